From an optimization exercise on the open Yosys and OpenROAD flow, aimed at small area; shortcuts taken in it are not production practice. RTL that was checked went through simulation tests only; none was proved equivalent to the original. Order is by start time. A run may have started before the one above it ended, and the first run may already hold edits. The series may have gaps, and a smaller design here may also do less where the tests do not look. Only the layout flow was run in runs 4, 26, 29 and 33 to 36; the RTL was not checked for function there. In runs 18 to 37 the design's own scripts or RTL, not TritonCTS, make the clock network. The clock input has no modelled driver; a real chip could not lean on it and would need a root buffer or a full tree.

==> flow/design.v <==
module fir_filter(clk,reset,data_in,data_out);
input clk,reset;
input signed [15:0] data_in;  
output reg signed [15:0] data_out;  
parameter signed [15:0] b0=16'b1100101110011001;
parameter signed [15:0] b1=16'b1110101010001110;
parameter signed [15:0] b2=16'b0011001111011011;
parameter signed [15:0] b3=16'b0110100000001000;
parameter signed [15:0] b4=16'b0110100000001000;
parameter signed [15:0] b5=16'b0011001111011011;
parameter signed [15:0] b6=16'b1110101010001110;
parameter signed [15:0] b7=16'b1101110110111011;
wire signed [39:0]y;  
reg signed [15:0]x[0:7]; 
always @(posedge clk or posedge reset)
	if(reset)
		begin
		x[0] <=0;
		x[1] <=0;
		x[2] <=0;
		x[3] <=0;
		x[4] <=0;
		x[5] <=0;
		x[6] <=0;
		x[7] <=0;
		data_out<=0;
		end
	else
		begin
		x[0] <= data_in;
		x[1] <= x[0];
		x[2] <= x[1];
		x[3] <= x[2];
		x[4] <= x[3];
		x[5] <= x[4];
		x[6] <= x[5];
		x[7] <= x[6];
		data_out <= y[30:15];
		end
assign y=x[0] * b0 + x[1] * b1 + x[2] * b2 + x[3] * b3 + x[4] * b4 + x[5] * b5 + x[6] * b6 + x[7] * b7;
endmodule 
==> flow/run.sh <==
#!/bin/bash
# synth_recipe.tcl (not shown) runs the flow's synth.tcl, then flattens the netlist and writes it again
# the make line also repeats each setting of config.mk as NAME=value (left out here)
make -C /OpenROAD-flow-scripts/flow DESIGN_CONFIG=/design/flow/config.mk WORK_HOME=/design/flow/orfs CLKGATE_MAP_FILE= SYNTH_SCRIPT=/design/flow/synth_recipe.tcl finish
==> flow/config.mk <==
export PLATFORM = sky130hd
export DESIGN_NAME = fir_filter
export DESIGN_NICKNAME = fir_filter
export VERILOG_FILES = /design/flow/design.v
export SDC_FILE = /design/flow/constraint.sdc
export NUM_CORES = 4
export LEC_CHECK = 0
export CAP_MARGIN = 20
export CORE_MARGIN = 2
export CORE_UTILIZATION = 40
export SLEW_MARGIN = 20
==> flow/constraint.sdc <==
create_clock -name core_clock -period 13.0 [get_ports {clk}]
set_input_delay 2.6000 -clock core_clock [delete_from_list [all_inputs] [get_ports {clk}]]
set_output_delay 2.6000 -clock core_clock [all_outputs]
set_load 0.01 [all_outputs]
==> run_results.csv, run 1 <==
group,metric,value,unit
synth,async_reset_ff_share,100,%
setup_path,rrSetupSlack,0.66,ns
global_routing,grt_usage,21.4,%
sta,rsz0062_at_grt,"no",
setup_path,critical-path-slowest-cell,"fa_1",
drt,vias_per_cell,4.65,
layout,drive_above_1_share,1.59,%
place,hpwl,97600,um
clock_network,cts_tree,"yes",
layout,mostFrequentLayoutCell,"inv_1",
clock_network,clock-sinks,144,
die,ios,34,
synth,synth_edf_count,0,
flow_run,maxCapViolCount,0,
setup_path,slowest_delay,0.59,ns
die,core,0.103,mm^2
die,die_y,326,um
place,place_congestion,0.956,
setup_path,startpoint_type,"flip-flop",
clock_network,ctsHtreeMaxLevel,4,
global_routing,grt_pass1_vias,27200,
drt,vias,25200,
layout,seq_area,0.00360,mm^2
sta,finalHoldViolCount,0,
synth,synthMuxAreaShare,0.290,%
sta,slew_headroom,37.2,%
global_routing,antenna_found_initial,2,
setup_path,crit_arrival,12.74,ns
die,initial_core_util,40.2,%
setup_path,critPathBufInv,4,
sta,finalCriticalPeriod,12.34,ns
synth,synth_top_family_by_area,"adder cells",
setup_path,crit_required,13.41,ns
synth,netlist-cell-type-count,58,
drt,wl,107000,um
synth,ys.flop_type,"dfrtp_1",
synth,syn-cell-area,0.0414,mm^2
setup_path,crit_family,"adder cells",
setup_path,cpMostUsedCell,"fa_1",
clock_network,cts-buffers-inserted,17,
sta,setup_tns,0,ns
sta,fin_crit_sh,94.9,%
synth,yosysSeqAreaShare,8.69,%
synth,syn_area_per_cell,10.5,um^2
clock_network,clockBufferDepth,2,
layout,multi_input_area,0.0323,mm^2
place,placedInstanceArea,0.0436,mm^2
layout,syn_to_final_growth,6.71,%
synth,yosys.area_share.simple,2.47,%
setup_path,crit_type,"flip-flop to flip-flop",
layout,stdcell_area,0.0442,mm^2
drt,dr.pass1.iters,5,
hold_path,hold_path.class,"flip-flop to flip-flop",
drt,wl_per_cell,19.8,um
layout,num-fill-cells,9994,
synth,synth_adder_area_share,68.1,%
synth,synth-seq-cells,144,
sta,drv_slew,0,
global_routing,gr-total-overflow,0,
die,die_area,0.106,mm^2
drt,drtIter0Drc,1238,
synth,syn_inst,3950,
setup_path,crit_path_end_kind,"flip-flop",
sta,setup_viol,0,
outcome,status,"no timing/DRC/antenna violations",
global_routing,grt_first_pass_wirelength,166000,um
synth,ys_warn_count,2,
drt,drc_errors,0,
die,num_rows,118,
drt,final_antenna_net_count,0,
setup_path,crit_fanout,7,
clock_network,cts_root_buffer,"clkbuf_16",
clock_network,clk_pin_slew,0.09,ns
synth,synth-xor-area-share,3.76,%
sta,fmax,0.0811,GHz
layout,nets,5746,
clock_network,postCtsHoldBufs,0,
place,port_buffers,33,
synth,synth_compound_area_share,3.39,%
clock_network,worst_skew_pair.late_latency,0.53,ns
sta,worstMarginPinSlew,0.918,ns
sta,fin_skew,0.0206,ns
die,die_w,326,um
global_routing,grt_max_degree,52,
layout,final_cell_mix,"1468 x inv_1, 899 x fa_1, 816 x ha_1, 143 x dfrtp_1, 127 x xnor2_1",
## sequential cells by signal, summed over array words and instances (netlist names)
register,cells
x,128
data_out,16
## cell type report
cell class,count,area share [%]
Antenna cell,2,0.0113
Clock buffer,17,0.962
Clock inverter,15,0.385
Inverter,1469,12.5
Multi-Input combinational cell,2332,73.1
Sequential cell,144,8.15
Tap cell,1380,3.90
Timing Repair Buffer,49,1.02
## synthesized netlist by cell type, drive strengths merged, types with 8 or more instances
| cell | n | area, um^2 |
|---|---|---|
| nor2b | 18 | 113 |
| xnor2 | 128 | 1130 |
| dfrtp | 144 | 3600 |
| nor2 | 63 | 236 |
| ha | 816 | 10200 |
| or2 | 9 | 56.3 |
| a21boi | 8 | 60.1 |
| a211oi | 10 | 75.1 |
| mux2i | 12 | 120 |
| a21oi | 67 | 335 |
| o21ai | 50 | 250 |
| nand3 | 14 | 70.1 |
| inv | 1469 | 5510 |
| xor2 | 44 | 385 |
| nand2b | 13 | 81.3 |
| nor3 | 20 | 100 |
| nand2 | 47 | 176 |
| fa | 899 | 18000 |
| a21o | 23 | 173 |
## metrics by stage
stage,worst slack [ns],std cells,hold WS [ns],util (%)
final,0.662,5408,0.380,42.9
after global routing,0.0459,5406,0.388,42.9
after CTS,0.453,5406,0.383,42.8
after detailed placement,0.518,5374,0.365,42.3
after global placement,0.637,5374,0.367,42.3
after floorplan,1.21,3950,0.403,-
## final timing paths
path / from / to / cells after the start
setup / recovery: x[1][4] / data_out[15] / 40
hold / removal: x[6][15] / x[7][15] / 0
setup reg to reg: x[1][4] / data_out[15] / 40
hold reg to reg: x[6][15] / x[7][15] / 0
max in group asynchronous: reset / data_out[7] / 3
min in group asynchronous: reset / x[0][3] / 2
## cell families (layout without fill, tap and decap cells)
kind of cell	Yosys count	count (layout)
compound gates	219	219
other cells	0	2
simple gates	212	212
buf+inv	1474	1550
mux	12	12
flops	144	144
fa+ha+maj	1715	1715
xor+xnor	174	174
## per-layer routing
metal | vias up | track usage [%] | wire length [um]
met2 | 505 | 35.2 | 51500
li1 | 11700 | - | -
met3 | 111 | 4.46 | 6120
met1 | 12800 | 28.3 | 45900
met5 | - | 0 | 13
met4 | 2 | 6.63 | 3710
## timing repair
action | CTS | global route
setup buffers | 0 | 0
endpoints found under the setup margin | 0 | 1
gates resized for setup | 0 | 3
Power of run 1 is not shown: default switching activity piles up to over one toggle a cycle in this logic, so the estimate is an artifact.
==> run 2, diff against run 1 <==
==> flow/design.v (replaced) <==
module fir_filter(clk,reset,data_in,data_out);
input clk,reset;
input signed [15:0] data_in;  
output reg signed [15:0] data_out;  
reg [15:0] x0, x1, x2, x3, x4, x5, x6, x7;
wire [15:0] y;
always @(posedge clk or posedge reset)
  if (reset) begin
    x0 <= 0; x1 <= 0; x2 <= 0; x3 <= 0;
    x4 <= 0; x5 <= 0; x6 <= 0; x7 <= 0;
    data_out <= 0;
  end else begin
    x0 <= data_in; x1 <= x0; x2 <= x1; x3 <= x2;
    x4 <= x3; x5 <= x4; x6 <= x5; x7 <= x6;
    data_out <= y;
  end
  wire n1 = x1[0] ^ x6[0];
  wire n2 = x1[0] & x6[0];
  wire n3, n4;
  fir_fa u_n3 (.a(x1[1]), .b(x6[1]), .c(n2), .s(n3), .co(n4));
  wire n5, n6;
  fir_fa u_n5 (.a(x1[2]), .b(x6[2]), .c(n4), .s(n5), .co(n6));
  wire n7, n8;
  fir_fa u_n7 (.a(x1[3]), .b(x6[3]), .c(n6), .s(n7), .co(n8));
  wire n9, n10;
  fir_fa u_n9 (.a(x1[4]), .b(x6[4]), .c(n8), .s(n9), .co(n10));
  wire n11, n12;
  fir_fa u_n11 (.a(x1[5]), .b(x6[5]), .c(n10), .s(n11), .co(n12));
  wire n13, n14;
  fir_fa u_n13 (.a(x1[6]), .b(x6[6]), .c(n12), .s(n13), .co(n14));
  wire n15, n16;
  fir_fa u_n15 (.a(x1[7]), .b(x6[7]), .c(n14), .s(n15), .co(n16));
  wire n17, n18;
  fir_fa u_n17 (.a(x1[8]), .b(x6[8]), .c(n16), .s(n17), .co(n18));
  wire n19, n20;
  fir_fa u_n19 (.a(x1[9]), .b(x6[9]), .c(n18), .s(n19), .co(n20));
  wire n21, n22;
  fir_fa u_n21 (.a(x1[10]), .b(x6[10]), .c(n20), .s(n21), .co(n22));
  wire n23, n24;
  fir_fa u_n23 (.a(x1[11]), .b(x6[11]), .c(n22), .s(n23), .co(n24));
  wire n25, n26;
  fir_fa u_n25 (.a(x1[12]), .b(x6[12]), .c(n24), .s(n25), .co(n26));
  wire n27, n28;
  fir_fa u_n27 (.a(x1[13]), .b(x6[13]), .c(n26), .s(n27), .co(n28));
  wire n29, n30;
  fir_fa u_n29 (.a(x1[14]), .b(x6[14]), .c(n28), .s(n29), .co(n30));
  wire n31, n32;
  fir_fa u_n31 (.a(x1[15]), .b(x6[15]), .c(~n30), .s(n31), .co(n32));
  wire n33 = x2[0] ^ x5[0];
  wire n34 = x2[0] & x5[0];
  wire n35, n36;
  fir_fa u_n35 (.a(x2[1]), .b(x5[1]), .c(n34), .s(n35), .co(n36));
  wire n37, n38;
  fir_fa u_n37 (.a(x2[2]), .b(x5[2]), .c(n36), .s(n37), .co(n38));
  wire n39, n40;
  fir_fa u_n39 (.a(x2[3]), .b(x5[3]), .c(n38), .s(n39), .co(n40));
  wire n41, n42;
  fir_fa u_n41 (.a(x2[4]), .b(x5[4]), .c(n40), .s(n41), .co(n42));
  wire n43, n44;
  fir_fa u_n43 (.a(x2[5]), .b(x5[5]), .c(n42), .s(n43), .co(n44));
  wire n45, n46;
  fir_fa u_n45 (.a(x2[6]), .b(x5[6]), .c(n44), .s(n45), .co(n46));
  wire n47, n48;
  fir_fa u_n47 (.a(x2[7]), .b(x5[7]), .c(n46), .s(n47), .co(n48));
  wire n49, n50;
  fir_fa u_n49 (.a(x2[8]), .b(x5[8]), .c(n48), .s(n49), .co(n50));
  wire n51, n52;
  fir_fa u_n51 (.a(x2[9]), .b(x5[9]), .c(n50), .s(n51), .co(n52));
  wire n53, n54;
  fir_fa u_n53 (.a(x2[10]), .b(x5[10]), .c(n52), .s(n53), .co(n54));
  wire n55, n56;
  fir_fa u_n55 (.a(x2[11]), .b(x5[11]), .c(n54), .s(n55), .co(n56));
  wire n57, n58;
  fir_fa u_n57 (.a(x2[12]), .b(x5[12]), .c(n56), .s(n57), .co(n58));
  wire n59, n60;
  fir_fa u_n59 (.a(x2[13]), .b(x5[13]), .c(n58), .s(n59), .co(n60));
  wire n61, n62;
  fir_fa u_n61 (.a(x2[14]), .b(x5[14]), .c(n60), .s(n61), .co(n62));
  wire n63, n64;
  fir_fa u_n63 (.a(x2[15]), .b(x5[15]), .c(~n62), .s(n63), .co(n64));
  wire n65 = x3[0] ^ x4[0];
  wire n66 = x3[0] & x4[0];
  wire n67, n68;
  fir_fa u_n67 (.a(x3[1]), .b(x4[1]), .c(n66), .s(n67), .co(n68));
  wire n69, n70;
  fir_fa u_n69 (.a(x3[2]), .b(x4[2]), .c(n68), .s(n69), .co(n70));
  wire n71, n72;
  fir_fa u_n71 (.a(x3[3]), .b(x4[3]), .c(n70), .s(n71), .co(n72));
  wire n73, n74;
  fir_fa u_n73 (.a(x3[4]), .b(x4[4]), .c(n72), .s(n73), .co(n74));
  wire n75, n76;
  fir_fa u_n75 (.a(x3[5]), .b(x4[5]), .c(n74), .s(n75), .co(n76));
  wire n77, n78;
  fir_fa u_n77 (.a(x3[6]), .b(x4[6]), .c(n76), .s(n77), .co(n78));
  wire n79, n80;
  fir_fa u_n79 (.a(x3[7]), .b(x4[7]), .c(n78), .s(n79), .co(n80));
  wire n81, n82;
  fir_fa u_n81 (.a(x3[8]), .b(x4[8]), .c(n80), .s(n81), .co(n82));
  wire n83, n84;
  fir_fa u_n83 (.a(x3[9]), .b(x4[9]), .c(n82), .s(n83), .co(n84));
  wire n85, n86;
  fir_fa u_n85 (.a(x3[10]), .b(x4[10]), .c(n84), .s(n85), .co(n86));
  wire n87, n88;
  fir_fa u_n87 (.a(x3[11]), .b(x4[11]), .c(n86), .s(n87), .co(n88));
  wire n89, n90;
  fir_fa u_n89 (.a(x3[12]), .b(x4[12]), .c(n88), .s(n89), .co(n90));
  wire n91, n92;
  fir_fa u_n91 (.a(x3[13]), .b(x4[13]), .c(n90), .s(n91), .co(n92));
  wire n93, n94;
  fir_fa u_n93 (.a(x3[14]), .b(x4[14]), .c(n92), .s(n93), .co(n94));
  wire n95, n96;
  fir_fa u_n95 (.a(x3[15]), .b(x4[15]), .c(~n94), .s(n95), .co(n96));
  wire n97 = (~x0[0] & x7[0]) | (~x0[0] & n33) | (x7[0] & n33);
  wire n98, n99;
  fir_fa u_n98 (.a(x7[1]), .b(n1), .c(n35), .s(n98), .co(n99));
  wire n100 = (~x0[1] & n97) | (~x0[1] & n98) | (n97 & n98);
  wire n101, n102;
  fir_fa u_n101 (.a(1'b0), .b(x7[2]), .c(x7[0]), .s(n101), .co(n102));
  wire n103, n104;
  fir_fa u_n103 (.a(n33), .b(n101), .c(n3), .s(n103), .co(n104));
  wire n105, n106;
  fir_fa u_n105 (.a(n37), .b(n99), .c(n103), .s(n105), .co(n106));
  wire n107 = (~x0[2] & n100) | (~x0[2] & n105) | (n100 & n105);
  wire n108, n109;
  fir_fa u_n108 (.a(x0[0]), .b(x7[3]), .c(x7[1]), .s(n108), .co(n109));
  wire n110, n111;
  fir_fa u_n110 (.a(n102), .b(n108), .c(n35), .s(n110), .co(n111));
  wire n112, n113;
  fir_fa u_n112 (.a(n5), .b(n104), .c(n110), .s(n112), .co(n113));
  wire n114, n115;
  fir_fa u_n114 (.a(n39), .b(n106), .c(n112), .s(n114), .co(n115));
  wire n116, n117;
  fir_fa u_n116 (.a(x0[3]), .b(n65), .c(~n107), .s(n116), .co(n117));
  wire n118 = ~n114 & n116;
  wire n119, n120;
  fir_fa u_n119 (.a(1'b0), .b(x0[1]), .c(x7[4]), .s(n119), .co(n120));
  wire n121, n122;
  fir_fa u_n121 (.a(x7[2]), .b(n109), .c(n119), .s(n121), .co(n122));
  wire n123, n124;
  fir_fa u_n123 (.a(x0[4]), .b(n1), .c(n67), .s(n123), .co(n124));
  wire n125, n126;
  fir_fa u_n125 (.a(n121), .b(n37), .c(n111), .s(n125), .co(n126));
  wire n127, n128;
  fir_fa u_n127 (.a(n7), .b(n125), .c(n113), .s(n127), .co(n128));
  wire n129, n130;
  fir_fa u_n129 (.a(n41), .b(n115), .c(n127), .s(n129), .co(n130));
  wire n131, n132;
  fir_fa u_n131 (.a(n123), .b(n117), .c(n118), .s(n131), .co(n132));
  wire n133 = ~n129 & n131;
  wire n134, n135;
  fir_fa u_n134 (.a(1'b1), .b(x0[5]), .c(x0[0]), .s(n134), .co(n135));
  wire n136, n137;
  fir_fa u_n136 (.a(x0[2]), .b(x7[5]), .c(x7[3]), .s(n136), .co(n137));
  wire n138, n139;
  fir_fa u_n138 (.a(n33), .b(n120), .c(n136), .s(n138), .co(n139));
  wire n140, n141;
  fir_fa u_n140 (.a(n134), .b(n3), .c(n69), .s(n140), .co(n141));
  wire n142, n143;
  fir_fa u_n142 (.a(n122), .b(n138), .c(n126), .s(n142), .co(n143));
  wire n144, n145;
  fir_fa u_n144 (.a(n39), .b(n9), .c(n128), .s(n144), .co(n145));
  wire n146, n147;
  fir_fa u_n146 (.a(n142), .b(n43), .c(n130), .s(n146), .co(n147));
  wire n148, n149;
  fir_fa u_n148 (.a(n124), .b(n140), .c(~n144), .s(n148), .co(n149));
  wire n150, n151;
  fir_fa u_n150 (.a(n148), .b(n132), .c(n133), .s(n150), .co(n151));
  wire n152 = ~n146 & n150;
  wire n153, n154;
  fir_fa u_n153 (.a(1'b1), .b(x0[6]), .c(x0[1]), .s(n153), .co(n154));
  wire n155, n156;
  fir_fa u_n155 (.a(x0[3]), .b(x7[6]), .c(x7[4]), .s(n155), .co(n156));
  wire n157, n158;
  fir_fa u_n157 (.a(x7[0]), .b(n137), .c(n155), .s(n157), .co(n158));
  wire n159, n160;
  fir_fa u_n159 (.a(n35), .b(n139), .c(n157), .s(n159), .co(n160));
  wire n161, n162;
  fir_fa u_n161 (.a(n135), .b(n153), .c(n5), .s(n161), .co(n162));
  wire n163, n164;
  fir_fa u_n163 (.a(n141), .b(n71), .c(n161), .s(n163), .co(n164));
  wire n165, n166;
  fir_fa u_n165 (.a(n159), .b(n143), .c(n41), .s(n165), .co(n166));
  wire n167, n168;
  fir_fa u_n167 (.a(n11), .b(n145), .c(n165), .s(n167), .co(n168));
  wire n169, n170;
  fir_fa u_n169 (.a(n45), .b(n147), .c(n167), .s(n169), .co(n170));
  wire n171, n172;
  fir_fa u_n171 (.a(n163), .b(n149), .c(n151), .s(n171), .co(n172));
  wire n173 = (~n169 & n152) | (~n169 & n171) | (n152 & n171);
  wire n174, n175;
  fir_fa u_n174 (.a(1'b1), .b(x0[7]), .c(x0[2]), .s(n174), .co(n175));
  wire n176, n177;
  fir_fa u_n176 (.a(x0[4]), .b(x0[0]), .c(x7[7]), .s(n176), .co(n177));
  wire n178, n179;
  fir_fa u_n178 (.a(x7[5]), .b(x7[1]), .c(n156), .s(n178), .co(n179));
  wire n180, n181;
  fir_fa u_n180 (.a(n1), .b(n154), .c(n174), .s(n180), .co(n181));
  wire n182, n183;
  fir_fa u_n182 (.a(n176), .b(n158), .c(n178), .s(n182), .co(n183));
  wire n184, n185;
  fir_fa u_n184 (.a(n37), .b(n160), .c(n182), .s(n184), .co(n185));
  wire n186, n187;
  fir_fa u_n186 (.a(n180), .b(n162), .c(n7), .s(n186), .co(n187));
  wire n188, n189;
  fir_fa u_n188 (.a(n73), .b(n164), .c(n186), .s(n188), .co(n189));
  wire n190, n191;
  fir_fa u_n190 (.a(n184), .b(n43), .c(n166), .s(n190), .co(n191));
  wire n192, n193;
  fir_fa u_n192 (.a(n13), .b(n168), .c(n190), .s(n192), .co(n193));
  wire n194, n195;
  fir_fa u_n194 (.a(n47), .b(n170), .c(n192), .s(n194), .co(n195));
  wire n196, n197;
  fir_fa u_n196 (.a(n188), .b(n172), .c(n173), .s(n196), .co(n197));
  wire n198 = ~n194 & n196;
  wire n199, n200;
  fir_fa u_n199 (.a(x0[5]), .b(x0[1]), .c(x7[8]), .s(n199), .co(n200));
  wire n201, n202;
  fir_fa u_n201 (.a(x0[8]), .b(x0[3]), .c(n175), .s(n201), .co(n202));
  wire n203, n204;
  fir_fa u_n203 (.a(x7[6]), .b(x7[2]), .c(n177), .s(n203), .co(n204));
  wire n205, n206;
  fir_fa u_n205 (.a(n199), .b(n179), .c(n203), .s(n205), .co(n206));
  wire n207, n208;
  fir_fa u_n207 (.a(n3), .b(n181), .c(n201), .s(n207), .co(n208));
  wire n209, n210;
  fir_fa u_n209 (.a(n183), .b(n205), .c(n39), .s(n209), .co(n210));
  wire n211, n212;
  fir_fa u_n211 (.a(n207), .b(n9), .c(n187), .s(n211), .co(n212));
  wire n213, n214;
  fir_fa u_n213 (.a(n75), .b(n189), .c(n211), .s(n213), .co(n214));
  wire n215, n216;
  fir_fa u_n215 (.a(n185), .b(n209), .c(n45), .s(n215), .co(n216));
  wire n217, n218;
  fir_fa u_n217 (.a(n191), .b(n15), .c(n193), .s(n217), .co(n218));
  wire n219, n220;
  fir_fa u_n219 (.a(n215), .b(n49), .c(n217), .s(n219), .co(n220));
  wire n221, n222;
  fir_fa u_n221 (.a(~n213), .b(n195), .c(n219), .s(n221), .co(n222));
  wire n223 = (~n221 & n197) | (~n221 & n198) | (n197 & n198);
  wire n224, n225;
  fir_fa u_n224 (.a(1'b1), .b(x0[9]), .c(x0[4]), .s(n224), .co(n225));
  wire n226, n227;
  fir_fa u_n226 (.a(x0[6]), .b(x0[2]), .c(x7[9]), .s(n226), .co(n227));
  wire n228, n229;
  fir_fa u_n228 (.a(x7[7]), .b(x7[3]), .c(x7[0]), .s(n228), .co(n229));
  wire n230, n231;
  fir_fa u_n230 (.a(n200), .b(n226), .c(n228), .s(n230), .co(n231));
  wire n232, n233;
  fir_fa u_n232 (.a(n1), .b(n224), .c(n202), .s(n232), .co(n233));
  wire n234, n235;
  fir_fa u_n234 (.a(n204), .b(n230), .c(n206), .s(n234), .co(n235));
  wire n236, n237;
  fir_fa u_n236 (.a(n5), .b(n232), .c(n208), .s(n236), .co(n237));
  wire n238, n239;
  fir_fa u_n238 (.a(n234), .b(n41), .c(n210), .s(n238), .co(n239));
  wire n240, n241;
  fir_fa u_n240 (.a(n236), .b(n11), .c(n212), .s(n240), .co(n241));
  wire n242, n243;
  fir_fa u_n242 (.a(n77), .b(n214), .c(n240), .s(n242), .co(n243));
  wire n244, n245;
  fir_fa u_n244 (.a(n238), .b(n47), .c(n216), .s(n244), .co(n245));
  wire n246, n247;
  fir_fa u_n246 (.a(n17), .b(n218), .c(n244), .s(n246), .co(n247));
  wire n248, n249;
  fir_fa u_n248 (.a(n51), .b(n220), .c(n246), .s(n248), .co(n249));
  wire n250, n251;
  fir_fa u_n250 (.a(~n242), .b(n222), .c(n248), .s(n250), .co(n251));
  wire n252 = ~n250 & n223;
  wire n253, n254;
  fir_fa u_n253 (.a(1'b1), .b(x0[10]), .c(x0[5]), .s(n253), .co(n254));
  wire n255, n256;
  fir_fa u_n255 (.a(x0[7]), .b(x0[3]), .c(x0[0]), .s(n255), .co(n256));
  wire n257, n258;
  fir_fa u_n257 (.a(x7[10]), .b(x7[8]), .c(x7[4]), .s(n257), .co(n258));
  wire n259, n260;
  fir_fa u_n259 (.a(x7[1]), .b(n227), .c(n229), .s(n259), .co(n260));
  wire n261, n262;
  fir_fa u_n261 (.a(n33), .b(n225), .c(n253), .s(n261), .co(n262));
  wire n263, n264;
  fir_fa u_n263 (.a(n255), .b(n257), .c(n231), .s(n263), .co(n264));
  wire n265, n266;
  fir_fa u_n265 (.a(n3), .b(n261), .c(n233), .s(n265), .co(n266));
  wire n267, n268;
  fir_fa u_n267 (.a(n259), .b(n263), .c(n235), .s(n267), .co(n268));
  wire n269, n270;
  fir_fa u_n269 (.a(n7), .b(n237), .c(n265), .s(n269), .co(n270));
  wire n271, n272;
  fir_fa u_n271 (.a(n267), .b(n43), .c(n239), .s(n271), .co(n272));
  wire n273, n274;
  fir_fa u_n273 (.a(n269), .b(n13), .c(n241), .s(n273), .co(n274));
  wire n275, n276;
  fir_fa u_n275 (.a(n79), .b(n243), .c(n273), .s(n275), .co(n276));
  wire n277, n278;
  fir_fa u_n277 (.a(n271), .b(n49), .c(n245), .s(n277), .co(n278));
  wire n279, n280;
  fir_fa u_n279 (.a(n19), .b(n277), .c(n247), .s(n279), .co(n280));
  wire n281, n282;
  fir_fa u_n281 (.a(n53), .b(n249), .c(n279), .s(n281), .co(n282));
  wire n283, n284;
  fir_fa u_n283 (.a(~n275), .b(n251), .c(n281), .s(n283), .co(n284));
  wire n285 = ~n283 & n252;
  wire n286, n287;
  fir_fa u_n286 (.a(x0[8]), .b(x0[4]), .c(x0[1]), .s(n286), .co(n287));
  wire n288, n289;
  fir_fa u_n288 (.a(x7[11]), .b(x7[9]), .c(x7[5]), .s(n288), .co(n289));
  wire n290, n291;
  fir_fa u_n290 (.a(x0[11]), .b(x0[6]), .c(n1), .s(n290), .co(n291));
  wire n292, n293;
  fir_fa u_n292 (.a(x7[2]), .b(n256), .c(n258), .s(n292), .co(n293));
  wire n294, n295;
  fir_fa u_n294 (.a(n65), .b(n254), .c(n35), .s(n294), .co(n295));
  wire n296, n297;
  fir_fa u_n296 (.a(n286), .b(n288), .c(n260), .s(n296), .co(n297));
  wire n298, n299;
  fir_fa u_n298 (.a(n290), .b(n262), .c(n5), .s(n298), .co(n299));
  wire n300, n301;
  fir_fa u_n300 (.a(n292), .b(n296), .c(n264), .s(n300), .co(n301));
  wire n302, n303;
  fir_fa u_n302 (.a(n294), .b(n298), .c(n266), .s(n302), .co(n303));
  wire n304, n305;
  fir_fa u_n304 (.a(n9), .b(n270), .c(n302), .s(n304), .co(n305));
  wire n306, n307;
  fir_fa u_n306 (.a(n300), .b(n268), .c(n45), .s(n306), .co(n307));
  wire n308, n309;
  fir_fa u_n308 (.a(n304), .b(n15), .c(n274), .s(n308), .co(n309));
  wire n310, n311;
  fir_fa u_n310 (.a(n81), .b(n276), .c(n308), .s(n310), .co(n311));
  wire n312, n313;
  fir_fa u_n312 (.a(n272), .b(n306), .c(n51), .s(n312), .co(n313));
  wire n314, n315;
  fir_fa u_n314 (.a(n278), .b(n21), .c(n312), .s(n314), .co(n315));
  wire n316, n317;
  fir_fa u_n316 (.a(n280), .b(n55), .c(n314), .s(n316), .co(n317));
  wire n318, n319;
  fir_fa u_n318 (.a(n282), .b(n316), .c(n284), .s(n318), .co(n319));
  wire n320 = (n310 & ~n318) | (n310 & n285) | (~n318 & n285);
  wire n321, n322;
  fir_fa u_n321 (.a(1'b1), .b(x0[12]), .c(x0[7]), .s(n321), .co(n322));
  wire n323, n324;
  fir_fa u_n323 (.a(x0[9]), .b(x0[5]), .c(x0[2]), .s(n323), .co(n324));
  wire n325, n326;
  fir_fa u_n325 (.a(x7[12]), .b(x7[10]), .c(x7[6]), .s(n325), .co(n326));
  wire n327, n328;
  fir_fa u_n327 (.a(x7[3]), .b(n33), .c(n287), .s(n327), .co(n328));
  wire n329, n330;
  fir_fa u_n329 (.a(n289), .b(n323), .c(n325), .s(n329), .co(n330));
  wire n331, n332;
  fir_fa u_n331 (.a(x0[0]), .b(n321), .c(n3), .s(n331), .co(n332));
  wire n333, n334;
  fir_fa u_n333 (.a(n293), .b(n327), .c(n329), .s(n333), .co(n334));
  wire n335, n336;
  fir_fa u_n335 (.a(n67), .b(n291), .c(n37), .s(n335), .co(n336));
  wire n337, n338;
  fir_fa u_n337 (.a(n295), .b(n331), .c(n299), .s(n337), .co(n338));
  wire n339, n340;
  fir_fa u_n339 (.a(n297), .b(n333), .c(n301), .s(n339), .co(n340));
  wire n341, n342;
  fir_fa u_n341 (.a(n7), .b(n335), .c(n337), .s(n341), .co(n342));
  wire n343, n344;
  fir_fa u_n343 (.a(n303), .b(n11), .c(n341), .s(n343), .co(n344));
  wire n345, n346;
  fir_fa u_n345 (.a(n339), .b(n47), .c(n307), .s(n345), .co(n346));
  wire n347, n348;
  fir_fa u_n347 (.a(n305), .b(n343), .c(n17), .s(n347), .co(n348));
  wire n349, n350;
  fir_fa u_n349 (.a(n309), .b(n83), .c(n347), .s(n349), .co(n350));
  wire n351, n352;
  fir_fa u_n351 (.a(n345), .b(n53), .c(n313), .s(n351), .co(n352));
  wire n353, n354;
  fir_fa u_n353 (.a(n23), .b(n315), .c(n351), .s(n353), .co(n354));
  wire n355, n356;
  fir_fa u_n355 (.a(n57), .b(n317), .c(n353), .s(n355), .co(n356));
  wire n357, n358;
  fir_fa u_n357 (.a(n311), .b(n349), .c(~n355), .s(n357), .co(n358));
  wire n359 = (~n319 & n357) | (~n319 & n320) | (n357 & n320);
  wire n360, n361;
  fir_fa u_n360 (.a(1'b1), .b(x0[13]), .c(x0[8]), .s(n360), .co(n361));
  wire n362, n363;
  fir_fa u_n362 (.a(x0[10]), .b(x0[6]), .c(x0[3]), .s(n362), .co(n363));
  wire n364, n365;
  fir_fa u_n364 (.a(x7[13]), .b(x7[11]), .c(x7[7]), .s(n364), .co(n365));
  wire n366, n367;
  fir_fa u_n366 (.a(x7[4]), .b(x7[0]), .c(n1), .s(n366), .co(n367));
  wire n368, n369;
  fir_fa u_n368 (.a(n65), .b(n324), .c(n326), .s(n368), .co(n369));
  wire n370, n371;
  fir_fa u_n370 (.a(x0[1]), .b(n322), .c(n360), .s(n370), .co(n371));
  wire n372, n373;
  fir_fa u_n372 (.a(n362), .b(n364), .c(n35), .s(n372), .co(n373));
  wire n374, n375;
  fir_fa u_n374 (.a(n366), .b(n328), .c(n330), .s(n374), .co(n375));
  wire n376, n377;
  fir_fa u_n376 (.a(n370), .b(n5), .c(n69), .s(n376), .co(n377));
  wire n378, n379;
  fir_fa u_n378 (.a(n368), .b(n372), .c(n334), .s(n378), .co(n379));
  wire n380, n381;
  fir_fa u_n380 (.a(n332), .b(n336), .c(n39), .s(n380), .co(n381));
  wire n382, n383;
  fir_fa u_n382 (.a(n376), .b(n338), .c(n9), .s(n382), .co(n383));
  wire n384, n385;
  fir_fa u_n384 (.a(n374), .b(n378), .c(n340), .s(n384), .co(n385));
  wire n386, n387;
  fir_fa u_n386 (.a(n380), .b(n342), .c(n382), .s(n386), .co(n387));
  wire n388, n389;
  fir_fa u_n388 (.a(n13), .b(n344), .c(n386), .s(n388), .co(n389));
  wire n390, n391;
  fir_fa u_n390 (.a(n384), .b(n49), .c(n346), .s(n390), .co(n391));
  wire n392, n393;
  fir_fa u_n392 (.a(n388), .b(n19), .c(n348), .s(n392), .co(n393));
  wire n394, n395;
  fir_fa u_n394 (.a(n85), .b(n350), .c(n392), .s(n394), .co(n395));
  wire n396, n397;
  fir_fa u_n396 (.a(n390), .b(n55), .c(n352), .s(n396), .co(n397));
  wire n398, n399;
  fir_fa u_n398 (.a(n25), .b(n354), .c(n396), .s(n398), .co(n399));
  wire n400, n401;
  fir_fa u_n400 (.a(n59), .b(n356), .c(n398), .s(n400), .co(n401));
  wire n402, n403;
  fir_fa u_n402 (.a(n394), .b(n358), .c(~n400), .s(n402), .co(n403));
  wire n404 = n402 & n359;
  wire n405, n406;
  fir_fa u_n405 (.a(x0[14]), .b(x0[9]), .c(x0[2]), .s(n405), .co(n406));
  wire n407, n408;
  fir_fa u_n407 (.a(x0[11]), .b(x0[7]), .c(x0[4]), .s(n407), .co(n408));
  wire n409, n410;
  fir_fa u_n409 (.a(x0[0]), .b(x7[14]), .c(x7[12]), .s(n409), .co(n410));
  wire n411, n412;
  fir_fa u_n411 (.a(x7[8]), .b(x7[5]), .c(x7[1]), .s(n411), .co(n412));
  wire n413, n414;
  fir_fa u_n413 (.a(n33), .b(n361), .c(n405), .s(n413), .co(n414));
  wire n415, n416;
  fir_fa u_n415 (.a(n363), .b(n365), .c(n407), .s(n415), .co(n416));
  wire n417, n418;
  fir_fa u_n417 (.a(n409), .b(n411), .c(n3), .s(n417), .co(n418));
  wire n419, n420;
  fir_fa u_n419 (.a(n67), .b(n367), .c(n369), .s(n419), .co(n420));
  wire n421, n422;
  fir_fa u_n421 (.a(n415), .b(n37), .c(n373), .s(n421), .co(n422));
  wire n423, n424;
  fir_fa u_n423 (.a(n417), .b(n419), .c(n375), .s(n423), .co(n424));
  wire n425, n426;
  fir_fa u_n425 (.a(n371), .b(n413), .c(n377), .s(n425), .co(n426));
  wire n427, n428;
  fir_fa u_n427 (.a(n421), .b(n379), .c(n423), .s(n427), .co(n428));
  wire n429, n430;
  fir_fa u_n429 (.a(n7), .b(n71), .c(n41), .s(n429), .co(n430));
  wire n431, n432;
  fir_fa u_n431 (.a(n381), .b(n425), .c(n11), .s(n431), .co(n432));
  wire n433, n434;
  fir_fa u_n433 (.a(n383), .b(n429), .c(n387), .s(n433), .co(n434));
  wire n435, n436;
  fir_fa u_n435 (.a(n431), .b(n15), .c(n389), .s(n435), .co(n436));
  wire n437, n438;
  fir_fa u_n437 (.a(n427), .b(n385), .c(~n433), .s(n437), .co(n438));
  wire n439, n440;
  fir_fa u_n439 (.a(n437), .b(n51), .c(n391), .s(n439), .co(n440));
  wire n441, n442;
  fir_fa u_n441 (.a(n435), .b(n21), .c(n393), .s(n441), .co(n442));
  wire n443, n444;
  fir_fa u_n443 (.a(n87), .b(n395), .c(n441), .s(n443), .co(n444));
  wire n445, n446;
  fir_fa u_n445 (.a(n439), .b(n57), .c(n397), .s(n445), .co(n446));
  wire n447, n448;
  fir_fa u_n447 (.a(n27), .b(n399), .c(n445), .s(n447), .co(n448));
  wire n449, n450;
  fir_fa u_n449 (.a(n61), .b(n401), .c(n447), .s(n449), .co(n450));
  wire n451, n452;
  fir_fa u_n451 (.a(n443), .b(n403), .c(~n449), .s(n451), .co(n452));
  wire n453 = n451 & n404;
  wire n454, n455;
  fir_fa u_n454 (.a(1'b0), .b(x0[15]), .c(x0[12]), .s(n454), .co(n455));
  wire n456, n457;
  fir_fa u_n456 (.a(x0[10]), .b(x0[3]), .c(x7[15]), .s(n456), .co(n457));
  wire n458, n459;
  fir_fa u_n458 (.a(x0[8]), .b(x0[5]), .c(x0[1]), .s(n458), .co(n459));
  wire n460, n461;
  fir_fa u_n460 (.a(x7[13]), .b(x7[9]), .c(x7[6]), .s(n460), .co(n461));
  wire n462, n463;
  fir_fa u_n462 (.a(x7[2]), .b(n408), .c(n410), .s(n462), .co(n463));
  wire n464, n465;
  fir_fa u_n464 (.a(n65), .b(n406), .c(n456), .s(n464), .co(n465));
  wire n466, n467;
  fir_fa u_n466 (.a(n412), .b(n454), .c(n458), .s(n466), .co(n467));
  wire n468, n469;
  fir_fa u_n468 (.a(n460), .b(n416), .c(n462), .s(n468), .co(n469));
  wire n470, n471;
  fir_fa u_n470 (.a(n35), .b(n414), .c(n464), .s(n470), .co(n471));
  wire n472, n473;
  fir_fa u_n472 (.a(n466), .b(n5), .c(n69), .s(n472), .co(n473));
  wire n474, n475;
  fir_fa u_n474 (.a(n418), .b(n420), .c(n468), .s(n474), .co(n475));
  wire n476, n477;
  fir_fa u_n476 (.a(n422), .b(n39), .c(n472), .s(n476), .co(n477));
  wire n478, n479;
  fir_fa u_n478 (.a(n470), .b(n426), .c(n9), .s(n478), .co(n479));
  wire n480, n481;
  fir_fa u_n480 (.a(n424), .b(n474), .c(n476), .s(n480), .co(n481));
  wire n482, n483;
  fir_fa u_n482 (.a(n73), .b(n43), .c(n430), .s(n482), .co(n483));
  wire n484, n485;
  fir_fa u_n484 (.a(n478), .b(n13), .c(n432), .s(n484), .co(n485));
  wire n486, n487;
  fir_fa u_n486 (.a(n482), .b(n434), .c(n484), .s(n486), .co(n487));
  wire n488, n489;
  fir_fa u_n488 (.a(n428), .b(n480), .c(n438), .s(n488), .co(n489));
  wire n490, n491;
  fir_fa u_n490 (.a(n17), .b(n486), .c(n436), .s(n490), .co(n491));
  wire n492, n493;
  fir_fa u_n492 (.a(n488), .b(n53), .c(n440), .s(n492), .co(n493));
  wire n494, n495;
  fir_fa u_n494 (.a(n490), .b(n23), .c(n442), .s(n494), .co(n495));
  wire n496, n497;
  fir_fa u_n496 (.a(n89), .b(n444), .c(n494), .s(n496), .co(n497));
  wire n498, n499;
  fir_fa u_n498 (.a(n492), .b(n59), .c(n446), .s(n498), .co(n499));
  wire n500, n501;
  fir_fa u_n500 (.a(n29), .b(n448), .c(n498), .s(n500), .co(n501));
  wire n502, n503;
  fir_fa u_n502 (.a(n496), .b(n63), .c(n452), .s(n502), .co(n503));
  wire n504, n505;
  fir_fa u_n504 (.a(n450), .b(n500), .c(~n453), .s(n504), .co(n505));
  wire n506 = n502 ^ ~n504;
  wire n507 = n502 & ~n504;
  wire n508, n509;
  fir_fa u_n508 (.a(x0[13]), .b(x0[9]), .c(x0[6]), .s(n508), .co(n509));
  wire n510, n511;
  fir_fa u_n510 (.a(x0[2]), .b(x7[14]), .c(x7[10]), .s(n510), .co(n511));
  wire n512, n513;
  fir_fa u_n512 (.a(x0[11]), .b(x0[4]), .c(n457), .s(n512), .co(n513));
  wire n514, n515;
  fir_fa u_n514 (.a(x7[7]), .b(x7[3]), .c(n455), .s(n514), .co(n515));
  wire n516, n517;
  fir_fa u_n516 (.a(n459), .b(n461), .c(n508), .s(n516), .co(n517));
  wire n518, n519;
  fir_fa u_n518 (.a(n510), .b(n463), .c(n467), .s(n518), .co(n519));
  wire n520, n521;
  fir_fa u_n520 (.a(n67), .b(n465), .c(n512), .s(n520), .co(n521));
  wire n522, n523;
  fir_fa u_n522 (.a(n514), .b(n516), .c(n469), .s(n522), .co(n523));
  wire n524, n525;
  fir_fa u_n524 (.a(n37), .b(n471), .c(n520), .s(n524), .co(n525));
  wire n526, n527;
  fir_fa u_n526 (.a(n518), .b(n473), .c(n7), .s(n526), .co(n527));
  wire n528, n529;
  fir_fa u_n528 (.a(n71), .b(n475), .c(n522), .s(n528), .co(n529));
  wire n530, n531;
  fir_fa u_n530 (.a(n41), .b(n477), .c(n526), .s(n530), .co(n531));
  wire n532, n533;
  fir_fa u_n532 (.a(n524), .b(n11), .c(n75), .s(n532), .co(n533));
  wire n534, n535;
  fir_fa u_n534 (.a(n528), .b(n481), .c(n530), .s(n534), .co(n535));
  wire n536, n537;
  fir_fa u_n536 (.a(n479), .b(n45), .c(n483), .s(n536), .co(n537));
  wire n538, n539;
  fir_fa u_n538 (.a(n532), .b(n15), .c(n485), .s(n538), .co(n539));
  wire n540, n541;
  fir_fa u_n540 (.a(n536), .b(n487), .c(n538), .s(n540), .co(n541));
  wire n542, n543;
  fir_fa u_n542 (.a(n19), .b(n540), .c(n491), .s(n542), .co(n543));
  wire n544, n545;
  fir_fa u_n544 (.a(n534), .b(n489), .c(n55), .s(n544), .co(n545));
  wire n546, n547;
  fir_fa u_n546 (.a(n542), .b(n25), .c(n495), .s(n546), .co(n547));
  wire n548, n549;
  fir_fa u_n548 (.a(n91), .b(n497), .c(n546), .s(n548), .co(n549));
  wire n550, n551;
  fir_fa u_n550 (.a(n493), .b(n544), .c(n61), .s(n550), .co(n551));
  wire n552, n553;
  fir_fa u_n552 (.a(n548), .b(n64), .c(n31), .s(n552), .co(n553));
  wire n554, n555;
  fir_fa u_n554 (.a(n499), .b(n501), .c(n550), .s(n554), .co(n555));
  wire n556, n557;
  fir_fa u_n556 (.a(n552), .b(~n554), .c(n503), .s(n556), .co(n557));
  wire n558, n559;
  fir_fa u_n558 (.a(~n505), .b(n556), .c(n507), .s(n558), .co(n559));
  wire n560, n561;
  fir_fa u_n560 (.a(1'b0), .b(x0[14]), .c(x0[10]), .s(n560), .co(n561));
  wire n562, n563;
  fir_fa u_n562 (.a(x0[12]), .b(x0[5]), .c(x7[15]), .s(n562), .co(n563));
  wire n564, n565;
  fir_fa u_n564 (.a(x0[7]), .b(x0[3]), .c(x7[11]), .s(n564), .co(n565));
  wire n566, n567;
  fir_fa u_n566 (.a(x7[8]), .b(x7[4]), .c(n509), .s(n566), .co(n567));
  wire n568, n569;
  fir_fa u_n568 (.a(n511), .b(n560), .c(n564), .s(n568), .co(n569));
  wire n570, n571;
  fir_fa u_n570 (.a(n515), .b(n517), .c(n566), .s(n570), .co(n571));
  wire n572, n573;
  fir_fa u_n572 (.a(n562), .b(n513), .c(n69), .s(n572), .co(n573));
  wire n574, n575;
  fir_fa u_n574 (.a(n568), .b(n519), .c(n570), .s(n574), .co(n575));
  wire n576, n577;
  fir_fa u_n576 (.a(n521), .b(n39), .c(n572), .s(n576), .co(n577));
  wire n578, n579;
  fir_fa u_n578 (.a(n523), .b(n574), .c(n9), .s(n578), .co(n579));
  wire n580, n581;
  fir_fa u_n580 (.a(n73), .b(n527), .c(n529), .s(n580), .co(n581));
  wire n582, n583;
  fir_fa u_n582 (.a(n43), .b(n531), .c(n578), .s(n582), .co(n583));
  wire n584, n585;
  fir_fa u_n584 (.a(n525), .b(n576), .c(n13), .s(n584), .co(n585));
  wire n586, n587;
  fir_fa u_n586 (.a(n580), .b(n535), .c(n582), .s(n586), .co(n587));
  wire n588, n589;
  fir_fa u_n588 (.a(n77), .b(n533), .c(n47), .s(n588), .co(n589));
  wire n590, n591;
  fir_fa u_n590 (.a(n537), .b(n584), .c(n17), .s(n590), .co(n591));
  wire n592, n593;
  fir_fa u_n592 (.a(n539), .b(n588), .c(n590), .s(n592), .co(n593));
  wire n594, n595;
  fir_fa u_n594 (.a(n541), .b(n21), .c(n592), .s(n594), .co(n595));
  wire n596, n597;
  fir_fa u_n596 (.a(n586), .b(n57), .c(n545), .s(n596), .co(n597));
  wire n598, n599;
  fir_fa u_n598 (.a(n543), .b(n594), .c(n27), .s(n598), .co(n599));
  wire n600, n601;
  fir_fa u_n600 (.a(n547), .b(n93), .c(n549), .s(n600), .co(n601));
  wire n602, n603;
  fir_fa u_n602 (.a(n598), .b(n32), .c(n63), .s(n602), .co(n603));
  wire n604, n605;
  fir_fa u_n604 (.a(n596), .b(n551), .c(n555), .s(n604), .co(n605));
  wire n606, n607;
  fir_fa u_n606 (.a(n600), .b(n553), .c(n602), .s(n606), .co(n607));
  wire n608, n609;
  fir_fa u_n608 (.a(~n604), .b(n606), .c(n557), .s(n608), .co(n609));
  wire n610 = n608 ^ n559;
  wire n611 = n608 & n559;
  wire n612, n613;
  fir_fa u_n612 (.a(x0[15]), .b(x0[13]), .c(x0[6]), .s(n612), .co(n613));
  wire n614, n615;
  fir_fa u_n614 (.a(x0[11]), .b(x0[8]), .c(x0[4]), .s(n614), .co(n615));
  wire n616, n617;
  fir_fa u_n616 (.a(x7[12]), .b(x7[9]), .c(x7[5]), .s(n616), .co(n617));
  wire n618, n619;
  fir_fa u_n618 (.a(n561), .b(n565), .c(n614), .s(n618), .co(n619));
  wire n620, n621;
  fir_fa u_n620 (.a(n616), .b(n567), .c(n569), .s(n620), .co(n621));
  wire n622, n623;
  fir_fa u_n622 (.a(n618), .b(n571), .c(n620), .s(n622), .co(n623));
  wire n624, n625;
  fir_fa u_n624 (.a(n563), .b(n612), .c(n573), .s(n624), .co(n625));
  wire n626, n627;
  fir_fa u_n626 (.a(n71), .b(n41), .c(n577), .s(n626), .co(n627));
  wire n628, n629;
  fir_fa u_n628 (.a(n575), .b(n622), .c(n11), .s(n628), .co(n629));
  wire n630, n631;
  fir_fa u_n630 (.a(n75), .b(n579), .c(n581), .s(n630), .co(n631));
  wire n632, n633;
  fir_fa u_n632 (.a(n45), .b(n583), .c(n628), .s(n632), .co(n633));
  wire n634, n635;
  fir_fa u_n634 (.a(n624), .b(n626), .c(n15), .s(n634), .co(n635));
  wire n636, n637;
  fir_fa u_n636 (.a(n630), .b(n587), .c(n632), .s(n636), .co(n637));
  wire n638, n639;
  fir_fa u_n638 (.a(n79), .b(n585), .c(n49), .s(n638), .co(n639));
  wire n640, n641;
  fir_fa u_n640 (.a(n589), .b(n634), .c(n19), .s(n640), .co(n641));
  wire n642, n643;
  fir_fa u_n642 (.a(n591), .b(n638), .c(n593), .s(n642), .co(n643));
  wire n644, n645;
  fir_fa u_n644 (.a(n640), .b(n23), .c(n595), .s(n644), .co(n645));
  wire n646, n647;
  fir_fa u_n646 (.a(n636), .b(n59), .c(n597), .s(n646), .co(n647));
  wire n648, n649;
  fir_fa u_n648 (.a(n642), .b(n644), .c(n29), .s(n648), .co(n649));
  wire n650, n651;
  fir_fa u_n650 (.a(n599), .b(n64), .c(n601), .s(n650), .co(n651));
  wire n652, n653;
  fir_fa u_n652 (.a(n648), .b(n603), .c(n650), .s(n652), .co(n653));
  wire n654, n655;
  fir_fa u_n654 (.a(n646), .b(n95), .c(n605), .s(n654), .co(n655));
  wire n656, n657;
  fir_fa u_n656 (.a(n607), .b(n652), .c(n609), .s(n656), .co(n657));
  wire n658, n659;
  fir_fa u_n658 (.a(~n654), .b(n611), .c(n656), .s(n658), .co(n659));
  wire n660, n661;
  fir_fa u_n660 (.a(1'b1), .b(x0[14]), .c(x0[7]), .s(n660), .co(n661));
  wire n662, n663;
  fir_fa u_n662 (.a(x0[12]), .b(x0[9]), .c(x0[5]), .s(n662), .co(n663));
  wire n664, n665;
  fir_fa u_n664 (.a(x7[13]), .b(x7[10]), .c(x7[6]), .s(n664), .co(n665));
  wire n666, n667;
  fir_fa u_n666 (.a(n615), .b(n617), .c(n662), .s(n666), .co(n667));
  wire n668, n669;
  fir_fa u_n668 (.a(n664), .b(n619), .c(n666), .s(n668), .co(n669));
  wire n670, n671;
  fir_fa u_n670 (.a(n621), .b(n668), .c(n623), .s(n670), .co(n671));
  wire n672, n673;
  fir_fa u_n672 (.a(n613), .b(n660), .c(n625), .s(n672), .co(n673));
  wire n674, n675;
  fir_fa u_n674 (.a(n73), .b(n43), .c(n627), .s(n674), .co(n675));
  wire n676, n677;
  fir_fa u_n676 (.a(n670), .b(n13), .c(n77), .s(n676), .co(n677));
  wire n678, n679;
  fir_fa u_n678 (.a(n629), .b(n631), .c(n47), .s(n678), .co(n679));
  wire n680, n681;
  fir_fa u_n680 (.a(n672), .b(n674), .c(n17), .s(n680), .co(n681));
  wire n682, n683;
  fir_fa u_n682 (.a(n633), .b(n676), .c(n678), .s(n682), .co(n683));
  wire n684, n685;
  fir_fa u_n684 (.a(n81), .b(n635), .c(n51), .s(n684), .co(n685));
  wire n686, n687;
  fir_fa u_n686 (.a(n639), .b(n680), .c(n21), .s(n686), .co(n687));
  wire n688, n689;
  fir_fa u_n688 (.a(n641), .b(n684), .c(n643), .s(n688), .co(n689));
  wire n690, n691;
  fir_fa u_n690 (.a(n686), .b(n25), .c(n645), .s(n690), .co(n691));
  wire n692, n693;
  fir_fa u_n692 (.a(n637), .b(n682), .c(~n688), .s(n692), .co(n693));
  wire n694, n695;
  fir_fa u_n694 (.a(n692), .b(n61), .c(n647), .s(n694), .co(n695));
  wire n696, n697;
  fir_fa u_n696 (.a(n96), .b(n31), .c(n694), .s(n696), .co(n697));
  wire n698, n699;
  fir_fa u_n698 (.a(n690), .b(n649), .c(n651), .s(n698), .co(n699));
  wire n700, n701;
  fir_fa u_n700 (.a(~n696), .b(n653), .c(n698), .s(n700), .co(n701));
  wire n702, n703;
  fir_fa u_n702 (.a(n700), .b(n657), .c(n659), .s(n702), .co(n703));
  wire n704 = ~n655 ^ n702;
  wire n705 = ~n655 & n702;
  wire n706, n707;
  fir_fa u_n706 (.a(x0[15]), .b(x0[13]), .c(x0[10]), .s(n706), .co(n707));
  wire n708, n709;
  fir_fa u_n708 (.a(x0[6]), .b(x7[14]), .c(x7[11]), .s(n708), .co(n709));
  wire n710, n711;
  fir_fa u_n710 (.a(x7[7]), .b(n663), .c(n665), .s(n710), .co(n711));
  wire n712, n713;
  fir_fa u_n712 (.a(n706), .b(n708), .c(n667), .s(n712), .co(n713));
  wire n714, n715;
  fir_fa u_n714 (.a(n710), .b(n669), .c(n712), .s(n714), .co(n715));
  wire n716, n717;
  fir_fa u_n716 (.a(x0[8]), .b(n661), .c(n673), .s(n716), .co(n717));
  wire n718, n719;
  fir_fa u_n718 (.a(n75), .b(n45), .c(n675), .s(n718), .co(n719));
  wire n720, n721;
  fir_fa u_n720 (.a(n714), .b(n671), .c(n15), .s(n720), .co(n721));
  wire n722, n723;
  fir_fa u_n722 (.a(n79), .b(n677), .c(n49), .s(n722), .co(n723));
  wire n724, n725;
  fir_fa u_n724 (.a(n716), .b(n718), .c(n19), .s(n724), .co(n725));
  wire n726, n727;
  fir_fa u_n726 (.a(n679), .b(n720), .c(n722), .s(n726), .co(n727));
  wire n728, n729;
  fir_fa u_n728 (.a(n83), .b(n681), .c(n53), .s(n728), .co(n729));
  wire n730, n731;
  fir_fa u_n730 (.a(n685), .b(n724), .c(n23), .s(n730), .co(n731));
  wire n732, n733;
  fir_fa u_n732 (.a(n687), .b(n728), .c(n689), .s(n732), .co(n733));
  wire n734, n735;
  fir_fa u_n734 (.a(n683), .b(n726), .c(n693), .s(n734), .co(n735));
  wire n736, n737;
  fir_fa u_n736 (.a(n730), .b(n27), .c(n691), .s(n736), .co(n737));
  wire n738, n739;
  fir_fa u_n738 (.a(n732), .b(n736), .c(n63), .s(n738), .co(n739));
  wire n740, n741;
  fir_fa u_n740 (.a(n734), .b(n32), .c(n695), .s(n740), .co(n741));
  wire n742, n743;
  fir_fa u_n742 (.a(n697), .b(~n738), .c(n740), .s(n742), .co(n743));
  wire n744, n745;
  fir_fa u_n744 (.a(n699), .b(~n742), .c(n701), .s(n744), .co(n745));
  wire n746, n747;
  fir_fa u_n746 (.a(n744), .b(n703), .c(n705), .s(n746), .co(n747));
  wire n748, n749;
  fir_fa u_n748 (.a(x0[14]), .b(x0[11]), .c(x0[7]), .s(n748), .co(n749));
  wire n750, n751;
  fir_fa u_n750 (.a(x7[12]), .b(x7[8]), .c(n707), .s(n750), .co(n751));
  wire n752, n753;
  fir_fa u_n752 (.a(n709), .b(n748), .c(n711), .s(n752), .co(n753));
  wire n754, n755;
  fir_fa u_n754 (.a(n750), .b(n752), .c(n713), .s(n754), .co(n755));
  wire n756, n757;
  fir_fa u_n756 (.a(x0[9]), .b(x7[15]), .c(~n715), .s(n756), .co(n757));
  wire n758, n759;
  fir_fa u_n758 (.a(n756), .b(n717), .c(n77), .s(n758), .co(n759));
  wire n760, n761;
  fir_fa u_n760 (.a(n47), .b(n719), .c(n758), .s(n760), .co(n761));
  wire n762, n763;
  fir_fa u_n762 (.a(n754), .b(n17), .c(n81), .s(n762), .co(n763));
  wire n764, n765;
  fir_fa u_n764 (.a(n721), .b(n51), .c(n723), .s(n764), .co(n765));
  wire n766, n767;
  fir_fa u_n766 (.a(n760), .b(n21), .c(n85), .s(n766), .co(n767));
  wire n768, n769;
  fir_fa u_n768 (.a(n762), .b(n727), .c(n764), .s(n768), .co(n769));
  wire n770, n771;
  fir_fa u_n770 (.a(n725), .b(n55), .c(n729), .s(n770), .co(n771));
  wire n772, n773;
  fir_fa u_n772 (.a(n766), .b(n25), .c(n731), .s(n772), .co(n773));
  wire n774, n775;
  fir_fa u_n774 (.a(n770), .b(n733), .c(n772), .s(n774), .co(n775));
  wire n776, n777;
  fir_fa u_n776 (.a(n29), .b(n737), .c(n774), .s(n776), .co(n777));
  wire n778, n779;
  fir_fa u_n778 (.a(n768), .b(n735), .c(n741), .s(n778), .co(n779));
  wire n780, n781;
  fir_fa u_n780 (.a(n64), .b(n776), .c(n739), .s(n780), .co(n781));
  wire n782, n783;
  fir_fa u_n782 (.a(n743), .b(n778), .c(~n780), .s(n782), .co(n783));
  wire n784, n785;
  fir_fa u_n784 (.a(~n782), .b(n745), .c(n747), .s(n784), .co(n785));
  wire n786, n787;
  fir_fa u_n786 (.a(1'b1), .b(x0[15]), .c(x0[10]), .s(n786), .co(n787));
  wire n788, n789;
  fir_fa u_n788 (.a(x0[12]), .b(x0[8]), .c(x7[13]), .s(n788), .co(n789));
  wire n790, n791;
  fir_fa u_n790 (.a(x7[9]), .b(n749), .c(n788), .s(n790), .co(n791));
  wire n792, n793;
  fir_fa u_n792 (.a(n751), .b(n790), .c(n753), .s(n792), .co(n793));
  wire n794, n795;
  fir_fa u_n794 (.a(~n786), .b(n755), .c(n792), .s(n794), .co(n795));
  wire n796, n797;
  fir_fa u_n796 (.a(n757), .b(n79), .c(n759), .s(n796), .co(n797));
  wire n798, n799;
  fir_fa u_n798 (.a(n49), .b(n761), .c(n796), .s(n798), .co(n799));
  wire n800, n801;
  fir_fa u_n800 (.a(n794), .b(n19), .c(n83), .s(n800), .co(n801));
  wire n802, n803;
  fir_fa u_n802 (.a(n763), .b(n53), .c(n765), .s(n802), .co(n803));
  wire n804, n805;
  fir_fa u_n804 (.a(n798), .b(n23), .c(n87), .s(n804), .co(n805));
  wire n806, n807;
  fir_fa u_n806 (.a(n800), .b(n769), .c(n802), .s(n806), .co(n807));
  wire n808, n809;
  fir_fa u_n808 (.a(n767), .b(n57), .c(n771), .s(n808), .co(n809));
  wire n810, n811;
  fir_fa u_n810 (.a(n804), .b(n27), .c(n773), .s(n810), .co(n811));
  wire n812, n813;
  fir_fa u_n812 (.a(n808), .b(n775), .c(n810), .s(n812), .co(n813));
  wire n814, n815;
  fir_fa u_n814 (.a(n806), .b(n31), .c(~n777), .s(n814), .co(n815));
  wire n816, n817;
  fir_fa u_n816 (.a(n814), .b(n779), .c(n783), .s(n816), .co(n817));
  wire n818, n819;
  fir_fa u_n818 (.a(n812), .b(n781), .c(~n816), .s(n818), .co(n819));
  wire n820 = n818 ^ n785;
  wire n821 = n818 & n785;
  wire n822, n823;
  fir_fa u_n822 (.a(1'b0), .b(x0[13]), .c(x0[9]), .s(n822), .co(n823));
  wire n824, n825;
  fir_fa u_n824 (.a(x7[14]), .b(x7[10]), .c(n789), .s(n824), .co(n825));
  wire n826, n827;
  fir_fa u_n826 (.a(n822), .b(n791), .c(n824), .s(n826), .co(n827));
  wire n828, n829;
  fir_fa u_n828 (.a(x0[11]), .b(n787), .c(~n826), .s(n828), .co(n829));
  wire n830, n831;
  fir_fa u_n830 (.a(n793), .b(~n828), .c(n795), .s(n830), .co(n831));
  wire n832, n833;
  fir_fa u_n832 (.a(n81), .b(n797), .c(n51), .s(n832), .co(n833));
  wire n834, n835;
  fir_fa u_n834 (.a(n830), .b(n21), .c(n85), .s(n834), .co(n835));
  wire n836, n837;
  fir_fa u_n836 (.a(n801), .b(n55), .c(n803), .s(n836), .co(n837));
  wire n838, n839;
  fir_fa u_n838 (.a(n799), .b(n832), .c(n25), .s(n838), .co(n839));
  wire n840, n841;
  fir_fa u_n840 (.a(n834), .b(n807), .c(n836), .s(n840), .co(n841));
  wire n842, n843;
  fir_fa u_n842 (.a(n89), .b(n805), .c(n59), .s(n842), .co(n843));
  wire n844, n845;
  fir_fa u_n844 (.a(n809), .b(n838), .c(n29), .s(n844), .co(n845));
  wire n846, n847;
  fir_fa u_n846 (.a(n811), .b(n842), .c(n813), .s(n846), .co(n847));
  wire n848, n849;
  fir_fa u_n848 (.a(n840), .b(n32), .c(n815), .s(n848), .co(n849));
  wire n850, n851;
  fir_fa u_n850 (.a(n844), .b(n846), .c(~n848), .s(n850), .co(n851));
  wire n852, n853;
  fir_fa u_n852 (.a(n850), .b(~n817), .c(n819), .s(n852), .co(n853));
  wire n854 = n852 ^ n821;
  wire n855 = n852 & n821;
  wire n856, n857;
  fir_fa u_n856 (.a(1'b0), .b(x0[14]), .c(x0[10]), .s(n856), .co(n857));
  wire n858, n859;
  fir_fa u_n858 (.a(x7[11]), .b(n823), .c(n856), .s(n858), .co(n859));
  wire n860, n861;
  fir_fa u_n860 (.a(n825), .b(n858), .c(n827), .s(n860), .co(n861));
  wire n862, n863;
  fir_fa u_n862 (.a(x0[12]), .b(x7[15]), .c(n829), .s(n862), .co(n863));
  wire n864, n865;
  fir_fa u_n864 (.a(n860), .b(~n862), .c(n831), .s(n864), .co(n865));
  wire n866, n867;
  fir_fa u_n866 (.a(n83), .b(n53), .c(n833), .s(n866), .co(n867));
  wire n868, n869;
  fir_fa u_n868 (.a(n864), .b(n23), .c(n87), .s(n868), .co(n869));
  wire n870, n871;
  fir_fa u_n870 (.a(n835), .b(n57), .c(n837), .s(n870), .co(n871));
  wire n872, n873;
  fir_fa u_n872 (.a(n866), .b(n27), .c(n91), .s(n872), .co(n873));
  wire n874, n875;
  fir_fa u_n874 (.a(n868), .b(n841), .c(n870), .s(n874), .co(n875));
  wire n876, n877;
  fir_fa u_n876 (.a(n839), .b(n61), .c(n843), .s(n876), .co(n877));
  wire n878, n879;
  fir_fa u_n878 (.a(n872), .b(n845), .c(n876), .s(n878), .co(n879));
  wire n880, n881;
  fir_fa u_n880 (.a(n874), .b(n31), .c(n849), .s(n880), .co(n881));
  wire n882, n883;
  fir_fa u_n882 (.a(n847), .b(n878), .c(n851), .s(n882), .co(n883));
  wire n884, n885;
  fir_fa u_n884 (.a(~n880), .b(n882), .c(n853), .s(n884), .co(n885));
  wire n886 = n884 ^ n855;
  wire n887 = n884 & n855;
  wire n888, n889;
  fir_fa u_n888 (.a(x0[11]), .b(x7[12]), .c(n857), .s(n888), .co(n889));
  wire n890, n891;
  fir_fa u_n890 (.a(x0[15]), .b(x0[13]), .c(~n859), .s(n890), .co(n891));
  wire n892, n893;
  fir_fa u_n892 (.a(n888), .b(~n890), .c(n861), .s(n892), .co(n893));
  wire n894, n895;
  fir_fa u_n894 (.a(~n863), .b(n892), .c(n865), .s(n894), .co(n895));
  wire n896, n897;
  fir_fa u_n896 (.a(n85), .b(n55), .c(n867), .s(n896), .co(n897));
  wire n898, n899;
  fir_fa u_n898 (.a(n894), .b(n25), .c(n89), .s(n898), .co(n899));
  wire n900, n901;
  fir_fa u_n900 (.a(n869), .b(n59), .c(n871), .s(n900), .co(n901));
  wire n902, n903;
  fir_fa u_n902 (.a(n896), .b(n29), .c(n93), .s(n902), .co(n903));
  wire n904, n905;
  fir_fa u_n904 (.a(n898), .b(n875), .c(n900), .s(n904), .co(n905));
  wire n906, n907;
  fir_fa u_n906 (.a(n873), .b(n877), .c(n902), .s(n906), .co(n907));
  wire n908, n909;
  fir_fa u_n908 (.a(n32), .b(n63), .c(n904), .s(n908), .co(n909));
  wire n910, n911;
  fir_fa u_n910 (.a(n879), .b(n906), .c(~n908), .s(n910), .co(n911));
  wire n912, n913;
  fir_fa u_n912 (.a(n910), .b(~n881), .c(n883), .s(n912), .co(n913));
  wire n914, n915;
  fir_fa u_n914 (.a(n912), .b(n885), .c(n887), .s(n914), .co(n915));
  wire n916, n917;
  fir_fa u_n916 (.a(1'b0), .b(x0[12]), .c(x7[13]), .s(n916), .co(n917));
  wire n918, n919;
  fir_fa u_n918 (.a(~x0[14]), .b(n916), .c(n889), .s(n918), .co(n919));
  wire n920, n921;
  fir_fa u_n920 (.a(n918), .b(~n891), .c(n893), .s(n920), .co(n921));
  wire n922, n923;
  fir_fa u_n922 (.a(n87), .b(n57), .c(n897), .s(n922), .co(n923));
  wire n924, n925;
  fir_fa u_n924 (.a(n920), .b(n895), .c(n27), .s(n924), .co(n925));
  wire n926, n927;
  fir_fa u_n926 (.a(n91), .b(n899), .c(n61), .s(n926), .co(n927));
  wire n928, n929;
  fir_fa u_n928 (.a(n901), .b(n924), .c(n64), .s(n928), .co(n929));
  wire n930, n931;
  fir_fa u_n930 (.a(n31), .b(n95), .c(n905), .s(n930), .co(n931));
  wire n932, n933;
  fir_fa u_n932 (.a(n922), .b(n903), .c(n907), .s(n932), .co(n933));
  wire n934, n935;
  fir_fa u_n934 (.a(n926), .b(n928), .c(n909), .s(n934), .co(n935));
  wire n936, n937;
  fir_fa u_n936 (.a(~n930), .b(n932), .c(n911), .s(n936), .co(n937));
  wire n938, n939;
  fir_fa u_n938 (.a(~n934), .b(n936), .c(n913), .s(n938), .co(n939));
  wire n940 = n938 ^ n915;
  wire n941 = n938 & n915;
  wire n942, n943;
  fir_fa u_n942 (.a(1'b0), .b(x0[15]), .c(x0[13]), .s(n942), .co(n943));
  wire n944, n945;
  fir_fa u_n944 (.a(x7[14]), .b(n917), .c(n942), .s(n944), .co(n945));
  wire n946, n947;
  fir_fa u_n946 (.a(n944), .b(n919), .c(n921), .s(n946), .co(n947));
  wire n948, n949;
  fir_fa u_n948 (.a(n89), .b(n59), .c(n923), .s(n948), .co(n949));
  wire n950, n951;
  fir_fa u_n950 (.a(n946), .b(n29), .c(n93), .s(n950), .co(n951));
  wire n952, n953;
  fir_fa u_n952 (.a(n925), .b(n32), .c(n96), .s(n952), .co(n953));
  wire n954, n955;
  fir_fa u_n954 (.a(n927), .b(n950), .c(n929), .s(n954), .co(n955));
  wire n956, n957;
  fir_fa u_n956 (.a(n952), .b(n931), .c(n954), .s(n956), .co(n957));
  wire n958, n959;
  fir_fa u_n958 (.a(n948), .b(n63), .c(n933), .s(n958), .co(n959));
  wire n960, n961;
  fir_fa u_n960 (.a(n935), .b(n956), .c(~n958), .s(n960), .co(n961));
  wire n962, n963;
  fir_fa u_n962 (.a(n937), .b(~n960), .c(n939), .s(n962), .co(n963));
  wire n964 = n962 ^ n941;
  wire n965 = n962 & n941;
  wire n966, n967;
  fir_fa u_n966 (.a(1'b0), .b(x0[14]), .c(n943), .s(n966), .co(n967));
  wire n968, n969;
  fir_fa u_n968 (.a(~x7[15]), .b(n945), .c(n966), .s(n968), .co(n969));
  wire n970, n971;
  fir_fa u_n970 (.a(n91), .b(n61), .c(n949), .s(n970), .co(n971));
  wire n972, n973;
  fir_fa u_n972 (.a(n968), .b(n947), .c(n951), .s(n972), .co(n973));
  wire n974, n975;
  fir_fa u_n974 (.a(n64), .b(n31), .c(n95), .s(n974), .co(n975));
  wire n976, n977;
  fir_fa u_n976 (.a(n953), .b(n972), .c(n955), .s(n976), .co(n977));
  wire n978, n979;
  fir_fa u_n978 (.a(n970), .b(n974), .c(n959), .s(n978), .co(n979));
  wire n980, n981;
  fir_fa u_n980 (.a(n957), .b(n976), .c(n961), .s(n980), .co(n981));
  wire n982, n983;
  fir_fa u_n982 (.a(n978), .b(~n980), .c(n963), .s(n982), .co(n983));
  wire n984 = n982 ^ n965;
  wire n985 = n982 & n965;
  wire n986, n987;
  fir_fa u_n986 (.a(~x0[15]), .b(n967), .c(n969), .s(n986), .co(n987));
  wire n988, n989;
  fir_fa u_n988 (.a(n93), .b(n32), .c(n96), .s(n988), .co(n989));
  wire n990, n991;
  fir_fa u_n990 (.a(n986), .b(n63), .c(n973), .s(n990), .co(n991));
  wire n992, n993;
  fir_fa u_n992 (.a(n971), .b(n975), .c(n988), .s(n992), .co(n993));
  wire n994, n995;
  fir_fa u_n994 (.a(n990), .b(~n992), .c(n977), .s(n994), .co(n995));
  wire n996, n997;
  fir_fa u_n996 (.a(n994), .b(~n979), .c(n981), .s(n996), .co(n997));
  wire n998, n999;
  fir_fa u_n998 (.a(~n996), .b(n983), .c(n985), .s(n998), .co(n999));
  wire n1000 = n987 ^ n64 ^ n95;
  wire n1001 = ~n989 ^ n1000 ^ n991;
  wire n1002 = ~n993 ^ n1001 ^ n995;
  wire n1003 = n1002 ^ n997 ^ ~n999;
  assign y = {~n1003, n998, n984, n964, n940, n914, n886, n854, n820, n784, n746, n704, n658, n610, n558, n506};
endmodule
module fir_fa(a, b, c, s, co);
input a, b, c;
output s, co;
assign s = a ^ b ^ c;
assign co = (a & b) | (a & c) | (b & c);
endmodule
--- a/flow/config.mk
+++ b/flow/config.mk
@@ -11 +11,2 @@
 export SLEW_MARGIN = 20
+export SYNTH_HIERARCHICAL = 1
==> run 2 against run 1 <==
Largest cell class unchanged. Critical path type unchanged. Utilization is 4.8 points higher. Cell area fell by 64%. Register-to-register slack got worse by 0.52 ns. Routed wire length down 69%. Via count shrank 74%. Sequential cell count stayed put. Clock skew fell by 0.0053 ns.
==> run_results.csv, run 2 <==
group,metric,value,unit
sta,setup_viol,0,
layout,num-fill-cells,2886,
sta,fin_skew,0.0154,ns
drt,wl_per_cell,25.4,um
place,port_buffers,33,
layout,stdcell_area,0.0161,mm^2
sta,fmax,0.0778,GHz
layout,nets,1382,
setup_path,r2r-start,"x2[0]",
setup_path,crit_end,"data_out[15]",
drt,vias,6440,
clock_network,postCtsSetupRepairBufs,0,
drt,dr.pass1.iters,4,
die,core,0.0337,mm^2
clock_network,worst_skew_pair.late_latency,0.45,ns
setup_path,rr_worst_depth,43,
setup_path,startpoint_type,"flip-flop",
sta,slew_headroom,35.6,%
place,place_congestion,0.911,
drt,drtIter0Drc,381,
drt,vias_per_cell,4.83,
setup_path,crit_arrival,13.22,ns
clock_network,cts_root_buffer,"clkbuf_16",
global_routing,gr-total-overflow,0,
setup_path,critPathBufInv,2,
synth,synth-seq-cells,144,
global_routing,grt_usage,21.3,%
global_routing,antenna_found_initial,0,
layout,antenna_cells,0,
setup_path,slowest_delay,0.57,ns
hold_path,hold_path.class,"flip-flop to flip-flop",
synth,syn-cell-area,0.0138,mm^2
sta,fin_crit_sh,98.9,%
clock_network,clock-sinks,144,
flow_run,maxCapViolCount,0,
drt,final_antenna_net_count,0,
sta,setup_ws,0.139,ns
die,initial_core_util,40.9,%
setup_path,cpMostUsedCell,"fa_2",
sta,finalHoldViolCount,0,
die,die_w,190,um
layout,final_cell_mix,"441 x fa_1, 144 x dfrtp_1, 81 x buf_4, 56 x inv_1, 39 x fa_2",
layout,syn_to_final_growth,16.6,%
synth,synth_area_leaders,"fa_1 70%, dfrtp_1 26%, inv_1 1.6%",
setup_path,crit_type,"flip-flop to flip-flop",
clock_network,clk_pin_slew,0.06,ns
die,ios,34,
synth,syn_inst,723,
sta,whs,0.385,ns
synth,ys.flop_type,"dfrtp_1",
synth,netlist-cell-type-count,17,
layout,drive_above_1_share,18.0,%
synth,synth_most_common_cell,"fa_1",
outcome,status,"no timing/DRC/antenna violations",
clock_network,cts_tree,"yes",
setup_path,rrSetupSlack,0.14,ns
sta,drv_slew,0,
layout,stdcell_count,1332,
clock_network,clockBufferDepth,2,
global_routing,grt_max_degree,74,
sta,rsz0062_at_grt,"yes",
clock_network,cts-buffers-inserted,17,
global_routing,grt_pass1_vias,8073,
drt,wl,33800,um
synth,yosysSeqAreaShare,26.1,%
setup_path,crit_family,"adder cells",
synth,synth.top_cells.by_count,"480 x fa_1, 144 x dfrtp_1, 57 x inv_1, 12 x ha_1, 6 x xnor2_1",
synth,async_reset_ff_share,100,%
die,num_rows,67,
place,dp_cells,1301,
die,die_y,190,um
sta,finalCriticalPeriod,12.86,ns
setup_path,crit_path_end_kind,"flip-flop",
setup_path,startpoint,"x2[0]",
setup_path,path_depth,43,
synth,synth_edf_count,0,
synth,synth_top_cell_area_share,69.7,%
setup_path,critical-path-slowest-cell,"fa_2",
layout,mostFrequentLayoutCell,"fa_1",
drt,drc_errors,0,
clock_network,ctsHtreeMaxLevel,4,
synth,ys_warn_count,7,
setup_path,r2r-end,"data_out[15]",
synth,synth_top_area_cell,"fa_1",
place,hpwl,29600,um
global_routing,grt_first_pass_wirelength,52100,um
synth,syn_area_per_cell,19.1,um^2
setup_path,crit_fanout,2,
place,dp_slack,-0.393,ns
die,die_area,0.0360,mm^2
setup_path,crit_required,13.36,ns
sta,worstMarginPinSlew,0.966,ns
place,placedInstanceArea,0.0154,mm^2
clock_network,postCtsHoldBufs,0,
## run 2: worst min-delay path by stage
stage          start    end  slack, ns  cells past startpoint
2_1_floorplan  x4[0]  x5[0]       0.36                      0
3_3_place_gp   x5[0]  x6[0]       0.36                      0
3_5_place_dp   x5[0]  x6[0]       0.37                      0
4_1_cts        x5[0]  x6[0]       0.39                      0
5_1_grt        x5[0]  x6[0]       0.40                      0
6_report       x5[0]  x6[0]       0.39                      0
## run 2: layout make-up
class	instances	area [um^2]	area share (%)
multi-input cells	538	10100	63.2
clock inverters	12	158	0.981
flip-flops and latches	144	3600	22.4
repair buffers	114	938	5.84
clock buffers	19	443	2.76
inverters	57	219	1.36
well taps	448	561	3.49
## run 2: what timing repair did
action | CTS | global route
endpoints found under the setup margin | 1 | 1
gates cloned | 0 | 0
pin swaps | 15 | 3
resized for setup | 24 | 3
## run 2: layer usage
metal  global-route usage (%)  wire (um)
met1                     29.9      14200
met2                     33.9      17000
met3                     5.46       2130
met4                     4.71        437
met5                        0          0
## run 2: logic make-up (layout without fill, tap and decap cells)
family                   Yosys count  count (layout)  share of synthesized area [%]
adder cells (fa/ha/maj)          496             496                           71.1
flip-flops                       144             144                           26.1
buffers and inverters             57             202                           1.55
AND/OR/NAND/NOR                    9               9                          0.318
XOR/XNOR                           8               8                          0.508
AO/OA/AOI/OAI                      7               7                          0.327
other                              2              18                         0.0545
## run 2: stage by stage
| stage | setup TNS, ns | utilization [%] |
|---|---|---|
| finish | 0 | 47.7 |
| global route | -0.290 | 47.7 |
| CTS | 0 | 47.6 |
| detailed placement | -0.393 | 45.7 |
| global placement | -0.283 | 45.7 |
| floorplan | 0 | - |
## run 2: per-module statistics from Yosys (local to each module, per instance)
module	flops+latches	cells
fir_filter	144	243
fir_fa	0	1
Power of run 2 is left out for the same reason.
==> run 3, diff against run 2 <==
--- a/flow/config.mk
+++ b/flow/config.mk
@@ -9,3 +9,4 @@
 export CORE_MARGIN = 2
-export CORE_UTILIZATION = 40
+export CORE_UTILIZATION = 60
+export CTS_BUF_LIST = sky130_fd_sc_hd__clkbuf_8
 export SLEW_MARGIN = 20
==> run 3 against run 2 <==
Critical path depth is 4 lower. Synthesized area is the same. Final cell count fell by 13%. Via count increased by 2.7%. Die area decreased by 33%. Routed wire length decreased by 1.7%. Count of clock-buffer cells in the layout down 1. Critical endpoint unchanged.
==> run_results.csv, run 3 <==
group,metric,value,unit
setup_path,crit_fanout,2,
layout,antenna_cells,0,
synth,synth_most_common_cell,"fa_1",
synth,synth_edf_count,0,
die,num_rows,55,
synth,synth-seq-cells,144,
setup_path,startpoint_type,"flip-flop",
sta,drv_slew,0,
setup_path,r2r-start,"x2[0]",
sta,fmax,0.0785,GHz
synth,syn_inst,723,
drt,wl,33200,um
place,hpwl,29600,um
drt,drc_errors,0,
drt,drtIter0Drc,418,
global_routing,gr-total-overflow,0,
sta,setup_viol,0,
setup_path,critPathBufInv,1,
clock_network,ctsHtreeMaxLevel,4,
place,place_congestion,0.948,
sta,finalCriticalPeriod,12.74,ns
drt,vias_per_cell,5.68,
layout,nets,1377,
clock_network,clockBufferDepth,2,
sta,setup_tns,0,ns
setup_path,crit_family,"adder cells",
synth,synth_area_leaders,"fa_1 70%, dfrtp_1 26%, inv_1 1.6%",
sta,fin_crit_sh,98.0,%
setup_path,crit_type,"flip-flop to flip-flop",
setup_path,crit_required,13.40,ns
hold_path,hp-start,"x1[0]",
clock_network,cts_tree,"yes",
clock_network,worst_skew_pair.late_latency,0.47,ns
clock_network,cts-buffers-inserted,17,
die,ios,34,
global_routing,grt_max_degree,74,
global_routing,antenna_found_initial,0,
synth,synth_top_cell_area_share,69.7,%
global_routing,grt_pass1_vias,8420,
die,core,0.0226,mm^2
setup_path,slowest_delay,0.57,ns
setup_path,critical-path-slowest-cell,"fa_1",
setup_path,rr_worst_depth,39,
hold_path,holdPathEnd,"x2[0]",
setup_path,cpMostUsedCell,"fa_2",
drt,vias,6617,
clock_network,postCtsHoldBufs,0,
setup_path,rrSetupSlack,0.26,ns
layout,syn_to_final_growth,13.2,%
place,port_buffers,33,
die,initial_core_util,61.1,%
clock_network,clk_pin_slew,0.10,ns
synth,synth_top_area_cell,"fa_1",
sta,rsz0062_at_grt,"yes",
hold_path,whs_path_depth,0,
sta,finalHoldViolCount,0,
die,die_y,156,um
synth,ys_warn_count,7,
sta,slew_headroom,37.8,%
synth,syn_area_per_cell,19.1,um^2
global_routing,grt_first_pass_wirelength,51700,um
setup_path,path_depth,39,
synth,netlist-cell-type-count,17,
drt,dr.pass1.iters,4,
global_routing,grt_usage,31.4,%
layout,mostFrequentLayoutCell,"fa_1",
setup_path,r2r-end,"data_out[15]",
sta,fin_skew,0.0235,ns
synth,synth.top_cells.by_count,"480 x fa_1, 144 x dfrtp_1, 57 x inv_1, 12 x ha_1, 6 x xnor2_1",
layout,num-fill-cells,1525,
synth,async_reset_ff_share,100,%
layout,multi_input_area,0.0102,mm^2
drt,wl_per_cell,28.5,um
clock_network,cts_root_buffer,"clkbuf_8",
die,die_area,0.0242,mm^2
layout,final_cell_mix,"440 x fa_1, 144 x dfrtp_1, 76 x buf_4, 58 x inv_1, 40 x fa_2",
synth,ys.flop_type,"dfrtp_1",
synth,syn-cell-area,0.0138,mm^2
synth,yosysSeqAreaShare,26.1,%
setup_path,crit_path_end_kind,"flip-flop",
layout,seq_area,0.00360,mm^2
hold_path,hold_path.class,"flip-flop to flip-flop",
flow_run,maxCapViolCount,0,
die,die_w,156,um
setup_path,crit_arrival,13.14,ns
sta,worstMarginPinSlew,0.933,ns
clock_network,clock-sinks,144,
layout,drive_above_1_share,18.1,%
drt,final_antenna_net_count,0,
outcome,status,"no timing/DRC/antenna violations",
==> run 3: cell counts after synthesis <==
Identical to the previous run, type by type.
==> run 3: layout make-up <==
class | instances | share of cell area, %
multi-input combinational | 538 | 65.1
sequential | 144 | 23.1
timing repair buffer | 109 | 5.77
tap | 285 | 2.28
clock buffer | 18 | 1.59
inverter | 57 | 1.40
clock inverter | 14 | 0.721
==> run 3: cell families (layout without fill, tap and decap cells) <==
logic type | Yosys count | in the layout | share of synthesized area, %
other | 2 | 18 | 0.0545
buffers and inverters | 57 | 198 | 1.55
adder cells (fa/ha/maj) | 496 | 496 | 71.1
XOR/XNOR | 8 | 8 | 0.508
flip-flops | 144 | 144 | 26.1
AO/OA/AOI/OAI | 7 | 7 | 0.327
AND/OR/NAND/NOR | 9 | 9 | 0.318
==> run 3: timing repair <==
item	4_1_cts	5_1_grt
resized for setup	27	6
hold endpoints to repair	0	0
pin swaps	17	10
endpoints found under the setup margin	1	1
buffers inserted	0	0
cloned	0	0
==> run 3: worst max-delay path by stage <==
stage	slack, ns	start	endpoint
after global placement	-0.31	x2[0]	data_out[15]
after detailed placement	-0.44	x2[0]	data_out[15]
after CTS	0.002	x2[0]	data_out[15]
after global routing	-0.11	x2[0]	data_out[15]
final	0.26	x2[0]	data_out[15]
after floorplan	0.01	x1[0]	data_out[15]
==> run 3: Yosys stat by module (local to each module, per instance) <==
module | cell area [um^2] | cells | flops+latches
fir_filter | 4180 | 243 | 144
fir_fa | 20.0 | 1 | 0
==> run 3: routing by layer <==
metal  global-route usage, %  routed length [um]  vias to the layer above
met1                    45.9               13700                     3850
met3                    9.97                2710                       51
met2                    47.6               15900                      281
met4                    8.08                 825                        0
li1                        -                   -                     2435
met5                       0                   0                        -
==> run 3: metrics by stage <==
step	hold slack (ns)	utilization (%)	area, um^2	instances	setup WS (ns)
CTS	0.385	69.0	15600	1165	0.00223
floorplan	0.357	-	13900	739	0.0148
global placement	0.366	67.1	15200	1133	-0.314
finish	0.378	69.2	15600	1165	0.257
detailed placement	0.372	67.1	15200	1133	-0.436
global route	0.402	69.2	15600	1165	-0.113
Power of run 3 is left out for the same reason.
## Run 4: large edit since run 3, in outline
flow/design.v: 1027 -> 950 lines; modules unchanged: 1
  fir_filter: edited, 1021 -> 944 lines, shown in part
==> module fir_filter, changes in run 4, first 38 of 1451 lines <==
@@ -112,910 +112,833 @@
   fir_fa u_n95 (.a(x3[15]), .b(x4[15]), .c(~n94), .s(n95), .co(n96));
-  wire n97 = (~x0[0] & x7[0]) | (~x0[0] & n33) | (x7[0] & n33);
-  wire n98, n99;
-  fir_fa u_n98 (.a(x7[1]), .b(n1), .c(n35), .s(n98), .co(n99));
-  wire n100 = (~x0[1] & n97) | (~x0[1] & n98) | (n97 & n98);
+  wire n97 = n33 ^ ~x0[0];
+  wire n98 = n33 & ~x0[0];
+  wire n99, n100;
+  fir_fa u_n99 (.a(n35), .b(~x0[1]), .c(n98), .s(n99), .co(n100));
   wire n101, n102;
-  fir_fa u_n101 (.a(1'b0), .b(x7[2]), .c(x7[0]), .s(n101), .co(n102));
+  fir_fa u_n101 (.a(n37), .b(~x0[2]), .c(n100), .s(n101), .co(n102));
   wire n103, n104;
-  fir_fa u_n103 (.a(n33), .b(n101), .c(n3), .s(n103), .co(n104));
+  fir_fa u_n103 (.a(n39), .b(~x0[3]), .c(n102), .s(n103), .co(n104));
   wire n105, n106;
-  fir_fa u_n105 (.a(n37), .b(n99), .c(n103), .s(n105), .co(n106));
-  wire n107 = (~x0[2] & n100) | (~x0[2] & n105) | (n100 & n105);
-  wire n108, n109;
-  fir_fa u_n108 (.a(x0[0]), .b(x7[3]), .c(x7[1]), .s(n108), .co(n109));
-  wire n110, n111;
-  fir_fa u_n110 (.a(n102), .b(n108), .c(n35), .s(n110), .co(n111));
-  wire n112, n113;
-  fir_fa u_n112 (.a(n5), .b(n104), .c(n110), .s(n112), .co(n113));
-  wire n114, n115;
-  fir_fa u_n114 (.a(n39), .b(n106), .c(n112), .s(n114), .co(n115));
-  wire n116, n117;
-  fir_fa u_n116 (.a(x0[3]), .b(n65), .c(~n107), .s(n116), .co(n117));
-  wire n118 = ~n114 & n116;
+  fir_fa u_n105 (.a(n41), .b(~x0[4]), .c(n104), .s(n105), .co(n106));
+  wire n107, n108;
+  fir_fa u_n107 (.a(n43), .b(~x0[5]), .c(n106), .s(n107), .co(n108));
+  wire n109, n110;
+  fir_fa u_n109 (.a(n45), .b(~x0[6]), .c(n108), .s(n109), .co(n110));
+  wire n111, n112;
+  fir_fa u_n111 (.a(n47), .b(~x0[7]), .c(n110), .s(n111), .co(n112));
+  wire n113, n114;
==> run 4 against run 3 <==
Critical path depth shrank 4. Via count shrank 8.9%. Synthesized area shrank 4.8%. Global-route usage shrank 6.2 points. Worst hold slack lost 0.0026 ns. Non-clock buffer count shrank 68. Synthesized cell count grew 5.4%. Sequential cell count is the same.
==> run_results.csv, run 4 <==
group,metric,value,unit
synth,synth_adder_area_share,66.8,%
drt,drtIter0Drc,240,
layout,drive_above_1_share,5.52,%
place,port_buffers,33,
global_routing,top_usage_layer,"met2",
sta,fin_skew,0.0168,ns
global_routing,gr-total-overflow,0,
sta,setup_viol,0,
setup_path,startpoint_type,"flip-flop",
synth,synth.top_cells.by_count,"418 x fa_1, 144 x dfrtp_1, 134 x inv_1, 27 x ha_1, 9 x xnor2_1",
clock_network,cts-resized-gates,0,
layout,syn_to_final_growth,9.03,%
clock_network,clockBufferDepth,2,
place,hpwl,22800,um
sta,fmax,0.0825,GHz
layout,final_cell_mix,"418 x fa_1, 144 x dfrtp_1, 133 x inv_1, 33 x clkdlybuf4s50_1, 27 x ha_1",
setup_path,crit_required,13.39,ns
layout,multi_input_area,0.00901,mm^2
sta,finalHoldViolCount,0,
die,die_w,152,um
clock_network,ctsHtreeMaxLevel,4,
layout,nets,1284,
place,place_congestion,0.906,
die,die_area,0.0231,mm^2
setup_path,critical-path-slowest-cell,"fa_1",
clock_network,clk_pin_slew,0.11,ns
drt,vias,6028,
clock_network,cts_tree,"yes",
global_routing,grt_usage,25.1,%
global_routing,met2_usage,39.6,%
global_routing,use_met1,37.8,%
clock_network,cts-buffers-inserted,17,
die,core,0.0216,mm^2
global_routing,use_met3,4.42,%
synth,synth_top_cell_area_share,63.8,%
sta,fin_crit_sh,93.3,%
setup_path,slowest_delay,0.66,ns
layout,mostFrequentLayoutCell,"fa_1",
sta,worstMarginPinSlew,0.681,ns
synth,ys.flop_type,"dfrtp_1",
sta,rsz0062_at_grt,"no",
setup_path,crit_arrival,12.51,ns
sta,setup_tns,0,ns
sta,slew_headroom,54.5,%
sta,setup_ws,0.874,ns
place,dp_slack,0.803,ns
sta,whs,0.376,ns
sta,drv_slew,0,
drt,wl_per_cell,22.9,um
synth,synth-seq-cells,144,
clock_network,postCtsSetupRepairBufs,0,
synth,netlist-cell-type-count,25,
synth,synthMuxAreaShare,0.401,%
die,initial_core_util,60.7,%
synth,yosys.area_share.simple,0.334,%
clock_network,cts_root_buffer,"clkbuf_8",
outcome,status,"no timing/DRC/antenna violations",
clock_network,worst_skew_pair.late_latency,0.47,ns
setup_path,crit_fanout,8,
layout,seq_area,0.00360,mm^2
drt,wl,25500,um
die,ios,34,
layout,num-fill-cells,1532,
clock_network,clock-sinks,144,
synth,synth-xor-area-share,0.668,%
die,num_rows,54,
synth,synth_area_leaders,"fa_1 64%, dfrtp_1 27%, inv_1 3.8%",
setup_path,crit_path_end_kind,"flip-flop",
drt,dr.pass1.iters,4,
global_routing,grt_pass1_vias,7661,
drt,drc_errors,0,
synth,syn_inst,762,
global_routing,antenna_found_initial,0,
drt,vias_per_cell,5.41,
synth,syn_area_per_cell,17.2,um^2
synth,async_reset_ff_share,100,%
drt,final_antenna_net_count,0,
synth,yosysSeqAreaShare,27.5,%
synth,synth_edf_count,0,
global_routing,grt_first_pass_wirelength,42100,um
die,die_y,152,um
synth,synth_top_area_cell,"fa_1",
synth,synth_compound_area_share,0.496,%
clock_network,postCtsHoldBufs,0,
synth,ys_warn_count,7,
setup_path,cpMostUsedCell,"fa_1",
sta,finalCriticalPeriod,12.13,ns
synth,synth_top_family_by_area,"adder cells",
hold_path,hold_path.class,"flip-flop to flip-flop",
synth,synth_most_common_cell,"fa_1",
setup_path,crit_type,"flip-flop to flip-flop",
synth,syn-cell-area,0.0131,mm^2
layout,antenna_cells,0,
flow_run,maxCapViolCount,0,
global_routing,grt_max_degree,82,
-- run 4: cell count changes in the layout (fill, tap and decap cells not counted), sizes merged, moves of 15 or more --
| cell | previous run | this run |
|---|---|---|
| buf | 76 | 8 |
| inv | 62 | 140 |
| fa | 480 | 418 |
| conb | 18 | 0 |
| ha | 12 | 27 |
-- run 4: critical path: cells and delay by family (launching register included) --
family | cells | cell delay (ns)
adder cells (fa/ha/maj) | 27 | 10.80
flip-flops | 1 | 0.40
XOR/XNOR | 2 | 0.29
multiplexers | 1 | 0.29
buffers and inverters | 5 | 0.27
-- run 4: metal layers --
| metal | vias up | share of wire (%) |
|---|---|---|
| li1 | 2349 | - |
| met1 | 3530 | 42 |
| met2 | 120 | 51 |
| met3 | 29 | 4.9 |
| met4 | 0 | 1.8 |
| met5 | - | 0 |
-- run 4: final cells by class --
cell class,count,share of cell area [%]
Sequential cell,144,25.2
Multi-Input combinational cell,483,63.0
Inverter,134,3.55
Tap cell,280,2.45
Clock inverter,15,1.32
Timing Repair Buffer,41,2.87
Clock buffer,17,1.64
-- run 4: through the flow --
| step | instances | cell area, um^2 | util (%) |
|---|---|---|---|
| after detailed placement | 1081 | 13900 | 64.1 |
| after global routing | 1114 | 14300 | 66.2 |
| after floorplan | 762 | 13100 | - |
| after CTS | 1113 | 14300 | 66.0 |
| final | 1114 | 14300 | 66.2 |
| after global placement | 1081 | 13900 | 64.1 |
-- run 4: kinds of logic after synthesis --
group	after synthesis
buffers and inverters	135
adders and majority gates	450
xor gates and xnor gates	10
muxes	5
and+or+nand+nor	9
AOI/OAI and AO/OA	9
DFF	144
-- run 4: worst paths after layout --
| check | start | end | slack (ns) | cells after the start |
|---|---|---|---|---|
| setup reg to reg | x1[0] | data_out[15] | 0.87 | 35 |
| setup / recovery | x1[0] | data_out[15] | 0.87 | 35 |
| min in group asynchronous | reset | x0[6] | 2.55 | 2 |
| hold reg to reg | x3[0] | x4[0] | 0.38 | 0 |
| max in group asynchronous | reset | data_out[1] | 9.38 | 4 |
| hold / removal | x3[0] | x4[0] | 0.38 | 0 |
-- run 4: Yosys stat by module (local to each module, per instance) --
module	cells inside	times used	area, um^2
fir_filter	344	1	4750
fir_fa	1	418	20.0
Power of run 4 is left out for the same reason.
## Run 5: large edit since run 4, in outline
flow/design.v: 950 -> 947 lines; modules unchanged: 1
  fir_filter: edited, 944 -> 941 lines, shown in part
==> module fir_filter, changes in run 5, first 35 of 1134 lines <==
@@ -155,13 +155,13 @@
   wire n139, n140;
-  fir_fa u_n139 (.a(~x0[0]), .b(n3), .c(n137), .s(n139), .co(n140));
-  wire n141 = (n134 & n101) | (n134 & n139) | (n101 & n139);
+  fir_fa u_n139 (.a(n3), .b(n137), .c(n134), .s(n139), .co(n140));
+  wire n141 = (~x0[0] & n101) | (~x0[0] & n139) | (n101 & n139);
   wire n142, n143;
-  fir_fa u_n142 (.a(~x0[1]), .b(x7[3]), .c(x7[1]), .s(n142), .co(n143));
+  fir_fa u_n142 (.a(x7[3]), .b(x7[1]), .c(n136), .s(n142), .co(n143));
   wire n144, n145;
-  fir_fa u_n144 (.a(~n65), .b(n136), .c(n142), .s(n144), .co(n145));
+  fir_fa u_n144 (.a(n142), .b(n138), .c(n5), .s(n144), .co(n145));
   wire n146, n147;
-  fir_fa u_n146 (.a(n144), .b(n138), .c(n5), .s(n146), .co(n147));
+  fir_fa u_n146 (.a(x0[1]), .b(n65), .c(~n99), .s(n146), .co(n147));
   wire n148, n149;
-  fir_fa u_n148 (.a(n99), .b(n146), .c(n140), .s(n148), .co(n149));
-  wire n150 = (n141 & n148) | (n141 & n103) | (n148 & n103);
+  fir_fa u_n148 (.a(n144), .b(n140), .c(n103), .s(n148), .co(n149));
+  wire n150 = (~n146 & n141) | (~n146 & n148) | (n141 & n148);
   wire n151 = 1'b0 ^ x0[0] ^ x7[4];
@@ -169,12 +169,12 @@
   wire n153, n154;
-  fir_fa u_n153 (.a(x7[2]), .b(n143), .c(n151), .s(n153), .co(n154));
+  fir_fa u_n153 (.a(x0[2]), .b(n1), .c(n67), .s(n153), .co(n154));
   wire n155, n156;
-  fir_fa u_n155 (.a(x0[2]), .b(n1), .c(n67), .s(n155), .co(n156));
+  fir_fa u_n155 (.a(x7[2]), .b(n151), .c(n143), .s(n155), .co(n156));
   wire n157, n158;
-  fir_fa u_n157 (.a(n153), .b(n145), .c(~n155), .s(n157), .co(n158));
+  fir_fa u_n157 (.a(n155), .b(n7), .c(n145), .s(n157), .co(n158));
   wire n159, n160;
-  fir_fa u_n159 (.a(n7), .b(n147), .c(n157), .s(n159), .co(n160));
+  fir_fa u_n159 (.a(n153), .b(~n101), .c(n147), .s(n159), .co(n160));
   wire n161, n162;
removed: flow/run.sh
==> flow/flow/run.sh (new file) <==
#!/bin/bash
set -euo pipefail
export CTS_ARGS="-sink_clustering_enable -repair_clock_nets -buf_list sky130_fd_sc_hd__clkbuf_8 -dont_use_dummy_load"
bash standard.sh > standard_flow.log 2>&1
==> flow/standard.sh (new file) <==
#!/bin/bash
# synth_recipe.tcl (not shown) runs the flow's synth.tcl, then flattens the netlist and writes it again
# the make line also repeats each setting of config.mk as NAME=value (left out here)
make -C /OpenROAD-flow-scripts/flow DESIGN_CONFIG=/design/flow/config.mk WORK_HOME=/design/flow/orfs CLKGATE_MAP_FILE= SYNTH_SCRIPT=/design/flow/synth_recipe.tcl "${@:-finish}"
==> run 5 against run 4 <==
Die area down 1.3%. Cell area down 2.0%. Clock skew up 0.021 ns. Worst hold slack better by 0.0095 ns. Final cell count down 4.4%. Synthesized area down 1.4%. Global-route usage up 3.1 points. Critical path type unchanged. Highest routed layer unchanged.
==> run_results.csv, run 5 <==
group,metric,value,unit
sta,rsz0062_at_grt,"no",
setup_path,crit_fanout,7,
layout,drive_above_1_share,5.70,%
layout,syn_to_final_growth,8.31,%
hold_path,holdPathEnd,"x4[0]",
clock_network,cts_tree,"yes",
drt,final_antenna_net_count,0,
sta,setup_viol,0,
clock_network,clock-sinks,144,
layout,antenna_cells,0,
drt,wl_per_cell,26.0,um
die,num_rows,53,
clock_network,postCtsSetupRepairBufs,0,
synth,yosysSeqAreaShare,27.9,%
drt,vias,5910,
global_routing,antenna_found_initial,0,
clock_network,postCtsHoldBufs,0,
clock_network,worst_skew_pair.late_latency,0.45,ns
synth,netlist-cell-type-count,21,
setup_path,crit_type,"flip-flop to flip-flop",
synth,yosys.area_share.simple,0.329,%
synth,synth_area_leaders,"fa_1 65%, dfrtp_1 28%, inv_1 2.7%",
layout,final_cell_mix,"418 x fa_1, 144 x dfrtp_1, 91 x inv_1, 33 x clkdlybuf4s50_1, 26 x ha_1",
sta,setup_tns,0,ns
clock_network,ctsHtreeMaxLevel,4,
global_routing,gr-total-overflow,0,
setup_path,crit_required,13.35,ns
synth,synth_top_area_cell,"fa_1",
die,ios,34,
synth,synth_top_cell_area_share,64.7,%
synth,synth-seq-cells,144,
place,hpwl,24800,um
synth,synth_edf_count,0,
setup_path,slowest_delay,0.58,ns
drt,drtIter0Drc,360,
synth,async_reset_ff_share,100,%
setup_path,crit_path_end_kind,"flip-flop",
setup_path,r2r-end,"data_out[15]",
synth,ys.flop_type,"dfrtp_1",
setup_path,rrSetupSlack,0.65,ns
layout,mostFrequentLayoutCell,"fa_1",
outcome,status,"no timing/DRC/antenna violations",
synth,synthMuxAreaShare,0.319,%
synth,synth-xor-area-share,0.677,%
die,core,0.0211,mm^2
sta,slew_headroom,35.2,%
hold_path,hold_path.class,"flip-flop to flip-flop",
synth,synth_compound_area_share,0.348,%
sta,fin_crit_sh,95.0,%
clock_network,clockBufferDepth,2,
drt,drc_errors,0,
sta,worstMarginPinSlew,0.972,ns
setup_path,crit_family,"adder cells",
drt,dr.pass1.iters,4,
setup_path,critPathBufInv,3,
setup_path,startpoint_type,"flip-flop",
sta,finalCriticalPeriod,12.35,ns
synth,syn_area_per_cell,18.0,um^2
die,die_w,151,um
global_routing,grt_max_degree,80,
layout,fin_util,66.4,%
synth,ys_warn_count,7,
sta,drv_slew,0,
setup_path,critical-path-slowest-cell,"fa_1",
clock_network,clk_pin_slew,0.08,ns
sta,finalHoldViolCount,0,
die,initial_core_util,61.4,%
layout,nets,1254,
die,die_area,0.0228,mm^2
flow_run,maxCapViolCount,0,
die,die_y,151,um
hold_path,whs_path_depth,0,
synth,syn_inst,719,
clock_network,cts_root_buffer,"clkbuf_8",
place,port_buffers,33,
hold_path,hp-start,"x3[0]",
global_routing,grt_first_pass_wirelength,43800,um
global_routing,grt_pass1_vias,7348,
setup_path,rr_worst_depth,34,
setup_path,r2r-start,"x6[0]",
global_routing,grt_usage,28.2,%
synth,synth_top_family_by_area,"adder cells",
sta,fin_skew,0.0383,ns
clock_network,cts-buffers-inserted,17,
drt,wl,27700,um
setup_path,crit_arrival,12.70,ns
synth,synth.top_cells.by_count,"418 x fa_1, 144 x dfrtp_1, 92 x inv_1, 26 x ha_1, 8 x xnor2_1",
synth,synth_adder_area_share,67.8,%
setup_path,cpMostUsedCell,"fa_1",
place,place_congestion,0.959,
sta,fmax,0.0810,GHz
drt,vias_per_cell,5.55,
clock_network,cts-resized-gates,0,
synth,syn-cell-area,0.0129,mm^2
synth,synth_most_common_cell,"fa_1",
run 5: changes by cell type in the layout (fill, tap and decap cells not counted), sizes merged, moves of 2 or more:
cell,delta
nand2,+2
buf,+14
maj3,+2
a21oi,+2
inv,-48
clkinv,-9
run 5: per-module statistics from Yosys (local to each module, per instance):
| module | flip-flops and latches | copies in the design |
|---|---|---|
| fir_fa | 0 | 418 |
| fir_filter | 144 | 1 |
run 5: per-stage QoR:
stage / std cells / setup WS, ns / hold slack, ns / instance area, um^2
after floorplan: 719 / 1.04 / 0.357 / 12900
after global placement: 1048 / 0.837 / 0.363 / 13800
after detailed placement: 1048 / 0.584 / 0.371 / 13800
after CTS: 1065 / 0.562 / 0.381 / 14000
after global routing: 1065 / 0.236 / 0.384 / 14000
final: 1065 / 0.649 / 0.385 / 14000
run 5: logic make-up after synthesis:
group | after synthesis
fa+ha+maj | 451
mux | 4
buf+inv | 93
compound gates | 7
xor+xnor | 10
flops | 144
simple gates | 10
run 5: worst max-delay path by stage:
stage | from | end | cells after the start
floorplan | x1[0] | data_out[15] | 35
global placement | x2[0] | data_out[15] | 35
detailed placement | x1[0] | data_out[15] | 34
CTS | x6[0] | data_out[15] | 34
global route | x6[0] | data_out[13] | 34
finish | x6[0] | data_out[15] | 34
run 5: worst register-to-register path: cells and delay by family (launching register included):
kind	cells	cell delay [ns]
xor gates and xnor gates	2	0.29
adders and majority gates	28	11.13
buffers and inverters	3	0.18
DFF	1	0.40
muxes	1	0.27
run 5: area by class of cell:
cell class              instances  area [um^2]
repair buffers                 55          495
fillers                      1465         7080
well taps                     275          344
clock buffers                  17          234
inverters                      92          350
flip-flops and latches        144         3600
multi-input cells             482         8980
run 5: per-layer routing:
metal	vias up	GRT usage, %	wire length [um]
met2	179	40.9	12900
met1	3451	45.4	12400
met3	17	7.20	2090
li1	2263	-	-
met5	-	0	0
met4	0	5.14	274
Power of run 5 is left out for the same reason.
==> run 6, diff against run 5 <==
==> flow/run.sh (new file) <==
#!/bin/bash
# synth_recipe.tcl (not shown) runs the flow's synth.tcl, then flattens the netlist and writes it again
# the make line also repeats each setting of config.mk as NAME=value (left out here)
make -C /OpenROAD-flow-scripts/flow DESIGN_CONFIG=/design/flow/config.mk WORK_HOME=/design/flow/orfs CLKGATE_MAP_FILE= SYNTH_SCRIPT=/design/flow/synth_recipe.tcl finish
--- a/flow/config.mk
+++ b/flow/config.mk
@@ -10,3 +10,5 @@
 export CORE_UTILIZATION = 60
-export CTS_BUF_LIST = sky130_fd_sc_hd__clkbuf_8
+export CTS_BUF_LIST = sky130_fd_sc_hd__clkbuf_16
+export CTS_CLUSTER_DIAMETER = 150
+export CTS_CLUSTER_SIZE = 40
 export SLEW_MARGIN = 20
removed: flow/flow/run.sh
removed: flow/standard.sh
==> run 6 against run 5 <==
Sequential share of layout area down 0.68 points. Final cell count grew 1.4%. Worst hold slack improved by 0.0029 ns. Clock skew shrank 0.023 ns. Global-route usage grew 0.19 points. Non-clock buffer count did not move. Register-to-register slack worse by 0.02 ns. Critical path depth is the same. Critical endpoint unchanged.
==> run_results.csv, run 6 <==
group,metric,value,unit
outcome,status,"no timing/DRC/antenna violations",
synth,netlist-cell-type-count,21,
synth,synth_edf_count,0,
layout,final_cell_mix,"418 x fa_1, 144 x dfrtp_1, 91 x inv_1, 33 x clkdlybuf4s50_1, 26 x ha_1",
synth,synth_most_common_cell,"fa_1",
sta,whs,0.388,ns
sta,fin_skew,0.0152,ns
clock_network,worst_skew_pair.late_latency,0.43,ns
drt,vias,6041,
setup_path,crit_fanout,7,
sta,rsz0062_at_grt,"no",
synth,synth_compound_area_share,0.348,%
die,core,0.0211,mm^2
setup_path,critical-path-slowest-cell,"fa_1",
synth,ys_warn_count,7,
sta,setup_viol,0,
setup_path,startpoint_type,"flip-flop",
synth,synth.top_cells.by_count,"418 x fa_1, 144 x dfrtp_1, 92 x inv_1, 26 x ha_1, 8 x xnor2_1",
place,placedInstanceArea,0.0138,mm^2
global_routing,antenna_found_initial,0,
clock_network,postCtsHoldBufs,0,
global_routing,gr-total-overflow,0,
synth,async_reset_ff_share,100,%
sta,slew_headroom,35.9,%
synth,syn-cell-area,0.0129,mm^2
synth,syn_area_per_cell,18.0,um^2
global_routing,grt_max_degree,80,
layout,syn_to_final_growth,11.2,%
synth,synthMuxAreaShare,0.319,%
setup_path,crit_arrival,12.72,ns
setup_path,slowest_delay,0.59,ns
place,place_congestion,0.959,
global_routing,grt_usage,28.4,%
setup_path,crit_type,"flip-flop to flip-flop",
clock_network,cts_root_buffer,"clkbuf_16",
drt,drc_errors,0,
clock_network,ctsHtreeMaxLevel,4,
die,num_rows,53,
clock_network,cts_tree,"yes",
layout,antenna_cells,0,
sta,finalCriticalPeriod,12.38,ns
hold_path,hold_path.class,"flip-flop to flip-flop",
synth,synth_top_family_by_area,"adder cells",
die,die_w,151,um
synth,synth-xor-area-share,0.677,%
synth,yosys.area_share.simple,0.329,%
clock_network,cts-resized-gates,0,
setup_path,cpMostUsedCell,"fa_1",
synth,synth_top_cell_area_share,64.7,%
clock_network,clk_pin_slew,0.07,ns
drt,drtIter0Drc,381,
flow_run,maxCapViolCount,0,
sta,worstMarginPinSlew,0.962,ns
clock_network,clock-sinks,144,
drt,dr.pass1.iters,4,
drt,vias_per_cell,5.59,
die,ios,34,
global_routing,grt_first_pass_wirelength,44200,um
synth,yosysSeqAreaShare,27.9,%
global_routing,grt_pass1_vias,7450,
setup_path,crit_path_end_kind,"flip-flop",
setup_path,crit_required,13.35,ns
clock_network,clockBufferDepth,2,
layout,stdcell_area,0.0144,mm^2
layout,mostFrequentLayoutCell,"fa_1",
synth,synth_adder_area_share,67.8,%
place,hpwl,24800,um
die,die_area,0.0228,mm^2
sta,fin_crit_sh,95.2,%
clock_network,postCtsSetupRepairBufs,0,
synth,synth-seq-cells,144,
sta,finalHoldViolCount,0,
die,die_y,151,um
drt,wl,28000,um
layout,nets,1254,
sta,drv_slew,0,
synth,synth_top_area_cell,"fa_1",
sta,setup_tns,0,ns
layout,drive_above_1_share,7.45,%
place,port_buffers,33,
drt,final_antenna_net_count,0,
sta,fmax,0.0808,GHz
synth,ys.flop_type,"dfrtp_1",
die,initial_core_util,61.4,%
synth,syn_inst,719,
clock_network,cts-buffers-inserted,17,
drt,wl_per_cell,26.0,um
synth,synth_area_leaders,"fa_1 65%, dfrtp_1 28%, inv_1 2.7%",
==> run 6: cell counts after synthesis <==
No cell type changed its count.
==> run 6: through the flow <==
step / setup slack [ns] / util [%] / instances
6_report: 0.625 / 68.3 / 1080
5_1_grt: 0.243 / 68.3 / 1080
4_1_cts: 0.527 / 68.3 / 1080
3_5_place_dp: 0.584 / 65.3 / 1048
3_3_place_gp: 0.837 / 65.3 / 1048
2_1_floorplan: 1.04 / - / 719
==> run 6: area by class of cell <==
| cell class | count | area, um^2 |
|---|---|---|
| multi-input combinational | 482 | 8980 |
| fill | 1415 | 6700 |
| sequential | 144 | 3600 |
| timing repair buffer | 55 | 495 |
| clock buffer | 17 | 425 |
| inverter | 92 | 350 |
| tap | 275 | 344 |
| clock inverter | 15 | 189 |
==> run 6: final timing paths <==
| path | startpoint | to | slack [ns] | depth (start not counted) |
|---|---|---|---|---|
| max | x6[0] | data_out[15] | 0.62 | 34 |
| min | x3[0] | x4[0] | 0.39 | 0 |
| max reg2reg | x6[0] | data_out[15] | 0.62 | 34 |
| min reg2reg | x3[0] | x4[0] | 0.39 | 0 |
| max in group asynchronous | reset | data_out[1] | 9.02 | 3 |
| min in group asynchronous | reset | x0[5] | 2.60 | 2 |
==> run 6: Yosys stat by module, one instance, submodules excluded <==
module	cell area, um^2	times used
fir_filter	4570	1
fir_fa	20.0	418
==> run 6: kinds of logic after synthesis <==
logic type | Yosys count
AOI/OAI and AO/OA | 7
and+or+nand+nor | 10
buffers and inverters | 93
muxes | 4
DFF | 144
adders and majority gates | 451
xor gates and xnor gates | 10
==> run 6: critical path: cells and delay by family (launching register included) <==
family                     cells  cell delay [ns]
DFF                            1             0.41
buffers and inverters          3             0.18
xor gates and xnor gates       2             0.29
adders and majority gates     28            11.16
muxes                          1             0.27
==> run 6: per-layer routing <==
layer	routed length, um	global-route usage (%)	share of wire, %
met3	2200	7.47	7.9
met1	12400	45.2	44
met4	297	5.33	1.1
met2	13100	41.3	47
met5	0	0	0
Power of run 6 is left out for the same reason.
==> run 7, diff against run 6 <==
==> flow/flow/run.sh (new file) <==
#!/bin/bash
set -euo pipefail
export CTS_ARGS="-sink_clustering_enable -repair_clock_nets -buf_list sky130_fd_sc_hd__clkbuf_8 -sink_clustering_size 24 -sink_clustering_max_diameter 150 -dont_use_dummy_load"
bash standard.sh > standard_flow.log 2>&1
==> flow/standard.sh (new file) <==
#!/bin/bash
# synth_recipe.tcl (not shown) runs the flow's synth.tcl, then flattens the netlist and writes it again
# the make line also repeats each setting of config.mk as NAME=value (left out here)
make -C /OpenROAD-flow-scripts/flow DESIGN_CONFIG=/design/flow/config.mk WORK_HOME=/design/flow/orfs CLKGATE_MAP_FILE= SYNTH_SCRIPT=/design/flow/synth_recipe.tcl "${@:-finish}"
--- a/flow/config.mk
+++ b/flow/config.mk
@@ -10,5 +10,3 @@
 export CORE_UTILIZATION = 60
-export CTS_BUF_LIST = sky130_fd_sc_hd__clkbuf_16
-export CTS_CLUSTER_DIAMETER = 150
-export CTS_CLUSTER_SIZE = 40
+export GPL_TIMING_DRIVEN = 0
 export SLEW_MARGIN = 20
removed: flow/run.sh
==> run 7 against run 6 <==
Count of clock-buffer cells in the layout unchanged. Cell area decreased by 3.5%. Clock skew rose by 0.023 ns. Setup slack gained 0.054 ns. Critical path depth stayed put. Critical path type unchanged. Die area is the same. Worst hold slack worse by 0.00074 ns.
==> run_results.csv, run 7 <==
group,metric,value,unit
clock_network,cts-resized-gates,0,
global_routing,grt_pass1_vias,7214,
layout,mostFrequentLayoutCell,"fa_1",
layout,syn_to_final_growth,7.36,%
drt,vias_per_cell,5.53,
synth,syn-cell-area,0.0129,mm^2
global_routing,grt_max_degree,111,
sta,fin_skew,0.0386,ns
die,die_w,151,um
sta,finalCriticalPeriod,12.32,ns
sta,worstMarginPinSlew,0.738,ns
setup_path,cpMostUsedCell,"fa_1",
setup_path,critPathBufInv,3,
setup_path,crit_family,"adder cells",
place,place_congestion,0.890,
synth,ys_warn_count,7,
synth,netlist-cell-type-count,21,
hold_path,hold_path.class,"flip-flop to flip-flop",
sta,drv_slew,0,
die,ios,34,
global_routing,grt_first_pass_wirelength,40200,um
place,hpwl,21800,um
setup_path,startpoint_type,"flip-flop",
die,die_y,151,um
outcome,status,"no timing/DRC/antenna violations",
clock_network,clk_pin_slew,0.08,ns
sta,finalHoldViolCount,0,
sta,slew_headroom,50.7,%
global_routing,antenna_found_initial,0,
synth,synth_most_common_cell,"fa_1",
die,core,0.0211,mm^2
global_routing,grt_usage,25.6,%
drt,vias,5776,
synth,ys.flop_type,"dfrtp_1",
synth,synth.top_cells.by_count,"418 x fa_1, 144 x dfrtp_1, 92 x inv_1, 26 x ha_1, 8 x xnor2_1",
synth,synth_top_area_cell,"fa_1",
setup_path,crit_fanout,7,
drt,dr.pass1.iters,4,
die,initial_core_util,61.4,%
setup_path,crit_path_end_kind,"flip-flop",
setup_path,critical-path-slowest-cell,"fa_1",
setup_path,crit_required,13.34,ns
sta,fmax,0.0812,GHz
flow_run,maxCapViolCount,0,
drt,final_antenna_net_count,0,
clock_network,cts-buffers-inserted,17,
drt,drc_errors,0,
layout,nets,1233,
sta,setup_tns,0,ns
clock_network,postCtsHoldBufs,0,
clock_network,clock-sinks,144,
place,port_buffers,33,
setup_path,crit_arrival,12.66,ns
sta,fin_crit_sh,94.8,%
layout,drive_above_1_share,3.77,%
clock_network,clockBufferDepth,2,
layout,fin_util,65.9,%
global_routing,gr-total-overflow,0,
synth,syn_area_per_cell,18.0,um^2
sta,setup_viol,0,
die,num_rows,53,
synth,async_reset_ff_share,100,%
clock_network,cts_tree,"yes",
clock_network,ctsHtreeMaxLevel,4,
clock_network,postCtsSetupRepairBufs,0,
setup_path,crit_type,"flip-flop to flip-flop",
setup_path,slowest_delay,0.79,ns
synth,synth-seq-cells,144,
synth,syn_inst,719,
synth,yosysSeqAreaShare,27.9,%
clock_network,cts_root_buffer,"clkbuf_8",
layout,final_cell_mix,"414 x fa_1, 144 x dfrtp_1, 91 x inv_1, 33 x clkdlybuf4s50_1, 25 x ha_1",
die,die_area,0.0228,mm^2
sta,rsz0062_at_grt,"no",
drt,wl,24800,um
synth,synth_area_leaders,"fa_1 65%, dfrtp_1 28%, inv_1 2.7%",
synth,synth_edf_count,0,
layout,antenna_cells,0,
clock_network,worst_skew_pair.late_latency,0.46,ns
drt,wl_per_cell,23.8,um
synth,synth_top_cell_area_share,64.7,%
drt,drtIter0Drc,273,
-- run 7: cell counts after synthesis --
No cell type changed its count.
-- run 7: metal layers --
| metal | up-vias | routed length, um | GRT usage, % |
|---|---|---|---|
| met5 | - | 0 | 0 |
| met4 | 0 | 314 | 5.05 |
| met3 | 20 | 1230 | 4.73 |
| met2 | 116 | 12500 | 40.2 |
| met1 | 3408 | 10800 | 39.4 |
| li1 | 2232 | - | - |
-- run 7: final cells by class --
type | count | area, um^2
Timing Repair Buffer | 34 | 358
Tap cell | 275 | 344
Multi-Input combinational cell | 482 | 9000
Clock buffer | 17 | 234
Inverter | 92 | 353
Sequential cell | 144 | 3600
Fill cell | 1476 | 7200
-- run 7: per-stage QoR --
step	hold slack [ns]	instances	setup slack [ns]	area (um^2)
CTS	0.390	1045	0.176	13900
global route	0.405	1044	0.0952	13900
global placement	0.367	1027	0.259	13600
finish	0.387	1044	0.679	13900
floorplan	0.357	719	1.04	12900
detailed placement	0.375	1028	0.245	13600
-- run 7: kinds of logic (layout without fill, tap and decap cells) --
logic type      after synthesis  count (layout)  share of synthesized area (%)
flops                       144             144                           27.9
buf+inv                      93             143                           2.70
xor+xnor                     10              10                          0.677
simple gates                 10              10                          0.329
mux                           4               4                          0.319
fa+ha+maj                   451             451                           67.8
compound gates                7               7                          0.348
-- run 7: path summary, 6_finish.rpt --
check                      start           end  slack, ns  cells past startpoint
setup / recovery           x2[0]  data_out[15]       0.68                     34
hold / removal             x1[0]         x2[0]       0.39                      0
setup reg to reg           x2[0]  data_out[15]       0.68                     34
hold reg to reg            x1[0]         x2[0]       0.39                      0
max in group asynchronous  reset  data_out[13]       9.67                      3
min in group asynchronous  reset         x3[4]       2.49                      2
-- run 7: per-module statistics from Yosys, one instance, submodules excluded --
module      cell area [um^2]  cells  flops+latches
fir_fa                  20.0      1              0
fir_filter              4570    301            144
Power of run 7 is left out for the same reason.
==> run 8, diff against run 7 <==
==> flow/flow/run.sh (replaced) <==
#!/bin/bash
set -euo pipefail
export CTS_ARGS="-sink_clustering_enable -repair_clock_nets -buf_list sky130_fd_sc_hd__clkbuf_16 -sink_clustering_size 36 -sink_clustering_max_diameter 200 -dont_use_dummy_load"
bash standard.sh > standard_flow.log 2>&1
==> run 8 against run 7 <==
Sequential share of layout area decreased by 0.35 points. Worst hold slack got worse by 0.0034 ns. Final cell count did not move. Global-route usage is 0.15 points higher. Critical path depth did not move. Synthesized area unchanged. Critical path type unchanged. Non-clock buffer count unchanged.
==> run_results.csv, run 8 <==
group,metric,value,unit
clock_network,cts-buffers-inserted,17,
hold_path,holdPathEnd,"x2[0]",
global_routing,gr-total-overflow,0,
synth,ys.flop_type,"dfrtp_1",
drt,drtIter0Drc,291,
layout,nets,1233,
sta,worstMarginPinSlew,0.728,ns
clock_network,clockBufferDepth,2,
drt,wl_per_cell,24.0,um
setup_path,startpoint_type,"flip-flop",
place,place_congestion,0.890,
sta,slew_headroom,51.4,%
layout,stdcell_area,0.0141,mm^2
global_routing,grt_first_pass_wirelength,40500,um
flow_run,maxCapViolCount,0,
clock_network,cts_tree,"yes",
layout,num-fill-cells,1432,
sta,finalCriticalPeriod,12.38,ns
synth,yosysSeqAreaShare,27.9,%
synth,synth_top_cell_area_share,64.7,%
hold_path,hold_path.class,"flip-flop to flip-flop",
drt,wl,25000,um
setup_path,rr_worst_depth,34,
setup_path,crit_type,"flip-flop to flip-flop",
global_routing,grt_usage,25.8,%
setup_path,cpMostUsedCell,"fa_1",
outcome,status,"no timing/DRC/antenna violations",
layout,drive_above_1_share,3.77,%
global_routing,grt_pass1_vias,7258,
setup_path,r2r-end,"data_out[15]",
clock_network,postCtsHoldBufs,0,
sta,fin_skew,0.0294,ns
layout,antenna_cells,0,
place,port_buffers,33,
setup_path,critical-path-slowest-cell,"fa_1",
synth,synth_top_area_cell,"fa_1",
global_routing,antenna_found_initial,0,
layout,fin_util,66.8,%
clock_network,ctsHtreeMaxLevel,4,
die,die_area,0.0228,mm^2
synth,syn_area_per_cell,18.0,um^2
setup_path,crit_fanout,7,
sta,finalHoldViolCount,0,
setup_path,crit_path_end_kind,"flip-flop",
drt,dr.pass1.iters,4,
setup_path,r2r-start,"x2[0]",
layout,seq_area,0.00360,mm^2
hold_path,whs_path_depth,0,
clock_network,clock-sinks,144,
drt,final_antenna_net_count,0,
place,hpwl,21800,um
hold_path,hp-start,"x1[0]",
synth,synth_area_leaders,"fa_1 65%, dfrtp_1 28%, inv_1 2.7%",
die,num_rows,53,
sta,rsz0062_at_grt,"no",
synth,syn_inst,719,
die,ios,34,
sta,setup_viol,0,
die,die_w,151,um
sta,setup_tns,0,ns
synth,syn-cell-area,0.0129,mm^2
die,core,0.0211,mm^2
layout,final_cell_mix,"413 x fa_1, 144 x dfrtp_1, 91 x inv_1, 33 x clkdlybuf4s50_1, 26 x ha_1",
synth,synth_most_common_cell,"fa_1",
synth,synth-seq-cells,144,
setup_path,crit_required,13.32,ns
global_routing,grt_max_degree,111,
setup_path,crit_arrival,12.70,ns
layout,syn_to_final_growth,8.84,%
layout,multi_input_area,0.00900,mm^2
sta,drv_slew,0,
sta,whs,0.384,ns
setup_path,rrSetupSlack,0.62,ns
die,die_y,151,um
clock_network,cts_root_buffer,"clkbuf_16",
drt,drc_errors,0,
layout,mostFrequentLayoutCell,"fa_1",
drt,vias,5757,
synth,synth_edf_count,0,
sta,fmax,0.0808,GHz
die,initial_core_util,61.4,%
drt,vias_per_cell,5.51,
synth,async_reset_ff_share,100,%
synth,ys_warn_count,7,
sta,fin_crit_sh,95.2,%
place,placedInstanceArea,0.0136,mm^2
clock_network,worst_skew_pair.late_latency,0.42,ns
synth,synth.top_cells.by_count,"418 x fa_1, 144 x dfrtp_1, 92 x inv_1, 26 x ha_1, 8 x xnor2_1",
clock_network,clk_pin_slew,0.06,ns
setup_path,slowest_delay,0.81,ns
synth,netlist-cell-type-count,21,
==> run 8: cell count changes in the layout (fill, tap and decap cells not counted) <==
cell and change:
clkbuf_16 +17, clkbuf_8 -17, fa_1 -1, fa_2 +1, ha_1 +1, ha_2 -1
==> run 8: cell type report <==
cell class                      instances  share of cell area [%]
Sequential cell                       144                    25.6
Multi-Input combinational cell        482                    63.9
Clock buffer                           17                    3.02
Tap cell                              275                    2.44
Inverter                               92                    2.51
Timing Repair Buffer                   34                    2.54
==> run 8: kinds of logic (layout without fill, tap and decap cells) <==
group / count (synthesis) / in the layout / share of synthesized area [%]
flops: 144 / 144 / 27.9
mux: 4 / 4 / 0.319
compound gates: 7 / 7 / 0.348
xor+xnor: 10 / 10 / 0.677
buf+inv: 93 / 143 / 2.70
fa+ha+maj: 451 / 451 / 67.8
simple gates: 10 / 10 / 0.329
==> run 8: critical path: cells and delay by family, from the launching register on <==
kind / cells / cell delay (ns)
xor gates and xnor gates: 2 / 0.31
adders and majority gates: 28 / 11.17
buffers and inverters: 3 / 0.15
DFF: 1 / 0.39
muxes: 1 / 0.27
==> run 8: stage by stage <==
| step | instances | setup WS (ns) |
|---|---|---|
| after floorplan | 719 | 1.04 |
| after global placement | 1027 | 0.259 |
| after detailed placement | 1028 | 0.245 |
| after CTS | 1045 | 0.215 |
| after global routing | 1044 | 0.0311 |
| final | 1044 | 0.623 |
==> run 8: routing by layer <==
layer / vias to the layer above / track usage, % / wire (um)
li1: 2233 / - / -
met1: 3392 / 39.3 / 10900
met4: 0 / 5.37 / 340
met3: 21 / 4.58 / 1160
met5: - / 0 / 0
met2: 111 / 40.7 / 12700
==> run 8: what timing repair did <==
item,in CTS,in global routing
resized for setup,0,5
endpoints found under the setup margin,0,4
endpoints found under the hold margin,0,0
setup buffers,0,0
==> run 8: worst max-delay path by stage <==
stage	slack, ns	start	depth (start not counted)	end
finish	0.62	x2[0]	34	data_out[15]
global route	0.03	x1[0]	34	data_out[15]
global placement	0.26	x1[0]	35	data_out[15]
floorplan	1.04	x1[0]	35	data_out[15]
CTS	0.21	x1[0]	35	data_out[15]
detailed placement	0.25	x1[0]	35	data_out[15]
==> run 8: Yosys stat by module (local to each module, per instance) <==
module | cells | times used
fir_filter | 301 | 1
fir_fa | 1 | 418
Power of run 8 is left out for the same reason.
==> run 9, diff against run 8 <==
==> flow/flow/run.sh (replaced) <==
#!/bin/bash
set -euo pipefail
export CTS_ARGS="-sink_clustering_enable -repair_clock_nets -buf_list sky130_fd_sc_hd__clkbuf_8 -dont_use_dummy_load"
bash standard.sh > standard_flow.log 2>&1
==> run 9 against run 8 <==
First-iteration DRC count down 6.2%. Worst hold slack better by 0.0034 ns. Global-route usage down 0.15 points. Utilization down 0.91 points. Via count up 0.33%. Sequential cell count unchanged. Count of clock-buffer cells in the layout unchanged. Routed wire length down 0.93%. Die area unchanged. Clock skew up 0.0092 ns.
==> run_results.csv, run 9 <==
group,metric,value,unit
outcome,status,"no timing/DRC/antenna violations",
place,port_buffers,33,
clock_network,clk_pin_slew,0.08,ns
global_routing,antenna_found_initial,0,
synth,yosysSeqAreaShare,27.9,%
die,initial_core_util,61.4,%
die,ios,34,
synth,ys_warn_count,7,
setup_path,critPathBufInv,3,
drt,drtIter0Drc,273,
global_routing,grt_usage,25.6,%
sta,rsz0062_at_grt,"no",
die,core,0.0211,mm^2
drt,final_antenna_net_count,0,
setup_path,cpMostUsedCell,"fa_1",
sta,drv_slew,0,
synth,synth_top_area_cell,"fa_1",
place,placedInstanceArea,0.0136,mm^2
synth,syn-cell-area,0.0129,mm^2
setup_path,startpoint_type,"flip-flop",
global_routing,gr-total-overflow,0,
layout,stdcell_area,0.0139,mm^2
global_routing,grt_pass1_vias,7214,
drt,drc_errors,0,
die,num_rows,53,
synth,syn_inst,719,
setup_path,crit_family,"adder cells",
place,hpwl,21800,um
synth,synth.top_cells.by_count,"418 x fa_1, 144 x dfrtp_1, 92 x inv_1, 26 x ha_1, 8 x xnor2_1",
clock_network,cts_tree,"yes",
synth,synth_edf_count,0,
layout,final_cell_mix,"414 x fa_1, 144 x dfrtp_1, 91 x inv_1, 33 x clkdlybuf4s50_1, 25 x ha_1",
synth,synth_top_cell_area_share,64.7,%
drt,dr.pass1.iters,4,
die,die_y,151,um
synth,netlist-cell-type-count,21,
clock_network,postCtsHoldBufs,0,
clock_network,clockBufferDepth,2,
setup_path,crit_type,"flip-flop to flip-flop",
sta,finalHoldViolCount,0,
hold_path,hold_path.class,"flip-flop to flip-flop",
layout,mostFrequentLayoutCell,"fa_1",
drt,vias,5776,
setup_path,crit_fanout,7,
global_routing,grt_first_pass_wirelength,40200,um
sta,setup_ws,0.679,ns
synth,ys.flop_type,"dfrtp_1",
sta,worstMarginPinSlew,0.738,ns
die,die_w,151,um
sta,fin_skew,0.0386,ns
flow_run,maxCapViolCount,0,
setup_path,crit_arrival,12.66,ns
layout,antenna_cells,0,
place,place_congestion,0.890,
layout,drive_above_1_share,3.77,%
clock_network,cts_root_buffer,"clkbuf_8",
setup_path,slowest_delay,0.79,ns
drt,wl_per_cell,23.8,um
layout,syn_to_final_growth,7.36,%
clock_network,clock-sinks,144,
setup_path,crit_path_end_kind,"flip-flop",
sta,setup_tns,0,ns
sta,fmax,0.0812,GHz
clock_network,postCtsSetupRepairBufs,0,
clock_network,cts-buffers-inserted,17,
drt,wl,24800,um
sta,finalCriticalPeriod,12.32,ns
drt,vias_per_cell,5.53,
clock_network,worst_skew_pair.late_latency,0.46,ns
place,dp_slack,0.245,ns
clock_network,ctsHtreeMaxLevel,4,
sta,slew_headroom,50.7,%
setup_path,critical-path-slowest-cell,"fa_1",
synth,synth_most_common_cell,"fa_1",
synth,synth-seq-cells,144,
clock_network,cts-resized-gates,0,
sta,fin_crit_sh,94.8,%
sta,setup_viol,0,
layout,num-fill-cells,1476,
global_routing,grt_max_degree,111,
synth,synth_area_leaders,"fa_1 65%, dfrtp_1 28%, inv_1 2.7%",
layout,nets,1233,
setup_path,crit_required,13.34,ns
synth,async_reset_ff_share,100,%
die,die_area,0.0228,mm^2
synth,syn_area_per_cell,18.0,um^2
[run 9: cell counts after synthesis]
No cell type changed its count.
[run 9: cell type report]
cell class	count	area [um^2]	share of cell area [%]
clock buffers	17	234	1.68
inverters	92	353	2.54
repair buffers	34	358	2.58
well taps	275	344	2.48
flip-flops and latches	144	3600	25.9
multi-input cells	482	9000	64.8
[run 9: per-module statistics from Yosys, one instance, submodules excluded]
module | flops+latches | copies in the design | area [um^2]
fir_fa | 0 | 418 | 20.0
fir_filter | 144 | 1 | 4570
[run 9: through the flow]
stage          std cells  hold slack (ns)  util, %
2_1_floorplan        719            0.357        -
6_report            1044            0.387     65.9
3_3_place_gp        1027            0.367     64.5
4_1_cts             1045            0.390     65.8
3_5_place_dp        1028            0.375     64.7
5_1_grt             1044            0.405     65.9
[run 9: logic make-up after synthesis]
kind of cell | Yosys count | share of synthesized area, %
xor gates and xnor gates | 10 | 0.677
and+or+nand+nor | 10 | 0.329
DFF | 144 | 27.9
muxes | 4 | 0.319
AOI/OAI and AO/OA | 7 | 0.348
buffers and inverters | 93 | 2.70
adders and majority gates | 451 | 67.8
[run 9: final timing paths]
check	cells past startpoint	slack [ns]	endpoint	from
worst min-delay path	0	0.39	x2[0]	x1[0]
worst max register to register	34	0.68	data_out[15]	x2[0]
worst min register to register	0	0.39	x2[0]	x1[0]
min in group asynchronous	2	2.49	x3[4]	reset
max in group asynchronous	3	9.67	data_out[13]	reset
worst max-delay path	34	0.68	data_out[15]	x2[0]
[run 9: layer usage]
layer	share of wire (%)	up-vias	global-route usage (%)
met4	1.3	0	5.05
met1	43	3408	39.4
met2	50	116	40.2
met3	4.9	20	4.73
li1	-	2232	-
met5	0	-	0
Power of run 9 is left out for the same reason.
--- run 10: outline of the changes from run 9 ---
flow/design.v: 947 -> 865 lines; modules unchanged: 1
  fir_filter: edited, 941 -> 859 lines, shown in part
==> module fir_filter, changes in run 10, first 38 of 1278 lines <==
@@ -146,796 +146,714 @@
   wire n130 = ~n64 & n128;
-  wire n131 = (1'b0 & x7[0]) | (1'b0 & n97) | (x7[0] & n97);
-  wire n132 = 1'b0 ^ x7[1] ^ n1;
-  wire n133 = (1'b0 & x7[1]) | (1'b0 & n1) | (x7[1] & n1);
-  wire n134 = (n132 & n131) | (n132 & n99) | (n131 & n99);
-  wire n135 = 1'b0 ^ x7[2] ^ x7[0];
-  wire n136 = (1'b0 & x7[2]) | (1'b0 & x7[0]) | (x7[2] & x7[0]);
+  wire n131 = x0[0] ^ ~n1;
+  wire n132 = x0[0] & ~n1;
+  wire n133, n134;
+  fir_fa u_n133 (.a(x0[1]), .b(~n3), .c(n132), .s(n133), .co(n134));
+  wire n135, n136;
+  fir_fa u_n135 (.a(x0[2]), .b(~n5), .c(n134), .s(n135), .co(n136));
   wire n137, n138;
-  fir_fa u_n137 (.a(n135), .b(n97), .c(n133), .s(n137), .co(n138));
+  fir_fa u_n137 (.a(x0[3]), .b(~n7), .c(n136), .s(n137), .co(n138));
   wire n139, n140;
-  fir_fa u_n139 (.a(n3), .b(n137), .c(n134), .s(n139), .co(n140));
-  wire n141 = (~x0[0] & n101) | (~x0[0] & n139) | (n101 & n139);
-  wire n142, n143;
-  fir_fa u_n142 (.a(x7[3]), .b(x7[1]), .c(n136), .s(n142), .co(n143));
-  wire n144, n145;
-  fir_fa u_n144 (.a(n142), .b(n138), .c(n5), .s(n144), .co(n145));
-  wire n146, n147;
-  fir_fa u_n146 (.a(x0[1]), .b(n65), .c(~n99), .s(n146), .co(n147));
-  wire n148, n149;
-  fir_fa u_n148 (.a(n144), .b(n140), .c(n103), .s(n148), .co(n149));
-  wire n150 = (~n146 & n141) | (~n146 & n148) | (n141 & n148);
-  wire n151 = 1'b0 ^ x0[0] ^ x7[4];
-  wire n152 = (1'b0 & x0[0]) | (1'b0 & x7[4]) | (x0[0] & x7[4]);
+  fir_fa u_n139 (.a(x0[4]), .b(~n9), .c(n138), .s(n139), .co(n140));
+  wire n141, n142;
+  fir_fa u_n141 (.a(x0[5]), .b(~n11), .c(n140), .s(n141), .co(n142));
+  wire n143, n144;
+  fir_fa u_n143 (.a(x0[6]), .b(~n13), .c(n142), .s(n143), .co(n144));
+  wire n145, n146;
+  fir_fa u_n145 (.a(x0[7]), .b(~n15), .c(n144), .s(n145), .co(n146));
==> run 10 against run 9 <==
Still clean on timing, DRC and antenna. Synthesized area down 5.0%. Routed wire length down 5.8%. Clock skew up 0.0037 ns. Non-clock buffer count up 9. Utilization up 0.31 points. Register-to-register slack worse by 0.22 ns. Cell area down 3.9%. Die area down 4.9%. Count of clock-buffer cells in the layout unchanged. Global-route usage down 0.83 points. Sequential share of layout area up 1.1 points.
==> run_results.csv, run 10 <==
group,metric,value,unit
outcome,status,"no timing/DRC/antenna violations",
drt,dr.pass1.iters,4,
synth,netlist-cell-type-count,22,
place,placedInstanceArea,0.0130,mm^2
drt,vias_per_cell,5.31,
die,die_area,0.0216,mm^2
sta,fin_crit_sh,96.5,%
setup_path,rr_worst_depth,36,
setup_path,startpoint,"x5[0]",
hold_path,hold_path.class,"flip-flop to flip-flop",
sta,drv_slew,0,
global_routing,grt_first_pass_wirelength,38200,um
drt,wl,23400,um
synth,syn-cell-area,0.0123,mm^2
drt,wl_per_cell,22.3,um
setup_path,rrSetupSlack,0.46,ns
synth,async_reset_ff_share,100,%
place,hpwl,21100,um
die,ios,34,
setup_path,cpMostUsedCell,"fa_1",
layout,antenna_cells,0,
setup_path,crit_required,13.30,ns
setup_path,critical-path-slowest-cell,"fa_1",
synth,syn_area_per_cell,17.1,um^2
synth,ys.flop_type,"dfrtp_1",
sta,fmax,0.0797,GHz
synth,synth_top_area_cell,"fa_1",
synth,synth_top_cell_area_share,61.6,%
clock_network,postCtsHoldBufs,0,
layout,mostFrequentLayoutCell,"fa_1",
drt,drc_errors,0,
setup_path,r2r-end,"data_out[15]",
setup_path,crit_type,"flip-flop to flip-flop",
global_routing,grt_max_degree,102,
clock_network,clk_pin_slew,0.10,ns
sta,setup_viol,0,
synth,yosysSeqAreaShare,29.3,%
sta,finalCriticalPeriod,12.54,ns
global_routing,grt_usage,24.8,%
drt,final_antenna_net_count,0,
layout,final_cell_mix,"357 x fa_1, 144 x dfrtp_1, 129 x inv_1, 33 x clkdlybuf4s50_1, 30 x ha_1",
clock_network,clock-sinks,144,
setup_path,crit_path_end_kind,"flip-flop",
setup_path,crit_family,"adder cells",
synth,synth_area_leaders,"fa_1 62%, dfrtp_1 29%, inv_1 4.0%",
setup_path,r2r-start,"x5[0]",
synth,synth-seq-cells,144,
synth,ys_warn_count,7,
sta,worstMarginPinSlew,0.504,ns
layout,stdcell_area,0.0133,mm^2
clock_network,ctsHtreeMaxLevel,4,
layout,drive_above_1_share,6.81,%
place,place_congestion,0.891,
sta,rsz0062_at_grt,"no",
die,num_rows,52,
sta,finalHoldViolCount,0,
drt,vias,5567,
setup_path,path_depth,36,
die,die_y,147,um
synth,syn_inst,719,
setup_path,crit_end,"data_out[15]",
drt,drtIter0Drc,247,
clock_network,cts-buffers-inserted,17,
layout,num-fill-cells,1457,
synth,synth.top_cells.by_count,"378 x fa_1, 144 x dfrtp_1, 130 x inv_1, 30 x ha_1, 6 x xnor2_1",
layout,nets,1206,
setup_path,critPathBufInv,4,
clock_network,cts_tree,"yes",
global_routing,grt_pass1_vias,7099,
die,core,0.0202,mm^2
clock_network,cts_root_buffer,"clkbuf_8",
clock_network,clockBufferDepth,2,
sta,setup_tns,0,ns
global_routing,antenna_found_initial,0,
sta,fin_skew,0.0423,ns
layout,syn_to_final_growth,8.60,%
clock_network,worst_skew_pair.late_latency,0.46,ns
synth,synth_edf_count,0,
flow_run,maxCapViolCount,0,
sta,whs,0.381,ns
die,die_w,147,um
setup_path,startpoint_type,"flip-flop",
setup_path,slowest_delay,0.83,ns
global_routing,gr-total-overflow,0,
setup_path,crit_fanout,7,
sta,slew_headroom,66.4,%
synth,synth_most_common_cell,"fa_1",
layout,seq_area,0.00360,mm^2
die,initial_core_util,60.9,%
place,port_buffers,33,
setup_path,crit_arrival,12.84,ns
layout,multi_input_area,0.00825,mm^2
run 10: area by class of cell:
| type | count | area share, % |
|---|---|---|
| clock buffer | 17 | 1.75 |
| multi-input combinational | 444 | 61.8 |
| timing repair buffer | 43 | 3.19 |
| sequential | 144 | 27.0 |
| inverter | 130 | 3.71 |
| tap | 270 | 2.53 |
run 10: worst min path at each step:
stage | cells past startpoint | to | start
final | 0 | x4[3] | x3[3]
after floorplan | 0 | x5[0] | x4[0]
after global placement | 0 | x4[0] | x3[0]
after global routing | 0 | x4[3] | x3[3]
after CTS | 0 | x4[3] | x3[3]
after detailed placement | 0 | x4[0] | x3[0]
run 10: cells by family after synthesis:
kind of cell    Yosys count  share of synthesized area [%]
simple gates             16                          0.723
mux                       2                          0.173
fa+ha+maj               410                           64.8
flops                   144                           29.3
xor+xnor                  8                          0.570
buf+inv                 131                           4.00
compound gates            8                          0.407
run 10: routing by layer:
metal	vias to the layer above	GRT usage, %	routed length [um]
met4	0	5.96	255
li1	2214	-	-
met3	18	5.84	1460
met5	-	0	0
met1	3218	38.8	10500
met2	117	36.7	11200
run 10: stage by stage:
stage / std cells / setup slack, ns / util [%]
floorplan: 719 / 0.870 / -
global placement: 1022 / 0.0326 / 64.2
detailed placement: 1023 / -0.118 / 64.4
CTS: 1040 / 0.00801 / 65.7
global route: 1048 / 0.0115 / 66.2
finish: 1048 / 0.460 / 66.2
run 10: repair_timing:
item | 4_1_cts | 5_1_grt
gates resized for setup | 9 | 13
endpoints found under the setup margin | 1 | 2
pin swaps | 0 | 10
setup buffers | 0 | 9
run 10: Yosys stat by module, one instance, submodules excluded:
module / cells inside / flip-flops and latches / area (um^2) / copies in the design
fir_filter: 341 / 144 / 4720 / 1
fir_fa: 1 / 0 / 20.0 / 378
Power of run 10 is left out for the same reason.
==> run 11: too many edits to list; what changed since run 10 <==
flow/design.v: 865 -> 801 lines; modules unchanged: 1
  fir_filter: edited, 859 -> 795 lines, shown in part
==> module fir_filter, changes in run 11, first 37 of 1272 lines <==
@@ -146,714 +146,650 @@
   wire n130 = ~n64 & n128;
-  wire n131 = x0[0] ^ ~n1;
-  wire n132 = x0[0] & ~n1;
+  wire n131 = x0[3] ^ n1;
+  wire n132 = x0[3] & n1;
   wire n133, n134;
-  fir_fa u_n133 (.a(x0[1]), .b(~n3), .c(n132), .s(n133), .co(n134));
+  fir_fa u_n133 (.a(x0[4]), .b(n3), .c(n132), .s(n133), .co(n134));
   wire n135, n136;
-  fir_fa u_n135 (.a(x0[2]), .b(~n5), .c(n134), .s(n135), .co(n136));
+  fir_fa u_n135 (.a(x0[5]), .b(n5), .c(n134), .s(n135), .co(n136));
   wire n137, n138;
-  fir_fa u_n137 (.a(x0[3]), .b(~n7), .c(n136), .s(n137), .co(n138));
+  fir_fa u_n137 (.a(x0[6]), .b(n7), .c(n136), .s(n137), .co(n138));
   wire n139, n140;
-  fir_fa u_n139 (.a(x0[4]), .b(~n9), .c(n138), .s(n139), .co(n140));
+  fir_fa u_n139 (.a(x0[7]), .b(n9), .c(n138), .s(n139), .co(n140));
   wire n141, n142;
-  fir_fa u_n141 (.a(x0[5]), .b(~n11), .c(n140), .s(n141), .co(n142));
+  fir_fa u_n141 (.a(x0[8]), .b(n11), .c(n140), .s(n141), .co(n142));
   wire n143, n144;
-  fir_fa u_n143 (.a(x0[6]), .b(~n13), .c(n142), .s(n143), .co(n144));
+  fir_fa u_n143 (.a(x0[9]), .b(n13), .c(n142), .s(n143), .co(n144));
   wire n145, n146;
-  fir_fa u_n145 (.a(x0[7]), .b(~n15), .c(n144), .s(n145), .co(n146));
+  fir_fa u_n145 (.a(x0[10]), .b(n15), .c(n144), .s(n145), .co(n146));
   wire n147, n148;
-  fir_fa u_n147 (.a(x0[8]), .b(~n17), .c(n146), .s(n147), .co(n148));
+  fir_fa u_n147 (.a(x0[11]), .b(n17), .c(n146), .s(n147), .co(n148));
   wire n149, n150;
-  fir_fa u_n149 (.a(x0[9]), .b(~n19), .c(n148), .s(n149), .co(n150));
+  fir_fa u_n149 (.a(x0[12]), .b(n19), .c(n148), .s(n149), .co(n150));
   wire n151, n152;
-  fir_fa u_n151 (.a(x0[10]), .b(~n21), .c(n150), .s(n151), .co(n152));
+  fir_fa u_n151 (.a(x0[13]), .b(n21), .c(n150), .s(n151), .co(n152));
   wire n153, n154;
--- a/flow/config.mk
+++ b/flow/config.mk
@@ -10,3 +10,2 @@
 export CORE_UTILIZATION = 60
-export GPL_TIMING_DRIVEN = 0
 export SLEW_MARGIN = 20
==> run 11 against run 10 <==
Still clean. Setup slack got worse by 0.28 ns. Sequential share of layout area rose by 0.45 points. Routed wire length barely moved. Synthesized cell count down 11%. Global-route usage grew 1.9 points. Utilization is 4.0 points higher. Clock skew fell by 0.011 ns. Critical path type unchanged.
==> run_results.csv, run 11 <==
group,metric,value,unit
outcome,status,"no timing/DRC/antenna violations",
die,ios,34,
sta,drv_slew,0,
setup_path,crit_required,13.35,ns
synth,synth_adder_area_share,63.8,%
clock_network,ctsHtreeMaxLevel,4,
sta,finalCriticalPeriod,12.82,ns
die,die_y,142,um
setup_path,r2r-start,"x1[0]",
place,place_congestion,0.917,
setup_path,crit_type,"flip-flop to flip-flop",
layout,antenna_cells,0,
setup_path,startpoint,"x1[0]",
synth,syn_inst,643,
drt,dr.pass1.iters,5,
sta,setup_viol,0,
drt,vias,5363,
drt,final_antenna_net_count,0,
setup_path,crit_arrival,13.17,ns
synth,syn-cell-area,0.0115,mm^2
synth,async_reset_ff_share,100,%
sta,finalHoldViolCount,0,
drt,wl,23400,um
sta,slew_headroom,42.9,%
synth,synth_compound_area_share,0.328,%
clock_network,clk_pin_slew,0.07,ns
synth,yosys.area_share.simple,0.459,%
layout,mostFrequentLayoutCell,"fa_1",
die,initial_core_util,61.2,%
synth,ys_warn_count,7,
hold_path,hold_path.class,"flip-flop to flip-flop",
synth,synth-xor-area-share,0.535,%
sta,rsz0062_at_grt,"yes",
clock_network,clockBufferDepth,2,
synth,yosysSeqAreaShare,31.5,%
global_routing,grt_first_pass_wirelength,38000,um
setup_path,crit_fanout,2,
clock_network,clock-sinks,144,
synth,synth_top_family_by_area,"adder cells",
flow_run,maxCapViolCount,0,
synth,synth-seq-cells,144,
sta,whs,0.385,ns
global_routing,antenna_found_initial,0,
synth,ys.flop_type,"dfrtp_1",
drt,wl_per_cell,23.5,um
sta,fmax,0.0780,GHz
global_routing,gr-total-overflow,0,
drt,drtIter0Drc,226,
global_routing,grt_pass1_vias,6725,
setup_path,crit_path_end_kind,"flip-flop",
place,port_buffers,33,
setup_path,cpMostUsedCell,"fa_2",
die,die_w,142,um
synth,synthMuxAreaShare,0.295,%
place,dp_cells,963,
synth,synth_most_common_cell,"fa_1",
synth,synth.top_cells.by_count,"339 x fa_1, 144 x dfrtp_1, 92 x inv_1, 38 x ha_1, 4 x xnor2_1",
layout,drive_above_1_share,25.0,%
setup_path,critPathBufInv,7,
sta,setup_ws,0.182,ns
synth,netlist-cell-type-count,22,
sta,fin_crit_sh,98.6,%
hold_path,hp-start,"x2[0]",
place,hpwl,20500,um
synth,synth_edf_count,0,
die,core,0.0187,mm^2
clock_network,cts-buffers-inserted,17,
clock_network,worst_skew_pair.late_latency,0.45,ns
drt,drc_errors,0,
global_routing,grt_max_degree,74,
synth,syn_area_per_cell,17.8,um^2
setup_path,slowest_delay,0.61,ns
setup_path,startpoint_type,"flip-flop",
sta,worstMarginPinSlew,0.856,ns
layout,fin_util,70.2,%
die,die_area,0.0202,mm^2
sta,fin_skew,0.0308,ns
synth,synth_area_leaders,"fa_1 59%, dfrtp_1 31%, ha_1 4.2%",
layout,syn_to_final_growth,14.6,%
layout,nets,1157,
global_routing,grt_usage,26.7,%
die,num_rows,50,
clock_network,cts_root_buffer,"clkbuf_8",
drt,vias_per_cell,5.40,
setup_path,critical-path-slowest-cell,"fa_2",
synth,synth_top_cell_area_share,59.2,%
setup_path,crit_family,"adder cells",
place,dp_slack,-0.315,ns
synth,synth_top_area_cell,"fa_1",
clock_network,cts_tree,"yes",
layout,final_cell_mix,"253 x fa_1, 144 x dfrtp_1, 87 x inv_1, 86 x fa_2, 63 x buf_4",
layout,stdcell_count,994,
clock_network,postCtsHoldBufs,0,
==> run 11: cell count changes in the layout (fill, tap and decap cells not counted), moves of 3 or more <==
| cell | previous run | this run |
|---|---|---|
| nor2b_1 | 4 | 1 |
| buf_6 | 0 | 4 |
| maj3_1 | 0 | 3 |
| fa_2 | 21 | 86 |
| ha_4 | 0 | 5 |
| nand2b_1 | 4 | 0 |
| buf_4 | 9 | 63 |
| inv_1 | 129 | 87 |
| nor2_1 | 4 | 0 |
| inv_2 | 0 | 5 |
| xnor2_1 | 6 | 3 |
| fa_1 | 357 | 253 |
| a21oi_1 | 4 | 0 |
==> run 11: timing repair <==
action	4_1_cts	5_1_grt
gates cloned	0	0
setup endpoints to repair	1	1
resized for setup	83	25
setup buffers	9	5
pin swaps	59	56
==> run 11: metrics by stage <==
stage / instance area (um^2) / TNS (ns)
3_3_place_gp: 12500 / -0.137
4_1_cts: 13000 / 0
5_1_grt: 13100 / -0.185
6_report: 13100 / 0
2_1_floorplan: 11500 / 0
3_5_place_dp: 12500 / -0.315
==> run 11: layout make-up <==
cell class / instances / area, um^2
multi-input cells: 405 / 7790
fillers: 1206 / 5580
flip-flops and latches: 144 / 3600
repair buffers: 100 / 848
inverters: 94 / 358
well taps: 234 / 293
clock buffers: 17 / 234
==> run 11: path summary, 6_finish.rpt <==
path                           endpoint  slack, ns  cells past startpoint
min in group asynchronous         x0[5]       2.59                      2
min                               x3[0]       0.38                      0
min reg2reg                       x3[0]       0.38                      0
max                        data_out[15]       0.18                     42
max reg2reg                data_out[15]       0.18                     42
max in group asynchronous        x1[15]       9.08                      3
==> run 11: per-module statistics from Yosys (local to each module, per instance) <==
module | flip-flops and latches | cell area (um^2)
fir_fa | 0 | 20.0
fir_filter | 144 | 4690
==> run 11: cells by family after synthesis <==
group                      count (synthesis)
AOI/OAI and AO/OA                          5
xor gates and xnor gates                   7
adders and majority gates                382
buffers and inverters                     94
DFF                                      144
muxes                                      3
and+or+nand+nor                            8
==> run 11: layer usage <==
layer,routed length (um),global-route usage (%),vias up,share of wire [%]
met5,0,0,-,0
li1,-,-,2133,-
met2,11300,40.7,144,48
met1,10400,41.1,3069,44
met3,1540,6.46,17,6.6
met4,209,4.89,0,0.89
Power of run 11 is left out for the same reason.
==> run 12, diff against run 11 <==
--- a/flow/config.mk
+++ b/flow/config.mk
@@ -10,2 +10,3 @@
 export CORE_UTILIZATION = 60
+export GPL_TIMING_DRIVEN = 0
 export SLEW_MARGIN = 20
==> run 12 against run 11 <==
Final cell count decreased by 4.6%. Via count is 5.0% lower. Clock skew up 0.0047 ns. Setup slack gained 0.013 ns. Register-to-register slack about the same. Global-route usage down 1.5 points. Worst hold slack worse by 0.0032 ns. Critical path type unchanged. Cell area shrank 2.5%. Count of clock-buffer cells in the layout unchanged. Non-clock buffer count fell by 46. Routed wire length decreased by 5.7%. Maximum frequency hardly changed.
==> run_results.csv, run 12 <==
group,metric,value,unit
sta,setup_viol,0,
synth,synth_edf_count,0,
setup_path,crit_family,"adder cells",
hold_path,hp-start,"x4[0]",
hold_path,holdPathEnd,"x5[0]",
clock_network,ctsHtreeMaxLevel,4,
setup_path,startpoint_type,"flip-flop",
drt,met2_length,10100,um
sta,slew_headroom,65.2,%
synth,synth-seq-cells,144,
sta,drv_slew,0,
setup_path,r2r-end,"data_out[15]",
synth,synth.top_cells.by_count,"339 x fa_1, 144 x dfrtp_1, 92 x inv_1, 38 x ha_1, 4 x xnor2_1",
synth,syn_inst,643,
setup_path,startpoint,"x1[0]",
synth,synth_area_leaders,"fa_1 59%, dfrtp_1 31%, ha_1 4.2%",
setup_path,critical-path-slowest-cell,"fa_2",
synth,async_reset_ff_share,100,%
die,die_y,142,um
die,core,0.0187,mm^2
place,place_congestion,0.882,
synth,synth_top_area_cell,"fa_1",
layout,multi_input_area,0.00780,mm^2
die,ios,34,
sta,finalCriticalPeriod,12.81,ns
setup_path,crit_path_end_kind,"flip-flop",
drt,dr.pass1.iters,4,
synth,ys_warn_count,7,
clock_network,postCtsHoldBufs,0,
hold_path,whs_path_depth,0,
synth,netlist-cell-type-count,22,
layout,fin_util,68.4,%
setup_path,slowest_delay,0.56,ns
global_routing,gr-total-overflow,0,
sta,fin_skew,0.0355,ns
global_routing,grt_usage,25.3,%
sta,rsz0062_at_grt,"yes",
synth,synth_most_common_cell,"fa_1",
global_routing,grt_max_degree,80,
die,die_w,142,um
drt,wl,22100,um
clock_network,cts-buffers-inserted,17,
layout,mostFrequentLayoutCell,"fa_1",
drt,wl_met1,10300,um
clock_network,clockBufferDepth,2,
setup_path,cpMostUsedCell,"fa_2",
sta,fin_crit_sh,98.5,%
sta,worstMarginPinSlew,0.521,ns
global_routing,grt_first_pass_wirelength,35700,um
sta,finalHoldViolCount,0,
flow_run,maxCapViolCount,0,
layout,num-fill-cells,1241,
setup_path,crit_type,"flip-flop to flip-flop",
drt,final_antenna_net_count,0,
setup_path,rr_worst_depth,40,
drt,drc_errors,0,
layout,final_cell_mix,"246 x fa_1, 144 x dfrtp_1, 93 x fa_2, 89 x inv_1, 33 x clkdlybuf4s50_1",
place,port_buffers,33,
layout,antenna_cells,0,
die,num_rows,50,
synth,syn_area_per_cell,17.8,um^2
drt,vias,5093,
setup_path,rrSetupSlack,0.19,ns
sta,setup_tns,0,ns
clock_network,cts_tree,"yes",
setup_path,crit_arrival,13.16,ns
synth,synth_top_cell_area_share,59.2,%
clock_network,clk_pin_slew,0.07,ns
clock_network,cts_root_buffer,"clkbuf_8",
sta,fmax,0.0781,GHz
synth,yosysSeqAreaShare,31.5,%
setup_path,crit_fanout,3,
synth,syn-cell-area,0.0115,mm^2
die,initial_core_util,61.2,%
setup_path,r2r-start,"x1[0]",
synth,ys.flop_type,"dfrtp_1",
hold_path,hold_path.class,"flip-flop to flip-flop",
place,hpwl,19000,um
drt,drtIter0Drc,205,
drt,top_layer,"met4",
drt,wl_met3,1470,um
layout,syn_to_final_growth,11.7,%
setup_path,crit_required,13.35,ns
global_routing,antenna_found_initial,0,
clock_network,clock-sinks,144,
setup_path,critPathBufInv,5,
drt,wl_per_cell,23.3,um
layout,nets,1111,
drt,vias_per_cell,5.37,
layout,seq_area,0.00360,mm^2
global_routing,grt_pass1_vias,6282,
outcome,status,"no timing/DRC/antenna violations",
layout,drive_above_1_share,20.9,%
die,die_area,0.0202,mm^2
clock_network,worst_skew_pair.late_latency,0.44,ns
## run 12: area by class of cell
class,instances,share of cell area [%]
Multi-Input combinational cell,405,60.9
Sequential cell,144,28.2
Timing Repair Buffer,54,3.97
Tap cell,234,2.29
Clock buffer,17,1.83
Inverter,94,2.82
## run 12: routing by layer
metal,vias to the layer above,GRT usage (%)
met5,-,0
met4,0,5.63
met1,2896,41.5
li1,2036,-
met3,18,5.59
met2,143,35.7
## run 12: metrics by stage
stage	hold WS [ns]	cell area, um^2	setup WS, ns	std cells
after floorplan	0.357	11500	0.217	643
after global placement	0.367	12100	-0.518	910
after detailed placement	0.365	12100	-0.620	911
after CTS	0.382	12600	0.00725	942
after global routing	0.402	12800	-0.229	948
final	0.381	12800	0.195	948
## run 12: worst register-to-register path, delay by kind of cell, from the launching register on
kind       cells  cell delay, ns
fa+ha+maj     31           11.34
mux            1            0.31
xor+xnor       3            0.47
buf+inv        5            0.23
flops          1            0.39
## run 12: logic make-up (layout without fill, tap and decap cells)
logic type | Yosys count | after routing | share of synthesized area [%]
xor gates and xnor gates | 7 | 7 | 0.535
DFF | 144 | 144 | 31.5
muxes | 3 | 3 | 0.295
adders and majority gates | 382 | 382 | 63.8
and+or+nand+nor | 8 | 8 | 0.459
AOI/OAI and AO/OA | 5 | 5 | 0.328
buffers and inverters | 94 | 165 | 3.08
## run 12: worst max-delay path by stage
stage,to,slack [ns],cells after the start
5_1_grt,data_out[15],-0.23,40
3_5_place_dp,data_out[15],-0.62,41
4_1_cts,data_out[15],0.007,40
6_report,data_out[15],0.19,40
3_3_place_gp,data_out[15],-0.52,41
2_1_floorplan,data_out[15],0.22,41
## run 12: modules after synthesis, one instance, submodules excluded
module	cell area, um^2	cells inside	flops+latches
fir_fa	20.0	1	0
fir_filter	4690	305	144
## run 12: what timing repair did
action | 4_1_cts | 5_1_grt
resized for setup | 72 | 36
hold endpoints to repair | 0 | 0
setup buffers | 14 | 6
pin swaps | 30 | 34
setup endpoints to repair | 4 | 2
Power of run 12 is left out for the same reason.
==> run 13, diff against run 12 <==
==> flow/flow/run.sh (replaced) <==
#!/bin/bash
# The standard layout (bash standard.sh) with two settings changed:
#  - port buffers (one per input and output port, as standard) use buf_1 cells;
#  - clock tree synthesis uses clkbuf_8 buffers and adds no dummy loads.
# standard.sh's output goes to standard_flow.log; ORFS's per-step logs stay in orfs/logs.
set -euo pipefail
export BUFFER_PORTS_ARGS="-buffer_cell sky130_fd_sc_hd__buf_1"
export CTS_ARGS="-sink_clustering_enable -repair_clock_nets -buf_list sky130_fd_sc_hd__clkbuf_8 -dont_use_dummy_load"
bash standard.sh > standard_flow.log 2>&1
==> run 13 against run 12 <==
Still clean. Die area stayed put. Critical path depth up 1. Maximum frequency about the same. Routed wire length grew 2.6%. Synthesized area did not move. Sequential cell count stayed put. Synthesized cell count stayed put. Sequential share of layout area is 0.47 points higher. Count of clock-buffer cells in the layout unchanged.
==> run_results.csv, run 13 <==
group,metric,value,unit
clock_network,cts_root_buffer,"clkbuf_8",
clock_network,ctsHtreeMaxLevel,4,
synth,synth_area_leaders,"fa_1 59%, dfrtp_1 31%, ha_1 4.2%",
sta,slew_headroom,66.1,%
drt,drc_errors,0,
setup_path,slowest_delay,0.59,ns
synth,netlist-cell-type-count,22,
setup_path,rrSetupSlack,0.20,ns
die,die_area,0.0202,mm^2
die,initial_core_util,61.2,%
setup_path,crit_fanout,4,
setup_path,crit_required,13.35,ns
drt,drtIter0Drc,237,
place,hpwl,19500,um
setup_path,r2r-start,"x1[0]",
synth,synth_most_common_cell,"fa_1",
layout,fin_util,67.3,%
hold_path,hold_path.class,"flip-flop to flip-flop",
synth,synth_edf_count,0,
synth,async_reset_ff_share,100,%
synth,ys_warn_count,7,
place,port_buffers,33,
hold_path,whs_path_depth,0,
setup_path,crit_arrival,13.15,ns
sta,rsz0062_at_grt,"yes",
global_routing,grt_first_pass_wirelength,36500,um
setup_path,cpMostUsedCell,"fa_2",
synth,syn_inst,643,
global_routing,grt_max_degree,80,
layout,nets,1111,
sta,fin_crit_sh,98.5,%
die,num_rows,50,
setup_path,crit_path_end_kind,"flip-flop",
drt,final_antenna_net_count,0,
clock_network,worst_skew_pair.late_latency,0.45,ns
clock_network,clock-sinks,144,
global_routing,grt_usage,25.9,%
layout,mostFrequentLayoutCell,"fa_1",
sta,finalHoldViolCount,0,
clock_network,clockBufferDepth,2,
outcome,status,"no timing/DRC/antenna violations",
setup_path,critPathBufInv,6,
setup_path,crit_type,"flip-flop to flip-flop",
global_routing,gr-total-overflow,0,
setup_path,startpoint_type,"flip-flop",
synth,syn_area_per_cell,17.8,um^2
place,place_congestion,0.875,
hold_path,holdPathEnd,"x4[6]",
global_routing,antenna_found_initial,0,
global_routing,grt_pass1_vias,6386,
setup_path,r2r-end,"data_out[15]",
die,core,0.0187,mm^2
sta,fmax,0.0781,GHz
drt,vias_per_cell,5.42,
sta,worstMarginPinSlew,0.508,ns
die,die_w,142,um
sta,drv_slew,0,
die,ios,34,
setup_path,critical-path-slowest-cell,"fa_2",
sta,setup_tns,0,ns
synth,ys.flop_type,"dfrtp_1",
hold_path,hp-start,"x3[6]",
setup_path,crit_family,"adder cells",
clock_network,cts_tree,"yes",
drt,dr.pass1.iters,4,
clock_network,cts-buffers-inserted,17,
die,die_y,142,um
synth,yosysSeqAreaShare,31.5,%
drt,wl,22600,um
drt,vias,5140,
layout,final_cell_mix,"238 x fa_1, 144 x dfrtp_1, 101 x fa_2, 91 x inv_1, 34 x ha_1",
layout,antenna_cells,0,
sta,fin_skew,0.0304,ns
synth,synth-seq-cells,144,
synth,synth.top_cells.by_count,"339 x fa_1, 144 x dfrtp_1, 92 x inv_1, 38 x ha_1, 4 x xnor2_1",
sta,finalCriticalPeriod,12.80,ns
setup_path,rr_worst_depth,41,
drt,wl_per_cell,23.9,um
clock_network,clk_pin_slew,0.09,ns
flow_run,maxCapViolCount,0,
synth,synth_top_area_cell,"fa_1",
synth,syn-cell-area,0.0115,mm^2
synth,synth_top_cell_area_share,59.2,%
layout,drive_above_1_share,21.1,%
sta,setup_viol,0,
layout,syn_to_final_growth,9.88,%
-- run 13: cell counts after synthesis --
No cell type changed its count.
-- run 13: stage by stage --
stage | setup slack (ns) | std cells | hold WS [ns] | cell area, um^2
global route | -0.205 | 948 | 0.402 | 12600
CTS | 0.0184 | 944 | 0.390 | 12500
finish | 0.199 | 948 | 0.390 | 12600
floorplan | 0.217 | 643 | 0.357 | 11500
global placement | -0.547 | 910 | 0.365 | 11900
detailed placement | -0.673 | 911 | 0.375 | 11900
-- run 13: per-layer routing --
metal | up-vias | wire, um | part of all wire, % | track usage, %
met4 | 0 | 232 | 1.0 | 5.79
met2 | 148 | 10500 | 46 | 38.1
met3 | 14 | 1510 | 6.7 | 5.99
met1 | 2933 | 10400 | 46 | 40.9
met5 | - | 0 | 0 | 0
li1 | 2045 | - | - | -
-- run 13: cell families after synthesis --
logic type / synth area share [%]
DFF: 31.5
muxes: 0.295
buffers and inverters: 3.08
AOI/OAI and AO/OA: 0.328
xor gates and xnor gates: 0.535
and+or+nand+nor: 0.459
adders and majority gates: 63.8
-- run 13: per-module statistics from Yosys (local to each module, per instance) --
module,cells,area [um^2],flip-flops and latches,copies in the design
fir_fa,1,20.0,0,338
fir_filter,305,4690,144,1
-- run 13: cell type report --
class / instances / area, um^2
well taps: 234 / 293
flip-flops and latches: 144 / 3600
inverters: 94 / 360
fillers: 1294 / 6120
repair buffers: 54 / 318
multi-input cells: 405 / 7780
clock buffers: 17 / 234
-- run 13: worst max-delay path by stage --
stage	depth (start not counted)	slack (ns)	start	end
after detailed placement	41	-0.67	x1[0]	data_out[15]
after CTS	40	0.02	x1[0]	data_out[15]
final	41	0.20	x1[0]	data_out[15]
after floorplan	41	0.22	x1[0]	data_out[15]
after global placement	41	-0.55	x1[0]	data_out[15]
after global routing	41	-0.21	x1[0]	data_out[15]
-- run 13: worst reg2reg max path, delay by kind of cell (launching register included) --
| kind | cells | cell delay (ns) |
|---|---|---|
| adder cells (fa/ha/maj) | 31 | 11.07 |
| buffers and inverters | 6 | 0.45 |
| multiplexers | 1 | 0.33 |
| flip-flops | 1 | 0.39 |
| XOR/XNOR | 3 | 0.46 |
-- run 13: what timing repair did --
action / in CTS / in global routing
resized for setup: 79 / 29
pin swaps: 32 / 22
gates cloned: 0 / 0
hold buffers: 0 / 0
buffers inserted: 16 / 4
endpoints found under the setup margin: 4 / 2
Power of run 13 is left out for the same reason.
==> run 14: too many edits to list; what changed since run 13 <==
flow/design.v: 801 -> 802 lines; modules unchanged: 1
  fir_filter: edited, 795 -> 796 lines, shown in part
==> module fir_filter, changes in run 14, first 38 of 670 lines <==
@@ -302,6 +302,6 @@
   wire n286, n287;
-  fir_fa u_n286 (.a(n235), .b(n284), .c(n278), .s(n286), .co(n287));
+  fir_fa u_n286 (.a(~n65), .b(n235), .c(n284), .s(n286), .co(n287));
   wire n288, n289;
-  fir_fa u_n288 (.a(n205), .b(n286), .c(n279), .s(n288), .co(n289));
-  wire n290 = n65 & ~n288;
+  fir_fa u_n288 (.a(n278), .b(n205), .c(n286), .s(n288), .co(n289));
+  wire n290 = ~(n279 | n288);
   wire n291, n292;
@@ -317,17 +317,17 @@
   wire n301, n302;
-  fir_fa u_n301 (.a(n207), .b(n299), .c(n289), .s(n301), .co(n302));
+  fir_fa u_n301 (.a(n289), .b(n299), .c(n207), .s(n301), .co(n302));
   wire n303 = n290 & ~n301;
   wire n304, n305;
-  fir_fa u_n304 (.a(n131), .b(n292), .c(n133), .s(n304), .co(n305));
+  fir_fa u_n304 (.a(n131), .b(n292), .c(~n69), .s(n304), .co(n305));
   wire n306, n307;
-  fir_fa u_n306 (.a(n294), .b(n167), .c(n304), .s(n306), .co(n307));
+  fir_fa u_n306 (.a(n133), .b(n294), .c(n304), .s(n306), .co(n307));
   wire n308, n309;
-  fir_fa u_n308 (.a(n199), .b(n296), .c(n306), .s(n308), .co(n309));
+  fir_fa u_n308 (.a(n167), .b(n199), .c(n296), .s(n308), .co(n309));
   wire n310, n311;
-  fir_fa u_n310 (.a(n308), .b(n173), .c(n298), .s(n310), .co(n311));
+  fir_fa u_n310 (.a(n306), .b(n308), .c(n173), .s(n310), .co(n311));
   wire n312, n313;
-  fir_fa u_n312 (.a(n239), .b(n310), .c(n300), .s(n312), .co(n313));
+  fir_fa u_n312 (.a(n298), .b(n239), .c(n310), .s(n312), .co(n313));
   wire n314, n315;
-  fir_fa u_n314 (.a(n209), .b(n312), .c(n302), .s(n314), .co(n315));
-  wire n316 = (n69 & n303) | (n69 & ~n314) | (n303 & ~n314);
+  fir_fa u_n314 (.a(n300), .b(n312), .c(n302), .s(n314), .co(n315));
+  wire n316 = (n209 & ~n303) | (n209 & n314) | (~n303 & n314);
   wire n317 = 1'b0 ^ x0[0] ^ n133;
@@ -335,14 +335,14 @@
   wire n319, n320;
==> run 14 against run 13 <==
Still clean on timing, DRC and antenna. Critical path depth is 2 lower. Synthesized area is 1.2% higher. Maximum frequency is 1.7% higher. Worst hold slack got worse by 0.025 ns. Synthesized cell count increased by 5.9%. Highest routed layer unchanged.
==> run_results.csv, run 14 <==
group,metric,value,unit
place,dp_slack,-0.107,ns
drt,vias_per_cell,5.23,
sta,drv_slew,0,
layout,num-fill-cells,1355,
clock_network,cts_root_buffer,"clkbuf_8",
synth,syn_inst,681,
clock_network,worst_skew_pair.late_latency,0.46,ns
die,die_area,0.0205,mm^2
die,core,0.0188,mm^2
die,die_w,143,um
flow_run,maxCapViolCount,0,
global_routing,use_met1,39.6,%
global_routing,met2_usage,36.1,%
synth,synth.top_cells.by_count,"339 x fa_1, 144 x dfrtp_1, 128 x inv_1, 39 x ha_1, 4 x xnor2_1",
die,die_y,143,um
layout,mostFrequentLayoutCell,"fa_1",
synth,synth_edf_count,0,
sta,setup_ws,0.416,ns
setup_path,cpMostUsedCell,"fa_1",
drt,drc_errors,0,
clock_network,cts-buffers-inserted,17,
drt,final_antenna_net_count,0,
place,port_buffers,33,
drt,vias,5253,
global_routing,grt_max_degree,76,
setup_path,startpoint,"x6[0]",
global_routing,grt_pass1_vias,6391,
drt,wl_per_cell,22.3,um
layout,final_cell_mix,"315 x fa_1, 144 x dfrtp_1, 127 x inv_1, 39 x ha_1, 33 x buf_1",
clock_network,clock-sinks,144,
layout,syn_to_final_growth,7.59,%
hold_path,hp-start,"x4[0]",
setup_path,critical-path-slowest-cell,"fa_2",
synth,syn-cell-area,0.0116,mm^2
drt,wl,22400,um
synth,yosysSeqAreaShare,31.1,%
hold_path,hold_path.class,"flip-flop to flip-flop",
global_routing,gr-total-overflow,0,
place,hpwl,19800,um
synth,syn_area_per_cell,17.0,um^2
setup_path,crit_arrival,12.94,ns
setup_path,rrSetupSlack,0.42,ns
die,ios,34,
setup_path,slowest_delay,0.60,ns
sta,rsz0062_at_grt,"no",
synth,synth_top_cell_area_share,58.5,%
sta,worstMarginPinSlew,0.477,ns
global_routing,grt_first_pass_wirelength,36000,um
synth,synth_most_common_cell,"fa_1",
layout,drive_above_1_share,8.46,%
sta,fin_crit_sh,96.8,%
synth,synth_top_area_cell,"fa_1",
place,place_congestion,0.948,
drt,drtIter0Drc,315,
sta,slew_headroom,68.2,%
global_routing,antenna_found_initial,0,
synth,ys.flop_type,"dfrtp_1",
clock_network,ctsHtreeMaxLevel,4,
die,num_rows,50,
drt,dr.pass1.iters,4,
synth,synth_area_leaders,"fa_1 59%, dfrtp_1 31%, ha_1 4.2%",
synth,async_reset_ff_share,100,%
clock_network,clk_pin_slew,0.07,ns
sta,finalHoldViolCount,0,
synth,synth-seq-cells,144,
setup_path,crit_path_end_kind,"flip-flop",
setup_path,startpoint_type,"flip-flop",
layout,nets,1143,
sta,setup_viol,0,
setup_path,crit_required,13.36,ns
global_routing,grt_usage,25.0,%
setup_path,crit_fanout,7,
setup_path,crit_type,"flip-flop to flip-flop",
setup_path,r2r-start,"x6[0]",
global_routing,top_usage_layer,"met1",
synth,netlist-cell-type-count,23,
global_routing,use_met3,5.87,%
sta,fmax,0.0795,GHz
synth,ys_warn_count,7,
die,initial_core_util,61.6,%
sta,finalCriticalPeriod,12.58,ns
sta,fin_skew,0.0448,ns
clock_network,cts_tree,"yes",
clock_network,clockBufferDepth,2,
layout,antenna_cells,0,
outcome,status,"no timing/DRC/antenna violations",
clock_network,postCtsHoldBufs,0,
[run 14: final timing paths]
| kind | end | depth (start not counted) |
|---|---|---|
| setup reg to reg | data_out[15] | 39 |
| hold reg to reg | x5[0] | 0 |
| max in group asynchronous | x5[14] | 3 |
| setup / recovery | data_out[15] | 39 |
| min in group asynchronous | x1[5] | 2 |
| hold / removal | x5[0] | 0 |
[run 14: kinds of logic after synthesis]
group,share of synthesized area (%)
multiplexers,0.378
flip-flops,31.1
adder cells (fa/ha/maj),62.9
AO/OA/AOI/OAI,0.593
XOR/XNOR,0.529
AND/OR/NAND/NOR,0.302
buffers and inverters,4.19
[run 14: repair_timing]
item / in CTS / in global routing
buffers inserted: 0 / 13
resized for setup: 4 / 21
pin swaps: 0 / 8
endpoints found under the setup margin: 1 / 6
[run 14: cell type report]
cell class	instances	area (um^2)	share of cell area, %
Inverter	128	488	3.91
Buffer	1	5.00	0.0401
Tap cell	260	325	2.61
Clock buffer	17	234	1.88
Multi-Input combinational cell	408	7570	60.7
Timing Repair Buffer	47	249	2.00
Sequential cell	144	3600	28.9
[run 14: modules after synthesis, one instance, submodules excluded]
module      cells  copies in the design
fir_filter    343                     1
fir_fa          1                   338
[run 14: through the flow]
stage | std cells | hold slack (ns) | TNS, ns | cell area (um^2) | util, %
after floorplan | 681 | 0.357 | 0 | 11600 | -
after global placement | 974 | 0.374 | -0.00366 | 12000 | 64.0
after detailed placement | 975 | 0.374 | -0.107 | 12100 | 64.1
after CTS | 992 | 0.372 | 0 | 12300 | 65.4
after global routing | 1005 | 0.379 | 0 | 12500 | 66.2
final | 1005 | 0.365 | 0 | 12500 | 66.2
[run 14: routing by layer]
layer,wire length (um),vias up
met5,0,-
met4,289,0
met3,1430,20
met2,10300,157
met1,10400,2953
li1,-,2123
[run 14: critical path, delay by kind of cell (launching register included)]
family                   cells  cell delay (ns)
adder cells (fa/ha/maj)     28            10.97
buffers and inverters        8             0.67
flip-flops                   1             0.39
XOR/XNOR                     2             0.29
multiplexers                 1             0.22
Power of run 14 is left out for the same reason.
==> run 15, diff against run 14 <==
--- a/flow/config.mk
+++ b/flow/config.mk
@@ -9,3 +9,3 @@
 export CORE_MARGIN = 2
-export CORE_UTILIZATION = 60
+export CORE_UTILIZATION = 68
 export GPL_TIMING_DRIVEN = 0
==> run 15 against run 14 <==
Critical path depth unchanged. Worst hold slack gained 0.024 ns. First-iteration DRC count fell by 36%. Maximum frequency increased by 0.57%. Still clean on timing, DRC and antenna. Cell area is 0.69% lower.
==> run_results.csv, run 15 <==
group,metric,value,unit
drt,wl_met1,9980,um
clock_network,clk_pin_slew,0.08,ns
layout,final_cell_mix,"310 x fa_1, 144 x dfrtp_1, 127 x inv_1, 39 x ha_1, 33 x buf_1",
global_routing,gr-total-overflow,0,
global_routing,grt_pass1_vias,6558,
place,port_buffers,33,
setup_path,cpMostUsedCell,"fa_1",
clock_network,clockBufferDepth,2,
global_routing,grt_usage,28.0,%
global_routing,antenna_found_initial,0,
outcome,status,"no timing/DRC/antenna violations",
synth,netlist-cell-type-count,23,
synth,ys.flop_type,"dfrtp_1",
setup_path,crit_path_end_kind,"flip-flop",
die,core,0.0166,mm^2
drt,final_antenna_net_count,0,
sta,slew_headroom,71.1,%
sta,finalCriticalPeriod,12.51,ns
global_routing,grt_max_degree,86,
setup_path,slowest_delay,0.63,ns
synth,yosysSeqAreaShare,31.1,%
clock_network,clock-sinks,144,
synth,synth_area_leaders,"fa_1 59%, dfrtp_1 31%, ha_1 4.2%",
layout,antenna_cells,0,
synth,syn-cell-area,0.0116,mm^2
hold_path,hold_path.class,"flip-flop to flip-flop",
clock_network,cts-buffers-inserted,17,
die,die_w,135,um
layout,drive_above_1_share,8.25,%
die,die_y,135,um
setup_path,crit_type,"flip-flop to flip-flop",
setup_path,crit_required,13.34,ns
sta,finalHoldViolCount,0,
sta,fin_crit_sh,96.2,%
place,place_congestion,0.938,
drt,wl_per_cell,22.6,um
setup_path,crit_family,"adder cells",
die,initial_core_util,69.7,%
synth,synth_top_cell_area_share,58.5,%
sta,rsz0062_at_grt,"no",
layout,nets,1137,
sta,setup_viol,0,
synth,synth_edf_count,0,
sta,fin_skew,0.0431,ns
clock_network,ctsHtreeMaxLevel,4,
drt,dr.pass1.iters,4,
drt,vias_per_cell,5.50,
die,die_area,0.0181,mm^2
setup_path,crit_arrival,12.85,ns
flow_run,maxCapViolCount,0,
global_routing,grt_first_pass_wirelength,35800,um
drt,wl,21700,um
sta,setup_tns,0,ns
clock_network,cts_root_buffer,"clkbuf_8",
clock_network,worst_skew_pair.late_latency,0.45,ns
drt,drtIter0Drc,201,
synth,synth.top_cells.by_count,"339 x fa_1, 144 x dfrtp_1, 128 x inv_1, 39 x ha_1, 4 x xnor2_1",
setup_path,critical-path-slowest-cell,"fa_2",
clock_network,cts_tree,"yes",
synth,ys_warn_count,7,
sta,worstMarginPinSlew,0.433,ns
synth,synth_most_common_cell,"fa_1",
die,ios,34,
layout,syn_to_final_growth,6.84,%
sta,drv_slew,0,
synth,syn_inst,681,
die,num_rows,47,
setup_path,rrSetupSlack,0.49,ns
synth,synth_top_area_cell,"fa_1",
synth,async_reset_ff_share,100,%
setup_path,startpoint_type,"flip-flop",
synth,syn_area_per_cell,17.0,um^2
setup_path,critPathBufInv,7,
drt,met2_length,9940,um
drt,vias,5278,
place,hpwl,19300,um
layout,mostFrequentLayoutCell,"fa_1",
setup_path,crit_fanout,7,
drt,drc_errors,0,
sta,fmax,0.0799,GHz
drt,top_layer,"met4",
synth,synth-seq-cells,144,
drt,wl_met3,1450,um
[run 15: changes by cell type in the layout (fill, tap and decap cells not counted)]
cell,change
fa_2,+5
mux2i_2,-1
mux2i_1,+1
buf_4,-6
fa_1,-5
[run 15: worst reg2reg max path, delay by kind of cell, from the launching register on]
family / cells / cell delay [ns]
xor gates and xnor gates: 2 / 0.29
muxes: 1 / 0.19
buffers and inverters: 7 / 0.51
adders and majority gates: 29 / 11.04
DFF: 1 / 0.40
[run 15: path summary, 6_finish.rpt]
| path | startpoint | end | cells past startpoint |
|---|---|---|---|
| max in group asynchronous | reset | x3[14] | 3 |
| worst max register to register | x1[0] | data_out[15] | 39 |
| worst min register to register | x5[14] | x6[14] | 0 |
| worst max-delay path | x1[0] | data_out[15] | 39 |
| min in group asynchronous | reset | x4[4] | 2 |
| worst min-delay path | x5[14] | x6[14] | 0 |
[run 15: logic make-up after synthesis]
| kind of cell | count (synthesis) | synth area share, % |
|---|---|---|
| compound gates | 10 | 0.593 |
| flops | 144 | 31.1 |
| xor+xnor | 7 | 0.529 |
| fa+ha+maj | 380 | 62.9 |
| mux | 4 | 0.378 |
| buf+inv | 129 | 4.19 |
| simple gates | 7 | 0.302 |
[run 15: routing by layer]
metal | vias to the layer above | track usage, %
met1 | 3010 | 45.3
met4 | 0 | 6.73
li1 | 2106 | -
met3 | 21 | 7.02
met5 | - | 0
met2 | 141 | 40.1
[run 15: metrics by stage]
step	setup WS [ns]	utilization [%]	area, um^2	std cells	hold WS, ns
after CTS	0.0518	73.7	12300	952	0.386
after global routing	0.00625	74.4	12400	959	0.401
after floorplan	0.840	-	11600	681	0.357
after detailed placement	0.0557	72.3	12000	935	0.375
after global placement	0.124	72.1	12000	934	0.372
final	0.488	74.4	12400	959	0.389
[run 15: repair_timing]
| action | 4_1_cts | 5_1_grt |
|---|---|---|
| endpoints found under the hold margin | 0 | 0 |
| setup endpoints to repair | 0 | 6 |
| hold buffers | 0 | 0 |
| resized for setup | 0 | 29 |
| setup buffers | 0 | 7 |
[run 15: layout make-up]
cell class | count | area (um^2)
buffer | 1 | 5.00
clock buffer | 17 | 234
timing repair buffer | 41 | 204
fill | 1003 | 4250
sequential | 144 | 3600
inverter | 128 | 488
multi-input combinational | 408 | 7580
tap | 220 | 275
[run 15: modules after synthesis (local to each module, per instance)]
| module | area [um^2] | cells inside |
|---|---|---|
| fir_filter | 4830 | 343 |
| fir_fa | 20.0 | 1 |
Power of run 15 is left out for the same reason.
==> run 16, diff against run 15 <==
--- a/flow/config.mk
+++ b/flow/config.mk
@@ -9,3 +9,3 @@
 export CORE_MARGIN = 2
-export CORE_UTILIZATION = 68
+export CORE_UTILIZATION = 75
 export GPL_TIMING_DRIVEN = 0
==> run 16 against run 15 <==
Still clean on timing, DRC and antenna. Global-route usage increased by 4.8 points. Clock skew decreased by 0.0085 ns. Maximum frequency decreased by 1.3%. Register-to-register slack got worse by 0.16 ns. Sequential share of layout area increased by 0.12 points. Final cell count decreased by 3.4%. Non-clock buffer count decreased by 1. Setup slack got worse by 0.16 ns. Via count increased by 3.3%. Sequential cell count unchanged. Highest routed layer unchanged.
==> run_results.csv, run 16 <==
group,metric,value,unit
die,die_y,128,um
hold_path,hold_path.class,"flip-flop to flip-flop",
flow_run,maxCapViolCount,0,
setup_path,crit_path_end_kind,"flip-flop",
synth,netlist-cell-type-count,23,
die,core,0.0151,mm^2
outcome,status,"no timing/DRC/antenna violations",
synth,syn_area_per_cell,17.0,um^2
drt,vias,5451,
drt,top_layer,"met4",
layout,antenna_cells,0,
sta,fin_skew,0.0345,ns
sta,finalCriticalPeriod,12.67,ns
synth,ys_warn_count,7,
synth,synth_top_area_cell,"fa_1",
sta,fmax,0.0789,GHz
clock_network,cts-buffers-inserted,17,
clock_network,worst_skew_pair.late_latency,0.47,ns
clock_network,cts_root_buffer,"clkbuf_8",
layout,stdcell_count,926,
layout,syn_to_final_growth,6.40,%
synth,synth_most_common_cell,"fa_1",
drt,drtIter0Drc,399,
place,hpwl,19700,um
setup_path,crit_arrival,13.03,ns
sta,rsz0062_at_grt,"no",
setup_path,crit_fanout,7,
layout,fin_util,81.5,%
drt,drc_errors,0,
sta,finalHoldViolCount,0,
clock_network,clockBufferDepth,2,
layout,drive_above_1_share,7.18,%
global_routing,grt_usage,32.8,%
die,ios,34,
drt,wl_met3,2020,um
drt,dr.pass1.iters,5,
die,initial_core_util,76.6,%
setup_path,critical-path-slowest-cell,"fa_2",
place,dp_slack,-0.0939,ns
sta,slew_headroom,68.5,%
place,place_congestion,0.975,
synth,synth_top_cell_area_share,58.5,%
setup_path,startpoint_type,"flip-flop",
synth,synth_edf_count,0,
global_routing,gr-total-overflow,0,
drt,met2_length,11200,um
global_routing,antenna_found_initial,0,
global_routing,grt_pass1_vias,6844,
die,die_area,0.0165,mm^2
clock_network,clk_pin_slew,0.07,ns
clock_network,clock-sinks,144,
drt,wl_met1,9210,um
sta,setup_ws,0.326,ns
drt,wl_per_cell,24.8,um
global_routing,grt_max_degree,77,
die,num_rows,45,
synth,syn_inst,681,
synth,synth_area_leaders,"fa_1 59%, dfrtp_1 31%, ha_1 4.2%",
sta,setup_viol,0,
drt,wl,22900,um
sta,fin_crit_sh,97.5,%
sta,whs,0.376,ns
clock_network,ctsHtreeMaxLevel,4,
synth,yosysSeqAreaShare,31.1,%
synth,ys.flop_type,"dfrtp_1",
setup_path,crit_type,"flip-flop to flip-flop",
drt,vias_per_cell,5.89,
place,port_buffers,33,
global_routing,grt_first_pass_wirelength,37300,um
sta,drv_slew,0,
layout,final_cell_mix,"318 x fa_1, 144 x dfrtp_1, 127 x inv_1, 39 x ha_1, 33 x buf_1",
layout,mostFrequentLayoutCell,"fa_1",
clock_network,postCtsHoldBufs,0,
synth,async_reset_ff_share,100,%
place,dp_cells,903,
clock_network,cts_tree,"yes",
synth,synth-seq-cells,144,
synth,syn-cell-area,0.0116,mm^2
setup_path,crit_required,13.36,ns
setup_path,slowest_delay,0.61,ns
synth,synth.top_cells.by_count,"339 x fa_1, 144 x dfrtp_1, 128 x inv_1, 39 x ha_1, 4 x xnor2_1",
layout,nets,1136,
sta,worstMarginPinSlew,0.472,ns
drt,final_antenna_net_count,0,
die,die_w,128,um
setup_path,cpMostUsedCell,"fa_1",
[run 16: cell counts after synthesis]
No cell type changed its count.
[run 16: metrics by stage]
step	setup TNS [ns]	instance area, um^2
6_report	0	12300
5_1_grt	0	12300
4_1_cts	0	12200
3_5_place_dp	-0.0939	12000
3_3_place_gp	0	12000
2_1_floorplan	0	11600
[run 16: cell type report]
| class | count | area, um^2 |
|---|---|---|
| Buffer | 1 | 5.00 |
| Clock buffer | 17 | 234 |
| Fill cell | 769 | 2810 |
| Inverter | 128 | 488 |
| Multi-Input combinational cell | 408 | 7560 |
| Sequential cell | 144 | 3600 |
| Tap cell | 188 | 235 |
| Timing Repair Buffer | 40 | 209 |
[run 16: worst paths after layout]
check	from	endpoint	slack [ns]	depth (start not counted)
max	x1[0]	data_out[15]	0.33	39
min	x3[0]	x4[0]	0.38	0
max reg2reg	x1[0]	data_out[15]	0.33	39
min reg2reg	x3[0]	x4[0]	0.38	0
max in group asynchronous	reset	x5[14]	10.06	3
min in group asynchronous	reset	x1[5]	2.20	2
[run 16: critical path, delay by kind of cell (launching register included)]
kind / cells / cell delay, ns
XOR/XNOR: 2 / 0.30
flip-flops: 1 / 0.38
adder cells (fa/ha/maj): 28 / 11.02
buffers and inverters: 8 / 0.68
multiplexers: 1 / 0.21
[run 16: repair_timing]
action	in CTS	in global routing
buffers inserted	1	5
cloned	0	0
resized for setup	5	17
setup endpoints to repair	1	6
pin swaps	1	5
[run 16: routing by layer]
layer,up-vias,track usage (%)
met5,-,0
met2,273,49.1
li1,2102,-
met4,0,10.5
met1,3024,48.7
met3,52,9.94
[run 16: kinds of logic (layout without fill, tap and decap cells)]
group	count (synthesis)	count (layout)	share of synthesized area [%]
flops	144	144	31.1
simple gates	7	7	0.302
mux	4	4	0.378
compound gates	10	10	0.593
xor+xnor	7	7	0.529
buf+inv	129	186	4.19
fa+ha+maj	380	380	62.9
[run 16: per-module statistics from Yosys (local to each module, per instance)]
module,copies in the design,cells inside,flip-flops and latches
fir_filter,1,343,144
fir_fa,338,1,0
Power of run 16 is left out for the same reason.
==> run 17, diff against run 16 <==
--- a/flow/design.v
+++ b/flow/design.v
@@ -112,34 +112,34 @@
   fir_fa u_n95 (.a(x3[15]), .b(x4[15]), .c(~n94), .s(n95), .co(n96));
-  wire n97 = n33 ^ ~x0[0];
-  wire n98 = n33 & ~x0[0];
+  wire n97 = ~x0[0] ^ n33;
+  wire n98 = ~x0[0] & n33;
   wire n99, n100;
-  fir_fa u_n99 (.a(n35), .b(~x0[1]), .c(n98), .s(n99), .co(n100));
+  fir_fa u_n99 (.a(~x0[1]), .b(n98), .c(n35), .s(n99), .co(n100));
   wire n101, n102;
-  fir_fa u_n101 (.a(n37), .b(~x0[2]), .c(n100), .s(n101), .co(n102));
+  fir_fa u_n101 (.a(~x0[2]), .b(n37), .c(n100), .s(n101), .co(n102));
   wire n103, n104;
-  fir_fa u_n103 (.a(n39), .b(~x0[3]), .c(n102), .s(n103), .co(n104));
+  fir_fa u_n103 (.a(~x0[3]), .b(n39), .c(n102), .s(n103), .co(n104));
   wire n105, n106;
-  fir_fa u_n105 (.a(n41), .b(~x0[4]), .c(n104), .s(n105), .co(n106));
+  fir_fa u_n105 (.a(~x0[4]), .b(n41), .c(n104), .s(n105), .co(n106));
   wire n107, n108;
-  fir_fa u_n107 (.a(n43), .b(~x0[5]), .c(n106), .s(n107), .co(n108));
+  fir_fa u_n107 (.a(~x0[5]), .b(n43), .c(n106), .s(n107), .co(n108));
   wire n109, n110;
-  fir_fa u_n109 (.a(n45), .b(~x0[6]), .c(n108), .s(n109), .co(n110));
+  fir_fa u_n109 (.a(~x0[6]), .b(n45), .c(n108), .s(n109), .co(n110));
   wire n111, n112;
-  fir_fa u_n111 (.a(n47), .b(~x0[7]), .c(n110), .s(n111), .co(n112));
+  fir_fa u_n111 (.a(~x0[7]), .b(n47), .c(n110), .s(n111), .co(n112));
   wire n113, n114;
-  fir_fa u_n113 (.a(n49), .b(~x0[8]), .c(n112), .s(n113), .co(n114));
+  fir_fa u_n113 (.a(~x0[8]), .b(n49), .c(n112), .s(n113), .co(n114));
   wire n115, n116;
-  fir_fa u_n115 (.a(n51), .b(~x0[9]), .c(n114), .s(n115), .co(n116));
+  fir_fa u_n115 (.a(~x0[9]), .b(n51), .c(n114), .s(n115), .co(n116));
   wire n117, n118;
-  fir_fa u_n117 (.a(n53), .b(~x0[10]), .c(n116), .s(n117), .co(n118));
+  fir_fa u_n117 (.a(~x0[10]), .b(n53), .c(n116), .s(n117), .co(n118));
   wire n119, n120;
-  fir_fa u_n119 (.a(n55), .b(~x0[11]), .c(n118), .s(n119), .co(n120));
+  fir_fa u_n119 (.a(~x0[11]), .b(n55), .c(n118), .s(n119), .co(n120));
   wire n121, n122;
-  fir_fa u_n121 (.a(n57), .b(~x0[12]), .c(n120), .s(n121), .co(n122));
+  fir_fa u_n121 (.a(~x0[12]), .b(n57), .c(n120), .s(n121), .co(n122));
   wire n123, n124;
-  fir_fa u_n123 (.a(n59), .b(~x0[13]), .c(n122), .s(n123), .co(n124));
+  fir_fa u_n123 (.a(~x0[13]), .b(n59), .c(n122), .s(n123), .co(n124));
   wire n125, n126;
-  fir_fa u_n125 (.a(n61), .b(~x0[14]), .c(n124), .s(n125), .co(n126));
+  fir_fa u_n125 (.a(~x0[14]), .b(n61), .c(n124), .s(n125), .co(n126));
   wire n127, n128;
-  fir_fa u_n127 (.a(~n63), .b(x0[15]), .c(n126), .s(n127), .co(n128));
+  fir_fa u_n127 (.a(x0[15]), .b(~n63), .c(n126), .s(n127), .co(n128));
   wire n129 = ~n64 ^ n128;
@@ -149,3 +149,3 @@
   wire n133, n134;
-  fir_fa u_n133 (.a(x0[4]), .b(n3), .c(n132), .s(n133), .co(n134));
+  fir_fa u_n133 (.a(x0[4]), .b(n132), .c(n3), .s(n133), .co(n134));
   wire n135, n136;
@@ -174,40 +174,40 @@
   wire n158 = n27 & n156;
-  wire n159 = n29 ^ n158;
-  wire n160 = n29 & n158;
-  wire n161 = ~n31 ^ n160;
-  wire n162 = ~n31 & n160;
+  wire n159 = n158 ^ n29;
+  wire n160 = n158 & n29;
+  wire n161 = n160 ^ ~n31;
+  wire n162 = n160 & ~n31;
   wire n163 = ~n32 ^ n162;
   wire n164 = ~n32 & n162;
-  wire n165 = n3 ^ x7[0];
-  wire n166 = n3 & x7[0];
+  wire n165 = x7[0] ^ n3;
+  wire n166 = x7[0] & n3;
   wire n167, n168;
-  fir_fa u_n167 (.a(n5), .b(x7[1]), .c(n166), .s(n167), .co(n168));
+  fir_fa u_n167 (.a(x7[1]), .b(n166), .c(n5), .s(n167), .co(n168));
   wire n169, n170;
-  fir_fa u_n169 (.a(n7), .b(x7[2]), .c(n168), .s(n169), .co(n170));
+  fir_fa u_n169 (.a(x7[2]), .b(n7), .c(n168), .s(n169), .co(n170));
   wire n171, n172;
-  fir_fa u_n171 (.a(n9), .b(x7[3]), .c(n170), .s(n171), .co(n172));
+  fir_fa u_n171 (.a(x7[3]), .b(n9), .c(n170), .s(n171), .co(n172));
   wire n173, n174;
-  fir_fa u_n173 (.a(n11), .b(x7[4]), .c(n172), .s(n173), .co(n174));
+  fir_fa u_n173 (.a(x7[4]), .b(n11), .c(n172), .s(n173), .co(n174));
   wire n175, n176;
-  fir_fa u_n175 (.a(n13), .b(x7[5]), .c(n174), .s(n175), .co(n176));
+  fir_fa u_n175 (.a(x7[5]), .b(n13), .c(n174), .s(n175), .co(n176));
   wire n177, n178;
-  fir_fa u_n177 (.a(n15), .b(x7[6]), .c(n176), .s(n177), .co(n178));
+  fir_fa u_n177 (.a(x7[6]), .b(n15), .c(n176), .s(n177), .co(n178));
   wire n179, n180;
-  fir_fa u_n179 (.a(n17), .b(x7[7]), .c(n178), .s(n179), .co(n180));
+  fir_fa u_n179 (.a(x7[7]), .b(n17), .c(n178), .s(n179), .co(n180));
   wire n181, n182;
-  fir_fa u_n181 (.a(n19), .b(x7[8]), .c(n180), .s(n181), .co(n182));
+  fir_fa u_n181 (.a(x7[8]), .b(n19), .c(n180), .s(n181), .co(n182));
   wire n183, n184;
-  fir_fa u_n183 (.a(n21), .b(x7[9]), .c(n182), .s(n183), .co(n184));
+  fir_fa u_n183 (.a(x7[9]), .b(n21), .c(n182), .s(n183), .co(n184));
   wire n185, n186;
-  fir_fa u_n185 (.a(n23), .b(x7[10]), .c(n184), .s(n185), .co(n186));
+  fir_fa u_n185 (.a(x7[10]), .b(n23), .c(n184), .s(n185), .co(n186));
   wire n187, n188;
-  fir_fa u_n187 (.a(n25), .b(x7[11]), .c(n186), .s(n187), .co(n188));
+  fir_fa u_n187 (.a(x7[11]), .b(n25), .c(n186), .s(n187), .co(n188));
   wire n189, n190;
-  fir_fa u_n189 (.a(n27), .b(x7[12]), .c(n188), .s(n189), .co(n190));
+  fir_fa u_n189 (.a(x7[12]), .b(n27), .c(n188), .s(n189), .co(n190));
   wire n191, n192;
-  fir_fa u_n191 (.a(n29), .b(x7[13]), .c(n190), .s(n191), .co(n192));
+  fir_fa u_n191 (.a(x7[13]), .b(n29), .c(n190), .s(n191), .co(n192));
   wire n193, n194;
-  fir_fa u_n193 (.a(~n31), .b(x7[14]), .c(n192), .s(n193), .co(n194));
+  fir_fa u_n193 (.a(x7[14]), .b(n192), .c(~n31), .s(n193), .co(n194));
   wire n195, n196;
-  fir_fa u_n195 (.a(n32), .b(x7[15]), .c(~n194), .s(n195), .co(n196));
+  fir_fa u_n195 (.a(x7[15]), .b(n32), .c(~n194), .s(n195), .co(n196));
   wire n197 = x7[0] ^ n97;
@@ -215,15 +215,15 @@
   wire n199, n200;
-  fir_fa u_n199 (.a(x7[1]), .b(n99), .c(n198), .s(n199), .co(n200));
+  fir_fa u_n199 (.a(x7[1]), .b(n198), .c(n99), .s(n199), .co(n200));
   wire n201, n202;
-  fir_fa u_n201 (.a(x7[2]), .b(n101), .c(n200), .s(n201), .co(n202));
+  fir_fa u_n201 (.a(x7[2]), .b(n200), .c(n101), .s(n201), .co(n202));
   wire n203, n204;
-  fir_fa u_n203 (.a(x7[3]), .b(n103), .c(n202), .s(n203), .co(n204));
+  fir_fa u_n203 (.a(x7[3]), .b(n202), .c(n103), .s(n203), .co(n204));
   wire n205, n206;
-  fir_fa u_n205 (.a(x7[4]), .b(n105), .c(n204), .s(n205), .co(n206));
+  fir_fa u_n205 (.a(x7[4]), .b(n204), .c(n105), .s(n205), .co(n206));
   wire n207, n208;
-  fir_fa u_n207 (.a(x7[5]), .b(n107), .c(n206), .s(n207), .co(n208));
+  fir_fa u_n207 (.a(x7[5]), .b(n206), .c(n107), .s(n207), .co(n208));
   wire n209, n210;
-  fir_fa u_n209 (.a(x7[6]), .b(n109), .c(n208), .s(n209), .co(n210));
+  fir_fa u_n209 (.a(x7[6]), .b(n208), .c(n109), .s(n209), .co(n210));
   wire n211, n212;
-  fir_fa u_n211 (.a(x7[7]), .b(n111), .c(n210), .s(n211), .co(n212));
+  fir_fa u_n211 (.a(x7[7]), .b(n210), .c(n111), .s(n211), .co(n212));
   wire n213 = x7[8] ^ n113;
@@ -231,15 +231,15 @@
   wire n215, n216;
-  fir_fa u_n215 (.a(x7[9]), .b(n115), .c(n214), .s(n215), .co(n216));
+  fir_fa u_n215 (.a(x7[9]), .b(n214), .c(n115), .s(n215), .co(n216));
   wire n217, n218;
-  fir_fa u_n217 (.a(x7[10]), .b(n117), .c(n216), .s(n217), .co(n218));
+  fir_fa u_n217 (.a(x7[10]), .b(n216), .c(n117), .s(n217), .co(n218));
   wire n219, n220;
-  fir_fa u_n219 (.a(x7[11]), .b(n119), .c(n218), .s(n219), .co(n220));
+  fir_fa u_n219 (.a(x7[11]), .b(n218), .c(n119), .s(n219), .co(n220));
   wire n221, n222;
-  fir_fa u_n221 (.a(x7[12]), .b(n121), .c(n220), .s(n221), .co(n222));
+  fir_fa u_n221 (.a(x7[12]), .b(n220), .c(n121), .s(n221), .co(n222));
   wire n223, n224;
-  fir_fa u_n223 (.a(x7[13]), .b(n123), .c(n222), .s(n223), .co(n224));
+  fir_fa u_n223 (.a(x7[13]), .b(n222), .c(n123), .s(n223), .co(n224));
   wire n225, n226;
-  fir_fa u_n225 (.a(x7[14]), .b(n125), .c(n224), .s(n225), .co(n226));
+  fir_fa u_n225 (.a(x7[14]), .b(n224), .c(n125), .s(n225), .co(n226));
   wire n227, n228;
-  fir_fa u_n227 (.a(~x7[15]), .b(n127), .c(n226), .s(n227), .co(n228));
+  fir_fa u_n227 (.a(~x7[15]), .b(n226), .c(n127), .s(n227), .co(n228));
   wire n229 = n129 ^ n228;
@@ -248,36 +248,36 @@
   wire n232 = n130 & n230;
-  wire n233 = n99 ^ n65;
-  wire n234 = n99 & n65;
+  wire n233 = n65 ^ n99;
+  wire n234 = n65 & n99;
   wire n235, n236;
-  fir_fa u_n235 (.a(n101), .b(n67), .c(n234), .s(n235), .co(n236));
+  fir_fa u_n235 (.a(n67), .b(n234), .c(n101), .s(n235), .co(n236));
   wire n237, n238;
-  fir_fa u_n237 (.a(n103), .b(n69), .c(n236), .s(n237), .co(n238));
+  fir_fa u_n237 (.a(n69), .b(n236), .c(n103), .s(n237), .co(n238));
   wire n239, n240;
-  fir_fa u_n239 (.a(n105), .b(n71), .c(n238), .s(n239), .co(n240));
+  fir_fa u_n239 (.a(n71), .b(n238), .c(n105), .s(n239), .co(n240));
   wire n241, n242;
-  fir_fa u_n241 (.a(n107), .b(n73), .c(n240), .s(n241), .co(n242));
+  fir_fa u_n241 (.a(n73), .b(n240), .c(n107), .s(n241), .co(n242));
   wire n243, n244;
-  fir_fa u_n243 (.a(n109), .b(n75), .c(n242), .s(n243), .co(n244));
+  fir_fa u_n243 (.a(n75), .b(n242), .c(n109), .s(n243), .co(n244));
   wire n245, n246;
-  fir_fa u_n245 (.a(n111), .b(n77), .c(n244), .s(n245), .co(n246));
+  fir_fa u_n245 (.a(n77), .b(n244), .c(n111), .s(n245), .co(n246));
   wire n247, n248;
-  fir_fa u_n247 (.a(n113), .b(n79), .c(n246), .s(n247), .co(n248));
+  fir_fa u_n247 (.a(n79), .b(n246), .c(n113), .s(n247), .co(n248));
   wire n249, n250;
-  fir_fa u_n249 (.a(n115), .b(n81), .c(n248), .s(n249), .co(n250));
+  fir_fa u_n249 (.a(n81), .b(n248), .c(n115), .s(n249), .co(n250));
   wire n251, n252;
-  fir_fa u_n251 (.a(n117), .b(n83), .c(n250), .s(n251), .co(n252));
+  fir_fa u_n251 (.a(n83), .b(n250), .c(n117), .s(n251), .co(n252));
   wire n253, n254;
-  fir_fa u_n253 (.a(n119), .b(n85), .c(n252), .s(n253), .co(n254));
+  fir_fa u_n253 (.a(n85), .b(n252), .c(n119), .s(n253), .co(n254));
   wire n255, n256;
-  fir_fa u_n255 (.a(n121), .b(n87), .c(n254), .s(n255), .co(n256));
+  fir_fa u_n255 (.a(n87), .b(n254), .c(n121), .s(n255), .co(n256));
   wire n257, n258;
-  fir_fa u_n257 (.a(n123), .b(n89), .c(n256), .s(n257), .co(n258));
+  fir_fa u_n257 (.a(n89), .b(n256), .c(n123), .s(n257), .co(n258));
   wire n259, n260;
-  fir_fa u_n259 (.a(n125), .b(n91), .c(n258), .s(n259), .co(n260));
+  fir_fa u_n259 (.a(n91), .b(n258), .c(n125), .s(n259), .co(n260));
   wire n261, n262;
-  fir_fa u_n261 (.a(n127), .b(n93), .c(n260), .s(n261), .co(n262));
+  fir_fa u_n261 (.a(n93), .b(n260), .c(n127), .s(n261), .co(n262));
   wire n263, n264;
-  fir_fa u_n263 (.a(n129), .b(~n95), .c(n262), .s(n263), .co(n264));
+  fir_fa u_n263 (.a(~n95), .b(n129), .c(n262), .s(n263), .co(n264));
   wire n265, n266;
-  fir_fa u_n265 (.a(n130), .b(~n96), .c(n264), .s(n265), .co(n266));
+  fir_fa u_n265 (.a(~n96), .b(n130), .c(n264), .s(n265), .co(n266));
   wire n267 = (1'b0 & n1) | (1'b0 & n199) | (n1 & n199);
@@ -570,227 +570,238 @@
   fir_fa u_n553 (.a(n231), .b(n526), .c(n551), .s(n553), .co(n554));
-  wire n555 = n553 ^ n528;
-  wire n556 = ~(n553 | n528);
+  wire n555, n556;
+  fir_fa u_n555 (.a(~n239), .b(n175), .c(n530), .s(n555), .co(n556));
   wire n557, n558;
-  fir_fa u_n557 (.a(~n239), .b(n175), .c(n530), .s(n557), .co(n558));
+  fir_fa u_n557 (.a(n147), .b(n532), .c(n555), .s(n557), .co(n558));
   wire n559, n560;
-  fir_fa u_n559 (.a(n147), .b(n532), .c(n557), .s(n559), .co(n560));
+  fir_fa u_n559 (.a(n243), .b(n557), .c(n534), .s(n559), .co(n560));
   wire n561, n562;
-  fir_fa u_n561 (.a(n243), .b(n559), .c(n534), .s(n561), .co(n562));
+  fir_fa u_n561 (.a(n183), .b(n536), .c(n559), .s(n561), .co(n562));
   wire n563, n564;
-  fir_fa u_n563 (.a(n183), .b(n536), .c(n561), .s(n563), .co(n564));
+  fir_fa u_n563 (.a(n538), .b(n561), .c(n155), .s(n563), .co(n564));
   wire n565, n566;
-  fir_fa u_n565 (.a(n538), .b(n563), .c(n155), .s(n565), .co(n566));
+  fir_fa u_n565 (.a(n247), .b(n93), .c(~n157), .s(n565), .co(n566));
   wire n567, n568;
-  fir_fa u_n567 (.a(n247), .b(n93), .c(~n157), .s(n567), .co(n568));
+  fir_fa u_n567 (.a(~n540), .b(n542), .c(n563), .s(n567), .co(n568));
   wire n569, n570;
-  fir_fa u_n569 (.a(~n540), .b(n542), .c(n565), .s(n569), .co(n570));
+  fir_fa u_n569 (.a(n191), .b(n544), .c(n567), .s(n569), .co(n570));
   wire n571, n572;
-  fir_fa u_n571 (.a(n191), .b(n544), .c(n569), .s(n571), .co(n572));
+  fir_fa u_n571 (.a(n546), .b(n569), .c(n223), .s(n571), .co(n572));
   wire n573, n574;
-  fir_fa u_n573 (.a(n546), .b(n571), .c(n223), .s(n573), .co(n574));
+  fir_fa u_n573 (.a(n565), .b(n196), .c(~n548), .s(n573), .co(n574));
   wire n575, n576;
-  fir_fa u_n575 (.a(n567), .b(n196), .c(~n548), .s(n575), .co(n576));
+  fir_fa u_n575 (.a(n571), .b(n550), .c(n232), .s(n575), .co(n576));
   wire n577, n578;
-  fir_fa u_n577 (.a(n573), .b(n550), .c(n232), .s(n577), .co(n578));
+  fir_fa u_n577 (.a(n263), .b(n552), .c(n575), .s(n577), .co(n578));
   wire n579, n580;
-  fir_fa u_n579 (.a(n263), .b(n552), .c(n577), .s(n579), .co(n580));
-  wire n581, n582;
-  fir_fa u_n581 (.a(~n575), .b(n554), .c(n579), .s(n581), .co(n582));
-  wire n583 = 1'b1 ^ ~n177 ^ n241;
-  wire n584 = (1'b1 & ~n177) | (1'b1 & n241) | (~n177 & n241);
+  fir_fa u_n579 (.a(~n573), .b(n554), .c(n577), .s(n579), .co(n580));
+  wire n581 = 1'b1 ^ ~n177 ^ n241;
+  wire n582 = (1'b1 & ~n177) | (1'b1 & n241) | (~n177 & n241);
+  wire n583, n584;
+  fir_fa u_n583 (.a(n556), .b(n149), .c(n558), .s(n583), .co(n584));
   wire n585, n586;
-  fir_fa u_n585 (.a(n558), .b(n149), .c(n560), .s(n585), .co(n586));
+  fir_fa u_n585 (.a(n245), .b(n583), .c(n560), .s(n585), .co(n586));
   wire n587, n588;
-  fir_fa u_n587 (.a(n245), .b(n585), .c(n562), .s(n587), .co(n588));
+  fir_fa u_n587 (.a(n185), .b(n562), .c(n585), .s(n587), .co(n588));
   wire n589, n590;
-  fir_fa u_n589 (.a(n185), .b(n564), .c(n587), .s(n589), .co(n590));
+  fir_fa u_n589 (.a(n581), .b(n249), .c(~n157), .s(n589), .co(n590));
   wire n591, n592;
-  fir_fa u_n591 (.a(n583), .b(n249), .c(~n157), .s(n591), .co(n592));
+  fir_fa u_n591 (.a(n587), .b(n564), .c(n159), .s(n591), .co(n592));
   wire n593, n594;
-  fir_fa u_n593 (.a(n589), .b(n566), .c(n159), .s(n593), .co(n594));
+  fir_fa u_n593 (.a(~n95), .b(n566), .c(n589), .s(n593), .co(n594));
   wire n595, n596;
-  fir_fa u_n595 (.a(~n95), .b(n568), .c(n591), .s(n595), .co(n596));
+  fir_fa u_n595 (.a(n568), .b(n591), .c(n193), .s(n595), .co(n596));
   wire n597, n598;
-  fir_fa u_n597 (.a(n570), .b(n593), .c(n193), .s(n597), .co(n598));
+  fir_fa u_n597 (.a(n570), .b(n595), .c(n572), .s(n597), .co(n598));
   wire n599, n600;
-  fir_fa u_n599 (.a(n572), .b(n597), .c(n574), .s(n599), .co(n600));
+  fir_fa u_n599 (.a(~n593), .b(n225), .c(n597), .s(n599), .co(n600));
   wire n601, n602;
-  fir_fa u_n601 (.a(~n595), .b(n225), .c(n599), .s(n601), .co(n602));
+  fir_fa u_n601 (.a(~n574), .b(n599), .c(n576), .s(n601), .co(n602));
   wire n603, n604;
-  fir_fa u_n603 (.a(~n576), .b(n601), .c(n578), .s(n603), .co(n604));
-  wire n605, n606;
-  fir_fa u_n605 (.a(n265), .b(n580), .c(n603), .s(n605), .co(n606));
-  wire n607 = 1'b1 ^ n584 ^ n243;
-  wire n608 = (1'b1 & n584) | (1'b1 & n243) | (n584 & n243);
+  fir_fa u_n603 (.a(n265), .b(n578), .c(n601), .s(n603), .co(n604));
+  wire n605 = 1'b1 ^ n582 ^ n243;
+  wire n606 = (1'b1 & n582) | (1'b1 & n243) | (n582 & n243);
+  wire n607, n608;
+  fir_fa u_n607 (.a(n179), .b(n151), .c(n584), .s(n607), .co(n608));
   wire n609, n610;
-  fir_fa u_n609 (.a(n179), .b(n151), .c(n586), .s(n609), .co(n610));
+  fir_fa u_n609 (.a(n247), .b(n607), .c(n586), .s(n609), .co(n610));
   wire n611, n612;
-  fir_fa u_n611 (.a(n247), .b(n609), .c(n588), .s(n611), .co(n612));
+  fir_fa u_n611 (.a(n187), .b(n588), .c(n609), .s(n611), .co(n612));
   wire n613, n614;
-  fir_fa u_n613 (.a(n187), .b(n590), .c(n611), .s(n613), .co(n614));
+  fir_fa u_n613 (.a(n605), .b(n251), .c(n590), .s(n613), .co(n614));
   wire n615, n616;
-  fir_fa u_n615 (.a(n607), .b(n251), .c(n592), .s(n615), .co(n616));
+  fir_fa u_n615 (.a(n96), .b(n159), .c(n611), .s(n615), .co(n616));
   wire n617, n618;
-  fir_fa u_n617 (.a(n96), .b(n159), .c(n613), .s(n617), .co(n618));
+  fir_fa u_n617 (.a(n592), .b(n161), .c(n615), .s(n617), .co(n618));
   wire n619, n620;
-  fir_fa u_n619 (.a(n594), .b(n161), .c(n617), .s(n619), .co(n620));
+  fir_fa u_n619 (.a(n613), .b(n594), .c(n195), .s(n619), .co(n620));
   wire n621, n622;
-  fir_fa u_n621 (.a(n615), .b(n596), .c(n195), .s(n621), .co(n622));
+  fir_fa u_n621 (.a(n596), .b(n617), .c(n598), .s(n621), .co(n622));
   wire n623, n624;
-  fir_fa u_n623 (.a(n598), .b(n619), .c(n600), .s(n623), .co(n624));
+  fir_fa u_n623 (.a(n227), .b(n621), .c(n600), .s(n623), .co(n624));
   wire n625, n626;
-  fir_fa u_n625 (.a(n227), .b(n623), .c(n602), .s(n625), .co(n626));
+  fir_fa u_n625 (.a(~n619), .b(n266), .c(n623), .s(n625), .co(n626));
   wire n627, n628;
-  fir_fa u_n627 (.a(~n621), .b(n266), .c(n625), .s(n627), .co(n628));
+  fir_fa u_n627 (.a(n602), .b(n625), .c(n604), .s(n627), .co(n628));
   wire n629, n630;
-  fir_fa u_n629 (.a(n604), .b(n627), .c(n606), .s(n629), .co(n630));
+  fir_fa u_n629 (.a(~n181), .b(n606), .c(n245), .s(n629), .co(n630));
   wire n631, n632;
-  fir_fa u_n631 (.a(~n181), .b(n608), .c(n245), .s(n631), .co(n632));
+  fir_fa u_n631 (.a(~n629), .b(n153), .c(n608), .s(n631), .co(n632));
   wire n633, n634;
-  fir_fa u_n633 (.a(~n631), .b(n153), .c(n610), .s(n633), .co(n634));
+  fir_fa u_n633 (.a(n249), .b(n610), .c(n631), .s(n633), .co(n634));
   wire n635, n636;
-  fir_fa u_n635 (.a(n249), .b(n612), .c(n633), .s(n635), .co(n636));
+  fir_fa u_n635 (.a(n189), .b(n612), .c(n633), .s(n635), .co(n636));
   wire n637, n638;
-  fir_fa u_n637 (.a(n189), .b(n614), .c(n635), .s(n637), .co(n638));
+  fir_fa u_n637 (.a(n161), .b(n616), .c(n635), .s(n637), .co(n638));
   wire n639, n640;
-  fir_fa u_n639 (.a(n161), .b(n618), .c(n637), .s(n639), .co(n640));
+  fir_fa u_n639 (.a(n253), .b(n614), .c(~n163), .s(n639), .co(n640));
   wire n641, n642;
-  fir_fa u_n641 (.a(n253), .b(n616), .c(~n163), .s(n641), .co(n642));
+  fir_fa u_n641 (.a(n618), .b(~n196), .c(n637), .s(n641), .co(n642));
   wire n643, n644;
-  fir_fa u_n643 (.a(n620), .b(~n196), .c(n639), .s(n643), .co(n644));
+  fir_fa u_n643 (.a(n639), .b(n620), .c(~n641), .s(n643), .co(n644));
   wire n645, n646;
-  fir_fa u_n645 (.a(n641), .b(n622), .c(~n643), .s(n645), .co(n646));
+  fir_fa u_n645 (.a(n229), .b(n622), .c(~n643), .s(n645), .co(n646));
   wire n647, n648;
-  fir_fa u_n647 (.a(n229), .b(n624), .c(~n645), .s(n647), .co(n648));
+  fir_fa u_n647 (.a(n624), .b(n645), .c(n626), .s(n647), .co(n648));
   wire n649, n650;
-  fir_fa u_n649 (.a(n626), .b(n647), .c(n628), .s(n649), .co(n650));
+  fir_fa u_n649 (.a(~n183), .b(n247), .c(n630), .s(n649), .co(n650));
   wire n651, n652;
-  fir_fa u_n651 (.a(~n183), .b(n247), .c(n632), .s(n651), .co(n652));
+  fir_fa u_n651 (.a(~n649), .b(n155), .c(n632), .s(n651), .co(n652));
   wire n653, n654;
-  fir_fa u_n653 (.a(~n651), .b(n155), .c(n634), .s(n653), .co(n654));
+  fir_fa u_n653 (.a(n251), .b(n634), .c(n651), .s(n653), .co(n654));
   wire n655, n656;
-  fir_fa u_n655 (.a(n251), .b(n636), .c(n653), .s(n655), .co(n656));
+  fir_fa u_n655 (.a(n191), .b(n636), .c(n653), .s(n655), .co(n656));
   wire n657, n658;
-  fir_fa u_n657 (.a(n191), .b(n638), .c(n655), .s(n657), .co(n658));
+  fir_fa u_n657 (.a(n164), .b(n163), .c(~n255), .s(n657), .co(n658));
   wire n659, n660;
-  fir_fa u_n659 (.a(n164), .b(n163), .c(~n255), .s(n659), .co(n660));
+  fir_fa u_n659 (.a(n638), .b(n655), .c(n657), .s(n659), .co(n660));
   wire n661, n662;
-  fir_fa u_n661 (.a(n640), .b(n657), .c(n659), .s(n661), .co(n662));
+  fir_fa u_n661 (.a(~n640), .b(n642), .c(n659), .s(n661), .co(n662));
   wire n663, n664;
-  fir_fa u_n663 (.a(~n642), .b(n644), .c(n661), .s(n663), .co(n664));
+  fir_fa u_n663 (.a(~n644), .b(n661), .c(n231), .s(n663), .co(n664));
   wire n665, n666;
-  fir_fa u_n665 (.a(~n646), .b(n663), .c(n231), .s(n665), .co(n666));
+  fir_fa u_n665 (.a(n646), .b(n663), .c(n648), .s(n665), .co(n666));
   wire n667, n668;
-  fir_fa u_n667 (.a(n648), .b(n665), .c(n650), .s(n667), .co(n668));
+  fir_fa u_n667 (.a(~n185), .b(n249), .c(n650), .s(n667), .co(n668));
   wire n669, n670;
-  fir_fa u_n669 (.a(~n185), .b(n249), .c(n652), .s(n669), .co(n670));
+  fir_fa u_n669 (.a(n157), .b(~n667), .c(n652), .s(n669), .co(n670));
   wire n671, n672;
-  fir_fa u_n671 (.a(n157), .b(~n669), .c(n654), .s(n671), .co(n672));
+  fir_fa u_n671 (.a(n253), .b(n654), .c(n669), .s(n671), .co(n672));
   wire n673, n674;
-  fir_fa u_n673 (.a(n253), .b(n656), .c(n671), .s(n673), .co(n674));
+  fir_fa u_n673 (.a(n164), .b(n193), .c(n656), .s(n673), .co(n674));
   wire n675, n676;
-  fir_fa u_n675 (.a(n164), .b(n193), .c(n658), .s(n675), .co(n676));
+  fir_fa u_n675 (.a(n671), .b(~n257), .c(n658), .s(n675), .co(n676));
   wire n677, n678;
-  fir_fa u_n677 (.a(n673), .b(~n257), .c(n660), .s(n677), .co(n678));
+  fir_fa u_n677 (.a(n673), .b(n660), .c(n675), .s(n677), .co(n678));
   wire n679, n680;
-  fir_fa u_n679 (.a(n675), .b(n662), .c(n677), .s(n679), .co(n680));
+  fir_fa u_n679 (.a(n677), .b(n662), .c(n232), .s(n679), .co(n680));
   wire n681, n682;
-  fir_fa u_n681 (.a(n679), .b(n664), .c(n232), .s(n681), .co(n682));
+  fir_fa u_n681 (.a(n679), .b(n664), .c(n666), .s(n681), .co(n682));
   wire n683, n684;
-  fir_fa u_n683 (.a(n681), .b(n666), .c(n668), .s(n683), .co(n684));
+  fir_fa u_n683 (.a(~n187), .b(n251), .c(n668), .s(n683), .co(n684));
   wire n685, n686;
-  fir_fa u_n685 (.a(~n187), .b(n251), .c(n670), .s(n685), .co(n686));
+  fir_fa u_n685 (.a(n159), .b(~n683), .c(n670), .s(n685), .co(n686));
   wire n687, n688;
-  fir_fa u_n687 (.a(n159), .b(~n685), .c(n672), .s(n687), .co(n688));
+  fir_fa u_n687 (.a(n255), .b(n672), .c(n685), .s(n687), .co(n688));
   wire n689, n690;
-  fir_fa u_n689 (.a(n255), .b(n674), .c(n687), .s(n689), .co(n690));
+  fir_fa u_n689 (.a(n674), .b(n687), .c(n676), .s(n689), .co(n690));
   wire n691, n692;
-  fir_fa u_n691 (.a(n676), .b(n689), .c(n678), .s(n691), .co(n692));
+  fir_fa u_n691 (.a(n195), .b(n259), .c(~n678), .s(n691), .co(n692));
   wire n693, n694;
-  fir_fa u_n693 (.a(n195), .b(n259), .c(~n680), .s(n693), .co(n694));
-  wire n695, n696;
-  fir_fa u_n695 (.a(n691), .b(~n693), .c(n682), .s(n695), .co(n696));
-  wire n697 = 1'b1 ^ n253 ^ n686;
-  wire n698 = (1'b1 & n253) | (1'b1 & n686) | (n253 & n686);
+  fir_fa u_n693 (.a(n689), .b(~n691), .c(n680), .s(n693), .co(n694));
+  wire n695 = 1'b1 ^ n253 ^ n684;
+  wire n696 = (1'b1 & n253) | (1'b1 & n684) | (n253 & n684);
+  wire n697, n698;
+  fir_fa u_n697 (.a(n189), .b(n161), .c(n686), .s(n697), .co(n698));
   wire n699, n700;
-  fir_fa u_n699 (.a(n189), .b(n161), .c(n688), .s(n699), .co(n700));
+  fir_fa u_n699 (.a(n695), .b(n196), .c(~n257), .s(n699), .co(n700));
   wire n701, n702;
-  fir_fa u_n701 (.a(n697), .b(n196), .c(~n257), .s(n701), .co(n702));
+  fir_fa u_n701 (.a(n688), .b(n697), .c(~n699), .s(n701), .co(n702));
   wire n703, n704;
-  fir_fa u_n703 (.a(n690), .b(n699), .c(~n701), .s(n703), .co(n704));
+  fir_fa u_n703 (.a(n690), .b(~n261), .c(n701), .s(n703), .co(n704));
   wire n705, n706;
-  fir_fa u_n705 (.a(n692), .b(~n261), .c(n703), .s(n705), .co(n706));
+  fir_fa u_n705 (.a(~n692), .b(n703), .c(n694), .s(n705), .co(n706));
   wire n707, n708;
-  fir_fa u_n707 (.a(~n694), .b(n705), .c(n696), .s(n707), .co(n708));
+  fir_fa u_n707 (.a(n191), .b(~n696), .c(n163), .s(n707), .co(n708));
   wire n709, n710;
-  fir_fa u_n709 (.a(n191), .b(~n698), .c(n163), .s(n709), .co(n710));
+  fir_fa u_n709 (.a(~n255), .b(n707), .c(n698), .s(n709), .co(n710));
   wire n711, n712;
-  fir_fa u_n711 (.a(~n255), .b(n709), .c(n700), .s(n711), .co(n712));
+  fir_fa u_n711 (.a(n259), .b(~n700), .c(n709), .s(n711), .co(n712));
   wire n713, n714;
-  fir_fa u_n713 (.a(n259), .b(~n702), .c(n711), .s(n713), .co(n714));
+  fir_fa u_n713 (.a(n702), .b(n711), .c(~n263), .s(n713), .co(n714));
   wire n715, n716;
-  fir_fa u_n715 (.a(n704), .b(n713), .c(~n263), .s(n715), .co(n716));
-  wire n717, n718;
-  fir_fa u_n717 (.a(n706), .b(n715), .c(n708), .s(n717), .co(n718));
-  wire n719 = 1'b0 ^ n164 ^ n193;
-  wire n720 = (1'b0 & n164) | (1'b0 & n193) | (n164 & n193);
+  fir_fa u_n715 (.a(n704), .b(n713), .c(n706), .s(n715), .co(n716));
+  wire n717 = 1'b0 ^ n164 ^ n193;
+  wire n718 = (1'b0 & n164) | (1'b0 & n193) | (n164 & n193);
+  wire n719, n720;
+  fir_fa u_n719 (.a(n708), .b(~n257), .c(n717), .s(n719), .co(n720));
   wire n721, n722;
-  fir_fa u_n721 (.a(n710), .b(~n257), .c(n719), .s(n721), .co(n722));
+  fir_fa u_n721 (.a(n710), .b(n719), .c(n261), .s(n721), .co(n722));
   wire n723, n724;
-  fir_fa u_n723 (.a(n712), .b(n721), .c(n261), .s(n723), .co(n724));
+  fir_fa u_n723 (.a(n712), .b(n721), .c(n714), .s(n723), .co(n724));
   wire n725, n726;
-  fir_fa u_n725 (.a(n714), .b(n723), .c(n716), .s(n725), .co(n726));
-  wire n727, n728;
-  fir_fa u_n727 (.a(~n265), .b(n725), .c(n718), .s(n727), .co(n728));
-  wire n729 = 1'b1 ^ ~n720 ^ n195;
-  wire n730 = (1'b1 & ~n720) | (1'b1 & n195) | (~n720 & n195);
+  fir_fa u_n725 (.a(~n265), .b(n723), .c(n716), .s(n725), .co(n726));
+  wire n727 = 1'b1 ^ ~n718 ^ n195;
+  wire n728 = (1'b1 & ~n718) | (1'b1 & n195) | (~n718 & n195);
+  wire n729, n730;
+  fir_fa u_n729 (.a(n259), .b(~n720), .c(n727), .s(n729), .co(n730));
   wire n731, n732;
-  fir_fa u_n731 (.a(n259), .b(~n722), .c(n729), .s(n731), .co(n732));
+  fir_fa u_n731 (.a(~n729), .b(n722), .c(n263), .s(n731), .co(n732));
   wire n733, n734;
-  fir_fa u_n733 (.a(~n731), .b(n724), .c(n263), .s(n733), .co(n734));
+  fir_fa u_n733 (.a(~n266), .b(n731), .c(n724), .s(n733), .co(n734));
   wire n735, n736;
-  fir_fa u_n735 (.a(~n266), .b(n733), .c(n726), .s(n735), .co(n736));
+  fir_fa u_n735 (.a(n196), .b(n728), .c(n261), .s(n735), .co(n736));
   wire n737, n738;
-  fir_fa u_n737 (.a(n196), .b(n730), .c(n261), .s(n737), .co(n738));
+  fir_fa u_n737 (.a(n730), .b(n735), .c(~n265), .s(n737), .co(n738));
   wire n739, n740;
-  fir_fa u_n739 (.a(n732), .b(n737), .c(~n265), .s(n739), .co(n740));
-  wire n741, n742;
-  fir_fa u_n741 (.a(n734), .b(~n739), .c(n736), .s(n741), .co(n742));
-  wire n743 = n738 ^ n263 ^ ~n266;
-  wire n744 = n740 ^ n743 ^ ~n742;
-  wire n745 = n556 ^ ~n581;
-  wire n746 = n556 & ~n581;
+  fir_fa u_n739 (.a(n732), .b(~n737), .c(n734), .s(n739), .co(n740));
+  wire n741 = n736 ^ n263 ^ ~n266;
+  wire n742 = n738 ^ n741 ^ ~n740;
+  wire n743 = n528 ^ n553;
+  wire n744 = ~(n528 | n553);
+  wire n745 = ~n579 ^ n744;
+  wire n746 = ~n579 & n744;
   wire n747, n748;
-  fir_fa u_n747 (.a(n582), .b(n605), .c(~n746), .s(n747), .co(n748));
-  wire n749 = n629 ^ n748;
-  wire n750 = ~(n629 | n748);
+  fir_fa u_n747 (.a(n580), .b(n603), .c(~n746), .s(n747), .co(n748));
+  wire n749 = n627 ^ n748;
+  wire n750 = ~(n627 | n748);
   wire n751, n752;
-  fir_fa u_n751 (.a(n630), .b(n649), .c(~n750), .s(n751), .co(n752));
-  wire n753 = n667 ^ n752;
-  wire n754 = ~(n667 | n752);
-  wire n755 = ~n683 ^ n754;
-  wire n756 = ~n683 & n754;
-  wire n757, n758;
-  fir_fa u_n757 (.a(n684), .b(n695), .c(~n756), .s(n757), .co(n758));
-  wire n759 = n728 ^ n735;
-  wire n760 = ~(n728 | n735);
-  wire n761 = ~n741 ^ n760;
-  wire n762 = ~n741 & n760;
-  wire n763 = n744 ^ n762;
-  wire n764 = n717 ^ n707;
-  wire n765 = ~(n717 | n707);
-  wire n766 = ~n727 ^ n765;
-  wire n767 = ~n727 & n765;
-  wire n768, n769;
-  fir_fa u_n768 (.a(n728), .b(n735), .c(~n767), .s(n768), .co(n769));
-  wire n770 = n741 ^ n769;
-  wire n771 = ~(n741 | n769);
-  wire n772 = n744 ^ n771;
-  wire n773 = ~n758 ? n707 : ~n707;
-  wire n774 = ~n758 ? n764 : ~n717;
-  wire n775 = ~n758 ? n766 : ~n727;
-  wire n776 = ~n758 ? ~n768 : n759;
-  wire n777 = ~n758 ? n770 : n761;
-  wire n778 = ~n758 ? n772 : n763;
-  assign y = {n778, n777, n776, n775, n774, n773, ~n757, n755, n753, ~n751, n749, ~n747, n745, n555, ~n527, ~n501};
+  fir_fa u_n751 (.a(n628), .b(n647), .c(~n750), .s(n751), .co(n752));
+  wire n753 = n665 ^ n752;
+  wire n754 = ~(n665 | n752);
+  wire n755 = ~n681 ^ n754;
+  wire n756 = ~n681 & n754;
+  wire n757 = n682 ^ n693;
+  wire n758 = ~(n682 | n693);
+  wire n759 = ~n705 ^ n758;
+  wire n760 = ~n705 & n758;
+  wire n761 = ~n715 ^ n760;
+  wire n762 = ~n715 & n760;
+  wire n763 = ~n725 ^ n762;
+  wire n764 = ~n725 & n762;
+  wire n765, n766;
+  fir_fa u_n765 (.a(n726), .b(n733), .c(~n764), .s(n765), .co(n766));
+  wire n767 = n739 ^ n766;
+  wire n768 = ~(n739 | n766);
+  wire n769 = n742 ^ n768;
+  wire n770 = n682 ^ n693 ^ 1'b0;
+  wire n771 = (n682 & n693) | (n682 & 1'b0) | (n693 & 1'b0);
+  wire n772 = n705 ^ n771;
+  wire n773 = ~(n705 | n771);
+  wire n774 = ~n715 ^ n773;
+  wire n775 = ~n715 & n773;
+  wire n776 = ~n725 ^ n775;
+  wire n777 = ~n725 & n775;
+  wire n778, n779;
+  fir_fa u_n778 (.a(n726), .b(n733), .c(~n777), .s(n778), .co(n779));
+  wire n780 = n739 ^ n779;
+  wire n781 = ~(n739 | n779);
+  wire n782 = n742 ^ n781;
+  wire n783 = n756 ? ~n770 : n757;
+  wire n784 = n756 ? n772 : n759;
+  wire n785 = n756 ? n774 : n761;
+  wire n786 = n756 ? n776 : n763;
+  wire n787 = n756 ? n778 : n765;
+  wire n788 = n756 ? n780 : n767;
+  wire n789 = n756 ? n782 : n769;
+  assign y = {n789, n788, ~n787, n786, n785, n784, n783, n755, n753, ~n751, n749, ~n747, n745, n743, ~n527, ~n501};
 endmodule
--- a/flow/config.mk
+++ b/flow/config.mk
@@ -9,3 +9,3 @@
 export CORE_MARGIN = 2
-export CORE_UTILIZATION = 75
+export CORE_UTILIZATION = 72
 export GPL_TIMING_DRIVEN = 0
==> run 17 against run 16 <==
Still clean. Setup slack improved by 0.10 ns. First-iteration DRC count fell by 38%. Sequential cell count unchanged. Utilization shrank 3.6 points. Worst hold slack better by 0.0030 ns. Sequential share of layout area is essentially flat. Critical endpoint unchanged. Highest routed layer unchanged.
==> run_results.csv, run 17 <==
group,metric,value,unit
sta,rsz0062_at_grt,"no",
layout,drive_above_1_share,4.90,%
hold_path,hp-start,"x4[15]",
synth,synth_top_family_by_area,"adder cells",
drt,vias_per_cell,5.58,
layout,mostFrequentLayoutCell,"fa_1",
synth,synth_area_leaders,"fa_1 58%, dfrtp_1 31%, ha_1 4.1%",
drt,drc_errors,0,
global_routing,grt_first_pass_wirelength,35800,um
synth,synth-xor-area-share,0.755,%
clock_network,clockBufferDepth,2,
layout,final_cell_mix,"331 x fa_1, 144 x dfrtp_1, 121 x inv_1, 38 x ha_1, 33 x buf_1",
synth,syn-cell-area,0.0116,mm^2
setup_path,r2r-end,"data_out[15]",
setup_path,crit_type,"flip-flop to flip-flop",
sta,fin_crit_sh,96.7,%
clock_network,clock-sinks,144,
layout,nets,1132,
global_routing,gr-total-overflow,0,
layout,syn_to_final_growth,6.21,%
flow_run,maxCapViolCount,0,
setup_path,crit_arrival,12.89,ns
place,dp_slack,0.202,ns
die,initial_core_util,73.3,%
setup_path,crit_required,13.32,ns
synth,synth-seq-cells,144,
clock_network,cts-buffers-inserted,17,
global_routing,antenna_found_initial,0,
sta,worstMarginPinSlew,0.498,ns
synth,synth_top_area_cell,"fa_1",
synth,synth_top_cell_area_share,58.5,%
synth,yosys.area_share.simple,0.453,%
clock_network,ctsHtreeMaxLevel,4,
synth,synth_most_common_cell,"fa_1",
place,port_buffers,33,
setup_path,r2r-start,"x1[0]",
sta,setup_ws,0.426,ns
layout,num-fill-cells,897,
die,die_w,131,um
setup_path,crit_family,"adder cells",
hold_path,whs_path_depth,0,
synth,synth.top_cells.by_count,"339 x fa_1, 144 x dfrtp_1, 122 x inv_1, 38 x ha_1, 7 x xnor2_1",
sta,whs,0.379,ns
die,core,0.0158,mm^2
sta,fmax,0.0795,GHz
synth,synth_edf_count,0,
drt,wl_per_cell,23.0,um
sta,setup_viol,0,
drt,wl,21900,um
sta,fin_skew,0.0324,ns
drt,drtIter0Drc,249,
setup_path,crit_path_end_kind,"flip-flop",
synth,async_reset_ff_share,100,%
sta,drv_slew,0,
layout,antenna_cells,0,
setup_path,path_depth,34,
drt,vias,5302,
synth,netlist-cell-type-count,24,
hold_path,holdPathEnd,"x5[15]",
die,die_area,0.0171,mm^2
global_routing,grt_usage,30.2,%
sta,setup_tns,0,ns
clock_network,postCtsHoldBufs,0,
clock_network,clk_pin_slew,0.09,ns
sta,slew_headroom,66.8,%
synth,synth_adder_area_share,62.8,%
synth,ys.flop_type,"dfrtp_1",
drt,dr.pass1.iters,4,
die,ios,34,
setup_path,slowest_delay,0.61,ns
setup_path,crit_fanout,3,
setup_path,critPathBufInv,1,
die,die_y,131,um
global_routing,grt_pass1_vias,6635,
clock_network,cts_tree,"yes",
synth,synth_compound_area_share,0.550,%
place,hpwl,19300,um
synth,ys_warn_count,7,
drt,final_antenna_net_count,0,
clock_network,worst_skew_pair.late_latency,0.46,ns
synth,yosysSeqAreaShare,31.1,%
synth,synthMuxAreaShare,0.388,%
sta,finalHoldViolCount,0,
hold_path,hold_path.class,"flip-flop to flip-flop",
synth,syn_area_per_cell,17.1,um^2
synth,syn_inst,680,
setup_path,critical-path-slowest-cell,"fa_2",
place,place_congestion,0.908,
setup_path,rrSetupSlack,0.43,ns
setup_path,startpoint_type,"flip-flop",
die,num_rows,46,
global_routing,grt_max_degree,84,
outcome,status,"no timing/DRC/antenna violations",
setup_path,cpMostUsedCell,"fa_1",
setup_path,rr_worst_depth,34,
clock_network,cts_root_buffer,"clkbuf_8",
sta,finalCriticalPeriod,12.57,ns
-- run 17: cell count changes after synthesis --
cell and change:
inv_1 -6, mux2i_2 +1, ha_1 -1, buf_6 +1, buf_2 -1, nor2_1 +2
mux2_2 -2, mux2i_1 +1, maj3_1 +1, o21ai_0 -1, maj3_2 -1, nand2_1 +1
nand2b_1 +1, xnor2_1 +3
-- run 17: what timing repair did --
action,CTS,global route
resized for setup,0,9
setup endpoints to repair,0,1
buffers inserted,0,4
-- run 17: Yosys stat by module (local to each module, per instance) --
| module | cells inside | flops+latches |
|---|---|---|
| fir_fa | 1 | 0 |
| fir_filter | 342 | 144 |
-- run 17: cell families after synthesis --
kind of cell,count (synthesis)
multiplexers,4
adder cells (fa/ha/maj),379
flip-flops,144
AO/OA/AOI/OAI,9
buffers and inverters,123
XOR/XNOR,10
AND/OR/NAND/NOR,11
-- run 17: stage by stage --
step / util, % / std cells / instance area [um^2]
5_1_grt: 77.9 / 951 / 12300
3_5_place_dp: 76.0 / 930 / 12000
6_report: 77.9 / 951 / 12300
3_3_place_gp: 75.8 / 929 / 12000
2_1_floorplan: - / 680 / 11600
4_1_cts: 77.5 / 947 / 12300
-- run 17: final cells by class --
cell class / count / area [um^2] / share of cell area (%)
Multi-Input combinational cell: 413 / 7560 / 61.3
Sequential cell: 144 / 3600 / 29.2
Inverter: 122 / 465 / 3.78
Tap cell: 216 / 270 / 2.19
Clock buffer: 17 / 234 / 1.90
Timing Repair Buffer: 38 / 181 / 1.47
Buffer: 1 / 11.3 / 0.0914
-- run 17: metal layers --
| metal | vias up | wire [um] | track usage, % |
|---|---|---|---|
| li1 | 2107 | - | - |
| met1 | 3000 | 9480 | 46.6 |
| met2 | 172 | 10300 | 43.2 |
| met3 | 23 | 1860 | 10.6 |
| met4 | 0 | 288 | 7.45 |
| met5 | - | 0 | 0 |
-- run 17: how the worst max path moves through the flow --
stage,startpoint,endpoint
floorplan,x1[0],data_out[15]
global placement,x1[0],data_out[15]
detailed placement,x1[0],data_out[15]
CTS,x1[0],data_out[15]
global route,x1[0],data_out[15]
finish,x1[0],data_out[15]
-- run 17: worst register-to-register path, delay by kind of cell, from the launching register on --
family | cells | cell delay (ns)
xor+xnor | 2 | 0.28
buf+inv | 1 | 0.05
fa+ha+maj | 28 | 11.32
flops | 1 | 0.38
simple gates | 2 | 0.19
mux | 1 | 0.20
Power of run 17 is left out for the same reason.
==> run 18, diff against run 17 <==
==> flow/flow/run.sh (replaced) <==
#!/bin/bash
# The standard layout (bash standard.sh) with these changes:
#  - port buffers (one per input and output port, as standard) use buf_1 cells;
#  - after clock tree synthesis, its tree is replaced (POST_CTS_TCL hook) by a
#    two-level tree: clk -> one clkbuf_8 -> 9 clkbuf_8, each driving the
#    flip-flops of one placement cluster (flow/mantree.tcl, flow/rebuild.tcl).
# standard.sh's output goes to standard_flow.log; ORFS's per-step logs stay in orfs/logs.
set -euo pipefail
FLOWDIR="$PWD/flow"
cat > "$PWD/post_cts.tcl" <<EOF
source $FLOWDIR/mantree.tcl
source $FLOWDIR/rebuild.tcl
clktree_rebuild 9 sky130_fd_sc_hd__clkbuf_8 sky130_fd_sc_hd__clkbuf_8
detailed_placement
check_placement -verbose
estimate_parasitics -placement
report_worst_slack -max
report_worst_slack -min
EOF
export POST_CTS_TCL="$PWD/post_cts.tcl"
export BUFFER_PORTS_ARGS="-buffer_cell sky130_fd_sc_hd__buf_1"
export CTS_ARGS="-sink_clustering_enable -repair_clock_nets -buf_list sky130_fd_sc_hd__clkbuf_8 -dont_use_dummy_load"
bash standard.sh > standard_flow.log 2>&1
==> flow/flow/mantree.tcl (new file) <==
# Build a two-level clock tree by hand: the clock port drives one root
# buffer, which drives NLEAF leaf buffers, each feeding the flip-flops of one
# k-means cluster (by placed location) directly.
proc mantree_build { nleaf leaf_cell root_cell } {
  set db [ord::get_db]
  set block [ord::get_db_block]
  set clknet [$block findNet clk]
  set sinks {}
  foreach it [$clknet getITerms] {
    lappend sinks $it
  }
  set pts {}
  foreach it $sinks {
    set b [[$it getInst] getBBox]
    lappend pts [list [expr {([$b xMin] + [$b xMax]) / 2}] [expr {([$b yMin] + [$b yMax]) / 2}]]
  }
  set n [llength $pts]
  # k-means, deterministic init: sinks sorted by x then split evenly
  set order [lsort -integer -indices [lmap p $pts {lindex $p 0}]]
  set cent {}
  for {set k 0} {$k < $nleaf} {incr k} {
    set i [lindex $order [expr {int(($k + 0.5) * $n / $nleaf)}]]
    lappend cent [lindex $pts $i]
  }
  set cap [expr {int(ceil(double($n) / $nleaf)) + 2}]
  for {set iter 0} {$iter < 30} {incr iter} {
    # capacity-limited assignment: closest sink-centroid pairs first
    set pairs {}
    for {set i 0} {$i < $n} {incr i} {
      set p [lindex $pts $i]
      for {set k 0} {$k < $nleaf} {incr k} {
        set c [lindex $cent $k]
        set d [expr {abs([lindex $p 0] - [lindex $c 0]) + abs([lindex $p 1] - [lindex $c 1])}]
        lappend pairs [list $d $i $k]
      }
    }
    set pairs [lsort -real -index 0 $pairs]
    set asg [lrepeat $n -1]
    set cnt [lrepeat $nleaf 0]
    foreach pr $pairs {
      lassign $pr d i k
      if {[lindex $asg $i] >= 0} continue
      if {[lindex $cnt $k] >= $cap} continue
      lset asg $i $k
      lset cnt $k [expr {[lindex $cnt $k] + 1}]
    }
    set newc {}
    for {set k 0} {$k < $nleaf} {incr k} {
      set sx 0; set sy 0; set m 0
      for {set i 0} {$i < $n} {incr i} {
        if {[lindex $asg $i] == $k} {
          set sx [expr {$sx + [lindex $pts $i 0]}]
          set sy [expr {$sy + [lindex $pts $i 1]}]
          incr m
        }
      }
      if {$m > 0} {
        lappend newc [list [expr {$sx / $m}] [expr {$sy / $m}]]
      } else {
        lappend newc [lindex $cent $k]
      }
    }
    set cent $newc
  }
  # root buffer at the centroid of the leaves
  set rx 0; set ry 0
  foreach c $cent { set rx [expr {$rx + [lindex $c 0]}]; set ry [expr {$ry + [lindex $c 1]}] }
  set rx [expr {$rx / $nleaf}]; set ry [expr {$ry / $nleaf}]
  set rmaster [$db findMaster $root_cell]
  set lmaster [$db findMaster $leaf_cell]
  set root [odb::dbInst_create $block $rmaster "clkroot_buf"]
  $root setLocation [expr {int($rx)}] [expr {int($ry)}]
  $root setPlacementStatus PLACED
  set rnet [odb::dbNet_create $block "clk_root"]
  $rnet setSigType CLOCK
  foreach it $sinks { $it disconnect }
  [$root findITerm A] connect $clknet
  [$root findITerm X] connect $rnet
  for {set k 0} {$k < $nleaf} {incr k} {
    set leaf [odb::dbInst_create $block $lmaster "clkleaf_buf_$k"]
    $leaf setLocation [expr {int([lindex $cent $k 0])}] [expr {int([lindex $cent $k 1])}]
    $leaf setPlacementStatus PLACED
    set lnet [odb::dbNet_create $block "clk_leaf_$k"]
    $lnet setSigType CLOCK
    [$leaf findITerm A] connect $rnet
    [$leaf findITerm X] connect $lnet
    for {set i 0} {$i < $n} {incr i} {
      if {[lindex $asg $i] == $k} {
        [lindex $sinks $i] connect $lnet
      }
    }
  }
  puts "mantree: $n sinks, $nleaf leaves, cluster sizes $cnt"
}
==> flow/flow/rebuild.tcl (new file) <==
# Replace the clock tree that clock_tree_synthesis built with a two-level
# tree (mantree.tcl): every flip-flop clock pin goes back on the clock net,
# the CTS buffers and their nets are removed, then the new tree is built.
proc clktree_rebuild { nleaf leaf_cell root_cell } {
  set block [ord::get_db_block]
  set clknet [$block findNet clk]
  set bufs {}
  foreach inst [$block getInsts] {
    if {[string match "clkbuf_*" [$inst getName]] && [string match "sky130_fd_sc_hd__clkbuf_*" [[$inst getMaster] getName]]} {
      lappend bufs $inst
    }
  }
  set nets {}
  foreach b $bufs {
    set onet [[$b findITerm X] getNet]
    if {$onet ne "NULL"} { lappend nets $onet }
  }
  foreach onet $nets {
    foreach it [$onet getITerms] {
      set inst [$it getInst]
      if {[lsearch -exact $bufs $inst] >= 0} continue
      $it disconnect
      $it connect $clknet
    }
  }
  foreach b $bufs { odb::dbInst_destroy $b }
  foreach onet $nets { odb::dbNet_destroy $onet }
  puts "clktree_rebuild: removed [llength $bufs] CTS buffers"
  mantree_build $nleaf $leaf_cell $root_cell
}
==> run 18 against run 17 <==
Global-route usage is 1.6 points lower. Highest routed layer unchanged. Still clean. Maximum frequency shrank 0.15%. First-iteration DRC count up 6.4%. Sequential share of layout area up 0.27 points. Cell area shrank 0.92%. Final cell count fell by 0.95%.
==> run_results.csv, run 18 <==
group,metric,value,unit
place,placedInstanceArea,0.0120,mm^2
flow_run,maxCapViolCount,0,
synth,syn-cell-area,0.0116,mm^2
synth,synth_top_cell_area_share,58.5,%
clock_network,clock-sinks,144,
die,die_area,0.0171,mm^2
die,initial_core_util,73.3,%
layout,multi_input_area,0.00756,mm^2
drt,vias_per_cell,5.58,
synth,ys.flop_type,"dfrtp_1",
setup_path,crit_path_end_kind,"flip-flop",
synth,netlist-cell-type-count,24,
die,die_y,131,um
place,place_congestion,0.908,
drt,wl,21400,um
clock_network,worst_skew_pair.late_latency,0.45,ns
synth,synth_area_leaders,"fa_1 58%, dfrtp_1 31%, ha_1 4.1%",
setup_path,rrSetupSlack,0.41,ns
setup_path,critical-path-slowest-cell,"fa_2",
hold_path,hold_path.class,"flip-flop to flip-flop",
drt,vias,5254,
setup_path,startpoint_type,"flip-flop",
layout,mostFrequentLayoutCell,"fa_1",
sta,setup_tns,0,ns
layout,nets,1123,
setup_path,crit_required,13.33,ns
global_routing,grt_first_pass_wirelength,35100,um
global_routing,grt_pass1_vias,6504,
synth,async_reset_ff_share,100,%
synth,ys_warn_count,7,
layout,syn_to_final_growth,5.23,%
synth,synth.top_cells.by_count,"339 x fa_1, 144 x dfrtp_1, 122 x inv_1, 38 x ha_1, 7 x xnor2_1",
sta,slew_headroom,69.8,%
die,die_w,131,um
global_routing,antenna_found_initial,0,
die,num_rows,46,
synth,syn_area_per_cell,17.1,um^2
sta,setup_viol,0,
place,hpwl,19300,um
synth,synth-seq-cells,144,
layout,stdcell_area,0.0122,mm^2
global_routing,gr-total-overflow,0,
layout,seq_area,0.00360,mm^2
die,ios,34,
synth,synth_top_area_cell,"fa_1",
layout,num-fill-cells,903,
synth,synth_most_common_cell,"fa_1",
setup_path,crit_arrival,12.93,ns
clock_network,clk_pin_slew,0.11,ns
sta,finalCriticalPeriod,12.59,ns
sta,fin_skew,0.0147,ns
layout,final_cell_mix,"332 x fa_1, 144 x dfrtp_1, 121 x inv_1, 38 x ha_1, 33 x buf_1",
setup_path,cpMostUsedCell,"fa_1",
global_routing,grt_max_degree,84,
sta,rsz0062_at_grt,"no",
drt,final_antenna_net_count,0,
layout,drive_above_1_share,3.58,%
sta,drv_slew,0,
synth,yosysSeqAreaShare,31.1,%
die,core,0.0158,mm^2
outcome,status,"no timing/DRC/antenna violations",
synth,syn_inst,680,
drt,drtIter0Drc,265,
drt,wl_per_cell,22.7,um
place,port_buffers,33,
layout,fin_util,77.2,%
sta,fin_crit_sh,96.9,%
sta,finalHoldViolCount,0,
sta,worstMarginPinSlew,0.453,ns
global_routing,grt_usage,28.6,%
drt,dr.pass1.iters,4,
setup_path,slowest_delay,0.61,ns
layout,antenna_cells,0,
drt,drc_errors,0,
setup_path,crit_type,"flip-flop to flip-flop",
sta,fmax,0.0794,GHz
setup_path,crit_fanout,3,
synth,synth_edf_count,0,
run 18: cell counts after synthesis:
Identical to the previous run, type by type.
run 18: cell type report:
cell class              count  area share [%]
well taps                 216            2.21
inverters                 122            3.81
plain buffers              11            1.22
repair buffers             36            1.36
flip-flops and latches    144            29.5
multi-input cells         413            61.9
run 18: critical path, delay by kind of cell, from the launching register on:
| family | cells | cell delay, ns |
|---|---|---|
| DFF | 1 | 0.40 |
| xor gates and xnor gates | 2 | 0.28 |
| buffers and inverters | 1 | 0.05 |
| adders and majority gates | 28 | 11.33 |
| muxes | 1 | 0.20 |
| and+or+nand+nor | 2 | 0.19 |
run 18: modules after synthesis (local to each module, per instance):
module / flops+latches / times used / cell area [um^2] / cells
fir_fa: 0 / 338 / 20.0 / 1
fir_filter: 144 / 1 / 4840 / 342
run 18: logic make-up (layout without fill, tap and decap cells):
| kind of cell | after synthesis | after routing | synth area share [%] |
|---|---|---|---|
| fa+ha+maj | 379 | 379 | 62.8 |
| flops | 144 | 144 | 31.1 |
| buf+inv | 123 | 169 | 4.04 |
| simple gates | 11 | 11 | 0.453 |
| xor+xnor | 10 | 10 | 0.755 |
| compound gates | 9 | 9 | 0.550 |
| mux | 4 | 4 | 0.388 |
run 18: routing by layer:
layer  wire [um]  global-route usage (%)  vias up
met5           0                       0        -
met4         301                    4.38        0
met3        1630                    6.68       21
met2        9960                    42.2      157
met1        9510                    46.7     2993
li1            -                       -     2083
run 18: worst paths after layout:
path,cells after the start,start,end
min,0,x1[0],x2[0]
max reg2reg,34,x1[0],data_out[15]
min reg2reg,0,x1[0],x2[0]
max in group asynchronous,3,reset,x5[13]
min in group asynchronous,2,reset,x3[4]
max,34,x1[0],data_out[15]
run 18: stage by stage:
stage               hold slack, ns  setup slack [ns]  instances
finish                       0.401             0.406        942
floorplan                    0.357             0.957        680
global route                 0.409           0.00199        942
global placement             0.366             0.434        929
detailed placement           0.366             0.202        930
Power of run 18 is left out for the same reason.
## Run 19: large edit since run 18, in outline
flow/design.v: 813 -> 811 lines; modules unchanged: 1
  fir_filter: edited, 807 -> 805 lines, shown in part
==> module fir_filter, changes in run 19, first 37 of 1078 lines <==
@@ -144,664 +144,662 @@
   fir_fa u_n127 (.a(x0[15]), .b(~n63), .c(n126), .s(n127), .co(n128));
-  wire n129 = ~n64 ^ n128;
-  wire n130 = ~n64 & n128;
-  wire n131 = x0[3] ^ n1;
-  wire n132 = x0[3] & n1;
+  wire n129 = x0[3] ^ n1;
+  wire n130 = x0[3] & n1;
+  wire n131, n132;
+  fir_fa u_n131 (.a(x0[4]), .b(n130), .c(n3), .s(n131), .co(n132));
   wire n133, n134;
-  fir_fa u_n133 (.a(x0[4]), .b(n132), .c(n3), .s(n133), .co(n134));
+  fir_fa u_n133 (.a(x0[5]), .b(n5), .c(n132), .s(n133), .co(n134));
   wire n135, n136;
-  fir_fa u_n135 (.a(x0[5]), .b(n5), .c(n134), .s(n135), .co(n136));
+  fir_fa u_n135 (.a(x0[6]), .b(n7), .c(n134), .s(n135), .co(n136));
   wire n137, n138;
-  fir_fa u_n137 (.a(x0[6]), .b(n7), .c(n136), .s(n137), .co(n138));
+  fir_fa u_n137 (.a(x0[7]), .b(n9), .c(n136), .s(n137), .co(n138));
   wire n139, n140;
-  fir_fa u_n139 (.a(x0[7]), .b(n9), .c(n138), .s(n139), .co(n140));
+  fir_fa u_n139 (.a(x0[8]), .b(n11), .c(n138), .s(n139), .co(n140));
   wire n141, n142;
-  fir_fa u_n141 (.a(x0[8]), .b(n11), .c(n140), .s(n141), .co(n142));
+  fir_fa u_n141 (.a(x0[9]), .b(n13), .c(n140), .s(n141), .co(n142));
   wire n143, n144;
-  fir_fa u_n143 (.a(x0[9]), .b(n13), .c(n142), .s(n143), .co(n144));
+  fir_fa u_n143 (.a(x0[10]), .b(n15), .c(n142), .s(n143), .co(n144));
   wire n145, n146;
-  fir_fa u_n145 (.a(x0[10]), .b(n15), .c(n144), .s(n145), .co(n146));
+  fir_fa u_n145 (.a(x0[11]), .b(n17), .c(n144), .s(n145), .co(n146));
   wire n147, n148;
-  fir_fa u_n147 (.a(x0[11]), .b(n17), .c(n146), .s(n147), .co(n148));
+  fir_fa u_n147 (.a(x0[12]), .b(n19), .c(n146), .s(n147), .co(n148));
   wire n149, n150;
-  fir_fa u_n149 (.a(x0[12]), .b(n19), .c(n148), .s(n149), .co(n150));
+  fir_fa u_n149 (.a(x0[13]), .b(n21), .c(n148), .s(n149), .co(n150));
==> run 19 against run 18 <==
Clock skew increased by 0.0020 ns. Routed wire length decreased by 1.9%. Register-to-register slack improved by 0.06 ns. Via count decreased by 2.8%. Global-route usage decreased by 0.23 points. Die area decreased by 0.76%. Setup slack improved by 0.057 ns. First-iteration DRC count increased by 7.5%. Largest cell class unchanged. Highest routed layer unchanged.
==> run_results.csv, run 19 <==
group,metric,value,unit
layout,num-fill-cells,899,
setup_path,rr_worst_depth,39,
sta,rsz0062_at_grt,"no",
setup_path,crit_path_end_kind,"flip-flop",
synth,netlist-cell-type-count,22,
place,hpwl,18900,um
place,place_congestion,0.900,
sta,fin_skew,0.0168,ns
drt,dr.pass1.iters,5,
setup_path,crit_type,"flip-flop to flip-flop",
synth,synth_most_common_cell,"fa_1",
synth,synth.top_cells.by_count,"337 x fa_1, 144 x dfrtp_1, 113 x inv_1, 36 x ha_1, 9 x xnor2_1",
sta,finalCriticalPeriod,12.54,ns
synth,synth_edf_count,0,
layout,antenna_cells,0,
die,die_y,130,um
clock_network,clock-sinks,144,
sta,slew_headroom,68.0,%
die,ios,34,
drt,vias,5107,
synth,synth_top_cell_area_share,58.6,%
drt,vias_per_cell,5.49,
synth,synth_top_area_cell,"fa_1",
clock_network,clk_pin_slew,0.09,ns
global_routing,grt_usage,28.4,%
sta,drv_slew,0,
hold_path,whs_path_depth,0,
setup_path,crit_required,13.35,ns
layout,mostFrequentLayoutCell,"fa_1",
die,initial_core_util,73.0,%
setup_path,slowest_delay,0.66,ns
setup_path,critical-path-slowest-cell,"fa_2",
global_routing,grt_pass1_vias,6342,
drt,final_antenna_net_count,0,
global_routing,gr-total-overflow,0,
sta,finalHoldViolCount,0,
flow_run,maxCapViolCount,0,
synth,yosysSeqAreaShare,31.3,%
layout,seq_area,0.00360,mm^2
place,port_buffers,33,
synth,synth-seq-cells,144,
synth,ys.flop_type,"dfrtp_1",
drt,drtIter0Drc,285,
hold_path,hold_path.class,"flip-flop to flip-flop",
setup_path,startpoint_type,"flip-flop",
setup_path,crit_family,"adder cells",
sta,setup_viol,0,
synth,synth_area_leaders,"fa_1 59%, dfrtp_1 31%, ha_1 3.9%",
layout,final_cell_mix,"336 x fa_1, 144 x dfrtp_1, 112 x inv_1, 36 x ha_1, 33 x buf_1",
synth,async_reset_ff_share,100,%
die,core,0.0158,mm^2
outcome,status,"no timing/DRC/antenna violations",
layout,nets,1108,
sta,setup_tns,0,ns
setup_path,crit_arrival,12.89,ns
sta,fin_crit_sh,96.4,%
drt,wl,21000,um
setup_path,crit_fanout,4,
sta,worstMarginPinSlew,0.480,ns
synth,syn_area_per_cell,17.2,um^2
global_routing,grt_max_degree,83,
setup_path,cpMostUsedCell,"fa_1",
layout,syn_to_final_growth,4.94,%
synth,syn-cell-area,0.0115,mm^2
global_routing,antenna_found_initial,0,
drt,drc_errors,0,
layout,drive_above_1_share,2.10,%
global_routing,grt_first_pass_wirelength,34500,um
sta,fmax,0.0798,GHz
layout,multi_input_area,0.00748,mm^2
setup_path,critPathBufInv,6,
die,num_rows,46,
die,die_w,130,um
setup_path,path_depth,39,
synth,syn_inst,671,
clock_network,worst_skew_pair.late_latency,0.42,ns
drt,wl_per_cell,22.6,um
synth,ys_warn_count,7,
die,die_area,0.0170,mm^2
## run 19: cell types whose count changed after synthesis, sizes merged, moves of 2 or more
| cell | change |
|---|---|
| nand2 | +3 |
| xnor2 | +2 |
| inv | -9 |
| ha | -2 |
| a21oi | +2 |
| maj3 | -2 |
| fa | -2 |
## run 19: Yosys stat by module, one instance, submodules excluded
module      area, um^2  times used  cells inside
fir_fa            20.0         337             1
fir_filter        4770           1           334
## run 19: path summary, 6_finish.rpt
check	from	end	slack [ns]
min	x4[0]	x5[0]	0.39
max reg2reg	x1[0]	data_out[15]	0.46
min in group asynchronous	reset	x5[4]	2.21
min reg2reg	x4[0]	x5[0]	0.39
max	x1[0]	data_out[15]	0.46
max in group asynchronous	reset	x6[13]	10.08
## run 19: cells by family (layout without fill, tap and decap cells)
logic type	after synthesis	in the layout	share of synthesized area (%)
flops	144	144	31.3
buf+inv	114	158	3.78
compound gates	12	12	0.706
fa+ha+maj	373	373	62.5
simple gates	14	14	0.576
xor+xnor	11	11	0.837
mux	3	3	0.293
## run 19: worst reg2reg max path, delay by kind of cell, from the launching register on
kind	cells	cell delay [ns]
simple gates	1	0.10
flops	1	0.42
mux	1	0.25
buf+inv	6	0.41
fa+ha+maj	29	10.99
xor+xnor	2	0.32
## run 19: stage by stage
step	instances	setup slack (ns)	cell area, um^2	hold WS, ns	util (%)
after detailed placement	921	0.347	11900	0.374	75.7
after global placement	920	0.451	11900	0.372	75.5
after global routing	931	0.0271	12100	0.402	76.6
final	931	0.463	12100	0.389	76.6
after floorplan	671	1.09	11500	0.357	-
## run 19: cell type report
cell class / instances / area share [%]
plain buffers: 11 / 1.23
flip-flops and latches: 144 / 29.8
well taps: 216 / 2.24
inverters: 113 / 3.57
repair buffers: 34 / 1.25
multi-input cells: 413 / 61.9
## run 19: routing by layer
| layer | global-route usage, % | part of all wire, % | up-vias |
|---|---|---|---|
| li1 | - | - | 2062 |
| met1 | 46.1 | 45 | 2903 |
| met2 | 42.6 | 47 | 120 |
| met3 | 6.68 | 6.8 | 22 |
| met4 | 3.82 | 1.3 | 0 |
| met5 | 0 | 0 | - |
Power of run 19 is left out for the same reason.
==> run 20: too many edits to list; what changed since run 19 <==
flow/design.v: 811 -> 779 lines; modules unchanged: 1
  fir_filter: edited, 805 -> 773 lines, shown in part
==> module fir_filter, changes in run 20, first 37 of 1036 lines <==
@@ -144,102 +144,102 @@
   fir_fa u_n127 (.a(x0[15]), .b(~n63), .c(n126), .s(n127), .co(n128));
-  wire n129 = x0[3] ^ n1;
-  wire n130 = x0[3] & n1;
-  wire n131, n132;
-  fir_fa u_n131 (.a(x0[4]), .b(n130), .c(n3), .s(n131), .co(n132));
+  wire n129 = ~n64 ^ n128;
+  wire n130 = ~n64 & n128;
+  wire n131 = x0[3] ^ n1;
+  wire n132 = x0[3] & n1;
   wire n133, n134;
-  fir_fa u_n133 (.a(x0[5]), .b(n5), .c(n132), .s(n133), .co(n134));
+  fir_fa u_n133 (.a(x0[4]), .b(n132), .c(n3), .s(n133), .co(n134));
   wire n135, n136;
-  fir_fa u_n135 (.a(x0[6]), .b(n7), .c(n134), .s(n135), .co(n136));
+  fir_fa u_n135 (.a(x0[5]), .b(n5), .c(n134), .s(n135), .co(n136));
   wire n137, n138;
-  fir_fa u_n137 (.a(x0[7]), .b(n9), .c(n136), .s(n137), .co(n138));
+  fir_fa u_n137 (.a(x0[6]), .b(n7), .c(n136), .s(n137), .co(n138));
   wire n139, n140;
-  fir_fa u_n139 (.a(x0[8]), .b(n11), .c(n138), .s(n139), .co(n140));
+  fir_fa u_n139 (.a(x0[7]), .b(n9), .c(n138), .s(n139), .co(n140));
   wire n141, n142;
-  fir_fa u_n141 (.a(x0[9]), .b(n13), .c(n140), .s(n141), .co(n142));
+  fir_fa u_n141 (.a(x0[8]), .b(n11), .c(n140), .s(n141), .co(n142));
   wire n143, n144;
-  fir_fa u_n143 (.a(x0[10]), .b(n15), .c(n142), .s(n143), .co(n144));
+  fir_fa u_n143 (.a(x0[9]), .b(n13), .c(n142), .s(n143), .co(n144));
   wire n145, n146;
-  fir_fa u_n145 (.a(x0[11]), .b(n17), .c(n144), .s(n145), .co(n146));
+  fir_fa u_n145 (.a(x0[10]), .b(n15), .c(n144), .s(n145), .co(n146));
   wire n147, n148;
-  fir_fa u_n147 (.a(x0[12]), .b(n19), .c(n146), .s(n147), .co(n148));
+  fir_fa u_n147 (.a(x0[11]), .b(n17), .c(n146), .s(n147), .co(n148));
   wire n149, n150;
-  fir_fa u_n149 (.a(x0[13]), .b(n21), .c(n148), .s(n149), .co(n150));
+  fir_fa u_n149 (.a(x0[12]), .b(n19), .c(n148), .s(n149), .co(n150));
==> run 20 against run 19 <==
Synthesized cell count is 0.30% lower. Critical endpoint unchanged. Sequential cell count stayed put. Highest routed layer unchanged. Sequential share of layout area is 0.29 points higher. Die area is 1.9% lower. Global-route usage is 0.36 points higher. Setup slack worse by 0.026 ns. Register-to-register slack worse by 0.03 ns.
==> run_results.csv, run 20 <==
group,metric,value,unit
setup_path,crit_family,"adder cells",
outcome,status,"no timing/DRC/antenna violations",
setup_path,crit_arrival,12.91,ns
global_routing,antenna_found_initial,0,
die,die_y,129,um
synth,synth_top_area_cell,"fa_1",
setup_path,startpoint_type,"flip-flop",
clock_network,clock-sinks,144,
place,port_buffers,33,
die,ios,34,
sta,slew_headroom,67.7,%
drt,dr.pass1.iters,4,
sta,setup_tns,0,ns
global_routing,grt_pass1_vias,6410,
die,core,0.0153,mm^2
die,die_area,0.0167,mm^2
global_routing,gr-total-overflow,0,
drt,drtIter0Drc,283,
sta,worstMarginPinSlew,0.484,ns
drt,vias,5116,
drt,wl,21300,um
hold_path,hold_path.class,"flip-flop to flip-flop",
clock_network,worst_skew_pair.late_latency,0.42,ns
synth,synth.top_cells.by_count,"323 x fa_1, 144 x dfrtp_1, 127 x inv_1, 35 x ha_1, 7 x xnor2_1",
synth,yosysSeqAreaShare,31.9,%
synth,syn_area_per_cell,16.9,um^2
setup_path,crit_type,"flip-flop to flip-flop",
global_routing,grt_first_pass_wirelength,34600,um
synth,netlist-cell-type-count,24,
synth,synth_edf_count,0,
layout,mostFrequentLayoutCell,"fa_1",
layout,antenna_cells,0,
sta,fin_crit_sh,96.6,%
layout,final_cell_mix,"300 x fa_1, 144 x dfrtp_1, 126 x inv_1, 33 x ha_1, 33 x buf_1",
synth,synth_top_cell_area_share,57.3,%
sta,finalHoldViolCount,0,
synth,synth_area_leaders,"fa_1 57%, dfrtp_1 32%, inv_1 4.2%",
setup_path,crit_path_end_kind,"flip-flop",
sta,setup_viol,0,
setup_path,slowest_delay,0.56,ns
flow_run,maxCapViolCount,0,
setup_path,critical-path-slowest-cell,"fa_1",
synth,synth_most_common_cell,"fa_1",
place,hpwl,18800,um
synth,async_reset_ff_share,100,%
place,place_congestion,0.940,
die,num_rows,45,
drt,wl_per_cell,22.9,um
global_routing,grt_usage,28.8,%
layout,syn_to_final_growth,6.04,%
synth,ys_warn_count,7,
setup_path,critPathBufInv,6,
setup_path,crit_required,13.35,ns
drt,final_antenna_net_count,0,
die,die_w,129,um
setup_path,cpMostUsedCell,"fa_1",
setup_path,crit_fanout,5,
sta,drv_slew,0,
clock_network,clk_pin_slew,0.10,ns
synth,syn-cell-area,0.0113,mm^2
layout,drive_above_1_share,6.14,%
drt,vias_per_cell,5.51,
sta,finalCriticalPeriod,12.56,ns
sta,fmax,0.0796,GHz
synth,syn_inst,669,
die,initial_core_util,74.0,%
layout,nets,1095,
synth,synth-seq-cells,144,
drt,drc_errors,0,
synth,ys.flop_type,"dfrtp_1",
global_routing,grt_max_degree,75,
sta,fin_skew,0.0165,ns
run 20: changes by cell type after synthesis, sizes merged, moves of 2 or more:
cell and change:
maj3 +2, nor2 +2, a21oi -3, nand2 -2, xnor2 -2, inv +14
fa -14
run 20: metal layers:
layer	global-route usage (%)	up-vias	wire length (um)
met3	6.73	25	1540
met1	43.5	2882	8870
met5	0	-	0
li1	-	2047	-
met2	46.0	162	10500
met4	4.09	0	335
run 20: kinds of logic after synthesis:
logic type | after synthesis | share of synthesized area [%]
buffers and inverters | 128 | 4.32
xor gates and xnor gates | 9 | 0.699
muxes | 4 | 0.399
DFF | 144 | 31.9
and+or+nand+nor | 14 | 0.610
AOI/OAI and AO/OA | 10 | 0.676
adders and majority gates | 360 | 61.4
run 20: final cells by class:
type | instances | area, um^2
multi-input combinational | 397 | 7280
inverter | 127 | 484
sequential | 144 | 3600
timing repair buffer | 38 | 181
tap | 211 | 264
fill | 850 | 3290
buffer | 11 | 149
run 20: modules after synthesis (local to each module, per instance):
| module | cells inside | copies in the design | flops+latches | area, um^2 |
|---|---|---|---|---|
| fir_fa | 1 | 323 | 0 | 20.0 |
| fir_filter | 346 | 1 | 144 | 4820 |
run 20: worst register-to-register path: cells and delay by family, from the launching register on:
| kind | cells | cell delay [ns] |
|---|---|---|
| multiplexers | 1 | 0.24 |
| AND/OR/NAND/NOR | 1 | 0.09 |
| buffers and inverters | 6 | 0.43 |
| XOR/XNOR | 2 | 0.32 |
| flip-flops | 1 | 0.39 |
| adder cells (fa/ha/maj) | 29 | 11.02 |
run 20: stage by stage:
stage / hold WS, ns / cell area (um^2) / setup WS, ns / cells / util (%)
global route: 0.411 / 12000 / -0.0176 / 928 / 78.4
global placement: 0.372 / 11700 / 0.315 / 913 / 76.5
floorplan: 0.357 / 11300 / 0.963 / 669 / -
detailed placement: 0.368 / 11700 / 0.0821 / 914 / 76.7
finish: 0.395 / 12000 / 0.438 / 928 / 78.4
run 20: worst paths after layout:
path	slack (ns)	depth (start not counted)	startpoint	to
min in group asynchronous	2.24	2	reset	x0[5]
max	0.44	39	x2[0]	data_out[15]
min	0.39	0	x4[0]	x5[0]
min reg2reg	0.39	0	x4[0]	x5[0]
max reg2reg	0.44	39	x2[0]	data_out[15]
max in group asynchronous	10.06	3	reset	x5[13]
Power of run 20 is left out for the same reason.
--- run 21: outline of the changes from run 20 ---
flow/design.v: 779 -> 777 lines; modules unchanged: 1
  fir_filter: edited, 773 -> 771 lines, shown in part
==> module fir_filter, changes in run 21, first 45 of 785 lines <==
@@ -48,4 +48,4 @@
   fir_fa u_n31 (.a(x1[15]), .b(x6[15]), .c(~n30), .s(n31), .co(n32));
-  wire n33 = x2[0] ^ x5[0];
-  wire n34 = x2[0] & x5[0];
+  wire n33 = 1'b1 ^ x2[0] ^ x5[0];
+  wire n34 = (1'b1 & x2[0]) | (1'b1 & x5[0]) | (x2[0] & x5[0]);
   wire n35, n36;
@@ -180,6 +180,6 @@
   wire n164 = ~n32 & n162;
-  wire n165 = x7[0] ^ n3;
-  wire n166 = x7[0] & n3;
+  wire n165 = 1'b1 ^ x7[0] ^ n3;
+  wire n166 = (1'b1 & x7[0]) | (1'b1 & n3) | (x7[0] & n3);
   wire n167, n168;
-  fir_fa u_n167 (.a(x7[1]), .b(n166), .c(n5), .s(n167), .co(n168));
+  fir_fa u_n167 (.a(x7[1]), .b(n5), .c(n166), .s(n167), .co(n168));
   wire n169, n170;
@@ -212,4 +212,4 @@
   fir_fa u_n195 (.a(x7[15]), .b(n32), .c(~n194), .s(n195), .co(n196));
-  wire n197 = x7[0] ^ n97;
-  wire n198 = x7[0] & n97;
+  wire n197 = 1'b1 ^ x7[0] ^ n97;
+  wire n198 = (1'b1 & x7[0]) | (1'b1 & n97) | (x7[0] & n97);
   wire n199, n200;
@@ -278,4 +278,4 @@
   fir_fa u_n261 (.a(~n96), .b(n130), .c(n260), .s(n261), .co(n262));
-  wire n263 = x0[0] ^ n201;
-  wire n264 = x0[0] & n201;
+  wire n263 = 1'b1 ^ x0[0] ^ n201;
+  wire n264 = (1'b1 & x0[0]) | (1'b1 & n201) | (x0[0] & n201);
   wire n265, n266;
@@ -314,460 +314,458 @@
   wire n298 = n294 & n295;
-  wire n299 = (1'b0 & n1) | (1'b0 & n199) | (n1 & n199);
+  wire n299 = ~(n1 | n199);
   wire n300, n301;
-  fir_fa u_n300 (.a(n97), .b(n165), .c(n299), .s(n300), .co(n301));
-  wire n302 = ~(n263 | n300);
-  wire n303 = 1'b0 ^ x0[0] ^ n229;
-  wire n304 = (1'b0 & x0[0]) | (1'b0 & n229) | (x0[0] & n229);
+  fir_fa u_n300 (.a(n97), .b(n165), .c(~n299), .s(n300), .co(n301));
+  wire n302 = ~(n300 | n263);
+  wire n303 = 1'b0 ^ x0[0] ^ n167;
+  wire n304 = (1'b0 & x0[0]) | (1'b0 & n167) | (x0[0] & n167);
   wire n305, n306;
==> run 21 against run 20 <==
Still clean. Utilization rose by 1.3 points. Cell area rose by 1.3%. Setup slack got worse by 0.053 ns. Clock skew rose by 0.011 ns. Sequential cell count did not move. Routed wire length fell by 3.1%. Synthesized area fell by 0.72%. Critical path type unchanged. Largest cell class unchanged. Highest routed layer unchanged.
==> run_results.csv, run 21 <==
group,metric,value,unit
outcome,status,"no timing/DRC/antenna violations",
drt,wl_per_cell,22.8,um
place,dp_cells,872,
global_routing,grt_usage,27.8,%
synth,synth_most_common_cell,"fa_1",
synth,synth_adder_area_share,61.7,%
synth,syn-cell-area,0.0112,mm^2
place,hpwl,17700,um
sta,whs,0.384,ns
synth,synth_compound_area_share,0.659,%
layout,multi_input_area,0.00739,mm^2
global_routing,antenna_found_initial,0,
clock_network,clock-sinks,144,
die,core,0.0152,mm^2
place,place_congestion,0.962,
die,ios,34,
place,placedInstanceArea,0.0116,mm^2
global_routing,grt_first_pass_wirelength,33400,um
clock_network,clk_pin_slew,0.07,ns
synth,syn_area_per_cell,17.2,um^2
synth,synth_top_area_cell,"fa_1",
drt,dr.pass1.iters,4,
layout,mostFrequentLayoutCell,"fa_1",
sta,slew_headroom,69.8,%
synth,syn_inst,650,
synth,synth-seq-cells,144,
synth,yosys.area_share.simple,0.570,%
clock_network,worst_skew_pair.late_latency,0.43,ns
drt,wl_met3,1350,um
die,die_area,0.0166,mm^2
sta,fmax,0.0793,GHz
drt,top_layer,"met4",
setup_path,crit_fanout,5,
layout,stdcell_count,905,
layout,antenna_cells,0,
drt,wl,20600,um
layout,stdcell_area,0.0121,mm^2
sta,worstMarginPinSlew,0.454,ns
setup_path,r2r-start,"x2[0]",
sta,setup_ws,0.384,ns
setup_path,crit_arrival,12.91,ns
synth,yosysSeqAreaShare,32.2,%
die,die_y,129,um
setup_path,r2r-end,"data_out[15]",
synth,netlist-cell-type-count,24,
sta,fin_skew,0.0280,ns
synth,synth_edf_count,0,
synth,async_reset_ff_share,100,%
sta,setup_viol,0,
drt,vias,5113,
drt,drc_errors,0,
setup_path,rrSetupSlack,0.38,ns
global_routing,gr-total-overflow,0,
setup_path,startpoint_type,"flip-flop",
drt,wl_met1,8680,um
setup_path,critical-path-slowest-cell,"fa_1",
sta,finalCriticalPeriod,12.62,ns
setup_path,crit_type,"flip-flop to flip-flop",
sta,finalHoldViolCount,0,
setup_path,crit_required,13.30,ns
synth,synth-xor-area-share,0.704,%
setup_path,crit_path_end_kind,"flip-flop",
setup_path,startpoint,"x2[0]",
sta,drv_slew,0,
layout,final_cell_mix,"250 x fa_1, 144 x dfrtp_1, 108 x inv_1, 73 x fa_2, 34 x ha_1",
place,port_buffers,33,
layout,num-fill-cells,840,
flow_run,maxCapViolCount,0,
layout,seq_area,0.00360,mm^2
global_routing,grt_max_degree,77,
drt,vias_per_cell,5.65,
layout,drive_above_1_share,16.2,%
die,num_rows,45,
drt,final_antenna_net_count,0,
synth,synth_top_cell_area_share,57.7,%
drt,met2_length,10300,um
hold_path,hold_path.class,"flip-flop to flip-flop",
global_routing,grt_pass1_vias,6084,
setup_path,crit_end,"data_out[15]",
setup_path,cpMostUsedCell,"fa_1",
place,dp_slack,-0.442,ns
setup_path,slowest_delay,0.65,ns
layout,nets,1095,
setup_path,rr_worst_depth,41,
synth,synth.top_cells.by_count,"323 x fa_1, 144 x dfrtp_1, 110 x inv_1, 35 x ha_1, 7 x xnor2_1",
drt,drtIter0Drc,213,
sta,fin_crit_sh,97.0,%
synth,synth_area_leaders,"fa_1 58%, dfrtp_1 32%, ha_1 3.9%",
synth,ys_warn_count,7,
synth,synth_top_family_by_area,"adder cells",
synth,synthMuxAreaShare,0.402,%
layout,syn_to_final_growth,8.17,%
die,die_w,129,um
die,initial_core_util,73.7,%
synth,ys.flop_type,"dfrtp_1",
[run 21: final cells by class]
type                            instances  area share (%)
Multi-Input combinational cell        395            61.0
Sequential cell                       144            29.7
Inverter                              110            3.47
Timing Repair Buffer                   57            2.67
Tap cell                              188            1.94
Buffer                                 11            1.23
[run 21: worst min-delay path by stage]
stage,depth (start not counted),from,endpoint,slack [ns]
after floorplan,0,x2[0],x3[0],0.35
after global placement,0,x2[0],x3[0],0.37
after detailed placement,0,x5[0],x6[0],0.36
after global routing,0,x5[0],x6[0],0.40
final,0,x5[0],x6[0],0.38
[run 21: cell families after synthesis]
family | after synthesis
compound gates | 10
xor+xnor | 9
fa+ha+maj | 359
buf+inv | 111
flops | 144
mux | 4
simple gates | 13
[run 21: through the flow]
stage	utilization, %	TNS (ns)
final	79.7	0
after global routing	79.7	-0.0174
after detailed placement	76.3	-1.23
after global placement	76.1	-0.405
after floorplan	-	0
[run 21: metal layers]
metal / global-route usage (%) / vias to the layer above
met5: 0 / -
met4: 3.58 / 0
met3: 5.28 / 16
met2: 43.4 / 155
met1: 44.2 / 2892
li1: - / 2050
[run 21: modules after synthesis, one instance, submodules excluded]
module / cells / flops+latches / cell area, um^2 / copies in the design
fir_fa: 1 / 0 / 20.0 / 323
fir_filter: 327 / 144 / 4740 / 1
[run 21: worst max-delay path: cells and delay by family (launching register included)]
family	cells	cell delay [ns]
mux	1	0.23
buf+inv	9	0.69
simple gates	1	0.11
fa+ha+maj	28	10.78
flops	1	0.39
xor+xnor	2	0.27
Power of run 21 is left out for the same reason.
==> run 22, diff against run 21 <==
==> flow/design.v: back to that of run 20 <==
--- a/flow/config.mk
+++ b/flow/config.mk
@@ -9,3 +9,3 @@
 export CORE_MARGIN = 2
-export CORE_UTILIZATION = 72
+export CORE_UTILIZATION = 66
 export GPL_TIMING_DRIVEN = 0
==> run 22 against run 21 <==
Still clean. Global-route usage shrank 2.2 points. First-iteration DRC count shrank 13%. Routed wire length shrank 1.1%. Maximum frequency is essentially flat. Sequential cell count is the same. Clock skew shrank 0.0088 ns. Synthesized area grew 0.73%. Via count shrank 3.1%. Critical endpoint unchanged.
==> run_results.csv, run 22 <==
group,metric,value,unit
clock_network,worst_skew_pair.late_latency,0.43,ns
setup_path,crit_type,"flip-flop to flip-flop",
synth,synth_most_common_cell,"fa_1",
layout,nets,1095,
outcome,status,"no timing/DRC/antenna violations",
layout,num-fill-cells,1070,
synth,synth_area_leaders,"fa_1 57%, dfrtp_1 32%, inv_1 4.2%",
hold_path,hold_path.class,"flip-flop to flip-flop",
sta,slew_headroom,67.0,%
global_routing,grt_pass1_vias,6262,
die,core,0.0166,mm^2
setup_path,crit_fanout,5,
die,die_y,135,um
setup_path,cpMostUsedCell,"fa_1",
synth,syn_inst,669,
die,ios,34,
setup_path,crit_arrival,12.95,ns
layout,syn_to_final_growth,6.03,%
clock_network,clock-sinks,144,
setup_path,startpoint_type,"flip-flop",
flow_run,maxCapViolCount,0,
sta,finalCriticalPeriod,12.61,ns
drt,vias_per_cell,5.29,
drt,drtIter0Drc,186,
synth,synth_top_area_cell,"fa_1",
drt,wl,20400,um
global_routing,grt_usage,25.5,%
layout,mostFrequentLayoutCell,"fa_1",
synth,ys_warn_count,7,
synth,netlist-cell-type-count,24,
die,num_rows,47,
setup_path,crit_required,13.34,ns
synth,synth.top_cells.by_count,"323 x fa_1, 144 x dfrtp_1, 127 x inv_1, 35 x ha_1, 7 x xnor2_1",
synth,synth_top_cell_area_share,57.3,%
synth,synth-seq-cells,144,
drt,vias,4953,
die,die_w,135,um
die,initial_core_util,67.8,%
sta,setup_viol,0,
clock_network,clk_pin_slew,0.10,ns
setup_path,rrSetupSlack,0.39,ns
setup_path,critical-path-slowest-cell,"fa_2",
sta,finalHoldViolCount,0,
setup_path,slowest_delay,0.62,ns
place,dp_cells,923,
synth,async_reset_ff_share,100,%
place,hpwl,18400,um
place,place_congestion,0.930,
die,die_area,0.0182,mm^2
synth,syn-cell-area,0.0113,mm^2
sta,fin_skew,0.0191,ns
setup_path,crit_family,"adder cells",
layout,final_cell_mix,"305 x fa_1, 144 x dfrtp_1, 126 x inv_1, 33 x ha_1, 33 x buf_1",
sta,worstMarginPinSlew,0.495,ns
setup_path,crit_path_end_kind,"flip-flop",
layout,antenna_cells,0,
place,port_buffers,33,
drt,wl_per_cell,21.7,um
sta,fin_crit_sh,97.0,%
synth,synth_edf_count,0,
synth,syn_area_per_cell,16.9,um^2
sta,fmax,0.0793,GHz
drt,final_antenna_net_count,0,
synth,yosysSeqAreaShare,31.9,%
sta,drv_slew,0,
synth,ys.flop_type,"dfrtp_1",
layout,stdcell_count,937,
drt,drc_errors,0,
global_routing,grt_first_pass_wirelength,33800,um
setup_path,critPathBufInv,6,
drt,dr.pass1.iters,4,
sta,setup_tns,0,ns
global_routing,grt_max_degree,74,
layout,drive_above_1_share,5.44,%
global_routing,antenna_found_initial,0,
global_routing,gr-total-overflow,0,
## run 22: routing by layer
metal	wire [um]	up-vias	global-route usage, %
met3	1220	21	5.11
met4	309	0	3.63
met2	9810	106	39.8
li1	-	2053	-
met5	0	-	0
met1	9030	2773	39.9
## run 22: path summary, 6_finish.rpt
kind,startpoint,end,cells after the start
min in group asynchronous,reset,x1[6],2
hold / removal,x5[10],x6[10],0
hold reg to reg,x5[10],x6[10],0
max in group asynchronous,reset,x1[13],3
setup reg to reg,x5[0],data_out[15],39
setup / recovery,x5[0],data_out[15],39
## run 22: final cells by class
cell class / count / area (um^2) / area share [%]
multi-input combinational: 397 / 7270 / 60.8
sequential: 144 / 3600 / 30.1
tap: 220 / 275 / 2.30
inverter: 127 / 484 / 4.05
buffer: 11 / 149 / 1.24
timing repair buffer: 38 / 181 / 1.52
## run 22: cells by family after synthesis
| group | share of synthesized area (%) |
|---|---|
| fa+ha+maj | 61.4 |
| flops | 31.9 |
| buf+inv | 4.32 |
| simple gates | 0.610 |
| compound gates | 0.676 |
| xor+xnor | 0.699 |
| mux | 0.399 |
## run 22: metrics by stage
step	area (um^2)	utilization (%)	worst slack (ns)	hold WS [ns]
floorplan	11300	-	0.963	0.357
global placement	11700	70.2	0.261	0.369
detailed placement	11700	70.4	0.0975	0.366
global route	12000	71.9	-0.00161	0.409
finish	12000	71.9	0.392	0.388
## run 22: Yosys stat by module, one instance, submodules excluded
module,copies in the design,flops+latches,cells,area [um^2]
fir_fa,323,0,1,20.0
fir_filter,1,144,346,4820
Power of run 22 is left out for the same reason.
==> run 23, diff against run 22 <==
--- a/flow/config.mk
+++ b/flow/config.mk
@@ -9,3 +9,3 @@
 export CORE_MARGIN = 2
-export CORE_UTILIZATION = 66
+export CORE_UTILIZATION = 80
 export GPL_TIMING_DRIVEN = 0
==> run 23 against run 22 <==
Final cell count is 4.1% lower. Synthesized area unchanged. Maximum frequency shrank 0.82%. Global-route usage is 10 points higher. Utilization up 15 points. Critical path type unchanged. Routed wire length rose by 16%. First-iteration DRC count rose by 110%. Cell area barely moved. Worst hold slack improved by 0.011 ns. Critical endpoint unchanged. Register-to-register slack worse by 0.10 ns. Synthesized cell count unchanged.
==> run_results.csv, run 23 <==
group,metric,value,unit
outcome,status,"no timing/DRC/antenna violations",
clock_network,clock-sinks,144,
global_routing,grt_usage,35.7,%
layout,num-fill-cells,578,
drt,vias_per_cell,6.03,
sta,setup_viol,0,
sta,fin_crit_sh,97.8,%
global_routing,grt_first_pass_wirelength,37500,um
synth,ys.flop_type,"dfrtp_1",
drt,vias,5420,
setup_path,crit_path_end_kind,"flip-flop",
synth,synth-seq-cells,144,
synth,syn_area_per_cell,16.9,um^2
setup_path,crit_arrival,13.00,ns
drt,top_layer,"met4",
hold_path,hold_path.class,"flip-flop to flip-flop",
global_routing,grt_max_degree,75,
die,num_rows,43,
clock_network,worst_skew_pair.late_latency,0.41,ns
sta,fmax,0.0787,GHz
die,die_w,123,um
drt,dr.pass1.iters,4,
setup_path,crit_required,13.29,ns
drt,drc_errors,0,
setup_path,critical-path-slowest-cell,"fa_2",
drt,wl_met3,1860,um
sta,drv_slew,0,
drt,wl_per_cell,26.3,um
drt,met2_length,12400,um
drt,wl_met1,8790,um
setup_path,cpMostUsedCell,"fa_1",
die,die_y,123,um
sta,finalHoldViolCount,0,
layout,fin_util,86.6,%
synth,ys_warn_count,7,
place,place_congestion,0.990,
global_routing,antenna_found_initial,0,
synth,syn_inst,669,
sta,worstMarginPinSlew,0.494,ns
flow_run,maxCapViolCount,0,
sta,finalCriticalPeriod,12.71,ns
layout,syn_to_final_growth,6.08,%
die,core,0.0138,mm^2
synth,yosysSeqAreaShare,31.9,%
die,initial_core_util,81.6,%
layout,seq_area,0.00360,mm^2
drt,drtIter0Drc,387,
synth,syn-cell-area,0.0113,mm^2
layout,final_cell_mix,"292 x fa_1, 144 x dfrtp_1, 126 x inv_1, 33 x ha_1, 33 x buf_1",
global_routing,gr-total-overflow,0,
drt,final_antenna_net_count,0,
synth,async_reset_ff_share,100,%
synth,synth_edf_count,0,
drt,wl,23700,um
setup_path,startpoint_type,"flip-flop",
global_routing,grt_pass1_vias,6770,
synth,synth_top_area_cell,"fa_1",
sta,slew_headroom,67.1,%
layout,nets,1097,
place,hpwl,20400,um
die,die_area,0.0151,mm^2
synth,netlist-cell-type-count,24,
die,ios,34,
setup_path,slowest_delay,0.59,ns
setup_path,crit_fanout,2,
layout,mostFrequentLayoutCell,"fa_1",
synth,synth_most_common_cell,"fa_1",
layout,multi_input_area,0.00731,mm^2
synth,synth_top_cell_area_share,57.3,%
setup_path,crit_type,"flip-flop to flip-flop",
synth,synth.top_cells.by_count,"323 x fa_1, 144 x dfrtp_1, 127 x inv_1, 35 x ha_1, 7 x xnor2_1",
place,port_buffers,33,
clock_network,clk_pin_slew,0.09,ns
sta,fin_skew,0.0187,ns
layout,antenna_cells,0,
layout,drive_above_1_share,7.65,%
synth,synth_area_leaders,"fa_1 57%, dfrtp_1 32%, inv_1 4.2%",
[run 23: kinds of logic after synthesis]
family          after synthesis  share of synthesized area, %
buf+inv                     128                          4.32
fa+ha+maj                   360                          61.4
mux                           4                         0.399
simple gates                 14                         0.610
compound gates               10                         0.676
flops                       144                          31.9
xor+xnor                      9                         0.699
[run 23: critical path, delay by kind of cell (launching register included)]
kind | cells | cell delay (ns)
muxes | 1 | 0.18
DFF | 1 | 0.41
xor gates and xnor gates | 2 | 0.27
adders and majority gates | 27 | 11.16
and+or+nand+nor | 2 | 0.20
buffers and inverters | 4 | 0.34
[run 23: layout make-up]
type / instances / area share, %
repair buffers: 40 / 1.64
plain buffers: 11 / 1.24
well taps: 180 / 1.88
flip-flops and latches: 144 / 30.1
inverters: 127 / 4.05
multi-input cells: 397 / 61.1
[run 23: per-stage QoR]
stage               cells  setup TNS [ns]  hold slack, ns  setup slack, ns  cell area [um^2]
floorplan             669               0           0.357            0.963             11300
global placement      882               0           0.372            0.310             11600
detailed placement    883               0           0.374           0.0410             11700
global route          899         -0.0128           0.412          -0.0128             12000
finish                899               0           0.399            0.287             12000
[run 23: final timing paths]
kind | startpoint | to | slack [ns] | cells past startpoint
hold / removal | x5[0] | x6[0] | 0.40 | 0
min in group asynchronous | reset | x0[5] | 2.24 | 2
setup / recovery | x1[0] | data_out[15] | 0.29 | 36
hold reg to reg | x5[0] | x6[0] | 0.40 | 0
max in group asynchronous | reset | x2[13] | 10.05 | 3
setup reg to reg | x1[0] | data_out[15] | 0.29 | 36
[run 23: layer usage]
layer	GRT usage [%]	up-vias
li1	-	2056
met1	49.1	3074
met2	58.9	240
met3	9.25	50
met4	9.77	0
met5	0	-
[run 23: per-module statistics from Yosys, one instance, submodules excluded]
module	cell area, um^2	copies in the design	flops+latches	cells inside
fir_fa	20.0	323	0	1
fir_filter	4820	1	144	346
Power of run 23 is left out for the same reason.
==> run 24, diff against run 23 <==
--- a/flow/flow/run.sh
+++ b/flow/flow/run.sh
@@ -4,3 +4,3 @@
 #  - after clock tree synthesis, its tree is replaced (POST_CTS_TCL hook) by a
-#    two-level tree: clk -> one clkbuf_8 -> 9 clkbuf_8, each driving the
+#    two-level tree: clk -> one clkbuf_8 -> 8 clkbuf_8, each driving the
 #    flip-flops of one placement cluster (flow/mantree.tcl, flow/rebuild.tcl).
@@ -12,3 +12,3 @@
 source $FLOWDIR/rebuild.tcl
-clktree_rebuild 9 sky130_fd_sc_hd__clkbuf_8 sky130_fd_sc_hd__clkbuf_8
+clktree_rebuild 8 sky130_fd_sc_hd__clkbuf_8 sky130_fd_sc_hd__clkbuf_8
 detailed_placement
--- a/flow/config.mk
+++ b/flow/config.mk
@@ -9,3 +9,3 @@
 export CORE_MARGIN = 2
-export CORE_UTILIZATION = 80
+export CORE_UTILIZATION = 72
 export GPL_TIMING_DRIVEN = 0
==> run 24 against run 23 <==
Cell area shrank 0.23%. Synthesized area unchanged. Via count down 6.4%. Highest routed layer unchanged. Critical path type unchanged. Critical endpoint unchanged. Register-to-register slack better by 0.12 ns.
==> run_results.csv, run 24 <==
group,metric,value,unit
layout,final_cell_mix,"301 x fa_1, 144 x dfrtp_1, 126 x inv_1, 33 x ha_1, 33 x buf_1",
layout,mostFrequentLayoutCell,"fa_1",
sta,setup_tns,0,ns
setup_path,crit_type,"flip-flop to flip-flop",
synth,synth_most_common_cell,"fa_1",
outcome,status,"no timing/DRC/antenna violations",
synth,synth_edf_count,0,
sta,fin_skew,0.0201,ns
sta,fin_crit_sh,96.8,%
setup_path,rr_worst_depth,39,
synth,netlist-cell-type-count,24,
setup_path,critical-path-slowest-cell,"fa_1",
synth,syn_inst,669,
die,core,0.0153,mm^2
layout,stdcell_area,0.0119,mm^2
synth,ys_warn_count,7,
setup_path,cpMostUsedCell,"fa_1",
drt,final_antenna_net_count,0,
place,port_buffers,33,
drt,drtIter0Drc,246,
sta,setup_viol,0,
setup_path,r2r-end,"data_out[15]",
setup_path,crit_path_end_kind,"flip-flop",
synth,syn_area_per_cell,16.9,um^2
place,hpwl,18800,um
hold_path,hold_path.class,"flip-flop to flip-flop",
synth,synth_top_area_cell,"fa_1",
drt,vias,5074,
die,die_y,129,um
flow_run,maxCapViolCount,0,
sta,drv_slew,0,
global_routing,grt_pass1_vias,6425,
setup_path,crit_fanout,5,
synth,async_reset_ff_share,100,%
drt,dr.pass1.iters,4,
clock_network,clk_pin_slew,0.10,ns
place,place_congestion,0.940,
drt,vias_per_cell,5.48,
clock_network,worst_skew_pair.late_latency,0.42,ns
die,num_rows,45,
setup_path,r2r-start,"x2[0]",
sta,worstMarginPinSlew,0.485,ns
setup_path,slowest_delay,0.56,ns
layout,antenna_cells,0,
drt,drc_errors,0,
setup_path,crit_arrival,12.92,ns
sta,finalHoldViolCount,0,
synth,synth.top_cells.by_count,"323 x fa_1, 144 x dfrtp_1, 127 x inv_1, 35 x ha_1, 7 x xnor2_1",
drt,wl_per_cell,23.0,um
setup_path,crit_required,13.33,ns
layout,syn_to_final_growth,5.83,%
setup_path,startpoint_type,"flip-flop",
synth,synth_top_cell_area_share,57.3,%
synth,syn-cell-area,0.0113,mm^2
hold_path,holdPathEnd,"x3[0]",
global_routing,antenna_found_initial,0,
layout,nets,1093,
setup_path,rrSetupSlack,0.41,ns
global_routing,grt_first_pass_wirelength,34600,um
synth,synth-seq-cells,144,
clock_network,clock-sinks,144,
hold_path,whs_path_depth,0,
global_routing,grt_max_degree,75,
drt,wl,21300,um
sta,finalCriticalPeriod,12.59,ns
global_routing,grt_usage,28.8,%
die,die_area,0.0167,mm^2
place,placedInstanceArea,0.0117,mm^2
sta,fmax,0.0794,GHz
die,ios,34,
die,initial_core_util,74.0,%
global_routing,gr-total-overflow,0,
synth,yosysSeqAreaShare,31.9,%
synth,synth_area_leaders,"fa_1 57%, dfrtp_1 32%, inv_1 4.2%",
synth,ys.flop_type,"dfrtp_1",
hold_path,hp-start,"x2[0]",
layout,drive_above_1_share,5.73,%
die,die_w,129,um
sta,slew_headroom,67.7,%
[run 24: cell count changes in the layout (fill, tap and decap cells not counted)]
cell,before,now
buf_4,6,3
clkbuf_8,10,9
fa_1,292,301
fa_2,31,22
xnor2_1,6,7
xnor2_2,1,0
[run 24: per-module statistics from Yosys (local to each module, per instance)]
module	flip-flops and latches	times used	area, um^2
fir_filter	144	1	4820
fir_fa	0	323	20.0
[run 24: logic make-up (layout without fill, tap and decap cells)]
logic type,count (synthesis),count (layout),synth area share [%]
and+or+nand+nor,14,14,0.610
buffers and inverters,128,174,4.32
AOI/OAI and AO/OA,10,10,0.676
xor gates and xnor gates,9,9,0.699
adders and majority gates,360,360,61.4
muxes,4,4,0.399
DFF,144,144,31.9
[run 24: how the worst max path moves through the flow]
stage,slack [ns],cells past startpoint,start,to
floorplan,0.96,39,x1[0],data_out[15]
global placement,0.31,39,x1[0],data_out[15]
detailed placement,0.08,39,x1[0],data_out[15]
global route,-0.008,39,x2[0],data_out[15]
finish,0.41,39,x2[0],data_out[15]
[run 24: routing by layer]
layer  GRT usage [%]  vias to the layer above  part of all wire, %
li1                -                     2045                    -
met1            43.8                     2852                   42
met2            45.7                      154                   49
met3            6.52                       23                  7.0
met4            4.22                        0                  1.5
met5               0                        -                    0
[run 24: worst max-delay path, delay by kind of cell (launching register included)]
kind	cells	cell delay (ns)
buf+inv	6	0.43
flops	1	0.40
fa+ha+maj	29	11.01
mux	1	0.24
simple gates	1	0.09
xor+xnor	2	0.32
[run 24: layout make-up]
| cell class | instances | area, um^2 |
|---|---|---|
| multi-input combinational | 397 | 7280 |
| sequential | 144 | 3600 |
| fill | 855 | 3320 |
| inverter | 127 | 484 |
| tap | 211 | 264 |
| timing repair buffer | 37 | 174 |
| buffer | 10 | 135 |
[run 24: metrics by stage]
stage | util (%) | worst slack (ns) | hold WS [ns] | std cells
2_1_floorplan | - | 0.963 | 0.357 | 669
6_report | 78.3 | 0.412 | 0.397 | 926
3_3_place_gp | 76.5 | 0.315 | 0.372 | 913
5_1_grt | 78.3 | -0.00770 | 0.413 | 926
3_5_place_dp | 76.7 | 0.0821 | 0.368 | 914
Power of run 24 is left out for the same reason.
==> run 25, diff against run 24 <==
==> flow/design.v: back to that of run 21 <==
--- a/flow/flow/run.sh
+++ b/flow/flow/run.sh
@@ -4,4 +4,9 @@
 #  - after clock tree synthesis, its tree is replaced (POST_CTS_TCL hook) by a
-#    two-level tree: clk -> one clkbuf_8 -> 8 clkbuf_8, each driving the
-#    flip-flops of one placement cluster (flow/mantree.tcl, flow/rebuild.tcl).
+#    two-level tree (flow/mantree.tcl, flow/rebuild.tcl): clk -> one clkbuf_8
+#    -> 8 clkbuf_8 leaves, each driving the x* sample flip-flops of one
+#    placement cluster; the 16 data_out flip-flops get their own leaf, fed
+#    through two clkdlybuf4s50_1 cells.  That skew only helps the
+#    register-to-register paths x* -> data_out (the filter arithmetic); the
+#    input paths (data_in -> x0) see the normal clock and the output paths
+#    (data_out -> ports) only lose slack.
 # standard.sh's output goes to standard_flow.log; ORFS's per-step logs stay in orfs/logs.
@@ -12,3 +17,3 @@
 source $FLOWDIR/rebuild.tcl
-clktree_rebuild 8 sky130_fd_sc_hd__clkbuf_8 sky130_fd_sc_hd__clkbuf_8
+clktree_rebuild 8 sky130_fd_sc_hd__clkbuf_8 sky130_fd_sc_hd__clkbuf_8 {data_out*} sky130_fd_sc_hd__clkdlybuf4s50_1 2
 detailed_placement
--- a/flow/flow/mantree.tcl
+++ b/flow/flow/mantree.tcl
@@ -3,3 +3,3 @@
 # k-means cluster (by placed location) directly.
-proc mantree_build { nleaf leaf_cell root_cell } {
+proc mantree_build { nleaf leaf_cell root_cell {late_pat ""} {dly_cell ""} {ndly 0} } {
   set db [ord::get_db]
@@ -8,4 +8,9 @@
   set sinks {}
+  set late {}
   foreach it [$clknet getITerms] {
-    lappend sinks $it
+    if {$late_pat ne "" && [string match $late_pat [[$it getInst] getName]]} {
+      lappend late $it
+    } else {
+      lappend sinks $it
+    }
   }
@@ -76,2 +81,3 @@
   foreach it $sinks { $it disconnect }
+  foreach it $late { $it disconnect }
   [$root findITerm A] connect $clknet
@@ -92,3 +98,33 @@
   }
-  puts "mantree: $n sinks, $nleaf leaves, cluster sizes $cnt"
+  if {[llength $late] > 0} {
+    # the late cluster: root net -> ndly delay cells -> one leaf buffer
+    set lx 0; set ly 0
+    foreach it $late {
+      set b [[$it getInst] getBBox]
+      set lx [expr {$lx + ([$b xMin] + [$b xMax]) / 2}]
+      set ly [expr {$ly + ([$b yMin] + [$b yMax]) / 2}]
+    }
+    set lx [expr {int($lx / [llength $late])}]; set ly [expr {int($ly / [llength $late])}]
+    set prev $rnet
+    set dmaster [$db findMaster $dly_cell]
+    for {set d 0} {$d < $ndly} {incr d} {
+      set di [odb::dbInst_create $block $dmaster "clkdly_buf_$d"]
+      $di setLocation $lx $ly
+      $di setPlacementStatus PLACED
+      set dn [odb::dbNet_create $block "clk_dly_$d"]
+      $dn setSigType CLOCK
+      [$di findITerm A] connect $prev
+      [$di findITerm X] connect $dn
+      set prev $dn
+    }
+    set leaf [odb::dbInst_create $block $lmaster "clkleaf_buf_late"]
+    $leaf setLocation $lx $ly
+    $leaf setPlacementStatus PLACED
+    set lnet [odb::dbNet_create $block "clk_leaf_late"]
+    $lnet setSigType CLOCK
+    [$leaf findITerm A] connect $prev
+    [$leaf findITerm X] connect $lnet
+    foreach it $late { $it connect $lnet }
+  }
+  puts "mantree: $n sinks, $nleaf leaves, cluster sizes $cnt, late [llength $late] via $ndly $dly_cell"
 }
--- a/flow/flow/rebuild.tcl
+++ b/flow/flow/rebuild.tcl
@@ -3,3 +3,3 @@
 # the CTS buffers and their nets are removed, then the new tree is built.
-proc clktree_rebuild { nleaf leaf_cell root_cell } {
+proc clktree_rebuild { nleaf leaf_cell root_cell {late_pat ""} {dly_cell ""} {ndly 0} } {
   set block [ord::get_db_block]
@@ -28,3 +28,3 @@
   puts "clktree_rebuild: removed [llength $bufs] CTS buffers"
-  mantree_build $nleaf $leaf_cell $root_cell
+  mantree_build $nleaf $leaf_cell $root_cell $late_pat $dly_cell $ndly
 }
==> run 25 against run 24 <==
Sequential share of layout area grew 0.18 points. Maximum frequency grew 4.6%. First-iteration DRC count shrank 6.9%. Sequential cell count is the same. Die area shrank 0.70%. Setup slack gained 0.56 ns. Global-route usage shrank 1.2 points. Worst hold slack lost 0.067 ns. Clock skew grew 0.94 ns. Critical path type unchanged. Largest cell class unchanged. Highest routed layer unchanged.
==> run_results.csv, run 25 <==
group,metric,value,unit
setup_path,crit_fanout,5,
synth,synth_top_area_cell,"fa_1",
synth,syn-cell-area,0.0112,mm^2
layout,stdcell_count,891,
sta,fmax,0.0831,GHz
sta,finalCriticalPeriod,12.03,ns
global_routing,antenna_found_initial,0,
drt,dr.pass1.iters,4,
setup_path,crit_type,"flip-flop to flip-flop",
layout,final_cell_mix,"297 x fa_1, 144 x dfrtp_1, 109 x inv_1, 35 x ha_1, 33 x buf_1",
flow_run,maxCapViolCount,0,
synth,synth-seq-cells,144,
place,port_buffers,33,
drt,drc_errors,0,
layout,mostFrequentLayoutCell,"fa_1",
clock_network,clk_pin_slew,0.09,ns
sta,finalHoldViolCount,0,
setup_path,slowest_delay,0.60,ns
layout,num-fill-cells,889,
die,die_w,129,um
sta,rsz0062_at_grt,"no",
layout,drive_above_1_share,7.11,%
setup_path,crit_required,14.29,ns
place,place_congestion,0.962,
sta,setup_viol,0,
synth,yosysSeqAreaShare,32.2,%
layout,syn_to_final_growth,5.97,%
synth,synth_most_common_cell,"fa_1",
synth,synth.top_cells.by_count,"323 x fa_1, 144 x dfrtp_1, 110 x inv_1, 35 x ha_1, 7 x xnor2_1",
setup_path,cpMostUsedCell,"fa_1",
sta,slew_headroom,69.7,%
drt,wl_per_cell,22.5,um
layout,nets,1081,
clock_network,worst_skew_pair.late_latency,1.36,ns
drt,wl,20100,um
drt,drtIter0Drc,229,
global_routing,grt_usage,27.6,%
clock_network,clock-sinks,144,
synth,syn_area_per_cell,17.2,um^2
setup_path,crit_arrival,13.32,ns
sta,worstMarginPinSlew,0.455,ns
setup_path,rr_worst_depth,40,
global_routing,grt_pass1_vias,6134,
die,num_rows,45,
drt,final_antenna_net_count,0,
synth,netlist-cell-type-count,24,
die,core,0.0152,mm^2
layout,fin_util,78.1,%
sta,fin_crit_sh,92.6,%
global_routing,grt_first_pass_wirelength,33400,um
die,ios,34,
sta,setup_ws,0.967,ns
setup_path,r2r-end,"data_out[15]",
setup_path,startpoint_type,"flip-flop",
setup_path,crit_path_end_kind,"flip-flop",
drt,vias_per_cell,5.63,
die,die_y,129,um
die,die_area,0.0166,mm^2
sta,fin_skew,0.962,ns
synth,synth_area_leaders,"fa_1 58%, dfrtp_1 32%, ha_1 3.9%",
place,hpwl,17700,um
hold_path,holdPathEnd,"data_out[15]",
setup_path,rrSetupSlack,0.97,ns
synth,async_reset_ff_share,100,%
global_routing,grt_max_degree,77,
place,dp_slack,-0.442,ns
synth,ys_warn_count,7,
hold_path,hold_path.class,"flip-flop to flip-flop",
die,initial_core_util,73.7,%
synth,synth_edf_count,0,
synth,synth_top_cell_area_share,57.7,%
place,dp_cells,872,
hold_path,whs_path_depth,5,
setup_path,critical-path-slowest-cell,"fa_2",
synth,ys.flop_type,"dfrtp_1",
drt,vias,5016,
layout,antenna_cells,0,
hold_path,hp-start,"x7[15]",
outcome,status,"no timing/DRC/antenna violations",
sta,drv_slew,0,
global_routing,gr-total-overflow,0,
setup_path,r2r-start,"x3[0]",
synth,syn_inst,650,
## run 25: changes by cell type after synthesis, moves of 2 or more
cell | before | now
a31oi_1 | 0 | 2
inv_1 | 127 | 110
a221oi_1 | 2 | 0
and2_1 | 2 | 0
nor2b_1 | 0 | 2
## run 25: how the worst max path moves through the flow
| stage | from | endpoint | depth (start not counted) |
|---|---|---|---|
| finish | x3[0] | data_out[15] | 40 |
| global route | x3[0] | data_out[15] | 40 |
| detailed placement | x1[0] | data_out[15] | 40 |
| global placement | x1[0] | data_out[15] | 40 |
| floorplan | x1[0] | data_out[15] | 40 |
## run 25: routing by layer
layer	track usage (%)	wire, um	vias up
met3	4.74	1260	20
met4	4.16	286	0
met1	44.1	8620	2814
met5	0	0	-
li1	-	-	2023
met2	43.2	9920	159
## run 25: metrics by stage
step / area [um^2] / hold slack [ns] / TNS (ns)
after floorplan: 11200 / 0.354 / 0
after global placement: 11600 / 0.370 / -0.405
after detailed placement: 11600 / 0.365 / -1.23
after global routing: 11900 / 0.347 / 0
final: 11900 / 0.330 / 0
## run 25: cell families (layout without fill, tap and decap cells)
| kind of cell | Yosys count | in the layout | share of synthesized area, % |
|---|---|---|---|
| and+or+nand+nor | 13 | 13 | 0.570 |
| DFF | 144 | 144 | 32.2 |
| muxes | 4 | 4 | 0.402 |
| xor gates and xnor gates | 9 | 9 | 0.704 |
| adders and majority gates | 359 | 359 | 61.7 |
| AOI/OAI and AO/OA | 10 | 10 | 0.659 |
| buffers and inverters | 111 | 164 | 3.79 |
## run 25: area by class of cell
type                       count  area, um^2  area share [%]
buffer                        13         169            1.42
sequential                   144        3600            30.4
tap                          188         235            1.98
inverter                     110         420            3.54
timing repair buffer          41         204            1.72
multi-input combinational    395        7240            61.0
## run 25: modules after synthesis, one instance, submodules excluded
module / cells / area, um^2 / copies in the design
fir_filter: 327 / 4740 / 1
fir_fa: 1 / 20.0 / 323
## run 25: worst max-delay path: cells and delay by family, from the launching register on
| kind | cells | cell delay (ns) |
|---|---|---|
| adder cells (fa/ha/maj) | 29 | 11.35 |
| buffers and inverters | 7 | 0.49 |
| flip-flops | 1 | 0.41 |
| XOR/XNOR | 2 | 0.33 |
| multiplexers | 1 | 0.25 |
| AND/OR/NAND/NOR | 1 | 0.10 |
Power of run 25 is left out for the same reason.
--- run 26: outline of the changes from run 25 ---
flow/design.v: 777 -> 789 lines; modules unchanged: 1
  fir_filter: edited, 771 -> 783 lines, shown in part
==> module fir_filter, changes in run 26, first 46 of 803 lines <==
@@ -48,4 +48,4 @@
   fir_fa u_n31 (.a(x1[15]), .b(x6[15]), .c(~n30), .s(n31), .co(n32));
-  wire n33 = 1'b1 ^ x2[0] ^ x5[0];
-  wire n34 = (1'b1 & x2[0]) | (1'b1 & x5[0]) | (x2[0] & x5[0]);
+  wire n33 = x2[0] ^ x5[0];
+  wire n34 = x2[0] & x5[0];
   wire n35, n36;
@@ -180,6 +180,6 @@
   wire n164 = ~n32 & n162;
-  wire n165 = 1'b1 ^ x7[0] ^ n3;
-  wire n166 = (1'b1 & x7[0]) | (1'b1 & n3) | (x7[0] & n3);
+  wire n165 = x7[0] ^ n3;
+  wire n166 = x7[0] & n3;
   wire n167, n168;
-  fir_fa u_n167 (.a(x7[1]), .b(n5), .c(n166), .s(n167), .co(n168));
+  fir_fa u_n167 (.a(x7[1]), .b(n166), .c(n5), .s(n167), .co(n168));
   wire n169, n170;
@@ -202,6 +202,6 @@
   fir_fa u_n185 (.a(x7[10]), .b(n23), .c(n184), .s(n185), .co(n186));
-  wire n187, n188;
-  fir_fa u_n187 (.a(x7[11]), .b(n25), .c(n186), .s(n187), .co(n188));
+  wire n187 = x7[11] ^ n25;
+  wire n188 = x7[11] & n25;
   wire n189, n190;
-  fir_fa u_n189 (.a(x7[12]), .b(n27), .c(n188), .s(n189), .co(n190));
+  fir_fa u_n189 (.a(x7[12]), .b(n188), .c(n27), .s(n189), .co(n190));
   wire n191, n192;
@@ -212,4 +212,4 @@
   fir_fa u_n195 (.a(x7[15]), .b(n32), .c(~n194), .s(n195), .co(n196));
-  wire n197 = 1'b1 ^ x7[0] ^ n97;
-  wire n198 = (1'b1 & x7[0]) | (1'b1 & n97) | (x7[0] & n97);
+  wire n197 = x7[0] ^ n97;
+  wire n198 = x7[0] & n97;
   wire n199, n200;
@@ -278,4 +278,4 @@
   fir_fa u_n261 (.a(~n96), .b(n130), .c(n260), .s(n261), .co(n262));
-  wire n263 = 1'b1 ^ x0[0] ^ n201;
-  wire n264 = (1'b1 & x0[0]) | (1'b1 & n201) | (x0[0] & n201);
+  wire n263 = x0[0] ^ n201;
+  wire n264 = x0[0] & n201;
   wire n265, n266;
@@ -314,13 +314,13 @@
   wire n298 = n294 & n295;
-  wire n299 = ~(n1 | n199);
+  wire n299 = (1'b0 & n1) | (1'b0 & n199) | (n1 & n199);
   wire n300, n301;
--- a/flow/flow/run.sh
+++ b/flow/flow/run.sh
@@ -25,2 +25,4 @@
 export POST_CTS_TCL="$PWD/post_cts.tcl"
+# the timing repair that follows global routing runs with the final clock tree
+export SKIP_CTS_REPAIR_TIMING=1
 export BUFFER_PORTS_ARGS="-buffer_cell sky130_fd_sc_hd__buf_1"
==> run 26 against run 25 <==
Via count shrank 1.6%. Routed wire length is 3.0% higher. Die area decreased by 0.35%. Critical endpoint unchanged. Clock skew grew 0.018 ns. Largest cell class unchanged. Global-route usage grew 0.76 points. Sequential cell count did not move. Worst hold slack gained 0.061 ns. Cell area shrank 0.95%. Still clean on timing, DRC and antenna. Critical path depth fell by 5. Synthesized cell count down 3.8%.
==> run_results.csv, run 26 <==
group,metric,value,unit
outcome,status,"no timing/DRC/antenna violations",
global_routing,grt_usage,28.4,%
die,initial_core_util,73.4,%
drt,wl_met3,1440,um
drt,drtIter0Drc,289,
synth,synth_area_leaders,"fa_1 58%, dfrtp_1 32%, ha_1 4.1%",
sta,finalCriticalPeriod,12.59,ns
setup_path,critPathBufInv,1,
sta,setup_ws,0.415,ns
synth,synth_adder_area_share,62.7,%
global_routing,grt_first_pass_wirelength,33700,um
synth,synth_top_family_by_area,"adder cells",
die,num_rows,45,
synth,syn-cell-area,0.0112,mm^2
setup_path,crit_type,"flip-flop to flip-flop",
hold_path,hold_path.class,"flip-flop to flip-flop",
synth,synth_top_cell_area_share,58.5,%
synth,synth_edf_count,0,
synth,syn_area_per_cell,17.9,um^2
sta,drv_slew,0,
global_routing,grt_max_degree,76,
drt,top_layer,"met4",
sta,worstMarginPinSlew,0.492,ns
sta,fin_crit_sh,96.8,%
die,core,0.0152,mm^2
layout,antenna_cells,0,
hold_path,whs_path_depth,0,
sta,setup_viol,0,
synth,synth_top_area_cell,"fa_1",
setup_path,cpMostUsedCell,"fa_1",
global_routing,grt_pass1_vias,6088,
drt,wl_met1,8960,um
setup_path,path_depth,35,
clock_network,worst_skew_pair.late_latency,1.38,ns
place,place_congestion,0.956,
place,port_buffers,33,
synth,netlist-cell-type-count,25,
synth,synth-xor-area-share,0.706,%
synth,yosys.area_share.simple,0.549,%
drt,wl_per_cell,24.1,um
synth,synth-seq-cells,144,
drt,vias,4938,
drt,met2_length,9930,um
synth,syn_inst,625,
layout,drive_above_1_share,3.58,%
setup_path,crit_arrival,13.88,ns
setup_path,crit_family,"adder cells",
sta,fmax,0.0795,GHz
setup_path,critical-path-slowest-cell,"fa_1",
drt,wl,20700,um
synth,synth.top_cells.by_count,"326 x fa_1, 144 x dfrtp_1, 84 x inv_1, 37 x ha_1, 7 x xnor2_1",
drt,vias_per_cell,5.75,
setup_path,crit_path_end_kind,"flip-flop",
clock_network,clock-sinks,144,
clock_network,clk_pin_slew,0.09,ns
sta,slew_headroom,67.2,%
synth,ys_warn_count,7,
place,dp_slack,-0.664,ns
setup_path,crit_required,14.30,ns
setup_path,slowest_delay,0.51,ns
flow_run,maxCapViolCount,0,
sta,fin_skew,0.980,ns
synth,ys.flop_type,"dfrtp_1",
sta,finalHoldViolCount,0,
synth,synthMuxAreaShare,0.291,%
synth,synth_most_common_cell,"fa_1",
synth,synth_compound_area_share,0.616,%
place,hpwl,18400,um
global_routing,gr-total-overflow,0,
drt,final_antenna_net_count,0,
synth,async_reset_ff_share,100,%
die,die_w,129,um
layout,nets,1054,
setup_path,startpoint_type,"flip-flop",
synth,yosysSeqAreaShare,32.3,%
die,die_area,0.0165,mm^2
layout,syn_to_final_growth,5.35,%
drt,drc_errors,0,
layout,mostFrequentLayoutCell,"fa_1",
global_routing,antenna_found_initial,0,
drt,dr.pass1.iters,4,
die,ios,34,
setup_path,crit_fanout,3,
layout,final_cell_mix,"320 x fa_1, 144 x dfrtp_1, 83 x inv_1, 35 x ha_1, 33 x buf_1",
setup_path,rr_worst_depth,35,
die,die_y,129,um
==> run 26: changes by cell type in the layout (fill, tap and decap cells not counted), sizes merged, moves of 2 or more <==
cell and delta:
a31oi -2, buf -8, ha +2, mux2i -2, inv -26, nor2b -2
fa +3
==> run 26: cell type report <==
class                      count  area (um^2)
buffer                        12          158
fill                         849         3440
inverter                      85          327
multi-input combinational    396         7290
sequential                   144         3600
tap                          188          235
timing repair buffer          34          151
==> run 26: cell families after synthesis <==
group	count (synthesis)
flops	144
xor+xnor	9
fa+ha+maj	364
buf+inv	85
compound gates	9
simple gates	11
mux	3
==> run 26: per-layer routing <==
metal | vias up | global-route usage (%)
met5 | - | 0
met4 | 0 | 5.37
met3 | 28 | 4.99
met2 | 159 | 44.1
met1 | 2789 | 44.9
li1 | 1962 | -
==> run 26: per-stage QoR <==
stage / std cells / setup TNS (ns) / area (um^2) / hold WS (ns) / util (%)
after floorplan: 625 / 0 / 11200 / 0.357 / -
after global placement: 846 / -0.829 / 11500 / 0.370 / 75.8
after detailed placement: 847 / -1.34 / 11600 / 0.369 / 76.0
after global routing: 859 / -0.0147 / 11800 / 0.401 / 77.4
final: 859 / 0 / 11800 / 0.391 / 77.4
==> run 26: worst paths after layout <==
kind                            startpoint           end  slack (ns)
worst max-delay path                 x5[0]  data_out[15]        0.41
worst min-delay path                 x2[0]         x3[0]        0.39
worst max register to register       x5[0]  data_out[15]        0.41
worst min register to register       x2[0]         x3[0]        0.39
max in group asynchronous            reset        x2[13]       10.06
min in group asynchronous            reset   data_out[1]        1.30
==> run 26: modules after synthesis (local to each module, per instance) <==
module / area (um^2) / flip-flops and latches
fir_fa: 20.0 / 0
fir_filter: 4640 / 144
Power of run 26 is left out for the same reason.
==> run 27, diff against run 26 <==
==> flow/design.v: back to that of run 21 <==
==> run 27 against run 26 <==
Die area up 0.35%. Utilization about the same. Sequential share of layout area about the same. Via count about the same. Setup slack better by 0.16 ns. Highest routed layer unchanged. Critical path depth up 5.
==> run_results.csv, run 27 <==
group,metric,value,unit
layout,nets,1074,
synth,synth.top_cells.by_count,"323 x fa_1, 144 x dfrtp_1, 110 x inv_1, 35 x ha_1, 7 x xnor2_1",
sta,slew_headroom,69.6,%
sta,drv_slew,0,
synth,ys_warn_count,7,
drt,drc_errors,0,
setup_path,crit_arrival,13.71,ns
layout,antenna_cells,0,
setup_path,cpMostUsedCell,"fa_1",
clock_network,clock-sinks,144,
die,die_y,129,um
layout,fin_util,77.3,%
synth,synth-xor-area-share,0.704,%
hold_path,hold_path.class,"flip-flop to flip-flop",
synth,synth_area_leaders,"fa_1 58%, dfrtp_1 32%, ha_1 3.9%",
sta,fmax,0.0805,GHz
synth,netlist-cell-type-count,24,
synth,synth_most_common_cell,"fa_1",
sta,whs,0.333,ns
place,hpwl,17700,um
synth,synth_top_family_by_area,"adder cells",
drt,vias_per_cell,5.59,
sta,setup_tns,0,ns
die,die_area,0.0166,mm^2
flow_run,maxCapViolCount,0,
synth,synth-seq-cells,144,
synth,synth_compound_area_share,0.659,%
setup_path,crit_required,14.29,ns
synth,synth_top_cell_area_share,57.7,%
synth,syn_area_per_cell,17.2,um^2
global_routing,antenna_found_initial,0,
synth,syn_inst,650,
die,core,0.0152,mm^2
synth,ys.flop_type,"dfrtp_1",
drt,final_antenna_net_count,0,
sta,fin_skew,0.962,ns
drt,wl,19600,um
place,dp_cells,872,
outcome,status,"no timing/DRC/antenna violations",
sta,fin_crit_sh,95.6,%
synth,yosysSeqAreaShare,32.2,%
setup_path,startpoint_type,"flip-flop",
setup_path,crit_fanout,5,
drt,wl_per_cell,22.2,um
synth,synthMuxAreaShare,0.402,%
sta,rsz0062_at_grt,"no",
layout,mostFrequentLayoutCell,"fa_1",
die,ios,34,
layout,syn_to_final_growth,4.92,%
layout,stdcell_count,884,
synth,synth_edf_count,0,
sta,setup_viol,0,
layout,drive_above_1_share,2.44,%
drt,vias,4941,
global_routing,gr-total-overflow,0,
die,die_w,129,um
setup_path,crit_type,"flip-flop to flip-flop",
sta,finalHoldViolCount,0,
setup_path,slowest_delay,0.76,ns
die,num_rows,45,
sta,worstMarginPinSlew,0.455,ns
synth,synth_top_area_cell,"fa_1",
place,place_congestion,0.962,
setup_path,critical-path-slowest-cell,"fa_1",
global_routing,grt_first_pass_wirelength,33000,um
setup_path,crit_path_end_kind,"flip-flop",
layout,final_cell_mix,"323 x fa_1, 144 x dfrtp_1, 109 x inv_1, 35 x ha_1, 33 x buf_1",
die,initial_core_util,73.7,%
global_routing,grt_pass1_vias,6091,
synth,synth_adder_area_share,61.7,%
global_routing,grt_usage,27.1,%
drt,dr.pass1.iters,5,
clock_network,worst_skew_pair.late_latency,1.36,ns
clock_network,clk_pin_slew,0.09,ns
synth,syn-cell-area,0.0112,mm^2
layout,num-fill-cells,900,
global_routing,grt_max_degree,77,
drt,drtIter0Drc,255,
place,port_buffers,33,
synth,yosys.area_share.simple,0.570,%
synth,async_reset_ff_share,100,%
sta,finalCriticalPeriod,12.42,ns
-- run 27: path summary, 6_finish.rpt --
kind / from / end / slack (ns) / cells after the start
worst max-delay path: x1[0] / data_out[15] / 0.58 / 40
worst max register to register: x1[0] / data_out[15] / 0.58 / 40
worst min register to register: x7[15] / data_out[15] / 0.33 / 5
min in group asynchronous: reset / data_out[1] / 1.72 / 3
max in group asynchronous: reset / x0[0] / 10.06 / 3
worst min-delay path: x7[15] / data_out[15] / 0.33 / 5
-- run 27: cell families after synthesis --
| logic type | after synthesis |
|---|---|
| AOI/OAI and AO/OA | 10 |
| adders and majority gates | 359 |
| DFF | 144 |
| muxes | 4 |
| xor gates and xnor gates | 9 |
| and+or+nand+nor | 13 |
| buffers and inverters | 111 |
-- run 27: final cells by class --
class                      instances  area [um^2]  share of cell area (%)
buffer                            13          169                    1.44
inverter                         110          420                    3.58
multi-input combinational        395         7180                    61.0
sequential                       144         3600                    30.7
tap                              188          235                    2.00
timing repair buffer              34          151                    1.29
-- run 27: per-module statistics from Yosys (local to each module, per instance) --
module / area [um^2] / flip-flops and latches / cells / copies in the design
fir_fa: 20.0 / 0 / 1 / 323
fir_filter: 4740 / 144 / 327 / 1
-- run 27: layer usage --
metal	part of all wire [%]	vias up	GRT usage, %
li1	-	2006	-
met1	44	2786	43.8
met5	0	-	0
met4	1.2	0	3.84
met3	5.9	15	4.45
met2	49	134	42.1
-- run 27: per-stage QoR --
stage | setup WS (ns) | cell area [um^2]
2_1_floorplan | 0.413 | 11200
3_3_place_gp | -0.277 | 11600
3_5_place_dp | -0.442 | 11600
5_1_grt | 0.119 | 11800
6_report | 0.575 | 11800
-- run 27: critical path: cells and delay by family (launching register included) --
family                   cells  cell delay (ns)
XOR/XNOR                     2             0.33
multiplexers                 1             0.25
AND/OR/NAND/NOR              1             0.10
flip-flops                   1             0.39
buffers and inverters        6             0.42
adder cells (fa/ha/maj)     30            11.80
Power of run 27 is left out for the same reason.
==> run 28, diff against run 27 <==
--- a/flow/config.mk
+++ b/flow/config.mk
@@ -7,3 +7,3 @@
 export LEC_CHECK = 0
-export CAP_MARGIN = 20
+export CAP_MARGIN = 0
 export CORE_MARGIN = 2
@@ -11,3 +11,3 @@
 export GPL_TIMING_DRIVEN = 0
-export SLEW_MARGIN = 20
+export SLEW_MARGIN = 0
 export SYNTH_HIERARCHICAL = 1
==> run 28 against run 27 <==
Cell area about the same. Critical path type unchanged. Critical path depth unchanged. Utilization about the same. Synthesized cell count unchanged. First-iteration DRC count increased by 6.7%. Die area unchanged. Highest routed layer unchanged. Global-route usage about the same. Setup slack improved by 0.018 ns.
==> run_results.csv, run 28 <==
group,metric,value,unit
die,die_w,129,um
setup_path,crit_required,14.30,ns
global_routing,use_met1,44.2,%
global_routing,gr-total-overflow,0,
clock_network,worst_skew_pair.late_latency,1.37,ns
layout,nets,1074,
synth,synth_most_common_cell,"fa_1",
layout,multi_input_area,0.00718,mm^2
synth,netlist-cell-type-count,24,
setup_path,startpoint,"x1[0]",
flow_run,maxCapViolCount,0,
setup_path,cpMostUsedCell,"fa_1",
sta,slew_headroom,60.3,%
setup_path,crit_arrival,13.70,ns
layout,syn_to_final_growth,4.90,%
outcome,status,"no timing/DRC/antenna violations",
drt,vias,5017,
global_routing,grt_pass1_vias,6091,
drt,drc_errors,0,
layout,num-fill-cells,878,
global_routing,grt_usage,27.1,%
synth,synth_area_leaders,"fa_1 58%, dfrtp_1 32%, ha_1 3.9%",
sta,drv_slew,0,
synth,synth_edf_count,0,
die,core,0.0152,mm^2
sta,setup_viol,0,
place,place_congestion,0.962,
drt,wl_per_cell,22.3,um
setup_path,startpoint_type,"flip-flop",
synth,syn_inst,650,
place,port_buffers,33,
layout,antenna_cells,0,
die,initial_core_util,73.7,%
synth,syn_area_per_cell,17.2,um^2
global_routing,top_usage_layer,"met1",
synth,syn-cell-area,0.0112,mm^2
setup_path,crit_fanout,5,
global_routing,met2_usage,41.2,%
drt,dr.pass1.iters,4,
global_routing,use_met3,4.99,%
setup_path,slowest_delay,0.77,ns
die,ios,34,
sta,fmax,0.0806,GHz
hold_path,hp-start,"x7[15]",
synth,synth_top_cell_area_share,57.7,%
synth,synth.top_cells.by_count,"323 x fa_1, 144 x dfrtp_1, 110 x inv_1, 35 x ha_1, 7 x xnor2_1",
sta,worstMarginPinSlew,0.595,ns
global_routing,antenna_found_initial,0,
hold_path,hold_path.class,"flip-flop to flip-flop",
setup_path,crit_path_end_kind,"flip-flop",
synth,yosysSeqAreaShare,32.2,%
place,hpwl,17700,um
layout,mostFrequentLayoutCell,"fa_1",
die,num_rows,45,
synth,synth_top_area_cell,"fa_1",
global_routing,grt_max_degree,77,
drt,drtIter0Drc,272,
drt,vias_per_cell,5.68,
die,die_y,129,um
place,dp_slack,-0.418,ns
clock_network,clock-sinks,144,
global_routing,grt_first_pass_wirelength,32900,um
drt,final_antenna_net_count,0,
synth,ys_warn_count,7,
sta,finalHoldViolCount,0,
die,die_area,0.0166,mm^2
sta,setup_ws,0.594,ns
setup_path,critical-path-slowest-cell,"fa_1",
sta,fin_skew,0.982,ns
setup_path,crit_type,"flip-flop to flip-flop",
sta,fin_crit_sh,95.4,%
synth,synth-seq-cells,144,
sta,rsz0062_at_grt,"no",
synth,ys.flop_type,"dfrtp_1",
layout,seq_area,0.00360,mm^2
drt,wl,19700,um
synth,async_reset_ff_share,100,%
sta,finalCriticalPeriod,12.41,ns
setup_path,r2r-start,"x1[0]",
clock_network,clk_pin_slew,0.10,ns
layout,final_cell_mix,"323 x fa_1, 144 x dfrtp_1, 109 x inv_1, 35 x ha_1, 33 x buf_1",
layout,drive_above_1_share,2.44,%
run 28: cell counts after synthesis:
Identical to the previous run, type by type.
run 28: path summary, 6_finish.rpt:
kind | to | slack (ns) | cells after the start
worst min-delay path | data_out[15] | 0.34 | 5
worst min register to register | data_out[15] | 0.34 | 5
max in group asynchronous | x3[0] | 9.96 | 3
min in group asynchronous | data_out[0] | 1.79 | 3
worst max register to register | data_out[15] | 0.59 | 40
worst max-delay path | data_out[15] | 0.59 | 40
run 28: modules after synthesis (local to each module, per instance):
module / cells inside / copies in the design / cell area [um^2]
fir_fa: 1 / 323 / 20.0
fir_filter: 327 / 1 / 4740
run 28: area by class of cell:
| class | instances | area share (%) |
|---|---|---|
| Multi-Input combinational cell | 395 | 61.1 |
| Inverter | 110 | 3.56 |
| Buffer | 13 | 1.44 |
| Timing Repair Buffer | 34 | 1.29 |
| Sequential cell | 144 | 30.7 |
| Tap cell | 188 | 2.00 |
run 28: stage by stage:
stage / util, % / cells / cell area (um^2) / setup TNS, ns / hold slack (ns)
floorplan: - / 650 / 11200 / 0 / 0.354
global placement: 76.1 / 871 / 11600 / -0.405 / 0.370
detailed placement: 76.3 / 872 / 11600 / -1.10 / 0.370
global route: 77.3 / 884 / 11800 / 0 / 0.393
finish: 77.3 / 884 / 11800 / 0 / 0.340
run 28: cells by family after synthesis:
group / after synthesis / share of synthesized area [%]
adder cells (fa/ha/maj): 359 / 61.7
flip-flops: 144 / 32.2
buffers and inverters: 111 / 3.79
AND/OR/NAND/NOR: 13 / 0.570
AO/OA/AOI/OAI: 10 / 0.659
XOR/XNOR: 9 / 0.704
multiplexers: 4 / 0.402
run 28: per-layer routing:
layer / wire length, um / vias to the layer above / part of all wire (%)
met3: 1240 / 24 / 6.3
met5: 0 / - / 0
li1: - / 2009 / -
met2: 9470 / 148 / 48
met4: 278 / 0 / 1.4
met1: 8700 / 2836 / 44
run 28: critical path: cells and delay by family (launching register included):
kind          cells  cell delay (ns)
simple gates      1             0.10
buf+inv           6             0.41
mux               1             0.24
flops             1             0.38
fa+ha+maj        30            11.80
xor+xnor          2             0.33
Power of run 28 is left out for the same reason.
==> run 29: too many edits to list; what changed since run 28 <==
flow/design.v: 777 -> 778 lines; modules unchanged: 1
  fir_filter: edited, 771 -> 772 lines, shown in part
==> module fir_filter, changes in run 29, first 49 of 830 lines <==
@@ -47,5 +47,5 @@
   wire n31, n32;
-  fir_fa u_n31 (.a(x1[15]), .b(x6[15]), .c(~n30), .s(n31), .co(n32));
-  wire n33 = 1'b1 ^ x2[0] ^ x5[0];
-  wire n34 = (1'b1 & x2[0]) | (1'b1 & x5[0]) | (x2[0] & x5[0]);
+  fir_fa u_n31 (.a(~x1[15]), .b(~x6[15]), .c(n30), .s(n31), .co(n32));
+  wire n33 = x2[0] ^ x5[0];
+  wire n34 = x2[0] & x5[0];
   wire n35, n36;
@@ -79,3 +79,3 @@
   wire n63, n64;
-  fir_fa u_n63 (.a(x2[15]), .b(x5[15]), .c(~n62), .s(n63), .co(n64));
+  fir_fa u_n63 (.a(~x2[15]), .b(~x5[15]), .c(n62), .s(n63), .co(n64));
   wire n65 = x3[0] ^ x4[0];
@@ -111,3 +111,3 @@
   wire n95, n96;
-  fir_fa u_n95 (.a(x3[15]), .b(x4[15]), .c(~n94), .s(n95), .co(n96));
+  fir_fa u_n95 (.a(~x3[15]), .b(~x4[15]), .c(n94), .s(n95), .co(n96));
   wire n97 = ~x0[0] ^ n33;
@@ -143,5 +143,5 @@
   wire n127, n128;
-  fir_fa u_n127 (.a(x0[15]), .b(~n63), .c(n126), .s(n127), .co(n128));
-  wire n129 = ~n64 ^ n128;
-  wire n130 = ~n64 & n128;
+  fir_fa u_n127 (.a(x0[15]), .b(n63), .c(n126), .s(n127), .co(n128));
+  wire n129 = n64 ^ n128;
+  wire n130 = n64 & n128;
   wire n131 = x0[3] ^ n1;
@@ -176,10 +176,10 @@
   wire n160 = n158 & n29;
-  wire n161 = n160 ^ ~n31;
-  wire n162 = n160 & ~n31;
-  wire n163 = ~n32 ^ n162;
-  wire n164 = ~n32 & n162;
-  wire n165 = 1'b1 ^ x7[0] ^ n3;
-  wire n166 = (1'b1 & x7[0]) | (1'b1 & n3) | (x7[0] & n3);
+  wire n161 = n160 ^ n31;
+  wire n162 = n160 & n31;
+  wire n163 = n32 ^ n162;
+  wire n164 = n32 & n162;
+  wire n165 = x7[0] ^ n3;
+  wire n166 = x7[0] & n3;
   wire n167, n168;
-  fir_fa u_n167 (.a(x7[1]), .b(n5), .c(n166), .s(n167), .co(n168));
+  fir_fa u_n167 (.a(x7[1]), .b(n166), .c(n5), .s(n167), .co(n168));
   wire n169, n170;
@@ -202,6 +202,6 @@
   fir_fa u_n185 (.a(x7[10]), .b(n23), .c(n184), .s(n185), .co(n186));
-  wire n187, n188;
--- a/flow/config.mk
+++ b/flow/config.mk
@@ -7,3 +7,3 @@
 export LEC_CHECK = 0
-export CAP_MARGIN = 0
+export CAP_MARGIN = 20
 export CORE_MARGIN = 2
@@ -11,3 +11,3 @@
 export GPL_TIMING_DRIVEN = 0
-export SLEW_MARGIN = 0
+export SLEW_MARGIN = 20
 export SYNTH_HIERARCHICAL = 1
==> run 29 against run 28 <==
Still clean. Sequential share of layout area shrank 0.052 points. Synthesized cell count shrank 4.9%. Setup slack lost 0.20 ns. Maximum frequency shrank 1.6%. Synthesized area shrank 0.67%. Register-to-register slack lost 0.20 ns.
==> run_results.csv, run 29 <==
group,metric,value,unit
outcome,status,"no timing/DRC/antenna violations",
sta,fmax,0.0793,GHz
global_routing,antenna_found_initial,0,
flow_run,maxCapViolCount,0,
sta,worstMarginPinSlew,0.481,ns
synth,ys_warn_count,7,
global_routing,grt_first_pass_wirelength,34800,um
synth,synth_top_area_cell,"fa_1",
synth,netlist-cell-type-count,18,
setup_path,rrSetupSlack,0.40,ns
setup_path,critical-path-slowest-cell,"fa_1",
sta,fin_crit_sh,96.9,%
hold_path,hold_path.class,"flip-flop to flip-flop",
layout,nets,1049,
drt,wl,21000,um
die,num_rows,45,
synth,synth_area_leaders,"fa_1 59%, dfrtp_1 32%, ha_1 4.3%",
die,die_y,128,um
global_routing,gr-total-overflow,0,
synth,synth.top_cells.by_count,"326 x fa_1, 144 x dfrtp_1, 82 x inv_1, 38 x ha_1, 5 x xnor2_1",
drt,wl_met1,8790,um
layout,syn_to_final_growth,5.79,%
die,ios,34,
setup_path,startpoint_type,"flip-flop",
die,initial_core_util,73.5,%
sta,setup_viol,0,
setup_path,cpMostUsedCell,"fa_1",
synth,syn-cell-area,0.0111,mm^2
drt,top_layer,"met4",
drt,dr.pass1.iters,4,
setup_path,critPathBufInv,5,
die,core,0.0151,mm^2
sta,setup_tns,0,ns
setup_path,crit_type,"flip-flop to flip-flop",
layout,antenna_cells,0,
sta,drv_slew,0,
synth,async_reset_ff_share,100,%
clock_network,clk_pin_slew,0.10,ns
sta,whs,0.373,ns
drt,drc_errors,0,
setup_path,slowest_delay,0.61,ns
hold_path,whs_path_depth,4,
layout,drive_above_1_share,6.92,%
synth,synth-seq-cells,144,
synth,syn_area_per_cell,18.0,um^2
drt,met2_length,10200,um
global_routing,grt_pass1_vias,6194,
drt,vias,4996,
clock_network,clock-sinks,144,
sta,finalCriticalPeriod,12.60,ns
sta,slew_headroom,67.9,%
synth,syn_inst,618,
setup_path,crit_required,14.28,ns
setup_path,path_depth,40,
sta,finalHoldViolCount,0,
setup_path,rr_worst_depth,40,
layout,final_cell_mix,"301 x fa_1, 144 x dfrtp_1, 81 x inv_1, 37 x ha_1, 33 x buf_1",
drt,wl_met3,1600,um
global_routing,grt_usage,29.6,%
synth,ys.flop_type,"dfrtp_1",
setup_path,crit_fanout,4,
synth,synth_edf_count,0,
setup_path,crit_arrival,13.89,ns
place,port_buffers,33,
layout,mostFrequentLayoutCell,"fa_1",
drt,wl_per_cell,24.6,um
drt,final_antenna_net_count,0,
die,die_w,128,um
global_routing,grt_max_degree,77,
sta,fin_skew,0.996,ns
setup_path,crit_family,"adder cells",
setup_path,crit_path_end_kind,"flip-flop",
synth,yosysSeqAreaShare,32.4,%
clock_network,worst_skew_pair.late_latency,1.39,ns
synth,synth_most_common_cell,"fa_1",
place,placedInstanceArea,0.0116,mm^2
drt,drtIter0Drc,240,
layout,stdcell_area,0.0118,mm^2
drt,vias_per_cell,5.86,
synth,synth_top_cell_area_share,58.6,%
place,hpwl,18400,um
die,die_area,0.0165,mm^2
place,place_congestion,0.930,
## run 29: cell types whose count changed after synthesis, sizes merged, moves of 3 or more
cell / delta
mux2: +3
a22oi: +3
fa: +3
ha: +3
mux2i: -3
inv: -28
## run 29: per-module statistics from Yosys, one instance, submodules excluded
module | cells | area [um^2] | times used
fir_fa | 1 | 20.0 | 326
fir_filter | 292 | 4600 | 1
## run 29: logic make-up after synthesis
group | synth area share [%]
buf+inv | 2.77
compound gates | 0.596
xor+xnor | 0.472
flops | 32.4
simple gates | 0.371
fa+ha+maj | 63.0
mux | 0.405
## run 29: layout make-up
type | instances | area (um^2)
buffer | 12 | 158
fill | 800 | 3370
inverter | 82 | 315
multi-input combinational | 392 | 7300
sequential | 144 | 3600
tap | 188 | 235
timing repair buffer | 35 | 159
## run 29: final timing paths
| kind | startpoint | endpoint |
|---|---|---|
| setup / recovery | x6[0] | data_out[15] |
| hold / removal | x7[15] | data_out[15] |
| setup reg to reg | x6[0] | data_out[15] |
| hold reg to reg | x7[15] | data_out[15] |
| max in group asynchronous | reset | x3[8] |
| min in group asynchronous | reset | data_out[0] |
## run 29: routing by layer
layer | up-vias | track usage (%)
met5 | - | 0
met4 | 0 | 4.85
met3 | 33 | 8.51
met2 | 162 | 45.9
met1 | 2849 | 44.8
li1 | 1952 | -
## run 29: tightest hold or removal path, delay by kind of cell (launching register included)
| kind | cells | cell delay [ns] |
|---|---|---|
| DFF | 1 | 0.39 |
| adders and majority gates | 2 | 0.72 |
| xor gates and xnor gates | 2 | 0.20 |
## run 29: through the flow
stage / cells / worst slack (ns) / utilization [%]
finish: 853 / 0.397 / 77.7
global route: 853 / -0.0100 / 77.7
detailed placement: 840 / -0.788 / 76.5
global placement: 839 / -0.603 / 76.2
floorplan: 618 / 0.00896 / -
Power of run 29 is left out for the same reason.
==> run 30: too many edits to list; what changed since run 29 <==
flow/design.v: 778 -> 777 lines; modules unchanged: 1
  fir_filter: edited, 772 -> 771 lines, shown in part
==> module fir_filter, changes in run 30, first 46 of 793 lines <==
@@ -48,4 +48,4 @@
   fir_fa u_n31 (.a(~x1[15]), .b(~x6[15]), .c(n30), .s(n31), .co(n32));
-  wire n33 = x2[0] ^ x5[0];
-  wire n34 = x2[0] & x5[0];
+  wire n33 = 1'b1 ^ x2[0] ^ x5[0];
+  wire n34 = (1'b1 & x2[0]) | (1'b1 & x5[0]) | (x2[0] & x5[0]);
   wire n35, n36;
@@ -180,6 +180,6 @@
   wire n164 = n32 & n162;
-  wire n165 = x7[0] ^ n3;
-  wire n166 = x7[0] & n3;
+  wire n165 = 1'b1 ^ x7[0] ^ n3;
+  wire n166 = (1'b1 & x7[0]) | (1'b1 & n3) | (x7[0] & n3);
   wire n167, n168;
-  fir_fa u_n167 (.a(x7[1]), .b(n166), .c(n5), .s(n167), .co(n168));
+  fir_fa u_n167 (.a(x7[1]), .b(n5), .c(n166), .s(n167), .co(n168));
   wire n169, n170;
@@ -202,6 +202,6 @@
   fir_fa u_n185 (.a(x7[10]), .b(n23), .c(n184), .s(n185), .co(n186));
-  wire n187 = x7[11] ^ n25;
-  wire n188 = x7[11] & n25;
+  wire n187, n188;
+  fir_fa u_n187 (.a(x7[11]), .b(n25), .c(n186), .s(n187), .co(n188));
   wire n189, n190;
-  fir_fa u_n189 (.a(x7[12]), .b(n188), .c(n27), .s(n189), .co(n190));
+  fir_fa u_n189 (.a(x7[12]), .b(n27), .c(n188), .s(n189), .co(n190));
   wire n191, n192;
@@ -211,5 +211,5 @@
   wire n195, n196;
-  fir_fa u_n195 (.a(x7[15]), .b(~n32), .c(~n194), .s(n195), .co(n196));
-  wire n197 = x7[0] ^ n97;
-  wire n198 = x7[0] & n97;
+  fir_fa u_n195 (.a(~x7[15]), .b(n32), .c(n194), .s(n195), .co(n196));
+  wire n197 = 1'b1 ^ x7[0] ^ n97;
+  wire n198 = (1'b1 & x7[0]) | (1'b1 & n97) | (x7[0] & n97);
   wire n199, n200;
@@ -278,4 +278,4 @@
   fir_fa u_n261 (.a(n96), .b(n130), .c(n260), .s(n261), .co(n262));
-  wire n263 = x0[0] ^ n201;
-  wire n264 = x0[0] & n201;
+  wire n263 = 1'b1 ^ x0[0] ^ n201;
+  wire n264 = (1'b1 & x0[0]) | (1'b1 & n201) | (x0[0] & n201);
   wire n265, n266;
@@ -314,13 +314,13 @@
   wire n298 = n294 & n295;
-  wire n299 = (1'b0 & n1) | (1'b0 & n199) | (n1 & n199);
==> run 30 against run 29 <==
Still clean on timing, DRC and antenna. Global-route usage fell by 1.3 points. Clock skew is 0.0014 ns lower. Synthesized cell count grew 4.2%. First-iteration DRC count rose by 17%. Worst hold slack got worse by 0.032 ns. Sequential cell count unchanged. Largest cell class unchanged.
==> run_results.csv, run 30 <==
group,metric,value,unit
sta,finalCriticalPeriod,12.45,ns
layout,syn_to_final_growth,4.94,%
place,dp_slack,-0.476,ns
setup_path,crit_required,14.31,ns
die,core,0.0152,mm^2
drt,wl_met1,9130,um
die,num_rows,45,
drt,drc_errors,0,
sta,setup_ws,0.546,ns
layout,mostFrequentLayoutCell,"fa_1",
drt,wl,20500,um
sta,rsz0062_at_grt,"no",
place,port_buffers,33,
synth,synth_most_common_cell,"fa_1",
outcome,status,"no timing/DRC/antenna violations",
drt,met2_length,9860,um
drt,wl_per_cell,23.3,um
drt,vias_per_cell,5.74,
drt,dr.pass1.iters,4,
sta,fmax,0.0803,GHz
layout,seq_area,0.00360,mm^2
die,die_y,129,um
global_routing,antenna_found_initial,0,
clock_network,clk_pin_slew,0.09,ns
setup_path,critical-path-slowest-cell,"fa_1",
setup_path,crit_type,"flip-flop to flip-flop",
global_routing,grt_max_degree,77,
setup_path,startpoint_type,"flip-flop",
hold_path,hold_path.class,"flip-flop to flip-flop",
place,place_congestion,0.945,
die,die_w,129,um
hold_path,hp-start,"x7[15]",
synth,netlist-cell-type-count,24,
flow_run,maxCapViolCount,0,
layout,num-fill-cells,858,
clock_network,worst_skew_pair.late_latency,1.38,ns
sta,fin_skew,0.994,ns
synth,ys.flop_type,"dfrtp_1",
synth,async_reset_ff_share,100,%
layout,antenna_cells,0,
global_routing,grt_pass1_vias,6279,
synth,syn_inst,644,
synth,synth-seq-cells,144,
die,die_area,0.0165,mm^2
sta,setup_viol,0,
global_routing,gr-total-overflow,0,
drt,drtIter0Drc,281,
setup_path,r2r-start,"x1[0]",
setup_path,startpoint,"x1[0]",
global_routing,grt_first_pass_wirelength,33900,um
drt,top_layer,"met4",
synth,yosysSeqAreaShare,32.2,%
layout,final_cell_mix,"323 x fa_1, 144 x dfrtp_1, 103 x inv_1, 35 x ha_1, 33 x buf_1",
sta,worstMarginPinSlew,0.452,ns
setup_path,crit_path_end_kind,"flip-flop",
synth,synth_top_cell_area_share,57.8,%
layout,drive_above_1_share,2.46,%
drt,vias,5041,
die,initial_core_util,73.5,%
synth,synth.top_cells.by_count,"323 x fa_1, 144 x dfrtp_1, 104 x inv_1, 35 x ha_1, 7 x xnor2_1",
sta,slew_headroom,69.9,%
synth,synth_area_leaders,"fa_1 58%, dfrtp_1 32%, ha_1 3.9%",
layout,multi_input_area,0.00718,mm^2
setup_path,cpMostUsedCell,"fa_1",
global_routing,grt_usage,28.3,%
setup_path,crit_arrival,13.76,ns
drt,wl_met3,1080,um
sta,setup_tns,0,ns
synth,synth_top_area_cell,"fa_1",
setup_path,crit_fanout,5,
place,hpwl,18200,um
synth,syn-cell-area,0.0112,mm^2
clock_network,clock-sinks,144,
die,ios,34,
synth,syn_area_per_cell,17.4,um^2
sta,finalHoldViolCount,0,
sta,drv_slew,0,
sta,fin_crit_sh,95.8,%
synth,ys_warn_count,7,
synth,synth_edf_count,0,
layout,nets,1068,
drt,final_antenna_net_count,0,
setup_path,slowest_delay,0.75,ns
## run 30: final cells by class
type | instances | area share, %
multi-input combinational | 395 | 61.2
sequential | 144 | 30.7
inverter | 104 | 3.39
tap | 188 | 2.00
buffer | 13 | 1.44
timing repair buffer | 34 | 1.29
## run 30: cell families (layout without fill, tap and decap cells)
logic type	count (synthesis)	in the layout	share of synthesized area, %
muxes	4	4	0.403
adders and majority gates	359	359	61.8
AOI/OAI and AO/OA	10	10	0.660
buffers and inverters	105	151	3.59
and+or+nand+nor	13	13	0.571
xor gates and xnor gates	9	9	0.705
DFF	144	144	32.2
## run 30: per-stage QoR
step / util [%] / cells / hold slack, ns / instance area (um^2)
after floorplan: - / 644 / 0.354 / 11200
after global placement: 75.9 / 865 / 0.356 / 11500
after detailed placement: 76.1 / 866 / 0.363 / 11600
after global routing: 77.2 / 878 / 0.371 / 11700
final: 77.2 / 878 / 0.342 / 11700
## run 30: modules after synthesis, one instance, submodules excluded
module | flip-flops and latches | cells | copies in the design | cell area [um^2]
fir_filter | 144 | 321 | 1 | 4710
fir_fa | 0 | 1 | 323 | 20.0
## run 30: final timing paths
kind                                endpoint  slack, ns  cells after the start
worst min register to register   data_out[0]       0.34                      5
worst min-delay path             data_out[0]       0.34                      5
max in group asynchronous              x0[0]      10.04                      3
min in group asynchronous        data_out[0]       1.70                      3
worst max-delay path            data_out[15]       0.55                     40
worst max register to register  data_out[15]       0.55                     40
## run 30: per-layer routing
metal  vias to the layer above  global-route usage [%]
li1                       1999                       -
met1                      2865                    45.7
met2                       145                    44.2
met3                        32                    3.58
met4                         0                    5.31
met5                         -                       0
## run 30: critical path: cells and delay by family (launching register included)
| kind | cells | cell delay, ns |
|---|---|---|
| and+or+nand+nor | 1 | 0.10 |
| xor gates and xnor gates | 2 | 0.34 |
| adders and majority gates | 30 | 11.86 |
| buffers and inverters | 6 | 0.43 |
| muxes | 1 | 0.25 |
| DFF | 1 | 0.39 |
Power of run 30 is left out for the same reason.
==> run 31, diff against run 30 <==
--- a/flow/config.mk
+++ b/flow/config.mk
@@ -9,3 +9,3 @@
 export CORE_MARGIN = 2
-export CORE_UTILIZATION = 72
+export CORE_UTILIZATION = 64
 export GPL_TIMING_DRIVEN = 0
==> run 31 against run 30 <==
Maximum frequency grew 0.58%. Clock skew shrank 0.010 ns. Routed wire length shrank 3.4%. Register-to-register slack gained 0.07 ns. Critical path depth is the same. Largest cell class unchanged. Highest routed layer unchanged.
==> run_results.csv, run 31 <==
group,metric,value,unit
outcome,status,"no timing/DRC/antenna violations",
drt,drtIter0Drc,157,
synth,netlist-cell-type-count,24,
drt,final_antenna_net_count,0,
clock_network,clk_pin_slew,0.09,ns
layout,syn_to_final_growth,5.35,%
place,hpwl,18000,um
synth,synth_area_leaders,"fa_1 58%, dfrtp_1 32%, ha_1 3.9%",
setup_path,r2r-start,"x1[0]",
setup_path,crit_required,14.32,ns
setup_path,startpoint,"x1[0]",
synth,ys_warn_count,7,
setup_path,startpoint_type,"flip-flop",
sta,drv_slew,0,
flow_run,maxCapViolCount,0,
layout,nets,1068,
drt,wl_per_cell,21.6,um
sta,fin_crit_sh,95.3,%
global_routing,grt_pass1_vias,6146,
global_routing,grt_usage,24.4,%
synth,ys.flop_type,"dfrtp_1",
setup_path,critical-path-slowest-cell,"fa_1",
hold_path,hold_path.class,"flip-flop to flip-flop",
synth,yosysSeqAreaShare,32.2,%
synth,synth-seq-cells,144,
setup_path,crit_type,"flip-flop to flip-flop",
layout,drive_above_1_share,2.46,%
sta,fin_skew,0.984,ns
setup_path,cpMostUsedCell,"fa_1",
layout,final_cell_mix,"323 x fa_1, 144 x dfrtp_1, 103 x inv_1, 35 x ha_1, 33 x buf_1",
clock_network,clock-sinks,144,
sta,worstMarginPinSlew,0.491,ns
drt,drc_errors,0,
layout,antenna_cells,0,
synth,synth_top_area_cell,"fa_1",
global_routing,grt_max_degree,74,
drt,wl,19800,um
drt,vias,4879,
sta,finalCriticalPeriod,12.38,ns
sta,finalHoldViolCount,0,
clock_network,worst_skew_pair.late_latency,1.38,ns
sta,fmax,0.0808,GHz
global_routing,gr-total-overflow,0,
place,dp_slack,-0.448,ns
setup_path,crit_arrival,13.70,ns
drt,vias_per_cell,5.33,
sta,rsz0062_at_grt,"no",
drt,dr.pass1.iters,4,
synth,synth_edf_count,0,
die,initial_core_util,65.1,%
die,num_rows,48,
sta,setup_viol,0,
synth,syn_area_per_cell,17.4,um^2
die,ios,34,
die,die_y,136,um
synth,synth_most_common_cell,"fa_1",
place,port_buffers,33,
synth,syn_inst,644,
synth,synth_top_cell_area_share,57.8,%
die,die_w,136,um
die,core,0.0172,mm^2
sta,slew_headroom,67.2,%
synth,syn-cell-area,0.0112,mm^2
global_routing,antenna_found_initial,0,
sta,setup_ws,0.617,ns
synth,async_reset_ff_share,100,%
global_routing,grt_first_pass_wirelength,33000,um
setup_path,slowest_delay,0.74,ns
place,place_congestion,0.906,
setup_path,crit_fanout,5,
setup_path,crit_path_end_kind,"flip-flop",
layout,mostFrequentLayoutCell,"fa_1",
die,die_area,0.0185,mm^2
hold_path,hp-start,"x0[13]",
synth,synth.top_cells.by_count,"323 x fa_1, 144 x dfrtp_1, 104 x inv_1, 35 x ha_1, 7 x xnor2_1",
-- run 31: cell counts after synthesis --
No cell type changed its count.
-- run 31: cell type report --
type	count	area [um^2]
Sequential cell	144	3600
Timing Repair Buffer	34	151
Multi-Input combinational cell	395	7180
Fill cell	1235	5400
Tap cell	225	282
Inverter	104	398
Buffer	13	169
-- run 31: worst paths after layout --
| path | endpoint | slack (ns) | cells past startpoint |
|---|---|---|---|
| max | data_out[15] | 0.62 | 40 |
| min | data_out[0] | 0.35 | 4 |
| max reg2reg | data_out[15] | 0.62 | 40 |
| min reg2reg | data_out[0] | 0.35 | 4 |
| max in group asynchronous | x3[13] | 10.08 | 3 |
| min in group asynchronous | data_out[1] | 1.31 | 2 |
-- run 31: cells by family after synthesis --
group / Yosys count / synth area share (%)
fa+ha+maj: 359 / 61.8
flops: 144 / 32.2
buf+inv: 105 / 3.59
simple gates: 13 / 0.571
compound gates: 10 / 0.660
xor+xnor: 9 / 0.705
mux: 4 / 0.403
-- run 31: worst max-delay path, delay by kind of cell, from the launching register on --
| family | cells | cell delay (ns) |
|---|---|---|
| adder cells (fa/ha/maj) | 30 | 11.80 |
| buffers and inverters | 6 | 0.40 |
| flip-flops | 1 | 0.39 |
| XOR/XNOR | 2 | 0.32 |
| multiplexers | 1 | 0.25 |
| AND/OR/NAND/NOR | 1 | 0.10 |
-- run 31: per-layer routing --
layer	vias up	track usage, %	routed length (um)	part of all wire (%)
li1	1994	-	-	-
met1	2748	38.5	9070	46
met2	113	38.0	9350	47
met3	24	3.80	998	5.0
met4	0	4.11	361	1.8
met5	-	0	0	0
-- run 31: modules after synthesis, one instance, submodules excluded --
module	times used	cell area [um^2]	flops+latches	cells inside
fir_filter	1	4710	144	321
fir_fa	323	20.0	0	1
-- run 31: per-stage QoR --
step | instance area [um^2] | setup TNS (ns) | cells | utilization (%) | hold slack (ns)
floorplan | 11200 | 0 | 644 | - | 0.354
global placement | 11600 | -0.774 | 902 | 67.5 | 0.356
detailed placement | 11600 | -1.24 | 903 | 67.7 | 0.364
global route | 11800 | 0 | 915 | 68.6 | 0.398
finish | 11800 | 0 | 915 | 68.6 | 0.349
Power of run 31 is left out for the same reason.
==> run 32, diff against run 31 <==
--- a/flow/config.mk
+++ b/flow/config.mk
@@ -9,3 +9,3 @@
 export CORE_MARGIN = 2
-export CORE_UTILIZATION = 64
+export CORE_UTILIZATION = 80
 export GPL_TIMING_DRIVEN = 0
==> run 32 against run 31 <==
Still clean. Die area decreased by 19%. Utilization increased by 17 points. Synthesized cell count unchanged. Register-to-register slack got worse by 0.25 ns. Setup slack got worse by 0.25 ns. Routed wire length increased by 21%. Sequential share of layout area increased by 0.14 points. Clock skew decreased by 0.0039 ns.
==> run_results.csv, run 32 <==
group,metric,value,unit
layout,antenna_cells,0,
setup_path,slowest_delay,0.73,ns
setup_path,startpoint_type,"flip-flop",
global_routing,use_met1,49.9,%
die,die_area,0.0149,mm^2
clock_network,worst_skew_pair.late_latency,1.36,ns
layout,seq_area,0.00360,mm^2
drt,final_antenna_net_count,0,
synth,yosys.area_share.simple,0.571,%
place,dp_slack,-0.668,ns
synth,ys.flop_type,"dfrtp_1",
synth,syn_area_per_cell,17.4,um^2
drt,wl,24000,um
synth,syn_inst,644,
setup_path,crit_type,"flip-flop to flip-flop",
synth,synth_edf_count,0,
place,hpwl,19700,um
clock_network,clock-sinks,144,
layout,drive_above_1_share,2.61,%
synth,synth-seq-cells,144,
setup_path,cpMostUsedCell,"fa_1",
synth,async_reset_ff_share,100,%
synth,netlist-cell-type-count,24,
die,die_w,122,um
sta,worstMarginPinSlew,0.476,ns
sta,fin_skew,0.980,ns
clock_network,clk_pin_slew,0.09,ns
sta,fmax,0.0792,GHz
die,die_y,122,um
synth,syn-cell-area,0.0112,mm^2
global_routing,gr-total-overflow,0,
synth,synth_area_leaders,"fa_1 58%, dfrtp_1 32%, ha_1 3.9%",
global_routing,top_usage_layer,"met2",
die,ios,34,
layout,num-fill-cells,616,
synth,synth.top_cells.by_count,"323 x fa_1, 144 x dfrtp_1, 104 x inv_1, 35 x ha_1, 7 x xnor2_1",
global_routing,grt_max_degree,75,
sta,setup_viol,0,
global_routing,grt_pass1_vias,6759,
synth,synthMuxAreaShare,0.403,%
synth,synth_top_cell_area_share,57.8,%
global_routing,antenna_found_initial,0,
sta,setup_ws,0.370,ns
synth,synth_top_family_by_area,"adder cells",
global_routing,use_met3,8.83,%
hold_path,hold_path.class,"flip-flop to flip-flop",
sta,finalHoldViolCount,0,
synth,yosysSeqAreaShare,32.2,%
drt,vias,5328,
synth,ys_warn_count,7,
sta,slew_headroom,68.3,%
drt,drtIter0Drc,382,
sta,whs,0.337,ns
sta,finalCriticalPeriod,12.63,ns
drt,wl_per_cell,27.6,um
synth,synth_top_area_cell,"fa_1",
setup_path,crit_path_end_kind,"flip-flop",
layout,nets,1068,
flow_run,maxCapViolCount,0,
drt,vias_per_cell,6.12,
layout,mostFrequentLayoutCell,"fa_1",
global_routing,grt_usage,36.4,%
setup_path,crit_arrival,13.92,ns
sta,drv_slew,0,
setup_path,rrSetupSlack,0.37,ns
setup_path,crit_fanout,5,
synth,synth_compound_area_share,0.660,%
setup_path,crit_required,14.29,ns
place,port_buffers,33,
synth,synth-xor-area-share,0.705,%
setup_path,critical-path-slowest-cell,"fa_1",
sta,fin_crit_sh,97.2,%
sta,rsz0062_at_grt,"no",
place,place_congestion,0.948,
synth,synth_adder_area_share,61.8,%
drt,dr.pass1.iters,4,
layout,multi_input_area,0.00718,mm^2
die,initial_core_util,81.2,%
die,core,0.0138,mm^2
global_routing,grt_first_pass_wirelength,37900,um
synth,synth_most_common_cell,"fa_1",
outcome,status,"no timing/DRC/antenna violations",
drt,drc_errors,0,
layout,final_cell_mix,"322 x fa_1, 144 x dfrtp_1, 103 x inv_1, 35 x ha_1, 33 x buf_1",
layout,syn_to_final_growth,4.87,%
die,num_rows,43,
global_routing,met2_usage,57.8,%
run 32: cell counts after synthesis:
Identical to the previous run, type by type.
run 32: path summary, 6_finish.rpt:
| check | start | end | depth (start not counted) |
|---|---|---|---|
| max in group asynchronous | reset | x0[0] | 3 |
| min in group asynchronous | reset | data_out[3] | 3 |
| hold reg to reg | x0[13] | data_out[0] | 4 |
| hold / removal | x0[13] | data_out[0] | 4 |
| setup reg to reg | x6[0] | data_out[15] | 40 |
| setup / recovery | x6[0] | data_out[15] | 40 |
run 32: layout make-up:
| cell class | instances | share of cell area (%) |
|---|---|---|
| flip-flops and latches | 144 | 30.7 |
| well taps | 180 | 1.92 |
| repair buffers | 34 | 1.29 |
| plain buffers | 13 | 1.44 |
| multi-input cells | 395 | 61.2 |
| inverters | 104 | 3.39 |
run 32: metal layers:
metal	up-vias	part of all wire [%]
met1	2958	36
met2	295	50
met4	0	5.5
met5	-	0
met3	84	8.4
li1	1991	-
run 32: worst max-delay path, delay by kind of cell (launching register included):
kind / cells / cell delay (ns)
adders and majority gates: 30 / 11.98
buffers and inverters: 6 / 0.45
DFF: 1 / 0.40
xor gates and xnor gates: 2 / 0.35
muxes: 1 / 0.24
and+or+nand+nor: 1 / 0.10
run 32: per-module statistics from Yosys, one instance, submodules excluded:
module	copies in the design	cell area, um^2
fir_fa	323	20.0
fir_filter	1	4710
run 32: metrics by stage:
stage	area, um^2	instances	TNS (ns)	util (%)
final	11700	870	0	85.1
after floorplan	11200	644	0	-
after global placement	11500	857	-0.334	83.7
after global routing	11700	870	0	85.1
after detailed placement	11600	858	-2.69	84.0
run 32: kinds of logic (layout without fill, tap and decap cells):
logic type / Yosys count / after routing
muxes: 4 / 4
adders and majority gates: 359 / 359
xor gates and xnor gates: 9 / 9
buffers and inverters: 105 / 151
DFF: 144 / 144
AOI/OAI and AO/OA: 10 / 10
and+or+nand+nor: 13 / 13
Power of run 32 is left out for the same reason.
==> run 33, diff against run 32 <==
--- a/flow/design.v
+++ b/flow/design.v
@@ -544,228 +544,208 @@
   fir_fa u_n527 (.a(n525), .b(n297), .c(n504), .s(n527), .co(n528));
-  wire n529, n530;
-  fir_fa u_n529 (.a(n175), .b(~n235), .c(n508), .s(n529), .co(n530));
+  wire n529 = n527 ^ n506;
+  wire n530 = ~(n527 | n506);
   wire n531, n532;
-  fir_fa u_n531 (.a(n529), .b(n239), .c(n510), .s(n531), .co(n532));
+  fir_fa u_n531 (.a(n175), .b(~n235), .c(n508), .s(n531), .co(n532));
   wire n533, n534;
-  fir_fa u_n533 (.a(n183), .b(n531), .c(n512), .s(n533), .co(n534));
+  fir_fa u_n533 (.a(n531), .b(n239), .c(n510), .s(n533), .co(n534));
   wire n535, n536;
-  fir_fa u_n535 (.a(n243), .b(n93), .c(n514), .s(n535), .co(n536));
+  fir_fa u_n535 (.a(n183), .b(n533), .c(n512), .s(n535), .co(n536));
   wire n537, n538;
-  fir_fa u_n537 (.a(n155), .b(n157), .c(n533), .s(n537), .co(n538));
+  fir_fa u_n537 (.a(n243), .b(n93), .c(n514), .s(n537), .co(n538));
   wire n539, n540;
-  fir_fa u_n539 (.a(n191), .b(n516), .c(n537), .s(n539), .co(n540));
+  fir_fa u_n539 (.a(n155), .b(n157), .c(n535), .s(n539), .co(n540));
   wire n541, n542;
-  fir_fa u_n541 (.a(~n535), .b(n539), .c(n518), .s(n541), .co(n542));
+  fir_fa u_n541 (.a(n191), .b(n516), .c(n539), .s(n541), .co(n542));
   wire n543, n544;
-  fir_fa u_n543 (.a(n196), .b(n520), .c(n541), .s(n543), .co(n544));
+  fir_fa u_n543 (.a(~n537), .b(n541), .c(n518), .s(n543), .co(n544));
   wire n545, n546;
-  fir_fa u_n545 (.a(n522), .b(n285), .c(n543), .s(n545), .co(n546));
+  fir_fa u_n545 (.a(n196), .b(n520), .c(n543), .s(n545), .co(n546));
   wire n547, n548;
-  fir_fa u_n547 (.a(n524), .b(n545), .c(n526), .s(n547), .co(n548));
+  fir_fa u_n547 (.a(n522), .b(n285), .c(n545), .s(n547), .co(n548));
   wire n549, n550;
-  fir_fa u_n549 (.a(n259), .b(n296), .c(n547), .s(n549), .co(n550));
+  fir_fa u_n549 (.a(n524), .b(n547), .c(n526), .s(n549), .co(n550));
   wire n551, n552;
-  fir_fa u_n551 (.a(n298), .b(n549), .c(n528), .s(n551), .co(n552));
-  wire n553 = 1'b0 ^ n177 ^ n530;
-  wire n554 = (1'b0 & n177) | (1'b0 & n530) | (n177 & n530);
-  wire n555, n556;
-  fir_fa u_n555 (.a(~n237), .b(n553), .c(n241), .s(n555), .co(n556));
-  wire n557, n558;
-  fir_fa u_n557 (.a(n532), .b(n185), .c(n555), .s(n557), .co(n558));
+  fir_fa u_n551 (.a(n259), .b(n296), .c(n549), .s(n551), .co(n552));
+  wire n553, n554;
+  fir_fa u_n553 (.a(n298), .b(n551), .c(n528), .s(n553), .co(n554));
+  wire n555 = ~n553 ^ n530;
+  wire n556 = ~n553 & n530;
+  wire n557 = 1'b0 ^ n177 ^ n532;
+  wire n558 = (1'b0 & n177) | (1'b0 & n532) | (n177 & n532);
   wire n559, n560;
-  fir_fa u_n559 (.a(n157), .b(n534), .c(n557), .s(n559), .co(n560));
+  fir_fa u_n559 (.a(~n237), .b(n557), .c(n241), .s(n559), .co(n560));
   wire n561, n562;
-  fir_fa u_n561 (.a(n159), .b(~n95), .c(n538), .s(n561), .co(n562));
+  fir_fa u_n561 (.a(n534), .b(n185), .c(n559), .s(n561), .co(n562));
   wire n563, n564;
-  fir_fa u_n563 (.a(~n245), .b(~n536), .c(n559), .s(n563), .co(n564));
+  fir_fa u_n563 (.a(n157), .b(n536), .c(n561), .s(n563), .co(n564));
   wire n565, n566;
-  fir_fa u_n565 (.a(n540), .b(n561), .c(n193), .s(n565), .co(n566));
+  fir_fa u_n565 (.a(n159), .b(~n95), .c(n540), .s(n565), .co(n566));
   wire n567, n568;
-  fir_fa u_n567 (.a(n563), .b(n542), .c(n565), .s(n567), .co(n568));
+  fir_fa u_n567 (.a(~n245), .b(~n538), .c(n563), .s(n567), .co(n568));
   wire n569, n570;
-  fir_fa u_n569 (.a(n544), .b(n567), .c(n287), .s(n569), .co(n570));
+  fir_fa u_n569 (.a(n542), .b(n565), .c(n193), .s(n569), .co(n570));
   wire n571, n572;
-  fir_fa u_n571 (.a(n546), .b(n569), .c(n548), .s(n571), .co(n572));
+  fir_fa u_n571 (.a(n567), .b(n544), .c(n569), .s(n571), .co(n572));
   wire n573, n574;
-  fir_fa u_n573 (.a(n261), .b(n550), .c(n571), .s(n573), .co(n574));
-  wire n575 = 1'b0 ^ n179 ^ n554;
-  wire n576 = (1'b0 & n179) | (1'b0 & n554) | (n179 & n554);
+  fir_fa u_n573 (.a(n546), .b(n571), .c(n287), .s(n573), .co(n574));
+  wire n575, n576;
+  fir_fa u_n575 (.a(n548), .b(n573), .c(n550), .s(n575), .co(n576));
   wire n577, n578;
-  fir_fa u_n577 (.a(n575), .b(n243), .c(n556), .s(n577), .co(n578));
+  fir_fa u_n577 (.a(n261), .b(n552), .c(n575), .s(n577), .co(n578));
   wire n579, n580;
-  fir_fa u_n579 (.a(n187), .b(n558), .c(n577), .s(n579), .co(n580));
-  wire n581, n582;
-  fir_fa u_n581 (.a(~n239), .b(n159), .c(~n96), .s(n581), .co(n582));
+  fir_fa u_n579 (.a(n577), .b(n554), .c(~n556), .s(n579), .co(n580));
+  wire n581 = 1'b0 ^ n179 ^ n558;
+  wire n582 = (1'b0 & n179) | (1'b0 & n558) | (n179 & n558);
   wire n583, n584;
-  fir_fa u_n583 (.a(~n247), .b(n560), .c(n579), .s(n583), .co(n584));
+  fir_fa u_n583 (.a(n581), .b(n243), .c(n560), .s(n583), .co(n584));
   wire n585, n586;
-  fir_fa u_n585 (.a(n161), .b(n581), .c(n562), .s(n585), .co(n586));
+  fir_fa u_n585 (.a(n187), .b(n562), .c(n583), .s(n585), .co(n586));
   wire n587, n588;
-  fir_fa u_n587 (.a(n564), .b(n583), .c(n585), .s(n587), .co(n588));
+  fir_fa u_n587 (.a(~n239), .b(n159), .c(~n96), .s(n587), .co(n588));
   wire n589, n590;
-  fir_fa u_n589 (.a(n566), .b(n195), .c(n587), .s(n589), .co(n590));
+  fir_fa u_n589 (.a(~n247), .b(n564), .c(n585), .s(n589), .co(n590));
   wire n591, n592;
-  fir_fa u_n591 (.a(n568), .b(n589), .c(n570), .s(n591), .co(n592));
+  fir_fa u_n591 (.a(n161), .b(n587), .c(n566), .s(n591), .co(n592));
   wire n593, n594;
-  fir_fa u_n593 (.a(n289), .b(n262), .c(n591), .s(n593), .co(n594));
+  fir_fa u_n593 (.a(n568), .b(n589), .c(n591), .s(n593), .co(n594));
   wire n595, n596;
-  fir_fa u_n595 (.a(n572), .b(n593), .c(n574), .s(n595), .co(n596));
+  fir_fa u_n595 (.a(n570), .b(n195), .c(n593), .s(n595), .co(n596));
   wire n597, n598;
-  fir_fa u_n597 (.a(n181), .b(n576), .c(~n241), .s(n597), .co(n598));
+  fir_fa u_n597 (.a(n572), .b(n595), .c(n574), .s(n597), .co(n598));
   wire n599, n600;
-  fir_fa u_n599 (.a(n597), .b(n578), .c(n245), .s(n599), .co(n600));
+  fir_fa u_n599 (.a(n289), .b(n262), .c(n597), .s(n599), .co(n600));
   wire n601, n602;
-  fir_fa u_n601 (.a(n189), .b(n580), .c(n599), .s(n601), .co(n602));
-  wire n603, n604;
-  fir_fa u_n603 (.a(n161), .b(n582), .c(~n249), .s(n603), .co(n604));
+  fir_fa u_n601 (.a(n576), .b(n599), .c(n578), .s(n601), .co(n602));
+  wire n603 = n601 ^ n580;
+  wire n604 = ~(n601 | n580);
   wire n605, n606;
-  fir_fa u_n605 (.a(n584), .b(n601), .c(n163), .s(n605), .co(n606));
+  fir_fa u_n605 (.a(n181), .b(n582), .c(~n241), .s(n605), .co(n606));
   wire n607, n608;
-  fir_fa u_n607 (.a(n586), .b(n603), .c(n605), .s(n607), .co(n608));
+  fir_fa u_n607 (.a(n605), .b(n584), .c(n245), .s(n607), .co(n608));
   wire n609, n610;
-  fir_fa u_n609 (.a(n196), .b(n588), .c(n607), .s(n609), .co(n610));
+  fir_fa u_n609 (.a(n189), .b(n586), .c(n607), .s(n609), .co(n610));
   wire n611, n612;
-  fir_fa u_n611 (.a(n590), .b(n609), .c(n293), .s(n611), .co(n612));
+  fir_fa u_n611 (.a(n161), .b(n588), .c(~n249), .s(n611), .co(n612));
   wire n613, n614;
-  fir_fa u_n613 (.a(n592), .b(n611), .c(n594), .s(n613), .co(n614));
+  fir_fa u_n613 (.a(n590), .b(n609), .c(n163), .s(n613), .co(n614));
   wire n615, n616;
-  fir_fa u_n615 (.a(n183), .b(~n243), .c(n598), .s(n615), .co(n616));
+  fir_fa u_n615 (.a(n592), .b(n611), .c(n613), .s(n615), .co(n616));
   wire n617, n618;
-  fir_fa u_n617 (.a(n615), .b(n600), .c(n247), .s(n617), .co(n618));
+  fir_fa u_n617 (.a(n196), .b(n594), .c(n615), .s(n617), .co(n618));
   wire n619, n620;
-  fir_fa u_n619 (.a(n191), .b(n602), .c(n617), .s(n619), .co(n620));
+  fir_fa u_n619 (.a(n596), .b(n617), .c(n293), .s(n619), .co(n620));
   wire n621, n622;
-  fir_fa u_n621 (.a(n164), .b(n163), .c(n604), .s(n621), .co(n622));
+  fir_fa u_n621 (.a(n598), .b(n619), .c(n600), .s(n621), .co(n622));
   wire n623, n624;
-  fir_fa u_n623 (.a(~n251), .b(n619), .c(n606), .s(n623), .co(n624));
+  fir_fa u_n623 (.a(n621), .b(n602), .c(~n604), .s(n623), .co(n624));
   wire n625, n626;
-  fir_fa u_n625 (.a(n621), .b(n608), .c(n623), .s(n625), .co(n626));
+  fir_fa u_n625 (.a(n183), .b(~n243), .c(n606), .s(n625), .co(n626));
   wire n627, n628;
-  fir_fa u_n627 (.a(n625), .b(n610), .c(n297), .s(n627), .co(n628));
+  fir_fa u_n627 (.a(n625), .b(n608), .c(n247), .s(n627), .co(n628));
   wire n629, n630;
-  fir_fa u_n629 (.a(n612), .b(n627), .c(n614), .s(n629), .co(n630));
+  fir_fa u_n629 (.a(n191), .b(n610), .c(n627), .s(n629), .co(n630));
   wire n631, n632;
-  fir_fa u_n631 (.a(n185), .b(~n245), .c(n616), .s(n631), .co(n632));
+  fir_fa u_n631 (.a(n164), .b(n163), .c(n612), .s(n631), .co(n632));
   wire n633, n634;
-  fir_fa u_n633 (.a(n157), .b(n631), .c(n618), .s(n633), .co(n634));
+  fir_fa u_n633 (.a(~n251), .b(n629), .c(n614), .s(n633), .co(n634));
   wire n635, n636;
-  fir_fa u_n635 (.a(n249), .b(n164), .c(n193), .s(n635), .co(n636));
+  fir_fa u_n635 (.a(n631), .b(n616), .c(n633), .s(n635), .co(n636));
   wire n637, n638;
-  fir_fa u_n637 (.a(n620), .b(n633), .c(n635), .s(n637), .co(n638));
+  fir_fa u_n637 (.a(n635), .b(n618), .c(n297), .s(n637), .co(n638));
   wire n639, n640;
-  fir_fa u_n639 (.a(n622), .b(~n253), .c(n624), .s(n639), .co(n640));
-  wire n641, n642;
-  fir_fa u_n641 (.a(n637), .b(n626), .c(n639), .s(n641), .co(n642));
+  fir_fa u_n639 (.a(n620), .b(n637), .c(n622), .s(n639), .co(n640));
+  wire n641 = n639 ^ n624;
+  wire n642 = ~(n639 | n624);
   wire n643, n644;
-  fir_fa u_n643 (.a(n641), .b(n296), .c(n298), .s(n643), .co(n644));
+  fir_fa u_n643 (.a(n185), .b(~n245), .c(n626), .s(n643), .co(n644));
   wire n645, n646;
-  fir_fa u_n645 (.a(n628), .b(n643), .c(n630), .s(n645), .co(n646));
+  fir_fa u_n645 (.a(n157), .b(n643), .c(n628), .s(n645), .co(n646));
   wire n647, n648;
-  fir_fa u_n647 (.a(n187), .b(n159), .c(n632), .s(n647), .co(n648));
+  fir_fa u_n647 (.a(n249), .b(n164), .c(n193), .s(n647), .co(n648));
   wire n649, n650;
-  fir_fa u_n649 (.a(~n247), .b(n647), .c(n634), .s(n649), .co(n650));
+  fir_fa u_n649 (.a(n630), .b(n645), .c(n647), .s(n649), .co(n650));
   wire n651, n652;
-  fir_fa u_n651 (.a(n251), .b(n636), .c(n195), .s(n651), .co(n652));
+  fir_fa u_n651 (.a(n632), .b(~n253), .c(n634), .s(n651), .co(n652));
   wire n653, n654;
-  fir_fa u_n653 (.a(n649), .b(n638), .c(n651), .s(n653), .co(n654));
+  fir_fa u_n653 (.a(n649), .b(n636), .c(n651), .s(n653), .co(n654));
   wire n655, n656;
-  fir_fa u_n655 (.a(~n255), .b(n640), .c(n653), .s(n655), .co(n656));
+  fir_fa u_n655 (.a(n653), .b(n296), .c(n298), .s(n655), .co(n656));
   wire n657, n658;
-  fir_fa u_n657 (.a(n642), .b(n655), .c(n644), .s(n657), .co(n658));
-  wire n659 = 1'b0 ^ n189 ^ n648;
-  wire n660 = (1'b0 & n189) | (1'b0 & n648) | (n189 & n648);
+  fir_fa u_n657 (.a(n638), .b(n655), .c(n640), .s(n657), .co(n658));
+  wire n659 = ~n657 ^ n642;
+  wire n660 = ~n657 & n642;
   wire n661, n662;
-  fir_fa u_n661 (.a(n161), .b(~n249), .c(n659), .s(n661), .co(n662));
+  fir_fa u_n661 (.a(n187), .b(n159), .c(n644), .s(n661), .co(n662));
   wire n663, n664;
-  fir_fa u_n663 (.a(n196), .b(n650), .c(n253), .s(n663), .co(n664));
+  fir_fa u_n663 (.a(~n247), .b(n661), .c(n646), .s(n663), .co(n664));
   wire n665, n666;
-  fir_fa u_n665 (.a(n661), .b(n652), .c(n663), .s(n665), .co(n666));
+  fir_fa u_n665 (.a(n251), .b(n648), .c(n195), .s(n665), .co(n666));
   wire n667, n668;
-  fir_fa u_n667 (.a(n654), .b(~n257), .c(n665), .s(n667), .co(n668));
+  fir_fa u_n667 (.a(n663), .b(n650), .c(n665), .s(n667), .co(n668));
   wire n669, n670;
-  fir_fa u_n669 (.a(n656), .b(n667), .c(n658), .s(n669), .co(n670));
+  fir_fa u_n669 (.a(~n255), .b(n652), .c(n667), .s(n669), .co(n670));
   wire n671, n672;
-  fir_fa u_n671 (.a(n191), .b(n163), .c(n660), .s(n671), .co(n672));
+  fir_fa u_n671 (.a(n654), .b(n669), .c(n656), .s(n671), .co(n672));
   wire n673, n674;
-  fir_fa u_n673 (.a(~n251), .b(n671), .c(n662), .s(n673), .co(n674));
-  wire n675, n676;
-  fir_fa u_n675 (.a(n255), .b(n664), .c(n673), .s(n675), .co(n676));
+  fir_fa u_n673 (.a(n671), .b(n658), .c(~n660), .s(n673), .co(n674));
+  wire n675 = 1'b0 ^ n189 ^ n662;
+  wire n676 = (1'b0 & n189) | (1'b0 & n662) | (n189 & n662);
   wire n677, n678;
-  fir_fa u_n677 (.a(n666), .b(n675), .c(~n259), .s(n677), .co(n678));
+  fir_fa u_n677 (.a(n161), .b(~n249), .c(n675), .s(n677), .co(n678));
   wire n679, n680;
-  fir_fa u_n679 (.a(n668), .b(n677), .c(n670), .s(n679), .co(n680));
-  wire n681 = 1'b0 ^ n164 ^ n193;
-  wire n682 = (1'b0 & n164) | (1'b0 & n193) | (n164 & n193);
+  fir_fa u_n679 (.a(n196), .b(n664), .c(n253), .s(n679), .co(n680));
+  wire n681, n682;
+  fir_fa u_n681 (.a(n677), .b(n666), .c(n679), .s(n681), .co(n682));
   wire n683, n684;
-  fir_fa u_n683 (.a(n672), .b(n681), .c(~n253), .s(n683), .co(n684));
+  fir_fa u_n683 (.a(n668), .b(~n257), .c(n681), .s(n683), .co(n684));
   wire n685, n686;
-  fir_fa u_n685 (.a(n674), .b(n683), .c(n257), .s(n685), .co(n686));
-  wire n687, n688;
-  fir_fa u_n687 (.a(n676), .b(n685), .c(n678), .s(n687), .co(n688));
+  fir_fa u_n685 (.a(n670), .b(n683), .c(n672), .s(n685), .co(n686));
+  wire n687 = n685 ^ n674;
+  wire n688 = ~(n685 | n674);
   wire n689, n690;
-  fir_fa u_n689 (.a(~n261), .b(n687), .c(n680), .s(n689), .co(n690));
-  wire n691 = 1'b1 ^ ~n682 ^ ~n195;
-  wire n692 = (1'b1 & ~n682) | (1'b1 & ~n195) | (~n682 & ~n195);
+  fir_fa u_n689 (.a(n191), .b(n163), .c(n676), .s(n689), .co(n690));
+  wire n691, n692;
+  fir_fa u_n691 (.a(~n251), .b(n689), .c(n678), .s(n691), .co(n692));
   wire n693, n694;
-  fir_fa u_n693 (.a(n691), .b(n255), .c(~n684), .s(n693), .co(n694));
+  fir_fa u_n693 (.a(n255), .b(n680), .c(n691), .s(n693), .co(n694));
   wire n695, n696;
-  fir_fa u_n695 (.a(~n693), .b(n686), .c(n259), .s(n695), .co(n696));
+  fir_fa u_n695 (.a(n682), .b(n693), .c(~n259), .s(n695), .co(n696));
   wire n697, n698;
-  fir_fa u_n697 (.a(~n262), .b(n695), .c(n688), .s(n697), .co(n698));
-  wire n699, n700;
-  fir_fa u_n699 (.a(~n196), .b(n692), .c(n257), .s(n699), .co(n700));
-  wire n701, n702;
-  fir_fa u_n701 (.a(n694), .b(n699), .c(~n261), .s(n701), .co(n702));
+  fir_fa u_n697 (.a(n684), .b(n695), .c(n686), .s(n697), .co(n698));
+  wire n699 = ~n697 ^ n688;
+  wire n700 = ~n697 & n688;
+  wire n701 = 1'b0 ^ n164 ^ n193;
+  wire n702 = (1'b0 & n164) | (1'b0 & n193) | (n164 & n193);
   wire n703, n704;
-  fir_fa u_n703 (.a(n696), .b(~n701), .c(n698), .s(n703), .co(n704));
-  wire n705 = n700 ^ n259 ^ ~n262;
-  wire n706 = n702 ^ n705 ^ ~n704;
-  wire n707 = n506 ^ n527;
-  wire n708 = ~(n506 | n527);
-  wire n709 = ~n551 ^ n708;
-  wire n710 = ~n551 & n708;
-  wire n711, n712;
-  fir_fa u_n711 (.a(n552), .b(n573), .c(~n710), .s(n711), .co(n712));
-  wire n713 = n595 ^ n712;
-  wire n714 = ~(n595 | n712);
+  fir_fa u_n703 (.a(n690), .b(n701), .c(~n253), .s(n703), .co(n704));
+  wire n705, n706;
+  fir_fa u_n705 (.a(n692), .b(n703), .c(n257), .s(n705), .co(n706));
+  wire n707, n708;
+  fir_fa u_n707 (.a(n694), .b(n705), .c(n696), .s(n707), .co(n708));
+  wire n709, n710;
+  fir_fa u_n709 (.a(~n261), .b(n707), .c(n698), .s(n709), .co(n710));
+  wire n711 = ~n709 ^ n700;
+  wire n712 = ~n709 & n700;
+  wire n713 = 1'b1 ^ ~n702 ^ ~n195;
+  wire n714 = (1'b1 & ~n702) | (1'b1 & ~n195) | (~n702 & ~n195);
   wire n715, n716;
-  fir_fa u_n715 (.a(n596), .b(n613), .c(~n714), .s(n715), .co(n716));
-  wire n717 = n629 ^ n716;
-  wire n718 = ~(n629 | n716);
-  wire n719 = ~n645 ^ n718;
-  wire n720 = ~n645 & n718;
-  wire n721 = n646 ^ n657;
-  wire n722 = ~(n646 | n657);
-  wire n723 = ~n669 ^ n722;
-  wire n724 = ~n669 & n722;
-  wire n725 = ~n679 ^ n724;
-  wire n726 = ~n679 & n724;
-  wire n727 = ~n689 ^ n726;
-  wire n728 = ~n689 & n726;
-  wire n729, n730;
-  fir_fa u_n729 (.a(n690), .b(n697), .c(~n728), .s(n729), .co(n730));
-  wire n731 = n703 ^ n730;
-  wire n732 = ~(n703 | n730);
-  wire n733 = n706 ^ n732;
-  wire n734 = n646 ^ n657 ^ 1'b0;
-  wire n735 = (n646 & n657) | (n646 & 1'b0) | (n657 & 1'b0);
-  wire n736 = n669 ^ n735;
-  wire n737 = ~(n669 | n735);
-  wire n738 = ~n679 ^ n737;
-  wire n739 = ~n679 & n737;
-  wire n740 = ~n689 ^ n739;
-  wire n741 = ~n689 & n739;
-  wire n742, n743;
-  fir_fa u_n742 (.a(n690), .b(n697), .c(~n741), .s(n742), .co(n743));
-  wire n744 = n703 ^ n743;
-  wire n745 = ~(n703 | n743);
-  wire n746 = n706 ^ n745;
-  wire n747 = n720 ? ~n734 : n721;
-  wire n748 = n720 ? n736 : n723;
-  wire n749 = n720 ? n738 : n725;
-  wire n750 = n720 ? n740 : n727;
-  wire n751 = n720 ? n742 : n729;
-  wire n752 = n720 ? n744 : n731;
-  wire n753 = n720 ? n746 : n733;
-  assign y = {n753, n752, ~n751, n750, n749, n748, n747, n719, n717, ~n715, n713, ~n711, n709, n707, ~n505, ~n483};
+  fir_fa u_n715 (.a(n713), .b(n255), .c(~n704), .s(n715), .co(n716));
+  wire n717, n718;
+  fir_fa u_n717 (.a(~n715), .b(n706), .c(n259), .s(n717), .co(n718));
+  wire n719, n720;
+  fir_fa u_n719 (.a(~n262), .b(n717), .c(n708), .s(n719), .co(n720));
+  wire n721, n722;
+  fir_fa u_n721 (.a(n719), .b(n710), .c(~n712), .s(n721), .co(n722));
+  wire n723, n724;
+  fir_fa u_n723 (.a(~n196), .b(n714), .c(n257), .s(n723), .co(n724));
+  wire n725, n726;
+  fir_fa u_n725 (.a(n716), .b(n723), .c(~n261), .s(n725), .co(n726));
+  wire n727, n728;
+  fir_fa u_n727 (.a(n718), .b(~n725), .c(n720), .s(n727), .co(n728));
+  wire n729 = n727 ^ n722;
+  wire n730 = ~(n727 | n722);
+  wire n731 = n724 ^ n259 ^ ~n262;
+  wire n732 = n726 ^ n731 ^ ~n728;
+  wire n733 = n732 ^ n730;
+  assign y = {n733, n729, ~n721, n711, n699, n687, ~n673, n659, n641, ~n623, n603, ~n579, n555, n529, ~n505, ~n483};
 endmodule
--- a/flow/config.mk
+++ b/flow/config.mk
@@ -9,3 +9,3 @@
 export CORE_MARGIN = 2
-export CORE_UTILIZATION = 80
+export CORE_UTILIZATION = 72
 export GPL_TIMING_DRIVEN = 0
==> run 33 against run 32 <==
Sequential cell count stayed put. Cell area increased by 2.2%. Maximum frequency down 0.46%. Routed wire length is 17% lower. Global-route usage shrank 8.7 points. Synthesized cell count fell by 1.2%. Die area increased by 9.9%. Utilization fell by 6.0 points. Clock skew rose by 0.035 ns. Critical path type unchanged. Highest routed layer unchanged. Final cell count grew 1.3%. Setup slack worse by 0.058 ns.
==> run_results.csv, run 33 <==
group,metric,value,unit
synth,synth.top_cells.by_count,"323 x fa_1, 144 x dfrtp_1, 110 x inv_1, 35 x ha_1, 4 x xnor2_1",
setup_path,startpoint_type,"flip-flop",
synth,syn_area_per_cell,17.4,um^2
synth,synth_compound_area_share,0.666,%
die,core,0.0151,mm^2
flow_run,maxCapViolCount,0,
hold_path,hold_path.class,"flip-flop to flip-flop",
clock_network,clock-sinks,144,
drt,wl,20000,um
setup_path,crit_arrival,14.04,ns
synth,synth_top_cell_area_share,58.3,%
synth,syn_inst,636,
die,die_area,0.0164,mm^2
global_routing,grt_first_pass_wirelength,32700,um
synth,ys_warn_count,7,
synth,synth-seq-cells,144,
die,ios,34,
synth,synth_top_family_by_area,"adder cells",
clock_network,clk_pin_slew,0.09,ns
hold_path,hp-start,"x7[15]",
layout,mostFrequentLayoutCell,"fa_1",
layout,nets,1070,
sta,finalHoldViolCount,0,
place,port_buffers,33,
synth,netlist-cell-type-count,20,
sta,slew_headroom,68.6,%
layout,fin_util,79.1,%
hold_path,whs_path_depth,5,
synth,synth_top_area_cell,"fa_1",
layout,num-fill-cells,836,
die,die_w,128,um
layout,final_cell_mix,"260 x fa_1, 144 x dfrtp_1, 102 x inv_1, 63 x fa_2, 33 x buf_1",
drt,wl_per_cell,22.8,um
setup_path,r2r-start,"x3[0]",
global_routing,grt_usage,27.7,%
setup_path,crit_path_end_kind,"flip-flop",
synth,synth_area_leaders,"fa_1 58%, dfrtp_1 32%, ha_1 3.9%",
place,hpwl,17900,um
global_routing,grt_max_degree,76,
synth,synth-xor-area-share,0.395,%
drt,wl_met1,8740,um
setup_path,critical-path-slowest-cell,"fa_2",
place,place_congestion,0.935,
synth,synth_most_common_cell,"fa_1",
global_routing,antenna_found_initial,1,
sta,fin_crit_sh,97.6,%
setup_path,slowest_delay,0.58,ns
drt,top_layer,"met4",
drt,wl_met3,1370,um
synth,yosys.area_share.simple,0.384,%
die,num_rows,45,
setup_path,crit_type,"flip-flop to flip-flop",
outcome,status,"no timing/DRC/antenna violations",
drt,final_antenna_net_count,0,
sta,fin_skew,1.02,ns
global_routing,gr-total-overflow,0,
die,initial_core_util,73.2,%
global_routing,grt_pass1_vias,6109,
sta,worstMarginPinSlew,0.471,ns
setup_path,rr_worst_depth,48,
sta,finalCriticalPeriod,12.69,ns
drt,drc_errors,0,
layout,drive_above_1_share,15.2,%
sta,fmax,0.0788,GHz
synth,synthMuxAreaShare,0,%
drt,vias,4885,
setup_path,r2r-end,"data_out[15]",
sta,setup_viol,0,
synth,synth_adder_area_share,62.3,%
drt,vias_per_cell,5.54,
die,die_y,128,um
drt,dr.pass1.iters,4,
setup_path,rrSetupSlack,0.31,ns
layout,syn_to_final_growth,8.02,%
clock_network,worst_skew_pair.late_latency,1.43,ns
sta,setup_tns,0,ns
synth,yosysSeqAreaShare,32.5,%
synth,async_reset_ff_share,100,%
drt,met2_length,9560,um
sta,drv_slew,0,
setup_path,crit_fanout,2,
hold_path,holdPathEnd,"data_out[0]",
setup_path,cpMostUsedCell,"fa_1",
setup_path,crit_required,14.35,ns
synth,syn-cell-area,0.0111,mm^2
synth,ys.flop_type,"dfrtp_1",
synth,synth_edf_count,0,
drt,drtIter0Drc,212,
==> run 33: cell count changes in the layout (fill, tap and decap cells not counted), moves of 7 or more <==
cell	before	now
buf_4	0	10
fa_1	322	260
fa_2	1	63
ha_1	35	25
ha_4	0	7
inv_2	0	7
==> run 33: kinds of logic (layout without fill, tap and decap cells) <==
family          after synthesis  in the layout
fa+ha+maj                   359            359
flops                       144            144
buf+inv                     110            166
compound gates               10             10
simple gates                  8              8
xor+xnor                      5              5
other cells                   0              1
==> run 33: layer usage <==
layer,vias up,GRT usage [%]
met1,2734,42.8
met4,0,5.24
met5,-,0
met3,28,6.39
li1,1977,-
met2,146,42.8
==> run 33: stage by stage <==
step / instance area (um^2) / hold slack [ns] / setup WS (ns) / instances
after global routing: 12000 / 0.397 / -0.00679 / 880
after detailed placement: 11700 / 0.364 / -1.10 / 858
after floorplan: 11300 / 0.354 / -0.236 / 636
after global placement: 11600 / 0.356 / -0.869 / 857
final: 12000 / 0.318 / 0.312 / 881
==> run 33: how the worst max path moves through the flow <==
stage / from / slack, ns / endpoint
global route: x2[0] / -0.007 / data_out[15]
detailed placement: x2[0] / -1.10 / data_out[15]
finish: x3[0] / 0.31 / data_out[15]
floorplan: x6[0] / -0.24 / data_out[15]
global placement: x2[0] / -0.87 / data_out[15]
==> run 33: modules after synthesis, one instance, submodules excluded <==
| module | copies in the design | flops+latches | area, um^2 |
|---|---|---|---|
| fir_filter | 1 | 144 | 4620 |
| fir_fa | 323 | 0 | 20.0 |
==> run 33: worst max-delay path: cells and delay by family, from the launching register on <==
family     cells  cell delay, ns
buf+inv       10            0.55
fa+ha+maj     35           12.25
flops          1            0.41
xor+xnor       3            0.41
==> run 33: layout make-up <==
| class | count | area, um^2 | area share (%) |
|---|---|---|---|
| Tap cell | 188 | 235 | 1.96 |
| Antenna cell | 1 | 2.50 | 0.0209 |
| Timing Repair Buffer | 44 | 226 | 1.89 |
| Inverter | 110 | 420 | 3.51 |
| Multi-Input combinational cell | 382 | 7330 | 61.2 |
| Sequential cell | 144 | 3600 | 30.1 |
| Buffer | 12 | 158 | 1.32 |
Power of run 33 is left out for the same reason.
==> run 34, diff against run 33 <==
--- a/flow/flow/run.sh
+++ b/flow/flow/run.sh
@@ -7,3 +7,3 @@
 #    placement cluster; the 16 data_out flip-flops get their own leaf, fed
-#    through two clkdlybuf4s50_1 cells.  That skew only helps the
+#    through three clkdlybuf4s50_1 cells.  That skew only helps the
 #    register-to-register paths x* -> data_out (the filter arithmetic); the
@@ -17,3 +17,3 @@
 source $FLOWDIR/rebuild.tcl
-clktree_rebuild 8 sky130_fd_sc_hd__clkbuf_8 sky130_fd_sc_hd__clkbuf_8 {data_out*} sky130_fd_sc_hd__clkdlybuf4s50_1 2
+clktree_rebuild 8 sky130_fd_sc_hd__clkbuf_8 sky130_fd_sc_hd__clkbuf_8 {data_out*} sky130_fd_sc_hd__clkdlybuf4s50_1 3
 detailed_placement
==> run 34 against run 33 <==
Critical path type unchanged. Critical path depth grew 3. Setup slack improved by 0.10 ns. Cell area fell by 0.65%. Routed wire length down 0.18%. Worst hold slack lost 0.21 ns. Sequential share of layout area increased by 0.20 points. Global-route usage rose by 0.060 points. Register-to-register slack gained 0.10 ns. Critical endpoint unchanged. Via count decreased by 0.45%. Sequential cell count unchanged. First-iteration DRC count increased by 4.2%. Synthesized area is the same.
==> run_results.csv, run 34 <==
group,metric,value,unit
global_routing,gr-total-overflow,0,
layout,stdcell_count,876,
synth,synth-seq-cells,144,
synth,netlist-cell-type-count,20,
sta,finalHoldViolCount,0,
place,place_congestion,0.935,
sta,fmax,0.0795,GHz
synth,ys.flop_type,"dfrtp_1",
die,initial_core_util,73.2,%
sta,drv_slew,0,
clock_network,clk_pin_slew,0.09,ns
die,die_y,128,um
die,die_w,128,um
synth,ys_warn_count,7,
global_routing,antenna_found_initial,0,
layout,stdcell_area,0.0119,mm^2
global_routing,grt_max_degree,76,
synth,synth_area_leaders,"fa_1 58%, dfrtp_1 32%, ha_1 3.9%",
synth,async_reset_ff_share,100,%
layout,seq_area,0.00360,mm^2
place,placedInstanceArea,0.0117,mm^2
synth,synth.top_cells.by_count,"323 x fa_1, 144 x dfrtp_1, 110 x inv_1, 35 x ha_1, 4 x xnor2_1",
sta,rsz0062_at_grt,"no",
place,port_buffers,33,
setup_path,crit_required,14.81,ns
synth,syn-cell-area,0.0111,mm^2
drt,drc_errors,0,
outcome,status,"no timing/DRC/antenna violations",
layout,final_cell_mix,"279 x fa_1, 144 x dfrtp_1, 102 x inv_1, 44 x fa_2, 33 x buf_1",
synth,syn_area_per_cell,17.4,um^2
clock_network,clock-sinks,144,
sta,fin_skew,1.48,ns
layout,syn_to_final_growth,7.32,%
setup_path,cpMostUsedCell,"fa_1",
synth,synth_edf_count,0,
drt,wl_per_cell,22.8,um
setup_path,crit_path_end_kind,"flip-flop",
synth,yosysSeqAreaShare,32.5,%
drt,drtIter0Drc,221,
drt,dr.pass1.iters,4,
global_routing,grt_pass1_vias,6124,
drt,vias,4863,
drt,final_antenna_net_count,0,
hold_path,hold_path.class,"flip-flop to flip-flop",
layout,antenna_cells,0,
layout,drive_above_1_share,10.9,%
sta,slew_headroom,68.7,%
place,hpwl,17900,um
global_routing,grt_usage,27.7,%
setup_path,critical-path-slowest-cell,"fa_1",
layout,multi_input_area,0.00727,mm^2
setup_path,crit_fanout,2,
die,die_area,0.0164,mm^2
synth,synth_most_common_cell,"fa_1",
drt,wl,20000,um
global_routing,grt_first_pass_wirelength,32800,um
setup_path,crit_type,"flip-flop to flip-flop",
layout,mostFrequentLayoutCell,"fa_1",
sta,finalCriticalPeriod,12.59,ns
setup_path,crit_family,"adder cells",
drt,vias_per_cell,5.55,
setup_path,startpoint_type,"flip-flop",
sta,fin_crit_sh,96.8,%
synth,synth_top_area_cell,"fa_1",
place,dp_cells,858,
setup_path,crit_arrival,14.39,ns
sta,worstMarginPinSlew,0.470,ns
clock_network,worst_skew_pair.late_latency,1.88,ns
sta,setup_viol,0,
layout,nets,1066,
synth,synth_top_cell_area_share,58.3,%
flow_run,maxCapViolCount,0,
layout,num-fill-cells,841,
die,core,0.0151,mm^2
die,ios,34,
synth,syn_inst,636,
setup_path,slowest_delay,0.64,ns
die,num_rows,45,
setup_path,critPathBufInv,11,
-- run 34: path summary, 6_finish.rpt --
kind | start | endpoint | slack, ns | cells after the start
worst max-delay path | x2[0] | data_out[15] | 0.41 | 51
worst min-delay path | x7[6] | data_out[0] | 0.11 | 7
max in group asynchronous | reset | x7[14] | 10.08 | 3
worst max register to register | x2[0] | data_out[15] | 0.41 | 51
worst min register to register | x7[6] | data_out[0] | 0.11 | 7
min in group asynchronous | reset | data_out[0] | 0.80 | 2
-- run 34: stage by stage --
step / setup WS (ns) / setup TNS (ns) / util [%] / hold slack [ns]
finish: 0.415 / 0 / 78.6 / 0.110
global route: 0.0560 / 0 / 78.6 / 0.161
detailed placement: -1.10 / -2.86 / 77.1 / 0.364
global placement: -0.869 / -1.95 / 76.9 / 0.356
floorplan: -0.236 / -0.236 / - / 0.354
-- run 34: area by class of cell --
class,count,area share (%)
Buffer,13,1.41
Inverter,110,3.53
Sequential cell,144,30.3
Timing Repair Buffer,39,1.69
Tap cell,188,1.98
Multi-Input combinational cell,382,61.1
-- run 34: tightest hold or removal path: stages (launching register included) --
cell and delay, ns:
dfrtp_1 0.42, fa_1 0.22, fa_1 0.23, o22ai_1 0.10, a31oi_1 0.15, o221a_2 0.23
fa_1 0.16, inv_1 0.04
-- run 34: cells by family (layout without fill, tap and decap cells) --
family | after synthesis | in the layout | share of synthesized area (%)
XOR/XNOR | 5 | 5 | 0.395
AND/OR/NAND/NOR | 8 | 8 | 0.384
flip-flops | 144 | 144 | 32.5
adder cells (fa/ha/maj) | 359 | 359 | 62.3
AO/OA/AOI/OAI | 10 | 10 | 0.666
buffers and inverters | 110 | 162 | 3.72
-- run 34: routing by layer --
layer / track usage (%) / vias up / part of all wire (%)
met5: 0 / - / 0
met2: 43.0 / 143 / 48
met3: 6.09 / 25 / 6.1
met4: 5.56 / 0 / 2.0
li1: - / 1969 / -
met1: 42.8 / 2726 / 44
-- run 34: modules after synthesis, one instance, submodules excluded --
module      flip-flops and latches  cells inside  area, um^2  times used
fir_filter                     144           313        4620           1
fir_fa                           0             1        20.0         323
Power of run 34 is left out for the same reason.
==> run 35, diff against run 34 <==
==> flow/design.v: back to that of run 29 <==
==> run 35 against run 34 <==
Register-to-register slack better by 0.28 ns. Sequential share of layout area up 0.35 points. Utilization down 0.89 points. Clock skew down 0.019 ns. Setup slack better by 0.28 ns. Maximum frequency up 2.3%. Critical path depth down 7. Die area up 0.33%.
==> run_results.csv, run 35 <==
group,metric,value,unit
outcome,status,"no timing/DRC/antenna violations",
sta,setup_viol,0,
global_routing,grt_first_pass_wirelength,34800,um
synth,yosysSeqAreaShare,32.4,%
die,initial_core_util,73.5,%
drt,dr.pass1.iters,4,
synth,async_reset_ff_share,100,%
layout,final_cell_mix,"303 x fa_1, 144 x dfrtp_1, 81 x inv_1, 38 x ha_1, 33 x buf_1",
drt,vias_per_cell,5.84,
setup_path,crit_fanout,5,
synth,netlist-cell-type-count,18,
setup_path,critical-path-slowest-cell,"fa_1",
layout,drive_above_1_share,6.00,%
place,hpwl,18400,um
clock_network,clock-sinks,144,
synth,synth_most_common_cell,"fa_1",
hold_path,hold_path.class,"flip-flop to flip-flop",
setup_path,cpMostUsedCell,"fa_1",
drt,drtIter0Drc,253,
setup_path,crit_required,14.79,ns
die,num_rows,45,
clock_network,clk_pin_slew,0.10,ns
synth,ys_warn_count,7,
setup_path,crit_arrival,14.09,ns
drt,drc_errors,0,
sta,fin_crit_sh,94.6,%
synth,syn_inst,618,
synth,synth_area_leaders,"fa_1 59%, dfrtp_1 32%, ha_1 4.3%",
die,core,0.0151,mm^2
sta,finalHoldViolCount,0,
synth,synth-seq-cells,144,
global_routing,antenna_found_initial,0,
die,die_w,128,um
drt,vias,4995,
sta,fin_skew,1.46,ns
sta,rsz0062_at_grt,"no",
layout,mostFrequentLayoutCell,"fa_1",
setup_path,crit_type,"flip-flop to flip-flop",
global_routing,gr-total-overflow,0,
synth,synth_top_area_cell,"fa_1",
clock_network,worst_skew_pair.late_latency,1.86,ns
global_routing,grt_max_degree,77,
setup_path,crit_path_end_kind,"flip-flop",
layout,fin_util,77.7,%
sta,finalCriticalPeriod,12.30,ns
drt,final_antenna_net_count,0,
sta,worstMarginPinSlew,0.485,ns
die,die_y,128,um
synth,ys.flop_type,"dfrtp_1",
die,ios,34,
sta,fmax,0.0813,GHz
setup_path,slowest_delay,0.52,ns
sta,whs,0.00705,ns
drt,wl_per_cell,24.5,um
die,die_area,0.0165,mm^2
synth,synth.top_cells.by_count,"326 x fa_1, 144 x dfrtp_1, 82 x inv_1, 38 x ha_1, 5 x xnor2_1",
layout,antenna_cells,0,
layout,nets,1051,
synth,syn-cell-area,0.0111,mm^2
sta,drv_slew,0,
drt,wl,20900,um
place,place_congestion,0.930,
flow_run,maxCapViolCount,0,
sta,slew_headroom,67.6,%
global_routing,grt_usage,29.6,%
place,port_buffers,33,
setup_path,startpoint_type,"flip-flop",
synth,synth_edf_count,0,
synth,syn_area_per_cell,18.0,um^2
global_routing,grt_pass1_vias,6194,
layout,syn_to_final_growth,5.75,%
synth,synth_top_cell_area_share,58.6,%
==> run 35: modules after synthesis (local to each module, per instance) <==
| module | cells inside | area (um^2) |
|---|---|---|
| fir_fa | 1 | 20.0 |
| fir_filter | 292 | 4600 |
==> run 35: metal layers <==
layer | up-vias | wire, um | track usage, %
met1 | 2852 | 8730 | 44.8
met5 | - | 0 | 0
met2 | 158 | 10200 | 45.9
li1 | 1954 | - | -
met4 | 0 | 351 | 4.85
met3 | 31 | 1640 | 8.51
==> run 35: path summary, 6_finish.rpt <==
check	endpoint	slack [ns]	cells past startpoint	from
min reg2reg	data_out[0]	0.007	6	x7[15]
max in group asynchronous	x3[8]	10.08	3	reset
min	data_out[0]	0.007	6	x7[15]
max	data_out[15]	0.70	44	x2[0]
max reg2reg	data_out[15]	0.70	44	x2[0]
min in group asynchronous	data_out[0]	0.83	2	reset
==> run 35: critical path, delay by kind of cell (launching register included) <==
| family | cells | cell delay, ns |
|---|---|---|
| and+or+nand+nor | 2 | 0.21 |
| DFF | 1 | 0.40 |
| adders and majority gates | 32 | 11.63 |
| muxes | 1 | 0.36 |
| xor gates and xnor gates | 3 | 0.46 |
| buffers and inverters | 5 | 0.27 |
| AOI/OAI and AO/OA | 1 | 0.36 |
==> run 35: through the flow <==
stage          std cells  worst slack, ns  TNS (ns)  area, um^2
2_1_floorplan        618          0.00896         0       11200
3_3_place_gp         839           -0.603    -0.859       11500
3_5_place_dp         840           -0.788     -1.74       11600
5_1_grt              855            0.146         0       11800
6_report             855            0.697         0       11800
==> run 35: kinds of logic (layout without fill, tap and decap cells) <==
group / after synthesis / in the layout / synth area share (%)
AND/OR/NAND/NOR: 8 / 8 / 0.371
multiplexers: 4 / 4 / 0.405
AO/OA/AOI/OAI: 9 / 9 / 0.596
buffers and inverters: 82 / 131 / 2.77
XOR/XNOR: 6 / 6 / 0.472
adder cells (fa/ha/maj): 365 / 365 / 63.0
flip-flops: 144 / 144 / 32.4
==> run 35: final cells by class <==
| type | instances | area [um^2] |
|---|---|---|
| Inverter | 82 | 315 |
| Buffer | 13 | 168 |
| Sequential cell | 144 | 3600 |
| Multi-Input combinational cell | 392 | 7270 |
| Timing Repair Buffer | 36 | 171 |
| Fill cell | 808 | 3380 |
| Tap cell | 188 | 235 |
Power of run 35 is left out for the same reason.
--- run 36: outline of the changes from run 35 ---
flow/design.v: 778 -> 766 lines; modules unchanged: 1
  fir_filter: edited, 772 -> 760 lines, shown in part
==> module fir_filter, changes in run 36, first 46 of 784 lines <==
@@ -48,4 +48,4 @@
   fir_fa u_n31 (.a(~x1[15]), .b(~x6[15]), .c(n30), .s(n31), .co(n32));
-  wire n33 = x2[0] ^ x5[0];
-  wire n34 = x2[0] & x5[0];
+  wire n33 = 1'b1 ^ x2[0] ^ x5[0];
+  wire n34 = (1'b1 & x2[0]) | (1'b1 & x5[0]) | (x2[0] & x5[0]);
   wire n35, n36;
@@ -180,6 +180,6 @@
   wire n164 = n32 & n162;
-  wire n165 = x7[0] ^ n3;
-  wire n166 = x7[0] & n3;
+  wire n165 = 1'b1 ^ x7[0] ^ n3;
+  wire n166 = (1'b1 & x7[0]) | (1'b1 & n3) | (x7[0] & n3);
   wire n167, n168;
-  fir_fa u_n167 (.a(x7[1]), .b(n166), .c(n5), .s(n167), .co(n168));
+  fir_fa u_n167 (.a(x7[1]), .b(n5), .c(n166), .s(n167), .co(n168));
   wire n169, n170;
@@ -202,6 +202,6 @@
   fir_fa u_n185 (.a(x7[10]), .b(n23), .c(n184), .s(n185), .co(n186));
-  wire n187 = x7[11] ^ n25;
-  wire n188 = x7[11] & n25;
+  wire n187, n188;
+  fir_fa u_n187 (.a(x7[11]), .b(n25), .c(n186), .s(n187), .co(n188));
   wire n189, n190;
-  fir_fa u_n189 (.a(x7[12]), .b(n188), .c(n27), .s(n189), .co(n190));
+  fir_fa u_n189 (.a(x7[12]), .b(n27), .c(n188), .s(n189), .co(n190));
   wire n191, n192;
@@ -211,5 +211,5 @@
   wire n195, n196;
-  fir_fa u_n195 (.a(x7[15]), .b(~n32), .c(~n194), .s(n195), .co(n196));
-  wire n197 = x7[0] ^ n97;
-  wire n198 = x7[0] & n97;
+  fir_fa u_n195 (.a(~x7[15]), .b(n32), .c(n194), .s(n195), .co(n196));
+  wire n197 = 1'b1 ^ x7[0] ^ n97;
+  wire n198 = (1'b1 & x7[0]) | (1'b1 & n97) | (x7[0] & n97);
   wire n199, n200;
@@ -278,4 +278,4 @@
   fir_fa u_n261 (.a(n96), .b(n130), .c(n260), .s(n261), .co(n262));
-  wire n263 = x0[0] ^ n201;
-  wire n264 = x0[0] & n201;
+  wire n263 = 1'b1 ^ x0[0] ^ n201;
+  wire n264 = (1'b1 & x0[0]) | (1'b1 & n201) | (x0[0] & n201);
   wire n265, n266;
@@ -314,13 +314,13 @@
   wire n298 = n294 & n295;
-  wire n299 = (1'b0 & n1) | (1'b0 & n199) | (n1 & n199);
--- a/flow/flow/run.sh
+++ b/flow/flow/run.sh
@@ -7,3 +7,3 @@
 #    placement cluster; the 16 data_out flip-flops get their own leaf, fed
-#    through three clkdlybuf4s50_1 cells.  That skew only helps the
+#    through two clkdlybuf4s50_1 cells.  That skew only helps the
 #    register-to-register paths x* -> data_out (the filter arithmetic); the
@@ -17,3 +17,3 @@
 source $FLOWDIR/rebuild.tcl
-clktree_rebuild 8 sky130_fd_sc_hd__clkbuf_8 sky130_fd_sc_hd__clkbuf_8 {data_out*} sky130_fd_sc_hd__clkdlybuf4s50_1 3
+clktree_rebuild 8 sky130_fd_sc_hd__clkbuf_8 sky130_fd_sc_hd__clkbuf_8 {data_out*} sky130_fd_sc_hd__clkdlybuf4s50_1 2
 detailed_placement
==> run 36 against run 35 <==
Routed wire length shrank 0.67%. Final cell count grew 2.8%. Worst hold slack gained 0.33 ns. Largest cell class unchanged. Synthesized cell count grew 4.2%. Cell area shrank 0.16%. Critical path type unchanged. Highest routed layer unchanged. Clock skew shrank 0.48 ns.
==> run_results.csv, run 36 <==
group,metric,value,unit
synth,synth_top_family_by_area,"adder cells",
synth,synth_most_common_cell,"fa_1",
setup_path,crit_fanout,7,
drt,drtIter0Drc,264,
sta,finalHoldViolCount,0,
hold_path,hold_path.class,"flip-flop to flip-flop",
sta,drv_slew,0,
place,dp_slack,-0.787,ns
die,die_w,129,um
die,ios,34,
synth,synth-xor-area-share,0.471,%
hold_path,hp-start,"x7[15]",
clock_network,worst_skew_pair.late_latency,1.36,ns
global_routing,antenna_found_initial,0,
synth,yosysSeqAreaShare,32.3,%
place,place_congestion,0.933,
drt,vias_per_cell,5.68,
die,die_y,129,um
setup_path,critical-path-slowest-cell,"fa_2",
layout,stdcell_count,879,
setup_path,rrSetupSlack,0.49,ns
global_routing,grt_first_pass_wirelength,34100,um
synth,synth_top_area_cell,"fa_1",
synth,async_reset_ff_share,100,%
setup_path,startpoint,"x1[0]",
sta,finalCriticalPeriod,12.51,ns
sta,fin_crit_sh,96.2,%
setup_path,crit_type,"flip-flop to flip-flop",
synth,ys_warn_count,7,
drt,vias,4992,
die,num_rows,45,
synth,yosys.area_share.simple,0.347,%
setup_path,r2r-start,"x1[0]",
layout,final_cell_mix,"316 x fa_1, 144 x dfrtp_1, 109 x inv_1, 36 x ha_1, 33 x buf_1",
synth,synth_adder_area_share,61.9,%
outcome,status,"no timing/DRC/antenna violations",
layout,antenna_cells,0,
drt,final_antenna_net_count,0,
place,port_buffers,33,
synth,ys.flop_type,"dfrtp_1",
flow_run,maxCapViolCount,0,
synth,synth_top_cell_area_share,57.9,%
drt,dr.pass1.iters,4,
global_routing,grt_max_degree,75,
layout,nets,1070,
setup_path,crit_required,14.29,ns
synth,synthMuxAreaShare,0.392,%
die,initial_core_util,73.5,%
sta,rsz0062_at_grt,"no",
synth,syn-cell-area,0.0112,mm^2
synth,synth_area_leaders,"fa_1 58%, dfrtp_1 32%, ha_1 4.0%",
die,die_area,0.0165,mm^2
die,core,0.0152,mm^2
sta,worstMarginPinSlew,0.463,ns
global_routing,grt_pass1_vias,6324,
synth,synth.top_cells.by_count,"323 x fa_1, 144 x dfrtp_1, 110 x inv_1, 36 x ha_1, 4 x xnor2_1",
synth,synth_edf_count,0,
sta,setup_viol,0,
sta,setup_ws,0.488,ns
synth,synth_compound_area_share,0.851,%
setup_path,crit_path_end_kind,"flip-flop",
setup_path,startpoint_type,"flip-flop",
synth,syn_inst,644,
setup_path,r2r-end,"data_out[15]",
drt,wl,20800,um
hold_path,holdPathEnd,"data_out[0]",
setup_path,slowest_delay,0.64,ns
layout,mostFrequentLayoutCell,"fa_1",
clock_network,clock-sinks,144,
sta,whs,0.342,ns
sta,slew_headroom,69.2,%
sta,fmax,0.0799,GHz
place,dp_cells,866,
synth,synth-seq-cells,144,
sta,fin_skew,0.979,ns
layout,drive_above_1_share,3.91,%
setup_path,crit_arrival,13.81,ns
global_routing,grt_usage,28.5,%
setup_path,rr_worst_depth,41,
layout,syn_to_final_growth,5.20,%
hold_path,whs_path_depth,5,
clock_network,clk_pin_slew,0.09,ns
place,hpwl,18800,um
drt,wl_per_cell,23.6,um
global_routing,gr-total-overflow,0,
drt,drc_errors,0,
synth,syn_area_per_cell,17.3,um^2
setup_path,cpMostUsedCell,"fa_1",
synth,netlist-cell-type-count,24,
run 36: final cells by class:
type	instances	area, um^2
fillers	847	3450
well taps	188	235
multi-input cells	389	7170
inverters	110	420
flip-flops and latches	144	3600
plain buffers	13	163
repair buffers	35	159
run 36: routing by layer:
layer | up-vias | track usage, % | part of all wire [%]
met3 | 29 | 3.99 | 5.1
met2 | 136 | 45.8 | 49
met1 | 2830 | 44.4 | 44
met4 | 0 | 5.24 | 2.0
met5 | - | 0 | 0
li1 | 1997 | - | -
run 36: how the worst max path moves through the flow:
stage              endpoint  slack (ns)
3_5_place_dp   data_out[15]       -0.79
3_3_place_gp   data_out[15]       -0.54
2_1_floorplan  data_out[15]        0.19
5_1_grt        data_out[15]        0.01
6_report       data_out[15]        0.49
run 36: through the flow:
stage          setup TNS, ns  utilization (%)  area (um^2)
2_1_floorplan              0                -        11200
3_3_place_gp           -2.14             75.8        11500
3_5_place_dp           -3.71             76.1        11600
5_1_grt                    0             77.3        11700
6_report                   0             77.3        11700
run 36: logic make-up after synthesis:
kind of cell | count (synthesis)
xor gates and xnor gates | 6
muxes | 4
AOI/OAI and AO/OA | 13
and+or+nand+nor | 7
DFF | 144
adders and majority gates | 359
buffers and inverters | 111
run 36: worst max-delay path, delay by kind of cell, from the launching register on:
| family | cells | cell delay, ns |
|---|---|---|
| adders and majority gates | 31 | 11.99 |
| muxes | 1 | 0.22 |
| buffers and inverters | 7 | 0.52 |
| DFF | 1 | 0.40 |
| xor gates and xnor gates | 2 | 0.29 |
run 36: per-module statistics from Yosys (local to each module, per instance):
| module | cell area [um^2] | copies in the design |
|---|---|---|
| fir_filter | 4700 | 1 |
| fir_fa | 20.0 | 323 |
Power of run 36 is left out for the same reason.
## Run 37: large edit since run 36, in outline
flow/design.v: 766 -> 779 lines; modules unchanged: 1
  fir_filter: edited, 760 -> 773 lines, not shown
--- a/flow/flow/run.sh
+++ b/flow/flow/run.sh
@@ -5,8 +5,4 @@
 #    two-level tree (flow/mantree.tcl, flow/rebuild.tcl): clk -> one clkbuf_8
-#    -> 8 clkbuf_8 leaves, each driving the x* sample flip-flops of one
-#    placement cluster; the 16 data_out flip-flops get their own leaf, fed
-#    through two clkdlybuf4s50_1 cells.  That skew only helps the
-#    register-to-register paths x* -> data_out (the filter arithmetic); the
-#    input paths (data_in -> x0) see the normal clock and the output paths
-#    (data_out -> ports) only lose slack.
+#    -> 9 clkbuf_8 leaves, each driving the flip-flops of one placement cluster;
+#  - timing repair runs after global routing (with the final clock tree) only.
 # standard.sh's output goes to standard_flow.log; ORFS's per-step logs stay in orfs/logs.
@@ -17,3 +13,3 @@
 source $FLOWDIR/rebuild.tcl
-clktree_rebuild 8 sky130_fd_sc_hd__clkbuf_8 sky130_fd_sc_hd__clkbuf_8 {data_out*} sky130_fd_sc_hd__clkdlybuf4s50_1 2
+clktree_rebuild 9 sky130_fd_sc_hd__clkbuf_8 sky130_fd_sc_hd__clkbuf_8
 detailed_placement
==> run 37 against run 36 <==
Via count rose by 1.9%. Maximum frequency fell by 0.88%. Utilization grew 0.66 points. Critical path depth is 2 lower. Worst hold slack improved by 0.041 ns. Global-route usage up 1.1 points. Synthesized cell count grew 0.16%. Routed wire length increased by 4.9%. Sequential cell count stayed put. Setup slack lost 0.11 ns. Largest cell class unchanged. Highest routed layer unchanged.
==> run_results.csv, run 37 <==
group,metric,value,unit
setup_path,crit_type,"flip-flop to flip-flop",
layout,final_cell_mix,"299 x fa_1, 144 x dfrtp_1, 102 x inv_1, 33 x ha_1, 33 x buf_1",
drt,final_antenna_net_count,0,
synth,syn-cell-area,0.0112,mm^2
outcome,status,"no timing/DRC/antenna violations",
layout,syn_to_final_growth,5.85,%
clock_network,clock-sinks,144,
synth,synth.top_cells.by_count,"323 x fa_1, 144 x dfrtp_1, 103 x inv_1, 35 x ha_1, 7 x xnor2_1",
sta,worstMarginPinSlew,0.492,ns
synth,synth_area_leaders,"fa_1 58%, dfrtp_1 32%, ha_1 3.9%",
synth,synth_most_common_cell,"fa_1",
die,die_area,0.0166,mm^2
sta,finalHoldViolCount,0,
sta,setup_viol,0,
die,die_w,129,um
synth,synth_top_cell_area_share,57.8,%
setup_path,critical-path-slowest-cell,"fa_2",
die,ios,34,
sta,finalCriticalPeriod,12.62,ns
layout,antenna_cells,0,
synth,yosysSeqAreaShare,32.2,%
drt,dr.pass1.iters,4,
sta,fin_crit_sh,97.1,%
layout,fin_util,77.9,%
setup_path,crit_path_end_kind,"flip-flop",
hold_path,hold_path.class,"flip-flop to flip-flop",
setup_path,startpoint_type,"flip-flop",
sta,fmax,0.0792,GHz
setup_path,rrSetupSlack,0.38,ns
drt,vias,5087,
synth,async_reset_ff_share,100,%
place,hpwl,18800,um
clock_network,worst_skew_pair.late_latency,0.41,ns
setup_path,crit_arrival,12.95,ns
setup_path,slowest_delay,0.64,ns
layout,num-fill-cells,841,
clock_network,clk_pin_slew,0.09,ns
global_routing,grt_usage,29.6,%
die,core,0.0152,mm^2
sta,slew_headroom,67.2,%
global_routing,grt_first_pass_wirelength,35100,um
sta,fin_skew,0.0177,ns
setup_path,cpMostUsedCell,"fa_1",
global_routing,grt_pass1_vias,6362,
drt,wl_per_cell,24.7,um
synth,synth_edf_count,0,
global_routing,grt_max_degree,74,
synth,ys_warn_count,7,
layout,drive_above_1_share,6.63,%
die,die_y,129,um
global_routing,gr-total-overflow,0,
global_routing,antenna_found_initial,0,
place,port_buffers,33,
flow_run,maxCapViolCount,0,
drt,drtIter0Drc,279,
synth,syn_area_per_cell,17.4,um^2
synth,netlist-cell-type-count,24,
place,place_congestion,0.944,
synth,synth-seq-cells,144,
synth,syn_inst,645,
drt,vias_per_cell,5.77,
die,num_rows,45,
setup_path,crit_required,13.33,ns
sta,drv_slew,0,
drt,drc_errors,0,
setup_path,crit_fanout,5,
die,initial_core_util,73.6,%
synth,ys.flop_type,"dfrtp_1",
synth,synth_top_area_cell,"fa_1",
drt,wl,21800,um
layout,nets,1072,
layout,mostFrequentLayoutCell,"fa_1",
[run 37: cell types whose count changed in the layout (fill, tap and decap cells not counted), sizes merged, moves of 3 or more]
cell | before | now
nor2 | 0 | 4
xnor2 | 4 | 7
inv | 110 | 103
buf | 36 | 40
[run 37: final timing paths]
path / start / end / depth (start not counted)
worst max-delay path: x1[0] / data_out[15] / 39
worst min-delay path: x4[15] / x5[15] / 0
worst max register to register: x1[0] / data_out[15] / 39
worst min register to register: x4[15] / x5[15] / 0
max in group asynchronous: reset / x1[15] / 3
min in group asynchronous: reset / x3[6] / 2
[run 37: worst max-delay path: cells and delay by family (launching register included)]
| family | cells | cell delay [ns] |
|---|---|---|
| fa+ha+maj | 29 | 11.08 |
| flops | 1 | 0.40 |
| buf+inv | 6 | 0.40 |
| xor+xnor | 2 | 0.33 |
| mux | 1 | 0.24 |
| simple gates | 1 | 0.10 |
[run 37: per-stage QoR]
step / area, um^2 / setup WS (ns) / TNS, ns / cells / hold slack, ns
after global placement: 11600 / 0.306 / 0 / 866 / 0.356
after detailed placement: 11600 / 0.0689 / 0 / 867 / 0.362
after floorplan: 11200 / 0.963 / 0 / 645 / 0.354
after global routing: 11800 / -0.0120 / -0.0120 / 882 / 0.397
final: 11800 / 0.377 / 0 / 882 / 0.383
[run 37: final cells by class]
type	instances	area (um^2)	area share, %
Buffer	11	149	1.26
Inverter	103	394	3.33
Multi-Input combinational cell	397	7280	61.4
Sequential cell	144	3600	30.4
Tap cell	188	235	1.99
Timing Repair Buffer	39	189	1.59
[run 37: logic make-up (layout without fill, tap and decap cells)]
group           count (synthesis)  after routing  share of synthesized area [%]
mux                             4              4                          0.402
compound gates                 10             10                          0.682
fa+ha+maj                     360            360                           61.9
simple gates                   14             14                          0.615
xor+xnor                        9              9                          0.704
flops                         144            144                           32.2
buf+inv                       104            153                           3.55
[run 37: metal layers]
layer,GRT usage (%),part of all wire [%],up-vias
met1,43.7,41,2884
met2,48.4,51,161
met4,6.20,2.2,0
met3,5.78,6.2,35
li1,-,-,2007
met5,0,0,-
[run 37: modules after synthesis (local to each module, per instance)]
module,cells inside,times used,area (um^2)
fir_fa,1,323,20.0
fir_filter,322,1,4730
Power of run 37 is left out for the same reason.

==> static timing again, ports no longer ideal <==
Ports are ideal in the flow. The routed layouts listed here were re-timed in OpenROAD. Step 1 assumes that a clkbuf_16 drives the clock port and a buf_2 every other input. Step 2, shift: input delay + t, output delay - t, t = (earliest + latest rising clock arrival at the registers) / 2. This alone moves slack from input paths to output paths. Slacks: ideal / step 1 / step 2; pairs: ideal / step 1.
run	t, ns	slack for setup (ns)	hold WS [ns]	clock arrival spread, ns
run 1	0.577	0.662 / 0.662 / 0.662	0.380 / 0.380 / 0.380	0.023 / 0.023
run 2	0.490	0.139 / 0.139 / 0.139	0.385 / 0.385 / 0.385	0.016 / 0.015
run 3	0.498	0.257 / 0.257 / 0.257	0.378 / 0.378 / 0.378	0.024 / 0.024
run 4	0.503	0.874 / 0.874 / 0.874	0.376 / 0.376 / 0.376	0.020 / 0.020
run 5	0.478	0.649 / 0.649 / 0.649	0.385 / 0.385 / 0.385	0.039 / 0.039
run 6	0.470	0.625 / 0.625 / 0.625	0.388 / 0.388 / 0.388	0.015 / 0.015
run 7	0.477	0.679 / 0.679 / 0.679	0.387 / 0.387 / 0.387	0.038 / 0.038
run 8	0.447	0.623 / 0.623 / 0.623	0.384 / 0.384 / 0.384	0.030 / 0.030
run 9	0.477	0.679 / 0.679 / 0.679	0.387 / 0.387 / 0.387	0.038 / 0.038
run 10	0.477	0.460 / 0.460 / 0.460	0.381 / 0.381 / 0.381	0.043 / 0.042
run 11	0.477	0.182 / 0.182 / 0.182	0.385 / 0.385 / 0.385	0.030 / 0.031
run 12	0.469	0.195 / 0.195 / 0.195	0.381 / 0.381 / 0.381	0.036 / 0.036
run 13	0.477	0.199 / 0.199 / 0.199	0.390 / 0.390 / 0.390	0.031 / 0.031
run 14	0.477	0.416 / 0.416 / 0.416	0.365 / 0.365 / 0.365	0.045 / 0.045
run 15	0.466	0.488 / 0.488 / 0.488	0.389 / 0.389 / 0.389	0.043 / 0.043
run 16	0.482	0.326 / 0.326 / 0.326	0.376 / 0.376 / 0.376	0.046 / 0.046
run 17	0.482	0.426 / 0.426 / 0.426	0.379 / 0.379 / 0.379	0.037 / 0.037
run 18	0.471	0.406 / 0.406 / 0.406	0.401 / 0.401 / 0.401	0.020 / 0.020
run 19	0.455	0.463 / 0.463 / 0.463	0.389 / 0.389 / 0.389	0.028 / 0.028
run 20	0.446	0.438 / 0.438 / 0.438	0.395 / 0.395 / 0.395	0.019 / 0.019
run 21	0.454	0.384 / 0.384 / 0.384	0.384 / 0.384 / 0.384	0.028 / 0.028
run 22	0.451	0.392 / 0.392 / 0.392	0.388 / 0.388 / 0.388	0.024 / 0.024
run 23	0.433	0.287 / 0.287 / 0.287	0.399 / 0.399 / 0.399	0.019 / 0.018
run 24	0.445	0.412 / 0.412 / 0.412	0.397 / 0.397 / 0.397	0.024 / 0.024
run 25	0.907	0.967 / 0.967 / 0.967	0.330 / 0.330 / 0.330	0.962 / 0.961
run 26	0.927	0.415 / 0.415 / 0.415	0.391 / 0.391 / 0.391	0.980 / 0.979
run 27	0.908	0.575 / 0.575 / 0.575	0.333 / 0.333 / 0.333	0.962 / 0.962
run 28	0.905	0.594 / 0.594 / 0.594	0.340 / 0.340 / 0.340	0.982 / 0.982
run 29	0.923	0.397 / 0.397 / 0.397	0.373 / 0.373 / 0.373	0.996 / 0.996
run 30	0.916	0.546 / 0.546 / 0.546	0.342 / 0.342 / 0.342	0.994 / 0.994
run 31	0.925	0.617 / 0.617 / 0.617	0.349 / 0.349 / 0.349	0.984 / 0.984
run 32	0.896	0.370 / 0.370 / 0.370	0.337 / 0.337 / 0.337	0.980 / 0.980
run 33	0.955	0.312 / 0.312 / 0.312	0.318 / 0.318 / 0.318	1.015 / 1.016
run 34	1.175	0.415 / 0.415 / 0.415	0.110 / 0.110 / 0.110	1.480 / 1.480
run 35	1.159	0.697 / 0.697 / 0.697	0.007 / 0.007 / 0.007	1.460 / 1.460
run 36	0.904	0.488 / 0.488 / 0.488	0.342 / 0.342 / 0.342	0.979 / 0.979
run 37	0.441	0.377 / 0.377 / 0.377	0.383 / 0.383 / 0.383	0.023 / 0.022
Clock arrivals are far apart in 12 of these runs, so t is only a midpoint there and step 2 fits no single register.
